Source: an optimization exercise on an open RTL-to-GDS flow (aim: small area, a short achievable clock period and few clock cycles). Production flows keep margins and buffers that such runs may drop. Where RTL was checked, it was by simulation tests only, not by an equivalence proof against the original. Order is by start time. A run may have started before the one above it ended, and the first run may already hold edits. Some runs may be left out. An edit can pass the tests and still lose a function that they never use. For runs 1, 3 to 8, 14 and 15, only the layout was checked, not whether the RTL still works. Power figures rest on the tool's default switching activity, not on a simulated workload.

File: flow/run.sh
#!/bin/bash
# synth_recipe.tcl (not shown) runs the flow's synth.tcl, then flattens the netlist and writes it again
# the make line also repeats each setting of config.mk as NAME=value (left out here)
make -C /OpenROAD-flow-scripts/flow DESIGN_CONFIG=/design/flow/config.mk WORK_HOME=/design/flow/orfs CLKGATE_MAP_FILE= SYNTH_SCRIPT=/design/flow/synth_recipe.tcl finish
File: flow/config.mk
export PLATFORM = sky130hd
export DESIGN_NAME = qdec_Arith_decoder
export DESIGN_NICKNAME = qdec_Arith_decoder
export VERILOG_FILES = /design/flow/design.v
export SDC_FILE = /design/flow/constraint.sdc
export NUM_CORES = 4
export LEC_CHECK = 0
export CAP_MARGIN = 20
export CORE_MARGIN = 2
export CORE_UTILIZATION = 40
export SLEW_MARGIN = 20
File: flow/constraint.sdc
create_clock -name core_clock -period 8.0 [get_ports {clk}]
set_input_delay 1.6000 -clock core_clock [delete_from_list [all_inputs] [get_ports {clk}]]
set_output_delay 1.6000 -clock core_clock [all_outputs]
set_load 0.01 [all_outputs]
File: flow/design.v
module qdec_Arith_decoder (
    input  logic        clk,
    input  logic        rst_n,
    input  logic        arithInit,  
    input  logic        dec_run,    
    input  logic        EPMode,     
    input  logic [6:0]  ctxState,   
    output logic        dec_rdy,    
    output logic        ruiBin,
    output logic        ruiBin_vld,
    output logic [6:0]  ctxStateUpdate,
    input  logic [7:0]  bitstreamFetch,
    input  logic        bitstreamFetch_vld,
    output logic        bitstreamFetch_rdy
);
function automatic logic [7:0] lps_rom(input logic [7:0] i);
    case(i)
    8'd0: lps_rom = 8'd128;
    8'd1: lps_rom = 8'd176;
    8'd2: lps_rom = 8'd208;
    8'd3: lps_rom = 8'd240;
    8'd4: lps_rom = 8'd128;
    8'd5: lps_rom = 8'd167;
    8'd6: lps_rom = 8'd197;
    8'd7: lps_rom = 8'd227;
    8'd8: lps_rom = 8'd128;
    8'd9: lps_rom = 8'd158;
    8'd10: lps_rom = 8'd187;
    8'd11: lps_rom = 8'd216;
    8'd12: lps_rom = 8'd123;
    8'd13: lps_rom = 8'd150;
    8'd14: lps_rom = 8'd178;
    8'd15: lps_rom = 8'd205;
    8'd16: lps_rom = 8'd116;
    8'd17: lps_rom = 8'd142;
    8'd18: lps_rom = 8'd169;
    8'd19: lps_rom = 8'd195;
    8'd20: lps_rom = 8'd111;
    8'd21: lps_rom = 8'd135;
    8'd22: lps_rom = 8'd160;
    8'd23: lps_rom = 8'd185;
    8'd24: lps_rom = 8'd105;
    8'd25: lps_rom = 8'd128;
    8'd26: lps_rom = 8'd152;
    8'd27: lps_rom = 8'd175;
    8'd28: lps_rom = 8'd100;
    8'd29: lps_rom = 8'd122;
    8'd30: lps_rom = 8'd144;
    8'd31: lps_rom = 8'd166;
    8'd32: lps_rom = 8'd95;
    8'd33: lps_rom = 8'd116;
    8'd34: lps_rom = 8'd137;
    8'd35: lps_rom = 8'd158;
    8'd36: lps_rom = 8'd90;
    8'd37: lps_rom = 8'd110;
    8'd38: lps_rom = 8'd130;
    8'd39: lps_rom = 8'd150;
    8'd40: lps_rom = 8'd85;
    8'd41: lps_rom = 8'd104;
    8'd42: lps_rom = 8'd123;
    8'd43: lps_rom = 8'd142;
    8'd44: lps_rom = 8'd81;
    8'd45: lps_rom = 8'd99;
    8'd46: lps_rom = 8'd117;
    8'd47: lps_rom = 8'd135;
    8'd48: lps_rom = 8'd77;
    8'd49: lps_rom = 8'd94;
    8'd50: lps_rom = 8'd111;
    8'd51: lps_rom = 8'd128;
    8'd52: lps_rom = 8'd73;
    8'd53: lps_rom = 8'd89;
    8'd54: lps_rom = 8'd105;
    8'd55: lps_rom = 8'd122;
    8'd56: lps_rom = 8'd69;
    8'd57: lps_rom = 8'd85;
    8'd58: lps_rom = 8'd100;
    8'd59: lps_rom = 8'd116;
    8'd60: lps_rom = 8'd66;
    8'd61: lps_rom = 8'd80;
    8'd62: lps_rom = 8'd95;
    8'd63: lps_rom = 8'd110;
    8'd64: lps_rom = 8'd62;
    8'd65: lps_rom = 8'd76;
    8'd66: lps_rom = 8'd90;
    8'd67: lps_rom = 8'd104;
    8'd68: lps_rom = 8'd59;
    8'd69: lps_rom = 8'd72;
    8'd70: lps_rom = 8'd86;
    8'd71: lps_rom = 8'd99;
    8'd72: lps_rom = 8'd56;
    8'd73: lps_rom = 8'd69;
    8'd74: lps_rom = 8'd81;
    8'd75: lps_rom = 8'd94;
    8'd76: lps_rom = 8'd53;
    8'd77: lps_rom = 8'd65;
    8'd78: lps_rom = 8'd77;
    8'd79: lps_rom = 8'd89;
    8'd80: lps_rom = 8'd51;
    8'd81: lps_rom = 8'd62;
    8'd82: lps_rom = 8'd73;
    8'd83: lps_rom = 8'd85;
    8'd84: lps_rom = 8'd48;
    8'd85: lps_rom = 8'd59;
    8'd86: lps_rom = 8'd69;
    8'd87: lps_rom = 8'd80;
    8'd88: lps_rom = 8'd46;
    8'd89: lps_rom = 8'd56;
    8'd90: lps_rom = 8'd66;
    8'd91: lps_rom = 8'd76;
    8'd92: lps_rom = 8'd43;
    8'd93: lps_rom = 8'd53;
    8'd94: lps_rom = 8'd63;
    8'd95: lps_rom = 8'd72;
    8'd96: lps_rom = 8'd41;
    8'd97: lps_rom = 8'd50;
    8'd98: lps_rom = 8'd59;
    8'd99: lps_rom = 8'd69;
    8'd100: lps_rom = 8'd39;
    8'd101: lps_rom = 8'd48;
    8'd102: lps_rom = 8'd56;
    8'd103: lps_rom = 8'd65;
    8'd104: lps_rom = 8'd37;
    8'd105: lps_rom = 8'd45;
    8'd106: lps_rom = 8'd54;
    8'd107: lps_rom = 8'd62;
    8'd108: lps_rom = 8'd35;
    8'd109: lps_rom = 8'd43;
    8'd110: lps_rom = 8'd51;
    8'd111: lps_rom = 8'd59;
    8'd112: lps_rom = 8'd33;
    8'd113: lps_rom = 8'd41;
    8'd114: lps_rom = 8'd48;
    8'd115: lps_rom = 8'd56;
    8'd116: lps_rom = 8'd32;
    8'd117: lps_rom = 8'd39;
    8'd118: lps_rom = 8'd46;
    8'd119: lps_rom = 8'd53;
    8'd120: lps_rom = 8'd30;
    8'd121: lps_rom = 8'd37;
    8'd122: lps_rom = 8'd43;
    8'd123: lps_rom = 8'd50;
    8'd124: lps_rom = 8'd29;
    8'd125: lps_rom = 8'd35;
    8'd126: lps_rom = 8'd41;
    8'd127: lps_rom = 8'd48;
    8'd128: lps_rom = 8'd27;
    8'd129: lps_rom = 8'd33;
    8'd130: lps_rom = 8'd39;
    8'd131: lps_rom = 8'd45;
    8'd132: lps_rom = 8'd26;
    8'd133: lps_rom = 8'd31;
    8'd134: lps_rom = 8'd37;
    8'd135: lps_rom = 8'd43;
    8'd136: lps_rom = 8'd24;
    8'd137: lps_rom = 8'd30;
    8'd138: lps_rom = 8'd35;
    8'd139: lps_rom = 8'd41;
    8'd140: lps_rom = 8'd23;
    8'd141: lps_rom = 8'd28;
    8'd142: lps_rom = 8'd33;
    8'd143: lps_rom = 8'd39;
    8'd144: lps_rom = 8'd22;
    8'd145: lps_rom = 8'd27;
    8'd146: lps_rom = 8'd32;
    8'd147: lps_rom = 8'd37;
    8'd148: lps_rom = 8'd21;
    8'd149: lps_rom = 8'd26;
    8'd150: lps_rom = 8'd30;
    8'd151: lps_rom = 8'd35;
    8'd152: lps_rom = 8'd20;
    8'd153: lps_rom = 8'd24;
    8'd154: lps_rom = 8'd29;
    8'd155: lps_rom = 8'd33;
    8'd156: lps_rom = 8'd19;
    8'd157: lps_rom = 8'd23;
    8'd158: lps_rom = 8'd27;
    8'd159: lps_rom = 8'd31;
    8'd160: lps_rom = 8'd18;
    8'd161: lps_rom = 8'd22;
    8'd162: lps_rom = 8'd26;
    8'd163: lps_rom = 8'd30;
    8'd164: lps_rom = 8'd17;
    8'd165: lps_rom = 8'd21;
    8'd166: lps_rom = 8'd25;
    8'd167: lps_rom = 8'd28;
    8'd168: lps_rom = 8'd16;
    8'd169: lps_rom = 8'd20;
    8'd170: lps_rom = 8'd23;
    8'd171: lps_rom = 8'd27;
    8'd172: lps_rom = 8'd15;
    8'd173: lps_rom = 8'd19;
    8'd174: lps_rom = 8'd22;
    8'd175: lps_rom = 8'd25;
    8'd176: lps_rom = 8'd14;
    8'd177: lps_rom = 8'd18;
    8'd178: lps_rom = 8'd21;
    8'd179: lps_rom = 8'd24;
    8'd180: lps_rom = 8'd14;
    8'd181: lps_rom = 8'd17;
    8'd182: lps_rom = 8'd20;
    8'd183: lps_rom = 8'd23;
    8'd184: lps_rom = 8'd13;
    8'd185: lps_rom = 8'd16;
    8'd186: lps_rom = 8'd19;
    8'd187: lps_rom = 8'd22;
    8'd188: lps_rom = 8'd12;
    8'd189: lps_rom = 8'd15;
    8'd190: lps_rom = 8'd18;
    8'd191: lps_rom = 8'd21;
    8'd192: lps_rom = 8'd12;
    8'd193: lps_rom = 8'd14;
    8'd194: lps_rom = 8'd17;
    8'd195: lps_rom = 8'd20;
    8'd196: lps_rom = 8'd11;
    8'd197: lps_rom = 8'd14;
    8'd198: lps_rom = 8'd16;
    8'd199: lps_rom = 8'd19;
    8'd200: lps_rom = 8'd11;
    8'd201: lps_rom = 8'd13;
    8'd202: lps_rom = 8'd15;
    8'd203: lps_rom = 8'd18;
    8'd204: lps_rom = 8'd10;
    8'd205: lps_rom = 8'd12;
    8'd206: lps_rom = 8'd15;
    8'd207: lps_rom = 8'd17;
    8'd208: lps_rom = 8'd10;
    8'd209: lps_rom = 8'd12;
    8'd210: lps_rom = 8'd14;
    8'd211: lps_rom = 8'd16;
    8'd212: lps_rom = 8'd9;
    8'd213: lps_rom = 8'd11;
    8'd214: lps_rom = 8'd13;
    8'd215: lps_rom = 8'd15;
    8'd216: lps_rom = 8'd9;
    8'd217: lps_rom = 8'd11;
    8'd218: lps_rom = 8'd12;
    8'd219: lps_rom = 8'd14;
    8'd220: lps_rom = 8'd8;
    8'd221: lps_rom = 8'd10;
    8'd222: lps_rom = 8'd12;
    8'd223: lps_rom = 8'd14;
    8'd224: lps_rom = 8'd8;
    8'd225: lps_rom = 8'd9;
    8'd226: lps_rom = 8'd11;
    8'd227: lps_rom = 8'd13;
    8'd228: lps_rom = 8'd7;
    8'd229: lps_rom = 8'd9;
    8'd230: lps_rom = 8'd11;
    8'd231: lps_rom = 8'd12;
    8'd232: lps_rom = 8'd7;
    8'd233: lps_rom = 8'd9;
    8'd234: lps_rom = 8'd10;
    8'd235: lps_rom = 8'd12;
    8'd236: lps_rom = 8'd7;
    8'd237: lps_rom = 8'd8;
    8'd238: lps_rom = 8'd10;
    8'd239: lps_rom = 8'd11;
    8'd240: lps_rom = 8'd6;
    8'd241: lps_rom = 8'd8;
    8'd242: lps_rom = 8'd9;
    8'd243: lps_rom = 8'd11;
    8'd244: lps_rom = 8'd6;
    8'd245: lps_rom = 8'd7;
    8'd246: lps_rom = 8'd9;
    8'd247: lps_rom = 8'd10;
    8'd248: lps_rom = 8'd6;
    8'd249: lps_rom = 8'd7;
    8'd250: lps_rom = 8'd8;
    8'd251: lps_rom = 8'd9;
    8'd252: lps_rom = 8'd2;
    8'd253: lps_rom = 8'd2;
    8'd254: lps_rom = 8'd2;
    8'd255: lps_rom = 8'd2;
    default: lps_rom = 8'd0;
    endcase
endfunction
function automatic logic [2:0] renorm_rom(input logic [7:0] i);
    case(i)
    8'd0: renorm_rom = 3'd1;
    8'd1: renorm_rom = 3'd1;
    8'd2: renorm_rom = 3'd1;
    8'd3: renorm_rom = 3'd1;
    8'd4: renorm_rom = 3'd1;
    8'd5: renorm_rom = 3'd1;
    8'd6: renorm_rom = 3'd1;
    8'd7: renorm_rom = 3'd1;
    8'd8: renorm_rom = 3'd1;
    8'd9: renorm_rom = 3'd1;
    8'd10: renorm_rom = 3'd1;
    8'd11: renorm_rom = 3'd1;
    8'd12: renorm_rom = 3'd2;
    8'd13: renorm_rom = 3'd1;
    8'd14: renorm_rom = 3'd1;
    8'd15: renorm_rom = 3'd1;
    8'd16: renorm_rom = 3'd2;
    8'd17: renorm_rom = 3'd1;
    8'd18: renorm_rom = 3'd1;
    8'd19: renorm_rom = 3'd1;
    8'd20: renorm_rom = 3'd2;
    8'd21: renorm_rom = 3'd1;
    8'd22: renorm_rom = 3'd1;
    8'd23: renorm_rom = 3'd1;
    8'd24: renorm_rom = 3'd2;
    8'd25: renorm_rom = 3'd1;
    8'd26: renorm_rom = 3'd1;
    8'd27: renorm_rom = 3'd1;
    8'd28: renorm_rom = 3'd2;
    8'd29: renorm_rom = 3'd2;
    8'd30: renorm_rom = 3'd1;
    8'd31: renorm_rom = 3'd1;
    8'd32: renorm_rom = 3'd2;
    8'd33: renorm_rom = 3'd2;
    8'd34: renorm_rom = 3'd1;
    8'd35: renorm_rom = 3'd1;
    8'd36: renorm_rom = 3'd2;
    8'd37: renorm_rom = 3'd2;
    8'd38: renorm_rom = 3'd1;
    8'd39: renorm_rom = 3'd1;
    8'd40: renorm_rom = 3'd2;
    8'd41: renorm_rom = 3'd2;
    8'd42: renorm_rom = 3'd2;
    8'd43: renorm_rom = 3'd1;
    8'd44: renorm_rom = 3'd2;
    8'd45: renorm_rom = 3'd2;
    8'd46: renorm_rom = 3'd2;
    8'd47: renorm_rom = 3'd1;
    8'd48: renorm_rom = 3'd2;
    8'd49: renorm_rom = 3'd2;
    8'd50: renorm_rom = 3'd2;
    8'd51: renorm_rom = 3'd1;
    8'd52: renorm_rom = 3'd2;
    8'd53: renorm_rom = 3'd2;
    8'd54: renorm_rom = 3'd2;
    8'd55: renorm_rom = 3'd2;
    8'd56: renorm_rom = 3'd2;
    8'd57: renorm_rom = 3'd2;
    8'd58: renorm_rom = 3'd2;
    8'd59: renorm_rom = 3'd2;
    8'd60: renorm_rom = 3'd2;
    8'd61: renorm_rom = 3'd2;
    8'd62: renorm_rom = 3'd2;
    8'd63: renorm_rom = 3'd2;
    8'd64: renorm_rom = 3'd3;
    8'd65: renorm_rom = 3'd2;
    8'd66: renorm_rom = 3'd2;
    8'd67: renorm_rom = 3'd2;
    8'd68: renorm_rom = 3'd3;
    8'd69: renorm_rom = 3'd2;
    8'd70: renorm_rom = 3'd2;
    8'd71: renorm_rom = 3'd2;
    8'd72: renorm_rom = 3'd3;
    8'd73: renorm_rom = 3'd2;
    8'd74: renorm_rom = 3'd2;
    8'd75: renorm_rom = 3'd2;
    8'd76: renorm_rom = 3'd3;
    8'd77: renorm_rom = 3'd2;
    8'd78: renorm_rom = 3'd2;
    8'd79: renorm_rom = 3'd2;
    8'd80: renorm_rom = 3'd3;
    8'd81: renorm_rom = 3'd3;
    8'd82: renorm_rom = 3'd2;
    8'd83: renorm_rom = 3'd2;
    8'd84: renorm_rom = 3'd3;
    8'd85: renorm_rom = 3'd3;
    8'd86: renorm_rom = 3'd2;
    8'd87: renorm_rom = 3'd2;
    8'd88: renorm_rom = 3'd3;
    8'd89: renorm_rom = 3'd3;
    8'd90: renorm_rom = 3'd2;
    8'd91: renorm_rom = 3'd2;
    8'd92: renorm_rom = 3'd3;
    8'd93: renorm_rom = 3'd3;
    8'd94: renorm_rom = 3'd3;
    8'd95: renorm_rom = 3'd2;
    8'd96: renorm_rom = 3'd3;
    8'd97: renorm_rom = 3'd3;
    8'd98: renorm_rom = 3'd3;
    8'd99: renorm_rom = 3'd2;
    8'd100: renorm_rom = 3'd3;
    8'd101: renorm_rom = 3'd3;
    8'd102: renorm_rom = 3'd3;
    8'd103: renorm_rom = 3'd2;
    8'd104: renorm_rom = 3'd3;
    8'd105: renorm_rom = 3'd3;
    8'd106: renorm_rom = 3'd3;
    8'd107: renorm_rom = 3'd3;
    8'd108: renorm_rom = 3'd3;
    8'd109: renorm_rom = 3'd3;
    8'd110: renorm_rom = 3'd3;
    8'd111: renorm_rom = 3'd3;
    8'd112: renorm_rom = 3'd3;
    8'd113: renorm_rom = 3'd3;
    8'd114: renorm_rom = 3'd3;
    8'd115: renorm_rom = 3'd3;
    8'd116: renorm_rom = 3'd3;
    8'd117: renorm_rom = 3'd3;
    8'd118: renorm_rom = 3'd3;
    8'd119: renorm_rom = 3'd3;
    8'd120: renorm_rom = 3'd4;
    8'd121: renorm_rom = 3'd3;
    8'd122: renorm_rom = 3'd3;
    8'd123: renorm_rom = 3'd3;
    8'd124: renorm_rom = 3'd4;
    8'd125: renorm_rom = 3'd3;
    8'd126: renorm_rom = 3'd3;
    8'd127: renorm_rom = 3'd3;
    8'd128: renorm_rom = 3'd4;
    8'd129: renorm_rom = 3'd3;
    8'd130: renorm_rom = 3'd3;
    8'd131: renorm_rom = 3'd3;
    8'd132: renorm_rom = 3'd4;
    8'd133: renorm_rom = 3'd4;
    8'd134: renorm_rom = 3'd3;
    8'd135: renorm_rom = 3'd3;
    8'd136: renorm_rom = 3'd4;
    8'd137: renorm_rom = 3'd4;
    8'd138: renorm_rom = 3'd3;
    8'd139: renorm_rom = 3'd3;
    8'd140: renorm_rom = 3'd4;
    8'd141: renorm_rom = 3'd4;
    8'd142: renorm_rom = 3'd3;
    8'd143: renorm_rom = 3'd3;
    8'd144: renorm_rom = 3'd4;
    8'd145: renorm_rom = 3'd4;
    8'd146: renorm_rom = 3'd3;
    8'd147: renorm_rom = 3'd3;
    8'd148: renorm_rom = 3'd4;
    8'd149: renorm_rom = 3'd4;
    8'd150: renorm_rom = 3'd4;
    8'd151: renorm_rom = 3'd3;
    8'd152: renorm_rom = 3'd4;
    8'd153: renorm_rom = 3'd4;
    8'd154: renorm_rom = 3'd4;
    8'd155: renorm_rom = 3'd3;
    8'd156: renorm_rom = 3'd4;
    8'd157: renorm_rom = 3'd4;
    8'd158: renorm_rom = 3'd4;
    8'd159: renorm_rom = 3'd4;
    8'd160: renorm_rom = 3'd4;
    8'd161: renorm_rom = 3'd4;
    8'd162: renorm_rom = 3'd4;
    8'd163: renorm_rom = 3'd4;
    8'd164: renorm_rom = 3'd4;
    8'd165: renorm_rom = 3'd4;
    8'd166: renorm_rom = 3'd4;
    8'd167: renorm_rom = 3'd4;
    8'd168: renorm_rom = 3'd4;
    8'd169: renorm_rom = 3'd4;
    8'd170: renorm_rom = 3'd4;
    8'd171: renorm_rom = 3'd4;
    8'd172: renorm_rom = 3'd5;
    8'd173: renorm_rom = 3'd4;
    8'd174: renorm_rom = 3'd4;
    8'd175: renorm_rom = 3'd4;
    8'd176: renorm_rom = 3'd5;
    8'd177: renorm_rom = 3'd4;
    8'd178: renorm_rom = 3'd4;
    8'd179: renorm_rom = 3'd4;
    8'd180: renorm_rom = 3'd5;
    8'd181: renorm_rom = 3'd4;
    8'd182: renorm_rom = 3'd4;
    8'd183: renorm_rom = 3'd4;
    8'd184: renorm_rom = 3'd5;
    8'd185: renorm_rom = 3'd4;
    8'd186: renorm_rom = 3'd4;
    8'd187: renorm_rom = 3'd4;
    8'd188: renorm_rom = 3'd5;
    8'd189: renorm_rom = 3'd5;
    8'd190: renorm_rom = 3'd4;
    8'd191: renorm_rom = 3'd4;
    8'd192: renorm_rom = 3'd5;
    8'd193: renorm_rom = 3'd5;
    8'd194: renorm_rom = 3'd4;
    8'd195: renorm_rom = 3'd4;
    8'd196: renorm_rom = 3'd5;
    8'd197: renorm_rom = 3'd5;
    8'd198: renorm_rom = 3'd4;
    8'd199: renorm_rom = 3'd4;
    8'd200: renorm_rom = 3'd5;
    8'd201: renorm_rom = 3'd5;
    8'd202: renorm_rom = 3'd5;
    8'd203: renorm_rom = 3'd4;
    8'd204: renorm_rom = 3'd5;
    8'd205: renorm_rom = 3'd5;
    8'd206: renorm_rom = 3'd5;
    8'd207: renorm_rom = 3'd4;
    8'd208: renorm_rom = 3'd5;
    8'd209: renorm_rom = 3'd5;
    8'd210: renorm_rom = 3'd5;
    8'd211: renorm_rom = 3'd4;
    8'd212: renorm_rom = 3'd5;
    8'd213: renorm_rom = 3'd5;
    8'd214: renorm_rom = 3'd5;
    8'd215: renorm_rom = 3'd5;
    8'd216: renorm_rom = 3'd5;
    8'd217: renorm_rom = 3'd5;
    8'd218: renorm_rom = 3'd5;
    8'd219: renorm_rom = 3'd5;
    8'd220: renorm_rom = 3'd5;
    8'd221: renorm_rom = 3'd5;
    8'd222: renorm_rom = 3'd5;
    8'd223: renorm_rom = 3'd5;
    8'd224: renorm_rom = 3'd5;
    8'd225: renorm_rom = 3'd5;
    8'd226: renorm_rom = 3'd5;
    8'd227: renorm_rom = 3'd5;
    8'd228: renorm_rom = 3'd6;
    8'd229: renorm_rom = 3'd5;
    8'd230: renorm_rom = 3'd5;
    8'd231: renorm_rom = 3'd5;
    8'd232: renorm_rom = 3'd6;
    8'd233: renorm_rom = 3'd5;
    8'd234: renorm_rom = 3'd5;
    8'd235: renorm_rom = 3'd5;
    8'd236: renorm_rom = 3'd6;
    8'd237: renorm_rom = 3'd5;
    8'd238: renorm_rom = 3'd5;
    8'd239: renorm_rom = 3'd5;
    8'd240: renorm_rom = 3'd6;
    8'd241: renorm_rom = 3'd5;
    8'd242: renorm_rom = 3'd5;
    8'd243: renorm_rom = 3'd5;
    8'd244: renorm_rom = 3'd6;
    8'd245: renorm_rom = 3'd6;
    8'd246: renorm_rom = 3'd5;
    8'd247: renorm_rom = 3'd5;
    8'd248: renorm_rom = 3'd6;
    8'd249: renorm_rom = 3'd6;
    8'd250: renorm_rom = 3'd5;
    8'd251: renorm_rom = 3'd5;
    8'd252: renorm_rom = 3'd6;
    8'd253: renorm_rom = 3'd6;
    8'd254: renorm_rom = 3'd6;
    8'd255: renorm_rom = 3'd6;
    default: renorm_rom = 3'd0;
    endcase
endfunction
function automatic logic [6:0] nxt_mps_rom(input logic [6:0] i);
    case(i)
    7'd0: nxt_mps_rom = 7'd2;
    7'd1: nxt_mps_rom = 7'd3;
    7'd2: nxt_mps_rom = 7'd4;
    7'd3: nxt_mps_rom = 7'd5;
    7'd4: nxt_mps_rom = 7'd6;
    7'd5: nxt_mps_rom = 7'd7;
    7'd6: nxt_mps_rom = 7'd8;
    7'd7: nxt_mps_rom = 7'd9;
    7'd8: nxt_mps_rom = 7'd10;
    7'd9: nxt_mps_rom = 7'd11;
    7'd10: nxt_mps_rom = 7'd12;
    7'd11: nxt_mps_rom = 7'd13;
    7'd12: nxt_mps_rom = 7'd14;
    7'd13: nxt_mps_rom = 7'd15;
    7'd14: nxt_mps_rom = 7'd16;
    7'd15: nxt_mps_rom = 7'd17;
    7'd16: nxt_mps_rom = 7'd18;
    7'd17: nxt_mps_rom = 7'd19;
    7'd18: nxt_mps_rom = 7'd20;
    7'd19: nxt_mps_rom = 7'd21;
    7'd20: nxt_mps_rom = 7'd22;
    7'd21: nxt_mps_rom = 7'd23;
    7'd22: nxt_mps_rom = 7'd24;
    7'd23: nxt_mps_rom = 7'd25;
    7'd24: nxt_mps_rom = 7'd26;
    7'd25: nxt_mps_rom = 7'd27;
    7'd26: nxt_mps_rom = 7'd28;
    7'd27: nxt_mps_rom = 7'd29;
    7'd28: nxt_mps_rom = 7'd30;
    7'd29: nxt_mps_rom = 7'd31;
    7'd30: nxt_mps_rom = 7'd32;
    7'd31: nxt_mps_rom = 7'd33;
    7'd32: nxt_mps_rom = 7'd34;
    7'd33: nxt_mps_rom = 7'd35;
    7'd34: nxt_mps_rom = 7'd36;
    7'd35: nxt_mps_rom = 7'd37;
    7'd36: nxt_mps_rom = 7'd38;
    7'd37: nxt_mps_rom = 7'd39;
    7'd38: nxt_mps_rom = 7'd40;
    7'd39: nxt_mps_rom = 7'd41;
    7'd40: nxt_mps_rom = 7'd42;
    7'd41: nxt_mps_rom = 7'd43;
    7'd42: nxt_mps_rom = 7'd44;
    7'd43: nxt_mps_rom = 7'd45;
    7'd44: nxt_mps_rom = 7'd46;
    7'd45: nxt_mps_rom = 7'd47;
    7'd46: nxt_mps_rom = 7'd48;
    7'd47: nxt_mps_rom = 7'd49;
    7'd48: nxt_mps_rom = 7'd50;
    7'd49: nxt_mps_rom = 7'd51;
    7'd50: nxt_mps_rom = 7'd52;
    7'd51: nxt_mps_rom = 7'd53;
    7'd52: nxt_mps_rom = 7'd54;
    7'd53: nxt_mps_rom = 7'd55;
    7'd54: nxt_mps_rom = 7'd56;
    7'd55: nxt_mps_rom = 7'd57;
    7'd56: nxt_mps_rom = 7'd58;
    7'd57: nxt_mps_rom = 7'd59;
    7'd58: nxt_mps_rom = 7'd60;
    7'd59: nxt_mps_rom = 7'd61;
    7'd60: nxt_mps_rom = 7'd62;
    7'd61: nxt_mps_rom = 7'd63;
    7'd62: nxt_mps_rom = 7'd64;
    7'd63: nxt_mps_rom = 7'd65;
    7'd64: nxt_mps_rom = 7'd66;
    7'd65: nxt_mps_rom = 7'd67;
    7'd66: nxt_mps_rom = 7'd68;
    7'd67: nxt_mps_rom = 7'd69;
    7'd68: nxt_mps_rom = 7'd70;
    7'd69: nxt_mps_rom = 7'd71;
    7'd70: nxt_mps_rom = 7'd72;
    7'd71: nxt_mps_rom = 7'd73;
    7'd72: nxt_mps_rom = 7'd74;
    7'd73: nxt_mps_rom = 7'd75;
    7'd74: nxt_mps_rom = 7'd76;
    7'd75: nxt_mps_rom = 7'd77;
    7'd76: nxt_mps_rom = 7'd78;
    7'd77: nxt_mps_rom = 7'd79;
    7'd78: nxt_mps_rom = 7'd80;
    7'd79: nxt_mps_rom = 7'd81;
    7'd80: nxt_mps_rom = 7'd82;
    7'd81: nxt_mps_rom = 7'd83;
    7'd82: nxt_mps_rom = 7'd84;
    7'd83: nxt_mps_rom = 7'd85;
    7'd84: nxt_mps_rom = 7'd86;
    7'd85: nxt_mps_rom = 7'd87;
    7'd86: nxt_mps_rom = 7'd88;
    7'd87: nxt_mps_rom = 7'd89;
    7'd88: nxt_mps_rom = 7'd90;
    7'd89: nxt_mps_rom = 7'd91;
    7'd90: nxt_mps_rom = 7'd92;
    7'd91: nxt_mps_rom = 7'd93;
    7'd92: nxt_mps_rom = 7'd94;
    7'd93: nxt_mps_rom = 7'd95;
    7'd94: nxt_mps_rom = 7'd96;
    7'd95: nxt_mps_rom = 7'd97;
    7'd96: nxt_mps_rom = 7'd98;
    7'd97: nxt_mps_rom = 7'd99;
    7'd98: nxt_mps_rom = 7'd100;
    7'd99: nxt_mps_rom = 7'd101;
    7'd100: nxt_mps_rom = 7'd102;
    7'd101: nxt_mps_rom = 7'd103;
    7'd102: nxt_mps_rom = 7'd104;
    7'd103: nxt_mps_rom = 7'd105;
    7'd104: nxt_mps_rom = 7'd106;
    7'd105: nxt_mps_rom = 7'd107;
    7'd106: nxt_mps_rom = 7'd108;
    7'd107: nxt_mps_rom = 7'd109;
    7'd108: nxt_mps_rom = 7'd110;
    7'd109: nxt_mps_rom = 7'd111;
    7'd110: nxt_mps_rom = 7'd112;
    7'd111: nxt_mps_rom = 7'd113;
    7'd112: nxt_mps_rom = 7'd114;
    7'd113: nxt_mps_rom = 7'd115;
    7'd114: nxt_mps_rom = 7'd116;
    7'd115: nxt_mps_rom = 7'd117;
    7'd116: nxt_mps_rom = 7'd118;
    7'd117: nxt_mps_rom = 7'd119;
    7'd118: nxt_mps_rom = 7'd120;
    7'd119: nxt_mps_rom = 7'd121;
    7'd120: nxt_mps_rom = 7'd122;
    7'd121: nxt_mps_rom = 7'd123;
    7'd122: nxt_mps_rom = 7'd124;
    7'd123: nxt_mps_rom = 7'd125;
    7'd124: nxt_mps_rom = 7'd124;
    7'd125: nxt_mps_rom = 7'd125;
    7'd126: nxt_mps_rom = 7'd126;
    7'd127: nxt_mps_rom = 7'd127;
    default: nxt_mps_rom = 7'd0;
    endcase
endfunction
function automatic logic [6:0] nxt_lps_rom(input logic [6:0] i);
    case(i)
    7'd0: nxt_lps_rom = 7'd1;
    7'd1: nxt_lps_rom = 7'd0;
    7'd2: nxt_lps_rom = 7'd0;
    7'd3: nxt_lps_rom = 7'd1;
    7'd4: nxt_lps_rom = 7'd2;
    7'd5: nxt_lps_rom = 7'd3;
    7'd6: nxt_lps_rom = 7'd4;
    7'd7: nxt_lps_rom = 7'd5;
    7'd8: nxt_lps_rom = 7'd4;
    7'd9: nxt_lps_rom = 7'd5;
    7'd10: nxt_lps_rom = 7'd8;
    7'd11: nxt_lps_rom = 7'd9;
    7'd12: nxt_lps_rom = 7'd8;
    7'd13: nxt_lps_rom = 7'd9;
    7'd14: nxt_lps_rom = 7'd10;
    7'd15: nxt_lps_rom = 7'd11;
    7'd16: nxt_lps_rom = 7'd12;
    7'd17: nxt_lps_rom = 7'd13;
    7'd18: nxt_lps_rom = 7'd14;
    7'd19: nxt_lps_rom = 7'd15;
    7'd20: nxt_lps_rom = 7'd16;
    7'd21: nxt_lps_rom = 7'd17;
    7'd22: nxt_lps_rom = 7'd18;
    7'd23: nxt_lps_rom = 7'd19;
    7'd24: nxt_lps_rom = 7'd18;
    7'd25: nxt_lps_rom = 7'd19;
    7'd26: nxt_lps_rom = 7'd22;
    7'd27: nxt_lps_rom = 7'd23;
    7'd28: nxt_lps_rom = 7'd22;
    7'd29: nxt_lps_rom = 7'd23;
    7'd30: nxt_lps_rom = 7'd24;
    7'd31: nxt_lps_rom = 7'd25;
    7'd32: nxt_lps_rom = 7'd26;
    7'd33: nxt_lps_rom = 7'd27;
    7'd34: nxt_lps_rom = 7'd26;
    7'd35: nxt_lps_rom = 7'd27;
    7'd36: nxt_lps_rom = 7'd30;
    7'd37: nxt_lps_rom = 7'd31;
    7'd38: nxt_lps_rom = 7'd30;
    7'd39: nxt_lps_rom = 7'd31;
    7'd40: nxt_lps_rom = 7'd32;
    7'd41: nxt_lps_rom = 7'd33;
    7'd42: nxt_lps_rom = 7'd32;
    7'd43: nxt_lps_rom = 7'd33;
    7'd44: nxt_lps_rom = 7'd36;
    7'd45: nxt_lps_rom = 7'd37;
    7'd46: nxt_lps_rom = 7'd36;
    7'd47: nxt_lps_rom = 7'd37;
    7'd48: nxt_lps_rom = 7'd38;
    7'd49: nxt_lps_rom = 7'd39;
    7'd50: nxt_lps_rom = 7'd38;
    7'd51: nxt_lps_rom = 7'd39;
    7'd52: nxt_lps_rom = 7'd42;
    7'd53: nxt_lps_rom = 7'd43;
    7'd54: nxt_lps_rom = 7'd42;
    7'd55: nxt_lps_rom = 7'd43;
    7'd56: nxt_lps_rom = 7'd44;
    7'd57: nxt_lps_rom = 7'd45;
    7'd58: nxt_lps_rom = 7'd44;
    7'd59: nxt_lps_rom = 7'd45;
    7'd60: nxt_lps_rom = 7'd46;
    7'd61: nxt_lps_rom = 7'd47;
    7'd62: nxt_lps_rom = 7'd48;
    7'd63: nxt_lps_rom = 7'd49;
    7'd64: nxt_lps_rom = 7'd48;
    7'd65: nxt_lps_rom = 7'd49;
    7'd66: nxt_lps_rom = 7'd50;
    7'd67: nxt_lps_rom = 7'd51;
    7'd68: nxt_lps_rom = 7'd52;
    7'd69: nxt_lps_rom = 7'd53;
    7'd70: nxt_lps_rom = 7'd52;
    7'd71: nxt_lps_rom = 7'd53;
    7'd72: nxt_lps_rom = 7'd54;
    7'd73: nxt_lps_rom = 7'd55;
    7'd74: nxt_lps_rom = 7'd54;
    7'd75: nxt_lps_rom = 7'd55;
    7'd76: nxt_lps_rom = 7'd56;
    7'd77: nxt_lps_rom = 7'd57;
    7'd78: nxt_lps_rom = 7'd58;
    7'd79: nxt_lps_rom = 7'd59;
    7'd80: nxt_lps_rom = 7'd58;
    7'd81: nxt_lps_rom = 7'd59;
    7'd82: nxt_lps_rom = 7'd60;
    7'd83: nxt_lps_rom = 7'd61;
    7'd84: nxt_lps_rom = 7'd60;
    7'd85: nxt_lps_rom = 7'd61;
    7'd86: nxt_lps_rom = 7'd60;
    7'd87: nxt_lps_rom = 7'd61;
    7'd88: nxt_lps_rom = 7'd62;
    7'd89: nxt_lps_rom = 7'd63;
    7'd90: nxt_lps_rom = 7'd64;
    7'd91: nxt_lps_rom = 7'd65;
    7'd92: nxt_lps_rom = 7'd64;
    7'd93: nxt_lps_rom = 7'd65;
    7'd94: nxt_lps_rom = 7'd66;
    7'd95: nxt_lps_rom = 7'd67;
    7'd96: nxt_lps_rom = 7'd66;
    7'd97: nxt_lps_rom = 7'd67;
    7'd98: nxt_lps_rom = 7'd66;
    7'd99: nxt_lps_rom = 7'd67;
    7'd100: nxt_lps_rom = 7'd68;
    7'd101: nxt_lps_rom = 7'd69;
    7'd102: nxt_lps_rom = 7'd68;
    7'd103: nxt_lps_rom = 7'd69;
    7'd104: nxt_lps_rom = 7'd70;
    7'd105: nxt_lps_rom = 7'd71;
    7'd106: nxt_lps_rom = 7'd70;
    7'd107: nxt_lps_rom = 7'd71;
    7'd108: nxt_lps_rom = 7'd70;
    7'd109: nxt_lps_rom = 7'd71;
    7'd110: nxt_lps_rom = 7'd72;
    7'd111: nxt_lps_rom = 7'd73;
    7'd112: nxt_lps_rom = 7'd72;
    7'd113: nxt_lps_rom = 7'd73;
    7'd114: nxt_lps_rom = 7'd72;
    7'd115: nxt_lps_rom = 7'd73;
    7'd116: nxt_lps_rom = 7'd74;
    7'd117: nxt_lps_rom = 7'd75;
    7'd118: nxt_lps_rom = 7'd74;
    7'd119: nxt_lps_rom = 7'd75;
    7'd120: nxt_lps_rom = 7'd74;
    7'd121: nxt_lps_rom = 7'd75;
    7'd122: nxt_lps_rom = 7'd76;
    7'd123: nxt_lps_rom = 7'd77;
    7'd124: nxt_lps_rom = 7'd76;
    7'd125: nxt_lps_rom = 7'd77;
    7'd126: nxt_lps_rom = 7'd126;
    7'd127: nxt_lps_rom = 7'd127;
    default: nxt_lps_rom = 7'd0;
    endcase
endfunction
localparam logic [2:0] S_IDLE  = 3'd0;  
localparam logic [2:0] S_INIT0 = 3'd1;  
localparam logic [2:0] S_INIT1 = 3'd2;  
localparam logic [2:0] S_READY = 3'd3;  
localparam logic [2:0] S_L1    = 3'd4;
localparam logic [2:0] S_L2    = 3'd5;
localparam logic [2:0] S_L3    = 3'd6;
logic [2:0]  state;
logic [7:0]  uiLPS;
logic [6:0]  nxtState_mps;
logic [6:0]  nxtState_lps;
logic [2:0]  numBits_lps;
logic        mps;
logic [15:0] scaledRange;
logic [3:0]  bitsNeeded_mps;
logic [3:0]  bitsNeeded_lps;
logic [16:0] uiValue_tmp;
logic [8:0]  uiRange_lps;
logic [8:0]  uiRange_mps;
logic [15:0] uiValue;
logic [8:0]  uiRange;
logic [3:0]  bitsNeeded_plus1;
logic [3:0]  bitsNeeded;  
logic        byteDecodeComplete;
logic [1:0]  numByteInDecoder;
logic [7:0]  bitstreamFetch_ping, bitstreamFetch_pong;  
logic [7:0]  byteBeDecode;
logic        fetch;
assign fetch = bitstreamFetch_vld & bitstreamFetch_rdy;
assign bitstreamFetch_rdy = (numByteInDecoder != 2'b10);
assign byteBeDecode = bitstreamFetch_ping;
always_ff @(posedge clk)
    if(!rst_n) numByteInDecoder <= 0;
    else if(fetch & !byteDecodeComplete) numByteInDecoder <= numByteInDecoder + 2'b01;
    else if(byteDecodeComplete & !fetch) numByteInDecoder <= numByteInDecoder + 2'b11;
    else numByteInDecoder <= numByteInDecoder;
always_ff @(posedge clk)
    case({fetch, byteDecodeComplete})
    2'b10: begin
        if(numByteInDecoder == 2'b00) bitstreamFetch_ping <= bitstreamFetch;
        else bitstreamFetch_pong <= bitstreamFetch;
    end
    2'b01: bitstreamFetch_ping <= bitstreamFetch_pong;
    2'b11: begin
        if(numByteInDecoder == 2'b01) bitstreamFetch_ping <= bitstreamFetch;
        else begin
            bitstreamFetch_ping <= bitstreamFetch_pong;
            bitstreamFetch_pong <= bitstreamFetch;
        end
    end
    default: ;
    endcase
logic accept, accept_ep, accept_reg, haveByte;
assign haveByte   = (numByteInDecoder != 2'b00);
assign dec_rdy    = (state == S_READY) & haveByte;
assign accept     = dec_run & dec_rdy;
assign accept_ep  = accept & EPMode;
assign accept_reg = accept & !EPMode;
always_ff @(posedge clk)
    if(!rst_n) state <= S_IDLE;
    else if(arithInit) state <= S_INIT0;
    else case(state)
    S_INIT0 : state <= haveByte ? S_INIT1 : S_INIT0;
    S_INIT1 : state <= haveByte ? S_READY : S_INIT1;
    S_READY : state <= accept_reg ? S_L1 : S_READY;
    S_L1    : state <= S_L2;
    S_L2    : state <= S_L3;
    S_L3    : state <= S_READY;
    default : state <= S_IDLE;
    endcase
logic [7:0] lps_idx;
assign lps_idx = {ctxState[6:1], uiRange[7:6]};
always_ff @(posedge clk)
    if(accept_reg) begin
        uiLPS        <= lps_rom(lps_idx);
        numBits_lps  <= renorm_rom(lps_idx);
        nxtState_mps <= nxt_mps_rom(ctxState);
        nxtState_lps <= nxt_lps_rom(ctxState);
        mps          <= ctxState[0];
    end
always_ff @(posedge clk)
    if(state == S_L1) begin
        scaledRange    <= {(uiRange - {1'b0, uiLPS}), 7'h0};
        bitsNeeded_mps <= bitsNeeded + 4'd1;
        bitsNeeded_lps <= bitsNeeded + {1'b0, numBits_lps};
    end
always_ff @(posedge clk)
    if(state == S_L2) begin
        uiValue_tmp <= {1'b0, uiValue} - {1'b0, scaledRange};
        uiRange_lps <= {1'b0, uiLPS} << numBits_lps;
        uiRange_mps <= scaledRange[15] ? scaledRange[15:7] : scaledRange[14:6];
    end
logic        isMps;
logic        renormMps;
logic [15:0] uiValue_lps;
logic [16:0] uiValue_ep;
logic [3:0]  bitsNeeded_lps_m8;
assign isMps             = uiValue_tmp[16];
assign renormMps         = !scaledRange[15];
assign uiValue_lps       = uiValue_tmp[15:0] << numBits_lps;
assign bitsNeeded_lps_m8 = bitsNeeded_lps - 4'd8;
assign bitsNeeded_plus1  = bitsNeeded + 4'd1;
assign uiValue_ep        = {uiValue, 1'b0} + (bitsNeeded_plus1[3] ? {9'h0, byteBeDecode} : 17'h0);
always_ff @(posedge clk)
    if(!rst_n) begin
        uiValue    <= 0;
        uiRange    <= 0;
        bitsNeeded <= 0;
    end
    else if(arithInit) begin
        uiRange    <= 9'd510;
        bitsNeeded <= 0;
    end
    else if(state == S_INIT0) begin
        if(haveByte) uiValue[15:8] <= byteBeDecode;
    end
    else if(state == S_INIT1) begin
        if(haveByte) uiValue[7:0] <= byteBeDecode;
    end
    else if(accept_ep) begin
        uiValue    <= (uiValue_ep < {1'b0, uiRange, 7'h0}) ? uiValue_ep[15:0] : (uiValue_ep[15:0] - {uiRange[8:0], 7'h0});
        bitsNeeded <= {1'b0, bitsNeeded_plus1[2:0]};
    end
    else if(state == S_L3) begin
        if(isMps) begin
            uiRange <= uiRange_mps;
            if(renormMps) begin
                uiValue    <= {uiValue[14:0], 1'b0} + (bitsNeeded_mps[3] ? {8'h0, byteBeDecode} : 16'h0);
                bitsNeeded <= {1'b0, bitsNeeded_mps[2:0]};
            end
        end
        else begin
            uiRange <= uiRange_lps;
            if(bitsNeeded_lps[3]) begin
                uiValue    <= uiValue_lps + ({8'h0, byteBeDecode} << bitsNeeded_lps_m8[2:0]);
                bitsNeeded <= bitsNeeded_lps_m8;
            end
            else begin
                uiValue    <= uiValue_lps;
                bitsNeeded <= bitsNeeded_lps;
            end
        end
    end
always_comb
    if(state == S_INIT0 || state == S_INIT1) byteDecodeComplete = haveByte & !arithInit;
    else if(accept_ep) byteDecodeComplete = bitsNeeded_plus1[3];
    else if(state == S_L3) byteDecodeComplete = isMps ? (renormMps & bitsNeeded_mps[3]) : bitsNeeded_lps[3];
    else byteDecodeComplete = 1'b0;
always_ff @(posedge clk)
    if(!rst_n) ruiBin_vld <= 0;
    else ruiBin_vld <= (state == S_L3) | accept_ep;
always_ff @(posedge clk)
    if(accept_ep) ruiBin <= !(uiValue_ep < {1'b0, uiRange, 7'h0});
    else if(state == S_L3) ruiBin <= isMps ? mps : !mps;
always_ff @(posedge clk)
    if(state == S_L3) ctxStateUpdate <= isMps ? nxtState_mps : nxtState_lps;
endmodule
==> results of run 1 <==
worst reg2reg max path: stages (launching register included):
cell,delay (ns)
dfxtp_1,0.38
inv_1,0.09
nor3_1,0.70
and2_1,0.23
ha_1,0.18
inv_1,0.06
fa_1,0.40
nor2b_1,0.16
o31a_1,0.18
o21bai_1,0.16
a21oi_1,0.21
xnor2_1,0.17
ha_1,0.30
nand2b_1,0.10
a21oi_1,0.09
o31ai_1,0.36
a21oi_1,0.20
nor2b_4,0.37
mux2i_1,0.27
o2111ai_1,0.12
and3_1,0.23
placed cells by master (no fill, tap or decap), types with 21 or more instances in the layout:
cell type	count
ha_1	80
and2_1	24
clkdlybuf4s50_1	27
edfxtp_1	101
nand3_1	37
nand2_1	140
o211ai_1	21
a21oi_1	126
nor2_1	130
nor3_1	30
o21ai_0	121
xor2_1	25
dfxtp_1	34
xnor2_1	30
inv_1	72
a211oi_1	29
mux2_2	21
nor2b_1	23
nand2b_1	30
mux2i_1	41
kinds of logic (layout without fill, tap and decap cells):
logic type      after synthesis  after routing  synth area share (%)
xor+xnor                     55             55                  3.89
simple gates                465            465                  17.8
buf+inv                     176            159                  6.12
mux                          84             84                  8.80
flops                       135            135                  30.0
fa+ha+maj                    87             87                  9.21
compound gates              467            467                  24.2
stage by stage:
stage | total power [W] | worst slack, ns | area [µm²] | instances
final | 0.00216 | 2.95 | 13400 | 1848
after detailed placement | 0.00138 | 3.02 | 12800 | 1816
after global routing | 0.00226 | 2.49 | 13400 | 1848
after floorplan | 0.00124 | 3.81 | 12400 | 1469
after global placement | 0.00137 | 3.16 | 12800 | 1816
after CTS | 0.00216 | 2.98 | 13400 | 1848
registers in the layout, summed over array words and instances (netlist names):
register / flops
bitsNeeded: 3
bitsNeeded_lps: 4
bitsNeeded_mps: 4
bitstreamFetch_ping: 8
bitstreamFetch_pong: 8
ctxStateUpdate: 7
numBits_lps: 3
numByteInDecoder: 2
nxtState_lps: 7
nxtState_mps: 7
ruiBin: 1
ruiBin_vld: 1
scaledRange: 9
state: 3
uiLPS: 8
uiRange: 9
uiRange_lps: 9
uiRange_mps: 9
uiValue: 16
uiValue_tmp: 17
layer usage:
layer	vias to the layer above	wire [µm]
met5	-	0
met4	0	836
met3	66	2750
met2	478	17200
met1	5389	17300
li1	5351	-
how the worst max path moves through the flow:
stage / to / cells past startpoint / startpoint
after CTS: uiValue[11]$_SDFFE_PN0P_ / 20 / bitsNeeded[1]$_SDFFE_PP0P_
after detailed placement: uiValue[11]$_SDFFE_PN0P_ / 20 / bitsNeeded[1]$_SDFFE_PP0P_
after global routing: uiValue[11]$_SDFFE_PN0P_ / 20 / bitsNeeded[1]$_SDFFE_PP0P_
after global placement: uiValue[11]$_SDFFE_PN0P_ / 20 / bitsNeeded[1]$_SDFFE_PP0P_
final: uiValue[11]$_SDFFE_PN0P_ / 20 / bitsNeeded[1]$_SDFFE_PP0P_
after floorplan: uiValue[8]$_SDFFE_PN0P_ / 22 / bitsNeeded[1]$_SDFFE_PP0P_
cell type report:
cell class / count / area, µm²
sequential: 135 / 3710
fill: 3005 / 17100
clock inverter: 13 / 146
tap: 396 / 495
inverter: 79 / 297
clock buffer: 19 / 433
timing repair buffer: 48 / 418
multi-input combinational: 1158 / 7920
power by group through the flow:
stage	logic, W	clock network, W	registers (W)
after CTS	0.000517	0.000798	0.000848
after global placement	0.000509	0	0.000862
after detailed placement	0.000513	0	0.000863
after global routing	0.000581	0.000821	0.000854
after floorplan	0.000410	0	0.000830
final	0.000525	0.000789	0.000850
==> results.toml, run 1 <==
[route]
routed_wl_mm = 38.1
drc = 0
drt.antenna.violating_nets = 0
firstDrtPassIters = 5
vias = 11300
wl_per_cell_um = 20.6
drt_iter0_drc = 1147
vias_per_cell = 6.11

[sta]
drv_slew = 0
skew_ns = 0.0123
hold_ws_ns = 0.494
hold_viol_final = 0
rsz0062_at_grt = "false"
slew_headroom_pct = 28.4
final.setup.tns_ns = 0
fin_crit_ns = 5.05
setup_viol = 0
post-route-period-util_pct = 63.2
worstMarginPinSlew_ns = 1.07
max_freq_ghz = 0.198

[cells_and_area]
final_util_pct = 44.0
drive_above_1_share_pct = 8.20
antennaDiodeCount = 0
nets = 1547
area_delta_synth_final_pct = 8.41

[logic_synthesis]
synth_edf_count = 101
synth_top_area_share_pct = 24.5
syn-mean-instance-area_um2 = 8.43
seq_area_frac_synth_pct = 30.0
yosysWarnings = 1
synth.ff_latch_count = 135
yosys.cell_count.top_type = "nand2_1"
synthTopCellsByCount = "nand2_1, nor2_1, a21oi_1"
synthesis.area_um2 = 12400
async_flop_share_pct = 0
synth_top_area_cell = "edfxtp_1"
synth.distinct_cells = 93
synth_nets = 1577
syn-instance-count = 1469
synthTopCellsByArea = "edfxtp_1, ha_1, dfxtp_1, a21oi_1, o21ai_0"
ys.flop_type = "edfxtp_1"

[power_and_ir_drop]
clkPwrFrac_pct = 36.5
seqPwrFrac_pct = 39.3
switching_power_w = 0.000702
combPwrFrac_pct = 24.3
netSwitchingFraction_pct = 32.4
p_leak_nw = 5.19
power_density_nw_per_um2 = 161
max-vdd-ir-drop_uv = 176
p_int_w = 0.00146

[global_routing]
overflow = 0
grt_max_degree = 96
grt_pass1_wl_mm = 59.9
use_met2_pct = 36.2
grt_use_met1_pct = 32.8
grt_use_met3_pct = 4.15
grtUsageTotal_pct = 23.3
grt_pass1_vias = 10600
antenna_found_initial = 0
busiest_layer = "met2"

[clock_network]
ctsResizeCount = 0
cts_sinks = 135
post-cts-setup-buffers = 0
clkTransAtPathRegs_ns = 0.06
clk_latency_ns = 0.43
cts_root_buffer = "clkbuf_16"
ctsHtreeMaxLevel = 4
hold_buffers = 0
cts_buffer_depth = 2
numCtsBuffers = 17
cts_tree = "built"

[floorplan]
dieHeight_um = 180
core_area_um2 = 30500
die_area_um2 = 32400
ios = 32
die_w_um = 180
core.rowCount = 64
start_util_pct = 40.6

[setup_path]
critical_path_class = "reg2reg"
r2r-start = "bitsNeeded[1]$_SDFFE_PP0P_"
cp-end-kind = "register"
crit_required_ns = 8.32
r2r-end = "uiValue[11]$_SDFFE_PN0P_"
cp_cell_sequence = "inv_1, nor3_1, and2_1, ha_1, inv_1, fa_1, nor2b_1, o31a_1, o21bai_1, a21oi_1, xnor2_1, ha_1, nand2b_1, a21oi_1, o31ai_1, a21oi_1, nor2b_4, mux2i_1, o2111ai_1, and3_1"
path_buf_inv = 2
cp_top_family = "simple AND/OR/NAND/NOR gates"
arrival_ns = 5.38
r2r_cells = 20
cp_common_cell = "a21oi_1"
slowest_stage = "nor3_1"
cp_max_fo = 13
timing.reg2reg.setup_slack_ns = 2.95
start_kind = "register"
critical-path-max-stage-delay_ns = 0.70

[run_status]
status = "timing/DRC/antenna clean"

[min_path]
hold_end = "uiRange[8]$_SDFFE_PN0P_"
hp-start = "uiRange[8]$_SDFFE_PN0P_"
hold_depth = 2
hold_path_class = "reg2reg"

[placement]
port_buffers = 31
place_hpwl_mm = 27.2
gp_congestion = 0.950

[job]
cap_violations = 0
==> run 2, diff against run 1 <==
--- a/flow/design.v
+++ b/flow/design.v
@@ -537,135 +537,2 @@
 endfunction
-function automatic logic [6:0] nxt_mps_rom(input logic [6:0] i);
-    case(i)
-    7'd0: nxt_mps_rom = 7'd2;
-    7'd1: nxt_mps_rom = 7'd3;
-    7'd2: nxt_mps_rom = 7'd4;
-    7'd3: nxt_mps_rom = 7'd5;
-    7'd4: nxt_mps_rom = 7'd6;
-    7'd5: nxt_mps_rom = 7'd7;
-    7'd6: nxt_mps_rom = 7'd8;
-    7'd7: nxt_mps_rom = 7'd9;
-    7'd8: nxt_mps_rom = 7'd10;
-    7'd9: nxt_mps_rom = 7'd11;
-    7'd10: nxt_mps_rom = 7'd12;
-    7'd11: nxt_mps_rom = 7'd13;
-    7'd12: nxt_mps_rom = 7'd14;
-    7'd13: nxt_mps_rom = 7'd15;
-    7'd14: nxt_mps_rom = 7'd16;
-    7'd15: nxt_mps_rom = 7'd17;
-    7'd16: nxt_mps_rom = 7'd18;
-    7'd17: nxt_mps_rom = 7'd19;
-    7'd18: nxt_mps_rom = 7'd20;
-    7'd19: nxt_mps_rom = 7'd21;
-    7'd20: nxt_mps_rom = 7'd22;
-    7'd21: nxt_mps_rom = 7'd23;
-    7'd22: nxt_mps_rom = 7'd24;
-    7'd23: nxt_mps_rom = 7'd25;
-    7'd24: nxt_mps_rom = 7'd26;
-    7'd25: nxt_mps_rom = 7'd27;
-    7'd26: nxt_mps_rom = 7'd28;
-    7'd27: nxt_mps_rom = 7'd29;
-    7'd28: nxt_mps_rom = 7'd30;
-    7'd29: nxt_mps_rom = 7'd31;
-    7'd30: nxt_mps_rom = 7'd32;
-    7'd31: nxt_mps_rom = 7'd33;
-    7'd32: nxt_mps_rom = 7'd34;
-    7'd33: nxt_mps_rom = 7'd35;
-    7'd34: nxt_mps_rom = 7'd36;
-    7'd35: nxt_mps_rom = 7'd37;
-    7'd36: nxt_mps_rom = 7'd38;
-    7'd37: nxt_mps_rom = 7'd39;
-    7'd38: nxt_mps_rom = 7'd40;
-    7'd39: nxt_mps_rom = 7'd41;
-    7'd40: nxt_mps_rom = 7'd42;
-    7'd41: nxt_mps_rom = 7'd43;
-    7'd42: nxt_mps_rom = 7'd44;
-    7'd43: nxt_mps_rom = 7'd45;
-    7'd44: nxt_mps_rom = 7'd46;
-    7'd45: nxt_mps_rom = 7'd47;
-    7'd46: nxt_mps_rom = 7'd48;
-    7'd47: nxt_mps_rom = 7'd49;
-    7'd48: nxt_mps_rom = 7'd50;
-    7'd49: nxt_mps_rom = 7'd51;
-    7'd50: nxt_mps_rom = 7'd52;
-    7'd51: nxt_mps_rom = 7'd53;
-    7'd52: nxt_mps_rom = 7'd54;
-    7'd53: nxt_mps_rom = 7'd55;
-    7'd54: nxt_mps_rom = 7'd56;
-    7'd55: nxt_mps_rom = 7'd57;
-    7'd56: nxt_mps_rom = 7'd58;
-    7'd57: nxt_mps_rom = 7'd59;
-    7'd58: nxt_mps_rom = 7'd60;
-    7'd59: nxt_mps_rom = 7'd61;
-    7'd60: nxt_mps_rom = 7'd62;
-    7'd61: nxt_mps_rom = 7'd63;
-    7'd62: nxt_mps_rom = 7'd64;
-    7'd63: nxt_mps_rom = 7'd65;
-    7'd64: nxt_mps_rom = 7'd66;
-    7'd65: nxt_mps_rom = 7'd67;
-    7'd66: nxt_mps_rom = 7'd68;
-    7'd67: nxt_mps_rom = 7'd69;
-    7'd68: nxt_mps_rom = 7'd70;
-    7'd69: nxt_mps_rom = 7'd71;
-    7'd70: nxt_mps_rom = 7'd72;
-    7'd71: nxt_mps_rom = 7'd73;
-    7'd72: nxt_mps_rom = 7'd74;
-    7'd73: nxt_mps_rom = 7'd75;
-    7'd74: nxt_mps_rom = 7'd76;
-    7'd75: nxt_mps_rom = 7'd77;
-    7'd76: nxt_mps_rom = 7'd78;
-    7'd77: nxt_mps_rom = 7'd79;
-    7'd78: nxt_mps_rom = 7'd80;
-    7'd79: nxt_mps_rom = 7'd81;
-    7'd80: nxt_mps_rom = 7'd82;
-    7'd81: nxt_mps_rom = 7'd83;
-    7'd82: nxt_mps_rom = 7'd84;
-    7'd83: nxt_mps_rom = 7'd85;
-    7'd84: nxt_mps_rom = 7'd86;
-    7'd85: nxt_mps_rom = 7'd87;
-    7'd86: nxt_mps_rom = 7'd88;
-    7'd87: nxt_mps_rom = 7'd89;
-    7'd88: nxt_mps_rom = 7'd90;
-    7'd89: nxt_mps_rom = 7'd91;
-    7'd90: nxt_mps_rom = 7'd92;
-    7'd91: nxt_mps_rom = 7'd93;
-    7'd92: nxt_mps_rom = 7'd94;
-    7'd93: nxt_mps_rom = 7'd95;
-    7'd94: nxt_mps_rom = 7'd96;
-    7'd95: nxt_mps_rom = 7'd97;
-    7'd96: nxt_mps_rom = 7'd98;
-    7'd97: nxt_mps_rom = 7'd99;
-    7'd98: nxt_mps_rom = 7'd100;
-    7'd99: nxt_mps_rom = 7'd101;
-    7'd100: nxt_mps_rom = 7'd102;
-    7'd101: nxt_mps_rom = 7'd103;
-    7'd102: nxt_mps_rom = 7'd104;
-    7'd103: nxt_mps_rom = 7'd105;
-    7'd104: nxt_mps_rom = 7'd106;
-    7'd105: nxt_mps_rom = 7'd107;
-    7'd106: nxt_mps_rom = 7'd108;
-    7'd107: nxt_mps_rom = 7'd109;
-    7'd108: nxt_mps_rom = 7'd110;
-    7'd109: nxt_mps_rom = 7'd111;
-    7'd110: nxt_mps_rom = 7'd112;
-    7'd111: nxt_mps_rom = 7'd113;
-    7'd112: nxt_mps_rom = 7'd114;
-    7'd113: nxt_mps_rom = 7'd115;
-    7'd114: nxt_mps_rom = 7'd116;
-    7'd115: nxt_mps_rom = 7'd117;
-    7'd116: nxt_mps_rom = 7'd118;
-    7'd117: nxt_mps_rom = 7'd119;
-    7'd118: nxt_mps_rom = 7'd120;
-    7'd119: nxt_mps_rom = 7'd121;
-    7'd120: nxt_mps_rom = 7'd122;
-    7'd121: nxt_mps_rom = 7'd123;
-    7'd122: nxt_mps_rom = 7'd124;
-    7'd123: nxt_mps_rom = 7'd125;
-    7'd124: nxt_mps_rom = 7'd124;
-    7'd125: nxt_mps_rom = 7'd125;
-    7'd126: nxt_mps_rom = 7'd126;
-    7'd127: nxt_mps_rom = 7'd127;
-    default: nxt_mps_rom = 7'd0;
-    endcase
-endfunction
 function automatic logic [6:0] nxt_lps_rom(input logic [6:0] i);
@@ -803,51 +670,27 @@
 endfunction
-localparam logic [2:0] S_IDLE  = 3'd0;  
-localparam logic [2:0] S_INIT0 = 3'd1;  
-localparam logic [2:0] S_INIT1 = 3'd2;  
-localparam logic [2:0] S_READY = 3'd3;  
-localparam logic [2:0] S_L1    = 3'd4;
-localparam logic [2:0] S_L2    = 3'd5;
-localparam logic [2:0] S_L3    = 3'd6;
-logic [2:0]  state;
-logic [7:0]  uiLPS;
-logic [6:0]  nxtState_mps;
-logic [6:0]  nxtState_lps;
-logic [2:0]  numBits_lps;
-logic        mps;
-logic [15:0] scaledRange;
-logic [3:0]  bitsNeeded_mps;
-logic [3:0]  bitsNeeded_lps;
-logic [16:0] uiValue_tmp;
-logic [8:0]  uiRange_lps;
-logic [8:0]  uiRange_mps;
+localparam logic [1:0] S_IDLE  = 2'd0;  
+localparam logic [1:0] S_INIT0 = 2'd1;  
+localparam logic [1:0] S_INIT1 = 2'd2;  
+localparam logic [1:0] S_READY = 2'd3;  
+logic [1:0]  state;
 logic [15:0] uiValue;
-logic [8:0]  uiRange;
-logic [3:0]  bitsNeeded_plus1;
-logic [3:0]  bitsNeeded;  
-logic        byteDecodeComplete;
-logic [1:0]  numByteInDecoder;
-logic [7:0]  bitstreamFetch_ping, bitstreamFetch_pong;  
-logic [7:0]  byteBeDecode;
+logic [7:0]  uiRange;
+logic [2:0]  bitsNeeded;  
+logic [1:0]  numByte;
+logic [7:0]  byte0, byte1;  
 logic        fetch;
+logic [1:0]  pop;           
+assign bitstreamFetch_rdy = (numByte != 2'd2);
 assign fetch = bitstreamFetch_vld & bitstreamFetch_rdy;
-assign bitstreamFetch_rdy = (numByteInDecoder != 2'b10);
-assign byteBeDecode = bitstreamFetch_ping;
+logic [1:0] remain;
+assign remain = numByte - pop;
 always_ff @(posedge clk)
-    if(!rst_n) numByteInDecoder <= 0;
-    else if(fetch & !byteDecodeComplete) numByteInDecoder <= numByteInDecoder + 2'b01;
-    else if(byteDecodeComplete & !fetch) numByteInDecoder <= numByteInDecoder + 2'b11;
-    else numByteInDecoder <= numByteInDecoder;
+    if(!rst_n) numByte <= 2'd0;
+    else numByte <= remain + {1'b0, fetch};
 always_ff @(posedge clk)
-    case({fetch, byteDecodeComplete})
-    2'b10: begin
-        if(numByteInDecoder == 2'b00) bitstreamFetch_ping <= bitstreamFetch;
-        else bitstreamFetch_pong <= bitstreamFetch;
-    end
-    2'b01: bitstreamFetch_ping <= bitstreamFetch_pong;
-    2'b11: begin
-        if(numByteInDecoder == 2'b01) bitstreamFetch_ping <= bitstreamFetch;
-        else begin
-            bitstreamFetch_ping <= bitstreamFetch_pong;
-            bitstreamFetch_pong <= bitstreamFetch;
-        end
+    case(remain)
+    2'd0: byte0 <= bitstreamFetch;
+    2'd1: begin
+        if(pop != 2'd0) byte0 <= byte1;
+        byte1 <= bitstreamFetch;
     end
@@ -855,4 +698,4 @@
     endcase
-logic accept, accept_ep, accept_reg, haveByte;
-assign haveByte   = (numByteInDecoder != 2'b00);
+logic haveByte, accept, accept_ep, accept_reg;
+assign haveByte   = (numByte != 2'd0);
 assign dec_rdy    = (state == S_READY) & haveByte;
@@ -861,100 +704,88 @@
 assign accept_reg = accept & !EPMode;
-always_ff @(posedge clk)
-    if(!rst_n) state <= S_IDLE;
-    else if(arithInit) state <= S_INIT0;
-    else case(state)
-    S_INIT0 : state <= haveByte ? S_INIT1 : S_INIT0;
-    S_INIT1 : state <= haveByte ? S_READY : S_INIT1;
-    S_READY : state <= accept_reg ? S_L1 : S_READY;
-    S_L1    : state <= S_L2;
-    S_L2    : state <= S_L3;
-    S_L3    : state <= S_READY;
-    default : state <= S_IDLE;
-    endcase
-logic [7:0] lps_idx;
-assign lps_idx = {ctxState[6:1], uiRange[7:6]};
-always_ff @(posedge clk)
-    if(accept_reg) begin
-        uiLPS        <= lps_rom(lps_idx);
-        numBits_lps  <= renorm_rom(lps_idx);
-        nxtState_mps <= nxt_mps_rom(ctxState);
-        nxtState_lps <= nxt_lps_rom(ctxState);
-        mps          <= ctxState[0];
-    end
-always_ff @(posedge clk)
-    if(state == S_L1) begin
-        scaledRange    <= {(uiRange - {1'b0, uiLPS}), 7'h0};
-        bitsNeeded_mps <= bitsNeeded + 4'd1;
-        bitsNeeded_lps <= bitsNeeded + {1'b0, numBits_lps};
-    end
-always_ff @(posedge clk)
-    if(state == S_L2) begin
-        uiValue_tmp <= {1'b0, uiValue} - {1'b0, scaledRange};
-        uiRange_lps <= {1'b0, uiLPS} << numBits_lps;
-        uiRange_mps <= scaledRange[15] ? scaledRange[15:7] : scaledRange[14:6];
-    end
+logic [7:0]  uiLPS;
+logic [2:0]  numBits;
+logic [8:0]  valHi;      
+logic [8:0]  valDist;       
 logic        isMps;
+logic [8:0]  rangeMps;   
 logic        renormMps;
-logic [15:0] uiValue_lps;
-logic [16:0] uiValue_ep;
-logic [3:0]  bitsNeeded_lps_m8;
-assign isMps             = uiValue_tmp[16];
-assign renormMps         = !scaledRange[15];
-assign uiValue_lps       = uiValue_tmp[15:0] << numBits_lps;
-assign bitsNeeded_lps_m8 = bitsNeeded_lps - 4'd8;
-assign bitsNeeded_plus1  = bitsNeeded + 4'd1;
-assign uiValue_ep        = {uiValue, 1'b0} + (bitsNeeded_plus1[3] ? {9'h0, byteBeDecode} : 17'h0);
+logic [7:0]  lpsOff;     
+logic [15:0] valueLps;
+logic [3:0]  bitsLps;
+logic [15:0] valueLpsIn;
+assign uiLPS     = lps_rom({ctxState[6:1], uiRange[7:6]});
+assign numBits   = renorm_rom({ctxState[6:1], uiRange[7:6]});
+assign valHi     = uiValue[15:7];
+assign valDist      = {1'b1, uiRange} - valHi;
+assign isMps     = ({1'b0, uiLPS} < valDist);
+assign rangeMps  = {1'b1, uiRange} - {1'b0, uiLPS};
+assign renormMps = !rangeMps[8];
+assign lpsOff    = uiLPS - valDist[7:0];
+assign valueLps  = {1'b0, lpsOff, uiValue[6:0]} << numBits;
+assign bitsLps   = {1'b0, bitsNeeded} + {1'b0, numBits};
+assign valueLpsIn = valueLps | (bitsLps[3] ? ({8'h0, byte0} << bitsLps[2:0]) : 16'h0);
+logic [15:0] valueShift;  
+assign valueShift = {uiValue[14:0], 1'b0} | ((bitsNeeded == 3'd7) ? {8'h0, byte0} : 16'h0);
+logic [9:0]  epHi;
+logic [9:0]  epDiff;
+logic        epBin;
+assign epHi   = {uiValue, 1'b0} >> 7 | {9'h0, (bitsNeeded == 3'd7) & byte0[7]};
+assign epDiff = epHi - {1'b0, 1'b1, uiRange};
+assign epBin  = !epDiff[9];
+always_comb begin
+    pop = 2'd0;
+    if(state == S_INIT0 || arithInit) pop = (numByte == 2'd2) ? 2'd2 : numByte;
+    else if(state == S_INIT1) pop = {1'b0, haveByte};
+    else if(accept_ep) pop = {1'b0, bitsNeeded == 3'd7};
+    else if(accept_reg) pop = {1'b0, isMps ? (renormMps & (bitsNeeded == 3'd7)) : bitsLps[3]};
+end
 always_ff @(posedge clk)
-    if(!rst_n) begin
-        uiValue    <= 0;
-        uiRange    <= 0;
-        bitsNeeded <= 0;
+    if(!rst_n) state <= S_IDLE;
+    else if(arithInit || state == S_INIT0) begin
+        if(numByte == 2'd2) state <= S_READY;
+        else if(numByte == 2'd1) state <= S_INIT1;
+        else state <= S_INIT0;
     end
-    else if(arithInit) begin
-        uiRange    <= 9'd510;
-        bitsNeeded <= 0;
+    else if(state == S_INIT1) begin
+        if(haveByte) state <= S_READY;
     end
-    else if(state == S_INIT0) begin
-        if(haveByte) uiValue[15:8] <= byteBeDecode;
+always_ff @(posedge clk)
+    if(arithInit || state == S_INIT0) begin
+        uiRange    <= 8'd254;  
+        bitsNeeded <= 3'd0;
+        if(numByte == 2'd2) uiValue <= {byte0, byte1};
+        else if(numByte == 2'd1) uiValue[15:8] <= byte0;
     end
     else if(state == S_INIT1) begin
-        if(haveByte) uiValue[7:0] <= byteBeDecode;
+        if(haveByte) uiValue[7:0] <= byte0;
     end
     else if(accept_ep) begin
-        uiValue    <= (uiValue_ep < {1'b0, uiRange, 7'h0}) ? uiValue_ep[15:0] : (uiValue_ep[15:0] - {uiRange[8:0], 7'h0});
-        bitsNeeded <= {1'b0, bitsNeeded_plus1[2:0]};
+        uiValue    <= {epBin ? epDiff[8:0] : epHi[8:0], valueShift[6:0]};
+        bitsNeeded <= bitsNeeded + 3'd1;
     end
-    else if(state == S_L3) begin
+    else if(accept_reg) begin
         if(isMps) begin
-            uiRange <= uiRange_mps;
             if(renormMps) begin
-                uiValue    <= {uiValue[14:0], 1'b0} + (bitsNeeded_mps[3] ? {8'h0, byteBeDecode} : 16'h0);
-                bitsNeeded <= {1'b0, bitsNeeded_mps[2:0]};
+                uiRange    <= {rangeMps[6:0], 1'b0};
+                uiValue    <= valueShift;
+                bitsNeeded <= bitsNeeded + 3'd1;
             end
+            else uiRange <= rangeMps[7:0];
         end
         else begin
-            uiRange <= uiRange_lps;
-            if(bitsNeeded_lps[3]) begin
-                uiValue    <= uiValue_lps + ({8'h0, byteBeDecode} << bitsNeeded_lps_m8[2:0]);
-                bitsNeeded <= bitsNeeded_lps_m8;
-            end
-            else begin
-                uiValue    <= uiValue_lps;
-                bitsNeeded <= bitsNeeded_lps;
-            end
+            uiRange    <= uiLPS << numBits;
+            uiValue    <= valueLpsIn;
+            bitsNeeded <= bitsLps[2:0];
         end
     end
-always_comb
-    if(state == S_INIT0 || state == S_INIT1) byteDecodeComplete = haveByte & !arithInit;
-    else if(accept_ep) byteDecodeComplete = bitsNeeded_plus1[3];
-    else if(state == S_L3) byteDecodeComplete = isMps ? (renormMps & bitsNeeded_mps[3]) : bitsNeeded_lps[3];
-    else byteDecodeComplete = 1'b0;
+logic [6:0] nxtMps;  
+assign nxtMps = {(ctxState[6:1] >= 6'd62) ? ctxState[6:1] : ctxState[6:1] + 6'd1, ctxState[0]};
 always_ff @(posedge clk)
-    if(!rst_n) ruiBin_vld <= 0;
-    else ruiBin_vld <= (state == S_L3) | accept_ep;
+    if(!rst_n) ruiBin_vld <= 1'b0;
+    else ruiBin_vld <= accept;
 always_ff @(posedge clk)
-    if(accept_ep) ruiBin <= !(uiValue_ep < {1'b0, uiRange, 7'h0});
-    else if(state == S_L3) ruiBin <= isMps ? mps : !mps;
+    if(accept_ep) ruiBin <= epBin;
+    else if(accept_reg) ruiBin <= isMps ? ctxState[0] : !ctxState[0];
 always_ff @(posedge clk)
-    if(state == S_L3) ctxStateUpdate <= isMps ? nxtState_mps : nxtState_lps;
+    if(accept_reg) ctxStateUpdate <= isMps ? nxtMps : nxt_lps_rom(ctxState);
 endmodule
==> run 2 against run 1 <==
Compared with the run above:
- largest power group is now combinational cells
- clock power down 68%
- synthesized cell count down 21%
- critical endpoint is now byte0[2]$_DFFE_PP_
- non-clock buffer count up 26
- final area down 29%
- combinational power rose to 2.8 times the previous value
- critical path depth unchanged
- critical path type is now in2reg
- die area down 27%
- still clean on timing, DRC and antenna
==> results.toml, run 2 <==
[setup_path]
r2r-end = "byte0[2]$_DFFE_PP_"
r2r-start = "uiRange[7]$_SDFFE_PN1P_"
r2r_cells = 20
cp_max_fo = 22
timing.reg2reg.setup_slack_ns = 1.17
cp-end-kind = "register"
crit_required_ns = 7.94
path_buf_inv = 3
start_kind = "input pin"
cp_top_family = "compound AO/OA/AOI/OAI gates"
critical-path-max-stage-delay_ns = 0.90
critical_path_class = "in2reg"
slowest_stage = "nor3_1"
cp_cell_sequence = "buf_2, inv_2, ha_1, nand2b_1, o311a_1, a311oi_1, o21ai_0, a221oi_4, ha_1, inv_1, fa_1, and3_1, a41oi_1, nand3_2, o22ai_4, o21ai_1, o2bb2ai_1, ha_1, xor2_1, nor3_1"
cp_common_cell = "ha_1"
path_depth = 20
arrival_ns = 7.38

[route]
drt_iter0_drc = 980
drc = 0
drt.antenna.violating_nets = 0
vias = 9213
routed_wl_mm = 30.2
wl_per_cell_um = 21.1
firstDrtPassIters = 6
vias_per_cell = 6.44

[logic_synthesis]
synth_nets = 1248
synthTopCellsByCount = "nand2_1, nor2_1, a21oi_1"
seq_area_frac_synth_pct = 16.9
yosysWarnings = 1
synth.distinct_cells = 114
synth_top_area_cell = "edfxtp_1"
ys.flop_type = "edfxtp_1"
synthTopCellsByArea = "edfxtp_1, ha_1, a21oi_1, nand2_1, nor2_1"
synthesis.area_um2 = 8980
synth_edf_count = 40
synth_top_area_share_pct = 13.4
syn-instance-count = 1162
yosys.cell_count.top_type = "nand2_1"
syn-mean-instance-area_um2 = 7.73
synth.ff_latch_count = 56
async_flop_share_pct = 0

[clock_network]
clk_latency_ns = 0.31
cts_sinks = 56
numCtsBuffers = 5
ctsHtreeMaxLevel = 2
clkTransAtPathRegs_ns = 0.08
hold_buffers = 0
cts_tree = "built"
post-cts-setup-buffers = 0
cts_root_buffer = "clkbuf_16"
cts_buffer_depth = 2
ctsResizeCount = 0

[min_path]
hold_end = "bitsNeeded[2]$_SDFFE_PN0P_"
hp-start = "bitsNeeded[2]$_SDFFE_PN0P_"
hold_path_class = "reg2reg"
hold_depth = 2

[job]
cap_violations = 0

[cells_and_area]
seqCellArea_um2 = 1520
final_cell_mix = "nand2_1, nor2_1, a21oi_1, o21ai_0, ha_1"
num-fill-cells = 2221
nets = 1236
antennaDiodeCount = 0
stdcell_area_um2 = 9590
final_common_cell = "nand2_1"
largest_reg_flops = 16
drive_above_1_share_pct = 11.1
top_register = "uiValue"
multi_input_area_um2 = 6690
area_delta_synth_final_pct = 6.77

[global_routing]
grt_pass1_vias = 8681
grt_max_degree = 49
grt_pass1_wl_mm = 47.6
antenna_found_initial = 0
overflow = 0
grtUsageTotal_pct = 25.0

[placement]
place_hpwl_mm = 22.4
pre_cts_ws_ns = 0.467
port_buffers = 31
gp_congestion = 0.959
placed_cell_area_um2 = 9430

[power_and_ir_drop]
max-vdd-ir-drop_uv = 271
power_density_nw_per_um2 = 238
p_leak_nw = 3.70

[sta]
final.setup.tns_ns = 0
rsz0062_at_grt = "false"
setup_viol = 0
slew_headroom_pct = 25.8
fin_crit_ns = 7.44
drv_slew = 0
skew_ns = 0.0154
max_freq_ghz = 0.134
setup_slack_ns = 0.561
hold_viol_final = 0
post-route-period-util_pct = 93.0
worstMarginPinSlew_ns = 1.10

[floorplan]
core_area_um2 = 22000
die_area_um2 = 23700
ios = 32
die_w_um = 154
core.rowCount = 54
start_util_pct = 40.9
dieHeight_um = 154

[run_status]
status = "timing/DRC/antenna clean"
==> run 2: cell count changes in the layout (fill, tap and decap cells not counted), moves of 18 or more <==
cell / before / now
a21oi_1: 126 / 94
inv_1: 72 / 52
o21ai_0: 121 / 60
buf_4: 17 / 41
ha_1: 80 / 60
dfxtp_1: 34 / 16
nand2_1: 140 / 104
edfxtp_1: 101 / 40
nor2_1: 130 / 96
==> run 2: cell type report <==
class,count,share of cell area (%)
clock buffer,5,1.30
clock inverter,3,0.300
inverter,59,2.39
multi-input combinational,954,69.8
sequential,56,15.9
tap,280,3.65
timing repair buffer,74,6.71
==> run 2: per-stage QoR <==
| stage | utilization (%) | std cells | total power, W | hold slack (ns) |
|---|---|---|---|---|
| after global placement | 43.0 | 1423 | 0.00202 | 0.533 |
| after CTS | 43.7 | 1431 | 0.00227 | 0.574 |
| after detailed placement | 43.0 | 1423 | 0.00202 | 0.554 |
| after floorplan | - | 1162 | 0.00163 | 0.486 |
| final | 43.7 | 1431 | 0.00229 | 0.569 |
| after global routing | 43.7 | 1431 | 0.00245 | 0.606 |
==> run 2: worst reg2reg max path, stage by stage (launching register included) <==
cell and delay [ns]:
dfxtp_1 0.32, inv_1 0.37, ha_1 0.50, buf_4 0.28, nand2_1 0.09, a21oi_1 0.07, o311ai_0 0.43, a31oi_1 0.22
a221oi_4 0.49, ha_1 0.22, inv_1 0.06, fa_1 0.45, and3_1 0.22, a41oi_1 0.27, nand3_2 0.14, o22ai_4 0.27
o21ai_1 0.24, o2bb2ai_1 0.48, ha_1 0.33, xor2_1 0.11, nor3_1 0.90
==> run 2: power by group <==
group          total [W]  switching, W  internal (W)  leakage, nW
Clock           0.000249      0.000127      0.000122       0.0767
Combinational    0.00148      0.000876      0.000605         3.12
Sequential      0.000556      0.000101      0.000456        0.504
Total            0.00229       0.00110       0.00118         3.70
==> run 2: cells by family (layout without fill, tap and decap cells) <==
family	count (synthesis)	count (layout)	synth area share, %
simple gates	380	380	20.8
buf+inv	152	141	8.58
flops	56	56	16.9
mux	58	58	7.33
xor+xnor	33	33	3.22
fa+ha+maj	66	66	9.60
compound gates	417	417	33.5
==> run 2: worst max path at each step <==
stage | startpoint | end
global placement | ctxState[1] | byte0[2]$_DFFE_PP_
global route | ctxState[1] | byte0[7]$_DFFE_PP_
CTS | ctxState[1] | byte0[1]$_DFFE_PP_
detailed placement | ctxState[1] | byte0[2]$_DFFE_PP_
finish | ctxState[1] | byte0[2]$_DFFE_PP_
floorplan | ctxState[1] | byte0[0]$_DFFE_PP_
==> run 2: metal layers <==
metal | up-vias | part of all wire [%] | track usage, % | routed length (µm)
met4 | 0 | 3.3 | 8.90 | 1000
met2 | 442 | 45 | 40.1 | 13500
met3 | 74 | 8.1 | 3.80 | 2450
met5 | - | 0 | 0 | 0
li1 | 4366 | - | - | -
met1 | 4331 | 44 | 34.3 | 13200
Testbench counts for the RTL of run 2, summed over its fixed seeds: cycles 32,072.
==> run 3, diff against run 2 <==
--- a/flow/design.v
+++ b/flow/design.v
@@ -679,2 +679,4 @@
 logic [1:0]  numByte;
+logic [7:0]  byteMem0, byteMem1;
+logic        rdPtr;
 logic [7:0]  byte0, byte1;  
@@ -684,16 +686,18 @@
 assign fetch = bitstreamFetch_vld & bitstreamFetch_rdy;
-logic [1:0] remain;
-assign remain = numByte - pop;
+assign byte0 = rdPtr ? byteMem1 : byteMem0;
+assign byte1 = rdPtr ? byteMem0 : byteMem1;
 always_ff @(posedge clk)
-    if(!rst_n) numByte <= 2'd0;
-    else numByte <= remain + {1'b0, fetch};
+    if(!rst_n) begin
+        numByte <= 2'd0;
+        rdPtr   <= 1'b0;
+    end
+    else begin
+        numByte <= numByte - pop + {1'b0, fetch};
+        rdPtr   <= rdPtr ^ pop[0];
+    end
 always_ff @(posedge clk)
-    case(remain)
-    2'd0: byte0 <= bitstreamFetch;
-    2'd1: begin
-        if(pop != 2'd0) byte0 <= byte1;
-        byte1 <= bitstreamFetch;
+    if(fetch) begin
+        if(rdPtr ^ numByte[0]) byteMem1 <= bitstreamFetch;
+        else byteMem0 <= bitstreamFetch;
     end
-    default: ;
-    endcase
 logic haveByte, accept, accept_ep, accept_reg;
@@ -704,2 +708,8 @@
 assign accept_reg = accept & !EPMode;
+logic [23:0] valueX;
+logic [15:0] valueF;
+logic [7:0]  nextBits;
+assign valueX   = {uiValue, 8'h00} | ({16'h0, byte0} << bitsNeeded);
+assign valueF   = valueX[23:8];
+assign nextBits = valueX[7:0];
 logic [7:0]  uiLPS;
@@ -707,3 +717,3 @@
 logic [8:0]  valHi;      
-logic [8:0]  valDist;       
+logic [8:0]  valDist;    
 logic        isMps;
@@ -712,5 +722,4 @@
 logic [7:0]  lpsOff;     
-logic [15:0] valueLps;
+logic [23:0] valueLpsW;
 logic [3:0]  bitsLps;
-logic [15:0] valueLpsIn;
 assign uiLPS     = lps_rom({ctxState[6:1], uiRange[7:6]});
@@ -718,3 +727,3 @@
 assign valHi     = uiValue[15:7];
-assign valDist      = {1'b1, uiRange} - valHi;
+assign valDist   = {1'b1, uiRange} - valHi;
 assign isMps     = ({1'b0, uiLPS} < valDist);
@@ -723,12 +732,9 @@
 assign lpsOff    = uiLPS - valDist[7:0];
-assign valueLps  = {1'b0, lpsOff, uiValue[6:0]} << numBits;
+assign valueLpsW = {1'b0, lpsOff, valueF[6:0], nextBits} << numBits;
 assign bitsLps   = {1'b0, bitsNeeded} + {1'b0, numBits};
-assign valueLpsIn = valueLps | (bitsLps[3] ? ({8'h0, byte0} << bitsLps[2:0]) : 16'h0);
 logic [15:0] valueShift;  
-assign valueShift = {uiValue[14:0], 1'b0} | ((bitsNeeded == 3'd7) ? {8'h0, byte0} : 16'h0);
-logic [9:0]  epHi;
+assign valueShift = {valueF[14:0], nextBits[7]};
 logic [9:0]  epDiff;
 logic        epBin;
-assign epHi   = {uiValue, 1'b0} >> 7 | {9'h0, (bitsNeeded == 3'd7) & byte0[7]};
-assign epDiff = epHi - {1'b0, 1'b1, uiRange};
+assign epDiff = valueF[15:6] - {1'b0, 1'b1, uiRange};
 assign epBin  = !epDiff[9];
@@ -762,3 +768,3 @@
     else if(accept_ep) begin
-        uiValue    <= {epBin ? epDiff[8:0] : epHi[8:0], valueShift[6:0]};
+        uiValue    <= {epBin ? epDiff[8:0] : valueF[14:6], valueShift[6:0]};
         bitsNeeded <= bitsNeeded + 3'd1;
@@ -776,3 +782,3 @@
             uiRange    <= uiLPS << numBits;
-            uiValue    <= valueLpsIn;
+            uiValue    <= valueLpsW[23:8];
             bitsNeeded <= bitsLps[2:0];
@@ -780,4 +786,6 @@
     end
+logic [6:0] resState;
+logic       resMps;
 logic [6:0] nxtMps;  
-assign nxtMps = {(ctxState[6:1] >= 6'd62) ? ctxState[6:1] : ctxState[6:1] + 6'd1, ctxState[0]};
+assign nxtMps = {(resState[6:1] >= 6'd62) ? resState[6:1] : resState[6:1] + 6'd1, resState[0]};
 always_ff @(posedge clk)
@@ -786,6 +794,8 @@
 always_ff @(posedge clk)
-    if(accept_ep) ruiBin <= epBin;
-    else if(accept_reg) ruiBin <= isMps ? ctxState[0] : !ctxState[0];
-always_ff @(posedge clk)
-    if(accept_reg) ctxStateUpdate <= isMps ? nxtMps : nxt_lps_rom(ctxState);
+    if(accept) begin
+        resState <= {ctxState[6:1], ctxState[0] | EPMode};
+        resMps   <= EPMode ? epBin : isMps;
+    end
+assign ruiBin = !(resState[0] ^ resMps);
+assign ctxStateUpdate = resMps ? nxtMps : nxt_lps_rom(resState);
 endmodule
==> run 3 against run 2 <==
Compared with the run above:
- worst hold slack better by 0.00054 ns
- clock skew down 0.0075 ns
- global-route usage down 0.12 points
- power up 8.0%
- clock power up 64%
- largest cell class unchanged
==> results.toml, run 3 <==
[clock_network]
cts_sinks = 64
ctsHtreeMaxLevel = 3
numCtsBuffers = 9
post-cts-setup-buffers = 0
cts_buffer_depth = 2
clk_latency_ns = 0.34
clkTransAtPathRegs_ns = 0.06
cts_root_buffer = "clkbuf_16"
cts_tree = "built"
hold_buffers = 0
ctsResizeCount = 0

[power_and_ir_drop]
p_int_w = 0.00130
power_density_nw_per_um2 = 251
switching_power_w = 0.00117
seqPwrFrac_pct = 21.2
clkPwrFrac_pct = 16.5
netSwitchingFraction_pct = 47.2
max-vdd-ir-drop_uv = 140
p_leak_nw = 3.81
combPwrFrac_pct = 62.3

[placement]
place_hpwl_mm = 22.1
port_buffers = 31
gp_congestion = 0.987

[cells_and_area]
drive_above_1_share_pct = 10.9
top_register = "uiValue"
final_cell_mix = "nand2_1, nor2_1, a21oi_1, mux2i_1"
nets = 1208
antennaDiodeCount = 0
area_delta_synth_final_pct = 8.96
final_util_pct = 44.8
num-fill-cells = 2180
largest_reg_flops = 16
final_common_cell = "nand2_1"

[sta]
skew_ns = 0.00785
fin_crit_ns = 6.75
hold_viol_final = 0
post-route-period-util_pct = 84.3
drv_slew = 0
worstMarginPinSlew_ns = 1.01
slew_headroom_pct = 32.2
rsz0062_at_grt = "false"
setup_viol = 0
max_freq_ghz = 0.148
final.setup.tns_ns = 0

[route]
routed_wl_mm = 29.7
wl_per_cell_um = 21.1
drt_iter0_drc = 892
drt.antenna.violating_nets = 0
vias_per_cell = 6.43
firstDrtPassIters = 7
drc = 0
vias = 9024

[job]
cap_violations = 0

[logic_synthesis]
yosys.cell_count.top_type = "nand2_1"
synthTopCellsByArea = "edfxtp_1, ha_1, mux2i_1, dfxtp_1, a21oi_1"
async_flop_share_pct = 0
synth.ff_latch_count = 64
synth_edf_count = 40
ys.flop_type = "edfxtp_1"
synth_top_area_share_pct = 13.3
synth_nets = 1221
syn-mean-instance-area_um2 = 7.97
synth.distinct_cells = 87
syn-instance-count = 1132
synthesis.area_um2 = 9020
yosysWarnings = 1
synth_top_area_cell = "edfxtp_1"
seq_area_frac_synth_pct = 18.6
synthTopCellsByCount = "nand2_1, nor2_1, a21oi_1"

[floorplan]
die_w_um = 154
die_area_um2 = 23800
start_util_pct = 41.1
core_area_um2 = 22000
core.rowCount = 54
dieHeight_um = 154
ios = 32

[global_routing]
grtUsageTotal_pct = 24.9
overflow = 0
grt_pass1_vias = 8352
antenna_found_initial = 0
grt_pass1_wl_mm = 47.4
grt_max_degree = 46

[setup_path]
arrival_ns = 6.99
cp_max_fo = 45
crit_required_ns = 8.24
start_kind = "input pin"
cp_cell_sequence = "buf_2, buf_4, nor2b_1, nor2_1, mux4_2, mux4_2, a2bb2oi_1, buf_4, inv_1, ha_1, nand2b_1, and2_1, o21ai_0, a2111oi_4, o21ai_1, nand3_1, a21o_1, a31oi_1, ha_1, inv_1, ha_1, xor2_1, xnor2_1, and2_1"
slowest_stage = "buf_2"
critical-path-max-stage-delay_ns = 0.60
cp_common_cell = "ha_1"
cp-end-kind = "register"
critical_path_class = "in2reg"

[min_path]
hold_path_class = "reg2reg"

[run_status]
status = "timing/DRC/antenna clean"
==> run 3: through the flow <==
step	setup WS [ns]	cell area, µm²	hold WS, ns	power [W]	cells
after floorplan	1.86	9020	0.490	0.00163	1132
after global placement	1.13	9510	0.568	0.00203	1388
after detailed placement	1.01	9510	0.569	0.00203	1388
after CTS	1.34	9820	0.574	0.00245	1404
after global routing	0.918	9830	0.611	0.00264	1404
final	1.25	9830	0.570	0.00247	1404
==> run 3: critical path, delay by kind of cell <==
kind                       cells  cell delay (ns)
and+or+nand+nor                6             0.87
muxes                          2             0.93
xor gates and xnor gates       2             0.27
buffers and inverters          5             1.30
adders and majority gates      3             0.56
AOI/OAI and AO/OA              6             1.45
==> run 3: cell type report <==
cell class	count	area, µm²	area share, %
Sequential cell	64	1680	17.1
Clock inverter	7	80.1	0.815
Inverter	67	251	2.56
Clock buffer	9	225	2.29
Multi-Input combinational cell	916	6720	68.4
Timing Repair Buffer	61	520	5.30
Tap cell	280	350	3.57
==> run 3: cell families after synthesis <==
logic type / after synthesis / share of synthesized area (%)
xor gates and xnor gates: 35 / 3.48
muxes: 102 / 13.6
AOI/OAI and AO/OA: 392 / 30.4
and+or+nand+nor: 317 / 16.7
DFF: 64 / 18.6
adders and majority gates: 70 / 10.1
buffers and inverters: 152 / 7.08
==> run 3: routing by layer <==
metal	vias to the layer above	GRT usage, %	wire length (µm)
li1	4246	-	-
met4	0	8.81	1070
met1	4195	34.8	12900
met2	498	39.0	13100
met5	-	0	0
met3	85	3.75	2660
==> run 3: final timing paths <==
kind	start	endpoint	slack [ns]	depth (start not counted)
worst max-delay path	ctxState[1]	numByte[1]$_SDFF_PN0_	1.25	24
worst min-delay path	state[1]$_SDFFE_PN0P_	state[1]$_SDFFE_PN0P_	0.57	2
worst max register to register	uiRange[7]$_SDFFE_PN1P_	numByte[1]$_SDFF_PN0_	2.09	24
worst min register to register	state[1]$_SDFFE_PN0P_	state[1]$_SDFFE_PN0P_	0.57	2
==> run 3: power groups by stage <==
stage / clock [W] / combinational, W / sequential, W
after global placement: 0 / 0.00151 / 0.000527
final: 0.000408 / 0.00154 / 0.000524
after CTS: 0.000413 / 0.00151 / 0.000522
after global routing: 0.000429 / 0.00168 / 0.000533
after detailed placement: 0 / 0.00150 / 0.000528
after floorplan: 0 / 0.00113 / 0.000496
==> run 4, diff against run 3 <==
--- a/flow/config.mk
+++ b/flow/config.mk
@@ -7,2 +7,3 @@
 export LEC_CHECK = 0
+export ABC_AREA = 1
 export CAP_MARGIN = 20
==> run 4 against run 3 <==
Compared with the run above:
- synthesized cell count increased by 27%
- register-to-register slack improved by 0.63 ns
- final area decreased by 2.4%
- fmax increased by 8.4%
==> results.toml, run 4 <==
[logic_synthesis]
synth.distinct_cells = 62
synth.ff_latch_count = 64
async_flop_share_pct = 0
ys.flop_type = "edfxtp_1"
synthesis.area_um2 = 8870
yosys.cell_count.top_type = "nand2_1"
synth-xor-area-share_pct = 2.37
synth_top_area_cell = "nand2_1"
seq_area_frac_synth_pct = 19.0
synth_nets = 1526
synthTopCellsByArea = "nand2_1, edfxtp_1, nand3_1, ha_1, inv_1"
yosysWarnings = 1
synth_top_family_by_area = "simple AND/OR/NAND/NOR gates"
syn-mean-instance-area_um2 = 6.18
syn-instance-count = 1437
synth-adder-area-share_pct = 10.0
yosys.area_share.simple_pct = 37.3
synthMuxAreaShare_pct = 0
synth_compound_area_share_pct = 19.7
synth_top_area_share_pct = 18.1
synthTopCellsByCount = "nand2_1, nand3_1, inv_1"
synth_edf_count = 40

[global_routing]
grt_pass1_vias = 9126
grt_pass1_wl_mm = 48.1
grt_max_degree = 36
antenna_found_initial = 0
grtUsageTotal_pct = 25.1
overflow = 0

[job]
cap_violations = 0

[route]
met3_length_mm = 2.38
wl_per_cell_um = 17.2
drt.antenna.violating_nets = 0
drc = 0
route.layer.met1.wl_mm = 12.7
vias = 9745
drt_iter0_drc = 1249
highest_layer = "met4"
wl_met2_mm = 13.4
vias_per_cell = 5.67
routed_wl_mm = 29.5
firstDrtPassIters = 8

[floorplan]
start_util_pct = 40.7
core_area_um2 = 21800
dieHeight_um = 153
core.rowCount = 54
die_area_um2 = 23400
ios = 32
die_w_um = 153

[setup_path]
cp_common_cell = "nand2_1"
arrival_ns = 6.20
cp_cell_sequence = "clkdlybuf4s50_1, buf_4, inv_1, buf_4, nor3_2, a21oi_2, o31ai_1, nand2_1, nand2_1, inv_1, ha_1, a21oi_1, nor2_1, a211oi_1, nand2_1, nand3_1, nand2_1, a21oi_1"
cp-end-kind = "register"
start_kind = "input pin"
crit_required_ns = 7.97
critical_path_class = "in2reg"
slowest_stage = "a21oi_1"
cp_max_fo = 16
critical-path-max-stage-delay_ns = 0.73

[cells_and_area]
largest_reg_flops = 16
area_delta_synth_final_pct = 8.09
nets = 1522
multi_input_area_um2 = 6160
drive_above_1_share_pct = 7.09
seqCellArea_um2 = 1680
final_common_cell = "nand2_1"
antennaDiodeCount = 0
top_register = "uiValue"
final_cell_mix = "nand2_1, nand3_1, inv_1, o21ai_0, a21oi_1"
num-fill-cells = 2295

[sta]
fin_crit_ns = 6.23
post-route-period-util_pct = 77.8
setup_slack_ns = 1.77
worstMarginPinSlew_ns = 0.942
skew_ns = 0.00692
slew_headroom_pct = 36.6
max_freq_ghz = 0.161
drv_slew = 0
rsz0062_at_grt = "false"
final.setup.tns_ns = 0
hold_viol_final = 0
setup_viol = 0

[clock_network]
cts_sinks = 64
hold_buffers = 0
numCtsBuffers = 9
cts_buffer_depth = 2
cts_root_buffer = "clkbuf_16"
clkTransAtPathRegs_ns = 0.06
cts_tree = "built"
clk_latency_ns = 0.34
ctsHtreeMaxLevel = 3
ctsResizeCount = 0
post-cts-setup-buffers = 0

[placement]
place_hpwl_mm = 22.4
pre_cts_ws_ns = 1.60
port_buffers = 31
gp_congestion = 1.01

[min_path]
hold_path_class = "reg2reg"

[run_status]
status = "timing/DRC/antenna clean"

[power_and_ir_drop]
p_leak_nw = 4.64
max-vdd-ir-drop_uv = 140
power_density_nw_per_um2 = 273
-- run 4: report_power, final --
| group | leakage (nW) | internal [W] | switching [W] |
|---|---|---|---|
| combinational | 3.91 | 0.000560 | 0.00109 |
| sequential | 0.571 | 0.000462 | 0.0000566 |
| clock | 0.157 | 0.000277 | 0.000165 |
| total | 4.64 | 0.00130 | 0.00131 |
-- run 4: worst paths after layout --
kind                                start                     to  slack [ns]  cells past startpoint
setup / recovery              ctxState[3]   uiValue[0]$_DFFE_PP_        1.77                     18
setup reg to reg  uiRange[6]$_SDFFE_PN1P_   uiValue[0]$_DFFE_PP_        2.72                     18
hold / removal      state[0]$_SDFFE_PN0P_  state[0]$_SDFFE_PN0P_        0.51                      2
hold reg to reg     state[0]$_SDFFE_PN0P_  state[0]$_SDFFE_PN0P_        0.51                      2
-- run 4: routing by layer --
metal  vias up  track usage, %
li1       4791               -
met1      4384            34.1
met2       478            40.9
met3        92            3.60
met4         0            8.55
met5         -               0
-- run 4: logic make-up (layout without fill, tap and decap cells) --
kind of cell / Yosys count / count (layout)
fa+ha+maj: 68 / 68
simple gates: 752 / 752
compound gates: 298 / 298
flops: 64 / 64
buf+inv: 231 / 232
xor+xnor: 24 / 24
-- run 4: critical path, delay by kind of cell --
kind	cells	cell delay [ns]
AO/OA/AOI/OAI	5	1.65
adder cells (fa/ha/maj)	1	0.21
buffers and inverters	5	1.46
AND/OR/NAND/NOR	7	1.25
-- run 4: cell type report --
type / instances / area share [%]
Multi-Input combinational cell: 1142 / 64.2
Sequential cell: 64 / 17.5
Inverter: 168 / 6.65
Timing Repair Buffer: 48 / 4.51
Tap cell: 280 / 3.65
Clock buffer: 9 / 2.35
Clock inverter: 7 / 1.07
-- run 4: metrics by stage --
stage | total power, W | hold WS, ns | area, µm² | utilization (%) | std cells
floorplan | 0.00179 | 0.459 | 8870 | - | 1437
global placement | 0.00215 | 0.497 | 9260 | 42.4 | 1702
detailed placement | 0.00216 | 0.488 | 9260 | 42.4 | 1702
CTS | 0.00261 | 0.508 | 9590 | 44.0 | 1718
global route | 0.00287 | 0.531 | 9590 | 44.0 | 1718
finish | 0.00261 | 0.509 | 9590 | 44.0 | 1718
==> run 5, diff against run 4 <==
--- a/flow/design.v
+++ b/flow/design.v
@@ -675,3 +675,3 @@
 logic [1:0]  state;
-logic [15:0] uiValue;
+logic [15:0] uiDist;
 logic [7:0]  uiRange;
@@ -683,3 +683,5 @@
 logic        fetch;
-logic [1:0]  pop;           
+logic [1:0]  popInit;       
+logic        popBin;        
+logic [1:0]  numKeep, numTake;
 assign bitstreamFetch_rdy = (numByte != 2'd2);
@@ -688,2 +690,4 @@
 assign byte1 = rdPtr ? byteMem0 : byteMem1;
+assign numKeep = numByte - popInit + {1'b0, fetch};
+assign numTake = numByte - 2'd1 + {1'b0, fetch};
 always_ff @(posedge clk)
@@ -694,4 +698,4 @@
     else begin
-        numByte <= numByte - pop + {1'b0, fetch};
-        rdPtr   <= rdPtr ^ pop[0];
+        numByte <= popBin ? numTake : numKeep;
+        rdPtr   <= rdPtr ^ popInit[0] ^ popBin;
     end
@@ -708,12 +712,9 @@
 assign accept_reg = accept & !EPMode;
-logic [23:0] valueX;
-logic [15:0] valueF;
-logic [7:0]  nextBits;
-assign valueX   = {uiValue, 8'h00} | ({16'h0, byte0} << bitsNeeded);
-assign valueF   = valueX[23:8];
-assign nextBits = valueX[7:0];
+logic [23:0] distX;
+assign distX = {uiDist, 8'hFF} & ~({16'h0, byte0} << bitsNeeded);
 logic [7:0]  uiLPS;
 logic [2:0]  numBits;
-logic [8:0]  valHi;      
-logic [8:0]  valDist;    
+logic [9:0]  subHi;      
+logic [9:0]  diffHi;
+logic        borrow;
 logic        isMps;
@@ -721,27 +722,23 @@
 logic        renormMps;
-logic [7:0]  lpsOff;     
-logic [23:0] valueLpsW;
-logic [3:0]  bitsLps;
-assign uiLPS     = lps_rom({ctxState[6:1], uiRange[7:6]});
-assign numBits   = renorm_rom({ctxState[6:1], uiRange[7:6]});
-assign valHi     = uiValue[15:7];
-assign valDist   = {1'b1, uiRange} - valHi;
-assign isMps     = ({1'b0, uiLPS} < valDist);
+logic [23:0] distSel;
+logic [2:0]  shiftBy;
+logic [23:0] distNext;
+logic [3:0]  bitsNext;
+qdec_lps_tab u_lps(.i({ctxState[6:1], uiRange[7:6]}), .lps(uiLPS), .nb(numBits));
+assign subHi     = EPMode ? {2'b01, uiRange} : {1'b0, uiLPS, 1'b0};
+assign diffHi    = distX[23:14] - subHi;
+assign borrow    = (distX[23:14] < subHi);
+assign isMps     = !borrow;
 assign rangeMps  = {1'b1, uiRange} - {1'b0, uiLPS};
-assign renormMps = !rangeMps[8];
-assign lpsOff    = uiLPS - valDist[7:0];
-assign valueLpsW = {1'b0, lpsOff, valueF[6:0], nextBits} << numBits;
-assign bitsLps   = {1'b0, bitsNeeded} + {1'b0, numBits};
-logic [15:0] valueShift;  
-assign valueShift = {valueF[14:0], nextBits[7]};
-logic [9:0]  epDiff;
-logic        epBin;
-assign epDiff = valueF[15:6] - {1'b0, 1'b1, uiRange};
-assign epBin  = !epDiff[9];
+assign renormMps = (uiLPS > uiRange);
+assign distSel   = borrow ? distX : {diffHi, distX[13:0]};
+assign shiftBy   = EPMode ? 3'd1 : borrow ? numBits : {2'b00, renormMps};
+assign distNext  = distSel << shiftBy;
+assign bitsNext  = {1'b0, bitsNeeded} + {1'b0, shiftBy};
 always_comb begin
-    pop = 2'd0;
-    if(state == S_INIT0 || arithInit) pop = (numByte == 2'd2) ? 2'd2 : numByte;
-    else if(state == S_INIT1) pop = {1'b0, haveByte};
-    else if(accept_ep) pop = {1'b0, bitsNeeded == 3'd7};
-    else if(accept_reg) pop = {1'b0, isMps ? (renormMps & (bitsNeeded == 3'd7)) : bitsLps[3]};
+    popInit = 2'd0;
+    popBin  = 1'b0;
+    if(state == S_INIT0 || arithInit) popInit = numByte;
+    else if(state == S_INIT1) popInit = {1'b0, haveByte};
+    else if(accept) popBin = bitsNext[3];
 end
@@ -761,26 +758,16 @@
         bitsNeeded <= 3'd0;
-        if(numByte == 2'd2) uiValue <= {byte0, byte1};
-        else if(numByte == 2'd1) uiValue[15:8] <= byte0;
+        if(numByte == 2'd2) uiDist <= {8'hFE - byte0, ~byte1};
+        else if(numByte == 2'd1) uiDist[15:8] <= 8'hFE - byte0;
     end
     else if(state == S_INIT1) begin
-        if(haveByte) uiValue[7:0] <= byte0;
+        if(haveByte) uiDist[7:0] <= ~byte0;
     end
-    else if(accept_ep) begin
-        uiValue    <= {epBin ? epDiff[8:0] : valueF[14:6], valueShift[6:0]};
-        bitsNeeded <= bitsNeeded + 3'd1;
-    end
-    else if(accept_reg) begin
-        if(isMps) begin
-            if(renormMps) begin
-                uiRange    <= {rangeMps[6:0], 1'b0};
-                uiValue    <= valueShift;
-                bitsNeeded <= bitsNeeded + 3'd1;
-            end
+    else if(accept) begin
+        uiDist     <= distNext[23:8];
+        bitsNeeded <= bitsNext[2:0];
+        if(!EPMode) begin
+            if(borrow) uiRange <= uiLPS << numBits;
+            else if(renormMps) uiRange <= {rangeMps[6:0], 1'b0};
             else uiRange <= rangeMps[7:0];
         end
-        else begin
-            uiRange    <= uiLPS << numBits;
-            uiValue    <= valueLpsW[23:8];
-            bitsNeeded <= bitsLps[2:0];
-        end
     end
@@ -795,4 +782,4 @@
     if(accept) begin
-        resState <= {ctxState[6:1], ctxState[0] | EPMode};
-        resMps   <= EPMode ? epBin : isMps;
+        resState <= {ctxState[6:1], ctxState[0] & !EPMode};
+        resMps   <= !borrow;
     end
@@ -801 +788,1336 @@
 endmodule
+module qdec_lps_tab(i, lps, nb);
+  input [7:0] i;
+  output [7:0] lps;
+  output [2:0] nb;
+  wire n0, n1, n2, n3, n4, n5, n6, n7, n8, n9, n10, n11, n12, n13, n14, n15;
+  wire n16, n17, n18, n19, n20, n21, n22, n23, n24, n25, n26, n27, n28, n29, n30, n31;
+  wire n32, n33, n34, n35, n36, n37, n38, n39, n40, n41, n42, n43, n44, n45, n46, n47;
+  wire n48, n49, n50, n51, n52, n53, n54, n55, n56, n57, n58, n59, n60, n61, n62, n63;
+  wire n64, n65, n66, n67, n68, n69, n70, n71, n72, n73, n74, n75, n76, n77, n78, n79;
+  wire n80, n81, n82, n83, n84, n85, n86, n87, n88, n89, n90, n91, n92, n93, n94, n95;
+  wire n96, n97, n98, n99, n100, n101, n102, n103, n104, n105, n106, n107, n108, n109, n110, n111;
+  wire n112, n113, n114, n115, n116, n117, n118, n119, n120, n121, n122, n123, n124, n125, n126, n127;
+  wire n128, n129, n130, n131, n132, n133, n134, n135, n136, n137, n138, n139, n140, n141, n142, n143;
+  wire n144, n145, n146, n147, n148, n149, n150, n151, n152, n153, n154, n155, n156, n157, n158, n159;
+  wire n160, n161, n162, n163, n164, n165, n166, n167, n168, n169, n170, n171, n172, n173, n174, n175;
+  wire n176, n177, n178, n179, n180, n181, n182, n183, n184, n185, n186, n187, n188, n189, n190, n191;
+  wire n192, n193, n194, n195, n196, n197, n198, n199, n200, n201, n202, n203, n204, n205, n206, n207;
+  wire n208, n209, n210, n211, n212, n213, n214, n215, n216, n217, n218, n219, n220, n221, n222, n223;
+  wire n224, n225, n226, n227, n228, n229, n230, n231, n232, n233, n234, n235, n236, n237, n238, n239;
+  wire n240, n241, n242, n243, n244, n245, n246, n247, n248, n249, n250, n251, n252, n253, n254, n255;
+  wire n256, n257, n258, n259, n260, n261, n262, n263, n264, n265, n266, n267, n268, n269, n270, n271;
+  wire n272, n273, n274, n275, n276, n277, n278, n279, n280, n281, n282, n283, n284, n285, n286, n287;
+  wire n288, n289, n290, n291, n292, n293, n294, n295, n296, n297, n298, n299, n300, n301, n302, n303;
+  wire n304, n305, n306, n307, n308, n309, n310, n311, n312, n313, n314, n315, n316, n317, n318, n319;
+  wire n320, n321, n322, n323, n324, n325, n326, n327, n328, n329, n330, n331, n332, n333, n334, n335;
+  wire n336, n337, n338, n339, n340, n341, n342, n343, n344, n345, n346, n347, n348, n349, n350, n351;
+  wire n352, n353, n354, n355, n356, n357, n358, n359, n360, n361, n362, n363, n364, n365, n366, n367;
+  wire n368, n369, n370, n371, n372, n373, n374, n375, n376, n377, n378, n379, n380, n381, n382, n383;
+  wire n384, n385, n386, n387, n388, n389, n390, n391, n392, n393, n394, n395, n396, n397, n398, n399;
+  wire n400, n401, n402, n403, n404, n405, n406, n407, n408, n409, n410, n411, n412, n413, n414, n415;
+  wire n416, n417, n418, n419, n420, n421, n422, n423, n424, n425, n426, n427, n428, n429, n430, n431;
+  wire n432, n433, n434, n435, n436, n437, n438, n439, n440, n441, n442, n443, n444, n445, n446, n447;
+  wire n448, n449, n450, n451, n452, n453, n454, n455, n456, n457, n458, n459, n460, n461, n462, n463;
+  wire n464, n465, n466, n467, n468, n469, n470, n471, n472, n473, n474, n475, n476, n477, n478, n479;
+  wire n480, n481, n482, n483, n484, n485, n486, n487, n488, n489, n490, n491, n492, n493, n494, n495;
+  wire n496, n497, n498, n499, n500, n501, n502, n503, n504, n505, n506, n507, n508, n509, n510, n511;
+  wire n512, n513, n514, n515, n516, n517, n518, n519, n520, n521, n522, n523, n524, n525, n526, n527;
+  wire n528, n529, n530, n531, n532, n533, n534, n535, n536, n537, n538, n539, n540, n541, n542, n543;
+  wire n544, n545, n546, n547, n548, n549, n550, n551, n552, n553, n554, n555, n556, n557, n558, n559;
+  wire n560, n561, n562, n563, n564, n565, n566, n567, n568, n569, n570, n571, n572, n573, n574, n575;
+  wire n576, n577, n578, n579, n580, n581, n582, n583, n584, n585, n586, n587, n588, n589, n590, n591;
+  wire n592, n593, n594, n595, n596, n597, n598, n599, n600, n601, n602, n603, n604, n605, n606, n607;
+  wire n608, n609, n610, n611, n612, n613, n614, n615, n616, n617, n618, n619, n620, n621, n622, n623;
+  wire n624, n625, n626, n627, n628, n629, n630, n631, n632, n633, n634, n635, n636, n637, n638, n639;
+  wire n640, n641, n642, n643, n644, n645, n646, n647, n648, n649, n650, n651, n652, n653, n654, n655;
+  wire n656, n657, n658, n659, n660, n661, n662, n663, n664, n665, n666, n667, n668, n669, n670, n671;
+  wire n672, n673, n674, n675, n676, n677, n678, n679, n680, n681, n682, n683, n684, n685, n686, n687;
+  wire n688, n689, n690, n691, n692, n693, n694, n695, n696, n697, n698, n699, n700, n701, n702, n703;
+  wire n704, n705, n706, n707, n708, n709, n710, n711, n712, n713, n714, n715, n716, n717, n718, n719;
+  wire n720, n721, n722, n723, n724, n725, n726, n727, n728, n729, n730, n731, n732, n733, n734, n735;
+  wire n736, n737, n738, n739, n740, n741, n742, n743, n744, n745, n746, n747, n748, n749, n750, n751;
+  wire n752, n753, n754, n755, n756, n757, n758, n759, n760, n761, n762, n763, n764, n765, n766, n767;
+  wire n768, n769, n770, n771, n772, n773, n774, n775, n776, n777, n778, n779, n780, n781, n782, n783;
+  wire n784, n785, n786, n787, n788, n789, n790, n791, n792, n793, n794, n795, n796, n797, n798, n799;
+  wire n800, n801, n802, n803, n804, n805, n806, n807, n808, n809, n810, n811, n812, n813, n814, n815;
+  wire n816, n817, n818, n819, n820, n821, n822, n823, n824, n825, n826, n827, n828, n829, n830, n831;
+  wire n832, n833, n834, n835, n836, n837, n838, n839, n840, n841, n842, n843, n844, n845, n846, n847;
+  wire n848, n849, n850, n851, n852, n853, n854, n855, n856, n857, n858, n859, n860, n861, n862, n863;
+  wire n864, n865, n866, n867, n868, n869, n870, n871, n872, n873, n874, n875, n876, n877, n878, n879;
+  wire n880, n881, n882, n883, n884, n885, n886, n887, n888, n889, n890, n891, n892, n893, n894, n895;
+  wire n896, n897, n898, n899, n900, n901, n902, n903, n904, n905, n906, n907, n908, n909, n910, n911;
+  wire n912, n913, n914, n915, n916, n917, n918, n919, n920, n921, n922, n923, n924, n925, n926, n927;
+  wire n928, n929, n930, n931, n932, n933, n934, n935, n936, n937, n938, n939, n940, n941, n942, n943;
+  wire n944, n945, n946, n947, n948, n949, n950, n951, n952, n953, n954, n955, n956, n957, n958, n959;
+  wire n960, n961, n962, n963, n964, n965, n966, n967, n968, n969, n970, n971, n972, n973, n974, n975;
+  wire n976, n977, n978, n979, n980, n981, n982, n983, n984, n985, n986, n987, n988, n989, n990, n991;
+  wire n992, n993, n994, n995, n996, n997, n998, n999, n1000, n1001, n1002, n1003, n1004, n1005, n1006, n1007;
+  wire n1008, n1009, n1010, n1011, n1012, n1013, n1014, n1015, n1016, n1017, n1018, n1019, n1020, n1021, n1022, n1023;
+  wire n1024, n1025, n1026, n1027, n1028, n1029, n1030, n1031, n1032, n1033, n1034, n1035, n1036, n1037, n1038, n1039;
+  wire n1040, n1041, n1042, n1043, n1044, n1045, n1046, n1047, n1048, n1049, n1050, n1051, n1052, n1053, n1054, n1055;
+  wire n1056, n1057, n1058, n1059, n1060, n1061, n1062, n1063, n1064, n1065, n1066, n1067, n1068, n1069, n1070, n1071;
+  wire n1072, n1073, n1074, n1075, n1076, n1077, n1078, n1079, n1080, n1081, n1082, n1083, n1084, n1085, n1086, n1087;
+  wire n1088, n1089, n1090, n1091, n1092, n1093, n1094, n1095, n1096, n1097, n1098, n1099, n1100, n1101, n1102, n1103;
+  wire n1104, n1105, n1106, n1107, n1108, n1109, n1110, n1111, n1112, n1113, n1114, n1115, n1116, n1117, n1118, n1119;
+  wire n1120, n1121, n1122, n1123, n1124, n1125, n1126, n1127, n1128, n1129, n1130, n1131, n1132, n1133, n1134, n1135;
+  wire n1136, n1137, n1138, n1139, n1140, n1141, n1142, n1143, n1144, n1145, n1146, n1147, n1148, n1149, n1150, n1151;
+  wire n1152, n1153, n1154, n1155, n1156, n1157, n1158, n1159, n1160, n1161, n1162, n1163, n1164, n1165, n1166, n1167;
+  wire n1168, n1169, n1170, n1171, n1172, n1173, n1174, n1175, n1176, n1177, n1178, n1179, n1180, n1181, n1182, n1183;
+  wire n1184, n1185, n1186, n1187, n1188, n1189, n1190, n1191, n1192, n1193, n1194, n1195, n1196, n1197, n1198, n1199;
+  wire n1200, n1201, n1202, n1203, n1204, n1205, n1206, n1207, n1208, n1209, n1210, n1211, n1212, n1213, n1214, n1215;
+  wire n1216, n1217, n1218, n1219, n1220, n1221, n1222, n1223, n1224, n1225, n1226, n1227, n1228, n1229, n1230, n1231;
+  wire n1232, n1233, n1234, n1235, n1236, n1237, n1238, n1239, n1240;
+  assign n0 = ~i[4];
+  assign n1 = ~i[1];
+  assign n2 = n3 & n4;
+  assign n3 = ~i[5];
+  assign n4 = ~i[6];
+  assign n5 = ~n2;
+  assign n6 = n7 & n8;
+  assign n7 = ~n1;
+  assign n8 = ~n5;
+  assign n9 = n10 & n11;
+  assign n10 = ~i[0];
+  assign n11 = ~n0;
+  assign n12 = n13 & n14;
+  assign n13 = ~n1;
+  assign n14 = ~n9;
+  assign n15 = ~i[2];
+  assign n16 = n17 & n18;
+  assign n17 = ~i[3];
+  assign n18 = ~n15;
+  assign n19 = ~n16;
+  assign n20 = n21 | n22;
+  assign n21 = ~n19;
+  assign n22 = ~n2;
+  assign n23 = n24 & n25;
+  assign n24 = ~i[3];
+  assign n25 = ~n0;
+  assign n26 = n27 & n28;
+  assign n27 = ~i[2];
+  assign n28 = ~n1;
+  assign n29 = ~i[0];
+  assign n30 = n31 & n32;
+  assign n31 = ~i[4];
+  assign n32 = ~n29;
+  assign n33 = ~n30;
+  assign n34 = n35 & n36;
+  assign n35 = ~i[3];
+  assign n36 = ~n33;
+  assign n37 = n38 & n39;
+  assign n40 = n41 & n42;
+  assign n43 = n37 | n40;
+  assign n38 = ~n23;
+  assign n39 = ~n34;
+  assign n41 = ~n26;
+  assign n42 = ~n34;
+  assign n44 = ~i[3];
+  assign n45 = n46 & n47;
+  assign n46 = ~n15;
+  assign n47 = ~n44;
+  assign n48 = ~n45;
+  assign n49 = n50 & n51;
+  assign n50 = ~n0;
+  assign n51 = ~n48;
+  assign n52 = ~n49;
+  assign n53 = n54 & n55;
+  assign n54 = ~n0;
+  assign n55 = ~n29;
+  assign n56 = ~n53;
+  assign n57 = n58 | n59;
+  assign n58 = ~n48;
+  assign n59 = ~n56;
+  assign n60 = n61 | n62;
+  assign n63 = n60 | n64;
+  assign n61 = ~n52;
+  assign n62 = ~n6;
+  assign n64 = ~n57;
+  assign n65 = n66 & n67;
+  assign n68 = n65 & n69;
+  assign n70 = n68 | n71;
+  assign n72 = n70 | n73;
+  assign n66 = ~n12;
+  assign n67 = ~n20;
+  assign n69 = ~n43;
+  assign n71 = ~i[7];
+  assign n73 = ~n63;
+  assign n74 = n75 & n76;
+  assign n77 = n78 & n79;
+  assign n80 = n74 | n77;
+  assign n75 = ~n0;
+  assign n76 = ~n72;
+  assign n78 = ~n6;
+  assign n79 = ~n72;
+  assign n81 = ~n80;
+  assign n82 = ~n9;
+  assign n83 = n84 & n85;
+  assign n84 = ~i[1];
+  assign n85 = ~n44;
+  assign n86 = ~n83;
+  assign n87 = n88 & n89;
+  assign n88 = ~n82;
+  assign n89 = ~n86;
+  assign n90 = ~i[5];
+  assign n91 = ~i[6];
+  assign n92 = n93 & n94;
+  assign n93 = ~n90;
+  assign n94 = ~n91;
+  assign n95 = n96 | n97;
+  assign n96 = ~n87;
+  assign n97 = ~n92;
+  assign nb[2] = n98 | n99;
+  assign n98 = ~n81;
+  assign n99 = ~n95;
+  assign n100 = n101 & n102;
+  assign n101 = ~i[2];
+  assign n102 = ~i[3];
+  assign n103 = n104 & n105;
+  assign n104 = ~i[3];
+  assign n105 = ~n29;
+  assign n106 = n107 & n108;
+  assign n107 = ~i[0];
+  assign n108 = ~n44;
+  assign n109 = n110 & n111;
+  assign n110 = ~n103;
+  assign n111 = ~n106;
+  assign n112 = n113 & n114;
+  assign n113 = ~n100;
+  assign n114 = ~n109;
+  assign n115 = n116 | n117;
+  assign n118 = n115 | n119;
+  assign n116 = ~n112;
+  assign n117 = ~i[1];
+  assign n119 = ~n33;
+  assign n120 = n121 & n122;
+  assign n121 = ~n44;
+  assign n122 = ~n0;
+  assign n123 = ~n120;
+  assign n124 = n125 | n126;
+  assign n127 = n124 | n128;
+  assign n125 = ~n118;
+  assign n126 = ~n123;
+  assign n128 = ~n12;
+  assign n129 = n130 & n131;
+  assign n130 = ~i[1];
+  assign n131 = ~n15;
+  assign n132 = ~n129;
+  assign n133 = n134 & n135;
+  assign n134 = ~i[4];
+  assign n135 = ~i[0];
+  assign n136 = n137 & n138;
+  assign n137 = ~n133;
+  assign n138 = ~n53;
+  assign n139 = n140 & n141;
+  assign n140 = ~n132;
+  assign n141 = ~n136;
+  assign n142 = n143 & n144;
+  assign n145 = n142 & n146;
+  assign n147 = n148 & n149;
+  assign n150 = n147 & n151;
+  assign n152 = n153 & n154;
+  assign n155 = n152 & n156;
+  assign n157 = n158 & n159;
+  assign n160 = n157 & n161;
+  assign n162 = n145 | n150;
+  assign n163 = n162 | n155;
+  assign n164 = n163 | n160;
+  assign n143 = ~n1;
+  assign n144 = ~n139;
+  assign n146 = ~i[6];
+  assign n148 = ~n1;
+  assign n149 = ~i[3];
+  assign n151 = ~i[6];
+  assign n153 = ~n9;
+  assign n154 = ~n139;
+  assign n156 = ~i[6];
+  assign n158 = ~n9;
+  assign n159 = ~i[3];
+  assign n161 = ~i[6];
+  assign n165 = ~n164;
+  assign n166 = n167 & n168;
+  assign n169 = n170 & n171;
+  assign n172 = n166 | n169;
+  assign n167 = ~i[5];
+  assign n168 = ~n165;
+  assign n170 = ~n127;
+  assign n171 = ~n165;
+  assign n173 = ~n172;
+  assign lps[7] = n174 & n175;
+  assign n174 = ~i[7];
+  assign n175 = ~n173;
+  assign n176 = n177 & n178;
+  assign n177 = ~i[1];
+  assign n178 = ~n30;
+  assign n179 = ~n176;
+  assign n180 = ~n92;
+  assign n181 = n182 & n183;
+  assign n182 = ~i[1];
+  assign n183 = ~i[4];
+  assign n184 = n185 & n186;
+  assign n185 = ~n181;
+  assign n186 = ~n48;
+  assign n187 = ~n184;
+  assign n188 = n189 & n190;
+  assign n189 = ~n1;
+  assign n190 = ~n44;
+  assign n191 = n192 | n193;
+  assign n192 = ~n188;
+  assign n193 = ~i[4];
+  assign n194 = n195 | n196;
+  assign n195 = ~n191;
+  assign n196 = ~n33;
+  assign n197 = n198 & n199;
+  assign n198 = ~i[1];
+  assign n199 = ~n9;
+  assign n200 = n201 | n202;
+  assign n201 = ~n197;
+  assign n202 = ~n100;
+  assign n203 = ~n200;
+  assign n204 = n205 & n206;
+  assign n207 = n208 & n209;
+  assign n210 = n204 | n207;
+  assign n205 = ~n187;
+  assign n206 = ~n203;
+  assign n208 = ~n194;
+  assign n209 = ~n203;
+  assign n211 = ~n210;
+  assign n212 = n213 & n214;
+  assign n213 = ~n180;
+  assign n214 = ~n211;
+  assign n215 = ~n212;
+  assign n216 = n217 & n218;
+  assign n219 = n220 & n221;
+  assign n222 = n216 | n219;
+  assign n217 = ~n52;
+  assign n218 = ~n215;
+  assign n220 = ~n179;
+  assign n221 = ~n215;
+  assign n223 = ~n222;
+  assign n224 = n225 & n226;
+  assign n227 = n228 & n229;
+  assign nb[1] = n224 | n227;
+  assign n225 = ~n81;
+  assign n226 = ~n223;
+  assign n228 = ~nb[2];
+  assign n229 = ~lps[7];
+  assign n230 = ~n34;
+  assign n231 = n232 & n233;
+  assign n232 = ~n1;
+  assign n233 = ~n230;
+  assign n234 = n235 & n236;
+  assign n235 = ~n180;
+  assign n236 = ~n231;
+  assign n237 = n238 | n239;
+  assign n238 = ~n45;
+  assign n239 = ~n9;
+  assign n240 = n241 | n242;
+  assign n241 = ~n179;
+  assign n242 = ~n237;
+  assign n243 = n244 | n245;
+  assign n244 = ~n240;
+  assign n245 = ~i[6];
+  assign n246 = ~n243;
+  assign n247 = n248 & n249;
+  assign n250 = n247 & n251;
+  assign n248 = ~n234;
+  assign n249 = ~n246;
+  assign n251 = ~n172;
+  assign n252 = n253 & n254;
+  assign n253 = ~i[5];
+  assign n254 = ~n127;
+  assign n255 = n256 & n257;
+  assign n258 = n255 & n259;
+  assign n256 = ~n2;
+  assign n257 = ~n164;
+  assign n259 = ~n252;
+  assign n260 = n261 | n262;
+  assign n263 = n260 | n264;
+  assign n261 = ~n223;
+  assign n262 = ~nb[2];
+  assign n264 = ~n258;
+  assign n265 = n266 & n267;
+  assign nb[0] = n265 | n268;
+  assign n266 = ~nb[2];
+  assign n267 = ~n250;
+  assign n268 = ~n263;
+  assign n269 = n270 & n271;
+  assign n270 = ~n252;
+  assign n271 = ~n250;
+  assign lps[6] = n272 & n273;
+  assign n272 = ~i[7];
+  assign n273 = ~n269;
+  assign n274 = n275 & n276;
+  assign n275 = ~n12;
+  assign n276 = ~n87;
+  assign n277 = ~n274;
+  assign n278 = ~n136;
+  assign n279 = n280 & n281;
+  assign n280 = ~i[2];
+  assign n281 = ~i[1];
+  assign n282 = n283 | n284;
+  assign n283 = ~n278;
+  assign n284 = ~n279;
+  assign n285 = n286 & n287;
+  assign n286 = ~i[2];
+  assign n287 = ~n0;
+  assign n288 = n289 & n290;
+  assign n291 = n292 & n293;
+  assign n294 = n288 | n291;
+  assign n289 = ~n103;
+  assign n290 = ~i[6];
+  assign n292 = ~n285;
+  assign n293 = ~i[6];
+  assign n295 = n296 & n297;
+  assign n296 = ~i[1];
+  assign n297 = ~n0;
+  assign n298 = n299 & n300;
+  assign n301 = n302 & n303;
+  assign n304 = n298 | n301;
+  assign n299 = ~n103;
+  assign n300 = ~i[5];
+  assign n302 = ~n295;
+  assign n303 = ~i[5];
+  assign n305 = n306 | n307;
+  assign n308 = n305 | n309;
+  assign n306 = ~n282;
+  assign n307 = ~n294;
+  assign n309 = ~n304;
+  assign n310 = ~n100;
+  assign n311 = n312 | n313;
+  assign n312 = ~n44;
+  assign n313 = ~n0;
+  assign n314 = n315 | n316;
+  assign n315 = ~n310;
+  assign n316 = ~n311;
+  assign n317 = n318 & n319;
+  assign n318 = ~n314;
+  assign n319 = ~n278;
+  assign n320 = n321 | n322;
+  assign n321 = ~n317;
+  assign n322 = ~n194;
+  assign n323 = n324 | n325;
+  assign n324 = ~n278;
+  assign n325 = ~n314;
+  assign n326 = n327 | n328;
+  assign n327 = ~n320;
+  assign n328 = ~n323;
+  assign n329 = n330 & n331;
+  assign n332 = n333 & n334;
+  assign n335 = n329 | n332;
+  assign n330 = ~n308;
+  assign n331 = ~n326;
+  assign n333 = ~n180;
+  assign n334 = ~n277;
+  assign n336 = n337 & n338;
+  assign n337 = ~i[5];
+  assign n338 = ~n91;
+  assign n339 = ~n336;
+  assign n340 = ~i[7];
+  assign n341 = n342 | n343;
+  assign n342 = ~n339;
+  assign n343 = ~n340;
+  assign n344 = n345 & n346;
+  assign n345 = ~n240;
+  assign n346 = ~n231;
+  assign n347 = n348 | n349;
+  assign n348 = ~n173;
+  assign n349 = ~n344;
+  assign n350 = n351 & n352;
+  assign n351 = ~n341;
+  assign n352 = ~n347;
+  assign n353 = n354 & n355;
+  assign n354 = ~n335;
+  assign n355 = ~n350;
+  assign n356 = n357 | n358;
+  assign n357 = ~n347;
+  assign n358 = ~n341;
+  assign n359 = n360 & n361;
+  assign n362 = n363 & n364;
+  assign lps[5] = n359 | n362;
+  assign n360 = ~n353;
+  assign n361 = ~n80;
+  assign n363 = ~n356;
+  assign n364 = ~n80;
+  assign n365 = ~n23;
+  assign n366 = n367 & n368;
+  assign n367 = ~n15;
+  assign n368 = ~n1;
+  assign n369 = ~n366;
+  assign n370 = n371 & n372;
+  assign n371 = ~n29;
+  assign n372 = ~n369;
+  assign n373 = ~n370;
+  assign n374 = n375 & n376;
+  assign n377 = n374 | n378;
+  assign n375 = ~n1;
+  assign n376 = ~n56;
+  assign n378 = ~n282;
+  assign n379 = ~n181;
+  assign n380 = n381 | n382;
+  assign n381 = ~n379;
+  assign n382 = ~n29;
+  assign n383 = n384 & n385;
+  assign n384 = ~i[4];
+  assign n385 = ~n44;
+  assign n386 = n387 & n388;
+  assign n387 = ~i[6];
+  assign n388 = ~n90;
+  assign n389 = n390 | n391;
+  assign n392 = n389 | n393;
+  assign n390 = ~n344;
+  assign n391 = ~n30;
+  assign n393 = ~n310;
+  assign n394 = n395 & n396;
+  assign n397 = n394 & n398;
+  assign n399 = n397 | n400;
+  assign n401 = n399 | n402;
+  assign n395 = ~n45;
+  assign n396 = ~n380;
+  assign n398 = ~n383;
+  assign n400 = ~n386;
+  assign n402 = ~n392;
+  assign n403 = n404 & n405;
+  assign n406 = n407 & n408;
+  assign n409 = n403 | n406;
+  assign n410 = n409 | n411;
+  assign n404 = ~n20;
+  assign n405 = ~n377;
+  assign n407 = ~n365;
+  assign n408 = ~n373;
+  assign n411 = ~n401;
+  assign n412 = ~n26;
+  assign n413 = n414 & n415;
+  assign n416 = n413 | n417;
+  assign n414 = ~n365;
+  assign n415 = ~n412;
+  assign n417 = ~n187;
+  assign n418 = n419 | n420;
+  assign n419 = ~n373;
+  assign n420 = ~n412;
+  assign n421 = n422 & n423;
+  assign n424 = n425 & n426;
+  assign n427 = n421 | n424;
+  assign n422 = ~n416;
+  assign n423 = ~n87;
+  assign n425 = ~n418;
+  assign n426 = ~n87;
+  assign n428 = n429 & n430;
+  assign n429 = ~i[4];
+  assign n430 = ~n369;
+  assign n431 = n432 & n433;
+  assign n432 = ~n285;
+  assign n433 = ~n428;
+  assign n434 = ~n431;
+  assign n435 = n436 & n437;
+  assign n438 = n435 | n439;
+  assign n436 = ~n295;
+  assign n437 = ~n434;
+  assign n439 = ~n106;
+  assign n440 = n441 & n442;
+  assign n443 = n444 & n445;
+  assign n446 = n440 | n443;
+  assign n441 = ~n191;
+  assign n442 = ~n29;
+  assign n444 = ~n379;
+  assign n445 = ~n29;
+  assign n447 = n448 & n449;
+  assign n448 = ~i[3];
+  assign n449 = ~n82;
+  assign n450 = ~n447;
+  assign n451 = n452 & n453;
+  assign n452 = ~n1;
+  assign n453 = ~n450;
+  assign n454 = n455 & n456;
+  assign n457 = n454 & n458;
+  assign n455 = ~n339;
+  assign n456 = ~n446;
+  assign n458 = ~n451;
+  assign n459 = n460 | n461;
+  assign n460 = ~n274;
+  assign n461 = ~n43;
+  assign n462 = n438 & n457;
+  assign n463 = n462 & n230;
+  assign n464 = n234 & n459;
+  assign n465 = n463 | n464;
+  assign n466 = n467 & n468;
+  assign n469 = n470 & n471;
+  assign n472 = n466 | n469;
+  assign n467 = ~n410;
+  assign n468 = ~n465;
+  assign n470 = ~n427;
+  assign n471 = ~n465;
+  assign n473 = n474 & n475;
+  assign n476 = n477 & n478;
+  assign lps[4] = n473 | n476;
+  assign n474 = ~i[7];
+  assign n475 = ~n472;
+  assign n477 = ~n81;
+  assign n478 = ~n258;
+  assign n479 = ~n133;
+  assign n480 = n481 & n482;
+  assign n483 = n480 & n484;
+  assign n481 = ~n1;
+  assign n482 = ~n5;
+  assign n484 = ~n479;
+  assign n485 = n486 & n487;
+  assign n488 = n489 & n490;
+  assign n491 = n485 | n488;
+  assign n486 = ~n223;
+  assign n487 = ~n172;
+  assign n489 = ~n258;
+  assign n490 = ~n172;
+  assign n492 = n493 | n494;
+  assign n493 = ~n86;
+  assign n494 = ~n91;
+  assign n495 = n496 & n497;
+  assign n496 = ~n279;
+  assign n497 = ~n434;
+  assign n498 = n499 & n500;
+  assign n499 = ~n451;
+  assign n500 = ~n495;
+  assign n501 = n502 & n503;
+  assign n502 = ~n492;
+  assign n503 = ~n498;
+  assign n504 = n505 & n506;
+  assign n505 = ~i[2];
+  assign n506 = ~i[4];
+  assign n507 = n508 & n509;
+  assign n510 = n507 & n511;
+  assign n508 = ~i[1];
+  assign n509 = ~n0;
+  assign n511 = ~n492;
+  assign n512 = n513 & n514;
+  assign n515 = n516 & n517;
+  assign n518 = n512 | n515;
+  assign n513 = ~n109;
+  assign n514 = ~n510;
+  assign n516 = ~n504;
+  assign n517 = ~n510;
+  assign n519 = n520 & n521;
+  assign n520 = ~n44;
+  assign n521 = ~n91;
+  assign n522 = n523 & n524;
+  assign n523 = ~i[0];
+  assign n524 = ~n369;
+  assign n525 = n526 & n527;
+  assign n528 = n525 | n529;
+  assign n526 = ~n519;
+  assign n527 = ~n522;
+  assign n529 = ~n136;
+  assign n530 = n531 & n532;
+  assign n533 = n530 & n534;
+  assign n535 = n533 | n536;
+  assign n537 = n535 | n538;
+  assign n531 = ~n91;
+  assign n532 = ~n323;
+  assign n534 = ~n495;
+  assign n536 = ~n518;
+  assign n538 = ~n528;
+  assign n539 = n540 & n541;
+  assign n542 = n539 | n543;
+  assign n540 = ~n501;
+  assign n541 = ~n537;
+  assign n543 = ~i[5];
+  assign n544 = n545 & n546;
+  assign n545 = ~n26;
+  assign n546 = ~n129;
+  assign n547 = n548 | n549;
+  assign n548 = ~n544;
+  assign n549 = ~n56;
+  assign n550 = n551 & n552;
+  assign n553 = n550 | n554;
+  assign n551 = ~n9;
+  assign n552 = ~n544;
+  assign n554 = ~n547;
+  assign n555 = n556 & n557;
+  assign n558 = n559 & n560;
+  assign n561 = n555 | n558;
+  assign n556 = ~n197;
+  assign n557 = ~n15;
+  assign n559 = ~n33;
+  assign n560 = ~n15;
+  assign n562 = n563 | n564;
+  assign n563 = ~n282;
+  assign n564 = ~i[3];
+  assign n565 = n566 | n567;
+  assign n566 = ~n188;
+  assign n567 = ~n30;
+  assign n568 = n569 & n570;
+  assign n571 = n572 & n573;
+  assign n574 = n568 | n571;
+  assign n575 = n574 | n576;
+  assign n569 = ~n561;
+  assign n570 = ~n562;
+  assign n572 = ~i[3];
+  assign n573 = ~n553;
+  assign n576 = ~n565;
+  assign n577 = n578 | n579;
+  assign n578 = ~n575;
+  assign n579 = ~n2;
+  assign n580 = n581 | n582;
+  assign n581 = ~n30;
+  assign n582 = ~i[3];
+  assign n583 = n584 | n585;
+  assign n584 = ~n450;
+  assign n585 = ~n580;
+  assign n586 = n587 | n588;
+  assign n587 = ~n583;
+  assign n588 = ~n1;
+  assign n589 = n590 & n591;
+  assign n592 = n593 & n594;
+  assign n595 = n589 | n592;
+  assign n590 = ~n139;
+  assign n591 = ~n339;
+  assign n593 = ~i[3];
+  assign n594 = ~n339;
+  assign n596 = n597 & n598;
+  assign n599 = n596 & n600;
+  assign n601 = n599 | n602;
+  assign n597 = ~i[2];
+  assign n598 = ~n30;
+  assign n600 = ~n109;
+  assign n602 = ~n19;
+  assign n603 = n604 | n605;
+  assign n604 = ~n601;
+  assign n605 = ~i[1];
+  assign n606 = n607 | n608;
+  assign n609 = n606 | n610;
+  assign n607 = ~n586;
+  assign n608 = ~n595;
+  assign n610 = ~n603;
+  assign n611 = n612 | n613;
+  assign n614 = n611 | n615;
+  assign n612 = ~n542;
+  assign n613 = ~n577;
+  assign n615 = ~n609;
+  assign n616 = n617 | n618;
+  assign n617 = ~n614;
+  assign n618 = ~n340;
+  assign n619 = n620 & n621;
+  assign n622 = n619 & n623;
+  assign lps[3] = n622 | n624;
+  assign n620 = ~n72;
+  assign n621 = ~n483;
+  assign n623 = ~n491;
+  assign n624 = ~n616;
+  assign n625 = n626 & n627;
+  assign n628 = n625 | n629;
+  assign n630 = n628 | n631;
+  assign n626 = ~n310;
+  assign n627 = ~n210;
+  assign n629 = ~n118;
+  assign n631 = ~n457;
+  assign n632 = n633 | n634;
+  assign n633 = ~n630;
+  assign n634 = ~i[7];
+  assign n635 = n636 & n637;
+  assign n636 = ~n383;
+  assign n637 = ~n447;
+  assign n638 = ~n635;
+  assign n639 = n640 & n641;
+  assign n642 = n643 & n644;
+  assign n645 = n639 | n642;
+  assign n640 = ~n176;
+  assign n641 = ~n49;
+  assign n643 = ~n100;
+  assign n644 = ~n49;
+  assign n646 = n647 | n648;
+  assign n649 = n646 | n650;
+  assign n647 = ~n645;
+  assign n648 = ~n176;
+  assign n650 = ~n635;
+  assign n651 = n652 & n653;
+  assign n652 = ~n33;
+  assign n653 = ~n412;
+  assign n654 = ~n651;
+  assign n655 = n656 | n657;
+  assign n658 = n655 | n659;
+  assign n656 = ~n649;
+  assign n657 = ~n92;
+  assign n659 = ~n654;
+  assign n660 = n661 & n662;
+  assign n663 = n660 & n664;
+  assign n665 = n666 & n667;
+  assign n668 = n665 & n669;
+  assign n670 = n663 | n668;
+  assign n661 = ~n176;
+  assign n662 = ~n231;
+  assign n664 = ~n658;
+  assign n666 = ~n638;
+  assign n667 = ~n231;
+  assign n669 = ~n658;
+  assign n671 = n672 & n673;
+  assign n672 = ~n90;
+  assign n673 = ~n279;
+  assign n674 = n675 & n676;
+  assign n677 = n678 & n679;
+  assign n680 = n681 & n682;
+  assign n683 = n684 & n685;
+  assign n686 = n687 & n688;
+  assign n689 = n690 & n691;
+  assign n692 = n674 | n677;
+  assign n693 = n692 | n680;
+  assign n694 = n693 | n683;
+  assign n695 = n694 | n686;
+  assign n696 = n695 | n689;
+  assign n675 = ~n48;
+  assign n676 = ~n326;
+  assign n678 = ~n48;
+  assign n679 = ~n671;
+  assign n681 = ~n82;
+  assign n682 = ~n326;
+  assign n684 = ~n176;
+  assign n685 = ~n326;
+  assign n687 = ~n82;
+  assign n688 = ~n671;
+  assign n690 = ~n176;
+  assign n691 = ~n671;
+  assign n697 = n698 & n699;
+  assign n698 = ~i[1];
+  assign n699 = ~i[3];
+  assign n700 = n701 & n702;
+  assign n701 = ~i[2];
+  assign n702 = ~n9;
+  assign n703 = n704 & n705;
+  assign n706 = n703 | n707;
+  assign n704 = ~n188;
+  assign n705 = ~n697;
+  assign n707 = ~n700;
+  assign n708 = n709 | n710;
+  assign n709 = ~n416;
+  assign n710 = ~n29;
+  assign n711 = n712 & n713;
+  assign n714 = n711 | n715;
+  assign n716 = n714 | n717;
+  assign n712 = ~n373;
+  assign n713 = ~n416;
+  assign n715 = ~n706;
+  assign n717 = ~n708;
+  assign n718 = n719 | n720;
+  assign n719 = ~n716;
+  assign n720 = ~n2;
+  assign n721 = n722 & n723;
+  assign n724 = n721 | n725;
+  assign n722 = ~i[6];
+  assign n723 = ~n696;
+  assign n725 = ~n718;
+  assign n726 = n727 & n728;
+  assign n727 = ~n1;
+  assign n728 = ~n56;
+  assign n729 = n730 & n731;
+  assign n732 = n729 | n733;
+  assign n734 = n732 | n735;
+  assign n730 = ~n1;
+  assign n731 = ~n9;
+  assign n733 = ~n15;
+  assign n735 = ~n33;
+  assign n736 = n737 & n738;
+  assign n739 = n736 | n740;
+  assign n737 = ~n30;
+  assign n738 = ~n45;
+  assign n740 = ~n86;
+  assign n741 = n742 & n743;
+  assign n742 = ~n1;
+  assign n743 = ~n133;
+  assign n744 = n745 & n746;
+  assign n747 = n744 & n748;
+  assign n749 = n747 | n750;
+  assign n745 = ~i[3];
+  assign n746 = ~n181;
+  assign n748 = ~n741;
+  assign n750 = ~n580;
+  assign n751 = n752 | n753;
+  assign n752 = ~n749;
+  assign n753 = ~n412;
+  assign n754 = n755 & n756;
+  assign n757 = n758 & n759;
+  assign n760 = n754 | n757;
+  assign n755 = ~n136;
+  assign n756 = ~i[5];
+  assign n758 = ~n129;
+  assign n759 = ~i[5];
+  assign n761 = n762 & n763;
+  assign n764 = n765 & n766;
+  assign n767 = n768 & n769;
+  assign n770 = n771 & n772;
+  assign n773 = n774 & n775;
+  assign n776 = n777 & n778;
+  assign n779 = n761 | n764;
+  assign n780 = n779 | n767;
+  assign n781 = n780 | n770;
+  assign n782 = n781 | n773;
+  assign n783 = n782 | n776;
+  assign n762 = ~i[5];
+  assign n763 = ~n751;
+  assign n765 = ~i[5];
+  assign n766 = ~n760;
+  assign n768 = ~n734;
+  assign n769 = ~n751;
+  assign n771 = ~n739;
+  assign n772 = ~n751;
+  assign n774 = ~n734;
+  assign n775 = ~n760;
+  assign n777 = ~n739;
+  assign n778 = ~n760;
+  assign n784 = n785 & n786;
+  assign n787 = n784 & n788;
+  assign n789 = n790 & n791;
+  assign n792 = n789 & n793;
+  assign n794 = n787 | n792;
+  assign n785 = ~i[3];
+  assign n786 = ~i[6];
+  assign n788 = ~n783;
+  assign n790 = ~n726;
+  assign n791 = ~i[6];
+  assign n793 = ~n783;
+  assign n795 = n796 | n797;
+  assign n796 = ~n365;
+  assign n797 = ~i[2];
+  assign n798 = n799 & n800;
+  assign n801 = n798 | n802;
+  assign n799 = ~n365;
+  assign n800 = ~n366;
+  assign n802 = ~n795;
+  assign n803 = n804 & n805;
+  assign n806 = n803 & n807;
+  assign n804 = ~n100;
+  assign n805 = ~n285;
+  assign n807 = ~n801;
+  assign n808 = n809 & n810;
+  assign n809 = ~n522;
+  assign n810 = ~n203;
+  assign n811 = n812 | n813;
+  assign n812 = ~n277;
+  assign n813 = ~n285;
+  assign n814 = n815 & n816;
+  assign n817 = n814 | n818;
+  assign n819 = n817 | n820;
+  assign n821 = n819 | n822;
+  assign n815 = ~i[2];
+  assign n816 = ~n580;
+  assign n818 = ~n595;
+  assign n820 = ~n808;
+  assign n822 = ~n811;
+  assign n823 = n824 & n825;
+  assign n826 = n823 & n827;
+  assign n828 = n826 | n829;
+  assign n830 = n828 | n831;
+  assign n824 = ~n87;
+  assign n825 = ~n806;
+  assign n827 = ~n658;
+  assign n829 = ~n340;
+  assign n831 = ~n821;
+  assign n832 = n833 & n834;
+  assign n835 = n832 & n836;
+  assign n837 = n838 & n839;
+  assign lps[2] = n835 | n837;
+  assign n833 = ~n632;
+  assign n834 = ~n670;
+  assign n836 = ~n724;
+  assign n838 = ~n794;
+  assign n839 = ~n830;
+  assign n840 = n841 | n842;
+  assign n841 = ~n553;
+  assign n842 = ~n16;
+  assign n843 = n844 | n845;
+  assign n844 = ~n492;
+  assign n845 = ~n132;
+  assign n846 = n847 | n848;
+  assign n849 = n846 | n850;
+  assign n851 = n849 | n852;
+  assign n847 = ~n427;
+  assign n848 = ~n386;
+  assign n850 = ~n840;
+  assign n852 = ~n843;
+  assign n853 = n854 | n855;
+  assign n854 = ~n215;
+  assign n855 = ~n851;
+  assign n856 = ~n451;
+  assign n857 = n858 | n859;
+  assign n858 = ~n853;
+  assign n859 = ~n856;
+  assign n860 = n861 | n862;
+  assign n863 = n860 | n864;
+  assign n861 = ~n751;
+  assign n862 = ~n15;
+  assign n864 = ~n479;
+  assign n865 = n866 & n867;
+  assign n868 = n869 & n870;
+  assign n871 = n865 | n868;
+  assign n866 = ~n366;
+  assign n867 = ~n5;
+  assign n869 = ~n133;
+  assign n870 = ~n5;
+  assign n872 = n873 | n874;
+  assign n873 = ~n583;
+  assign n874 = ~n129;
+  assign n875 = n876 & n877;
+  assign n878 = n875 | n879;
+  assign n880 = n878 | n881;
+  assign n882 = n880 | n883;
+  assign n876 = ~n843;
+  assign n877 = ~n583;
+  assign n879 = ~n863;
+  assign n881 = ~n871;
+  assign n883 = ~n872;
+  assign n884 = n885 & n886;
+  assign n887 = n888 & n889;
+  assign n890 = n884 | n887;
+  assign n885 = ~n317;
+  assign n886 = ~n339;
+  assign n888 = ~n654;
+  assign n889 = ~n339;
+  assign n891 = n892 & n893;
+  assign n894 = n891 | n895;
+  assign n896 = n894 | n897;
+  assign n892 = ~n278;
+  assign n893 = ~n651;
+  assign n895 = ~n132;
+  assign n897 = ~n314;
+  assign n898 = n899 & n900;
+  assign n901 = n902 & n903;
+  assign n904 = n898 | n901;
+  assign n899 = ~n890;
+  assign n900 = ~n340;
+  assign n902 = ~n896;
+  assign n903 = ~n340;
+  assign n905 = n906 & n907;
+  assign n906 = ~n380;
+  assign n907 = ~n801;
+  assign n908 = n909 & n910;
+  assign n909 = ~n44;
+  assign n910 = ~n412;
+  assign n911 = n912 & n913;
+  assign n914 = n911 & n915;
+  assign n916 = n917 & n918;
+  assign n919 = n916 & n920;
+  assign n921 = n914 | n919;
+  assign n912 = ~n0;
+  assign n913 = ~n180;
+  assign n915 = ~n908;
+  assign n917 = ~n45;
+  assign n918 = ~n180;
+  assign n920 = ~n908;
+  assign n922 = n923 & n924;
+  assign n925 = n926 & n927;
+  assign n928 = n922 | n925;
+  assign n923 = ~n34;
+  assign n924 = ~n139;
+  assign n926 = ~n279;
+  assign n927 = ~n139;
+  assign n929 = n930 | n931;
+  assign n930 = ~n921;
+  assign n931 = ~n928;
+  assign n932 = n933 & n934;
+  assign n935 = n932 | n936;
+  assign n933 = ~i[4];
+  assign n934 = ~n19;
+  assign n936 = ~n386;
+  assign n937 = n938 | n939;
+  assign n938 = ~n654;
+  assign n939 = ~n237;
+  assign n940 = n941 & n942;
+  assign n943 = n940 & n944;
+  assign n945 = n946 & n947;
+  assign n948 = n945 & n949;
+  assign n950 = n943 | n948;
+  assign n941 = ~n380;
+  assign n942 = ~n935;
+  assign n944 = ~n937;
+  assign n946 = ~n561;
+  assign n947 = ~n935;
+  assign n949 = ~n937;
+  assign n951 = n952 | n953;
+  assign n952 = ~n278;
+  assign n953 = ~n697;
+  assign n954 = n955 & n956;
+  assign n957 = n954 | n958;
+  assign n955 = ~n1;
+  assign n956 = ~n635;
+  assign n958 = ~n951;
+  assign n959 = n960 | n961;
+  assign n960 = ~n957;
+  assign n961 = ~n15;
+  assign n962 = n963 | n964;
+  assign n963 = ~n950;
+  assign n964 = ~n959;
+  assign n965 = n966 & n967;
+  assign n968 = n965 | n969;
+  assign n966 = ~n697;
+  assign n967 = ~n741;
+  assign n969 = ~n15;
+  assign n970 = ~n968;
+  assign n971 = n972 & n973;
+  assign n972 = ~n29;
+  assign n973 = ~n366;
+  assign n974 = n975 & n976;
+  assign n977 = n974 | n978;
+  assign n975 = ~n311;
+  assign n976 = ~n971;
+  assign n978 = ~i[6];
+  assign n979 = n980 & n981;
+  assign n982 = n983 & n984;
+  assign n985 = n979 | n982;
+  assign n980 = ~n970;
+  assign n981 = ~n977;
+  assign n983 = ~n749;
+  assign n984 = ~n977;
+  assign n986 = n987 & n988;
+  assign n989 = n986 & n990;
+  assign n987 = ~n188;
+  assign n988 = ~n100;
+  assign n990 = ~n33;
+  assign n991 = n992 & n993;
+  assign n994 = n991 | n995;
+  assign n992 = ~n317;
+  assign n993 = ~n562;
+  assign n995 = ~n294;
+  assign n996 = n997 & n998;
+  assign n997 = ~n989;
+  assign n998 = ~n994;
+  assign n999 = n1000 | n1001;
+  assign n1000 = ~n510;
+  assign n1001 = ~i[2];
+  assign n1002 = n1003 | n1004;
+  assign n1003 = ~n519;
+  assign n1004 = ~n9;
+  assign n1005 = n1006 & n1007;
+  assign n1008 = n1005 | n1009;
+  assign n1010 = n1008 | n1011;
+  assign n1012 = n1010 | n1013;
+  assign n1006 = ~n985;
+  assign n1007 = ~n996;
+  assign n1009 = ~n304;
+  assign n1011 = ~n999;
+  assign n1013 = ~n1002;
+  assign n1014 = n1015 & n1016;
+  assign n1017 = n1014 | n1018;
+  assign n1019 = n1017 | n1020;
+  assign n1015 = ~n905;
+  assign n1016 = ~n929;
+  assign n1018 = ~n962;
+  assign n1020 = ~n1012;
+  assign n1021 = n1022 & n1023;
+  assign n1024 = n1025 & n1026;
+  assign n1027 = n1028 & n1029;
+  assign n1030 = n1031 & n1032;
+  assign n1033 = n1034 & n1035;
+  assign n1036 = n1037 & n1038;
+  assign n1039 = n1021 | n1024;
+  assign n1040 = n1039 | n1027;
+  assign n1041 = n1040 | n1030;
+  assign n1042 = n1041 | n1033;
+  assign lps[1] = n1042 | n1036;
+  assign n1022 = ~n857;
+  assign n1023 = ~n1019;
+  assign n1025 = ~n857;
+  assign n1026 = ~n340;
+  assign n1028 = ~n882;
+  assign n1029 = ~n1019;
+  assign n1031 = ~n904;
+  assign n1032 = ~n1019;
+  assign n1034 = ~n882;
+  assign n1035 = ~n340;
+  assign n1037 = ~n904;
+  assign n1038 = ~n340;
+  assign n1043 = n1044 & n1045;
+  assign n1046 = n1043 & n1047;
+  assign n1044 = ~i[2];
+  assign n1045 = ~n29;
+  assign n1047 = ~n120;
+  assign n1048 = n1049 & n1050;
+  assign n1049 = ~n123;
+  assign n1050 = ~n544;
+  assign n1051 = n1052 & n1053;
+  assign n1054 = n1051 & n1055;
+  assign n1056 = n1054 & n1057;
+  assign n1052 = ~n1046;
+  assign n1053 = ~n726;
+  assign n1055 = ~n935;
+  assign n1057 = ~n1048;
+  assign n1058 = n1059 & n1060;
+  assign n1061 = n1062 & n1063;
+  assign n1064 = n1058 | n1061;
+  assign n1059 = ~i[3];
+  assign n1060 = ~n23;
+  assign n1062 = ~n133;
+  assign n1063 = ~n23;
+  assign n1065 = n544 & n811;
+  assign n1066 = n1064 & n811;
+  assign n1067 = n1065 | n1066;
+  assign n1068 = n1069 & n1070;
+  assign n1071 = n1072 & n1073;
+  assign n1074 = n1068 | n1071;
+  assign n1069 = ~n428;
+  assign n1070 = ~n112;
+  assign n1072 = ~n44;
+  assign n1073 = ~i[0];
+  assign n1075 = n1076 & n1077;
+  assign n1078 = n1079 & n1080;
+  assign n1081 = n1075 | n1078;
+  assign n1076 = ~n1067;
+  assign n1077 = ~n5;
+  assign n1079 = ~n1074;
+  assign n1080 = ~n5;
+  assign n1082 = n1083 & n1084;
+  assign n1085 = n1082 & n1086;
+  assign n1083 = ~i[7];
+  assign n1084 = ~n1056;
+  assign n1086 = ~n1081;
+  assign n1087 = n1088 & n1089;
+  assign n1090 = n1091 & n1092;
+  assign n1093 = n1087 | n1090;
+  assign n1088 = ~n601;
+  assign n1089 = ~n34;
+  assign n1091 = ~n9;
+  assign n1092 = ~n34;
+  assign n1094 = n1095 & n1096;
+  assign n1097 = n1098 & n1099;
+  assign n1100 = n1094 | n1097;
+  assign n1095 = ~n908;
+  assign n1096 = ~n180;
+  assign n1098 = ~n0;
+  assign n1099 = ~n180;
+  assign n1101 = n1 & n1100;
+  assign n1102 = n30 & n1100;
+  assign n1103 = n504 & n1100;
+  assign n1104 = n112 & n1100;
+  assign n1105 = n1101 | n1102;
+  assign n1106 = n1105 | n1103;
+  assign n1107 = n1106 | n1104;
+  assign n1108 = n1109 & n1110;
+  assign n1111 = n1112 & n1113;
+  assign n1114 = n1108 | n1111;
+  assign n1109 = ~n479;
+  assign n1110 = ~n181;
+  assign n1112 = ~i[2];
+  assign n1113 = ~n181;
+  assign n1115 = n1116 & n1117;
+  assign n1118 = n1115 & n1119;
+  assign n1120 = n1121 & n1122;
+  assign n1123 = n1120 & n1124;
+  assign n1125 = n1126 & n1127;
+  assign n1128 = n1125 & n1129;
+  assign n1130 = n1131 & n1132;
+  assign n1133 = n1130 & n1134;
+  assign n1135 = n1118 | n1123;
+  assign n1136 = n1135 | n1128;
+  assign n1137 = n1136 | n1133;
+  assign n1116 = ~n1064;
+  assign n1117 = ~n377;
+  assign n1119 = ~n339;
+  assign n1121 = ~n1064;
+  assign n1122 = ~n412;
+  assign n1124 = ~n339;
+  assign n1126 = ~n1114;
+  assign n1127 = ~n377;
+  assign n1129 = ~n339;
+  assign n1131 = ~n1114;
+  assign n1132 = ~n412;
+  assign n1134 = ~n339;
+  assign n1138 = n1139 & n1140;
+  assign n1141 = n1142 & n1143;
+  assign n1144 = n1138 | n1141;
+  assign n1139 = ~n1107;
+  assign n1140 = ~n1137;
+  assign n1142 = ~i[1];
+  assign n1143 = ~n1093;
+  assign n1145 = n1146 | n1147;
+  assign n1146 = ~n139;
+  assign n1147 = ~n44;
+  assign n1148 = n1149 & n1150;
+  assign n1151 = n1148 | n1152;
+  assign n1149 = ~n15;
+  assign n1150 = ~n30;
+  assign n1152 = ~n83;
+  assign n1153 = n1154 | n1155;
+  assign n1156 = n1153 | n1157;
+  assign n1158 = n1156 | n1159;
+  assign n1154 = ~n856;
+  assign n1155 = ~n2;
+  assign n1157 = ~n1145;
+  assign n1159 = ~n1151;
+  assign n1160 = n1161 | n1162;
+  assign n1163 = n1160 | n1164;
+  assign n1161 = ~n366;
+  assign n1162 = ~i[3];
+  assign n1164 = ~n133;
+  assign n1165 = n1166 & n1167;
+  assign n1166 = ~n15;
+  assign n1167 = ~n82;
+  assign n1168 = n1169 & n1170;
+  assign n1171 = n1172 & n1173;
+  assign n1174 = n1168 | n1171;
+  assign n1169 = ~n700;
+  assign n1170 = ~n1165;
+  assign n1172 = ~n44;
+  assign n1173 = ~i[4];
+  assign n1175 = n1176 & n1177;
+  assign n1178 = n1175 | n1179;
+  assign n1180 = n1178 | n1181;
+  assign n1182 = n1180 | n1183;
+  assign n1176 = ~n1;
+  assign n1177 = ~n230;
+  assign n1179 = ~n386;
+  assign n1181 = ~n1163;
+  assign n1183 = ~n1174;
+  assign n1184 = n1185 & n1186;
+  assign n1187 = n1188 & n1189;
+  assign n1190 = n1191 & n1192;
+  assign n1193 = n1194 & n1195;
+  assign n1196 = n1184 | n1187;
+  assign n1197 = n1196 | n1190;
+  assign n1198 = n1197 | n1193;
+  assign n1185 = ~n279;
+  assign n1186 = ~n1158;
+  assign n1188 = ~n279;
+  assign n1189 = ~n1182;
+  assign n1191 = ~n638;
+  assign n1192 = ~n1158;
+  assign n1194 = ~n638;
+  assign n1195 = ~n1182;
+  assign n1199 = n1200 & n1201;
+  assign n1202 = n1199 & n1203;
+  assign n1204 = n1202 | n1205;
+  assign n1206 = n1204 | n1207;
+  assign n1200 = ~n795;
+  assign n1201 = ~n231;
+  assign n1203 = ~n957;
+  assign n1205 = ~n336;
+  assign n1207 = ~n968;
+  assign n1208 = n1209 & n1210;
+  assign n1211 = n1212 & n1213;
+  assign n1214 = n1208 | n1211;
+  assign n1209 = ~n45;
+  assign n1210 = ~n9;
+  assign n1212 = ~i[0];
+  assign n1213 = ~n9;
+  assign n1215 = n1216 | n1217;
+  assign n1216 = ~n112;
+  assign n1217 = ~i[1];
+  assign n1218 = n1219 & n1220;
+  assign n1221 = n1218 | n1222;
+  assign n1223 = n1221 | n1224;
+  assign n1225 = n1223 | n1226;
+  assign n1219 = ~i[1];
+  assign n1220 = ~n1214;
+  assign n1222 = ~n1215;
+  assign n1224 = ~n645;
+  assign n1226 = ~n1100;
+  assign n1227 = n1228 | n1229;
+  assign n1230 = n1227 | n1231;
+  assign n1228 = ~n1206;
+  assign n1229 = ~i[7];
+  assign n1231 = ~n1225;
+  assign n1232 = n1233 & n1234;
+  assign n1233 = ~n1198;
+  assign n1234 = ~n1230;
+  assign n1235 = n1236 & n1237;
+  assign n1238 = n1239 & n1240;
+  assign lps[0] = n1235 | n1238;
+  assign n1236 = ~n1085;
+  assign n1237 = ~n1232;
+  assign n1239 = ~n1144;
+  assign n1240 = ~n1232;
+endmodule
--- a/flow/config.mk
+++ b/flow/config.mk
@@ -11,2 +11,3 @@
 export CORE_UTILIZATION = 40
+export SETUP_SLACK_MARGIN = 4
 export SLEW_MARGIN = 20
==> run 5 against run 4 <==
Compared with the run above:
- still clean
- fmax up 24%
- register-to-register slack better by 0.49 ns
- final cell count down 11%
- sequential power up 5.4%
- worst hold slack worse by 0.013 ns
- global-route usage up 2.1 points
- synthesized cell count down 16%
- die area down 16%
- critical path depth up 12
- critical path type unchanged
- critical endpoint is now bitsNeeded[2]$_SDFFE_PN0P_
- largest cell class unchanged
- largest power group unchanged
==> results.toml, run 5 <==
[floorplan]
core.rowCount = 49
die_w_um = 140
dieHeight_um = 140
core_area_um2 = 18100
start_util_pct = 41.0
ios = 32
die_area_um2 = 19600

[logic_synthesis]
syn-mean-instance-area_um2 = 6.16
synthTopCellsByArea = "nand2_1, edfxtp_1, nand3_1, ha_1, dfxtp_1"
async_flop_share_pct = 0
synth.distinct_cells = 46
synth_nets = 1278
seq_area_frac_synth_pct = 22.7
yosysWarnings = 1
yosys.cell_count.top_type = "nand2_1"
synth.ff_latch_count = 64
synthTopCellsByCount = "nand2_1, nand3_1, inv_1"
ys.flop_type = "edfxtp_1"
synth_edf_count = 40
synth_top_area_cell = "nand2_1"
synthesis.area_um2 = 7420
synth_top_area_share_pct = 17.5
syn-instance-count = 1203

[clock_network]
cts_root_buffer = "clkbuf_16"
numCtsBuffers = 9
ctsHtreeMaxLevel = 3
cts_buffer_depth = 2
clk_latency_ns = 0.34
cts_tree = "built"
clkTransAtPathRegs_ns = 0.06
cts_sinks = 64

[route]
drc = 0
vias_per_cell = 5.95
wl_met2_mm = 12.2
drt_iter0_drc = 1070
met3_length_mm = 2.45
firstDrtPassIters = 6
drt.antenna.violating_nets = 0
highest_layer = "met4"
routed_wl_mm = 28.1
vias = 9099
wl_per_cell_um = 18.4
route.layer.met1.wl_mm = 12.3

[power_and_ir_drop]
power_density_nw_per_um2 = 274
p_leak_nw = 4.49
max-vdd-ir-drop_uv = 159

[cells_and_area]
final_common_cell = "nand2_1"
area_delta_synth_final_pct = 36.5
drive_above_1_share_pct = 25.1
top_register = "uiDist"
final_cell_mix = "nand2_1, nand3_1, inv_1, nor2_1, buf_4"
antennaDiodeCount = 0
nets = 1369
final_util_pct = 56.0
largest_reg_flops = 16

[global_routing]
grtUsageTotal_pct = 27.2
overflow = 0
grt_max_degree = 31
antenna_found_initial = 0
grt_pass1_wl_mm = 43.0
grt_pass1_vias = 8187

[setup_path]
slowest_stage = "ha_4"
cp_max_fo = 8
arrival_ns = 5.24
cp-end-kind = "register"
critical-path-max-stage-delay_ns = 0.25
critical_path_class = "in2reg"
start_kind = "input pin"
crit_required_ns = 8.23

[sta]
max_freq_ghz = 0.199
skew_ns = 0.00953
hold_viol_final = 0
worstMarginPinSlew_ns = 0.892
drv_slew = 0
rsz0062_at_grt = "true"
post-route-period-util_pct = 62.7
setup_viol = 0
slew_headroom_pct = 40.4
fin_crit_ns = 5.02
final.setup.tns_ns = 0

[job]
cap_violations = 0

[min_path]
hold_path_class = "reg2reg"

[placement]
place_hpwl_mm = 19.2
gp_congestion = 1.06
port_buffers = 31

[run_status]
status = "timing/DRC/antenna clean"
==> run 5: final cells by class <==
cell class / count / area [µm²]
Timing Repair Buffer: 116 / 1140
Clock inverter: 7 / 95.1
Multi-Input combinational cell: 966 / 6090
Tap cell: 229 / 287
Clock buffer: 9 / 225
Inverter: 136 / 599
Sequential cell: 64 / 1680
Timing Repair inverter: 1 / 8.76
Fill cell: 1744 / 7970
==> run 5: power breakdown <==
part / switching [W] / internal (W) / leakage [nW]
logic: 0.00109 / 0.000697 / 3.76
registers: 0.0000746 / 0.000472 / 0.571
clock network: 0.000160 / 0.000273 / 0.157
total: 0.00133 / 0.00144 / 4.49
==> run 5: routing by layer <==
| layer | vias up | GRT usage (%) |
|---|---|---|
| li1 | 4268 | - |
| met1 | 4169 | 39.3 |
| met2 | 553 | 40.6 |
| met3 | 109 | 3.76 |
| met4 | 0 | 11.5 |
| met5 | - | 0 |
==> run 5: per-stage QoR <==
step	hold slack [ns]	setup WS [ns]	instances	total power, W	instance area (µm²)
finish	0.496	2.98	1528	0.00277	10100
global route	0.514	2.85	1528	0.00296	10100
CTS	0.492	3.15	1502	0.00249	9370
detailed placement	0.483	1.26	1431	0.00183	8140
global placement	0.480	1.21	1431	0.00183	8140
floorplan	0.457	3.19	1203	0.00151	7710
==> run 5: path summary, 6_finish.rpt <==
path	cells after the start	endpoint	startpoint	slack (ns)
max reg2reg	29	bitsNeeded[2]$_SDFFE_PN0P_	uiRange[6]$_SDFFE_PN1P_	3.21
min	2	uiRange[0]$_SDFFE_PN0P_	uiRange[0]$_SDFFE_PN0P_	0.50
max	30	bitsNeeded[2]$_SDFFE_PN0P_	ctxState[3]	2.98
min reg2reg	2	uiRange[0]$_SDFFE_PN0P_	uiRange[0]$_SDFFE_PN0P_	0.50
==> run 5: critical path: cells and delay by family <==
family          cells  cell delay, ns
xor+xnor            1            0.12
fa+ha+maj           4            0.84
buf+inv             7            0.60
compound gates      4            0.58
simple gates       14            1.48
==> run 5: cell families after synthesis <==
| group | Yosys count | synth area share (%) |
|---|---|---|
| xor+xnor | 21 | 2.48 |
| flops | 64 | 22.7 |
| compound gates | 244 | 18.6 |
| simple gates | 640 | 37.2 |
| fa+ha+maj | 54 | 9.31 |
| mux | 2 | 0.270 |
| buf+inv | 178 | 9.50 |
==> run 5: what timing repair did <==
item                                    CTS  global route
gates resized for setup                 141           138
endpoints found under the setup margin   47            43
setup buffers                            46            25
hold buffers                              0             0
cloned                                    9             1
pin swaps                                42            67
==> run 6, diff against run 5 <==
--- a/flow/design.v
+++ b/flow/design.v
@@ -716,5 +716,3 @@
 logic [2:0]  numBits;
-logic [9:0]  subHi;      
-logic [9:0]  diffHi;
-logic        borrow;
+logic [8:0]  distMps;    
 logic        isMps;
@@ -722,17 +720,15 @@
 logic        renormMps;
-logic [23:0] distSel;
-logic [2:0]  shiftBy;
-logic [23:0] distNext;
-logic [3:0]  bitsNext;
+logic [23:0] distLps;
+logic [3:0]  bitsLps;
 qdec_lps_tab u_lps(.i({ctxState[6:1], uiRange[7:6]}), .lps(uiLPS), .nb(numBits));
-assign subHi     = EPMode ? {2'b01, uiRange} : {1'b0, uiLPS, 1'b0};
-assign diffHi    = distX[23:14] - subHi;
-assign borrow    = (distX[23:14] < subHi);
-assign isMps     = !borrow;
+assign distMps   = distX[23:15] - {1'b0, uiLPS};
+assign isMps     = !(distX[23:15] < {1'b0, uiLPS});
 assign rangeMps  = {1'b1, uiRange} - {1'b0, uiLPS};
 assign renormMps = (uiLPS > uiRange);
-assign distSel   = borrow ? distX : {diffHi, distX[13:0]};
-assign shiftBy   = EPMode ? 3'd1 : borrow ? numBits : {2'b00, renormMps};
-assign distNext  = distSel << shiftBy;
-assign bitsNext  = {1'b0, bitsNeeded} + {1'b0, shiftBy};
+assign distLps   = distX << numBits;
+assign bitsLps   = {1'b0, bitsNeeded} + {1'b0, numBits};
+logic [9:0]  distEp;
+logic        epBin;
+assign distEp = distX[23:14] - {1'b0, 1'b1, uiRange};
+assign epBin  = (distX[23:14] < {1'b0, 1'b1, uiRange});
 always_comb begin
@@ -742,3 +738,4 @@
     else if(state == S_INIT1) popInit = {1'b0, haveByte};
-    else if(accept) popBin = bitsNext[3];
+    else if(accept_ep) popBin = (bitsNeeded == 3'd7);
+    else if(accept_reg) popBin = isMps ? (renormMps & (bitsNeeded == 3'd7)) : bitsLps[3];
 end
@@ -764,9 +761,22 @@
     end
-    else if(accept) begin
-        uiDist     <= distNext[23:8];
-        bitsNeeded <= bitsNext[2:0];
-        if(!EPMode) begin
-            if(borrow) uiRange <= uiLPS << numBits;
-            else if(renormMps) uiRange <= {rangeMps[6:0], 1'b0};
-            else uiRange <= rangeMps[7:0];
+    else if(accept_ep) begin
+        uiDist     <= epBin ? distX[22:7] : {distEp[8:0], distX[13:7]};
+        bitsNeeded <= bitsNeeded + 3'd1;
+    end
+    else if(accept_reg) begin
+        if(isMps) begin
+            if(renormMps) begin
+                uiRange    <= {rangeMps[6:0], 1'b0};
+                uiDist     <= {distMps[7:0], distX[14:7]};
+                bitsNeeded <= bitsNeeded + 3'd1;
+            end
+            else begin
+                uiRange    <= rangeMps[7:0];
+                uiDist     <= {distMps, distX[14:8]};
+            end
+        end
+        else begin
+            uiRange    <= uiLPS << numBits;
+            uiDist     <= distLps[23:8];
+            bitsNeeded <= bitsLps[2:0];
         end
@@ -782,4 +792,4 @@
     if(accept) begin
-        resState <= {ctxState[6:1], ctxState[0] & !EPMode};
-        resMps   <= !borrow;
+        resState <= {ctxState[6:1], ctxState[0] | EPMode};
+        resMps   <= EPMode ? epBin : isMps;
     end
==> run 6 against run 5 <==
Compared with the run above:
- still clean on timing, DRC and antenna
- fmax increased by 8.4%
- via count rose by 9.9%
- flip-flop and latch count did not move
- final area rose by 7.4%
- clock power is 4% higher
- sequential share of layout area is 1.1 points lower
- non-clock buffer count decreased by 8
- first-iteration DRC count up 11%
- synthesized cell count is 15% higher
- critical path type unchanged
- highest routed layer unchanged
==> results.toml, run 6 <==
[run_status]
status = "timing/DRC/antenna clean"

[global_routing]
grtUsageTotal_pct = 27.5
antenna_found_initial = 0
overflow = 0
grt_pass1_vias = 9009
grt_pass1_wl_mm = 48.2
grt_max_degree = 30

[clock_network]
numCtsBuffers = 9
cts_buffer_depth = 2
clkTransAtPathRegs_ns = 0.07
ctsHtreeMaxLevel = 3
clk_latency_ns = 0.35
cts_root_buffer = "clkbuf_16"
hold_buffers = 0
cts_sinks = 64
cts_tree = "built"

[route]
routed_wl_mm = 31.6
vias = 10000
drt_iter0_drc = 1192
vias_per_cell = 5.77
drc = 0
firstDrtPassIters = 6
drt.antenna.violating_nets = 0
wl_per_cell_um = 18.2

[logic_synthesis]
synth_nets = 1469
synth.distinct_cells = 55
synthesis.area_um2 = 8330
synth_top_area_cell = "nand2_1"
synthTopCellsByArea = "nand2_1, edfxtp_1, nand3_1, ha_1, o21ai_0"
yosys.area_share.simple_pct = 39.6
syn-mean-instance-area_um2 = 6.03
synthTopCellsByCount = "nand2_1, nand3_1, inv_1"
synth_compound_area_share_pct = 17.7
syn-instance-count = 1382
synth_edf_count = 40
yosys.cell_count.top_type = "nand2_1"
synth_top_area_share_pct = 19.3
synth_top_family_by_area = "simple AND/OR/NAND/NOR gates"
async_flop_share_pct = 0
synth.ff_latch_count = 64
synth-xor-area-share_pct = 2.94
ys.flop_type = "edfxtp_1"
yosysWarnings = 1
synth-adder-area-share_pct = 10.3
synthMuxAreaShare_pct = 0
seq_area_frac_synth_pct = 20.2

[power_and_ir_drop]
p_int_w = 0.00150
netSwitchingFraction_pct = 49.2
p_leak_nw = 4.97
max-vdd-ir-drop_uv = 175
switching_power_w = 0.00145
clkPwrFrac_pct = 15.3
seqPwrFrac_pct = 19.1
combPwrFrac_pct = 65.6
power_density_nw_per_um2 = 272

[sta]
max_freq_ghz = 0.216
slew_headroom_pct = 37.8
rsz0062_at_grt = "true"
drv_slew = 0
hold_ws_ns = 0.490
final.setup.tns_ns = 0
worstMarginPinSlew_ns = 0.929
setup_slack_ns = 3.37
skew_ns = 0.00751
post-route-period-util_pct = 57.9
fin_crit_ns = 4.63
hold_viol_final = 0
setup_viol = 0

[job]
cap_violations = 0

[floorplan]
ios = 32
core.rowCount = 52
dieHeight_um = 148
die_area_um2 = 22000
start_util_pct = 40.9
die_w_um = 148
core_area_um2 = 20400

[cells_and_area]
antennaDiodeCount = 0
nets = 1545
final_cell_mix = "nand2_1, nand3_1, inv_1, nor2_1, a21oi_1"
top_register = "uiDist"
largest_reg_flops = 16
area_delta_synth_final_pct = 30.4
drive_above_1_share_pct = 22.2
final_common_cell = "nand2_1"

[setup_path]
critical-path-max-stage-delay_ns = 0.23
cp-end-kind = "register"
arrival_ns = 4.85
start_kind = "input pin"
slowest_stage = "nor2_4"
cp_max_fo = 8
cp_common_cell = "nand2_1"
crit_required_ns = 8.22
critical_path_class = "in2reg"

[placement]
pre_cts_ws_ns = 1.29
port_buffers = 31
place_hpwl_mm = 22.3
gp_congestion = 1.04

[min_path]
hold_path_class = "reg2reg"
==> run 6: area by class of cell <==
| cell class | instances | area, µm² |
|---|---|---|
| Fill cell | 1986 | 9500 |
| Multi-Input combinational cell | 1139 | 6880 |
| Sequential cell | 64 | 1680 |
| Timing Repair Buffer | 108 | 1040 |
| Inverter | 133 | 578 |
| Tap cell | 270 | 338 |
| Clock buffer | 9 | 225 |
| Clock inverter | 7 | 103 |
| Timing Repair inverter | 3 | 22.5 |
==> run 6: metal layers <==
metal / wire length, µm / track usage, % / part of all wire (%)
met2: 13900 / 42.9 / 44
met1: 13800 / 38.4 / 44
met5: 0 / 0 / 0
met4: 1040 / 9.10 / 3.3
met3: 2820 / 5.18 / 8.9
==> run 6: cell families after synthesis <==
| group | Yosys count |
|---|---|
| buffers and inverters | 184 |
| adder cells (fa/ha/maj) | 66 |
| AND/OR/NAND/NOR | 778 |
| XOR/XNOR | 28 |
| AO/OA/AOI/OAI | 262 |
| flip-flops | 64 |
==> run 6: through the flow <==
step,power [W],area [µm²],util (%),cells
floorplan,0.00173,8760,-,1382
global placement,0.00210,9090,44.6,1642
detailed placement,0.00210,9090,44.6,1642
CTS,0.00278,10300,50.5,1710
global route,0.00316,10900,53.4,1733
finish,0.00295,10900,53.4,1733
==> run 6: power groups by stage <==
| stage | Combinational (W) | Clock (W) | Sequential (W) |
|---|---|---|---|
| 2_1_floorplan | 0.00120 | 0 | 0.000527 |
| 3_3_place_gp | 0.00153 | 0 | 0.000569 |
| 3_5_place_dp | 0.00152 | 0 | 0.000571 |
| 4_1_cts | 0.00176 | 0.000455 | 0.000565 |
| 5_1_grt | 0.00212 | 0.000468 | 0.000577 |
| 6_report | 0.00194 | 0.000451 | 0.000565 |
==> run 6: worst max-delay path, delay by kind of cell <==
| kind | cells | cell delay (ns) |
|---|---|---|
| compound gates | 1 | 0.20 |
| fa+ha+maj | 2 | 0.34 |
| buf+inv | 7 | 0.87 |
| simple gates | 20 | 1.82 |
==> run 6: what timing repair did <==
item,CTS,global route
gates cloned,7,2
hold endpoints to repair,0,0
gates resized for setup,151,108
setup buffers,45,21
endpoints found under the setup margin,32,38
pin swaps,61,68
==> run 6: worst paths after layout <==
kind                           startpoint               endpoint  slack, ns  depth (start not counted)
setup / recovery              ctxState[3]    uiDist[1]$_DFFE_PP_       3.37                         30
hold / removal      state[0]$_SDFFE_PN0P_  state[0]$_SDFFE_PN0P_       0.49                          2
setup reg to reg  uiRange[6]$_SDFFE_PN1P_    uiDist[1]$_DFFE_PP_       3.50                         32
hold reg to reg     state[0]$_SDFFE_PN0P_  state[0]$_SDFFE_PN0P_       0.49                          2
==> run 7, diff against run 6 <==
--- a/flow/design.v
+++ b/flow/design.v
@@ -15,657 +15,2 @@
 );
-function automatic logic [7:0] lps_rom(input logic [7:0] i);
-    case(i)
-    8'd0: lps_rom = 8'd128;
-    8'd1: lps_rom = 8'd176;
-    8'd2: lps_rom = 8'd208;
-    8'd3: lps_rom = 8'd240;
-    8'd4: lps_rom = 8'd128;
-    8'd5: lps_rom = 8'd167;
-    8'd6: lps_rom = 8'd197;
-    8'd7: lps_rom = 8'd227;
-    8'd8: lps_rom = 8'd128;
-    8'd9: lps_rom = 8'd158;
-    8'd10: lps_rom = 8'd187;
-    8'd11: lps_rom = 8'd216;
-    8'd12: lps_rom = 8'd123;
-    8'd13: lps_rom = 8'd150;
-    8'd14: lps_rom = 8'd178;
-    8'd15: lps_rom = 8'd205;
-    8'd16: lps_rom = 8'd116;
-    8'd17: lps_rom = 8'd142;
-    8'd18: lps_rom = 8'd169;
-    8'd19: lps_rom = 8'd195;
-    8'd20: lps_rom = 8'd111;
-    8'd21: lps_rom = 8'd135;
-    8'd22: lps_rom = 8'd160;
-    8'd23: lps_rom = 8'd185;
-    8'd24: lps_rom = 8'd105;
-    8'd25: lps_rom = 8'd128;
-    8'd26: lps_rom = 8'd152;
-    8'd27: lps_rom = 8'd175;
-    8'd28: lps_rom = 8'd100;
-    8'd29: lps_rom = 8'd122;
-    8'd30: lps_rom = 8'd144;
-    8'd31: lps_rom = 8'd166;
-    8'd32: lps_rom = 8'd95;
-    8'd33: lps_rom = 8'd116;
-    8'd34: lps_rom = 8'd137;
-    8'd35: lps_rom = 8'd158;
-    8'd36: lps_rom = 8'd90;
-    8'd37: lps_rom = 8'd110;
-    8'd38: lps_rom = 8'd130;
-    8'd39: lps_rom = 8'd150;
-    8'd40: lps_rom = 8'd85;
-    8'd41: lps_rom = 8'd104;
-    8'd42: lps_rom = 8'd123;
-    8'd43: lps_rom = 8'd142;
-    8'd44: lps_rom = 8'd81;
-    8'd45: lps_rom = 8'd99;
-    8'd46: lps_rom = 8'd117;
-    8'd47: lps_rom = 8'd135;
-    8'd48: lps_rom = 8'd77;
-    8'd49: lps_rom = 8'd94;
-    8'd50: lps_rom = 8'd111;
-    8'd51: lps_rom = 8'd128;
-    8'd52: lps_rom = 8'd73;
-    8'd53: lps_rom = 8'd89;
-    8'd54: lps_rom = 8'd105;
-    8'd55: lps_rom = 8'd122;
-    8'd56: lps_rom = 8'd69;
-    8'd57: lps_rom = 8'd85;
-    8'd58: lps_rom = 8'd100;
-    8'd59: lps_rom = 8'd116;
-    8'd60: lps_rom = 8'd66;
-    8'd61: lps_rom = 8'd80;
-    8'd62: lps_rom = 8'd95;
-    8'd63: lps_rom = 8'd110;
-    8'd64: lps_rom = 8'd62;
-    8'd65: lps_rom = 8'd76;
-    8'd66: lps_rom = 8'd90;
-    8'd67: lps_rom = 8'd104;
-    8'd68: lps_rom = 8'd59;
-    8'd69: lps_rom = 8'd72;
-    8'd70: lps_rom = 8'd86;
-    8'd71: lps_rom = 8'd99;
-    8'd72: lps_rom = 8'd56;
-    8'd73: lps_rom = 8'd69;
-    8'd74: lps_rom = 8'd81;
-    8'd75: lps_rom = 8'd94;
-    8'd76: lps_rom = 8'd53;
-    8'd77: lps_rom = 8'd65;
-    8'd78: lps_rom = 8'd77;
-    8'd79: lps_rom = 8'd89;
-    8'd80: lps_rom = 8'd51;
-    8'd81: lps_rom = 8'd62;
-    8'd82: lps_rom = 8'd73;
-    8'd83: lps_rom = 8'd85;
-    8'd84: lps_rom = 8'd48;
-    8'd85: lps_rom = 8'd59;
-    8'd86: lps_rom = 8'd69;
-    8'd87: lps_rom = 8'd80;
-    8'd88: lps_rom = 8'd46;
-    8'd89: lps_rom = 8'd56;
-    8'd90: lps_rom = 8'd66;
-    8'd91: lps_rom = 8'd76;
-    8'd92: lps_rom = 8'd43;
-    8'd93: lps_rom = 8'd53;
-    8'd94: lps_rom = 8'd63;
-    8'd95: lps_rom = 8'd72;
-    8'd96: lps_rom = 8'd41;
-    8'd97: lps_rom = 8'd50;
-    8'd98: lps_rom = 8'd59;
-    8'd99: lps_rom = 8'd69;
-    8'd100: lps_rom = 8'd39;
-    8'd101: lps_rom = 8'd48;
-    8'd102: lps_rom = 8'd56;
-    8'd103: lps_rom = 8'd65;
-    8'd104: lps_rom = 8'd37;
-    8'd105: lps_rom = 8'd45;
-    8'd106: lps_rom = 8'd54;
-    8'd107: lps_rom = 8'd62;
-    8'd108: lps_rom = 8'd35;
-    8'd109: lps_rom = 8'd43;
-    8'd110: lps_rom = 8'd51;
-    8'd111: lps_rom = 8'd59;
-    8'd112: lps_rom = 8'd33;
-    8'd113: lps_rom = 8'd41;
-    8'd114: lps_rom = 8'd48;
-    8'd115: lps_rom = 8'd56;
-    8'd116: lps_rom = 8'd32;
-    8'd117: lps_rom = 8'd39;
-    8'd118: lps_rom = 8'd46;
-    8'd119: lps_rom = 8'd53;
-    8'd120: lps_rom = 8'd30;
-    8'd121: lps_rom = 8'd37;
-    8'd122: lps_rom = 8'd43;
-    8'd123: lps_rom = 8'd50;
-    8'd124: lps_rom = 8'd29;
-    8'd125: lps_rom = 8'd35;
-    8'd126: lps_rom = 8'd41;
-    8'd127: lps_rom = 8'd48;
-    8'd128: lps_rom = 8'd27;
-    8'd129: lps_rom = 8'd33;
-    8'd130: lps_rom = 8'd39;
-    8'd131: lps_rom = 8'd45;
-    8'd132: lps_rom = 8'd26;
-    8'd133: lps_rom = 8'd31;
-    8'd134: lps_rom = 8'd37;
-    8'd135: lps_rom = 8'd43;
-    8'd136: lps_rom = 8'd24;
-    8'd137: lps_rom = 8'd30;
-    8'd138: lps_rom = 8'd35;
-    8'd139: lps_rom = 8'd41;
-    8'd140: lps_rom = 8'd23;
-    8'd141: lps_rom = 8'd28;
-    8'd142: lps_rom = 8'd33;
-    8'd143: lps_rom = 8'd39;
-    8'd144: lps_rom = 8'd22;
-    8'd145: lps_rom = 8'd27;
-    8'd146: lps_rom = 8'd32;
-    8'd147: lps_rom = 8'd37;
-    8'd148: lps_rom = 8'd21;
-    8'd149: lps_rom = 8'd26;
-    8'd150: lps_rom = 8'd30;
-    8'd151: lps_rom = 8'd35;
-    8'd152: lps_rom = 8'd20;
-    8'd153: lps_rom = 8'd24;
-    8'd154: lps_rom = 8'd29;
-    8'd155: lps_rom = 8'd33;
-    8'd156: lps_rom = 8'd19;
-    8'd157: lps_rom = 8'd23;
-    8'd158: lps_rom = 8'd27;
-    8'd159: lps_rom = 8'd31;
-    8'd160: lps_rom = 8'd18;
-    8'd161: lps_rom = 8'd22;
-    8'd162: lps_rom = 8'd26;
-    8'd163: lps_rom = 8'd30;
-    8'd164: lps_rom = 8'd17;
-    8'd165: lps_rom = 8'd21;
-    8'd166: lps_rom = 8'd25;
-    8'd167: lps_rom = 8'd28;
-    8'd168: lps_rom = 8'd16;
-    8'd169: lps_rom = 8'd20;
-    8'd170: lps_rom = 8'd23;
-    8'd171: lps_rom = 8'd27;
-    8'd172: lps_rom = 8'd15;
-    8'd173: lps_rom = 8'd19;
-    8'd174: lps_rom = 8'd22;
-    8'd175: lps_rom = 8'd25;
-    8'd176: lps_rom = 8'd14;
-    8'd177: lps_rom = 8'd18;
-    8'd178: lps_rom = 8'd21;
-    8'd179: lps_rom = 8'd24;
-    8'd180: lps_rom = 8'd14;
-    8'd181: lps_rom = 8'd17;
-    8'd182: lps_rom = 8'd20;
-    8'd183: lps_rom = 8'd23;
-    8'd184: lps_rom = 8'd13;
-    8'd185: lps_rom = 8'd16;
-    8'd186: lps_rom = 8'd19;
-    8'd187: lps_rom = 8'd22;
-    8'd188: lps_rom = 8'd12;
-    8'd189: lps_rom = 8'd15;
-    8'd190: lps_rom = 8'd18;
-    8'd191: lps_rom = 8'd21;
-    8'd192: lps_rom = 8'd12;
-    8'd193: lps_rom = 8'd14;
-    8'd194: lps_rom = 8'd17;
-    8'd195: lps_rom = 8'd20;
-    8'd196: lps_rom = 8'd11;
-    8'd197: lps_rom = 8'd14;
-    8'd198: lps_rom = 8'd16;
-    8'd199: lps_rom = 8'd19;
-    8'd200: lps_rom = 8'd11;
-    8'd201: lps_rom = 8'd13;
-    8'd202: lps_rom = 8'd15;
-    8'd203: lps_rom = 8'd18;
-    8'd204: lps_rom = 8'd10;
-    8'd205: lps_rom = 8'd12;
-    8'd206: lps_rom = 8'd15;
-    8'd207: lps_rom = 8'd17;
-    8'd208: lps_rom = 8'd10;
-    8'd209: lps_rom = 8'd12;
-    8'd210: lps_rom = 8'd14;
-    8'd211: lps_rom = 8'd16;
-    8'd212: lps_rom = 8'd9;
-    8'd213: lps_rom = 8'd11;
-    8'd214: lps_rom = 8'd13;
-    8'd215: lps_rom = 8'd15;
-    8'd216: lps_rom = 8'd9;
-    8'd217: lps_rom = 8'd11;
-    8'd218: lps_rom = 8'd12;
-    8'd219: lps_rom = 8'd14;
-    8'd220: lps_rom = 8'd8;
-    8'd221: lps_rom = 8'd10;
-    8'd222: lps_rom = 8'd12;
-    8'd223: lps_rom = 8'd14;
-    8'd224: lps_rom = 8'd8;
-    8'd225: lps_rom = 8'd9;
-    8'd226: lps_rom = 8'd11;
-    8'd227: lps_rom = 8'd13;
-    8'd228: lps_rom = 8'd7;
-    8'd229: lps_rom = 8'd9;
-    8'd230: lps_rom = 8'd11;
-    8'd231: lps_rom = 8'd12;
-    8'd232: lps_rom = 8'd7;
-    8'd233: lps_rom = 8'd9;
-    8'd234: lps_rom = 8'd10;
-    8'd235: lps_rom = 8'd12;
-    8'd236: lps_rom = 8'd7;
-    8'd237: lps_rom = 8'd8;
-    8'd238: lps_rom = 8'd10;
-    8'd239: lps_rom = 8'd11;
-    8'd240: lps_rom = 8'd6;
-    8'd241: lps_rom = 8'd8;
-    8'd242: lps_rom = 8'd9;
-    8'd243: lps_rom = 8'd11;
-    8'd244: lps_rom = 8'd6;
-    8'd245: lps_rom = 8'd7;
-    8'd246: lps_rom = 8'd9;
-    8'd247: lps_rom = 8'd10;
-    8'd248: lps_rom = 8'd6;
-    8'd249: lps_rom = 8'd7;
-    8'd250: lps_rom = 8'd8;
-    8'd251: lps_rom = 8'd9;
-    8'd252: lps_rom = 8'd2;
-    8'd253: lps_rom = 8'd2;
-    8'd254: lps_rom = 8'd2;
-    8'd255: lps_rom = 8'd2;
-    default: lps_rom = 8'd0;
-    endcase
-endfunction
-function automatic logic [2:0] renorm_rom(input logic [7:0] i);
-    case(i)
-    8'd0: renorm_rom = 3'd1;
-    8'd1: renorm_rom = 3'd1;
-    8'd2: renorm_rom = 3'd1;
-    8'd3: renorm_rom = 3'd1;
-    8'd4: renorm_rom = 3'd1;
-    8'd5: renorm_rom = 3'd1;
-    8'd6: renorm_rom = 3'd1;
-    8'd7: renorm_rom = 3'd1;
-    8'd8: renorm_rom = 3'd1;
-    8'd9: renorm_rom = 3'd1;
-    8'd10: renorm_rom = 3'd1;
-    8'd11: renorm_rom = 3'd1;
-    8'd12: renorm_rom = 3'd2;
-    8'd13: renorm_rom = 3'd1;
-    8'd14: renorm_rom = 3'd1;
-    8'd15: renorm_rom = 3'd1;
-    8'd16: renorm_rom = 3'd2;
-    8'd17: renorm_rom = 3'd1;
-    8'd18: renorm_rom = 3'd1;
-    8'd19: renorm_rom = 3'd1;
-    8'd20: renorm_rom = 3'd2;
-    8'd21: renorm_rom = 3'd1;
-    8'd22: renorm_rom = 3'd1;
-    8'd23: renorm_rom = 3'd1;
-    8'd24: renorm_rom = 3'd2;
-    8'd25: renorm_rom = 3'd1;
-    8'd26: renorm_rom = 3'd1;
-    8'd27: renorm_rom = 3'd1;
-    8'd28: renorm_rom = 3'd2;
-    8'd29: renorm_rom = 3'd2;
-    8'd30: renorm_rom = 3'd1;
-    8'd31: renorm_rom = 3'd1;
-    8'd32: renorm_rom = 3'd2;
-    8'd33: renorm_rom = 3'd2;
-    8'd34: renorm_rom = 3'd1;
-    8'd35: renorm_rom = 3'd1;
-    8'd36: renorm_rom = 3'd2;
-    8'd37: renorm_rom = 3'd2;
-    8'd38: renorm_rom = 3'd1;
-    8'd39: renorm_rom = 3'd1;
-    8'd40: renorm_rom = 3'd2;
-    8'd41: renorm_rom = 3'd2;
-    8'd42: renorm_rom = 3'd2;
-    8'd43: renorm_rom = 3'd1;
-    8'd44: renorm_rom = 3'd2;
-    8'd45: renorm_rom = 3'd2;
-    8'd46: renorm_rom = 3'd2;
-    8'd47: renorm_rom = 3'd1;
-    8'd48: renorm_rom = 3'd2;
-    8'd49: renorm_rom = 3'd2;
-    8'd50: renorm_rom = 3'd2;
-    8'd51: renorm_rom = 3'd1;
-    8'd52: renorm_rom = 3'd2;
-    8'd53: renorm_rom = 3'd2;
-    8'd54: renorm_rom = 3'd2;
-    8'd55: renorm_rom = 3'd2;
-    8'd56: renorm_rom = 3'd2;
-    8'd57: renorm_rom = 3'd2;
-    8'd58: renorm_rom = 3'd2;
-    8'd59: renorm_rom = 3'd2;
-    8'd60: renorm_rom = 3'd2;
-    8'd61: renorm_rom = 3'd2;
-    8'd62: renorm_rom = 3'd2;
-    8'd63: renorm_rom = 3'd2;
-    8'd64: renorm_rom = 3'd3;
-    8'd65: renorm_rom = 3'd2;
-    8'd66: renorm_rom = 3'd2;
-    8'd67: renorm_rom = 3'd2;
-    8'd68: renorm_rom = 3'd3;
-    8'd69: renorm_rom = 3'd2;
-    8'd70: renorm_rom = 3'd2;
-    8'd71: renorm_rom = 3'd2;
-    8'd72: renorm_rom = 3'd3;
-    8'd73: renorm_rom = 3'd2;
-    8'd74: renorm_rom = 3'd2;
-    8'd75: renorm_rom = 3'd2;
-    8'd76: renorm_rom = 3'd3;
-    8'd77: renorm_rom = 3'd2;
-    8'd78: renorm_rom = 3'd2;
-    8'd79: renorm_rom = 3'd2;
-    8'd80: renorm_rom = 3'd3;
-    8'd81: renorm_rom = 3'd3;
-    8'd82: renorm_rom = 3'd2;
-    8'd83: renorm_rom = 3'd2;
-    8'd84: renorm_rom = 3'd3;
-    8'd85: renorm_rom = 3'd3;
-    8'd86: renorm_rom = 3'd2;
-    8'd87: renorm_rom = 3'd2;
-    8'd88: renorm_rom = 3'd3;
-    8'd89: renorm_rom = 3'd3;
-    8'd90: renorm_rom = 3'd2;
-    8'd91: renorm_rom = 3'd2;
-    8'd92: renorm_rom = 3'd3;
-    8'd93: renorm_rom = 3'd3;
-    8'd94: renorm_rom = 3'd3;
-    8'd95: renorm_rom = 3'd2;
-    8'd96: renorm_rom = 3'd3;
-    8'd97: renorm_rom = 3'd3;
-    8'd98: renorm_rom = 3'd3;
-    8'd99: renorm_rom = 3'd2;
-    8'd100: renorm_rom = 3'd3;
-    8'd101: renorm_rom = 3'd3;
-    8'd102: renorm_rom = 3'd3;
-    8'd103: renorm_rom = 3'd2;
-    8'd104: renorm_rom = 3'd3;
-    8'd105: renorm_rom = 3'd3;
-    8'd106: renorm_rom = 3'd3;
-    8'd107: renorm_rom = 3'd3;
-    8'd108: renorm_rom = 3'd3;
-    8'd109: renorm_rom = 3'd3;
-    8'd110: renorm_rom = 3'd3;
-    8'd111: renorm_rom = 3'd3;
-    8'd112: renorm_rom = 3'd3;
-    8'd113: renorm_rom = 3'd3;
-    8'd114: renorm_rom = 3'd3;
-    8'd115: renorm_rom = 3'd3;
-    8'd116: renorm_rom = 3'd3;
-    8'd117: renorm_rom = 3'd3;
-    8'd118: renorm_rom = 3'd3;
-    8'd119: renorm_rom = 3'd3;
-    8'd120: renorm_rom = 3'd4;
-    8'd121: renorm_rom = 3'd3;
-    8'd122: renorm_rom = 3'd3;
-    8'd123: renorm_rom = 3'd3;
-    8'd124: renorm_rom = 3'd4;
-    8'd125: renorm_rom = 3'd3;
-    8'd126: renorm_rom = 3'd3;
-    8'd127: renorm_rom = 3'd3;
-    8'd128: renorm_rom = 3'd4;
-    8'd129: renorm_rom = 3'd3;
-    8'd130: renorm_rom = 3'd3;
-    8'd131: renorm_rom = 3'd3;
-    8'd132: renorm_rom = 3'd4;
-    8'd133: renorm_rom = 3'd4;
-    8'd134: renorm_rom = 3'd3;
-    8'd135: renorm_rom = 3'd3;
-    8'd136: renorm_rom = 3'd4;
-    8'd137: renorm_rom = 3'd4;
-    8'd138: renorm_rom = 3'd3;
-    8'd139: renorm_rom = 3'd3;
-    8'd140: renorm_rom = 3'd4;
-    8'd141: renorm_rom = 3'd4;
-    8'd142: renorm_rom = 3'd3;
-    8'd143: renorm_rom = 3'd3;
-    8'd144: renorm_rom = 3'd4;
-    8'd145: renorm_rom = 3'd4;
-    8'd146: renorm_rom = 3'd3;
-    8'd147: renorm_rom = 3'd3;
-    8'd148: renorm_rom = 3'd4;
-    8'd149: renorm_rom = 3'd4;
-    8'd150: renorm_rom = 3'd4;
-    8'd151: renorm_rom = 3'd3;
-    8'd152: renorm_rom = 3'd4;
-    8'd153: renorm_rom = 3'd4;
-    8'd154: renorm_rom = 3'd4;
-    8'd155: renorm_rom = 3'd3;
-    8'd156: renorm_rom = 3'd4;
-    8'd157: renorm_rom = 3'd4;
-    8'd158: renorm_rom = 3'd4;
-    8'd159: renorm_rom = 3'd4;
-    8'd160: renorm_rom = 3'd4;
-    8'd161: renorm_rom = 3'd4;
-    8'd162: renorm_rom = 3'd4;
-    8'd163: renorm_rom = 3'd4;
-    8'd164: renorm_rom = 3'd4;
-    8'd165: renorm_rom = 3'd4;
-    8'd166: renorm_rom = 3'd4;
-    8'd167: renorm_rom = 3'd4;
-    8'd168: renorm_rom = 3'd4;
-    8'd169: renorm_rom = 3'd4;
-    8'd170: renorm_rom = 3'd4;
-    8'd171: renorm_rom = 3'd4;
-    8'd172: renorm_rom = 3'd5;
-    8'd173: renorm_rom = 3'd4;
-    8'd174: renorm_rom = 3'd4;
-    8'd175: renorm_rom = 3'd4;
-    8'd176: renorm_rom = 3'd5;
-    8'd177: renorm_rom = 3'd4;
-    8'd178: renorm_rom = 3'd4;
-    8'd179: renorm_rom = 3'd4;
-    8'd180: renorm_rom = 3'd5;
-    8'd181: renorm_rom = 3'd4;
-    8'd182: renorm_rom = 3'd4;
-    8'd183: renorm_rom = 3'd4;
-    8'd184: renorm_rom = 3'd5;
-    8'd185: renorm_rom = 3'd4;
-    8'd186: renorm_rom = 3'd4;
-    8'd187: renorm_rom = 3'd4;
-    8'd188: renorm_rom = 3'd5;
-    8'd189: renorm_rom = 3'd5;
-    8'd190: renorm_rom = 3'd4;
-    8'd191: renorm_rom = 3'd4;
-    8'd192: renorm_rom = 3'd5;
-    8'd193: renorm_rom = 3'd5;
-    8'd194: renorm_rom = 3'd4;
-    8'd195: renorm_rom = 3'd4;
-    8'd196: renorm_rom = 3'd5;
-    8'd197: renorm_rom = 3'd5;
-    8'd198: renorm_rom = 3'd4;
-    8'd199: renorm_rom = 3'd4;
-    8'd200: renorm_rom = 3'd5;
-    8'd201: renorm_rom = 3'd5;
-    8'd202: renorm_rom = 3'd5;
-    8'd203: renorm_rom = 3'd4;
-    8'd204: renorm_rom = 3'd5;
-    8'd205: renorm_rom = 3'd5;
-    8'd206: renorm_rom = 3'd5;
-    8'd207: renorm_rom = 3'd4;
-    8'd208: renorm_rom = 3'd5;
-    8'd209: renorm_rom = 3'd5;
-    8'd210: renorm_rom = 3'd5;
-    8'd211: renorm_rom = 3'd4;
-    8'd212: renorm_rom = 3'd5;
-    8'd213: renorm_rom = 3'd5;
-    8'd214: renorm_rom = 3'd5;
-    8'd215: renorm_rom = 3'd5;
-    8'd216: renorm_rom = 3'd5;
-    8'd217: renorm_rom = 3'd5;
-    8'd218: renorm_rom = 3'd5;
-    8'd219: renorm_rom = 3'd5;
-    8'd220: renorm_rom = 3'd5;
-    8'd221: renorm_rom = 3'd5;
-    8'd222: renorm_rom = 3'd5;
-    8'd223: renorm_rom = 3'd5;
-    8'd224: renorm_rom = 3'd5;
-    8'd225: renorm_rom = 3'd5;
-    8'd226: renorm_rom = 3'd5;
-    8'd227: renorm_rom = 3'd5;
-    8'd228: renorm_rom = 3'd6;
-    8'd229: renorm_rom = 3'd5;
-    8'd230: renorm_rom = 3'd5;
-    8'd231: renorm_rom = 3'd5;
-    8'd232: renorm_rom = 3'd6;
-    8'd233: renorm_rom = 3'd5;
-    8'd234: renorm_rom = 3'd5;
-    8'd235: renorm_rom = 3'd5;
-    8'd236: renorm_rom = 3'd6;
-    8'd237: renorm_rom = 3'd5;
-    8'd238: renorm_rom = 3'd5;
-    8'd239: renorm_rom = 3'd5;
-    8'd240: renorm_rom = 3'd6;
-    8'd241: renorm_rom = 3'd5;
-    8'd242: renorm_rom = 3'd5;
-    8'd243: renorm_rom = 3'd5;
-    8'd244: renorm_rom = 3'd6;
-    8'd245: renorm_rom = 3'd6;
-    8'd246: renorm_rom = 3'd5;
-    8'd247: renorm_rom = 3'd5;
-    8'd248: renorm_rom = 3'd6;
-    8'd249: renorm_rom = 3'd6;
-    8'd250: renorm_rom = 3'd5;
-    8'd251: renorm_rom = 3'd5;
-    8'd252: renorm_rom = 3'd6;
-    8'd253: renorm_rom = 3'd6;
-    8'd254: renorm_rom = 3'd6;
-    8'd255: renorm_rom = 3'd6;
-    default: renorm_rom = 3'd0;
-    endcase
-endfunction
-function automatic logic [6:0] nxt_lps_rom(input logic [6:0] i);
-    case(i)
-    7'd0: nxt_lps_rom = 7'd1;
-    7'd1: nxt_lps_rom = 7'd0;
-    7'd2: nxt_lps_rom = 7'd0;
-    7'd3: nxt_lps_rom = 7'd1;
-    7'd4: nxt_lps_rom = 7'd2;
-    7'd5: nxt_lps_rom = 7'd3;
-    7'd6: nxt_lps_rom = 7'd4;
-    7'd7: nxt_lps_rom = 7'd5;
-    7'd8: nxt_lps_rom = 7'd4;
-    7'd9: nxt_lps_rom = 7'd5;
-    7'd10: nxt_lps_rom = 7'd8;
-    7'd11: nxt_lps_rom = 7'd9;
-    7'd12: nxt_lps_rom = 7'd8;
-    7'd13: nxt_lps_rom = 7'd9;
-    7'd14: nxt_lps_rom = 7'd10;
-    7'd15: nxt_lps_rom = 7'd11;
-    7'd16: nxt_lps_rom = 7'd12;
-    7'd17: nxt_lps_rom = 7'd13;
-    7'd18: nxt_lps_rom = 7'd14;
-    7'd19: nxt_lps_rom = 7'd15;
-    7'd20: nxt_lps_rom = 7'd16;
-    7'd21: nxt_lps_rom = 7'd17;
-    7'd22: nxt_lps_rom = 7'd18;
-    7'd23: nxt_lps_rom = 7'd19;
-    7'd24: nxt_lps_rom = 7'd18;
-    7'd25: nxt_lps_rom = 7'd19;
-    7'd26: nxt_lps_rom = 7'd22;
-    7'd27: nxt_lps_rom = 7'd23;
-    7'd28: nxt_lps_rom = 7'd22;
-    7'd29: nxt_lps_rom = 7'd23;
-    7'd30: nxt_lps_rom = 7'd24;
-    7'd31: nxt_lps_rom = 7'd25;
-    7'd32: nxt_lps_rom = 7'd26;
-    7'd33: nxt_lps_rom = 7'd27;
-    7'd34: nxt_lps_rom = 7'd26;
-    7'd35: nxt_lps_rom = 7'd27;
-    7'd36: nxt_lps_rom = 7'd30;
-    7'd37: nxt_lps_rom = 7'd31;
-    7'd38: nxt_lps_rom = 7'd30;
-    7'd39: nxt_lps_rom = 7'd31;
-    7'd40: nxt_lps_rom = 7'd32;
-    7'd41: nxt_lps_rom = 7'd33;
-    7'd42: nxt_lps_rom = 7'd32;
-    7'd43: nxt_lps_rom = 7'd33;
-    7'd44: nxt_lps_rom = 7'd36;
-    7'd45: nxt_lps_rom = 7'd37;
-    7'd46: nxt_lps_rom = 7'd36;
-    7'd47: nxt_lps_rom = 7'd37;
-    7'd48: nxt_lps_rom = 7'd38;
-    7'd49: nxt_lps_rom = 7'd39;
-    7'd50: nxt_lps_rom = 7'd38;
-    7'd51: nxt_lps_rom = 7'd39;
-    7'd52: nxt_lps_rom = 7'd42;
-    7'd53: nxt_lps_rom = 7'd43;
-    7'd54: nxt_lps_rom = 7'd42;
-    7'd55: nxt_lps_rom = 7'd43;
-    7'd56: nxt_lps_rom = 7'd44;
-    7'd57: nxt_lps_rom = 7'd45;
-    7'd58: nxt_lps_rom = 7'd44;
-    7'd59: nxt_lps_rom = 7'd45;
-    7'd60: nxt_lps_rom = 7'd46;
-    7'd61: nxt_lps_rom = 7'd47;
-    7'd62: nxt_lps_rom = 7'd48;
-    7'd63: nxt_lps_rom = 7'd49;
-    7'd64: nxt_lps_rom = 7'd48;
-    7'd65: nxt_lps_rom = 7'd49;
-    7'd66: nxt_lps_rom = 7'd50;
-    7'd67: nxt_lps_rom = 7'd51;
-    7'd68: nxt_lps_rom = 7'd52;
-    7'd69: nxt_lps_rom = 7'd53;
-    7'd70: nxt_lps_rom = 7'd52;
-    7'd71: nxt_lps_rom = 7'd53;
-    7'd72: nxt_lps_rom = 7'd54;
-    7'd73: nxt_lps_rom = 7'd55;
-    7'd74: nxt_lps_rom = 7'd54;
-    7'd75: nxt_lps_rom = 7'd55;
-    7'd76: nxt_lps_rom = 7'd56;
-    7'd77: nxt_lps_rom = 7'd57;
-    7'd78: nxt_lps_rom = 7'd58;
-    7'd79: nxt_lps_rom = 7'd59;
-    7'd80: nxt_lps_rom = 7'd58;
-    7'd81: nxt_lps_rom = 7'd59;
-    7'd82: nxt_lps_rom = 7'd60;
-    7'd83: nxt_lps_rom = 7'd61;
-    7'd84: nxt_lps_rom = 7'd60;
-    7'd85: nxt_lps_rom = 7'd61;
-    7'd86: nxt_lps_rom = 7'd60;
-    7'd87: nxt_lps_rom = 7'd61;
-    7'd88: nxt_lps_rom = 7'd62;
-    7'd89: nxt_lps_rom = 7'd63;
-    7'd90: nxt_lps_rom = 7'd64;
-    7'd91: nxt_lps_rom = 7'd65;
-    7'd92: nxt_lps_rom = 7'd64;
-    7'd93: nxt_lps_rom = 7'd65;
-    7'd94: nxt_lps_rom = 7'd66;
-    7'd95: nxt_lps_rom = 7'd67;
-    7'd96: nxt_lps_rom = 7'd66;
-    7'd97: nxt_lps_rom = 7'd67;
-    7'd98: nxt_lps_rom = 7'd66;
-    7'd99: nxt_lps_rom = 7'd67;
-    7'd100: nxt_lps_rom = 7'd68;
-    7'd101: nxt_lps_rom = 7'd69;
-    7'd102: nxt_lps_rom = 7'd68;
-    7'd103: nxt_lps_rom = 7'd69;
-    7'd104: nxt_lps_rom = 7'd70;
-    7'd105: nxt_lps_rom = 7'd71;
-    7'd106: nxt_lps_rom = 7'd70;
-    7'd107: nxt_lps_rom = 7'd71;
-    7'd108: nxt_lps_rom = 7'd70;
-    7'd109: nxt_lps_rom = 7'd71;
-    7'd110: nxt_lps_rom = 7'd72;
-    7'd111: nxt_lps_rom = 7'd73;
-    7'd112: nxt_lps_rom = 7'd72;
-    7'd113: nxt_lps_rom = 7'd73;
-    7'd114: nxt_lps_rom = 7'd72;
-    7'd115: nxt_lps_rom = 7'd73;
-    7'd116: nxt_lps_rom = 7'd74;
-    7'd117: nxt_lps_rom = 7'd75;
-    7'd118: nxt_lps_rom = 7'd74;
-    7'd119: nxt_lps_rom = 7'd75;
-    7'd120: nxt_lps_rom = 7'd74;
-    7'd121: nxt_lps_rom = 7'd75;
-    7'd122: nxt_lps_rom = 7'd76;
-    7'd123: nxt_lps_rom = 7'd77;
-    7'd124: nxt_lps_rom = 7'd76;
-    7'd125: nxt_lps_rom = 7'd77;
-    7'd126: nxt_lps_rom = 7'd126;
-    7'd127: nxt_lps_rom = 7'd127;
-    default: nxt_lps_rom = 7'd0;
-    endcase
-endfunction
 localparam logic [1:0] S_IDLE  = 2'd0;  
@@ -681,5 +26,5 @@
 logic        rdPtr;
-logic [7:0]  byte0, byte1;  
+logic [7:0]  byte0;         
 logic        fetch;
-logic [1:0]  popInit;       
+logic        popInit;       
 logic        popBin;        
@@ -689,4 +34,3 @@
 assign byte0 = rdPtr ? byteMem1 : byteMem0;
-assign byte1 = rdPtr ? byteMem0 : byteMem1;
-assign numKeep = numByte - popInit + {1'b0, fetch};
+assign numKeep = numByte - {1'b0, popInit} + {1'b0, fetch};
 assign numTake = numByte - 2'd1 + {1'b0, fetch};
@@ -699,3 +43,3 @@
         numByte <= popBin ? numTake : numKeep;
-        rdPtr   <= rdPtr ^ popInit[0] ^ popBin;
+        rdPtr   <= rdPtr ^ popInit ^ popBin;
     end
@@ -716,19 +60,28 @@
 logic [2:0]  numBits;
-logic [8:0]  distMps;    
-logic        isMps;
+logic [9:0]  subHi;      
+logic [10:0] diffHi;     
+logic        borrow;
 logic [8:0]  rangeMps;   
 logic        renormMps;
-logic [23:0] distLps;
-logic [3:0]  bitsLps;
+logic [23:0] distSel;
+logic [8:0]  rangeSel;
+logic [2:0]  shiftBy;
+logic [23:0] distNext;
+logic [8:0]  rangeNext;
+logic [3:0]  bitsLps, bitsMps, bitsNext;
 qdec_lps_tab u_lps(.i({ctxState[6:1], uiRange[7:6]}), .lps(uiLPS), .nb(numBits));
-assign distMps   = distX[23:15] - {1'b0, uiLPS};
-assign isMps     = !(distX[23:15] < {1'b0, uiLPS});
+assign subHi     = EPMode ? {2'b01, uiRange} : {1'b0, uiLPS, 1'b0};
+assign diffHi    = {1'b0, distX[23:14]} - {1'b0, subHi};
+assign borrow    = diffHi[10];
 assign rangeMps  = {1'b1, uiRange} - {1'b0, uiLPS};
-assign renormMps = (uiLPS > uiRange);
-assign distLps   = distX << numBits;
+assign renormMps = !rangeMps[8];
+assign distSel   = borrow ? distX : {diffHi[9:0], distX[13:0]};
+assign rangeSel  = borrow ? {1'b0, uiLPS} : rangeMps;
+assign shiftBy   = EPMode ? 3'd1 : borrow ? numBits : {2'b00, renormMps};
+assign distNext  = distSel << shiftBy;
+assign rangeNext = rangeSel << shiftBy;
 assign bitsLps   = {1'b0, bitsNeeded} + {1'b0, numBits};
-logic [9:0]  distEp;
-logic        epBin;
-assign distEp = distX[23:14] - {1'b0, 1'b1, uiRange};
-assign epBin  = (distX[23:14] < {1'b0, 1'b1, uiRange});
+assign bitsMps   = {1'b0, bitsNeeded} + 4'd1;
+assign bitsNext  = (EPMode | (!borrow & renormMps)) ? bitsMps :
+                   borrow ? bitsLps : {1'b0, bitsNeeded};
 always_comb begin
@@ -736,6 +89,4 @@
     popBin  = 1'b0;
-    if(state == S_INIT0 || arithInit) popInit = numByte;
-    else if(state == S_INIT1) popInit = {1'b0, haveByte};
-    else if(accept_ep) popBin = (bitsNeeded == 3'd7);
-    else if(accept_reg) popBin = isMps ? (renormMps & (bitsNeeded == 3'd7)) : bitsLps[3];
+    if(state == S_INIT0 || state == S_INIT1 || arithInit) popInit = haveByte;
+    else if(accept) popBin = bitsNext[3];
 end
@@ -744,4 +95,3 @@
     else if(arithInit || state == S_INIT0) begin
-        if(numByte == 2'd2) state <= S_READY;
-        else if(numByte == 2'd1) state <= S_INIT1;
+        if(haveByte) state <= S_INIT1;
         else state <= S_INIT0;
@@ -755,4 +105,3 @@
         bitsNeeded <= 3'd0;
-        if(numByte == 2'd2) uiDist <= {8'hFE - byte0, ~byte1};
-        else if(numByte == 2'd1) uiDist[15:8] <= 8'hFE - byte0;
+        if(haveByte) uiDist[15:8] <= 8'hFE - byte0;
     end
@@ -761,23 +110,6 @@
     end
-    else if(accept_ep) begin
-        uiDist     <= epBin ? distX[22:7] : {distEp[8:0], distX[13:7]};
-        bitsNeeded <= bitsNeeded + 3'd1;
-    end
-    else if(accept_reg) begin
-        if(isMps) begin
-            if(renormMps) begin
-                uiRange    <= {rangeMps[6:0], 1'b0};
-                uiDist     <= {distMps[7:0], distX[14:7]};
-                bitsNeeded <= bitsNeeded + 3'd1;
-            end
-            else begin
-                uiRange    <= rangeMps[7:0];
-                uiDist     <= {distMps, distX[14:8]};
-            end
-        end
-        else begin
-            uiRange    <= uiLPS << numBits;
-            uiDist     <= distLps[23:8];
-            bitsNeeded <= bitsLps[2:0];
-        end
+    else if(accept) begin
+        uiDist     <= distNext[23:8];
+        bitsNeeded <= bitsNext[2:0];
+        if(!EPMode) uiRange <= rangeNext[7:0];
     end
@@ -786,3 +118,7 @@
 logic [6:0] nxtMps;  
+logic [6:0] nxtLps;  
+logic [5:0] nxtLpsIdx;
 assign nxtMps = {(resState[6:1] >= 6'd62) ? resState[6:1] : resState[6:1] + 6'd1, resState[0]};
+qdec_nxt_lps_tab u_nxt_lps(.i(resState[6:1]), .nl(nxtLpsIdx));
+assign nxtLps = {nxtLpsIdx, resState[0] ^ (resState[6:1] == 6'd0)};
 always_ff @(posedge clk)
@@ -790,9 +126,8 @@
     else ruiBin_vld <= accept;
-always_ff @(posedge clk)
-    if(accept) begin
-        resState <= {ctxState[6:1], ctxState[0] | EPMode};
-        resMps   <= EPMode ? epBin : isMps;
-    end
+always_ff @(posedge clk) begin
+    resState <= {ctxState[6:1], ctxState[0] & !EPMode};
+    resMps   <= !borrow;
+end
 assign ruiBin = !(resState[0] ^ resMps);
-assign ctxStateUpdate = resMps ? nxtMps : nxt_lps_rom(resState);
+assign ctxStateUpdate = resMps ? nxtMps : nxtLps;
 endmodule
@@ -2133 +1468,295 @@
 endmodule
+module qdec_nxt_lps_tab(i, nl);
+  input [5:0] i;
+  output [5:0] nl;
+  wire n0, n1, n2, n3, n4, n5, n6, n7, n8, n9, n10, n11, n12, n13, n14, n15;
+  wire n16, n17, n18, n19, n20, n21, n22, n23, n24, n25, n26, n27, n28, n29, n30, n31;
+  wire n32, n33, n34, n35, n36, n37, n38, n39, n40, n41, n42, n43, n44, n45, n46, n47;
+  wire n48, n49, n50, n51, n52, n53, n54, n55, n56, n57, n58, n59, n60, n61, n62, n63;
+  wire n64, n65, n66, n67, n68, n69, n70, n71, n72, n73, n74, n75, n76, n77, n78, n79;
+  wire n80, n81, n82, n83, n84, n85, n86, n87, n88, n89, n90, n91, n92, n93, n94, n95;
+  wire n96, n97, n98, n99, n100, n101, n102, n103, n104, n105, n106, n107, n108, n109, n110, n111;
+  wire n112, n113, n114, n115, n116, n117, n118, n119, n120, n121, n122, n123, n124, n125, n126, n127;
+  wire n128, n129, n130, n131, n132, n133, n134, n135, n136, n137, n138, n139, n140, n141, n142, n143;
+  wire n144, n145, n146, n147, n148, n149, n150, n151, n152, n153, n154, n155, n156, n157, n158, n159;
+  wire n160, n161, n162, n163, n164, n165, n166, n167, n168, n169, n170, n171, n172, n173, n174, n175;
+  wire n176, n177, n178, n179, n180, n181, n182, n183, n184, n185, n186, n187, n188, n189, n190, n191;
+  wire n192, n193, n194, n195, n196, n197, n198, n199, n200, n201, n202, n203, n204, n205, n206, n207;
+  wire n208, n209, n210, n211, n212, n213, n214, n215, n216, n217, n218, n219, n220, n221, n222, n223;
+  wire n224, n225, n226, n227, n228, n229, n230, n231, n232, n233, n234, n235, n236, n237, n238, n239;
+  wire n240, n241, n242, n243, n244, n245, n246, n247, n248, n249, n250, n251, n252, n253, n254, n255;
+  wire n256, n257, n258, n259, n260, n261, n262, n263, n264, n265, n266;
+  assign n0 = ~i[4];
+  assign n1 = ~i[0];
+  assign n2 = ~i[1];
+  assign n3 = ~i[2];
+  assign n4 = n5 & n6;
+  assign n7 = n8 & n9;
+  assign n10 = n4 | n7;
+  assign n5 = ~n1;
+  assign n6 = ~n3;
+  assign n8 = ~n2;
+  assign n9 = ~n3;
+  assign n11 = n12 | n13;
+  assign n12 = ~n10;
+  assign n13 = ~i[3];
+  assign n14 = n15 & n16;
+  assign n17 = n14 & n18;
+  assign n15 = ~n3;
+  assign n16 = ~n1;
+  assign n18 = ~n2;
+  assign n19 = ~n17;
+  assign n20 = ~i[3];
+  assign n21 = n22 & n23;
+  assign n22 = ~i[4];
+  assign n23 = ~n3;
+  assign n24 = ~n21;
+  assign n25 = n26 | n27;
+  assign n26 = ~n3;
+  assign n27 = ~i[4];
+  assign n28 = n29 | n30;
+  assign n29 = ~n24;
+  assign n30 = ~n25;
+  assign n31 = n32 & n33;
+  assign n32 = ~n20;
+  assign n33 = ~n28;
+  assign n34 = ~n31;
+  assign n35 = n36 & n37;
+  assign n36 = ~n19;
+  assign n37 = ~n34;
+  assign n38 = n39 & n40;
+  assign n41 = n42 & n43;
+  assign n44 = n45 & n46;
+  assign n47 = n38 | n41;
+  assign n48 = n47 | n44;
+  assign n39 = ~n0;
+  assign n40 = ~n35;
+  assign n42 = ~i[5];
+  assign n43 = ~n35;
+  assign n45 = ~n11;
+  assign n46 = ~n35;
+  assign n49 = n50 & n51;
+  assign n50 = ~i[5];
+  assign n51 = ~n0;
+  assign n52 = n53 & n54;
+  assign n55 = n52 | n56;
+  assign n53 = ~i[3];
+  assign n54 = ~i[2];
+  assign n56 = ~n49;
+  assign nl[4] = n57 | n58;
+  assign n57 = ~n48;
+  assign n58 = ~n55;
+  assign n59 = n60 & n61;
+  assign n60 = ~i[5];
+  assign n61 = ~n20;
+  assign n62 = ~n59;
+  assign n63 = n64 & n65;
+  assign n66 = n67 & n68;
+  assign n69 = n63 | n66;
+  assign n64 = ~n24;
+  assign n65 = ~n62;
+  assign n67 = ~n2;
+  assign n68 = ~n62;
+  assign n70 = n71 & n72;
+  assign n73 = n70 | n74;
+  assign n71 = ~n49;
+  assign n72 = ~n69;
+  assign n74 = ~n55;
+  assign nl[3] = n75 | n76;
+  assign n75 = ~n48;
+  assign n76 = ~n73;
+  assign n77 = ~i[5];
+  assign n78 = n79 & n80;
+  assign n81 = n78 & n82;
+  assign n79 = ~n20;
+  assign n80 = ~n77;
+  assign n82 = ~n10;
+  assign n83 = ~n69;
+  assign n84 = n85 & n86;
+  assign n87 = n88 & n89;
+  assign n90 = n84 | n87;
+  assign n85 = ~n10;
+  assign n86 = ~n83;
+  assign n88 = ~n19;
+  assign n89 = ~n83;
+  assign n91 = n92 & n93;
+  assign n94 = n95 & n96;
+  assign n97 = n91 | n94;
+  assign n92 = ~i[4];
+  assign n93 = ~n90;
+  assign n95 = ~n81;
+  assign n96 = ~n90;
+  assign n98 = n99 & n100;
+  assign n101 = n98 | n102;
+  assign n99 = ~n20;
+  assign n100 = ~n1;
+  assign n102 = ~n2;
+  assign n103 = n104 | n105;
+  assign n104 = ~n24;
+  assign n105 = ~n101;
+  assign n106 = n107 & n108;
+  assign n109 = n106 | n110;
+  assign n111 = n109 | n112;
+  assign n107 = ~n3;
+  assign n108 = ~n101;
+  assign n110 = ~n62;
+  assign n112 = ~n103;
+  assign n113 = n114 & n115;
+  assign n116 = n117 & n118;
+  assign n119 = n120 & n121;
+  assign n122 = n123 & n124;
+  assign n125 = n113 | n116;
+  assign n126 = n125 | n119;
+  assign n127 = n126 | n122;
+  assign n114 = ~i[4];
+  assign n115 = ~n77;
+  assign n117 = ~i[4];
+  assign n118 = ~i[0];
+  assign n120 = ~i[1];
+  assign n121 = ~n77;
+  assign n123 = ~i[1];
+  assign n124 = ~i[0];
+  assign n128 = n129 & n130;
+  assign n129 = ~n20;
+  assign n130 = ~n127;
+  assign n131 = n132 & n133;
+  assign n132 = ~n49;
+  assign n133 = ~n128;
+  assign n134 = ~n131;
+  assign n135 = n136 & n137;
+  assign n136 = ~n19;
+  assign n137 = ~n134;
+  assign n138 = ~n135;
+  assign n139 = n140 | n141;
+  assign n142 = n139 | n143;
+  assign n140 = ~n97;
+  assign n141 = ~n111;
+  assign n143 = ~n138;
+  assign n144 = n145 | n146;
+  assign n145 = ~n135;
+  assign n146 = ~i[4];
+  assign n147 = n148 & n149;
+  assign n150 = n147 & n151;
+  assign n148 = ~i[3];
+  assign n149 = ~n2;
+  assign n151 = ~n24;
+  assign n152 = ~n150;
+  assign n153 = n154 & n155;
+  assign n156 = n153 & n157;
+  assign n158 = n159 & n160;
+  assign n161 = n158 & n162;
+  assign n163 = n164 & n165;
+  assign n166 = n163 & n167;
+  assign n168 = n169 & n170;
+  assign n171 = n168 & n172;
+  assign n173 = n156 | n161;
+  assign n174 = n173 | n166;
+  assign n175 = n174 | n171;
+  assign n154 = ~n1;
+  assign n155 = ~i[3];
+  assign n157 = ~i[5];
+  assign n159 = ~n1;
+  assign n160 = ~n2;
+  assign n162 = ~i[5];
+  assign n164 = ~i[2];
+  assign n165 = ~i[3];
+  assign n167 = ~i[5];
+  assign n169 = ~i[2];
+  assign n170 = ~n2;
+  assign n172 = ~i[5];
+  assign n176 = n177 & n178;
+  assign n179 = n180 & n181;
+  assign n182 = n176 | n179;
+  assign n177 = ~n28;
+  assign n178 = ~n81;
+  assign n180 = ~n175;
+  assign n181 = ~n81;
+  assign n183 = n184 & n185;
+  assign n186 = n183 | n187;
+  assign n188 = n186 | n189;
+  assign nl[2] = n188 | n190;
+  assign n184 = ~n34;
+  assign n185 = ~n142;
+  assign n187 = ~n144;
+  assign n189 = ~n152;
+  assign n190 = ~n182;
+  assign n191 = n192 & n193;
+  assign n192 = ~i[4];
+  assign n193 = ~i[0];
+  assign n194 = n195 & n196;
+  assign n195 = ~i[1];
+  assign n196 = ~n191;
+  assign n197 = n198 & n199;
+  assign n200 = n197 & n201;
+  assign n198 = ~i[4];
+  assign n199 = ~i[0];
+  assign n201 = ~n2;
+  assign n202 = n203 & n204;
+  assign n203 = ~n194;
+  assign n204 = ~n200;
+  assign n205 = n206 & n207;
+  assign n208 = n205 & n209;
+  assign n206 = ~i[3];
+  assign n207 = ~i[5];
+  assign n209 = ~n202;
+  assign nl[1] = n210 & n211;
+  assign n210 = ~n208;
+  assign n211 = ~n142;
+  assign n212 = n213 & n214;
+  assign n215 = n216 & n217;
+  assign n218 = n212 | n215;
+  assign n213 = ~n20;
+  assign n214 = ~n35;
+  assign n216 = ~n194;
+  assign n217 = ~n35;
+  assign n219 = n220 | n221;
+  assign n222 = n219 | n223;
+  assign n224 = n222 | n225;
+  assign n220 = ~n152;
+  assign n221 = ~i[2];
+  assign n223 = ~n1;
+  assign n225 = ~n11;
+  assign n226 = n227 | n228;
+  assign n229 = n226 | n230;
+  assign n227 = ~n191;
+  assign n228 = ~i[3];
+  assign n230 = ~n2;
+  assign n231 = n232 | n233;
+  assign n234 = n231 | n235;
+  assign n232 = ~n218;
+  assign n233 = ~n224;
+  assign n235 = ~n229;
+  assign n236 = n237 | n238;
+  assign n237 = ~n234;
+  assign n238 = ~i[5];
+  assign n239 = n240 | n241;
+  assign n240 = ~n208;
+  assign n241 = ~n1;
+  assign n242 = n243 & n244;
+  assign n245 = n246 & n247;
+  assign n248 = n242 | n245;
+  assign n243 = ~n239;
+  assign n244 = ~i[2];
+  assign n246 = ~n131;
+  assign n247 = ~i[2];
+  assign n249 = n250 & n251;
+  assign n252 = n249 | n253;
+  assign n250 = ~n83;
+  assign n251 = ~n175;
+  assign n253 = ~n138;
+  assign n254 = n255 & n256;
+  assign n257 = n254 | n258;
+  assign n255 = ~n248;
+  assign n256 = ~n252;
+  assign n258 = ~n144;
+  assign nl[0] = n259 | n260;
+  assign n259 = ~n236;
+  assign n260 = ~n257;
+  assign n261 = n262 & n263;
+  assign n264 = n265 & n266;
+  assign nl[5] = n261 | n264;
+  assign n262 = ~n11;
+  assign n263 = ~n77;
+  assign n265 = ~n0;
+  assign n266 = ~n77;
+endmodule
--- a/flow/config.mk
+++ b/flow/config.mk
@@ -11,3 +11,3 @@
 export CORE_UTILIZATION = 40
-export SETUP_SLACK_MARGIN = 4
+export SETUP_SLACK_MARGIN = 3
 export SLEW_MARGIN = 20
==> run 7 against run 6 <==
Compared with the run above:
- largest power group unchanged
- combinational power fell by 15%
- clock power decreased by about 20%
- worst setup slack lost 0.69 ns
- final area decreased by 12%
- final cell count decreased by 13%
- critical path type unchanged
- sequential power down 19%
- worst hold slack better by 0.030 ns
- first-iteration DRC count is 18% lower
- global-route usage grew 0.79 points
==> results.toml, run 7 <==
[run_status]
status = "timing/DRC/antenna clean"

[power_and_ir_drop]
max-vdd-ir-drop_uv = 158
p_leak_nw = 4.34
power_density_nw_per_um2 = 257

[global_routing]
overflow = 0
grt_max_degree = 31
grt_use_met3_pct = 4.38
antenna_found_initial = 0
grtUsageTotal_pct = 28.3
busiest_layer = "met2"
use_met2_pct = 46.5
grt_use_met1_pct = 36.5
grt_pass1_wl_mm = 41.6
grt_pass1_vias = 7894

[logic_synthesis]
synth.distinct_cells = 50
ys.flop_type = "edfxtp_1"
synthTopCellsByCount = "nand2_1, nand3_1, inv_1"
synth_edf_count = 32
async_flop_share_pct = 0
yosysWarnings = 1
seq_area_frac_synth_pct = 20.5
synth_top_area_share_pct = 19.7
synthTopCellsByArea = "nand2_1, edfxtp_1, nand3_1, ha_1, o21ai_0"
synth.ff_latch_count = 57
synth_nets = 1277
synthesis.area_um2 = 7130
synth_top_area_cell = "nand2_1"
syn-mean-instance-area_um2 = 5.92
yosys.cell_count.top_type = "nand2_1"
syn-instance-count = 1205

[clock_network]
numCtsBuffers = 9
hold_buffers = 0
cts_buffer_depth = 2
clkTransAtPathRegs_ns = 0.06
clk_latency_ns = 0.34
cts_root_buffer = "clkbuf_16"
ctsHtreeMaxLevel = 3
cts_sinks = 57
cts_tree = "built"

[cells_and_area]
num-fill-cells = 1681
area_delta_synth_final_pct = 34.7
nets = 1356
final_cells = 1514
largest_reg_flops = 16
top_register = "uiDist"
final_cell_mix = "nand2_1, nand3_1, inv_1, nor2_1, o21ai_0"
seqCellArea_um2 = 1460
antennaDiodeCount = 0
final_common_cell = "nand2_1"
multi_input_area_um2 = 6020
drive_above_1_share_pct = 24.0

[setup_path]
arrival_ns = 5.41
critical_path_class = "in2reg"
crit_required_ns = 8.10
cp_max_fo = 6
slowest_stage = "ha_1"
critical-path-max-stage-delay_ns = 0.36
cp_top_family = "simple AND/OR/NAND/NOR gates"
cp-end-kind = "register"
path_buf_inv = 7
cp_common_cell = "nand2_1"
start_kind = "input pin"

[sta]
skew_ns = 0.00972
slew_headroom_pct = 31.8
worstMarginPinSlew_ns = 1.02
final.setup.tns_ns = 0
fin_crit_ns = 5.32
drv_slew = 0
setup_viol = 0
rsz0062_at_grt = "true"
hold_viol_final = 0
post-route-period-util_pct = 66.4
max_freq_ghz = 0.188

[floorplan]
die_area_um2 = 18900
start_util_pct = 41.1
core.rowCount = 48
dieHeight_um = 138
core_area_um2 = 17400
ios = 32
die_w_um = 138

[placement]
port_buffers = 31
place_hpwl_mm = 18.8
post-place-cells = 1425
gp_congestion = 0.991

[route]
wl_per_cell_um = 18.3
drt_iter0_drc = 982
drt.antenna.violating_nets = 0
firstDrtPassIters = 6
drc = 0
vias_per_cell = 5.77
routed_wl_mm = 27.7
vias = 8734

[job]
cap_violations = 0

[min_path]
hold_path_class = "reg2reg"
[run 7: changes by cell type after synthesis, moves of 10 or more]
cell / previous run / this run
o211ai_1: 25 / 6
xor2_1: 19 / 9
a21oi_1: 91 / 65
nand2_1: 428 / 375
ha_1: 62 / 48
nor2_1: 116 / 93
[run 7: tightest hold or removal path, delay by kind of cell (launching register included)]
| kind | cells | cell delay (ns) |
|---|---|---|
| compound gates | 1 | 0.06 |
| flops | 1 | 0.33 |
| simple gates | 1 | 0.08 |
[run 7: cell families (layout without fill, tap and decap cells)]
| kind of cell | count (synthesis) | after routing | synth area share, % |
|---|---|---|---|
| simple gates | 708 | 717 | 43.0 |
| buf+inv | 174 | 249 | 10.3 |
| xor+xnor | 15 | 15 | 1.84 |
| fa+ha+maj | 51 | 51 | 9.26 |
| flops | 57 | 57 | 20.5 |
| compound gates | 200 | 200 | 15.2 |
[run 7: where the power goes]
group | total (W) | switching (W) | internal (W)
Combinational | 0.00165 | 0.00103 | 0.000621
Clock | 0.000361 | 0.000153 | 0.000208
Sequential | 0.000456 | 0.0000566 | 0.000399
[run 7: layout make-up]
type	instances	area share, %
multi-input cells	983	62.7
flip-flops and latches	57	15.2
repair buffers	102	10.4
inverters	129	5.73
well taps	225	2.93
clock buffers	9	2.34
clock inverters	7	0.469
repair inverters	2	0.182
[run 7: metal layers]
layer	vias up	wire [µm]
met5	-	0
met4	0	1450
met3	126	2330
met2	488	12800
met1	3912	11200
li1	4208	-
[run 7: worst paths after layout]
check | startpoint | to | slack (ns) | cells past startpoint
worst max register to register | uiRange[7]$_SDFFE_PN1P_ | uiDist[13]$_DFFE_PP_ | 2.96 | 28
worst min register to register | uiRange[0]$_SDFFE_PN0P_ | uiRange[0]$_SDFFE_PN0P_ | 0.52 | 2
worst max-delay path | ctxState[3] | uiDist[13]$_DFFE_PP_ | 2.68 | 31
worst min-delay path | uiRange[0]$_SDFFE_PN0P_ | uiRange[0]$_SDFFE_PN0P_ | 0.52 | 2
[run 7: what timing repair did]
action / CTS / global route
pin swaps: 28 / 76
gates resized for setup: 113 / 224
endpoints found under the setup margin: 31 / 30
setup buffers: 29 / 32
gates cloned: 8 / 4
[run 7: per-stage QoR]
stage | hold slack [ns] | total power, W | util, % | cell area, µm² | setup slack, ns
after floorplan | 0.459 | 0.00130 | - | 7190 | 3.00
after global placement | 0.506 | 0.00160 | 43.7 | 7590 | 0.901
after detailed placement | 0.506 | 0.00159 | 43.7 | 7590 | 0.927
after CTS | 0.514 | 0.00208 | 48.5 | 8410 | 3.00
after global routing | 0.539 | 0.00263 | 55.4 | 9610 | 2.58
final | 0.521 | 0.00247 | 55.4 | 9610 | 2.68
==> run 8, diff against run 7 <==
==> flow/design.v (replaced) <==
module qdec_Arith_decoder (
    input  logic        clk,
    input  logic        rst_n,
    input  logic        arithInit,  
    input  logic        dec_run,    
    input  logic        EPMode,     
    input  logic [6:0]  ctxState,   
    output logic        dec_rdy,    
    output logic        ruiBin,
    output logic        ruiBin_vld,
    output logic [6:0]  ctxStateUpdate,
    input  logic [7:0]  bitstreamFetch,
    input  logic        bitstreamFetch_vld,
    output logic        bitstreamFetch_rdy
);
localparam logic [1:0] S_IDLE  = 2'd0;  
localparam logic [1:0] S_INIT0 = 2'd1;  
localparam logic [1:0] S_INIT1 = 2'd2;  
localparam logic [1:0] S_READY = 2'd3;  
logic [1:0]  state;
logic [15:0] uiDist;
logic [7:0]  uiRange;
logic [2:0]  bitsNeeded;  
logic        binVld;      
logic        binEp;
logic        binBorrow;   
logic [7:0]  binLps;
logic [2:0]  binLpsBits;  
logic        binRenorm;   
logic [6:0]  resState;    
logic [1:0]  numByte;
logic [7:0]  byteMem0, byteMem1;
logic        rdPtr;
logic [7:0]  byte0;         
logic        fetch;
logic        popInit;       
logic        popBin;        
logic        haveByte;      
assign bitstreamFetch_rdy = (numByte != 2'd2);
assign fetch = bitstreamFetch_vld & bitstreamFetch_rdy;
assign byte0 = rdPtr ? byteMem1 : byteMem0;
always_ff @(posedge clk)
    if(!rst_n) begin
        numByte <= 2'd0;
        rdPtr   <= 1'b0;
    end
    else begin
        numByte <= numByte - {1'b0, popBin | popInit} + {1'b0, fetch};
        rdPtr   <= rdPtr ^ popBin ^ popInit;
    end
always_ff @(posedge clk)
    if(fetch) begin
        if(rdPtr ^ numByte[0]) byteMem1 <= bitstreamFetch;
        else byteMem0 <= bitstreamFetch;
    end
logic [23:0] distX;
logic [8:0]  rangeMps;   
logic [9:0]  subHi;      
logic [9:0]  diffHi;
logic [23:0] distSel;
logic [8:0]  rangeSel;
logic [2:0]  shiftBy;
logic [23:0] distNext;
logic [8:0]  rangeNext;
logic [3:0]  bitsSum;
logic [15:0] curDist;    
logic [7:0]  curRange;
logic [2:0]  curBits;
assign distX     = {uiDist, 8'hFF} & ~({16'h0, byte0} << bitsNeeded);
assign rangeMps  = {1'b1, uiRange} - {1'b0, binLps};
assign subHi     = binEp ? {2'b01, uiRange} : {1'b0, binLps, 1'b0};
assign diffHi    = distX[23:14] - subHi;
assign distSel   = binBorrow ? distX : {diffHi, distX[13:0]};
assign rangeSel  = binBorrow ? {1'b0, binLps} : rangeMps;
assign shiftBy   = binEp ? 3'd1 : binBorrow ? binLpsBits : {2'b00, binRenorm};
assign distNext  = distSel << shiftBy;
assign rangeNext = rangeSel << shiftBy;
assign bitsSum   = {1'b0, bitsNeeded} + {1'b0, shiftBy};
assign popBin    = binVld & (binEp ? (bitsNeeded == 3'd7) :
                            binBorrow ? ({1'b0, bitsNeeded} + {1'b0, binLpsBits} >= 4'd8) :
                            (binRenorm & (bitsNeeded == 3'd7)));
assign curDist   = binVld ? distNext[23:8] : uiDist;
assign curRange  = (binVld & !binEp) ? rangeNext[7:0] : uiRange;
assign curBits   = binVld ? bitsSum[2:0] : bitsNeeded;
logic accept;
assign haveByte = (numByte != 2'd0) & !(numByte == 2'd1 & popBin);
assign dec_rdy  = (state == S_READY) & haveByte;
assign accept   = dec_run & dec_rdy;
logic [7:0]  uiLPS;
logic [2:0]  lpsBits;
logic [9:0]  epHi;
logic        borrow;
qdec_lps_tab u_lps(.i({ctxState[6:1], curRange[7:6]}), .lps(uiLPS));
assign lpsBits = uiLPS[7] ? 3'd1 : uiLPS[6] ? 3'd2 : uiLPS[5] ? 3'd3 :
                 uiLPS[4] ? 3'd4 : uiLPS[3] ? 3'd5 : 3'd6;
assign epHi   = {curDist[15:7], curDist[6] & !((curBits == 3'd7) & byte0[7])};
assign borrow = EPMode ? (epHi < {2'b01, curRange}) : (curDist[15:7] < {1'b0, uiLPS});
always_comb begin
    popInit = 1'b0;
    if(state == S_INIT0 || state == S_INIT1) popInit = (numByte != 2'd0);
end
always_ff @(posedge clk)
    if(!rst_n) state <= S_IDLE;
    else if(arithInit) state <= S_INIT0;
    else if(state == S_INIT0) begin
        if(popInit) state <= S_INIT1;
    end
    else if(state == S_INIT1) begin
        if(popInit) state <= S_READY;
    end
always_ff @(posedge clk)
    if(state == S_INIT0) begin
        if(popInit) uiDist[15:8] <= 8'hFE - byte0;
    end
    else if(state == S_INIT1) begin
        uiRange    <= 8'd254;  
        bitsNeeded <= 3'd0;
        if(popInit) uiDist[7:0] <= ~byte0;
    end
    else begin
        uiDist     <= curDist;
        uiRange    <= curRange;
        bitsNeeded <= curBits;
    end
always_ff @(posedge clk)
    if(!rst_n) binVld <= 1'b0;
    else binVld <= accept;
always_ff @(posedge clk) begin
    binEp     <= EPMode;
    binBorrow <= borrow;
    binLps    <= uiLPS;
    binLpsBits <= lpsBits;
    binRenorm <= (uiLPS > curRange);
    resState  <= {ctxState[6:1], ctxState[0] & !EPMode};
end
logic [6:0] nxtMps;  
logic [6:0] nxtLps;  
logic [5:0] nxtLpsIdx;
assign nxtMps = {(resState[6:1] >= 6'd62) ? resState[6:1] : resState[6:1] + 6'd1, resState[0]};
qdec_nxt_lps_tab u_nxt_lps(.i(resState[6:1]), .nl(nxtLpsIdx));
assign nxtLps = {nxtLpsIdx, resState[0] ^ (resState[6:1] == 6'd0)};
assign ruiBin_vld     = binVld;
assign ruiBin         = resState[0] ^ binBorrow;
assign ctxStateUpdate = binBorrow ? nxtLps : nxtMps;
endmodule
module qdec_lps_tab(i, lps);
  input [7:0] i;
  output [7:0] lps;
  wire n0, n1, n2, n3, n4, n5, n6, n7, n8, n9, n10, n11, n12, n13, n14, n15;
  wire n16, n17, n18, n19, n20, n21, n22, n23, n24, n25, n26, n27, n28, n29, n30, n31;
  wire n32, n33, n34, n35, n36, n37, n38, n39, n40, n41, n42, n43, n44, n45, n46, n47;
  wire n48, n49, n50, n51, n52, n53, n54, n55, n56, n57, n58, n59, n60, n61, n62, n63;
  wire n64, n65, n66, n67, n68, n69, n70, n71, n72, n73, n74, n75, n76, n77, n78, n79;
  wire n80, n81, n82, n83, n84, n85, n86, n87, n88, n89, n90, n91, n92, n93, n94, n95;
  wire n96, n97, n98, n99, n100, n101, n102, n103, n104, n105, n106, n107, n108, n109, n110, n111;
  wire n112, n113, n114, n115, n116, n117, n118, n119, n120, n121, n122, n123, n124, n125, n126, n127;
  wire n128, n129, n130, n131, n132, n133, n134, n135, n136, n137, n138, n139, n140, n141, n142, n143;
  wire n144, n145, n146, n147, n148, n149, n150, n151, n152, n153, n154, n155, n156, n157, n158, n159;
  wire n160, n161, n162, n163, n164, n165, n166, n167, n168, n169, n170, n171, n172, n173, n174, n175;
  wire n176, n177, n178, n179, n180, n181, n182, n183, n184, n185, n186, n187, n188, n189, n190, n191;
  wire n192, n193, n194, n195, n196, n197, n198, n199, n200, n201, n202, n203, n204, n205, n206, n207;
  wire n208, n209, n210, n211, n212, n213, n214, n215, n216, n217, n218, n219, n220, n221, n222, n223;
  wire n224, n225, n226, n227, n228, n229, n230, n231, n232, n233, n234, n235, n236, n237, n238, n239;
  wire n240, n241, n242, n243, n244, n245, n246, n247, n248, n249, n250, n251, n252, n253, n254, n255;
  wire n256, n257, n258, n259, n260, n261, n262, n263, n264, n265, n266, n267, n268, n269, n270, n271;
  wire n272, n273, n274, n275, n276, n277, n278, n279, n280, n281, n282, n283, n284, n285, n286, n287;
  wire n288, n289, n290, n291, n292, n293, n294, n295, n296, n297, n298, n299, n300, n301, n302, n303;
  wire n304, n305, n306, n307, n308, n309, n310, n311, n312, n313, n314, n315, n316, n317, n318, n319;
  wire n320, n321, n322, n323, n324, n325, n326, n327, n328, n329, n330, n331, n332, n333, n334, n335;
  wire n336, n337, n338, n339, n340, n341, n342, n343, n344, n345, n346, n347, n348, n349, n350, n351;
  wire n352, n353, n354, n355, n356, n357, n358, n359, n360, n361, n362, n363, n364, n365, n366, n367;
  wire n368, n369, n370, n371, n372, n373, n374, n375, n376, n377, n378, n379, n380, n381, n382, n383;
  wire n384, n385, n386, n387, n388, n389, n390, n391, n392, n393, n394, n395, n396, n397, n398, n399;
  wire n400, n401, n402, n403, n404, n405, n406, n407, n408, n409, n410, n411, n412, n413, n414, n415;
  wire n416, n417, n418, n419, n420, n421, n422, n423, n424, n425, n426, n427, n428, n429, n430, n431;
  wire n432, n433, n434, n435, n436, n437, n438, n439, n440, n441, n442, n443, n444, n445, n446, n447;
  wire n448, n449, n450, n451, n452, n453, n454, n455, n456, n457, n458, n459, n460, n461, n462, n463;
  wire n464, n465, n466, n467, n468, n469, n470, n471, n472, n473, n474, n475, n476, n477, n478, n479;
  wire n480, n481, n482, n483, n484, n485, n486, n487, n488, n489, n490, n491, n492, n493, n494, n495;
  wire n496, n497, n498, n499, n500, n501, n502, n503, n504, n505, n506, n507, n508, n509, n510, n511;
  wire n512, n513, n514, n515, n516, n517, n518, n519, n520, n521, n522, n523, n524, n525, n526, n527;
  wire n528, n529, n530, n531, n532, n533, n534, n535, n536, n537, n538, n539, n540, n541, n542, n543;
  wire n544, n545, n546, n547, n548, n549, n550, n551, n552, n553, n554, n555, n556, n557, n558, n559;
  wire n560, n561, n562, n563, n564, n565, n566, n567, n568, n569, n570, n571, n572, n573, n574, n575;
  wire n576, n577, n578, n579, n580, n581, n582, n583, n584, n585, n586, n587, n588, n589, n590, n591;
  wire n592, n593, n594, n595, n596, n597, n598, n599, n600, n601, n602, n603, n604, n605, n606, n607;
  wire n608, n609, n610, n611, n612, n613, n614, n615, n616, n617, n618, n619, n620, n621, n622, n623;
  wire n624, n625, n626, n627, n628, n629, n630, n631, n632, n633, n634, n635, n636, n637, n638, n639;
  wire n640, n641, n642, n643, n644, n645, n646, n647, n648, n649, n650, n651, n652, n653, n654, n655;
  wire n656, n657, n658, n659, n660, n661, n662, n663, n664, n665, n666, n667, n668, n669, n670, n671;
  wire n672, n673, n674, n675, n676, n677, n678, n679, n680, n681, n682, n683, n684, n685, n686, n687;
  wire n688, n689, n690, n691, n692, n693, n694, n695, n696, n697, n698, n699, n700, n701, n702, n703;
  wire n704, n705, n706, n707, n708, n709, n710, n711, n712, n713, n714, n715, n716, n717, n718, n719;
  wire n720, n721, n722, n723, n724, n725, n726, n727, n728, n729, n730, n731, n732, n733, n734, n735;
  wire n736, n737, n738, n739, n740, n741, n742, n743, n744, n745, n746, n747, n748, n749, n750, n751;
  wire n752, n753, n754, n755, n756, n757, n758, n759, n760, n761, n762, n763, n764, n765, n766, n767;
  wire n768, n769, n770, n771, n772, n773, n774, n775, n776, n777, n778, n779, n780, n781, n782, n783;
  wire n784, n785, n786, n787, n788, n789, n790, n791, n792, n793, n794, n795, n796, n797, n798, n799;
  wire n800, n801, n802, n803, n804, n805, n806, n807, n808, n809, n810, n811, n812, n813, n814, n815;
  wire n816, n817, n818, n819, n820, n821, n822, n823, n824, n825, n826, n827, n828, n829, n830, n831;
  wire n832, n833, n834, n835, n836, n837, n838, n839, n840, n841, n842, n843, n844, n845, n846, n847;
  wire n848, n849, n850, n851, n852, n853, n854, n855, n856, n857, n858, n859, n860, n861, n862, n863;
  wire n864, n865, n866, n867, n868, n869, n870, n871, n872, n873, n874, n875, n876, n877, n878, n879;
  wire n880, n881, n882, n883, n884, n885, n886, n887, n888, n889, n890, n891, n892, n893, n894, n895;
  wire n896, n897, n898, n899, n900, n901, n902, n903, n904, n905, n906, n907, n908, n909, n910, n911;
  wire n912, n913, n914, n915, n916, n917, n918, n919, n920, n921, n922, n923, n924, n925, n926, n927;
  wire n928, n929, n930, n931, n932, n933, n934, n935, n936, n937, n938, n939, n940, n941, n942, n943;
  wire n944, n945, n946, n947, n948, n949, n950, n951, n952, n953, n954, n955, n956, n957, n958, n959;
  wire n960, n961, n962, n963, n964, n965, n966, n967, n968, n969, n970, n971, n972, n973, n974, n975;
  wire n976, n977, n978, n979, n980, n981, n982, n983, n984, n985, n986, n987, n988, n989, n990, n991;
  wire n992, n993, n994, n995, n996, n997, n998, n999, n1000, n1001, n1002, n1003, n1004, n1005, n1006, n1007;
  wire n1008, n1009, n1010, n1011, n1012, n1013, n1014, n1015, n1016, n1017, n1018, n1019, n1020, n1021, n1022, n1023;
  wire n1024, n1025, n1026, n1027, n1028, n1029, n1030, n1031, n1032, n1033, n1034, n1035, n1036, n1037, n1038, n1039;
  wire n1040, n1041, n1042, n1043, n1044, n1045, n1046, n1047, n1048, n1049, n1050, n1051, n1052, n1053, n1054, n1055;
  wire n1056, n1057, n1058, n1059, n1060, n1061, n1062, n1063, n1064, n1065, n1066, n1067, n1068, n1069, n1070, n1071;
  wire n1072, n1073, n1074, n1075, n1076, n1077, n1078, n1079, n1080, n1081, n1082, n1083, n1084, n1085, n1086, n1087;
  wire n1088, n1089, n1090, n1091, n1092, n1093, n1094, n1095, n1096, n1097, n1098, n1099, n1100, n1101, n1102, n1103;
  wire n1104, n1105, n1106, n1107, n1108, n1109, n1110, n1111, n1112, n1113, n1114, n1115, n1116, n1117, n1118, n1119;
  wire n1120, n1121, n1122, n1123, n1124, n1125, n1126, n1127, n1128, n1129, n1130, n1131, n1132, n1133, n1134, n1135;
  wire n1136, n1137, n1138, n1139, n1140, n1141, n1142, n1143, n1144, n1145, n1146, n1147, n1148, n1149, n1150, n1151;
  wire n1152, n1153, n1154, n1155, n1156, n1157, n1158, n1159, n1160, n1161, n1162, n1163, n1164, n1165, n1166, n1167;
  wire n1168, n1169, n1170, n1171, n1172, n1173, n1174, n1175, n1176, n1177, n1178, n1179, n1180, n1181, n1182, n1183;
  wire n1184, n1185, n1186, n1187, n1188, n1189, n1190, n1191, n1192, n1193, n1194, n1195, n1196, n1197, n1198, n1199;
  wire n1200, n1201, n1202, n1203, n1204, n1205, n1206, n1207, n1208, n1209, n1210, n1211, n1212, n1213, n1214, n1215;
  wire n1216, n1217, n1218, n1219, n1220, n1221, n1222, n1223, n1224, n1225, n1226, n1227, n1228, n1229, n1230, n1231;
  wire n1232, n1233, n1234, n1235, n1236, n1237, n1238, n1239, n1240, n1241, n1242, n1243, n1244, n1245, n1246, n1247;
  wire n1248, n1249, n1250, n1251, n1252, n1253, n1254, n1255, n1256, n1257, n1258, n1259, n1260, n1261, n1262, n1263;
  wire n1264, n1265, n1266, n1267, n1268, n1269, n1270, n1271, n1272, n1273, n1274, n1275, n1276, n1277, n1278, n1279;
  wire n1280, n1281, n1282, n1283, n1284, n1285, n1286, n1287, n1288, n1289, n1290, n1291, n1292, n1293, n1294, n1295;
  wire n1296, n1297, n1298, n1299, n1300, n1301, n1302, n1303, n1304, n1305, n1306, n1307, n1308, n1309, n1310, n1311;
  wire n1312, n1313, n1314, n1315, n1316, n1317, n1318, n1319, n1320, n1321, n1322, n1323;
  assign n0 = ~i[1];
  assign n1 = ~i[3];
  assign n2 = n3 & n4;
  assign n3 = ~i[0];
  assign n4 = ~n1;
  assign n5 = n6 & n7;
  assign n6 = ~n0;
  assign n7 = ~n2;
  assign n8 = ~n5;
  assign n9 = n10 & n11;
  assign n10 = ~i[2];
  assign n11 = ~n0;
  assign n12 = ~n9;
  assign n13 = n14 | n15;
  assign n16 = n13 | n17;
  assign n14 = ~n8;
  assign n15 = ~i[4];
  assign n17 = ~n12;
  assign n18 = ~i[0];
  assign n19 = n20 & n21;
  assign n20 = ~n18;
  assign n21 = ~n0;
  assign n22 = n23 & n24;
  assign n25 = n26 & n27;
  assign n28 = n22 | n25;
  assign n23 = ~i[3];
  assign n24 = ~i[4];
  assign n26 = ~i[0];
  assign n27 = ~i[4];
  assign n29 = n30 | n31;
  assign n30 = ~n19;
  assign n31 = ~n28;
  assign n32 = n33 & n34;
  assign n33 = ~i[0];
  assign n34 = ~i[1];
  assign n35 = n36 & n37;
  assign n38 = n39 & n40;
  assign n41 = n35 | n38;
  assign n36 = ~n29;
  assign n37 = ~n32;
  assign n39 = ~i[5];
  assign n40 = ~n32;
  assign n42 = ~i[6];
  assign n43 = n44 & n45;
  assign n46 = n47 & n48;
  assign n49 = n43 | n46;
  assign n44 = ~n16;
  assign n45 = ~n42;
  assign n47 = ~n41;
  assign n48 = ~n42;
  assign n50 = ~i[2];
  assign n51 = n52 & n53;
  assign n52 = ~i[0];
  assign n53 = ~n50;
  assign n54 = n55 & n56;
  assign n55 = ~i[2];
  assign n56 = ~i[0];
  assign n57 = n58 & n59;
  assign n58 = ~i[3];
  assign n59 = ~n54;
  assign n60 = n61 & n62;
  assign n61 = ~n50;
  assign n62 = ~n0;
  assign n63 = ~n60;
  assign n64 = n65 & n66;
  assign n67 = n64 | n68;
  assign n69 = n67 | n70;
  assign n65 = ~i[1];
  assign n66 = ~n51;
  assign n68 = ~n57;
  assign n70 = ~n63;
  assign n71 = ~i[4];
  assign n72 = n73 & n74;
  assign n73 = ~i[3];
  assign n74 = ~n18;
  assign n75 = n76 | n77;
  assign n76 = ~n50;
  assign n77 = ~i[0];
  assign n78 = n79 | n80;
  assign n79 = ~n75;
  assign n80 = ~n0;
  assign n81 = n82 & n83;
  assign n82 = ~n72;
  assign n83 = ~n78;
  assign n84 = n85 & n86;
  assign n85 = ~n71;
  assign n86 = ~n81;
  assign n87 = n88 & n89;
  assign n88 = ~n32;
  assign n89 = ~n19;
  assign n90 = n91 & n92;
  assign n91 = ~n1;
  assign n92 = ~n50;
  assign n93 = ~n90;
  assign n94 = n95 | n96;
  assign n95 = ~i[3];
  assign n96 = ~i[1];
  assign n97 = n98 | n99;
  assign n98 = ~n93;
  assign n99 = ~n94;
  assign n100 = ~n97;
  assign n101 = n102 & n103;
  assign n102 = ~n87;
  assign n103 = ~n100;
  assign n104 = n105 & n106;
  assign n105 = ~i[4];
  assign n106 = ~n101;
  assign n107 = n108 | n109;
  assign n108 = ~n104;
  assign n109 = ~n8;
  assign n110 = ~n107;
  assign n111 = n112 & n113;
  assign n114 = n115 & n116;
  assign n117 = n111 | n114;
  assign n112 = ~n69;
  assign n113 = ~n110;
  assign n115 = ~n84;
  assign n116 = ~n110;
  assign n118 = ~i[5];
  assign n119 = n120 & n121;
  assign n122 = n123 & n124;
  assign n125 = n119 | n122;
  assign n120 = ~n63;
  assign n121 = ~n71;
  assign n123 = ~n57;
  assign n124 = ~n71;
  assign n126 = n127 & n128;
  assign n127 = ~n8;
  assign n128 = ~n125;
  assign n129 = n130 & n131;
  assign n132 = n129 | n133;
  assign n130 = ~n118;
  assign n131 = ~n126;
  assign n133 = ~n42;
  assign n134 = n135 & n136;
  assign n137 = n138 & n139;
  assign n140 = n134 | n137;
  assign n135 = ~n117;
  assign n136 = ~n132;
  assign n138 = ~n118;
  assign n139 = ~n132;
  assign n141 = n142 & n143;
  assign lps[6] = n141 & n144;
  assign n142 = ~i[7];
  assign n143 = ~n49;
  assign n144 = ~n140;
  assign n145 = ~n87;
  assign n146 = n147 & n148;
  assign n147 = ~n1;
  assign n148 = ~n145;
  assign n149 = n150 & n151;
  assign n150 = ~i[4];
  assign n151 = ~n146;
  assign n152 = n153 & n154;
  assign n153 = ~i[1];
  assign n154 = ~n18;
  assign n155 = ~n152;
  assign n156 = n157 | n158;
  assign n157 = ~n149;
  assign n158 = ~n155;
  assign n159 = n160 | n161;
  assign n162 = n159 | n163;
  assign n160 = ~n156;
  assign n161 = ~n69;
  assign n163 = ~n16;
  assign n164 = n165 & n166;
  assign n165 = ~n1;
  assign n166 = ~n9;
  assign n167 = n168 & n169;
  assign n170 = n171 & n172;
  assign n173 = n167 | n170;
  assign n168 = ~n87;
  assign n169 = ~n72;
  assign n171 = ~n164;
  assign n172 = ~n72;
  assign n174 = n175 & n176;
  assign n175 = ~i[3];
  assign n176 = ~i[1];
  assign n177 = n178 & n179;
  assign n178 = ~n71;
  assign n179 = ~n174;
  assign n180 = ~n177;
  assign n181 = n182 | n183;
  assign n182 = ~n173;
  assign n183 = ~n180;
  assign n184 = n185 & n186;
  assign n187 = n184 | n188;
  assign n185 = ~n71;
  assign n186 = ~n173;
  assign n188 = ~n181;
  assign n189 = n190 | n191;
  assign n190 = ~n145;
  assign n191 = ~n28;
  assign n192 = n193 & n194;
  assign n195 = n196 & n197;
  assign n198 = n192 | n195;
  assign n193 = ~n189;
  assign n194 = ~n42;
  assign n196 = ~n16;
  assign n197 = ~n42;
  assign n199 = ~n198;
  assign n200 = n201 & n202;
  assign n201 = ~n187;
  assign n202 = ~n199;
  assign n203 = n204 & n205;
  assign n206 = n207 & n208;
  assign n209 = n203 | n206;
  assign n204 = ~n42;
  assign n205 = ~n200;
  assign n207 = ~n162;
  assign n208 = ~n200;
  assign n210 = n211 & n212;
  assign n211 = ~i[4];
  assign n212 = ~n72;
  assign n213 = ~n2;
  assign n214 = n215 | n216;
  assign n215 = ~n210;
  assign n216 = ~n213;
  assign n217 = n218 | n219;
  assign n218 = ~n214;
  assign n219 = ~n42;
  assign n220 = ~n78;
  assign n221 = n222 & n223;
  assign n222 = ~n19;
  assign n223 = ~n220;
  assign n224 = n225 & n226;
  assign n225 = ~i[3];
  assign n226 = ~n152;
  assign n227 = n228 | n229;
  assign n228 = ~n224;
  assign n229 = ~n75;
  assign n230 = n231 & n232;
  assign n233 = n230 | n234;
  assign n231 = ~n1;
  assign n232 = ~n221;
  assign n234 = ~n227;
  assign n235 = n236 & n237;
  assign n236 = ~i[0];
  assign n237 = ~n97;
  assign n238 = n239 & n240;
  assign n239 = ~n18;
  assign n240 = ~n100;
  assign n241 = n242 & n243;
  assign n244 = n241 | n245;
  assign n242 = ~n235;
  assign n243 = ~n238;
  assign n245 = ~n71;
  assign n246 = n247 & n248;
  assign n249 = n246 | n250;
  assign n247 = ~n71;
  assign n248 = ~n233;
  assign n250 = ~n244;
  assign n251 = n252 & n253;
  assign n254 = n251 | n255;
  assign n256 = n254 | n257;
  assign n252 = ~n217;
  assign n253 = ~n249;
  assign n255 = ~n118;
  assign n257 = ~n199;
  assign n258 = n259 & n260;
  assign n261 = n258 | n262;
  assign n259 = ~n118;
  assign n260 = ~n209;
  assign n262 = ~n256;
  assign n263 = ~i[7];
  assign n264 = n265 & n266;
  assign n265 = ~i[2];
  assign n266 = ~n87;
  assign n267 = ~n264;
  assign n268 = n269 & n270;
  assign n269 = ~i[1];
  assign n270 = ~n50;
  assign n271 = ~n268;
  assign n272 = n273 | n274;
  assign n273 = ~n267;
  assign n274 = ~n271;
  assign n275 = n276 & n277;
  assign n276 = ~n50;
  assign n277 = ~n32;
  assign n278 = ~n275;
  assign n279 = n280 & n281;
  assign n280 = ~n19;
  assign n281 = ~n278;
  assign n282 = n283 & n284;
  assign n285 = n282 & n286;
  assign n283 = ~i[3];
  assign n284 = ~n152;
  assign n286 = ~n279;
  assign n287 = n288 & n289;
  assign n290 = n291 & n292;
  assign n293 = n287 | n290;
  assign n288 = ~n272;
  assign n289 = ~n285;
  assign n291 = ~i[3];
  assign n292 = ~n285;
  assign n294 = n295 | n296;
  assign n295 = ~n293;
  assign n296 = ~i[4];
  assign n297 = n298 & n299;
  assign n300 = n297 | n301;
  assign n298 = ~i[3];
  assign n299 = ~n75;
  assign n301 = ~n0;
  assign n302 = n303 | n304;
  assign n305 = n302 | n306;
  assign n303 = ~n294;
  assign n304 = ~n118;
  assign n306 = ~n300;
  assign n307 = n308 & n309;
  assign n308 = ~i[6];
  assign n309 = ~n305;
  assign n310 = n311 & n312;
  assign n311 = ~n263;
  assign n312 = ~n307;
  assign n313 = n314 & n315;
  assign n316 = n317 & n318;
  assign lps[5] = n313 | n316;
  assign n314 = ~n261;
  assign n315 = ~n310;
  assign n317 = ~n263;
  assign n318 = ~n310;
  assign n319 = n320 & n321;
  assign n322 = n319 | n323;
  assign n320 = ~i[3];
  assign n321 = ~i[2];
  assign n323 = ~n87;
  assign n324 = ~n174;
  assign n325 = n326 & n327;
  assign n328 = n329 & n330;
  assign n331 = n325 | n328;
  assign n326 = ~n322;
  assign n327 = ~n71;
  assign n329 = ~n324;
  assign n330 = ~n71;
  assign n332 = n333 & n334;
  assign n333 = ~i[1];
  assign n334 = ~n214;
  assign n335 = ~n332;
  assign n336 = n337 | n338;
  assign n339 = n336 | n340;
  assign n337 = ~n335;
  assign n338 = ~i[5];
  assign n340 = ~n189;
  assign n341 = n342 & n343;
  assign n344 = n341 | n345;
  assign n342 = ~n331;
  assign n343 = ~n339;
  assign n345 = ~i[6];
  assign n346 = n347 & n348;
  assign n349 = n350 & n351;
  assign n352 = n346 | n349;
  assign n347 = ~n118;
  assign n348 = ~n344;
  assign n350 = ~n187;
  assign n351 = ~n344;
  assign n353 = n354 & n355;
  assign n354 = ~i[0];
  assign n355 = ~n271;
  assign n356 = ~n353;
  assign n357 = n358 & n359;
  assign n358 = ~i[3];
  assign n359 = ~n9;
  assign n360 = n361 | n362;
  assign n361 = ~n356;
  assign n362 = ~n357;
  assign n363 = n364 & n365;
  assign n364 = ~n87;
  assign n365 = ~n360;
  assign n366 = ~n363;
  assign n367 = n368 & n369;
  assign n370 = n371 & n372;
  assign n373 = n374 & n375;
  assign n376 = n377 & n378;
  assign n379 = n367 | n370;
  assign n380 = n379 | n373;
  assign n381 = n380 | n376;
  assign n368 = ~n18;
  assign n369 = ~n71;
  assign n371 = ~i[3];
  assign n372 = ~n71;
  assign n374 = ~i[2];
  assign n375 = ~n71;
  assign n377 = ~i[1];
  assign n378 = ~n71;
  assign n382 = n383 & n384;
  assign n383 = ~n50;
  assign n384 = ~n18;
  assign n385 = n386 & n387;
  assign n386 = ~n54;
  assign n387 = ~n382;
  assign n388 = n389 & n390;
  assign n389 = ~n1;
  assign n390 = ~n385;
  assign n391 = n392 | n393;
  assign n392 = ~n388;
  assign n393 = ~n87;
  assign n394 = n395 | n396;
  assign n397 = n394 | n398;
  assign n395 = ~n366;
  assign n396 = ~n381;
  assign n398 = ~n391;
  assign n399 = ~n19;
  assign n400 = n401 | n402;
  assign n401 = ~n399;
  assign n402 = ~n90;
  assign n403 = ~n32;
  assign n404 = n405 | n406;
  assign n405 = ~n403;
  assign n406 = ~n50;
  assign n407 = n408 | n409;
  assign n410 = n407 | n411;
  assign n408 = ~n400;
  assign n409 = ~n71;
  assign n411 = ~n404;
  assign n412 = n413 | n414;
  assign n415 = n412 | n416;
  assign n413 = ~n397;
  assign n414 = ~n118;
  assign n416 = ~n410;
  assign n417 = n418 & n419;
  assign n418 = ~n1;
  assign n419 = ~n60;
  assign n420 = ~n417;
  assign n421 = n422 & n423;
  assign n422 = ~n18;
  assign n423 = ~n420;
  assign n424 = ~n357;
  assign n425 = n426 & n427;
  assign n428 = n425 | n429;
  assign n426 = ~n18;
  assign n427 = ~n424;
  assign n429 = ~n381;
  assign n430 = ~n279;
  assign n431 = n432 | n433;
  assign n432 = ~n430;
  assign n433 = ~n57;
  assign n434 = n435 | n436;
  assign n437 = n434 | n438;
  assign n435 = ~n431;
  assign n436 = ~n213;
  assign n438 = ~n403;
  assign n439 = n440 & n441;
  assign n442 = n443 & n444;
  assign n445 = n439 | n442;
  assign n446 = n445 | n447;
  assign n440 = ~i[4];
  assign n441 = ~n437;
  assign n443 = ~n421;
  assign n444 = ~n428;
  assign n447 = ~i[5];
  assign n448 = n449 | n450;
  assign n451 = n448 | n452;
  assign n449 = ~n415;
  assign n450 = ~n42;
  assign n452 = ~n446;
  assign n453 = n454 | n455;
  assign n454 = ~n451;
  assign n455 = ~n263;
  assign n456 = ~n126;
  assign n457 = n458 & n459;
  assign n458 = ~n279;
  assign n459 = ~n264;
  assign n460 = n461 & n462;
  assign n463 = n460 | n464;
  assign n461 = ~n9;
  assign n462 = ~n457;
  assign n464 = ~i[3];
  assign n465 = n466 | n467;
  assign n466 = ~n463;
  assign n467 = ~n71;
  assign n468 = n469 | n470;
  assign n469 = ~n465;
  assign n470 = ~n81;
  assign n471 = n472 & n473;
  assign n474 = n471 | n475;
  assign n472 = ~n118;
  assign n473 = ~n468;
  assign n475 = ~n305;
  assign n476 = n42 & n474;
  assign n477 = n456 & n474;
  assign n478 = n476 | n477;
  assign n479 = n480 & n481;
  assign n482 = n479 | n483;
  assign n480 = ~n42;
  assign n481 = ~n474;
  assign n483 = ~i[7];
  assign n484 = n485 & n486;
  assign n487 = n488 & n489;
  assign lps[4] = n484 | n487;
  assign n485 = ~n478;
  assign n486 = ~n482;
  assign n488 = ~n352;
  assign n489 = ~n453;
  assign n490 = ~n385;
  assign n491 = n492 & n493;
  assign n494 = n491 & n495;
  assign n492 = ~i[3];
  assign n493 = ~n32;
  assign n495 = ~n490;
  assign n496 = n497 & n498;
  assign n499 = n496 | n500;
  assign n497 = ~n2;
  assign n498 = ~n494;
  assign n500 = ~i[4];
  assign n501 = n502 & n503;
  assign n502 = ~n214;
  assign n503 = ~n353;
  assign n504 = ~n501;
  assign n505 = n506 & n507;
  assign n508 = n509 & n510;
  assign n511 = n505 | n508;
  assign n506 = ~n499;
  assign n507 = ~n118;
  assign n509 = ~n504;
  assign n510 = ~n118;
  assign n512 = n513 | n514;
  assign n513 = ~n490;
  assign n514 = ~i[1];
  assign n515 = n516 | n517;
  assign n516 = ~n512;
  assign n517 = ~n224;
  assign n518 = n519 | n520;
  assign n521 = n518 | n522;
  assign n519 = ~n366;
  assign n520 = ~n391;
  assign n522 = ~n515;
  assign n523 = n524 & n525;
  assign n524 = ~i[3];
  assign n525 = ~i[2];
  assign n526 = n527 & n528;
  assign n529 = n530 & n531;
  assign n532 = n526 | n529;
  assign n527 = ~n267;
  assign n528 = ~n1;
  assign n530 = ~n63;
  assign n531 = ~n1;
  assign n533 = n534 & n535;
  assign n536 = n533 & n537;
  assign n538 = n536 & n539;
  assign n534 = ~i[4];
  assign n535 = ~n523;
  assign n537 = ~n174;
  assign n539 = ~n532;
  assign n540 = n541 & n542;
  assign n543 = n540 & n544;
  assign n545 = n546 & n547;
  assign n548 = n545 & n549;
  assign n550 = n543 | n548;
  assign n541 = ~n521;
  assign n542 = ~i[5];
  assign n544 = ~n538;
  assign n546 = ~i[4];
  assign n547 = ~i[5];
  assign n549 = ~n538;
  assign n551 = n552 & n553;
  assign n552 = ~n164;
  assign n553 = ~n220;
  assign n554 = ~n551;
  assign n555 = n556 & n557;
  assign n558 = n555 | n559;
  assign n556 = ~n523;
  assign n557 = ~n403;
  assign n559 = ~n71;
  assign n560 = n561 & n562;
  assign n563 = n564 & n565;
  assign n566 = n560 | n563;
  assign n561 = ~n554;
  assign n562 = ~n118;
  assign n564 = ~n558;
  assign n565 = ~n118;
  assign n567 = n568 & n569;
  assign n570 = n567 | n571;
  assign n568 = ~i[5];
  assign n569 = ~n126;
  assign n571 = ~i[7];
  assign n572 = n573 & n574;
  assign n575 = n572 & n576;
  assign n577 = n578 & n579;
  assign n580 = n575 | n577;
  assign n573 = ~i[7];
  assign n574 = ~n511;
  assign n576 = ~n550;
  assign n578 = ~n566;
  assign n579 = ~n570;
  assign n581 = n582 & n583;
  assign n584 = n585 & n586;
  assign n587 = n581 | n584;
  assign n582 = ~n117;
  assign n583 = ~n263;
  assign n585 = ~i[5];
  assign n586 = ~n263;
  assign n588 = n589 & n590;
  assign n591 = n592 & n593;
  assign n594 = n588 | n591;
  assign n589 = ~n72;
  assign n590 = ~i[4];
  assign n592 = ~i[2];
  assign n593 = ~i[4];
  assign n595 = n596 & n597;
  assign n598 = n599 & n600;
  assign n601 = n602 & n603;
  assign n604 = n595 | n598;
  assign n605 = n604 | n601;
  assign n596 = ~n335;
  assign n597 = ~i[5];
  assign n599 = ~n267;
  assign n600 = ~i[5];
  assign n602 = ~n594;
  assign n603 = ~i[5];
  assign n606 = n607 & n608;
  assign n609 = n606 | n610;
  assign n607 = ~n71;
  assign n608 = ~n293;
  assign n610 = ~n605;
  assign n611 = n612 & n613;
  assign n614 = n615 & n616;
  assign n617 = n611 | n614;
  assign n612 = ~n587;
  assign n613 = ~i[6];
  assign n615 = ~n609;
  assign n616 = ~i[6];
  assign n618 = n619 & n620;
  assign n621 = n618 & n622;
  assign n623 = n624 & n625;
  assign n626 = n623 & n627;
  assign n628 = n629 & n630;
  assign n631 = n628 & n632;
  assign n633 = n634 & n635;
  assign n636 = n633 & n637;
  assign n638 = n621 | n626;
  assign n639 = n638 | n631;
  assign n640 = n639 | n636;
  assign n619 = ~n523;
  assign n620 = ~n404;
  assign n622 = ~i[4];
  assign n624 = ~n523;
  assign n625 = ~n324;
  assign n627 = ~i[4];
  assign n629 = ~n152;
  assign n630 = ~n404;
  assign n632 = ~i[4];
  assign n634 = ~n152;
  assign n635 = ~n324;
  assign n637 = ~i[4];
  assign n641 = n642 & n643;
  assign n644 = n641 & n645;
  assign n646 = n647 & n648;
  assign n649 = n646 & n650;
  assign n651 = n652 & n653;
  assign n654 = n651 & n655;
  assign n656 = n644 | n649;
  assign n657 = n656 | n654;
  assign n642 = ~n456;
  assign n643 = ~n118;
  assign n645 = ~n640;
  assign n647 = ~i[4];
  assign n648 = ~n118;
  assign n650 = ~n640;
  assign n652 = ~n420;
  assign n653 = ~n118;
  assign n655 = ~n640;
  assign n658 = n659 & n660;
  assign n661 = n662 & n663;
  assign n664 = n658 | n661;
  assign n659 = ~n50;
  assign n660 = ~n71;
  assign n662 = ~i[3];
  assign n663 = ~n71;
  assign n665 = n666 & n667;
  assign n666 = ~n664;
  assign n667 = ~n331;
  assign n668 = ~n665;
  assign n669 = n670 | n671;
  assign n670 = ~n457;
  assign n671 = ~n1;
  assign n672 = n673 | n674;
  assign n675 = n672 | n676;
  assign n673 = ~n668;
  assign n674 = ~n391;
  assign n676 = ~n669;
  assign n677 = n678 & n679;
  assign n680 = n681 & n682;
  assign n683 = n677 | n680;
  assign n678 = ~n675;
  assign n679 = ~i[5];
  assign n681 = ~n465;
  assign n682 = ~i[5];
  assign n684 = n685 & n686;
  assign n687 = n684 | n688;
  assign n685 = ~n657;
  assign n686 = ~n683;
  assign n688 = ~n263;
  assign n689 = n690 | n691;
  assign n690 = ~n617;
  assign n691 = ~n687;
  assign n692 = n693 & n694;
  assign lps[3] = n692 | n695;
  assign n693 = ~n42;
  assign n694 = ~n580;
  assign n695 = ~n689;
  assign n696 = n697 | n698;
  assign n697 = ~n145;
  assign n698 = ~i[2];
  assign n699 = n700 & n701;
  assign n700 = ~n424;
  assign n701 = ~n279;
  assign n702 = n703 & n704;
  assign n705 = n706 & n707;
  assign n708 = n709 & n710;
  assign n711 = n702 | n705;
  assign n712 = n711 | n708;
  assign n703 = ~n696;
  assign n704 = ~n699;
  assign n706 = ~i[3];
  assign n707 = ~n699;
  assign n709 = ~n155;
  assign n710 = ~n699;
  assign n713 = n714 & n715;
  assign n714 = ~i[4];
  assign n715 = ~n712;
  assign n716 = ~n515;
  assign n717 = n718 & n719;
  assign n720 = n717 & n721;
  assign n722 = n720 | n723;
  assign n718 = ~n71;
  assign n719 = ~n388;
  assign n721 = ~n716;
  assign n723 = ~n118;
  assign n724 = n725 & n726;
  assign n727 = n728 & n729;
  assign n730 = n724 | n727;
  assign n731 = n730 | n732;
  assign n725 = ~n713;
  assign n726 = ~n722;
  assign n728 = ~n118;
  assign n729 = ~n249;
  assign n732 = ~i[7];
  assign n733 = n734 | n735;
  assign n734 = ~n94;
  assign n735 = ~i[4];
  assign n736 = n737 & n738;
  assign n739 = n740 & n741;
  assign n742 = n736 | n739;
  assign n737 = ~n399;
  assign n738 = ~n733;
  assign n740 = ~n50;
  assign n741 = ~n733;
  assign n743 = n744 & n745;
  assign n746 = n743 | n747;
  assign n744 = ~i[0];
  assign n745 = ~n50;
  assign n747 = ~n174;
  assign n748 = n749 | n750;
  assign n749 = ~n210;
  assign n750 = ~n746;
  assign n751 = n752 & n753;
  assign n752 = ~n748;
  assign n753 = ~n532;
  assign n754 = ~n164;
  assign n755 = n756 & n757;
  assign n758 = n759 & n760;
  assign n761 = n755 | n758;
  assign n756 = ~n754;
  assign n757 = ~n28;
  assign n759 = ~n71;
  assign n760 = ~n28;
  assign n762 = n763 & n764;
  assign n763 = ~i[3];
  assign n764 = ~n430;
  assign n765 = n766 & n767;
  assign n768 = n769 & n770;
  assign n771 = n765 | n768;
  assign n772 = n771 | n773;
  assign n766 = ~n761;
  assign n767 = ~n762;
  assign n769 = ~n180;
  assign n770 = ~n101;
  assign n773 = ~n118;
  assign n774 = n775 & n776;
  assign n777 = n774 & n778;
  assign n779 = n777 | n780;
  assign n781 = n779 | n782;
  assign n775 = ~n118;
  assign n776 = ~n742;
  assign n778 = ~n751;
  assign n780 = ~n263;
  assign n782 = ~n772;
  assign n783 = n784 & n785;
  assign n786 = n787 & n788;
  assign n789 = n790 & n791;
  assign n792 = n783 | n786;
  assign n793 = n792 | n789;
  assign n784 = ~n267;
  assign n785 = ~n733;
  assign n787 = ~n1;
  assign n788 = ~n733;
  assign n790 = ~n271;
  assign n791 = ~n733;
  assign n794 = n795 & n796;
  assign n795 = ~n748;
  assign n796 = ~n421;
  assign n797 = n798 & n799;
  assign n800 = n801 & n802;
  assign n803 = n797 | n800;
  assign n798 = ~n420;
  assign n799 = ~n156;
  assign n801 = ~n501;
  assign n802 = ~n156;
  assign n804 = n794 & n233;
  assign n805 = n803 & n233;
  assign n806 = n804 | n805;
  assign n807 = n808 & n809;
  assign n808 = ~n733;
  assign n809 = ~n90;
  assign n810 = ~n807;
  assign n811 = n812 & n813;
  assign n812 = ~n810;
  assign n813 = ~n551;
  assign n814 = n815 & n816;
  assign n817 = n814 | n818;
  assign n815 = ~n811;
  assign n816 = ~n803;
  assign n818 = ~i[5];
  assign n819 = n820 & n821;
  assign n822 = n819 & n823;
  assign n824 = n822 | n825;
  assign n826 = n824 | n827;
  assign n820 = ~i[5];
  assign n821 = ~n793;
  assign n823 = ~n806;
  assign n825 = ~i[7];
  assign n827 = ~n817;
  assign n828 = n829 & n830;
  assign n831 = n828 | n494;
  assign n829 = ~n1;
  assign n830 = ~n457;
  assign n832 = n833 & n834;
  assign n835 = n836 & n837;
  assign n838 = n839 & n840;
  assign n841 = n832 | n835;
  assign n842 = n841 | n838;
  assign n833 = ~n399;
  assign n834 = ~i[3];
  assign n836 = ~n271;
  assign n837 = ~i[3];
  assign n839 = ~n12;
  assign n840 = ~i[3];
  assign n843 = n844 & n845;
  assign n846 = n843 | n847;
  assign n844 = ~n388;
  assign n845 = ~n842;
  assign n847 = ~n71;
  assign n848 = n849 & n850;
  assign n851 = n848 | n852;
  assign n853 = n851 | n854;
  assign n849 = ~n71;
  assign n850 = ~n831;
  assign n852 = ~n118;
  assign n854 = ~n846;
  assign n855 = n856 & n857;
  assign n856 = ~i[3];
  assign n857 = ~n278;
  assign n858 = n859 & n860;
  assign n859 = ~n71;
  assign n860 = ~n855;
  assign n861 = n862 & n863;
  assign n864 = n861 | n865;
  assign n862 = ~n275;
  assign n863 = ~n754;
  assign n865 = ~n858;
  assign n866 = n867 & n868;
  assign n869 = n870 & n871;
  assign n872 = n866 | n869;
  assign n867 = ~n50;
  assign n868 = ~i[4];
  assign n870 = ~i[3];
  assign n871 = ~i[4];
  assign n873 = n874 | n875;
  assign n874 = ~n69;
  assign n875 = ~n872;
  assign n876 = n877 | n878;
  assign n879 = n876 | n880;
  assign n877 = ~n864;
  assign n878 = ~i[5];
  assign n880 = ~n873;
  assign n881 = n882 & n883;
  assign n884 = n885 & n886;
  assign n887 = n888 & n889;
  assign n890 = n881 | n884;
  assign n891 = n890 | n887;
  assign n882 = ~n853;
  assign n883 = ~n42;
  assign n885 = ~n263;
  assign n886 = ~n42;
  assign n888 = ~n879;
  assign n889 = ~n42;
  assign n892 = n42 & n731;
  assign n893 = n892 & n781;
  assign n894 = n826 & n891;
  assign lps[2] = n893 | n894;
  assign n895 = ~n762;
  assign n896 = n897 & n898;
  assign n897 = ~n382;
  assign n898 = ~n669;
  assign n899 = n900 & n901;
  assign n902 = n899 & n903;
  assign n900 = ~i[4];
  assign n901 = ~n97;
  assign n903 = ~n896;
  assign n904 = n905 & n906;
  assign n907 = n904 & n908;
  assign n909 = n910 & n911;
  assign n912 = n909 & n913;
  assign n914 = n915 & n916;
  assign n917 = n914 & n918;
  assign n919 = n907 | n912;
  assign n920 = n919 | n917;
  assign n905 = ~n391;
  assign n906 = ~n118;
  assign n908 = ~n902;
  assign n910 = ~n668;
  assign n911 = ~n118;
  assign n913 = ~n902;
  assign n915 = ~n895;
  assign n916 = ~n118;
  assign n918 = ~n902;
  assign n921 = n922 & n923;
  assign n924 = n921 | n925;
  assign n922 = ~n872;
  assign n923 = ~n110;
  assign n925 = ~n227;
  assign n926 = n927 & n928;
  assign n927 = ~n71;
  assign n928 = ~n2;
  assign n929 = n930 & n931;
  assign n932 = n933 & n934;
  assign n935 = n929 | n932;
  assign n930 = ~n926;
  assign n931 = ~i[5];
  assign n933 = ~n746;
  assign n934 = ~i[5];
  assign n936 = n937 | n938;
  assign n937 = ~n924;
  assign n938 = ~n935;
  assign n939 = n940 | n941;
  assign n940 = ~n936;
  assign n941 = ~i[6];
  assign n942 = n943 & n944;
  assign n943 = ~i[3];
  assign n944 = ~n221;
  assign n945 = n946 & n947;
  assign n948 = n945 & n949;
  assign n950 = n948 | n951;
  assign n946 = ~n19;
  assign n947 = ~n942;
  assign n949 = ~n521;
  assign n951 = ~n71;
  assign n952 = n953 & n954;
  assign n953 = ~n762;
  assign n954 = ~n716;
  assign n955 = ~n421;
  assign n956 = n957 & n958;
  assign n959 = n960 & n961;
  assign n962 = n963 & n964;
  assign n965 = n956 | n959;
  assign n966 = n965 | n962;
  assign n957 = ~n952;
  assign n958 = ~n118;
  assign n960 = ~n955;
  assign n961 = ~n118;
  assign n963 = ~n664;
  assign n964 = ~n118;
  assign n967 = n968 & n969;
  assign n970 = n967 | n971;
  assign n968 = ~n18;
  assign n969 = ~n100;
  assign n971 = ~n125;
  assign n972 = n973 & n974;
  assign n975 = n972 | n976;
  assign n977 = n975 | n978;
  assign n973 = ~n1;
  assign n974 = ~n145;
  assign n976 = ~n400;
  assign n978 = ~n594;
  assign n979 = n980 & n981;
  assign n982 = n983 & n984;
  assign n985 = n979 | n982;
  assign n980 = ~n970;
  assign n981 = ~i[5];
  assign n983 = ~n977;
  assign n984 = ~i[5];
  assign n986 = n987 & n988;
  assign n989 = n990 & n991;
  assign n992 = n986 | n989;
  assign n987 = ~n950;
  assign n988 = ~n985;
  assign n990 = ~n966;
  assign n991 = ~n985;
  assign n993 = n994 & n995;
  assign n996 = n997 & n998;
  assign n999 = n993 | n996;
  assign n994 = ~i[6];
  assign n995 = ~n992;
  assign n997 = ~n920;
  assign n998 = ~n939;
  assign n1000 = n1001 & n1002;
  assign n1001 = ~n71;
  assign n1002 = ~n90;
  assign n1003 = n1004 & n1005;
  assign n1006 = n1003 & n1007;
  assign n1008 = n1009 & n1010;
  assign n1011 = n1008 & n1012;
  assign n1013 = n1014 & n1015;
  assign n1016 = n1013 & n1017;
  assign n1018 = n1019 & n1020;
  assign n1021 = n1018 & n1022;
  assign n1023 = n1006 | n1011;
  assign n1024 = n1023 | n1016;
  assign n1025 = n1024 | n1021;
  assign n1004 = ~n360;
  assign n1005 = ~n831;
  assign n1007 = ~i[5];
  assign n1009 = ~n360;
  assign n1010 = ~n71;
  assign n1012 = ~i[5];
  assign n1014 = ~n1000;
  assign n1015 = ~n831;
  assign n1017 = ~i[5];
  assign n1019 = ~n1000;
  assign n1020 = ~n71;
  assign n1022 = ~i[5];
  assign n1026 = n1027 & n1028;
  assign n1029 = n1026 | n1030;
  assign n1027 = ~i[1];
  assign n1028 = ~n1;
  assign n1030 = ~n50;
  assign n1031 = n1032 | n1033;
  assign n1032 = ~n696;
  assign n1033 = ~n97;
  assign n1034 = ~n1031;
  assign n1035 = n1036 & n1037;
  assign n1038 = n1035 & n1039;
  assign n1036 = ~n71;
  assign n1037 = ~n699;
  assign n1039 = ~n1034;
  assign n1040 = n1041 & n1042;
  assign n1043 = n1040 & n1044;
  assign n1045 = n1046 & n1047;
  assign n1048 = n1045 & n1049;
  assign n1050 = n1051 & n1052;
  assign n1053 = n1050 & n1054;
  assign n1055 = n1043 | n1048;
  assign n1056 = n1055 | n1053;
  assign n1041 = ~n71;
  assign n1042 = ~n118;
  assign n1044 = ~n1038;
  assign n1046 = ~n400;
  assign n1047 = ~n118;
  assign n1049 = ~n1038;
  assign n1051 = ~n1029;
  assign n1052 = ~n118;
  assign n1054 = ~n1038;
  assign n1057 = n1058 & n1059;
  assign n1058 = ~n164;
  assign n1059 = ~n942;
  assign n1060 = n1061 & n1062;
  assign n1061 = ~n71;
  assign n1062 = ~n1057;
  assign n1063 = n1064 & n1065;
  assign n1066 = n1063 | n1067;
  assign n1064 = ~n794;
  assign n1065 = ~n1060;
  assign n1067 = ~i[5];
  assign n1068 = ~n926;
  assign n1069 = n1070 & n1071;
  assign n1072 = n1073 & n1074;
  assign n1075 = n1069 | n1072;
  assign n1070 = ~n385;
  assign n1071 = ~n1068;
  assign n1073 = ~n1;
  assign n1074 = ~n1068;
  assign n1076 = n1077 & n1078;
  assign n1079 = n1080 & n1081;
  assign n1082 = n1083 & n1084;
  assign n1085 = n1076 | n1079;
  assign n1086 = n1085 | n1082;
  assign n1077 = ~n696;
  assign n1078 = ~n761;
  assign n1080 = ~n1;
  assign n1081 = ~n761;
  assign n1083 = ~n155;
  assign n1084 = ~n761;
  assign n1087 = n1088 & n1089;
  assign n1090 = n1087 | n1091;
  assign n1088 = ~n1075;
  assign n1089 = ~n1086;
  assign n1091 = ~n118;
  assign n1092 = n1093 | n1094;
  assign n1095 = n1092 | n1096;
  assign n1093 = ~n1066;
  assign n1094 = ~i[6];
  assign n1096 = ~n1090;
  assign n1097 = n1098 & n1099;
  assign n1100 = n1097 & n1101;
  assign n1102 = n1100 | n1103;
  assign n1098 = ~i[6];
  assign n1099 = ~n1025;
  assign n1101 = ~n1056;
  assign n1103 = ~n1095;
  assign n1104 = n1105 & n1106;
  assign n1107 = n1108 & i[7];
  assign lps[1] = n1104 | n1107;
  assign n1105 = ~n999;
  assign n1106 = ~i[7];
  assign n1108 = ~n1102;
  assign n1109 = n1110 & n1111;
  assign n1110 = ~n842;
  assign n1111 = ~n665;
  assign n1112 = n1113 | n1114;
  assign n1113 = ~n512;
  assign n1114 = ~n356;
  assign n1115 = n1116 & n1117;
  assign n1118 = n1115 & n1119;
  assign n1120 = n1121 & n1122;
  assign n1123 = n1120 & n1124;
  assign n1125 = n1118 | n1123;
  assign n1116 = ~n1112;
  assign n1117 = ~i[4];
  assign n1119 = ~n855;
  assign n1121 = ~i[3];
  assign n1122 = ~i[4];
  assign n1124 = ~n855;
  assign n1126 = n1127 & n1128;
  assign n1129 = n1126 & n1130;
  assign n1127 = ~i[4];
  assign n1128 = ~n54;
  assign n1130 = ~n90;
  assign n1131 = n1132 & n1133;
  assign n1134 = n1135 & n1136;
  assign n1137 = n1138 & n1139;
  assign n1140 = n1131 | n1134;
  assign n1141 = n1140 | n1137;
  assign n1132 = ~n399;
  assign n1133 = ~n1;
  assign n1135 = ~n271;
  assign n1136 = ~n1;
  assign n1138 = ~n12;
  assign n1139 = ~n1;
  assign n1142 = n1143 & n1144;
  assign n1145 = n1146 & n1147;
  assign n1148 = n1142 | n1145;
  assign n1143 = ~n72;
  assign n1144 = ~n1141;
  assign n1146 = ~n271;
  assign n1147 = ~n1141;
  assign n1149 = n1150 & n1151;
  assign n1152 = n1149 | n1153;
  assign n1150 = ~n71;
  assign n1151 = ~n1148;
  assign n1153 = ~i[5];
  assign n1154 = n1155 & n1156;
  assign n1157 = n1154 & n1158;
  assign n1159 = n1160 & n1161;
  assign n1162 = n1157 | n1159;
  assign n1155 = ~i[5];
  assign n1156 = ~n1109;
  assign n1158 = ~n1125;
  assign n1160 = ~n1129;
  assign n1161 = ~n1152;
  assign n1163 = n1164 | n1165;
  assign n1164 = ~n400;
  assign n1165 = ~i[4];
  assign n1166 = n1167 & n1168;
  assign n1169 = n1170 & n1171;
  assign n1172 = n1166 | n1169;
  assign n1167 = ~n523;
  assign n1168 = ~n1163;
  assign n1170 = ~n155;
  assign n1171 = ~n1163;
  assign n1173 = n895 & n1172;
  assign n1174 = n149 & n696;
  assign n1175 = n1173 | n1174;
  assign n1176 = n1175 | i[5];
  assign n1177 = n1178 & n1179;
  assign n1178 = ~n1163;
  assign n1179 = ~n146;
  assign n1180 = n1181 & n1182;
  assign n1183 = n1180 | n1184;
  assign n1181 = ~n51;
  assign n1182 = ~n424;
  assign n1184 = ~n1177;
  assign n1185 = n1186 & n1187;
  assign n1188 = n1185 & n1189;
  assign n1190 = n1188 | n1191;
  assign n1192 = n1190 | n1193;
  assign n1186 = ~i[4];
  assign n1187 = ~n164;
  assign n1189 = ~n285;
  assign n1191 = ~i[5];
  assign n1193 = ~n1183;
  assign n1194 = n1195 & n1196;
  assign n1197 = n1198 & n1199;
  assign n1200 = n1194 | n1197;
  assign n1195 = ~n1176;
  assign n1196 = ~n42;
  assign n1198 = ~n1192;
  assign n1199 = ~n42;
  assign n1201 = n1202 & n1203;
  assign n1204 = n1205 & n1206;
  assign n1207 = n1201 | n1204;
  assign n1202 = ~n1162;
  assign n1203 = ~n1200;
  assign n1205 = ~n42;
  assign n1206 = ~n1200;
  assign n1208 = n1209 & n1210;
  assign n1211 = n1208 & n1212;
  assign n1209 = ~n90;
  assign n1210 = ~n1068;
  assign n1212 = ~n699;
  assign n1213 = n1214 & n1215;
  assign n1216 = n1213 & n1217;
  assign n1214 = ~i[4];
  assign n1215 = ~n1034;
  assign n1217 = ~n363;
  assign n1218 = n1219 & n1220;
  assign n1219 = ~n382;
  assign n1220 = ~n754;
  assign n1221 = n1222 & n1223;
  assign n1224 = n1221 | n1225;
  assign n1222 = ~n1218;
  assign n1223 = ~n1112;
  assign n1225 = ~n71;
  assign n1226 = n1227 & n1228;
  assign n1229 = n1230 & n1231;
  assign n1232 = n1226 | n1229;
  assign n1227 = ~n1218;
  assign n1228 = ~n1224;
  assign n1230 = ~n1112;
  assign n1231 = ~n1224;
  assign n1233 = n1234 & n1235;
  assign n1236 = n1233 | n1237;
  assign n1234 = ~n523;
  assign n1235 = ~n810;
  assign n1237 = ~n118;
  assign n1238 = n1239 & n1240;
  assign n1241 = n1238 & n1242;
  assign n1243 = n1244 & n1245;
  assign n1246 = n1241 | n1243;
  assign n1239 = ~n118;
  assign n1240 = ~n1211;
  assign n1242 = ~n1216;
  assign n1244 = ~n1232;
  assign n1245 = ~n1236;
  assign n1247 = n1248 | n1249;
  assign n1250 = n1247 | n1251;
  assign n1248 = ~n104;
  assign n1249 = ~n0;
  assign n1251 = ~n746;
  assign n1252 = n1253 & n1254;
  assign n1255 = n1256 & n1257;
  assign n1258 = n1252 | n1255;
  assign n1253 = ~n431;
  assign n1254 = ~i[5];
  assign n1256 = ~n807;
  assign n1257 = ~i[5];
  assign n1259 = n1260 & n1261;
  assign n1260 = ~n50;
  assign n1261 = ~n952;
  assign n1262 = n1263 & n1264;
  assign n1265 = n1262 | n1266;
  assign n1263 = ~n1141;
  assign n1264 = ~n1259;
  assign n1266 = ~n71;
  assign n1267 = n1268 & n1269;
  assign n1270 = n1267 | n1271;
  assign n1268 = ~n177;
  assign n1269 = ~n742;
  assign n1271 = ~n490;
  assign n1272 = n1273 | n1274;
  assign n1273 = ~n1265;
  assign n1274 = ~n1270;
  assign n1275 = n1276 & n1277;
  assign n1278 = n1275 & n1279;
  assign n1280 = n1281 & n1282;
  assign n1283 = n1280 & n1284;
  assign n1285 = n1286 & n1287;
  assign n1288 = n1285 & n1289;
  assign n1290 = n1291 & n1292;
  assign n1293 = n1290 & n1294;
  assign n1295 = n1278 | n1283;
  assign n1296 = n1295 | n1288;
  assign n1297 = n1296 | n1293;
  assign n1276 = ~n1250;
  assign n1277 = ~n1272;
  assign n1279 = ~i[6];
  assign n1281 = ~n1250;
  assign n1282 = ~i[5];
  assign n1284 = ~i[6];
  assign n1286 = ~n1258;
  assign n1287 = ~n1272;
  assign n1289 = ~i[6];
  assign n1291 = ~n1258;
  assign n1292 = ~i[5];
  assign n1294 = ~i[6];
  assign n1298 = n1299 & n1300;
  assign n1301 = n1302 & n1303;
  assign n1304 = n1298 | n1301;
  assign n1299 = ~i[6];
  assign n1300 = ~n1297;
  assign n1302 = ~n1246;
  assign n1303 = ~n1297;
  assign n1305 = n1306 & n1307;
  assign n1306 = ~n263;
  assign n1307 = ~n1304;
  assign n1308 = n1309 & n1310;
  assign n1311 = n1312 & n1313;
  assign lps[0] = n1308 | n1311;
  assign n1309 = ~n263;
  assign n1310 = ~n1305;
  assign n1312 = ~n1207;
  assign n1313 = ~n1305;
  assign n1314 = n1315 & n1316;
  assign n1317 = n1314 & n1318;
  assign n1319 = n1320 & n1321;
  assign n1322 = n1319 & n1323;
  assign lps[7] = n1317 | n1322;
  assign n1315 = ~n465;
  assign n1316 = ~i[7];
  assign n1318 = ~n132;
  assign n1320 = ~n81;
  assign n1321 = ~i[7];
  assign n1323 = ~n132;
endmodule
module qdec_nxt_lps_tab(i, nl);
  input [5:0] i;
  output [5:0] nl;
  wire n0, n1, n2, n3, n4, n5, n6, n7, n8, n9, n10, n11, n12, n13, n14, n15;
  wire n16, n17, n18, n19, n20, n21, n22, n23, n24, n25, n26, n27, n28, n29, n30, n31;
  wire n32, n33, n34, n35, n36, n37, n38, n39, n40, n41, n42, n43, n44, n45, n46, n47;
  wire n48, n49, n50, n51, n52, n53, n54, n55, n56, n57, n58, n59, n60, n61, n62, n63;
  wire n64, n65, n66, n67, n68, n69, n70, n71, n72, n73, n74, n75, n76, n77, n78, n79;
  wire n80, n81, n82, n83, n84, n85, n86, n87, n88, n89, n90, n91, n92, n93, n94, n95;
  wire n96, n97, n98, n99, n100, n101, n102, n103, n104, n105, n106, n107, n108, n109, n110, n111;
  wire n112, n113, n114, n115, n116, n117, n118, n119, n120, n121, n122, n123, n124, n125, n126, n127;
  wire n128, n129, n130, n131, n132, n133, n134, n135, n136, n137, n138, n139, n140, n141, n142, n143;
  wire n144, n145, n146, n147, n148, n149, n150, n151, n152, n153, n154, n155, n156, n157, n158, n159;
  wire n160, n161, n162, n163, n164, n165, n166, n167, n168, n169, n170, n171, n172, n173, n174, n175;
  wire n176, n177, n178, n179, n180, n181, n182, n183, n184, n185, n186, n187, n188, n189, n190, n191;
  wire n192, n193, n194, n195, n196, n197, n198, n199, n200, n201, n202, n203, n204, n205, n206, n207;
  wire n208, n209, n210, n211, n212, n213, n214, n215, n216, n217, n218, n219, n220, n221, n222, n223;
  wire n224, n225, n226, n227, n228, n229, n230, n231, n232, n233, n234, n235, n236, n237, n238, n239;
  wire n240, n241, n242, n243, n244, n245, n246, n247, n248, n249, n250, n251, n252, n253, n254, n255;
  wire n256, n257, n258, n259, n260, n261, n262, n263, n264, n265, n266;
  assign n0 = ~i[4];
  assign n1 = ~i[0];
  assign n2 = ~i[1];
  assign n3 = ~i[2];
  assign n4 = n5 & n6;
  assign n7 = n8 & n9;
  assign n10 = n4 | n7;
  assign n5 = ~n1;
  assign n6 = ~n3;
  assign n8 = ~n2;
  assign n9 = ~n3;
  assign n11 = n12 | n13;
  assign n12 = ~n10;
  assign n13 = ~i[3];
  assign n14 = n15 & n16;
  assign n17 = n14 & n18;
  assign n15 = ~n3;
  assign n16 = ~n1;
  assign n18 = ~n2;
  assign n19 = ~n17;
  assign n20 = ~i[3];
  assign n21 = n22 & n23;
  assign n22 = ~i[4];
  assign n23 = ~n3;
  assign n24 = ~n21;
  assign n25 = n26 | n27;
  assign n26 = ~n3;
  assign n27 = ~i[4];
  assign n28 = n29 | n30;
  assign n29 = ~n24;
  assign n30 = ~n25;
  assign n31 = n32 & n33;
  assign n32 = ~n20;
  assign n33 = ~n28;
  assign n34 = ~n31;
  assign n35 = n36 & n37;
  assign n36 = ~n19;
  assign n37 = ~n34;
  assign n38 = n39 & n40;
  assign n41 = n42 & n43;
  assign n44 = n45 & n46;
  assign n47 = n38 | n41;
  assign n48 = n47 | n44;
  assign n39 = ~n0;
  assign n40 = ~n35;
  assign n42 = ~i[5];
  assign n43 = ~n35;
  assign n45 = ~n11;
  assign n46 = ~n35;
  assign n49 = n50 & n51;
  assign n50 = ~i[5];
  assign n51 = ~n0;
  assign n52 = n53 & n54;
  assign n55 = n52 | n56;
  assign n53 = ~i[3];
  assign n54 = ~i[2];
  assign n56 = ~n49;
  assign nl[4] = n57 | n58;
  assign n57 = ~n48;
  assign n58 = ~n55;
  assign n59 = n60 & n61;
  assign n60 = ~i[5];
  assign n61 = ~n20;
  assign n62 = ~n59;
  assign n63 = n64 & n65;
  assign n66 = n67 & n68;
  assign n69 = n63 | n66;
  assign n64 = ~n24;
  assign n65 = ~n62;
  assign n67 = ~n2;
  assign n68 = ~n62;
  assign n70 = n71 & n72;
  assign n73 = n70 | n74;
  assign n71 = ~n49;
  assign n72 = ~n69;
  assign n74 = ~n55;
  assign nl[3] = n75 | n76;
  assign n75 = ~n48;
  assign n76 = ~n73;
  assign n77 = ~i[5];
  assign n78 = n79 & n80;
  assign n81 = n78 & n82;
  assign n79 = ~n20;
  assign n80 = ~n77;
  assign n82 = ~n10;
  assign n83 = ~n69;
  assign n84 = n85 & n86;
  assign n87 = n88 & n89;
  assign n90 = n84 | n87;
  assign n85 = ~n10;
  assign n86 = ~n83;
  assign n88 = ~n19;
  assign n89 = ~n83;
  assign n91 = n92 & n93;
  assign n94 = n95 & n96;
  assign n97 = n91 | n94;
  assign n92 = ~i[4];
  assign n93 = ~n90;
  assign n95 = ~n81;
  assign n96 = ~n90;
  assign n98 = n99 & n100;
  assign n101 = n98 | n102;
  assign n99 = ~n20;
  assign n100 = ~n1;
  assign n102 = ~n2;
  assign n103 = n104 | n105;
  assign n104 = ~n24;
  assign n105 = ~n101;
  assign n106 = n107 & n108;
  assign n109 = n106 | n110;
  assign n111 = n109 | n112;
  assign n107 = ~n3;
  assign n108 = ~n101;
  assign n110 = ~n62;
  assign n112 = ~n103;
  assign n113 = n114 & n115;
  assign n116 = n117 & n118;
  assign n119 = n120 & n121;
  assign n122 = n123 & n124;
  assign n125 = n113 | n116;
  assign n126 = n125 | n119;
  assign n127 = n126 | n122;
  assign n114 = ~i[4];
  assign n115 = ~n77;
  assign n117 = ~i[4];
  assign n118 = ~i[0];
  assign n120 = ~i[1];
  assign n121 = ~n77;
  assign n123 = ~i[1];
  assign n124 = ~i[0];
  assign n128 = n129 & n130;
  assign n129 = ~n20;
  assign n130 = ~n127;
  assign n131 = n132 & n133;
  assign n132 = ~n49;
  assign n133 = ~n128;
  assign n134 = ~n131;
  assign n135 = n136 & n137;
  assign n136 = ~n19;
  assign n137 = ~n134;
  assign n138 = ~n135;
  assign n139 = n140 | n141;
  assign n142 = n139 | n143;
  assign n140 = ~n97;
  assign n141 = ~n111;
  assign n143 = ~n138;
  assign n144 = n145 | n146;
  assign n145 = ~n135;
  assign n146 = ~i[4];
  assign n147 = n148 & n149;
  assign n150 = n147 & n151;
  assign n148 = ~i[3];
  assign n149 = ~n2;
  assign n151 = ~n24;
  assign n152 = ~n150;
  assign n153 = n154 & n155;
  assign n156 = n153 & n157;
  assign n158 = n159 & n160;
  assign n161 = n158 & n162;
  assign n163 = n164 & n165;
  assign n166 = n163 & n167;
  assign n168 = n169 & n170;
  assign n171 = n168 & n172;
  assign n173 = n156 | n161;
  assign n174 = n173 | n166;
  assign n175 = n174 | n171;
  assign n154 = ~n1;
  assign n155 = ~i[3];
  assign n157 = ~i[5];
  assign n159 = ~n1;
  assign n160 = ~n2;
  assign n162 = ~i[5];
  assign n164 = ~i[2];
  assign n165 = ~i[3];
  assign n167 = ~i[5];
  assign n169 = ~i[2];
  assign n170 = ~n2;
  assign n172 = ~i[5];
  assign n176 = n177 & n178;
  assign n179 = n180 & n181;
  assign n182 = n176 | n179;
  assign n177 = ~n28;
  assign n178 = ~n81;
  assign n180 = ~n175;
  assign n181 = ~n81;
  assign n183 = n184 & n185;
  assign n186 = n183 | n187;
  assign n188 = n186 | n189;
  assign nl[2] = n188 | n190;
  assign n184 = ~n34;
  assign n185 = ~n142;
  assign n187 = ~n144;
  assign n189 = ~n152;
  assign n190 = ~n182;
  assign n191 = n192 & n193;
  assign n192 = ~i[4];
  assign n193 = ~i[0];
  assign n194 = n195 & n196;
  assign n195 = ~i[1];
  assign n196 = ~n191;
  assign n197 = n198 & n199;
  assign n200 = n197 & n201;
  assign n198 = ~i[4];
  assign n199 = ~i[0];
  assign n201 = ~n2;
  assign n202 = n203 & n204;
  assign n203 = ~n194;
  assign n204 = ~n200;
  assign n205 = n206 & n207;
  assign n208 = n205 & n209;
  assign n206 = ~i[3];
  assign n207 = ~i[5];
  assign n209 = ~n202;
  assign nl[1] = n210 & n211;
  assign n210 = ~n208;
  assign n211 = ~n142;
  assign n212 = n213 & n214;
  assign n215 = n216 & n217;
  assign n218 = n212 | n215;
  assign n213 = ~n20;
  assign n214 = ~n35;
  assign n216 = ~n194;
  assign n217 = ~n35;
  assign n219 = n220 | n221;
  assign n222 = n219 | n223;
  assign n224 = n222 | n225;
  assign n220 = ~n152;
  assign n221 = ~i[2];
  assign n223 = ~n1;
  assign n225 = ~n11;
  assign n226 = n227 | n228;
  assign n229 = n226 | n230;
  assign n227 = ~n191;
  assign n228 = ~i[3];
  assign n230 = ~n2;
  assign n231 = n232 | n233;
  assign n234 = n231 | n235;
  assign n232 = ~n218;
  assign n233 = ~n224;
  assign n235 = ~n229;
  assign n236 = n237 | n238;
  assign n237 = ~n234;
  assign n238 = ~i[5];
  assign n239 = n240 | n241;
  assign n240 = ~n208;
  assign n241 = ~n1;
  assign n242 = n243 & n244;
  assign n245 = n246 & n247;
  assign n248 = n242 | n245;
  assign n243 = ~n239;
  assign n244 = ~i[2];
  assign n246 = ~n131;
  assign n247 = ~i[2];
  assign n249 = n250 & n251;
  assign n252 = n249 | n253;
  assign n250 = ~n83;
  assign n251 = ~n175;
  assign n253 = ~n138;
  assign n254 = n255 & n256;
  assign n257 = n254 | n258;
  assign n255 = ~n248;
  assign n256 = ~n252;
  assign n258 = ~n144;
  assign nl[0] = n259 | n260;
  assign n259 = ~n236;
  assign n260 = ~n257;
  assign n261 = n262 & n263;
  assign n264 = n265 & n266;
  assign nl[5] = n261 | n264;
  assign n262 = ~n11;
  assign n263 = ~n77;
  assign n265 = ~n0;
  assign n266 = ~n77;
endmodule
==> run 8 against run 7 <==
Compared with the run above:
- flip-flop and latch count increased by 13
- routed wire length decreased by 6.6%
- synthesized cell count increased by 5.3%
- sequential share of layout area increased by 5.3 points
- fmax increased by 8.8%
- global-route usage decreased by 3.2 points
- sequential power increased by 21%
- register-to-register slack improved by 0.41 ns
- via count decreased by 2.3%
- area after synthesis increased by 11%
- final area decreased by 6.9%
- critical path type is now reg2out
- largest power group unchanged
==> results.toml, run 8 <==
[sta]
drv_slew = 0
hold_viol_final = 0
hold_ws_ns = 0.493
setup_viol = 0
setup_slack_ns = 3.11
worstMarginPinSlew_ns = 0.858
fin_crit_ns = 4.89
rsz0062_at_grt = "false"
final.setup.tns_ns = 0
post-route-period-util_pct = 61.1
max_freq_ghz = 0.205
skew_ns = 0.0125
slew_headroom_pct = 42.7

[placement]
post-place-cells = 1515
place_hpwl_mm = 19.6
pre_cts_ws_ns = 2.33
port_buffers = 31
gp_congestion = 0.953

[global_routing]
grt_pass1_wl_mm = 41.4
overflow = 0
grtUsageTotal_pct = 25.1
grt_pass1_vias = 7872
grt_max_degree = 40
antenna_found_initial = 0

[cells_and_area]
nets = 1360
area_delta_synth_final_pct = 12.8
final_common_cell = "nand2_1"
antennaDiodeCount = 0
seqCellArea_um2 = 1830
final_cells = 1553
largest_reg_flops = 16
drive_above_1_share_pct = 9.70
final_cell_mix = "nand2_1, nand3_1, inv_1, o21ai_0, nor2_1"
top_register = "uiDist"
multi_input_area_um2 = 5380
num-fill-cells = 2056

[logic_synthesis]
synthTopCellsByArea = "nand2_1, edfxtp_1, ha_1, nand3_1, dfxtp_1"
async_flop_share_pct = 0
synthMuxAreaShare_pct = 0.757
synth-xor-area-share_pct = 1.77
synth_nets = 1346
synth.distinct_cells = 59
synth.ff_latch_count = 70
synth-adder-area-share_pct = 9.11
yosysWarnings = 1
yosys.area_share.simple_pct = 36.5
synthesis.area_um2 = 7940
synth_compound_area_share_pct = 18.3
syn-instance-count = 1269
synthTopCellsByCount = "nand2_1, nand3_1, inv_1"
yosys.cell_count.top_type = "nand2_1"
seq_area_frac_synth_pct = 23.1
synth_top_area_cell = "nand2_1"
synth_edf_count = 43
syn-mean-instance-area_um2 = 6.25
ys.flop_type = "edfxtp_1"
synth_top_area_share_pct = 16.6
synth_top_family_by_area = "simple AND/OR/NAND/NOR gates"

[route]
drt.antenna.violating_nets = 0
vias_per_cell = 5.49
firstDrtPassIters = 5
routed_wl_mm = 25.9
drc = 0
wl_per_cell_um = 16.7
vias = 8530
drt_iter0_drc = 820

[setup_path]
r2r-end = "binRenorm$_DFF_P_"
cp-end-kind = "primary output"
crit_required_ns = 6.40
critical_path_class = "reg2out"
timing.reg2reg.setup_slack_ns = 3.37
start_kind = "register"
r2r-start = "binBorrow$_DFF_P_"
r2r_cells = 31
cp_max_fo = 10
arrival_ns = 3.29

[power_and_ir_drop]
max-vdd-ir-drop_uv = 143
p_leak_nw = 4.22
power_density_nw_per_um2 = 271
p_total_w = 0.00242

[min_path]
hp-start = "numByte[1]$_SDFF_PN0_"
hold_depth = 2
hold_path_class = "reg2reg"
hold_end = "numByte[1]$_SDFF_PN0_"

[floorplan]
dieHeight_um = 145
core_area_um2 = 19500
die_area_um2 = 21000
core.rowCount = 51
start_util_pct = 40.8
die_w_um = 145
ios = 32

[clock_network]
cts_buffer_depth = 2
cts_tree = "built"
clk_latency_ns = 0.34
ctsHtreeMaxLevel = 3
cts_root_buffer = "clkbuf_16"
clkTransAtPathRegs_ns = 0.06
cts_sinks = 70
hold_buffers = 0
numCtsBuffers = 9

[job]
cap_violations = 0

[run_status]
status = "timing/DRC/antenna clean"
-- run 8: cell types whose count changed in the layout (fill, tap and decap cells not counted), sizes merged, moves of 8 or more --
cell	change
nand3	-54
o21ai	+16
nor3	+8
nand2	-21
nor2	+11
a21oi	+17
edfxtp	+11
buf	-44
inv	+18
-- run 8: worst max path at each step --
stage                         to                        start  cells after the start  slack (ns)
4_1_cts        binBorrow$_DFF_P_                  ctxState[2]                     22        3.01
6_report       ctxStateUpdate[3]          resState[4]$_DFF_P_                     10        3.11
2_1_floorplan  binBorrow$_DFF_P_  bitsNeeded[0]$_SDFFCE_PP0N_                     27        4.12
5_1_grt        binRenorm$_DFF_P_     uiRange[0]$_SDFFCE_PP0N_                     35        2.98
3_3_place_gp   binRenorm$_DFF_P_            binBorrow$_DFF_P_                     30        2.25
3_5_place_dp   binBorrow$_DFF_P_            binBorrow$_DFF_P_                     31        2.33
-- run 8: critical path: stages (launching register included) --
cell	delay, ns
dfxtp_1	0.53
clkinv_1	0.32
or2_2	0.35
a221oi_1	0.34
nor2_1	0.13
nor3_1	0.25
nand3_1	0.11
nand2_1	0.07
nor3_1	0.04
o21ai_0	0.22
clkdlybuf4s50_1	0.58
-- run 8: where the power goes --
| part | internal (W) | switching (W) |
|---|---|---|
| sequential | 0.000480 | 0.0000741 |
| clock | 0.000217 | 0.000173 |
| combinational | 0.000513 | 0.000964 |
-- run 8: metal layers --
metal  global-route usage, %  vias up  share of wire (%)
li1                        -     4284                  -
met1                    36.6     3844                 47
met2                    37.5      351                 42
met3                    3.59       51                8.0
met4                    9.15        0                2.5
met5                       0        -                  0
-- run 8: layout make-up --
| class | count | share of cell area, % |
|---|---|---|
| tap | 265 | 3.71 |
| sequential | 70 | 20.5 |
| clock buffer | 9 | 2.52 |
| multi-input combinational | 996 | 60.1 |
| timing repair buffer | 63 | 6.19 |
| clock inverter | 7 | 0.713 |
| inverter | 143 | 6.24 |
-- run 8: stage by stage --
| stage | util [%] | area, µm² |
|---|---|---|
| 2_1_floorplan | - | 7940 |
| 3_3_place_gp | 43.0 | 8360 |
| 3_5_place_dp | 43.0 | 8360 |
| 4_1_cts | 44.6 | 8690 |
| 5_1_grt | 46.0 | 8950 |
| 6_report | 46.0 | 8950 |
-- run 8: repair_timing --
action                     CTS  global route
setup endpoints to repair    2             3
pin swaps                    0             3
buffers inserted             0            21
resized for setup            8            26
-- run 8: cells by family (layout without fill, tap and decap cells) --
family,after synthesis,count (layout)
and+or+nand+nor,662,662
AOI/OAI and AO/OA,256,256
buffers and inverters,203,222
DFF,70,70
adders and majority gates,56,56
xor gates and xnor gates,16,16
muxes,6,6
==> run 9, diff against run 8 <==
--- a/flow/design.v
+++ b/flow/design.v
@@ -34,2 +34,3 @@
 logic [7:0]  byte0;         
+logic [7:0]  byteNext;      
 logic        fetch;
@@ -41,2 +42,3 @@
 assign byte0 = rdPtr ? byteMem1 : byteMem0;
+assign byteNext = (rdPtr ^ popBin) ? byteMem1 : byteMem0;
 always_ff @(posedge clk)
@@ -68,3 +70,7 @@
 logic [2:0]  curBits;
-assign distX     = {uiDist, 8'hFF} & ~({16'h0, byte0} << bitsNeeded);
+logic [14:0] fillBits;
+logic [15:0] curDistF;   
+logic [7:0]  nextBits;
+assign nextBits  = byte0 << bitsNeeded;
+assign distX     = {uiDist, ~nextBits};
 assign rangeMps  = {1'b1, uiRange} - {1'b0, binLps};
@@ -84,2 +90,4 @@
 assign curBits   = binVld ? bitsSum[2:0] : bitsNeeded;
+assign fillBits  = {7'h0, byteNext} << curBits;
+assign curDistF  = curDist & ~{9'h0, fillBits[14:8]};
 logic accept;
@@ -95,3 +103,3 @@
                  uiLPS[4] ? 3'd4 : uiLPS[3] ? 3'd5 : 3'd6;
-assign epHi   = {curDist[15:7], curDist[6] & !((curBits == 3'd7) & byte0[7])};
+assign epHi   = curDistF[15:6];
 assign borrow = EPMode ? (epHi < {2'b01, curRange}) : (curDist[15:7] < {1'b0, uiLPS});
@@ -120,3 +128,3 @@
     else begin
-        uiDist     <= curDist;
+        uiDist     <= haveByte ? curDistF : curDist;
         uiRange    <= curRange;
==> run 9 against run 8 <==
Compared with the run above:
- routed wire length rose by 1.8%
- power rose by 11%
- final area rose by 2.3%
- clock skew fell by 0.0014 ns
- register-to-register slack improved by 0.04 ns
- utilization fell by 0.57 points
- synthesized cell count rose by 4.1%
- final cell count rose by 3.5%
- non-clock buffer count fell by 6
==> results.toml, run 9 <==
[logic_synthesis]
synthTopCellsByArea = "nand2_1, edfxtp_1, ha_1, nand3_1, o21ai_0"
synthTopCellsByCount = "nand2_1, inv_1, nand3_1"
synth.distinct_cells = 58
syn-instance-count = 1321
yosys.cell_count.top_type = "nand2_1"
synth-xor-area-share_pct = 1.49
synth_top_area_cell = "nand2_1"
seq_area_frac_synth_pct = 22.3
synth-adder-area-share_pct = 9.42
yosys.area_share.simple_pct = 34.9
yosysWarnings = 1
synthesis.area_um2 = 8210
synth_top_family_by_area = "simple AND/OR/NAND/NOR gates"
ys.flop_type = "edfxtp_1"
synth.ff_latch_count = 70
async_flop_share_pct = 0
synth_compound_area_share_pct = 20.6
synth_top_area_share_pct = 16.2
synth_nets = 1402
syn-mean-instance-area_um2 = 6.22
synthMuxAreaShare_pct = 0.366
synth_edf_count = 43

[cells_and_area]
seqCellArea_um2 = 1830
area_delta_synth_final_pct = 11.6
drive_above_1_share_pct = 7.55
multi_input_area_um2 = 5550
antennaDiodeCount = 0
final_cells = 1608
stdcell_area_um2 = 9160
final_cell_mix = "nand2_1, inv_1, nand3_1, o21ai_0, nor2_1"
top_register = "uiDist"
largest_reg_flops = 16
num-fill-cells = 2103
final_common_cell = "nand2_1"
final_util_pct = 45.4
nets = 1414

[sta]
skew_ns = 0.0111
post-route-period-util_pct = 58.2
final.setup.tns_ns = 0
worstMarginPinSlew_ns = 0.921
drv_slew = 0
rsz0062_at_grt = "false"
max_freq_ghz = 0.215
slew_headroom_pct = 38.4
setup_viol = 0
hold_viol_final = 0
hold_ws_ns = 0.506
fin_crit_ns = 4.66

[run_status]
status = "timing/DRC/antenna clean"

[global_routing]
grt_pass1_vias = 8243
overflow = 0
grt_pass1_wl_mm = 42.6
grt_max_degree = 38
antenna_found_initial = 0
grtUsageTotal_pct = 24.3

[setup_path]
start_kind = "input pin"
critical_path_class = "in2reg"
cp_max_fo = 37
arrival_ns = 4.95
cp-end-kind = "register"
crit_required_ns = 8.29

[power_and_ir_drop]
power_density_nw_per_um2 = 294
p_leak_nw = 4.31
max-vdd-ir-drop_uv = 129

[route]
drt_iter0_drc = 1025
vias_per_cell = 5.63
routed_wl_mm = 26.4
vias = 9060
wl_per_cell_um = 16.4
drt.antenna.violating_nets = 0
drc = 0
firstDrtPassIters = 6

[floorplan]
dieHeight_um = 147
die_area_um2 = 21700
die_w_um = 147
ios = 32
core.rowCount = 52
core_area_um2 = 20200
start_util_pct = 40.7

[placement]
placed_cell_area_um2 = 8610
post-place-cells = 1571
gp_congestion = 1.01
port_buffers = 31
place_hpwl_mm = 19.7

[clock_network]
cts_sinks = 70
cts_root_buffer = "clkbuf_16"
clkTransAtPathRegs_ns = 0.07
cts_buffer_depth = 2
cts_tree = "built"
numCtsBuffers = 9
clk_latency_ns = 0.34
ctsHtreeMaxLevel = 3

[job]
cap_violations = 0

[min_path]
hold_path_class = "reg2reg"
[run 9: cell count changes after synthesis, moves of 5 or more]
cell | previous run | this run
buf_4 | 2 | 9
o21ai_1 | 13 | 5
o21ai_0 | 104 | 129
inv_1 | 126 | 152
nor2_1 | 98 | 107
nand2_2 | 12 | 7
o22ai_1 | 7 | 17
clkbuf_1 | 38 | 29
inv_2 | 13 | 7
nor3_1 | 18 | 12
[run 9: worst max-delay path, stage by stage]
cell and delay [ns]:
clkdlybuf4s50_1 0.39, buf_4 0.26, inv_1 0.59, nand2_1 0.23
nor2_4 0.17, nand2_1 0.09, o21bai_1 0.17, nand2_1 0.07
nand2_1 0.06, nand3_1 0.06, nand2_1 0.09, nand2_1 0.04
nand2_1 0.08, nand2_1 0.07, ha_1 0.31, a21oi_1 0.14
nor2_1 0.05, a211oi_1 0.16, nor2_1 0.07, nor2_1 0.08
nand3_1 0.08, nand2_1 0.05
[run 9: area by class of cell]
class / instances / area share, %
clock buffers: 9 / 2.46
clock inverters: 7 / 0.697
inverters: 163 / 6.91
multi-input cells: 1032 / 60.6
flip-flops and latches: 70 / 20.0
well taps: 270 / 3.69
repair buffers: 57 / 5.63
[run 9: cells by family (layout without fill, tap and decap cells)]
family | after synthesis | after routing
AND/OR/NAND/NOR | 662 | 663
AO/OA/AOI/OAI | 292 | 292
buffers and inverters | 220 | 236
flip-flops | 70 | 70
adder cells (fa/ha/maj) | 60 | 60
XOR/XNOR | 14 | 14
multiplexers | 3 | 3
[run 9: worst paths after layout]
| path | startpoint | endpoint | slack, ns | depth (start not counted) |
|---|---|---|---|---|
| hold / removal | numByte[1]$_SDFF_PN0_ | numByte[1]$_SDFF_PN0_ | 0.51 | 2 |
| setup / recovery | ctxState[3] | binBorrow$_DFF_P_ | 3.34 | 22 |
| setup reg to reg | uiRange[0]$_SDFFCE_PP0N_ | binRenorm$_DFF_P_ | 3.41 | 32 |
| hold reg to reg | numByte[1]$_SDFF_PN0_ | numByte[1]$_SDFF_PN0_ | 0.51 | 2 |
[run 9: metal layers]
metal	GRT usage, %	part of all wire (%)	vias up
met3	4.84	8.6	67
met4	8.56	2.8	0
met2	37.3	43	461
met5	0	0	-
met1	33.9	46	4056
li1	-	-	4476
[run 9: stage by stage]
step                setup WS (ns)  power (W)
global route                 2.99    0.00296
detailed placement           2.58    0.00223
CTS                          3.05    0.00264
global placement             2.50    0.00223
finish                       3.34    0.00270
floorplan                    4.12    0.00182
[run 9: repair_timing]
item	CTS	global route
buffers inserted	1	19
hold buffers	0	0
pin swaps	1	4
cloned	1	0
resized for setup	6	20
setup endpoints to repair	2	2
[run 9: report_power, final]
| group | total (W) | leakage [nW] | internal (W) | switching (W) |
|---|---|---|---|---|
| combinational | 0.00169 | 3.52 | 0.000587 | 0.00111 |
| clock | 0.000388 | 0.136 | 0.000217 | 0.000172 |
| sequential | 0.000615 | 0.648 | 0.000517 | 0.0000974 |
Testbench counts for the RTL of run 9, summed over its fixed seeds: cycles 32,099.
==> run 10, diff against run 9 <==
--- a/flow/config.mk
+++ b/flow/config.mk
@@ -11,3 +11,3 @@
 export CORE_UTILIZATION = 40
-export SETUP_SLACK_MARGIN = 3
+export SETUP_SLACK_MARGIN = 4
 export SLEW_MARGIN = 20
==> run 10 against run 9 <==
Compared with the run above:
- via count up 4.2%
- area after synthesis is the same
- critical path depth is the same
- worst setup slack gained 0.45 ns
- clock power about the same
- final cell count rose by 2.7%
- final area is 12% higher
- sequential power about the same
- routed wire length is 11% higher
==> results.toml, run 10 <==
[clock_network]
ctsHtreeMaxLevel = 3
cts_tree = "built"
hold_buffers = 0
cts_sinks = 70
cts_root_buffer = "clkbuf_16"
clkTransAtPathRegs_ns = 0.07
clk_latency_ns = 0.35
numCtsBuffers = 9
cts_buffer_depth = 2

[route]
drt.antenna.violating_nets = 0
firstDrtPassIters = 11
drc = 0
wl_per_cell_um = 17.7
vias_per_cell = 5.72
drt_iter0_drc = 1103
routed_wl_mm = 29.2
vias = 9440

[power_and_ir_drop]
p_total_w = 0.00297
power_density_nw_per_um2 = 289
max-vdd-ir-drop_uv = 132
p_leak_nw = 4.72

[setup_path]
crit_required_ns = 8.27
path_buf_inv = 5
r2r-start = "binVld$_SDFF_PN0_"
cp_common_cell = "nand2_1"
endpoint = "binRenorm$_DFF_P_"
r2r-end = "binRenorm$_DFF_P_"
critical_path_class = "reg2reg"
arrival_ns = 4.48
slowest_stage = "nand2_1"
cp_top_family = "simple AND/OR/NAND/NOR gates"
cp_cell_sequence = "buf_4, inv_2, nor2_2, inv_1, nand2_1, nand2_8, buf_6, o211ai_1, nand3_2, nand3_1, nand2_1, nand2_1, nand2_1, nand2_2, nand2_4, buf_4, ha_4, nand2_2, o21ai_1, a21oi_1, nand3b_1, a31oi_1"
cp-end-kind = "register"
start_kind = "register"
r2r_cells = 22
cp_max_fo = 33
path_depth = 22
critPathLaunch = "binVld$_SDFF_PN0_"
critical-path-max-stage-delay_ns = 0.41
timing.reg2reg.setup_slack_ns = 3.79

[logic_synthesis]
synth.distinct_cells = 58
synthesis.area_um2 = 8210
synth_top_area_share_pct = 16.2
synthTopCellsByArea = "nand2_1, edfxtp_1, ha_1, nand3_1, o21ai_0"
ys.flop_type = "edfxtp_1"
synth_edf_count = 43
seq_area_frac_synth_pct = 22.3
syn-mean-instance-area_um2 = 6.22
yosys.area_share.simple_pct = 34.9
synth.ff_latch_count = 70
yosys.cell_count.top_type = "nand2_1"
synth-xor-area-share_pct = 1.49
synth-adder-area-share_pct = 9.42
synthMuxAreaShare_pct = 0.366
synth_compound_area_share_pct = 20.6
syn-instance-count = 1321
yosysWarnings = 1
async_flop_share_pct = 0
synthTopCellsByCount = "nand2_1, inv_1, nand3_1"
synth_nets = 1402
synth_top_area_cell = "nand2_1"
synth_top_family_by_area = "simple AND/OR/NAND/NOR gates"

[sta]
hold_viol_final = 0
drv_slew = 0
setup_viol = 0
worstMarginPinSlew_ns = 0.910
max_freq_ghz = 0.237
setup_slack_ns = 3.79
rsz0062_at_grt = "true"
post-route-period-util_pct = 52.7
skew_ns = 0.0103
slew_headroom_pct = 39.3
fin_crit_ns = 4.21
final.setup.tns_ns = 0

[job]
cap_violations = 0

[cells_and_area]
largest_reg_flops = 16
top_register = "uiDist"
antennaDiodeCount = 0
final_util_pct = 50.8
nets = 1457
drive_above_1_share_pct = 18.1
final_cell_mix = "nand2_1, inv_1, nand3_1, o21ai_0, nor2_1"
final_common_cell = "nand2_1"
area_delta_synth_final_pct = 24.8

[min_path]
hold_path_class = "reg2reg"
hold_depth = 2

[floorplan]
die_area_um2 = 21700
ios = 32
core.rowCount = 52
start_util_pct = 40.7
core_area_um2 = 20200
die_w_um = 147
dieHeight_um = 147

[global_routing]
grt_max_degree = 39
grtUsageTotal_pct = 26.2
grt_pass1_wl_mm = 45.9
overflow = 0
antenna_found_initial = 0
grt_pass1_vias = 8842

[placement]
gp_congestion = 1.01
place_hpwl_mm = 19.7
port_buffers = 31
pre_cts_ws_ns = 2.58

[run_status]
status = "timing/DRC/antenna clean"
## run 10: cell count changes in the layout (fill, tap and decap cells not counted), moves of 11 or more
cell and delta:
nand2_2 +12, nand2_4 +12, o21ai_0 -14, ha_1 -15
buf_4 +23, nand2_1 -24, ha_4 +12, inv_1 -12
nand3_2 +11, nand3_1 -14
## run 10: area by class of cell
| class | count | area [µm²] |
|---|---|---|
| Sequential cell | 70 | 1850 |
| Timing Repair inverter | 2 | 12.5 |
| Clock buffer | 9 | 225 |
| Multi-Input combinational cell | 1035 | 6150 |
| Timing Repair Buffer | 95 | 953 |
| Inverter | 163 | 658 |
| Fill cell | 1990 | 9920 |
| Tap cell | 270 | 338 |
| Clock inverter | 7 | 63.8 |
## run 10: worst min-delay path by stage
stage,startpoint,end,slack [ns]
after global routing,numByte[1]$_SDFF_PN0_,numByte[1]$_SDFF_PN0_,0.55
after detailed placement,numByte[1]$_SDFF_PN0_,numByte[1]$_SDFF_PN0_,0.49
after floorplan,numByte[1]$_SDFF_PN0_,numByte[1]$_SDFF_PN0_,0.46
after CTS,numByte[1]$_SDFF_PN0_,numByte[1]$_SDFF_PN0_,0.52
final,numByte[1]$_SDFF_PN0_,numByte[1]$_SDFF_PN0_,0.52
after global placement,numByte[1]$_SDFF_PN0_,numByte[1]$_SDFF_PN0_,0.48
## run 10: kinds of logic after synthesis
kind of cell,after synthesis
mux,3
fa+ha+maj,60
xor+xnor,14
compound gates,292
simple gates,662
buf+inv,220
flops,70
## run 10: report_power, final
part           internal (W)  switching, W  leakage [nW]  total (W)
sequential         0.000518     0.0000998         0.649   0.000618
combinational      0.000726       0.00123          3.93    0.00196
clock              0.000217      0.000174         0.136   0.000390
## run 10: per-layer routing
layer | global-route usage [%] | share of wire (%) | up-vias | wire length [µm]
met4 | 10.9 | 4.2 | 0 | 1240
li1 | - | - | 4543 | -
met5 | 0 | 0 | - | 0
met1 | 35.7 | 44 | 4275 | 12800
met2 | 40.3 | 44 | 500 | 12800
met3 | 5.43 | 8.5 | 122 | 2470
## run 10: worst reg2reg max path: stages (launching register included)
cell      delay, ns
dfxtp_1        0.31
buf_4          0.34
inv_2          0.19
nor2_2         0.37
inv_1          0.19
nand2_1        0.42
nand2_8        0.17
buf_6          0.18
o211ai_1       0.37
nand3_2        0.14
nand3_1        0.10
nand2_1        0.05
nand2_1        0.08
nand2_1        0.07
nand2_2        0.09
nand2_4        0.07
buf_4          0.15
ha_4           0.27
nand2_2        0.05
o21ai_1        0.14
a21oi_1        0.09
nand3b_1       0.15
a31oi_1        0.16
## run 10: repair_timing
action,4_1_cts,5_1_grt
setup buffers,41,14
pin swaps,31,55
gates cloned,8,1
gates resized for setup,115,101
endpoints found under the setup margin,27,8
## run 10: per-stage QoR
step	std cells	hold WS, ns	cell area (µm²)
4_1_cts	1636	0.520	9740
5_1_grt	1651	0.552	10200
2_1_floorplan	1321	0.461	8210
6_report	1651	0.520	10200
3_5_place_dp	1571	0.491	8610
3_3_place_gp	1571	0.484	8610
==> run 11, diff against run 10 <==
--- a/flow/config.mk
+++ b/flow/config.mk
@@ -10,4 +10,4 @@
 export CORE_MARGIN = 2
-export CORE_UTILIZATION = 40
-export SETUP_SLACK_MARGIN = 4
+export CORE_UTILIZATION = 50
+export SETUP_SLACK_MARGIN = 3
 export SLEW_MARGIN = 20
==> run 11 against run 10 <==
Compared with the run above:
- clock skew fell by 0.0013 ns
- register-to-register slack got worse by 0.46 ns
- area after synthesis did not move
- largest power group unchanged
- power decreased by 9.5%
- count of clock-buffer cells in the layout stayed put
- synthesized cell count is the same
- flip-flop and latch count did not move
- worst hold slack better by 0.0036 ns
- highest routed layer unchanged
- utilization increased by 5.7 points
==> results.toml, run 11 <==
[global_routing]
grt_max_degree = 38
grtUsageTotal_pct = 28.5
grt_pass1_vias = 7890
overflow = 0
grt_pass1_wl_mm = 40.7
antenna_found_initial = 0

[setup_path]
cp_max_fo = 13
start_kind = "register"
critical-path-max-stage-delay_ns = 0.41
cp_common_cell = "nand2_1"
crit_required_ns = 8.22
critical_path_class = "reg2reg"
slowest_stage = "fa_1"
cp-end-kind = "register"
arrival_ns = 4.89
path_buf_inv = 4
cp_top_family = "compound AO/OA/AOI/OAI gates"

[logic_synthesis]
synth.ff_latch_count = 70
seq_area_frac_synth_pct = 22.3
ys.flop_type = "edfxtp_1"
yosys.cell_count.top_type = "nand2_1"
syn-instance-count = 1321
synth_top_area_cell = "nand2_1"
syn-mean-instance-area_um2 = 6.22
synthesis.area_um2 = 8210
synth_top_area_share_pct = 16.2
async_flop_share_pct = 0
synthTopCellsByCount = "nand2_1, inv_1, nand3_1"
yosysWarnings = 1
synthTopCellsByArea = "nand2_1, edfxtp_1, ha_1, nand3_1, o21ai_0"
synth_edf_count = 43
synth.distinct_cells = 58
synth_nets = 1402

[sta]
final.setup.tns_ns = 0
worstMarginPinSlew_ns = 0.845
hold_viol_final = 0
max_freq_ghz = 0.214
fin_crit_ns = 4.67
slew_headroom_pct = 43.6
skew_ns = 0.00901
setup_viol = 0
post-route-period-util_pct = 58.4
drv_slew = 0
rsz0062_at_grt = "false"
setup_slack_ns = 3.33
hold_ws_ns = 0.524

[run_status]
status = "timing/DRC/antenna clean"

[power_and_ir_drop]
power_density_nw_per_um2 = 298
max-vdd-ir-drop_uv = 147
p_leak_nw = 4.25

[clock_network]
numCtsBuffers = 9
cts_tree = "built"
cts_root_buffer = "clkbuf_16"
ctsHtreeMaxLevel = 3
clk_latency_ns = 0.34
hold_buffers = 0
clkTransAtPathRegs_ns = 0.06
cts_buffer_depth = 2
cts_sinks = 70

[route]
vias = 8932
routed_wl_mm = 25.4
wl_per_cell_um = 16.4
firstDrtPassIters = 6
drt.antenna.violating_nets = 0
vias_per_cell = 5.79
drc = 0
drt_iter0_drc = 1040

[floorplan]
start_util_pct = 51.5
dieHeight_um = 132
core.rowCount = 46
die_w_um = 132
die_area_um2 = 17500
core_area_um2 = 15900
ios = 32

[cells_and_area]
final_common_cell = "nand2_1"
area_delta_synth_final_pct = 9.69
antennaDiodeCount = 0
top_register = "uiDist"
final_cell_mix = "nand2_1, inv_1, nand3_1, o21ai_0, nor2_1"
largest_reg_flops = 16
drive_above_1_share_pct = 6.71
nets = 1403
final_util_pct = 56.5

[min_path]
hold_path_class = "reg2reg"

[placement]
port_buffers = 31
gp_congestion = 1.07
place_hpwl_mm = 19.4
pre_cts_ws_ns = 2.66

[job]
cap_violations = 0
-- run 11: final cells by class --
cell class                      count  area, µm²
Tap cell                          216        270
Timing Repair inverter              1       5.00
Clock inverter                      7       80.1
Multi-Input combinational cell   1032       5540
Timing Repair Buffer               45        422
Clock buffer                        9        225
Sequential cell                    70       1830
Inverter                          163        628
Fill cell                        1633       6940
-- run 11: path summary, 6_finish.rpt --
| check | from | endpoint | cells after the start | slack [ns] |
|---|---|---|---|---|
| hold reg to reg | numByte[1]$_SDFF_PN0_ | numByte[1]$_SDFF_PN0_ | 2 | 0.52 |
| setup / recovery | uiRange[0]$_SDFFCE_PP0N_ | binRenorm$_DFF_P_ | 29 | 3.33 |
| hold / removal | numByte[1]$_SDFF_PN0_ | numByte[1]$_SDFF_PN0_ | 2 | 0.52 |
| setup reg to reg | uiRange[0]$_SDFFCE_PP0N_ | binRenorm$_DFF_P_ | 29 | 3.33 |
-- run 11: cells by family after synthesis --
family	synth area share (%)
flip-flops	22.3
buffers and inverters	11.0
adder cells (fa/ha/maj)	9.42
AND/OR/NAND/NOR	34.9
XOR/XNOR	1.49
multiplexers	0.366
AO/OA/AOI/OAI	20.6
-- run 11: power breakdown --
part | internal, W | switching (W) | total (W)
clock | 0.000246 | 0.000168 | 0.000414
sequential | 0.000517 | 0.0000880 | 0.000605
combinational | 0.000576 | 0.00109 | 0.00167
-- run 11: per-stage QoR --
step	total power, W	instance area, µm²	instances
6_report	0.00268	9010	1543
5_1_grt	0.00294	9010	1543
4_1_cts	0.00264	8870	1534
3_5_place_dp	0.00221	8550	1518
3_3_place_gp	0.00221	8550	1518
2_1_floorplan	0.00182	8210	1321
-- run 11: timing repair --
action,in CTS,in global routing
endpoints found under the setup margin,2,2
pin swaps,0,3
cloned,0,2
resized for setup,2,21
setup buffers,0,7
-- run 11: worst reg2reg max path: cells and delay by family (launching register included) --
family | cells | cell delay (ns)
AND/OR/NAND/NOR | 12 | 1.49
buffers and inverters | 4 | 0.29
flip-flops | 1 | 0.38
adder cells (fa/ha/maj) | 3 | 0.83
AO/OA/AOI/OAI | 10 | 1.56
-- run 11: per-layer routing --
metal | routed length, µm | up-vias | global-route usage (%)
met2 | 11000 | 456 | 44.1
met3 | 2250 | 83 | 4.77
li1 | - | 4452 | -
met4 | 749 | 0 | 8.45
met1 | 11400 | 3941 | 40.8
met5 | 0 | - | 0
==> run 12, diff against run 11 <==
--- a/flow/config.mk
+++ b/flow/config.mk
@@ -10,4 +10,4 @@
 export CORE_MARGIN = 2
-export CORE_UTILIZATION = 50
-export SETUP_SLACK_MARGIN = 3
+export CORE_UTILIZATION = 40
+export SETUP_SLACK_MARGIN = 3.5
 export SLEW_MARGIN = 20
==> run 12 against run 11 <==
Compared with the run above:
- still clean on timing, DRC and antenna
- clock skew about the same
- flip-flop and latch count unchanged
- power increased by 5.3%
- area after synthesis unchanged
- final cell count increased by 5.7%
- count of clock-buffer cells in the layout unchanged
- clock power decreased by 5.8%
- non-clock buffer count increased by 31
- critical endpoint unchanged
- largest cell class unchanged
==> results.toml, run 12 <==
[run_status]
status = "timing/DRC/antenna clean"

[placement]
gp_congestion = 1.01
post-place-cells = 1571
place_hpwl_mm = 19.7
port_buffers = 31

[route]
wl_per_cell_um = 16.9
routed_wl_mm = 27.5
drt_iter0_drc = 1038
drc = 0
firstDrtPassIters = 6
vias = 9232
drt.antenna.violating_nets = 0
vias_per_cell = 5.66

[global_routing]
grt_pass1_vias = 8259
grt_max_degree = 38
overflow = 0
grt_pass1_wl_mm = 42.7
busiest_layer = "met2"
grtUsageTotal_pct = 24.4
antenna_found_initial = 0
grt_use_met3_pct = 5.09
use_met2_pct = 37.8
grt_use_met1_pct = 33.9

[setup_path]
cp_max_fo = 30
crit_required_ns = 8.27
start_kind = "input pin"
r2r-start = "uiRange[0]$_SDFFCE_PP0N_"
endpoint = "binRenorm$_DFF_P_"
cp-end-kind = "register"
path_depth = 17
cp_cell_sequence = "clkdlybuf4s50_1, buf_8, clkinv_4, o21ai_0, o21ai_0, nand2_1, a21oi_1, o31ai_1, nand2_1, nand2_2, inv_1, ha_4, a21oi_2, o21ai_1, a21oi_1, nand3b_1, a31oi_1"
critical_path_class = "in2reg"
arrival_ns = 4.64
slowest_stage = "clkdlybuf4s50_1"
timing.reg2reg.setup_slack_ns = 3.74
critical-path-max-stage-delay_ns = 0.50
critPathLaunch = "ctxState[2]"
r2r-end = "binRenorm$_DFF_P_"
r2r_cells = 34
path_buf_inv = 4
cp_top_family = "compound AO/OA/AOI/OAI gates"

[cells_and_area]
final_common_cell = "nand2_1"
num-fill-cells = 2075
drive_above_1_share_pct = 12.6
antennaDiodeCount = 0
area_delta_synth_final_pct = 17.6
top_register = "uiDist"
nets = 1437
final_util_pct = 47.9
seqCellArea_um2 = 1840
final_cells = 1631
final_cell_mix = "nand2_1, inv_1, nand3_1, o21ai_0, nor2_1"
multi_input_area_um2 = 5850
largest_reg_flops = 16

[logic_synthesis]
synth.distinct_cells = 58
synth.ff_latch_count = 70
synthTopCellsByCount = "nand2_1, inv_1, nand3_1"
synth_nets = 1402
seq_area_frac_synth_pct = 22.3
synthesis.area_um2 = 8210
synth_edf_count = 43
ys.flop_type = "edfxtp_1"
synth_top_area_cell = "nand2_1"
syn-instance-count = 1321
syn-mean-instance-area_um2 = 6.22
yosysWarnings = 1
async_flop_share_pct = 0
synthTopCellsByArea = "nand2_1, edfxtp_1, ha_1, nand3_1, o21ai_0"
synth_top_area_share_pct = 16.2
yosys.cell_count.top_type = "nand2_1"

[floorplan]
core.rowCount = 52
die_w_um = 147
dieHeight_um = 147
start_util_pct = 40.7
ios = 32
die_area_um2 = 21700
core_area_um2 = 20200

[clock_network]
ctsHtreeMaxLevel = 3
numCtsBuffers = 9
cts_sinks = 70
clkTransAtPathRegs_ns = 0.07
cts_tree = "built"
clk_latency_ns = 0.34
cts_root_buffer = "clkbuf_16"
cts_buffer_depth = 2
hold_buffers = 0

[power_and_ir_drop]
p_int_w = 0.00139
power_density_nw_per_um2 = 293
combPwrFrac_pct = 64.3
seqPwrFrac_pct = 21.9
p_leak_nw = 4.49
clkPwrFrac_pct = 13.8
netSwitchingFraction_pct = 50.9
switching_power_w = 0.00144
max-vdd-ir-drop_uv = 132

[sta]
slew_headroom_pct = 37.7
hold_viol_final = 0
post-route-period-util_pct = 54.6
hold_ws_ns = 0.520
max_freq_ghz = 0.229
rsz0062_at_grt = "true"
fin_crit_ns = 4.37
worstMarginPinSlew_ns = 0.934
final.setup.tns_ns = 0
drv_slew = 0
skew_ns = 0.00941
setup_viol = 0

[min_path]
hold_path_class = "reg2reg"

[job]
cap_violations = 0
-- run 12: cell types whose count changed in the layout (fill, tap and decap cells not counted), moves of 7 or more --
| cell | change |
|---|---|
| nand3_2 | +10 |
| buf_4 | +26 |
| nand2_2 | +7 |
| nand2_1 | -15 |
| nand3_1 | -12 |
| nand2_4 | +9 |
-- run 12: worst register-to-register path: cells and delay by family, from the launching register on --
kind	cells	cell delay (ns)
flops	1	0.36
compound gates	6	0.77
simple gates	19	1.61
buf+inv	6	0.63
fa+ha+maj	3	0.83
-- run 12: logic make-up after synthesis --
| logic type | count (synthesis) | share of synthesized area [%] |
|---|---|---|
| and+or+nand+nor | 662 | 34.9 |
| AOI/OAI and AO/OA | 292 | 20.6 |
| buffers and inverters | 220 | 11.0 |
| DFF | 70 | 22.3 |
| adders and majority gates | 60 | 9.42 |
| xor gates and xnor gates | 14 | 1.49 |
| muxes | 3 | 0.366 |
-- run 12: metrics by stage --
step	instance area (µm²)	total power [W]	setup slack [ns]
after detailed placement	8610	0.00223	2.58
after global routing	9660	0.00309	3.42
after global placement	8610	0.00223	2.50
after CTS	9060	0.00266	3.44
final	9660	0.00283	3.63
after floorplan	8210	0.00182	4.12
-- run 12: how the worst min path moves through the flow --
stage,startpoint,endpoint,slack (ns),depth (start not counted)
floorplan,numByte[1]$_SDFF_PN0_,numByte[1]$_SDFF_PN0_,0.46,2
global placement,numByte[1]$_SDFF_PN0_,numByte[1]$_SDFF_PN0_,0.48,2
detailed placement,numByte[1]$_SDFF_PN0_,numByte[1]$_SDFF_PN0_,0.49,2
CTS,numByte[1]$_SDFF_PN0_,numByte[1]$_SDFF_PN0_,0.51,2
global route,numByte[1]$_SDFF_PN0_,numByte[1]$_SDFF_PN0_,0.55,2
finish,numByte[1]$_SDFF_PN0_,numByte[1]$_SDFF_PN0_,0.52,2
-- run 12: power by group through the flow --
stage	combinational, W	clock, W	sequential (W)
final	0.00182	0.000390	0.000618
after global routing	0.00205	0.000411	0.000629
after CTS	0.00166	0.000394	0.000610
after detailed placement	0.00162	0	0.000617
after global placement	0.00161	0	0.000617
after floorplan	0.00125	0	0.000570
-- run 12: final cells by class --
type | instances | area share (%)
multi-input combinational | 1035 | 60.6
sequential | 70 | 19.0
timing repair buffer | 76 | 7.11
inverter | 163 | 6.73
tap | 270 | 3.50
clock buffer | 9 | 2.33
clock inverter | 7 | 0.661
timing repair inverter | 1 | 0.0518
-- run 12: per-layer routing --
| metal | up-vias | routed length [µm] |
|---|---|---|
| met3 | 90 | 2260 |
| li1 | 4520 | - |
| met1 | 4165 | 12400 |
| met5 | - | 0 |
| met4 | 0 | 979 |
| met2 | 457 | 11900 |
-- run 12: repair_timing --
item,in CTS,in global routing
gates resized for setup,26,82
setup buffers,10,29
gates cloned,1,4
pin swaps,3,31
endpoints found under the hold margin,0,0
endpoints found under the setup margin,10,7
==> run 13, diff against run 12 <==
--- a/flow/design.v
+++ b/flow/design.v
@@ -29,6 +29,7 @@
 logic        binRenorm;   
+logic [1:0]  binQMps;     
+logic [1:0]  binQLps;     
 logic [6:0]  resState;    
-logic [1:0]  numByte;
-logic [7:0]  byteMem0, byteMem1;
-logic        rdPtr;
+logic [7:0]  byteBuf;
+logic        byteVld;
 logic [7:0]  byte0;         
@@ -38,21 +39,15 @@
 logic        popBin;        
+logic        keepByte;      
 logic        haveByte;      
-assign bitstreamFetch_rdy = (numByte != 2'd2);
-assign fetch = bitstreamFetch_vld & bitstreamFetch_rdy;
-assign byte0 = rdPtr ? byteMem1 : byteMem0;
-assign byteNext = (rdPtr ^ popBin) ? byteMem1 : byteMem0;
+assign keepByte = byteVld & !popBin & !popInit;
+assign bitstreamFetch_rdy = !keepByte;
+assign fetch    = bitstreamFetch_vld & bitstreamFetch_rdy;
+assign byte0    = byteBuf;
+assign byteNext = keepByte ? byteBuf : bitstreamFetch;
+assign haveByte = keepByte | bitstreamFetch_vld;
 always_ff @(posedge clk)
-    if(!rst_n) begin
-        numByte <= 2'd0;
-        rdPtr   <= 1'b0;
-    end
-    else begin
-        numByte <= numByte - {1'b0, popBin | popInit} + {1'b0, fetch};
-        rdPtr   <= rdPtr ^ popBin ^ popInit;
-    end
+    if(!rst_n) byteVld <= 1'b0;
+    else byteVld <= haveByte;
 always_ff @(posedge clk)
-    if(fetch) begin
-        if(rdPtr ^ numByte[0]) byteMem1 <= bitstreamFetch;
-        else byteMem0 <= bitstreamFetch;
-    end
+    if(fetch) byteBuf <= bitstreamFetch;
 logic [23:0] distX;
@@ -69,2 +64,3 @@
 logic [7:0]  curRange;
+logic [1:0]  curQ;       
 logic [2:0]  curBits;
@@ -89,2 +85,3 @@
 assign curRange  = (binVld & !binEp) ? rangeNext[7:0] : uiRange;
+assign curQ      = !(binVld & !binEp) ? uiRange[7:6] : binBorrow ? binQLps : binQMps;
 assign curBits   = binVld ? bitsSum[2:0] : bitsNeeded;
@@ -93,3 +90,2 @@
 logic accept;
-assign haveByte = (numByte != 2'd0) & !(numByte == 2'd1 & popBin);
 assign dec_rdy  = (state == S_READY) & haveByte;
@@ -100,3 +96,7 @@
 logic        borrow;
-qdec_lps_tab u_lps(.i({ctxState[6:1], curRange[7:6]}), .lps(uiLPS));
+qdec_lps_tab u_lps(.i({ctxState[6:1], curQ}), .lps(uiLPS));
+logic [8:0]  rangeNow;
+logic [7:0]  rangeLpsNow;
+assign rangeNow    = {1'b1, curRange} - {1'b0, uiLPS};
+assign rangeLpsNow = uiLPS << lpsBits;
 assign lpsBits = uiLPS[7] ? 3'd1 : uiLPS[6] ? 3'd2 : uiLPS[5] ? 3'd3 :
@@ -107,3 +107,3 @@
     popInit = 1'b0;
-    if(state == S_INIT0 || state == S_INIT1) popInit = (numByte != 2'd0);
+    if(state == S_INIT0 || state == S_INIT1) popInit = byteVld;
 end
@@ -140,3 +140,5 @@
     binLpsBits <= lpsBits;
-    binRenorm <= (uiLPS > curRange);
+    binRenorm <= !rangeNow[8];
+    binQMps   <= rangeNow[8] ? rangeNow[7:6] : rangeNow[6:5];
+    binQLps   <= rangeLpsNow[7:6];
     resState  <= {ctxState[6:1], ctxState[0] & !EPMode};
--- a/flow/config.mk
+++ b/flow/config.mk
@@ -10,4 +10,4 @@
 export CORE_MARGIN = 2
-export CORE_UTILIZATION = 40
-export SETUP_SLACK_MARGIN = 3.5
+export CORE_UTILIZATION = 50
+export SETUP_SLACK_MARGIN = 3
 export SLEW_MARGIN = 20
==> run 13 against run 12 <==
Compared with the run above:
- first-iteration DRC count increased by 11%
- utilization increased by 8.1 points
- global-route usage increased by 6.5 points
- die area decreased by 21%
- combinational power decreased by 38%
- final cell count decreased by 3.2%
- largest cell class unchanged
- highest routed layer unchanged
- critical endpoint is now binQMps[1]$_DFF_P_
- clock power decreased by 3%
- final area decreased by 8.3%
- worst setup slack got worse by 0.31 ns
- routed wire length decreased by 2.1%
- flip-flop and latch count decreased by 6
- non-clock buffer count decreased by 30
==> results.toml, run 13 <==
[logic_synthesis]
synth_top_area_share_pct = 17.0
synth_edf_count = 35
ys.flop_type = "edfxtp_1"
synth.ff_latch_count = 64
synthTopCellsByCount = "nand2_1, inv_1, o21ai_0"
yosys.cell_count.top_type = "nand2_1"
syn-instance-count = 1351
synth_nets = 1432
yosysWarnings = 1
seq_area_frac_synth_pct = 20.2
syn-mean-instance-area_um2 = 5.98
synth.distinct_cells = 49
synthesis.area_um2 = 8080
async_flop_share_pct = 0
synth_top_area_cell = "nand2_1"
synthTopCellsByArea = "nand2_1, edfxtp_1, ha_1, o21ai_0, nand3_1"

[setup_path]
r2r-end = "binQMps[1]$_DFF_P_"
cp_cell_sequence = "clkdlybuf4s50_1, inv_1, nand2_2, nand3_1, nor2_1, a21oi_1, nand2_1, nand3_1, nand3_1, a21oi_2, ha_1, a21oi_1, nand3_1, nand3_1, nand2_1, nand3_1, nand2_1"
r2r-start = "binVld$_SDFF_PN0_"
timing.reg2reg.setup_slack_ns = 3.43
critical-path-max-stage-delay_ns = 0.50
arrival_ns = 4.91
cp_common_cell = "nand3_1"
critPathLaunch = "ctxState[2]"
start_kind = "input pin"
cp_max_fo = 15
critical_path_class = "in2reg"
r2r_cells = 23
slowest_stage = "clkdlybuf4s50_1"
cp-end-kind = "register"
crit_required_ns = 8.24

[min_path]
hold_path_class = "reg2reg"
hold_end = "state[1]$_SDFFE_PP0P_"
hold_depth = 2
hp-start = "state[1]$_SDFFE_PP0P_"

[route]
firstDrtPassIters = 6
highest_layer = "met4"
vias_per_cell = 5.82
wl_per_cell_um = 17.1
wl_met2_mm = 11.4
route.layer.met1.wl_mm = 12.1
drc = 0
vias = 9183
drt_iter0_drc = 1156
routed_wl_mm = 27.0
met3_length_mm = 2.51
drt.antenna.violating_nets = 0

[placement]
port_buffers = 31
gp_congestion = 1.05
place_hpwl_mm = 20.6
pre_cts_ws_ns = 2.57
post-place-cells = 1555

[clock_network]
cts_sinks = 64
cts_tree = "built"
clkTransAtPathRegs_ns = 0.06
clk_latency_ns = 0.34
ctsHtreeMaxLevel = 3
cts_root_buffer = "clkbuf_16"
numCtsBuffers = 9
hold_buffers = 0
cts_buffer_depth = 2

[floorplan]
die_area_um2 = 17200
die_w_um = 131
dieHeight_um = 131
ios = 32
start_util_pct = 51.1
core.rowCount = 46
core_area_um2 = 15800

[cells_and_area]
multi_input_area_um2 = 5550
num-fill-cells = 1663
final_cells = 1578
drive_above_1_share_pct = 6.10
nets = 1437
final_util_pct = 56.0
final_cell_mix = "nand2_1, inv_1, o21ai_0, nand3_1, nor2_1"
area_delta_synth_final_pct = 9.60
largest_reg_flops = 16
top_register = "uiDist"
final_common_cell = "nand2_1"
seqCellArea_um2 = 1630

[sta]
hold_ws_ns = 0.584
post-route-period-util_pct = 58.5
setup_viol = 0
setup_slack_ns = 3.32
fin_crit_ns = 4.68
hold_viol_final = 0
drv_slew = 0
max_freq_ghz = 0.214
rsz0062_at_grt = "false"
slew_headroom_pct = 37.0
final.setup.tns_ns = 0
skew_ns = 0.0104
worstMarginPinSlew_ns = 0.945

[job]
cap_violations = 0

[global_routing]
grt_pass1_vias = 8324
overflow = 0
antenna_found_initial = 1
grt_pass1_wl_mm = 43.3
grt_max_degree = 36
grtUsageTotal_pct = 30.9

[power_and_ir_drop]
max-vdd-ir-drop_uv = 114
power_density_nw_per_um2 = 223
p_leak_nw = 4.31

[run_status]
status = "timing/DRC/antenna clean"
run 13: cell types whose count changed in the layout (fill, tap and decap cells not counted), sizes merged, moves of 7 or more:
| cell | before | now |
|---|---|---|
| nand2 | 369 | 386 |
| o21ai | 135 | 142 |
| edfxtp | 43 | 35 |
| nor2 | 116 | 107 |
| buf | 46 | 15 |
| inv | 160 | 170 |
run 13: area by class of cell:
| cell class | count | share of cell area (%) |
|---|---|---|
| Tap cell | 216 | 3.05 |
| Inverter | 180 | 7.78 |
| Clock buffer | 12 | 2.67 |
| Timing Repair inverter | 1 | 0.0565 |
| Timing Repair Buffer | 46 | 4.86 |
| Antenna cell | 1 | 0.0283 |
| Clock inverter | 4 | 0.523 |
| Multi-Input combinational cell | 1054 | 62.6 |
| Sequential cell | 64 | 18.4 |
run 13: layer usage:
metal | up-vias | GRT usage, %
li1 | 4543 | -
met1 | 4086 | 43.1
met2 | 479 | 46.8
met3 | 75 | 6.33
met4 | 0 | 12.3
met5 | - | 0
run 13: worst max path at each step:
stage | end | slack (ns) | cells after the start
2_1_floorplan | binQMps[0]$_DFF_P_ | 3.89 | 17
3_3_place_gp | binQMps[0]$_DFF_P_ | 2.67 | 16
3_5_place_dp | binQMps[1]$_DFF_P_ | 2.57 | 18
4_1_cts | dec_rdy | 3.01 | 9
5_1_grt | binQMps[1]$_DFF_P_ | 3.03 | 24
6_report | binQMps[1]$_DFF_P_ | 3.32 | 17
run 13: critical path: cells and delay by family:
| family | cells | cell delay (ns) |
|---|---|---|
| buf+inv | 2 | 0.99 |
| simple gates | 11 | 1.25 |
| fa+ha+maj | 1 | 0.32 |
| compound gates | 3 | 0.75 |
run 13: logic make-up (layout without fill, tap and decap cells):
family	count (synthesis)	in the layout	synth area share [%]
other	0	1	0
multiplexers	3	3	0.372
AO/OA/AOI/OAI	299	299	20.6
XOR/XNOR	10	10	1.08
adder cells (fa/ha/maj)	60	60	9.57
buffers and inverters	233	243	11.3
flip-flops	64	64	20.2
AND/OR/NAND/NOR	682	682	36.8
run 13: repair_timing:
item / in CTS / in global routing
cloned: 0 / 1
hold endpoints to repair: 0 / 0
endpoints found under the setup margin: 3 / 5
resized for setup: 1 / 8
buffers inserted: 0 / 5
run 13: per-stage QoR:
stage / cell area [µm²] / total power (W)
final: 8860 / 0.00197
after global routing: 8850 / 0.00215
after CTS: 8780 / 0.00195
after detailed placement: 8500 / 0.00156
after global placement: 8500 / 0.00157
after floorplan: 8080 / 0.00128
run 13: power by group:
| group | internal (W) | switching [W] | total, W |
|---|---|---|---|
| clock | 0.000239 | 0.000140 | 0.000379 |
| sequential | 0.000418 | 0.0000567 | 0.000475 |
| combinational | 0.000379 | 0.000742 | 0.00112 |
Testbench counts for the RTL of run 13, summed over its fixed seeds: cycles 32,096.
==> run 14, diff against run 13 <==
--- a/flow/design.v
+++ b/flow/design.v
@@ -29,4 +29,2 @@
 logic        binRenorm;   
-logic [1:0]  binQMps;     
-logic [1:0]  binQLps;     
 logic [6:0]  resState;    
@@ -64,3 +62,2 @@
 logic [7:0]  curRange;
-logic [1:0]  curQ;       
 logic [2:0]  curBits;
@@ -85,3 +82,2 @@
 assign curRange  = (binVld & !binEp) ? rangeNext[7:0] : uiRange;
-assign curQ      = !(binVld & !binEp) ? uiRange[7:6] : binBorrow ? binQLps : binQMps;
 assign curBits   = binVld ? bitsSum[2:0] : bitsNeeded;
@@ -96,7 +92,3 @@
 logic        borrow;
-qdec_lps_tab u_lps(.i({ctxState[6:1], curQ}), .lps(uiLPS));
-logic [8:0]  rangeNow;
-logic [7:0]  rangeLpsNow;
-assign rangeNow    = {1'b1, curRange} - {1'b0, uiLPS};
-assign rangeLpsNow = uiLPS << lpsBits;
+qdec_lps_tab u_lps(.i({ctxState[6:1], curRange[7:6]}), .lps(uiLPS));
 assign lpsBits = uiLPS[7] ? 3'd1 : uiLPS[6] ? 3'd2 : uiLPS[5] ? 3'd3 :
@@ -140,5 +132,3 @@
     binLpsBits <= lpsBits;
-    binRenorm <= !rangeNow[8];
-    binQMps   <= rangeNow[8] ? rangeNow[7:6] : rangeNow[6:5];
-    binQLps   <= rangeLpsNow[7:6];
+    binRenorm <= (uiLPS > curRange);
     resState  <= {ctxState[6:1], ctxState[0] & !EPMode};
==> run 14 against run 13 <==
Compared with the run above:
- via count fell by 3.0%
- highest routed layer unchanged
- largest power group unchanged
- non-clock buffer count grew 14
- flip-flop and latch count down 4
- largest cell class unchanged
==> results.toml, run 14 <==
[setup_path]
cp_max_fo = 36
slowest_stage = "clkinvlp_4"
cp-end-kind = "register"
crit_required_ns = 8.22
r2r-start = "uiRange[0]$_SDFFCE_PP0N_"
critical-path-max-stage-delay_ns = 0.57
path_buf_inv = 3
cp_cell_sequence = "clkdlybuf4s50_1, buf_4, clkinvlp_4, a31oi_1, nand2_1, o2111ai_1, nand3_1, nand3_1, nand2_2, ha_1, a21oi_1, o21ai_1, a21oi_1, nand3b_1, a31oi_1"
start_kind = "input pin"
critical_path_class = "in2reg"
timing.reg2reg.setup_slack_ns = 3.25
r2r-end = "binRenorm$_DFF_P_"
cp_top_family = "buffers and inverters"
arrival_ns = 4.98
r2r_cells = 30

[min_path]
hp-start = "state[1]$_SDFFE_PP0P_"
hold_end = "state[1]$_SDFFE_PP0P_"
hold_path_class = "reg2reg"
hold_depth = 2

[cells_and_area]
drive_above_1_share_pct = 9.91
final_common_cell = "nand2_1"
nets = 1359
area_delta_synth_final_pct = 12.0
largest_reg_flops = 16
stdcell_area_um2 = 8660
final_cell_mix = "nand2_1, nand3_1, inv_1, o21ai_0, nor2_1"
top_register = "uiDist"
antennaDiodeCount = 0

[sta]
worstMarginPinSlew_ns = 1.01
hold_viol_final = 0
skew_ns = 0.0102
post-route-period-util_pct = 59.5
drv_slew = 0
final.setup.tns_ns = 0
slew_headroom_pct = 31.8
setup_viol = 0
fin_crit_ns = 4.76
max_freq_ghz = 0.210
rsz0062_at_grt = "true"

[placement]
gp_congestion = 0.970
place_hpwl_mm = 20.0
placed_cell_area_um2 = 8080
port_buffers = 31

[floorplan]
core_area_um2 = 15100
ios = 32
die_w_um = 128
dieHeight_um = 128
core.rowCount = 45
start_util_pct = 51.1
die_area_um2 = 16500

[logic_synthesis]
synthTopCellsByCount = "nand2_1, inv_1, nand3_1"
syn-instance-count = 1260
async_flop_share_pct = 0
synthesis.area_um2 = 7730
synth.ff_latch_count = 60
yosys.cell_count.top_type = "nand2_1"
synth_edf_count = 35
ys.flop_type = "edfxtp_1"
synth.distinct_cells = 59
synthTopCellsByArea = "nand2_1, edfxtp_1, ha_1, nand3_1, o21ai_0"
synth_nets = 1343
seq_area_frac_synth_pct = 20.1
synth_top_area_share_pct = 15.4
yosysWarnings = 1
syn-mean-instance-area_um2 = 6.14
synth_top_area_cell = "nand2_1"

[clock_network]
cts_root_buffer = "clkbuf_16"
numCtsBuffers = 9
cts_tree = "built"
cts_buffer_depth = 2
clkTransAtPathRegs_ns = 0.05
cts_sinks = 60
clk_latency_ns = 0.34
ctsHtreeMaxLevel = 3

[job]
cap_violations = 0

[route]
drt_iter0_drc = 1349
vias = 8904
drc = 0
firstDrtPassIters = 6
vias_per_cell = 6.06
routed_wl_mm = 26.5
wl_per_cell_um = 18.1
drt.antenna.violating_nets = 0

[power_and_ir_drop]
netSwitchingFraction_pct = 47.5
p_leak_nw = 4.12
power_density_nw_per_um2 = 213
max-vdd-ir-drop_uv = 113
combPwrFrac_pct = 57.0
clkPwrFrac_pct = 19.4
switching_power_w = 0.000875
p_int_w = 0.000967
seqPwrFrac_pct = 23.6

[global_routing]
antenna_found_initial = 0
overflow = 0
grt_pass1_wl_mm = 41.9
grt_max_degree = 39
grt_pass1_vias = 7815
grtUsageTotal_pct = 32.3

[run_status]
status = "timing/DRC/antenna clean"
-- run 14: changes by cell type after synthesis, moves of 8 or more --
cell      before  now
a21oi_1       85   77
nand2_1      366  318
o21ai_0      139  125
inv_1        162  135
clkbuf_1      24   33
-- run 14: worst register-to-register path: cells and delay by family, from the launching register on --
kind	cells	cell delay, ns
compound gates	8	1.25
fa+ha+maj	4	1.22
simple gates	11	1.05
buf+inv	7	0.70
flops	1	0.42
-- run 14: per-layer routing --
| layer | GRT usage, % | wire length (µm) |
|---|---|---|
| met1 | 48.0 | 11700 |
| met2 | 48.0 | 11200 |
| met5 | 0 | 0 |
| met4 | 10.8 | 869 |
| met3 | 4.74 | 2710 |
-- run 14: through the flow --
step                setup WS [ns]  instances  utilization [%]  power [W]  hold WS (ns)
floorplan                    3.70       1260                -    0.00115         0.526
global placement             2.38       1431             53.4    0.00140         0.579
detailed placement           2.47       1431             53.4    0.00140         0.583
CTS                          3.01       1449             55.4    0.00176         0.599
global route                 2.88       1469             57.2    0.00199         0.635
finish                       3.24       1469             57.2    0.00184         0.597
-- run 14: power by group through the flow --
stage                     clock (W)  combinational [W]  sequential [W]
after CTS                  0.000359           0.000972        0.000433
final                      0.000357            0.00105        0.000435
after global routing       0.000371            0.00118        0.000439
after global placement            0           0.000962        0.000440
after detailed placement          0           0.000958        0.000439
after floorplan                   0           0.000732        0.000414
-- run 14: cells by family after synthesis --
group,after synthesis,share of synthesized area [%]
AND/OR/NAND/NOR,636,36.6
buffers and inverters,208,10.7
AO/OA/AOI/OAI,280,20.6
XOR/XNOR,10,1.13
flip-flops,60,20.1
multiplexers,4,0.518
adder cells (fa/ha/maj),62,10.3
-- run 14: final cells by class --
type	count	area [µm²]
inverter	152	596
tap	188	235
sequential	60	1550
timing repair buffer	60	536
clock inverter	7	43.8
clock buffer	9	225
fill	1487	6480
multi-input combinational	993	5470
-- run 14: worst max-delay path by stage --
| stage | startpoint | to | slack (ns) | depth (start not counted) |
|---|---|---|---|---|
| after floorplan | uiRange[0]$_SDFFCE_PP0N_ | binBorrow$_DFF_P_ | 3.70 | 34 |
| after global placement | ctxState[1] | binBorrow$_DFF_P_ | 2.38 | 20 |
| after detailed placement | ctxState[1] | binBorrow$_DFF_P_ | 2.47 | 20 |
| after CTS | ctxState[1] | binBorrow$_DFF_P_ | 3.01 | 20 |
| after global routing | uiRange[0]$_SDFFCE_PP0N_ | binBorrow$_DFF_P_ | 2.88 | 34 |
| final | ctxState[3] | binRenorm$_DFF_P_ | 3.24 | 15 |
-- run 14: repair_timing --
| item | CTS | global route |
|---|---|---|
| resized for setup | 7 | 37 |
| gates cloned | 1 | 0 |
| hold buffers | 0 | 0 |
| setup endpoints to repair | 2 | 3 |
| buffers inserted | 1 | 20 |
| pin swaps | 1 | 5 |
==> run 15, diff against run 14 <==
--- a/flow/config.mk
+++ b/flow/config.mk
@@ -11,3 +11,4 @@
 export CORE_UTILIZATION = 50
-export SETUP_SLACK_MARGIN = 3
+export CTS_BUF_LIST = sky130_fd_sc_hd__clkbuf_4 sky130_fd_sc_hd__clkbuf_8
+export SETUP_SLACK_MARGIN = 3.5
 export SLEW_MARGIN = 20
==> run 15 against run 14 <==
Compared with the run above:
- critical endpoint is now binBorrow$_DFF_P_
- combinational power is 7% higher
- via count is 1.9% higher
- area after synthesis stayed put
- sequential power is 0.9% lower
- final area is 3.3% higher
- synthesized cell count stayed put
- fmax is 4.6% higher
==> results.toml, run 15 <==
[logic_synthesis]
synth.distinct_cells = 59
synthTopCellsByArea = "nand2_1, edfxtp_1, ha_1, nand3_1, o21ai_0"
seq_area_frac_synth_pct = 20.1
synth_top_family_by_area = "simple AND/OR/NAND/NOR gates"
yosys.area_share.simple_pct = 36.6
async_flop_share_pct = 0
synth-xor-area-share_pct = 1.13
synthMuxAreaShare_pct = 0.518
synth_top_area_cell = "nand2_1"
synth.ff_latch_count = 60
yosys.cell_count.top_type = "nand2_1"
synth_nets = 1343
ys.flop_type = "edfxtp_1"
syn-instance-count = 1260
synthTopCellsByCount = "nand2_1, inv_1, nand3_1"
synthesis.area_um2 = 7730
synth-adder-area-share_pct = 10.3
synth_edf_count = 35
yosysWarnings = 1
synth_top_area_share_pct = 15.4
syn-mean-instance-area_um2 = 6.14
synth_compound_area_share_pct = 20.6

[job]
cap_violations = 0

[clock_network]
ctsHtreeMaxLevel = 3
cts_tree = "built"
clkTransAtPathRegs_ns = 0.07
clk_latency_ns = 0.37
numCtsBuffers = 9
cts_sinks = 60
cts_root_buffer = "clkbuf_8"
hold_buffers = 0
cts_buffer_depth = 2

[sta]
setup_viol = 0
final.setup.tns_ns = 0
slew_headroom_pct = 28.1
post-route-period-util_pct = 56.9
drv_slew = 0
hold_viol_final = 0
worstMarginPinSlew_ns = 1.08
rsz0062_at_grt = "true"
skew_ns = 0.0186
max_freq_ghz = 0.220
fin_crit_ns = 4.55

[route]
vias_per_cell = 6.09
vias = 9069
drc = 0
drt.antenna.violating_nets = 0
firstDrtPassIters = 7
drt_iter0_drc = 1325
wl_per_cell_um = 18.5
routed_wl_mm = 27.5

[power_and_ir_drop]
netSwitchingFraction_pct = 50.1
switching_power_w = 0.000902
combPwrFrac_pct = 62.2
clkPwrFrac_pct = 13.8
seqPwrFrac_pct = 24.0
power_density_nw_per_um2 = 201
p_total_w = 0.00180
p_int_w = 0.000898
max-vdd-ir-drop_uv = 107
p_leak_nw = 4.20

[placement]
port_buffers = 31
place_hpwl_mm = 20.0
gp_congestion = 0.970

[floorplan]
start_util_pct = 51.1
dieHeight_um = 128
core.rowCount = 45
die_w_um = 128
die_area_um2 = 16500
core_area_um2 = 15100
ios = 32

[global_routing]
grt_pass1_vias = 8059
antenna_found_initial = 0
grt_pass1_wl_mm = 42.7
overflow = 0
grtUsageTotal_pct = 33.0
grt_max_degree = 39

[cells_and_area]
antennaDiodeCount = 0
final_common_cell = "nand2_1"
nets = 1378
top_register = "uiDist"
num-fill-cells = 1470
drive_above_1_share_pct = 14.6
largest_reg_flops = 16
final_cell_mix = "nand2_1, nand3_1, inv_1, o21ai_0, nor2_1"
area_delta_synth_final_pct = 15.7

[setup_path]
critical_path_class = "in2reg"
cp-end-kind = "register"
crit_required_ns = 8.31
cp_max_fo = 23
start_kind = "input pin"
arrival_ns = 4.86

[min_path]
hold_path_class = "reg2reg"

[run_status]
status = "timing/DRC/antenna clean"
run 15: path summary, 6_finish.rpt:
path         cells past startpoint                     to  slack [ns]                startpoint
max reg2reg                     31      binRenorm$_DFF_P_        3.49  uiRange[0]$_SDFFCE_PP0N_
min                              2  state[1]$_SDFFE_PP0P_        0.60     state[1]$_SDFFE_PP0P_
min reg2reg                      2  state[1]$_SDFFE_PP0P_        0.60     state[1]$_SDFFE_PP0P_
max                             16      binBorrow$_DFF_P_        3.45               ctxState[4]
run 15: logic make-up (layout without fill, tap and decap cells):
family,count (synthesis),count (layout)
xor+xnor,10,10
simple gates,636,638
fa+ha+maj,62,62
flops,60,60
compound gates,280,280
buf+inv,208,246
mux,4,4
run 15: cell type report:
| type | count | area (µm²) | area share, % |
|---|---|---|---|
| tap | 188 | 235 | 2.63 |
| clock inverter | 7 | 43.8 | 0.489 |
| multi-input combinational | 994 | 5700 | 63.7 |
| timing repair inverter | 1 | 5.00 | 0.0559 |
| timing repair buffer | 77 | 669 | 7.48 |
| clock buffer | 9 | 124 | 1.38 |
| inverter | 152 | 617 | 6.89 |
| sequential | 60 | 1560 | 17.4 |
run 15: timing repair:
item,CTS,global route
gates cloned,2,1
buffers inserted,18,20
gates resized for setup,49,65
setup endpoints to repair,9,8
pin swaps,13,42
run 15: metrics by stage:
stage / utilization (%) / area (µm²) / hold WS, ns / instances / worst slack [ns]
finish: 59.1 / 8950 / 0.600 / 1488 / 3.45
global placement: 53.4 / 8080 / 0.579 / 1431 / 2.38
floorplan: - / 7730 / 0.526 / 1260 / 3.70
detailed placement: 53.4 / 8080 / 0.583 / 1431 / 2.47
CTS: 56.5 / 8560 / 0.601 / 1467 / 3.49
global route: 59.1 / 8950 / 0.638 / 1488 / 3.21
run 15: power groups by stage:
stage	Sequential [W]	Clock [W]	Combinational, W
after global routing	0.000436	0.000261	0.00125
after global placement	0.000440	0	0.000962
after floorplan	0.000414	0	0.000732
final	0.000431	0.000248	0.00112
after detailed placement	0.000439	0	0.000958
after CTS	0.000428	0.000249	0.00102
run 15: metal layers:
| layer | up-vias | track usage (%) | wire, µm |
|---|---|---|---|
| li1 | 4328 | - | - |
| met1 | 4048 | 48.3 | 12000 |
| met2 | 598 | 49.1 | 11600 |
| met3 | 95 | 4.95 | 2840 |
| met4 | 0 | 12.4 | 1140 |
| met5 | - | 0 | 0 |
run 15: critical path, cell delays in order:
cell           delay (ns)
dlygate4sd2_1        0.90
clkinvlp_4           0.64
a31oi_1              0.34
a21oi_1              0.11
nand2_1              0.10
nand3_1              0.11
nand2_2              0.13
inv_2                0.04
ha_1                 0.33
nand2_1              0.09
nor2_1               0.05
a211oi_2             0.14
nor2_1               0.06
nor2_1               0.10
nand2_1              0.06
nand2_1              0.05
==> run 16, diff against run 15 <==
--- a/flow/design.v
+++ b/flow/design.v
@@ -29,2 +29,4 @@
 logic        binRenorm;   
+logic [1:0]  binQMps;     
+logic [1:0]  binQLps;     
 logic [6:0]  resState;    
@@ -62,2 +64,3 @@
 logic [7:0]  curRange;
+logic [1:0]  curQ;       
 logic [2:0]  curBits;
@@ -82,2 +85,3 @@
 assign curRange  = (binVld & !binEp) ? rangeNext[7:0] : uiRange;
+assign curQ      = !(binVld & !binEp) ? uiRange[7:6] : binBorrow ? binQLps : binQMps;
 assign curBits   = binVld ? bitsSum[2:0] : bitsNeeded;
@@ -92,3 +96,7 @@
 logic        borrow;
-qdec_lps_tab u_lps(.i({ctxState[6:1], curRange[7:6]}), .lps(uiLPS));
+qdec_lps_tab u_lps(.i({ctxState[6:1], curQ}), .lps(uiLPS));
+logic [8:0]  rangeNow;
+logic [7:0]  rangeLpsNow;
+assign rangeNow    = {1'b1, curRange} - {1'b0, uiLPS};
+assign rangeLpsNow = uiLPS << lpsBits;
 assign lpsBits = uiLPS[7] ? 3'd1 : uiLPS[6] ? 3'd2 : uiLPS[5] ? 3'd3 :
@@ -132,3 +140,5 @@
     binLpsBits <= lpsBits;
-    binRenorm <= (uiLPS > curRange);
+    binRenorm <= !rangeNow[8];
+    binQMps   <= rangeNow[8] ? rangeNow[7:6] : rangeNow[6:5];
+    binQLps   <= rangeLpsNow[7:6];
     resState  <= {ctxState[6:1], ctxState[0] & !EPMode};
==> run 16 against run 15 <==
Compared with the run above:
- clock power rose by 13%
- first-iteration DRC count fell by 20%
- worst setup slack improved by 0.23 ns
- sequential share of layout area is 0.84 points higher
- worst hold slack got worse by 0.015 ns
- flip-flop and latch count is 4 higher
- register-to-register slack gained 0.31 ns
- combinational power about the same
- count of clock-buffer cells in the layout increased by 3
- clock skew down 0.00060 ns
- global-route usage decreased by 1.8 points
- routed wire length down 1.0%
==> results.toml, run 16 <==
[run_status]
status = "timing/DRC/antenna clean"

[min_path]
hp-start = "state[1]$_SDFFE_PP0P_"
hold_depth = 2
hold_end = "state[1]$_SDFFE_PP0P_"
hold_path_class = "reg2reg"

[setup_path]
critical_path_class = "in2reg"
r2r-start = "binVld$_SDFF_PN0_"
cp-end-kind = "register"
crit_required_ns = 8.27
r2r-end = "binBorrow$_DFF_P_"
arrival_ns = 4.59
timing.reg2reg.setup_slack_ns = 3.80
r2r_cells = 24
cp_max_fo = 32
start_kind = "input pin"

[placement]
place_hpwl_mm = 20.6
post-place-cells = 1555
pre_cts_ws_ns = 2.57
port_buffers = 31
gp_congestion = 1.05
placed_cell_area_um2 = 8500

[logic_synthesis]
ys.flop_type = "edfxtp_1"
async_flop_share_pct = 0
yosys.cell_count.top_type = "nand2_1"
synth.distinct_cells = 49
yosysWarnings = 1
seq_area_frac_synth_pct = 20.2
syn-instance-count = 1351
synth_edf_count = 35
syn-mean-instance-area_um2 = 5.98
synthesis.area_um2 = 8080
synthTopCellsByCount = "nand2_1, inv_1, o21ai_0"
synth_top_area_cell = "nand2_1"
synth.ff_latch_count = 64
synthTopCellsByArea = "nand2_1, edfxtp_1, ha_1, o21ai_0, nand3_1"
synth_nets = 1432
synth_top_area_share_pct = 17.0

[sta]
slew_headroom_pct = 36.2
skew_ns = 0.0180
rsz0062_at_grt = "true"
post-route-period-util_pct = 54.0
max_freq_ghz = 0.231
fin_crit_ns = 4.32
worstMarginPinSlew_ns = 0.956
final.setup.tns_ns = 0
setup_viol = 0
hold_viol_final = 0
setup_slack_ns = 3.68
drv_slew = 0

[cells_and_area]
final_cell_mix = "nand2_1, inv_1, o21ai_0, nand3_1, nor2_1"
largest_reg_flops = 16
multi_input_area_um2 = 5590
drive_above_1_share_pct = 8.22
stdcell_area_um2 = 8940
final_cells = 1590
num-fill-cells = 1662
antennaDiodeCount = 0
area_delta_synth_final_pct = 10.7
final_common_cell = "nand2_1"
top_register = "uiDist"
seqCellArea_um2 = 1630
nets = 1450

[route]
firstDrtPassIters = 6
drt_iter0_drc = 1065
drc = 0
vias_per_cell = 5.84
wl_per_cell_um = 17.1
vias = 9286
drt.antenna.violating_nets = 0
routed_wl_mm = 27.2

[clock_network]
cts_buffer_depth = 2
cts_sinks = 64
cts_tree = "built"
ctsHtreeMaxLevel = 3
clk_latency_ns = 0.37
clkTransAtPathRegs_ns = 0.08
numCtsBuffers = 9
hold_buffers = 0
cts_root_buffer = "clkbuf_8"

[global_routing]
grtUsageTotal_pct = 31.2
overflow = 0
grt_pass1_vias = 8383
grt_pass1_wl_mm = 43.7
grt_max_degree = 36
antenna_found_initial = 0

[floorplan]
core_area_um2 = 15800
core.rowCount = 46
die_w_um = 131
ios = 32
start_util_pct = 51.1
dieHeight_um = 131
die_area_um2 = 17200

[power_and_ir_drop]
max-vdd-ir-drop_uv = 101
p_leak_nw = 4.38
power_density_nw_per_um2 = 213

[job]
cap_violations = 0
## run 16: cell count changes after synthesis, moves of 5 or more
cell / before / now
buf_2: 11 / 18
a21oi_1: 77 / 85
nand2_1: 318 / 366
nand2_2: 6 / 13
or2_2: 12 / 5
nor2_1: 111 / 104
a22oi_1: 1 / 7
inv_1: 135 / 162
clkbuf_1: 33 / 24
nand4_1: 12 / 17
o21ai_0: 125 / 139
## run 16: repair_timing
item,in CTS,in global routing
resized for setup,11,30
buffers inserted,8,10
hold endpoints to repair,0,0
pin swaps,0,2
endpoints found under the setup margin,6,8
gates cloned,1,0
## run 16: area by class of cell
cell class,instances,area share (%)
Timing Repair Buffer,59,6.21
Clock buffer,12,1.64
Multi-Input combinational cell,1054,62.5
Tap cell,216,3.02
Inverter,180,7.79
Timing Repair inverter,1,0.0560
Clock inverter,4,0.518
Sequential cell,64,18.3
## run 16: worst max path at each step
stage	startpoint	end	cells past startpoint
2_1_floorplan	ctxState[1]	binQMps[0]$_DFF_P_	17
3_3_place_gp	ctxState[1]	binQMps[0]$_DFF_P_	16
3_5_place_dp	ctxState[1]	binQMps[1]$_DFF_P_	18
4_1_cts	bitstreamFetch_vld	dec_rdy	4
5_1_grt	ctxState[4]	binQMps[1]$_DFF_P_	16
6_report	ctxState[3]	binQMps[1]$_DFF_P_	20
## run 16: per-stage QoR
| stage | hold WS, ns | utilization [%] | total power, W |
|---|---|---|---|
| after CTS | 0.591 | 55.5 | 0.00187 |
| after floorplan | 0.526 | - | 0.00128 |
| final | 0.586 | 56.5 | 0.00190 |
| after global placement | 0.574 | 53.7 | 0.00157 |
| after global routing | 0.598 | 56.5 | 0.00208 |
| after detailed placement | 0.581 | 53.7 | 0.00156 |
## run 16: cell families (layout without fill, tap and decap cells)
| logic type | after synthesis | after routing | synth area share (%) |
|---|---|---|---|
| AND/OR/NAND/NOR | 682 | 682 | 36.8 |
| AO/OA/AOI/OAI | 299 | 299 | 20.6 |
| buffers and inverters | 233 | 256 | 11.3 |
| flip-flops | 64 | 64 | 20.2 |
| adder cells (fa/ha/maj) | 60 | 60 | 9.57 |
| XOR/XNOR | 10 | 10 | 1.08 |
| multiplexers | 3 | 3 | 0.372 |
## run 16: power by group
group	switching, W	leakage (nW)	total [W]	internal (W)
logic	0.000756	3.69	0.00115	0.000397
registers	0.0000517	0.595	0.000469	0.000417
clock network	0.000129	0.0983	0.000281	0.000153
total	0.000936	4.38	0.00190	0.000967
## run 16: worst max-delay path, stage by stage
cell and delay [ns]:
clkdlybuf4s50_1 0.50, buf_12 0.20, clkinvlp_4 0.14, buf_4 0.17
buf_6 0.16, nand3_1 0.09, nand2_1 0.10, a21oi_1 0.14
nand3_1 0.11, nand3_1 0.09, nand3_1 0.12, nand2_2 0.09
inv_2 0.07, ha_1 0.30, nand2_1 0.13, a21oi_1 0.08
a211oi_1 0.24, nand3b_1 0.11, nand3_1 0.09, nand2_1 0.04
## run 16: layer usage
metal  share of wire, %  GRT usage [%]  vias to the layer above
met3                8.7           5.94                       96
met2                 42           47.0                      493
met1                 45           43.9                     4134
met4                4.0           12.9                        0
li1                   -              -                     4563
met5                  0              0                        -
Testbench counts for the RTL of run 16, summed over its fixed seeds: cycles 32,096.
==> run 17, diff against run 16 <==
--- a/flow/config.mk
+++ b/flow/config.mk
@@ -12,3 +12,3 @@
 export CTS_BUF_LIST = sky130_fd_sc_hd__clkbuf_4 sky130_fd_sc_hd__clkbuf_8
-export SETUP_SLACK_MARGIN = 3.5
+export SETUP_SLACK_MARGIN = 4
 export SLEW_MARGIN = 20
==> run 17 against run 16 <==
Compared with the run above:
- combinational power increased by 5%
- highest routed layer unchanged
- largest power group unchanged
- power up 1.9%
- still clean on timing, DRC and antenna
- area after synthesis unchanged
- sequential power barely moved
- fmax grew 8.6%
- non-clock buffer count up 14
==> results.toml, run 17 <==
[clock_network]
cts_buffer_depth = 2
clk_latency_ns = 0.36
ctsHtreeMaxLevel = 3
numCtsBuffers = 9
cts_tree = "built"
cts_sinks = 64
clkTransAtPathRegs_ns = 0.07
cts_root_buffer = "clkbuf_8"
hold_buffers = 0

[logic_synthesis]
synth.distinct_cells = 49
yosysWarnings = 1
synth_top_area_share_pct = 17.0
synth_edf_count = 35
syn-mean-instance-area_um2 = 5.98
async_flop_share_pct = 0
seq_area_frac_synth_pct = 20.2
synth_nets = 1432
synth.ff_latch_count = 64
syn-instance-count = 1351
synthTopCellsByArea = "nand2_1, edfxtp_1, ha_1, o21ai_0, nand3_1"
synthesis.area_um2 = 8080
yosys.cell_count.top_type = "nand2_1"
synth_top_area_cell = "nand2_1"
ys.flop_type = "edfxtp_1"
synthTopCellsByCount = "nand2_1, inv_1, o21ai_0"

[setup_path]
start_kind = "input pin"
cp_top_family = "simple AND/OR/NAND/NOR gates"
critical-path-max-stage-delay_ns = 0.30
critical_path_class = "in2reg"
crit_required_ns = 8.29
cp_cell_sequence = "buf_6, inv_4, ha_1, nor2_4, inv_2, nand2_2, nand2_2, nand2_1, nand4_1, nand3_1, nand3_1, a21oi_4, ha_1, a21oi_1, nor3_1, a211oi_1, nor2_1, nor2_1, nand3_1, nand2_1"
cp-end-kind = "register"
r2r-start = "binVld$_SDFF_PN0_"
cp_common_cell = "nand3_1"
cp_max_fo = 13
arrival_ns = 4.28
slowest_stage = "a21oi_4"
path_buf_inv = 3
critPathLaunch = "ctxState[1]"

[sta]
slew_headroom_pct = 36.4
final.setup.tns_ns = 0
rsz0062_at_grt = "true"
worstMarginPinSlew_ns = 0.954
drv_slew = 0
hold_viol_final = 0
hold_ws_ns = 0.599
setup_slack_ns = 4.02
setup_viol = 0
skew_ns = 0.0148
fin_crit_ns = 3.98
post-route-period-util_pct = 49.8
max_freq_ghz = 0.251

[cells_and_area]
final_cell_mix = "nand2_1, inv_1, nand3_1, o21ai_0, nor2_1"
drive_above_1_share_pct = 12.2
nets = 1464
top_register = "uiDist"
antennaDiodeCount = 0
largest_reg_flops = 16
final_util_pct = 59.0
final_common_cell = "nand2_1"
stdcell_area_um2 = 9340
area_delta_synth_final_pct = 15.5

[power_and_ir_drop]
power_density_nw_per_um2 = 208
seqPwrFrac_pct = 24.2
combPwrFrac_pct = 62.3
netSwitchingFraction_pct = 50.2
max-vdd-ir-drop_uv = 125
p_leak_nw = 4.50
switching_power_w = 0.000974
clkPwrFrac_pct = 13.5
p_int_w = 0.000965

[global_routing]
antenna_found_initial = 0
grt_max_degree = 36
grt_pass1_wl_mm = 43.8
grt_pass1_vias = 8423
grtUsageTotal_pct = 31.5
overflow = 0

[route]
firstDrtPassIters = 6
vias_per_cell = 5.84
vias = 9372
drc = 0
routed_wl_mm = 28.1
wl_per_cell_um = 17.5
drt_iter0_drc = 1076
drt.antenna.violating_nets = 0

[placement]
pre_cts_ws_ns = 2.66
placed_cell_area_um2 = 8510
port_buffers = 31
gp_congestion = 0.997
place_hpwl_mm = 20.6

[min_path]
hp-start = "state[1]$_SDFFE_PP0P_"
hold_path_class = "reg2reg"

[floorplan]
core.rowCount = 46
start_util_pct = 51.1
ios = 32
die_w_um = 131
dieHeight_um = 131
die_area_um2 = 17200
core_area_um2 = 15800

[run_status]
status = "timing/DRC/antenna clean"

[job]
cap_violations = 0
==> run 17: cell counts after synthesis <==
Identical to the previous run, type by type.
==> run 17: timing repair <==
item | 4_1_cts | 5_1_grt
gates cloned | 2 | 2
endpoints found under the setup margin | 19 | 14
resized for setup | 71 | 59
setup buffers | 16 | 13
pin swaps | 6 | 8
==> run 17: power by group through the flow <==
stage / combinational [W] / clock (W) / sequential (W)
floorplan: 0.000832 / 0 / 0.000449
global placement: 0.00109 / 0 / 0.000479
detailed placement: 0.00109 / 0 / 0.000478
CTS: 0.00113 / 0.000264 / 0.000467
global route: 0.00135 / 0.000281 / 0.000475
finish: 0.00121 / 0.000261 / 0.000470
==> run 17: cells by family (layout without fill, tap and decap cells) <==
kind of cell               after synthesis  after routing  synth area share [%]
AOI/OAI and AO/OA                      299            299                  20.6
xor gates and xnor gates                10             10                  1.08
adders and majority gates               60             60                  9.57
buffers and inverters                  233            270                  11.3
DFF                                     64             64                  20.2
muxes                                    3              3                 0.372
and+or+nand+nor                        682            682                  36.8
==> run 17: final timing paths <==
check / cells after the start / slack (ns) / to
worst max-delay path: 20 / 4.02 / binBorrow$_DFF_P_
worst max register to register: 24 / 4.22 / binBorrow$_DFF_P_
worst min register to register: 2 / 0.60 / state[1]$_SDFFE_PP0P_
worst min-delay path: 2 / 0.60 / state[1]$_SDFFE_PP0P_
==> run 17: per-stage QoR <==
| stage | power [W] | instances |
|---|---|---|
| 3_5_place_dp | 0.00157 | 1555 |
| 6_report | 0.00194 | 1604 |
| 4_1_cts | 0.00186 | 1589 |
| 2_1_floorplan | 0.00128 | 1351 |
| 5_1_grt | 0.00211 | 1604 |
| 3_3_place_gp | 0.00157 | 1555 |
==> run 17: per-layer routing <==
metal,track usage [%],up-vias,wire length [µm]
li1,-,4598,-
met4,10.8,0,902
met2,47.9,531,12000
met5,0,-,0
met3,5.86,83,2720
met1,44.9,4160,12500
==> run 17: worst reg2reg max path, cell delays in order (launching register included) <==
cell and delay (ns):
dfxtp_4 0.40, buf_12 0.17, inv_4 0.09, nor2_4 0.18, nand3_4 0.15, nand2_8 0.17
inv_2 0.09, ha_4 0.27, nand2_1 0.08, inv_1 0.11, nor2_2 0.17, nand2_2 0.12
a21oi_2 0.15, nand2_1 0.06, nand3_1 0.07, nand3_1 0.17, a21oi_4 0.30, ha_1 0.28
a21oi_1 0.14, nor3_1 0.06, a211oi_1 0.21, nor2_1 0.08, nor2_1 0.09, nand3_1 0.07
nand2_1 0.06
==> run 17: cell type report <==
class / count / area [µm²]
Tap cell: 216 / 270
Multi-Input combinational cell: 1054 / 5770
Fill cell: 1608 / 6490
Timing Repair Buffer: 73 / 733
Inverter: 180 / 721
Sequential cell: 64 / 1660
Timing Repair inverter: 1 / 7.51
Clock inverter: 5 / 32.5
Clock buffer: 11 / 145
==> run 18, diff against run 17 <==
--- a/flow/design.v
+++ b/flow/design.v
@@ -29,3 +29,3 @@
 logic        binRenorm;   
-logic [1:0]  binQMps;     
+logic [2:0]  binRmHi;     
 logic [1:0]  binQLps;     
@@ -85,3 +85,4 @@
 assign curRange  = (binVld & !binEp) ? rangeNext[7:0] : uiRange;
-assign curQ      = !(binVld & !binEp) ? uiRange[7:6] : binBorrow ? binQLps : binQMps;
+assign curQ      = !(binVld & !binEp) ? uiRange[7:6] : binBorrow ? binQLps :
+                   binRenorm ? binRmHi[1:0] : binRmHi[2:1];
 assign curBits   = binVld ? bitsSum[2:0] : bitsNeeded;
@@ -141,3 +142,3 @@
     binRenorm <= !rangeNow[8];
-    binQMps   <= rangeNow[8] ? rangeNow[7:6] : rangeNow[6:5];
+    binRmHi   <= rangeNow[7:5];
     binQLps   <= rangeLpsNow[7:6];
==> flow/flow/run.sh (new file) <==
#!/bin/bash
# The standard layout (standard.sh, unchanged synthesis and flow steps), with one
# difference: the buffers ORFS puts on the input and output ports are buf_4 cells instead
# of the delay cells buffer_ports picks by default. ORFS's output goes to standard.log.
set -euo pipefail
export BUFFER_PORTS_ARGS="-buffer_cell sky130_fd_sc_hd__buf_4"
bash standard.sh > standard.log 2>&1
==> flow/standard.sh (new file) <==
#!/bin/bash
# synth_recipe.tcl (not shown) runs the flow's synth.tcl, then flattens the netlist and writes it again
# the make line also repeats each setting of config.mk as NAME=value (left out here)
make -C /OpenROAD-flow-scripts/flow DESIGN_CONFIG=/design/flow/config.mk WORK_HOME=/design/flow/orfs CLKGATE_MAP_FILE= SYNTH_SCRIPT=/design/flow/synth_recipe.tcl "${@:-finish}"
removed: flow/run.sh
==> run 18 against run 17 <==
Compared with the run above:
- via count down 2.2%
- sequential share of layout area up 0.43 points
- clock power up 23%
- combinational power down 6%
- global-route usage down 0.61 points
- die area up 0.18%
- sequential power up 0.9%
- highest routed layer unchanged
- final cell count down 0.44%
- register-to-register slack better by 0.10 ns
- utilization down 1.0 points
- power down 0.18%
- clock skew up 0.0017 ns
- critical endpoint is now binRmHi[1]$_DFF_P_
==> results.toml, run 18 <==
[run_status]
status = "timing/DRC/antenna clean"

[global_routing]
overflow = 0
grt_max_degree = 38
grt_pass1_wl_mm = 43.3
antenna_found_initial = 0
grt_pass1_vias = 8196
grtUsageTotal_pct = 30.9

[floorplan]
dieHeight_um = 131
die_area_um2 = 17200
core_area_um2 = 15800
die_w_um = 131
ios = 32
core.rowCount = 46
start_util_pct = 51.2

[logic_synthesis]
seq_area_frac_synth_pct = 20.4
synth.distinct_cells = 56
synth.ff_latch_count = 65
ys.flop_type = "edfxtp_1"
synth_nets = 1429
synthesis.area_um2 = 8100
synthTopCellsByArea = "nand2_1, edfxtp_1, ha_1, o21ai_0, dfxtp_1"
synth_edf_count = 35
synth_top_area_cell = "nand2_1"
async_flop_share_pct = 0
syn-instance-count = 1348
synthTopCellsByCount = "nand2_1, inv_1, o21ai_0"
yosys.cell_count.top_type = "nand2_1"
yosysWarnings = 1
syn-mean-instance-area_um2 = 6.01
synth_top_area_share_pct = 17.5

[route]
wl_per_cell_um = 17.1
vias_per_cell = 5.74
routed_wl_mm = 27.3
drt_iter0_drc = 1001
vias = 9167
drc = 0
firstDrtPassIters = 5
drt.antenna.violating_nets = 0

[clock_network]
ctsHtreeMaxLevel = 3
cts_sinks = 65
cts_buffer_depth = 2
clk_latency_ns = 0.37
cts_tree = "built"
clkTransAtPathRegs_ns = 0.08
cts_root_buffer = "clkbuf_8"
numCtsBuffers = 9

[sta]
drv_slew = 0
worstMarginPinSlew_ns = 0.887
max_freq_ghz = 0.260
skew_ns = 0.0165
slew_headroom_pct = 40.9
final.setup.tns_ns = 0
hold_ws_ns = 0.577
rsz0062_at_grt = "true"
fin_crit_ns = 3.84
setup_viol = 0
hold_viol_final = 0
post-route-period-util_pct = 48.0

[setup_path]
start_kind = "input pin"
arrival_ns = 4.15
critical_path_class = "in2reg"
cp-end-kind = "register"
cp_max_fo = 13
crit_required_ns = 8.31

[cells_and_area]
drive_above_1_share_pct = 13.3
final_cell_mix = "nand2_1, inv_1, o21ai_0, nand3_1, nor2_1"
final_common_cell = "nand2_1"
nets = 1457
final_cells = 1597
top_register = "uiDist"
area_delta_synth_final_pct = 13.3
largest_reg_flops = 16
antennaDiodeCount = 0

[placement]
gp_congestion = 1.07
port_buffers = 31
post-place-cells = 1548
place_hpwl_mm = 20.5

[min_path]
hold_path_class = "reg2reg"

[power_and_ir_drop]
p_leak_nw = 4.50
power_density_nw_per_um2 = 211
max-vdd-ir-drop_uv = 132
p_total_w = 0.00194

[job]
cap_violations = 0
==> run 18: changes by cell type after synthesis, sizes merged, moves of 3 or more <==
cell    previous run  this run
nand3            142       126
o21ai            142       147
o211ai            16        23
clkbuf            24        33
nor2             107       112
nand3b             5         1
a22oi              7         1
buf               29        21
inv              172       175
nand2            386       393
==> run 18: where the power goes <==
part	leakage [nW]	internal [W]	switching, W
clock network	0.115	0.000183	0.000137
logic	3.78	0.000397	0.000746
registers	0.605	0.000422	0.0000514
==> run 18: through the flow <==
step	instance area, µm²	setup WS, ns	util (%)
after CTS	8710	4.00	55.0
after detailed placement	8410	3.39	53.2
final	9180	4.16	58.0
after global routing	9180	3.95	58.0
after floorplan	8100	4.04	-
after global placement	8410	3.28	53.2
==> run 18: per-layer routing <==
metal	global-route usage (%)	vias up	wire (µm)
met4	8.03	0	656
li1	-	4547	-
met3	5.94	83	2540
met5	0	-	0
met1	45.1	4079	12800
met2	46.6	458	11300
==> run 18: final timing paths <==
| check | from | to | slack [ns] | cells after the start |
|---|---|---|---|---|
| worst max register to register | binVld$_SDFF_PN0_ | binRmHi[1]$_DFF_P_ | 4.32 | 27 |
| worst max-delay path | ctxState[1] | binRmHi[1]$_DFF_P_ | 4.16 | 20 |
| worst min register to register | state[1]$_SDFFE_PP0P_ | state[1]$_SDFFE_PP0P_ | 0.58 | 2 |
| worst min-delay path | state[1]$_SDFFE_PP0P_ | state[1]$_SDFFE_PP0P_ | 0.58 | 2 |
==> run 18: repair_timing <==
action / in CTS / in global routing
endpoints found under the setup margin: 9 / 16
cloned: 1 / 2
resized for setup: 16 / 66
buffers inserted: 4 / 26
pin swaps: 1 / 8
hold buffers: 0 / 0
==> run 18: cell families (layout without fill, tap and decap cells) <==
family | Yosys count | count (layout) | share of synthesized area [%]
fa+ha+maj | 60 | 60 | 9.55
xor+xnor | 13 | 13 | 1.41
compound gates | 299 | 299 | 20.5
mux | 3 | 3 | 0.386
simple gates | 672 | 672 | 36.3
flops | 65 | 65 | 20.4
buf+inv | 236 | 269 | 11.5
==> run 18: final cells by class <==
class                   instances  area (µm²)
fillers                      1620        6650
flip-flops and latches         65        1670
clock inverters                 5        80.1
repair buffers                 69         588
clock buffers                  11         139
multi-input cells            1047        5700
inverters                     182         717
well taps                     216         270
repair inverters                2        12.5
==> run 18: critical path, stage by stage <==
cell and delay [ns]:
buf_8 0.15, inv_6 0.09, ha_4 0.17, nor2_2 0.21, nand2_1 0.12, inv_1 0.08, nor2_1 0.04, a21oi_1 0.16
a21oi_1 0.08, nand2_1 0.13, nand3_1 0.12, nand2_2 0.10, inv_2 0.07, ha_1 0.32, nand2_1 0.09, nor2_1 0.05
a211oi_2 0.25, buf_4 0.15, nand3_1 0.06, nand2_1 0.07
Testbench counts for the RTL of run 18, summed over its fixed seeds: cycles 32,096.
==> run 19, diff against run 18 <==
--- a/flow/config.mk
+++ b/flow/config.mk
@@ -12,3 +12,3 @@
 export CTS_BUF_LIST = sky130_fd_sc_hd__clkbuf_4 sky130_fd_sc_hd__clkbuf_8
-export SETUP_SLACK_MARGIN = 4
+export SETUP_SLACK_MARGIN = 4.5
 export SLEW_MARGIN = 20
==> run 19 against run 18 <==
Compared with the run above:
- flip-flop and latch count unchanged
- utilization rose by 7.7 points
- synthesized cell count is the same
- sequential share of layout area fell by 2.0 points
==> results.toml, run 19 <==
[sta]
worstMarginPinSlew_ns = 0.890
fin_crit_ns = 3.66
slew_headroom_pct = 40.6
final.setup.tns_ns = 0
skew_ns = 0.0144
max_freq_ghz = 0.273
rsz0062_at_grt = "true"
hold_viol_final = 0
hold_ws_ns = 0.595
post-route-period-util_pct = 45.7
drv_slew = 0
setup_viol = 0

[power_and_ir_drop]
p_total_w = 0.00213
max-vdd-ir-drop_uv = 92.0
power_density_nw_per_um2 = 204
p_leak_nw = 4.95

[cells_and_area]
top_register = "uiDist"
final_cell_mix = "nand2_1, inv_1, nand3_1, o21ai_0, buf_4"
largest_reg_flops = 16
nets = 1518
final_common_cell = "nand2_1"
antennaDiodeCount = 0
drive_above_1_share_pct = 22.9
area_delta_synth_final_pct = 28.4
num-fill-cells = 1444

[logic_synthesis]
yosys.cell_count.top_type = "nand2_1"
syn-instance-count = 1348
async_flop_share_pct = 0
synth.ff_latch_count = 65
synth_top_area_cell = "nand2_1"
syn-mean-instance-area_um2 = 6.01
synthTopCellsByArea = "nand2_1, edfxtp_1, ha_1, o21ai_0, dfxtp_1"
yosysWarnings = 1
synth.distinct_cells = 56
synth_nets = 1429
synthTopCellsByCount = "nand2_1, inv_1, o21ai_0"
synth_top_area_share_pct = 17.5
synth_edf_count = 35
synthesis.area_um2 = 8100
ys.flop_type = "edfxtp_1"
seq_area_frac_synth_pct = 20.4

[global_routing]
antenna_found_initial = 0
grtUsageTotal_pct = 32.3
grt_pass1_vias = 8387
grt_max_degree = 38
grt_pass1_wl_mm = 45.0
overflow = 0

[clock_network]
cts_tree = "built"
cts_sinks = 65
ctsHtreeMaxLevel = 3
cts_root_buffer = "clkbuf_8"
cts_buffer_depth = 2
clkTransAtPathRegs_ns = 0.07
numCtsBuffers = 9
clk_latency_ns = 0.37

[setup_path]
critical_path_class = "in2reg"
start_kind = "input pin"
critical-path-max-stage-delay_ns = 0.27
crit_required_ns = 8.25
cp_max_fo = 8
cp-end-kind = "register"
slowest_stage = "a21oi_4"
cp_cell_sequence = "buf_16, buf_12, nand3_2, nand3_1, and3_1, o21ai_0, nand2_1, nand3_1, a21oi_4, buf_6, ha_4, a21oi_4, nor2_1, nor2_1, o21ai_1, xor2_1"
arrival_ns = 3.90

[floorplan]
dieHeight_um = 131
die_area_um2 = 17200
ios = 32
die_w_um = 131
start_util_pct = 51.2
core.rowCount = 46
core_area_um2 = 15800

[route]
routed_wl_mm = 30.5
wl_per_cell_um = 18.4
drt_iter0_drc = 1263
drc = 0
vias_per_cell = 5.91
vias = 9806
firstDrtPassIters = 6
drt.antenna.violating_nets = 0

[placement]
place_hpwl_mm = 20.5
gp_congestion = 1.01
port_buffers = 31

[run_status]
status = "timing/DRC/antenna clean"

[job]
cap_violations = 0

[min_path]
hold_path_class = "reg2reg"
==> run 19: routing by layer <==
layer / GRT usage (%) / wire length (µm) / up-vias
met3: 6.52 / 3250 / 130
li1: - / - / 4671
met5: 0 / 0 / -
met1: 45.7 / 12800 / 4380
met2: 49.5 / 13300 / 625
met4: 10.4 / 1210 / 0
==> run 19: cell type report <==
| cell class | instances | area [µm²] | share of cell area (%) |
|---|---|---|---|
| clock buffers | 10 | 131 | 1.26 |
| clock inverters | 6 | 91.3 | 0.879 |
| inverters | 182 | 753 | 7.25 |
| multi-input cells | 1047 | 6230 | 59.9 |
| flip-flops and latches | 65 | 1690 | 16.2 |
| well taps | 216 | 270 | 2.60 |
| repair buffers | 131 | 1230 | 11.8 |
| repair inverters | 1 | 5.00 | 0.0482 |
==> run 19: path summary, 6_finish.rpt <==
| kind | startpoint | endpoint | slack [ns] | cells after the start |
|---|---|---|---|---|
| max | ctxState[1] | binRmHi[0]$_DFF_P_ | 4.34 | 16 |
| min | state[1]$_SDFFE_PP0P_ | state[1]$_SDFFE_PP0P_ | 0.60 | 2 |
| max reg2reg | binEp$_DFF_P_ | binRmHi[0]$_DFF_P_ | 4.39 | 24 |
| min reg2reg | state[1]$_SDFFE_PP0P_ | state[1]$_SDFFE_PP0P_ | 0.60 | 2 |
==> run 19: cell families after synthesis <==
logic type,after synthesis,share of synthesized area (%)
xor+xnor,13,1.41
mux,3,0.386
simple gates,672,36.3
buf+inv,236,11.5
fa+ha+maj,60,9.55
flops,65,20.4
compound gates,299,20.5
==> run 19: where the power goes <==
group          switching (W)  internal (W)  total, W
clock network       0.000144      0.000180  0.000324
registers          0.0000615      0.000422  0.000484
logic               0.000824      0.000493   0.00132
total                0.00103       0.00110   0.00213
==> run 19: timing repair <==
action	in CTS	in global routing
cloned	4	1
resized for setup	132	103
setup endpoints to repair	25	21
buffers inserted	52	38
pin swaps	33	53
hold buffers	0	0
==> run 19: metrics by stage <==
step / worst slack (ns) / instance area (µm²) / std cells / util [%]
after CTS: 4.34 / 9710 / 1619 / 61.3
final: 4.34 / 10400 / 1658 / 65.7
after detailed placement: 3.46 / 8510 / 1547 / 53.8
after global placement: 3.47 / 8510 / 1547 / 53.8
after floorplan: 4.27 / 8240 / 1348 / -
after global routing: 4.22 / 10400 / 1658 / 65.7
==> run 19: worst max-delay path, delay by kind of cell <==
family	cells	cell delay, ns
buffers and inverters	3	0.39
and+or+nand+nor	7	0.96
AOI/OAI and AO/OA	4	0.60
xor gates and xnor gates	1	0.14
adders and majority gates	1	0.21
==> run 20, diff against run 19 <==
==> flow/run.sh (new file) <==
#!/bin/bash
# synth_recipe.tcl (not shown) runs the flow's synth.tcl, then flattens the netlist and writes it again
# the make line also repeats each setting of config.mk as NAME=value (left out here)
make -C /OpenROAD-flow-scripts/flow DESIGN_CONFIG=/design/flow/config.mk WORK_HOME=/design/flow/orfs CLKGATE_MAP_FILE= SYNTH_SCRIPT=/design/flow/synth_recipe.tcl finish
--- a/flow/config.mk
+++ b/flow/config.mk
@@ -12,3 +12,3 @@
 export CTS_BUF_LIST = sky130_fd_sc_hd__clkbuf_4 sky130_fd_sc_hd__clkbuf_8
-export SETUP_SLACK_MARGIN = 4.5
+export SETUP_SLACK_MARGIN = 4
 export SLEW_MARGIN = 20
removed: flow/flow/run.sh
removed: flow/standard.sh
==> run 20 against run 19 <==
Compared with the run above:
- final area fell by 11%
- area after synthesis did not move
- critical path type is now in2out
- clock skew barely moved
- via count fell by 5.9%
- flip-flop and latch count did not move
- synthesized cell count did not move
- die area did not move
- routed wire length fell by 9.5%
- combinational power fell by 11%
- largest cell class unchanged
- first-iteration DRC count fell by 15%
- still clean on timing, DRC and antenna
==> results.toml, run 20 <==
[route]
drc = 0
drt.antenna.violating_nets = 0
vias_per_cell = 5.79
vias = 9232
firstDrtPassIters = 7
routed_wl_mm = 27.6
wl_per_cell_um = 17.3
drt_iter0_drc = 1078

[setup_path]
cp_cell_sequence = "dlygate4sd2_1, nor2_4, nor2_2, clkdlybuf4s15_2"
critical_path_class = "in2out"
arrival_ns = 2.31
crit_required_ns = 6.40
r2r-start = "binEp$_DFF_P_"
start_kind = "input pin"
slowest_stage = "dlygate4sd2_1"
timing.reg2reg.setup_slack_ns = 4.26
critPathLaunch = "bitstreamFetch_vld"
cp-end-kind = "primary output"
critical-path-max-stage-delay_ns = 0.27
r2r-end = "binBorrow$_DFF_P_"
r2r_cells = 24
cp_max_fo = 5
endpoint = "dec_rdy"

[logic_synthesis]
synth_edf_count = 35
seq_area_frac_synth_pct = 20.4
synth_nets = 1429
syn-instance-count = 1348
async_flop_share_pct = 0
synthesis.area_um2 = 8100
synthMuxAreaShare_pct = 0.386
syn-mean-instance-area_um2 = 6.01
synth_top_area_cell = "nand2_1"
ys.flop_type = "edfxtp_1"
synth-xor-area-share_pct = 1.41
synthTopCellsByCount = "nand2_1, inv_1, o21ai_0"
yosysWarnings = 1
synthTopCellsByArea = "nand2_1, edfxtp_1, ha_1, o21ai_0, dfxtp_1"
synth_top_family_by_area = "simple AND/OR/NAND/NOR gates"
synth_top_area_share_pct = 17.5
synth_compound_area_share_pct = 20.5
yosys.area_share.simple_pct = 36.3
yosys.cell_count.top_type = "nand2_1"
synth-adder-area-share_pct = 9.55
synth.ff_latch_count = 65
synth.distinct_cells = 56

[sta]
rsz0062_at_grt = "true"
drv_slew = 0
setup_viol = 0
max_freq_ghz = 0.256
worstMarginPinSlew_ns = 0.908
final.setup.tns_ns = 0
skew_ns = 0.0145
post-route-period-util_pct = 48.8
slew_headroom_pct = 39.5
hold_viol_final = 0
fin_crit_ns = 3.91

[clock_network]
clk_latency_ns = 0.36
cts_tree = "built"
clkTransAtPathRegs_ns = 0.08
hold_buffers = 0
cts_buffer_depth = 2
ctsHtreeMaxLevel = 3
numCtsBuffers = 9
cts_root_buffer = "clkbuf_8"
cts_sinks = 65

[floorplan]
start_util_pct = 51.2
ios = 32
die_w_um = 131
dieHeight_um = 131
die_area_um2 = 17200
core_area_um2 = 15800
core.rowCount = 46

[global_routing]
grt_pass1_vias = 8328
grtUsageTotal_pct = 31.0
overflow = 0
antenna_found_initial = 1
grt_pass1_wl_mm = 43.2
grt_max_degree = 33

[run_status]
status = "timing/DRC/antenna clean"

[placement]
gp_congestion = 1.00
place_hpwl_mm = 20.6
port_buffers = 31
placed_cell_area_um2 = 8510

[power_and_ir_drop]
netSwitchingFraction_pct = 50.0
clkPwrFrac_pct = 13.6
max-vdd-ir-drop_uv = 111
combPwrFrac_pct = 61.5
switching_power_w = 0.000953
p_int_w = 0.000953
p_leak_nw = 4.51
p_total_w = 0.00191
power_density_nw_per_um2 = 206
seqPwrFrac_pct = 24.9

[cells_and_area]
area_delta_synth_final_pct = 14.4
final_common_cell = "nand2_1"
top_register = "uiDist"
antennaDiodeCount = 0
num-fill-cells = 1640
drive_above_1_share_pct = 12.0
nets = 1454
final_cell_mix = "nand2_1, inv_1, o21ai_0, nand3_1, nor2_1"
stdcell_area_um2 = 9270
final_util_pct = 58.5
largest_reg_flops = 16

[min_path]
hold_path_class = "reg2reg"

[job]
cap_violations = 0
-- run 20: cell counts after synthesis --
Identical to the previous run, type by type.
-- run 20: layout make-up --
type                            instances  area (µm²)  area share (%)
Tap cell                              216         270            2.92
Sequential cell                        65        1670            18.0
Inverter                              182         734            7.93
Timing Repair Buffer                   68         692            7.47
Clock buffer                           10         131            1.42
Clock inverter                          6        41.3           0.446
Multi-Input combinational cell       1047        5730            61.8
-- run 20: cell families (layout without fill, tap and decap cells) --
family / Yosys count / count (layout)
AO/OA/AOI/OAI: 299 / 299
XOR/XNOR: 13 / 13
adder cells (fa/ha/maj): 60 / 60
buffers and inverters: 236 / 266
flip-flops: 65 / 65
multiplexers: 3 / 3
AND/OR/NAND/NOR: 672 / 672
-- run 20: how the worst min path moves through the flow --
stage,cells after the start,slack [ns],from,to
floorplan,2,0.53,state[1]$_SDFFE_PP0P_,state[1]$_SDFFE_PP0P_
global route,2,0.72,state[1]$_SDFFE_PP0P_,state[1]$_SDFFE_PP0P_
global placement,2,0.58,state[1]$_SDFFE_PP0P_,state[1]$_SDFFE_PP0P_
finish,2,0.60,state[1]$_SDFFE_PP0P_,state[1]$_SDFFE_PP0P_
CTS,2,0.60,state[1]$_SDFFE_PP0P_,state[1]$_SDFFE_PP0P_
detailed placement,2,0.58,state[1]$_SDFFE_PP0P_,state[1]$_SDFFE_PP0P_
-- run 20: power groups by stage --
stage	Combinational (W)	Sequential [W]	Clock (W)
global placement	0.00106	0.000481	0
detailed placement	0.00105	0.000481	0
finish	0.00117	0.000475	0.000258
global route	0.00131	0.000481	0.000275
floorplan	0.000804	0.000457	0
CTS	0.00110	0.000470	0.000263
-- run 20: stage by stage --
stage          std cells  worst slack, ns  hold WS, ns
2_1_floorplan       1348             4.04        0.526
3_3_place_gp        1551             2.47        0.583
3_5_place_dp        1551             2.37        0.577
4_1_cts             1580             4.01        0.596
5_1_grt             1594             3.95        0.716
6_report            1594             4.09        0.600
-- run 20: worst max-delay path, delay by kind of cell --
kind	cells	cell delay (ns)
buf+inv	2	0.49
simple gates	2	0.22
-- run 20: repair_timing --
action / CTS / global route
gates cloned: 1 / 1
gates resized for setup: 66 / 66
pin swaps: 3 / 6
setup endpoints to repair: 24 / 18
buffers inserted: 12 / 13
-- run 20: metal layers --
metal / up-vias / track usage (%) / share of wire, %
met3: 74 / 6.06 / 10
met4: 2 / 9.78 / 2.8
met1: 4136 / 44.9 / 45
li1: 4551 / - / -
met5: - / 0 / 0.054
met2: 469 / 46.5 / 42
==> run 21, diff against run 20 <==
--- a/flow/config.mk
+++ b/flow/config.mk
@@ -12,2 +12,3 @@
 export CTS_BUF_LIST = sky130_fd_sc_hd__clkbuf_4 sky130_fd_sc_hd__clkbuf_8
+export PLACE_DENSITY = 0.7
 export SETUP_SLACK_MARGIN = 4
==> run 21 against run 20 <==
Compared with the run above:
- first-iteration DRC count increased by 23%
- sequential share of layout area rose by 0.18 points
- clock skew shrank 0.0032 ns
- register-to-register slack got worse by 0.03 ns
- via count is 0.95% higher
- critical path type is now in2reg
==> results.toml, run 21 <==
[setup_path]
cp-end-kind = "register"
arrival_ns = 4.22
slowest_stage = "o31ai_1"
r2r-start = "binVld$_SDFF_PN0_"
timing.reg2reg.setup_slack_ns = 4.23
r2r-end = "binRmHi[2]$_DFF_P_"
start_kind = "input pin"
cp_max_fo = 9
cp_common_cell = "nand2_1"
endpoint = "binBorrow$_DFF_P_"
critical_path_class = "in2reg"
cp_top_family = "buffers and inverters"
cp_cell_sequence = "clkbuf_2, buf_12, clkinvlp_4, buf_4, o31ai_1, nand2_1, nand2_1, nand2_1, nor2_2, nor2_2, a21oi_2, buf_4, ha_1, a21oi_2, nor3_1, a211oi_1, nor2_1, nor2_1, nand3_1, nand2_1"
path_buf_inv = 5
critPathLaunch = "ctxState[2]"
path_depth = 20
crit_required_ns = 8.31
critical-path-max-stage-delay_ns = 0.25
r2r_cells = 30

[floorplan]
ios = 32
core_area_um2 = 15800
dieHeight_um = 131
die_w_um = 131
die_area_um2 = 17200
core.rowCount = 46
start_util_pct = 51.2

[logic_synthesis]
synth_top_family_by_area = "simple AND/OR/NAND/NOR gates"
syn-instance-count = 1348
async_flop_share_pct = 0
yosys.cell_count.top_type = "nand2_1"
synth.ff_latch_count = 65
synthTopCellsByCount = "nand2_1, inv_1, o21ai_0"
syn-mean-instance-area_um2 = 6.01
synth-xor-area-share_pct = 1.41
synth_top_area_cell = "nand2_1"
yosys.area_share.simple_pct = 36.3
synthMuxAreaShare_pct = 0.386
synth_compound_area_share_pct = 20.5
synth_top_area_share_pct = 17.5
synth_edf_count = 35
seq_area_frac_synth_pct = 20.4
synth_nets = 1429
synth.distinct_cells = 56
yosysWarnings = 1
synthTopCellsByArea = "nand2_1, edfxtp_1, ha_1, o21ai_0, dfxtp_1"
synth-adder-area-share_pct = 9.55
ys.flop_type = "edfxtp_1"
synthesis.area_um2 = 8100

[global_routing]
antenna_found_initial = 0
grt_pass1_wl_mm = 42.4
grt_max_degree = 36
grtUsageTotal_pct = 30.3
grt_pass1_vias = 8215
overflow = 0

[route]
firstDrtPassIters = 6
drc = 0
drt.antenna.violating_nets = 0
vias = 9320
routed_wl_mm = 27.1
vias_per_cell = 5.85
wl_per_cell_um = 17.0
drt_iter0_drc = 1321

[clock_network]
cts_tree = "built"
hold_buffers = 0
clkTransAtPathRegs_ns = 0.07
numCtsBuffers = 9
cts_sinks = 65
clk_latency_ns = 0.37
cts_root_buffer = "clkbuf_8"
ctsHtreeMaxLevel = 3
cts_buffer_depth = 2

[cells_and_area]
nets = 1452
final_util_pct = 58.1
top_register = "uiDist"
antennaDiodeCount = 0
final_cell_mix = "nand2_1, inv_1, o21ai_0, nand3_1, nor2_1"
drive_above_1_share_pct = 11.4
area_delta_synth_final_pct = 13.5
stdcell_area_um2 = 9190
largest_reg_flops = 16
final_common_cell = "nand2_1"

[placement]
pre_cts_ws_ns = 2.59
place_hpwl_mm = 19.7
placed_cell_area_um2 = 8510
port_buffers = 31
gp_congestion = 0.989

[sta]
setup_slack_ns = 4.09
final.setup.tns_ns = 0
max_freq_ghz = 0.256
slew_headroom_pct = 39.5
rsz0062_at_grt = "true"
fin_crit_ns = 3.91
worstMarginPinSlew_ns = 0.907
setup_viol = 0
hold_viol_final = 0
drv_slew = 0
skew_ns = 0.0112
post-route-period-util_pct = 48.9

[run_status]
status = "timing/DRC/antenna clean"

[min_path]
hold_depth = 2
hp-start = "state[1]$_SDFFE_PP0P_"
hold_path_class = "reg2reg"

[power_and_ir_drop]
max-vdd-ir-drop_uv = 104
p_leak_nw = 4.49
power_density_nw_per_um2 = 202

[job]
cap_violations = 0
run 21: cell counts after synthesis:
Identical to the previous run, type by type.
run 21: area by class of cell:
type,count,area [µm²]
Clock buffer,12,146
Inverter,182,713
Timing Repair Buffer,64,669
Multi-Input combinational cell,1047,5680
Timing Repair inverter,2,15.0
Sequential cell,65,1670
Clock inverter,4,20.0
Tap cell,216,270
Fill cell,1615,6640
run 21: timing repair:
item                       in CTS  in global routing
gates cloned                    4                  1
pin swaps                       2                  6
setup endpoints to repair      20                 14
gates resized for setup        61                 57
setup buffers                  12                  9
run 21: per-stage QoR:
| step | total power, W | hold WS [ns] | std cells |
|---|---|---|---|
| 3_3_place_gp | 0.00152 | 0.572 | 1550 |
| 3_5_place_dp | 0.00153 | 0.569 | 1550 |
| 5_1_grt | 0.00202 | 0.654 | 1592 |
| 2_1_floorplan | 0.00126 | 0.526 | 1348 |
| 6_report | 0.00186 | 0.586 | 1592 |
| 4_1_cts | 0.00180 | 0.587 | 1582 |
run 21: worst reg2reg max path, delay by kind of cell, from the launching register on:
family,cells,cell delay (ns)
fa+ha+maj,2,0.52
simple gates,23,2.17
flops,1,0.40
buf+inv,4,0.44
compound gates,1,0.13
run 21: logic make-up after synthesis:
family,after synthesis
adder cells (fa/ha/maj),60
buffers and inverters,236
flip-flops,65
multiplexers,3
AND/OR/NAND/NOR,672
AO/OA/AOI/OAI,299
XOR/XNOR,13
run 21: worst min path at each step:
stage / to / slack (ns)
2_1_floorplan: state[1]$_SDFFE_PP0P_ / 0.53
3_3_place_gp: state[1]$_SDFFE_PP0P_ / 0.57
3_5_place_dp: state[1]$_SDFFE_PP0P_ / 0.57
4_1_cts: state[1]$_SDFFE_PP0P_ / 0.59
5_1_grt: state[1]$_SDFFE_PP0P_ / 0.65
6_report: state[1]$_SDFFE_PP0P_ / 0.59
run 21: routing by layer:
metal / global-route usage, % / share of wire, % / vias to the layer above
met3: 5.02 / 9.4 / 84
met5: 0 / 0 / -
met1: 42.1 / 44 / 4162
li1: - / - / 4542
met4: 10.7 / 3.4 / 0
met2: 47.4 / 43 / 532
run 21: power by group:
part | internal [W] | switching [W]
Combinational | 0.000395 | 0.000736
Sequential | 0.000422 | 0.0000513
Clock | 0.000120 | 0.000134
Total | 0.000937 | 0.000921
==> run 22, diff against run 21 <==
==> flow/flow/run.sh (new file) <==
#!/bin/bash
# The standard layout (standard.sh, unchanged synthesis and flow steps), with one
# difference: the buffers ORFS puts on the input and output ports are buf_2 cells instead
# of the delay cells buffer_ports picks by default. ORFS's output goes to standard.log.
set -euo pipefail
export BUFFER_PORTS_ARGS="-buffer_cell sky130_fd_sc_hd__buf_2"
bash standard.sh > standard.log 2>&1
==> flow/standard.sh (new file) <==
#!/bin/bash
# synth_recipe.tcl (not shown) runs the flow's synth.tcl, then flattens the netlist and writes it again
# the make line also repeats each setting of config.mk as NAME=value (left out here)
make -C /OpenROAD-flow-scripts/flow DESIGN_CONFIG=/design/flow/config.mk WORK_HOME=/design/flow/orfs CLKGATE_MAP_FILE= SYNTH_SCRIPT=/design/flow/synth_recipe.tcl "${@:-finish}"
--- a/flow/config.mk
+++ b/flow/config.mk
@@ -12,3 +12,2 @@
 export CTS_BUF_LIST = sky130_fd_sc_hd__clkbuf_4 sky130_fd_sc_hd__clkbuf_8
-export PLACE_DENSITY = 0.7
 export SETUP_SLACK_MARGIN = 4
removed: flow/run.sh
==> run 22 against run 21 <==
Compared with the run above:
- global-route usage grew 0.56 points
- sequential power barely moved
- die area stayed put
- utilization shrank 0.83 points
- highest routed layer unchanged
- worst setup slack improved by 0.017 ns
- critical endpoint unchanged
- fmax grew 0.45%
- synthesized cell count unchanged
- still clean on timing, DRC and antenna
- flip-flop and latch count did not move
- routed wire length increased by 0.52%
==> results.toml, run 22 <==
[cells_and_area]
largest_reg_flops = 16
num-fill-cells = 1589
antennaDiodeCount = 0
final_cell_mix = "nand2_1, inv_1, o21ai_0, nand3_1, nor2_1"
drive_above_1_share_pct = 12.8
final_util_pct = 57.2
nets = 1455
stdcell_area_um2 = 9060
final_common_cell = "nand2_1"
top_register = "uiDist"
area_delta_synth_final_pct = 11.9

[job]
cap_violations = 0

[logic_synthesis]
synthTopCellsByCount = "nand2_1, inv_1, o21ai_0"
syn-mean-instance-area_um2 = 6.01
synth_edf_count = 35
yosys.cell_count.top_type = "nand2_1"
async_flop_share_pct = 0
syn-instance-count = 1348
synth.distinct_cells = 56
synthesis.area_um2 = 8100
ys.flop_type = "edfxtp_1"
synth_top_area_share_pct = 17.5
synth_top_area_cell = "nand2_1"
synth_nets = 1429
synthTopCellsByArea = "nand2_1, edfxtp_1, ha_1, o21ai_0, dfxtp_1"
yosysWarnings = 1
synth.ff_latch_count = 65
seq_area_frac_synth_pct = 20.4

[sta]
skew_ns = 0.0203
worstMarginPinSlew_ns = 0.946
hold_viol_final = 0
slew_headroom_pct = 36.9
setup_viol = 0
drv_slew = 0
rsz0062_at_grt = "true"
fin_crit_ns = 3.89
final.setup.tns_ns = 0
max_freq_ghz = 0.257
post-route-period-util_pct = 48.7
setup_slack_ns = 4.11

[placement]
place_hpwl_mm = 20.5
gp_congestion = 0.994
placed_cell_area_um2 = 8340
pre_cts_ws_ns = 3.23
port_buffers = 31

[floorplan]
core_area_um2 = 15800
die_area_um2 = 17200
core.rowCount = 46
ios = 32
die_w_um = 131
start_util_pct = 51.2
dieHeight_um = 131

[clock_network]
cts_sinks = 65
hold_buffers = 0
cts_buffer_depth = 2
clkTransAtPathRegs_ns = 0.08
cts_root_buffer = "clkbuf_8"
ctsHtreeMaxLevel = 3
cts_tree = "built"
numCtsBuffers = 9
clk_latency_ns = 0.38

[setup_path]
cp_cell_sequence = "buf_6, inv_6, nand3_4, nand2_1, o21ai_0, a21oi_1, o21ai_0, nand3_1, nand2_1, nor2_1, a21oi_2, ha_1, a21oi_1, nor3_1, a211oi_1, nor2_1, nor2_1, nand3_1, nand2_1"
cp_top_family = "simple AND/OR/NAND/NOR gates"
start_kind = "input pin"
cp-end-kind = "register"
slowest_stage = "o21ai_0"
critical-path-max-stage-delay_ns = 0.29
cp_max_fo = 13
arrival_ns = 4.15
critical_path_class = "in2reg"
path_buf_inv = 2
crit_required_ns = 8.26

[route]
drt.antenna.violating_nets = 0
drt_iter0_drc = 1009
wl_per_cell_um = 17.1
drc = 0
firstDrtPassIters = 7
routed_wl_mm = 27.3
vias_per_cell = 5.76
vias = 9183

[global_routing]
overflow = 0
grt_pass1_vias = 8050
grt_pass1_wl_mm = 42.6
grtUsageTotal_pct = 30.8
grt_max_degree = 38
antenna_found_initial = 0

[run_status]
status = "timing/DRC/antenna clean"

[power_and_ir_drop]
max-vdd-ir-drop_uv = 113
power_density_nw_per_um2 = 218
p_leak_nw = 4.46

[min_path]
hold_path_class = "reg2reg"
## run 22: worst paths after layout
check	startpoint	to	slack, ns	cells after the start
setup reg to reg	binBorrow$_DFF_P_	binBorrow$_DFF_P_	4.26	25
hold reg to reg	state[1]$_SDFFE_PP0P_	state[1]$_SDFFE_PP0P_	0.59	2
setup / recovery	ctxState[1]	binBorrow$_DFF_P_	4.11	19
hold / removal	state[1]$_SDFFE_PP0P_	state[1]$_SDFFE_PP0P_	0.59	2
## run 22: metrics by stage
stage	hold WS [ns]	power [W]	cells
3_3_place_gp	0.569	0.00152	1548
5_1_grt	0.684	0.00214	1595
4_1_cts	0.585	0.00189	1569
2_1_floorplan	0.526	0.00126	1348
3_5_place_dp	0.565	0.00152	1548
6_report	0.592	0.00197	1595
## run 22: cell families after synthesis
logic type	count (synthesis)	synth area share (%)
xor+xnor	13	1.41
flops	65	20.4
compound gates	299	20.5
fa+ha+maj	60	9.55
mux	3	0.386
simple gates	672	36.3
buf+inv	236	11.5
## run 22: cell type report
cell class,instances,area [µm²],area share [%]
flip-flops and latches,65,1660,18.3
repair inverters,1,5.00,0.0552
clock inverters,6,114,1.26
well taps,216,270,2.98
multi-input cells,1047,5660,62.5
repair buffers,68,485,5.36
clock buffers,10,131,1.45
inverters,182,732,8.08
## run 22: worst reg2reg max path, stage by stage, from the launching register on
cell and delay, ns:
dfxtp_2 0.35, buf_12 0.17, inv_12 0.14, nor2_2 0.06
nor2_2 0.18, nand2_4 0.11, nand2_8 0.14, inv_4 0.10
ha_4 0.27, nand2_1 0.14, inv_1 0.10, nor3_2 0.24
inv_1 0.11, a21oi_1 0.16, o21ai_0 0.10, nand2_1 0.06
nand3_1 0.11, a21oi_4 0.22, ha_1 0.27, a21oi_1 0.13
nor3_1 0.06, a211oi_1 0.19, nor2_1 0.07, nor2_1 0.08
nand3_1 0.07, nand2_1 0.05
## run 22: where the power goes
part	leakage [nW]	switching, W	internal [W]
registers	0.603	0.0000505	0.000423
clock network	0.117	0.000148	0.000212
logic	3.74	0.000746	0.000394
## run 22: routing by layer
metal / track usage, % / vias to the layer above / part of all wire [%]
li1: - / 4548 / -
met1: 45.5 / 4089 / 46
met2: 45.0 / 484 / 41
met3: 5.94 / 62 / 10
met4: 9.90 / 0 / 2.9
met5: 0 / - / 0
## run 22: what timing repair did
action | CTS | global route
resized for setup | 21 | 52
buffers inserted | 4 | 25
endpoints found under the setup margin | 17 | 17
pin swaps | 0 | 1
gates cloned | 1 | 1
==> run 23, diff against run 22 <==
==> flow/run.sh (new file) <==
#!/bin/bash
# synth_recipe.tcl (not shown) runs the flow's synth.tcl, then flattens the netlist and writes it again
# the make line also repeats each setting of config.mk as NAME=value (left out here)
make -C /OpenROAD-flow-scripts/flow DESIGN_CONFIG=/design/flow/config.mk WORK_HOME=/design/flow/orfs CLKGATE_MAP_FILE= SYNTH_SCRIPT=/design/flow/synth_recipe.tcl finish
--- a/flow/config.mk
+++ b/flow/config.mk
@@ -12,3 +12,3 @@
 export CTS_BUF_LIST = sky130_fd_sc_hd__clkbuf_4 sky130_fd_sc_hd__clkbuf_8
-export SETUP_SLACK_MARGIN = 4
+export SETUP_SLACK_MARGIN = 4.25
 export SLEW_MARGIN = 20
removed: flow/flow/run.sh
removed: flow/standard.sh
==> run 23 against run 22 <==
Compared with the run above:
- still clean on timing, DRC and antenna
- count of clock-buffer cells in the layout increased by 3
- first-iteration DRC count shrank 11%
- global-route usage increased by 0.48 points
- fmax increased by 6.5%
- critical path type is now reg2out
- critical endpoint is now ctxStateUpdate[3]
==> results.toml, run 23 <==
[logic_synthesis]
synth.distinct_cells = 56
synth_top_area_cell = "nand2_1"
synth_top_area_share_pct = 17.5
syn-instance-count = 1348
async_flop_share_pct = 0
synthTopCellsByArea = "nand2_1, edfxtp_1, ha_1, o21ai_0, dfxtp_1"
ys.flop_type = "edfxtp_1"
synthTopCellsByCount = "nand2_1, inv_1, o21ai_0"
yosys.cell_count.top_type = "nand2_1"
synthesis.area_um2 = 8100
synth.ff_latch_count = 65
syn-mean-instance-area_um2 = 6.01
synth_nets = 1429
yosysWarnings = 1
seq_area_frac_synth_pct = 20.4
synth_edf_count = 35

[cells_and_area]
antennaDiodeCount = 0
nets = 1482
final_util_pct = 61.4
largest_reg_flops = 16
area_delta_synth_final_pct = 20.0
final_common_cell = "nand2_1"
final_cells = 1622
drive_above_1_share_pct = 16.1
final_cell_mix = "nand2_1, inv_1, o21ai_0, nand3_1, nor2_1"
stdcell_area_um2 = 9720
num-fill-cells = 1569
top_register = "uiDist"

[global_routing]
overflow = 0
grt_pass1_vias = 8290
grt_max_degree = 33
grt_pass1_wl_mm = 43.5
grtUsageTotal_pct = 31.3
antenna_found_initial = 0

[sta]
fin_crit_ns = 3.66
post-route-period-util_pct = 45.7
hold_viol_final = 0
rsz0062_at_grt = "true"
setup_viol = 0
final.setup.tns_ns = 0
max_freq_ghz = 0.273
skew_ns = 0.0202
slew_headroom_pct = 39.7
drv_slew = 0
worstMarginPinSlew_ns = 0.905

[floorplan]
core.rowCount = 46
start_util_pct = 51.2
ios = 32
die_w_um = 131
dieHeight_um = 131
core_area_um2 = 15800
die_area_um2 = 17200

[min_path]
hold_path_class = "reg2reg"
hold_depth = 2

[power_and_ir_drop]
clkPwrFrac_pct = 14.1
power_density_nw_per_um2 = 203
p_total_w = 0.00197
max-vdd-ir-drop_uv = 103
switching_power_w = 0.000974
seqPwrFrac_pct = 24.2
combPwrFrac_pct = 61.7
p_leak_nw = 4.67
netSwitchingFraction_pct = 49.4
p_int_w = 0.000997

[setup_path]
cp_top_family = "simple AND/OR/NAND/NOR gates"
critical_path_class = "reg2out"
start_kind = "register"
crit_required_ns = 6.40
cp-end-kind = "primary output"
cp_common_cell = "nand2_1"
critical-path-max-stage-delay_ns = 0.39
path_depth = 12
arrival_ns = 2.06
path_buf_inv = 3
cp_cell_sequence = "inv_4, ha_2, o21ai_2, nand2_1, nand2_2, inv_1, nor3_2, nand3_1, nand4_1, nand2_1, o31ai_1, buf_2"
cp_max_fo = 6
r2r_cells = 28
slowest_stage = "dfxtp_4"
timing.reg2reg.setup_slack_ns = 4.38

[placement]
port_buffers = 31
placed_cell_area_um2 = 8570
gp_congestion = 1.03
place_hpwl_mm = 20.3
post-place-cells = 1550

[clock_network]
cts_buffer_depth = 2
clkTransAtPathRegs_ns = 0.09
cts_root_buffer = "clkbuf_8"
cts_tree = "built"
cts_sinks = 65
numCtsBuffers = 9
ctsHtreeMaxLevel = 3
hold_buffers = 0
clk_latency_ns = 0.38

[route]
drt.antenna.violating_nets = 0
drt_iter0_drc = 893
vias = 9474
routed_wl_mm = 28.9
firstDrtPassIters = 6
vias_per_cell = 5.84
wl_per_cell_um = 17.8
drc = 0

[job]
cap_violations = 0

[run_status]
status = "timing/DRC/antenna clean"
run 23: cell counts after synthesis:
No cell type changed its count.
run 23: area by class of cell:
cell class                 instances  area [µm²]  area share (%)
timing repair inverter             1        5.00          0.0515
clock inverter                     3        17.5           0.180
sequential                        65        1680            17.3
inverter                         182         748            7.70
multi-input combinational       1047        5910            60.8
tap                              216         270            2.78
timing repair buffer              95         918            9.45
clock buffer                      13         166            1.71
run 23: worst paths after layout:
check,start,to
min,state[1]$_SDFFE_PP0P_,state[1]$_SDFFE_PP0P_
max,resState[2]$_DFF_P_,ctxStateUpdate[3]
min reg2reg,state[1]$_SDFFE_PP0P_,state[1]$_SDFFE_PP0P_
max reg2reg,binBorrow$_DFF_P_,binBorrow$_DFF_P_
run 23: logic make-up (layout without fill, tap and decap cells):
family / after synthesis / in the layout / synth area share (%)
and+or+nand+nor: 672 / 672 / 36.3
AOI/OAI and AO/OA: 299 / 299 / 20.5
buffers and inverters: 236 / 294 / 11.5
DFF: 65 / 65 / 20.4
adders and majority gates: 60 / 60 / 9.55
xor gates and xnor gates: 13 / 13 / 1.41
muxes: 3 / 3 / 0.386
run 23: metrics by stage:
| step | hold slack, ns | worst slack, ns |
|---|---|---|
| final | 0.612 | 4.34 |
| after detailed placement | 0.603 | 2.53 |
| after global routing | 0.653 | 4.16 |
| after CTS | 0.623 | 4.17 |
| after floorplan | 0.526 | 4.26 |
| after global placement | 0.570 | 2.64 |
run 23: what timing repair did:
item,in CTS,in global routing
resized for setup,94,91
cloned,2,4
setup endpoints to repair,27,18
pin swaps,3,19
buffers inserted,14,36
run 23: per-layer routing:
layer / vias up / track usage [%] / routed length [µm]
li1: 4590 / - / -
met1: 4296 / 44.0 / 13000
met2: 495 / 47.5 / 12300
met3: 93 / 6.13 / 2500
met4: 0 / 11.7 / 1100
met5: - / 0 / 0
run 23: power by group through the flow:
stage / Sequential [W] / Combinational, W / Clock, W
2_1_floorplan: 0.000457 / 0.000816 / 0
3_3_place_gp: 0.000483 / 0.00106 / 0
3_5_place_dp: 0.000483 / 0.00106 / 0
4_1_cts: 0.000471 / 0.00109 / 0.000280
5_1_grt: 0.000483 / 0.00136 / 0.000297
6_report: 0.000477 / 0.00122 / 0.000278
run 23: worst min-delay path: cells and delay by family, from the launching register on:
kind / cells / cell delay (ns)
flip-flops: 1 / 0.35
AO/OA/AOI/OAI: 1 / 0.18
AND/OR/NAND/NOR: 1 / 0.05
==> run 24, diff against run 23 <==
--- a/flow/config.mk
+++ b/flow/config.mk
@@ -12,3 +12,3 @@
 export CTS_BUF_LIST = sky130_fd_sc_hd__clkbuf_4 sky130_fd_sc_hd__clkbuf_8
-export SETUP_SLACK_MARGIN = 4.25
+export SETUP_SLACK_MARGIN = 4.1
 export SLEW_MARGIN = 20
==> run 24 against run 23 <==
Compared with the run above:
- routed wire length is 3.6% lower
- clock power is 31% higher
- first-iteration DRC count is 19% higher
- flip-flop and latch count stayed put
- critical path type unchanged
==> results.toml, run 24 <==
[route]
vias = 9411
wl_per_cell_um = 17.4
vias_per_cell = 5.87
drt.antenna.violating_nets = 0
drc = 0
routed_wl_mm = 27.9
drt_iter0_drc = 1067
firstDrtPassIters = 6

[placement]
pre_cts_ws_ns = 2.44
port_buffers = 31
place_hpwl_mm = 20.3
gp_congestion = 1.03

[floorplan]
start_util_pct = 51.2
ios = 32
die_area_um2 = 17200
die_w_um = 131
core.rowCount = 46
dieHeight_um = 131
core_area_um2 = 15800

[logic_synthesis]
synth.ff_latch_count = 65
yosys.cell_count.top_type = "nand2_1"
synth_top_area_share_pct = 17.5
syn-mean-instance-area_um2 = 6.01
syn-instance-count = 1348
synth_top_area_cell = "nand2_1"
seq_area_frac_synth_pct = 20.4
synth_nets = 1429
synthTopCellsByArea = "nand2_1, edfxtp_1, ha_1, o21ai_0, dfxtp_1"
yosysWarnings = 1
synth.distinct_cells = 56
async_flop_share_pct = 0
synth_edf_count = 35
ys.flop_type = "edfxtp_1"
synthTopCellsByCount = "nand2_1, inv_1, o21ai_0"
synthesis.area_um2 = 8100

[clock_network]
numCtsBuffers = 9
cts_sinks = 65
cts_buffer_depth = 2
cts_tree = "built"
clk_latency_ns = 0.37
clkTransAtPathRegs_ns = 0.09
ctsHtreeMaxLevel = 3
cts_root_buffer = "clkbuf_8"

[setup_path]
r2r-end = "binRmHi[1]$_DFF_P_"
critPathLaunch = "resState[3]$_DFF_P_"
critical_path_class = "reg2out"
crit_required_ns = 6.40
r2r_cells = 27
start_kind = "register"
timing.reg2reg.setup_slack_ns = 4.22
arrival_ns = 2.33
r2r-start = "binBorrow$_DFF_P_"
cp_max_fo = 8
cp-end-kind = "primary output"

[sta]
post-route-period-util_pct = 49.1
hold_viol_final = 0
final.setup.tns_ns = 0
setup_slack_ns = 4.07
drv_slew = 0
fin_crit_ns = 3.93
worstMarginPinSlew_ns = 0.880
setup_viol = 0
rsz0062_at_grt = "true"
slew_headroom_pct = 41.3
skew_ns = 0.0148
max_freq_ghz = 0.254

[run_status]
status = "timing/DRC/antenna clean"

[cells_and_area]
drive_above_1_share_pct = 12.8
multi_input_area_um2 = 5740
num-fill-cells = 1578
seqCellArea_um2 = 1680
final_cell_mix = "nand2_1, inv_1, o21ai_0, nand3_1, nor2_1"
final_common_cell = "nand2_1"
nets = 1462
largest_reg_flops = 16
area_delta_synth_final_pct = 16.2
top_register = "uiDist"
antennaDiodeCount = 0
final_util_pct = 59.4

[power_and_ir_drop]
max-vdd-ir-drop_uv = 126
power_density_nw_per_um2 = 213
p_leak_nw = 4.55

[min_path]
hold_depth = 2
hold_path_class = "reg2reg"
hp-start = "state[1]$_SDFFE_PP0P_"
hold_end = "state[1]$_SDFFE_PP0P_"

[global_routing]
antenna_found_initial = 0
grt_max_degree = 36
grt_pass1_wl_mm = 43.4
grtUsageTotal_pct = 31.1
overflow = 0
grt_pass1_vias = 8365

[job]
cap_violations = 0
-- run 24: cell counts after synthesis --
No cell type changed its count.
-- run 24: cells by family after synthesis --
group	count (synthesis)	synth area share, %
simple gates	672	36.3
mux	3	0.386
xor+xnor	13	1.41
fa+ha+maj	60	9.55
flops	65	20.4
compound gates	299	20.5
buf+inv	236	11.5
-- run 24: metal layers --
metal | share of wire, % | track usage [%] | vias up
li1 | - | - | 4571
met1 | 44 | 44.5 | 4217
met2 | 42 | 46.7 | 541
met3 | 10 | 6.10 | 82
met4 | 3.0 | 10.7 | 0
met5 | 0 | 0 | -
-- run 24: where the power goes --
group          switching (W)  internal (W)
registers          0.0000527      0.000422
clock network       0.000146      0.000217
logic               0.000757      0.000413
total               0.000956       0.00105
-- run 24: how the worst max path moves through the flow --
stage,endpoint,depth (start not counted),slack (ns)
floorplan,binRmHi[1]$_DFF_P_,20,4.11
global placement,binBorrow$_DFF_P_,20,2.32
detailed placement,binBorrow$_DFF_P_,20,2.44
CTS,binBorrow$_DFF_P_,21,4.10
global route,ctxStateUpdate[5],7,3.98
finish,ctxStateUpdate[5],7,4.07
-- run 24: stage by stage --
step / power, W / std cells / cell area [µm²] / hold WS [ns]
6_report: 0.00201 / 1602 / 9410 / 0.606
3_5_place_dp: 0.00154 / 1550 / 8520 / 0.592
2_1_floorplan: 0.00126 / 1348 / 8120 / 0.526
4_1_cts: 0.00193 / 1584 / 9040 / 0.612
5_1_grt: 0.00217 / 1602 / 9410 / 0.632
3_3_place_gp: 0.00154 / 1550 / 8520 / 0.564
-- run 24: layout make-up --
class | count | share of cell area, %
Clock buffer | 10 | 1.46
Clock inverter | 6 | 1.20
Inverter | 182 | 7.78
Multi-Input combinational cell | 1047 | 61.0
Sequential cell | 65 | 17.8
Tap cell | 216 | 2.87
Timing Repair Buffer | 75 | 7.83
Timing Repair inverter | 1 | 0.0532
-- run 24: worst max-delay path, cell delays in order (launching register included) --
cell and delay, ns:
dfxtp_2 0.42, inv_1 0.16, nor3_2 0.32, nand3_1 0.15
o21ai_0 0.12, o21ai_0 0.14, o21ai_0 0.09, clkdlybuf4s50_1 0.55
-- run 24: what timing repair did --
action,in CTS,in global routing
pin swaps,3,6
setup endpoints to repair,25,20
hold buffers,0,0
resized for setup,67,60
cloned,2,1
buffers inserted,16,17
==> run 25, diff against run 24 <==
==> flow/flow/run.sh (new file) <==
#!/bin/bash
# The standard layout (standard.sh, unchanged synthesis and flow steps), with one
# difference: the buffers ORFS puts on the input and output ports are buf_4 cells instead
# of the delay cells buffer_ports picks by default. ORFS's output goes to standard.log.
set -euo pipefail
export BUFFER_PORTS_ARGS="-buffer_cell sky130_fd_sc_hd__buf_4"
bash standard.sh > standard.log 2>&1
==> flow/standard.sh (new file) <==
#!/bin/bash
# synth_recipe.tcl (not shown) runs the flow's synth.tcl, then flattens the netlist and writes it again
# the make line also repeats each setting of config.mk as NAME=value (left out here)
make -C /OpenROAD-flow-scripts/flow DESIGN_CONFIG=/design/flow/config.mk WORK_HOME=/design/flow/orfs CLKGATE_MAP_FILE= SYNTH_SCRIPT=/design/flow/synth_recipe.tcl "${@:-finish}"
--- a/flow/config.mk
+++ b/flow/config.mk
@@ -12,3 +12,3 @@
 export CTS_BUF_LIST = sky130_fd_sc_hd__clkbuf_4 sky130_fd_sc_hd__clkbuf_8
-export SETUP_SLACK_MARGIN = 4.1
+export SETUP_SLACK_MARGIN = 4.25
 export SLEW_MARGIN = 20
removed: flow/run.sh
==> run 25 against run 24 <==
Compared with the run above:
- still clean on timing, DRC and antenna
- clock skew about the same
- critical path depth decreased by 3
- routed wire length increased by 4.0%
- global-route usage increased by 0.16 points
- utilization increased by 1.9 points
- worst hold slack got worse by 0.0036 ns
- critical path type is now in2out
- largest cell class unchanged
==> results.toml, run 25 <==
[logic_synthesis]
synthTopCellsByArea = "nand2_1, edfxtp_1, ha_1, o21ai_0, dfxtp_1"
ys.flop_type = "edfxtp_1"
synth_top_area_cell = "nand2_1"
synth.distinct_cells = 56
syn-instance-count = 1348
synthTopCellsByCount = "nand2_1, inv_1, o21ai_0"
yosys.cell_count.top_type = "nand2_1"
syn-mean-instance-area_um2 = 6.01
seq_area_frac_synth_pct = 20.4
async_flop_share_pct = 0
synth_nets = 1429
yosysWarnings = 1
synth.ff_latch_count = 65
synth_edf_count = 35
synthesis.area_um2 = 8100
synth_top_area_share_pct = 17.5

[global_routing]
grt_pass1_wl_mm = 43.2
grt_pass1_vias = 8074
overflow = 0
grtUsageTotal_pct = 31.2
grt_max_degree = 38
antenna_found_initial = 0

[clock_network]
numCtsBuffers = 9
cts_buffer_depth = 2
cts_sinks = 65
cts_root_buffer = "clkbuf_8"
cts_tree = "built"
clk_latency_ns = 0.37
ctsHtreeMaxLevel = 3
hold_buffers = 0
clkTransAtPathRegs_ns = 0.07

[setup_path]
crit_required_ns = 6.40
cp_max_fo = 5
path_buf_inv = 2
start_kind = "input pin"
cp_cell_sequence = "buf_4, nor2_4, nor2_2, buf_4"
cp_top_family = "buffers and inverters"
critical-path-max-stage-delay_ns = 0.19
critical_path_class = "in2out"
cp_common_cell = "buf_4"
slowest_stage = "nor2_4"
cp-end-kind = "primary output"
arrival_ns = 2.12

[sta]
hold_viol_final = 0
rsz0062_at_grt = "true"
fin_crit_ns = 3.72
max_freq_ghz = 0.269
setup_slack_ns = 4.28
skew_ns = 0.0145
worstMarginPinSlew_ns = 0.902
post-route-period-util_pct = 46.5
setup_viol = 0
drv_slew = 0
slew_headroom_pct = 39.8
final.setup.tns_ns = 0

[cells_and_area]
multi_input_area_um2 = 5930
area_delta_synth_final_pct = 19.9
drive_above_1_share_pct = 18.1
num-fill-cells = 1597
seqCellArea_um2 = 1670
final_cells = 1624
largest_reg_flops = 16
top_register = "uiDist"
final_cell_mix = "nand2_1, inv_1, o21ai_0, nand3_1, nor2_1"
antennaDiodeCount = 0
nets = 1484
final_common_cell = "nand2_1"

[floorplan]
start_util_pct = 51.2
die_w_um = 131
dieHeight_um = 131
ios = 32
die_area_um2 = 17200
core_area_um2 = 15800
core.rowCount = 46

[power_and_ir_drop]
p_leak_nw = 4.70
power_density_nw_per_um2 = 206
max-vdd-ir-drop_uv = 138

[route]
firstDrtPassIters = 6
drt.antenna.violating_nets = 0
vias_per_cell = 5.86
wl_per_cell_um = 17.9
routed_wl_mm = 29.0
drc = 0
drt_iter0_drc = 1236
vias = 9513

[placement]
gp_congestion = 1.02
post-place-cells = 1548
pre_cts_ws_ns = 3.49
place_hpwl_mm = 20.5
port_buffers = 31

[run_status]
status = "timing/DRC/antenna clean"

[job]
cap_violations = 0

[min_path]
hold_path_class = "reg2reg"
[run 25: cell types whose count changed in the layout (fill, tap and decap cells not counted), moves of 5 or more]
| cell | change |
|---|---|
| o21ai_0 | -5 |
| a21oi_2 | +6 |
| ha_1 | -6 |
| buf_4 | +44 |
| a21oi_1 | -7 |
| ha_4 | +6 |
| nand2_2 | +8 |
| clkdlybuf4s50_1 | -21 |
| inv_4 | +8 |
| nor2_1 | -5 |
| nand2_1 | -9 |
[run 25: area by class of cell]
type | count | share of cell area [%]
clock buffer | 11 | 1.49
timing repair inverter | 2 | 0.116
clock inverter | 5 | 0.580
sequential | 65 | 17.2
multi-input combinational | 1047 | 61.1
inverter | 182 | 7.63
tap | 216 | 2.78
timing repair buffer | 96 | 9.06
[run 25: cell families (layout without fill, tap and decap cells)]
logic type,Yosys count,in the layout,share of synthesized area (%)
AND/OR/NAND/NOR,672,672,36.3
AO/OA/AOI/OAI,299,299,20.5
buffers and inverters,236,296,11.5
flip-flops,65,65,20.4
adder cells (fa/ha/maj),60,60,9.55
XOR/XNOR,13,13,1.41
multiplexers,3,3,0.386
[run 25: power by group]
group / internal (W) / switching (W)
clock network: 0.000155 / 0.000138
logic: 0.000450 / 0.000785
registers: 0.000423 / 0.0000531
total: 0.00103 / 0.000976
[run 25: timing repair]
item                                   in CTS  in global routing
resized for setup                          47                101
pin swaps                                   3                 32
setup endpoints to repair                  20                 15
setup buffers                              19                 34
endpoints found under the hold margin       0                  0
cloned                                      2                  5
[run 25: routing by layer]
metal	vias to the layer above	wire length, µm	GRT usage (%)
li1	4601	-	-
met2	548	12400	46.8
met4	0	907	9.36
met3	83	2910	5.02
met5	-	0	0
met1	4281	12800	46.0
[run 25: worst paths after layout]
path	depth (start not counted)	from	slack, ns	to
setup / recovery	4	bitstreamFetch_vld	4.28	dec_rdy
setup reg to reg	24	binBorrow$_DFF_P_	4.38	binBorrow$_DFF_P_
hold / removal	2	state[1]$_SDFFE_PP0P_	0.60	state[1]$_SDFFE_PP0P_
hold reg to reg	2	state[1]$_SDFFE_PP0P_	0.60	state[1]$_SDFFE_PP0P_
[run 25: worst register-to-register path, cell delays in order, from the launching register on]
cell	delay (ns)
dfxtp_4	0.42
buf_12	0.18
nand2_1	0.07
clkinv_1	0.07
nor2_4	0.05
nand2_4	0.15
nand2_8	0.09
buf_4	0.18
ha_1	0.29
nor2_2	0.29
nand2_1	0.20
nand3_2	0.13
nand2_1	0.06
nor2_1	0.13
nor2_1	0.07
nor2_2	0.14
a21oi_4	0.06
ha_1	0.33
a21oi_2	0.14
nor3_1	0.05
a211oi_1	0.17
nor2_1	0.06
nor2_1	0.08
nand3_1	0.07
nand2_1	0.06
[run 25: metrics by stage]
stage	instance area, µm²	util [%]	power [W]	hold slack, ns
4_1_cts	8970	56.6	0.00187	0.603
5_1_grt	9710	61.4	0.00217	0.610
2_1_floorplan	8190	-	0.00127	0.526
3_3_place_gp	8480	53.6	0.00154	0.571
6_report	9710	61.4	0.00200	0.603
3_5_place_dp	8480	53.6	0.00154	0.586

## what the ideal ports hide
The results above use ideal ports. As a check the final layouts listed here were re-extracted and re-timed, cells and wires unchanged. Step 1: set_driving_cell puts a clkbuf_16 on clk and a buf_2 on each other input, an assumption about the parent block. Step 2 adds t to the input delays and takes it off the output delays; t is the mean of the earliest and latest rising clock arrival at the registers after step 1. Input paths then give back, and output paths get back, about the clock's delay inside the block. Three values: no drivers, after step 1, after step 2; two values: the first two.
run | t (ns) | setup slack, ns | worst hold slack (ns)
run 1 | 0.476 | 2.945 / 2.945 / 2.945 | 0.494 / 0.494 / 0.494
run 2 | 0.350 | 0.561 / 0.582 / 0.233 | 0.569 / 0.569 / 0.569
run 3 | 0.380 | 1.252 / 1.269 / 0.889 | 0.570 / 0.570 / 0.570
run 4 | 0.379 | 1.772 / 1.783 / 1.404 | 0.509 / 0.509 / 0.509
run 5 | 0.377 | 2.984 / 2.964 / 2.588 | 0.496 / 0.496 / 0.496
run 6 | 0.385 | 3.372 / 3.332 / 2.947 | 0.490 / 0.490 / 0.490
run 7 | 0.379 | 2.685 / 2.669 / 2.291 | 0.521 / 0.521 / 0.521
run 8 | 0.373 | 3.114 / 3.077 / 2.881 | 0.493 / 0.493 / 0.493
run 9 | 0.381 | 3.342 / 3.364 / 2.983 | 0.506 / 0.506 / 0.506
run 10 | 0.388 | 3.788 / 3.788 / 3.498 | 0.520 / 0.520 / 0.520
run 11 | 0.378 | 3.332 / 3.332 / 2.998 | 0.524 / 0.524 / 0.524
run 12 | 0.383 | 3.633 / 3.617 / 3.272 | 0.520 / 0.520 / 0.520
run 13 | 0.376 | 3.323 / 3.336 / 2.961 | 0.584 / 0.584 / 0.584
run 14 | 0.382 | 3.238 / 3.207 / 2.878 | 0.597 / 0.597 / 0.597
run 15 | 0.397 | 3.448 / 3.470 / 3.073 | 0.600 / 0.600 / 0.600
run 16 | 0.396 | 3.677 / 3.644 / 3.295 | 0.586 / 0.586 / 0.586
run 17 | 0.390 | 4.019 / 4.016 / 3.627 | 0.599 / 0.599 / 0.599
run 18 | 0.397 | 4.157 / 4.138 / 3.749 | 0.577 / 0.577 / 0.577
run 19 | 0.400 | 4.342 / 4.286 / 3.886 | 0.595 / 0.595 / 0.595
run 20 | 0.391 | 4.095 / 4.079 / 3.762 | 0.600 / 0.600 / 0.600
run 21 | 0.401 | 4.090 / 4.080 / 3.699 | 0.586 / 0.586 / 0.586
run 22 | 0.408 | 4.108 / 4.109 / 3.701 | 0.592 / 0.592 / 0.592
run 23 | 0.411 | 4.344 / 4.306 / 3.920 | 0.612 / 0.612 / 0.612
run 24 | 0.396 | 4.070 / 4.033 / 3.779 | 0.606 / 0.606 / 0.606
run 25 | 0.405 | 4.278 / 4.216 / 3.811 | 0.603 / 0.603 / 0.603
After both steps setup and hold are still met in every run listed. For run 25, which loses most, drivers alone change the setup slack by -0.062 ns; drivers and shift together by -0.467 ns.
